This is an optimization exercise on Yosys and OpenROAD, whose aim is small area, not a production implementation. At most, simulation tests tie the RTL to the original design; equivalence was not proved. Order is by start time. A run may have started before the one above it ended, and the first run may already hold edits. Not every run is shown, and edits may drop behaviour that the tests do not exercise. Function not checked in run 3: the RTL went through the layout flow alone. Power and IR drop assume default switching activity.

File: flow/run.sh
#!/bin/bash
# synth_recipe.tcl (not shown) runs the flow's synth.tcl, then flattens the netlist and writes it again
# the make line also repeats each setting of config.mk as NAME=value (left out here)
make -C /OpenROAD-flow-scripts/flow DESIGN_CONFIG=/design/flow/config.mk WORK_HOME=/design/flow/orfs CLKGATE_MAP_FILE= SYNTH_SCRIPT=/design/flow/synth_recipe.tcl finish
File: flow/config.mk
export PLATFORM = sky130hd
export DESIGN_NAME = nvme_cmd_top
export DESIGN_NICKNAME = nvme_cmd_top
export VERILOG_FILES = /design/flow/design.v
export SDC_FILE = /design/flow/constraint.sdc
export NUM_CORES = 4
export LEC_CHECK = 0
export CAP_MARGIN = 20
export CORE_MARGIN = 2
export CORE_UTILIZATION = 40
export PLACE_DENSITY = 0.6
export SLEW_MARGIN = 20
File: flow/constraint.sdc
create_clock -name core_clock -period 10.0 [get_ports {clk_in}]
set_input_delay 2.0000 -clock core_clock [delete_from_list [all_inputs] [get_ports {clk_in}]]
set_output_delay 2.0000 -clock core_clock [all_outputs]
set_load 0.01 [all_outputs]
File: flow/design.v
module nvme_cmd_top #( 
    parameter  BASE_ADDR_XDMA = 64'h4_0000_0000 ,
    parameter  BASE_ADDR_BRAM = 32'ha010_0000 ,
    parameter  BASE_ADDR_BAR = 32'ha000_0000 ,
    parameter  PRPLIST_HEAP = 64'ha012_0000 ,
    parameter  ADDR_WIDTH = 32'd64 ,
    parameter  DATA_WIDTH = 32'd128 ,
    parameter  BLOCK_SIZE_EXP = 20 ,  
    parameter ASQ_ADDR = 32'ha010_0000 ,
    parameter ACQ_ADDR = 32'ha010_1000 ,
    parameter IO_SIZE = 16'h003f ,
    parameter IOSQ_ADDR = 32'ha010_2000 ,
    parameter IOCQ_ADDR = 32'ha010_3000 ,
    parameter idController_ADDR = 32'ha010_4000 ,
    parameter idNamespace_ADDR = 32'ha010_5000
) (  
    input clk_in ,
    input resetb ,
    input link_up ,  
    input init_start ,   
    output init_finish ,  
    input write_in_start , 
    output write_in_start_ack ,
    input write_done_ack ,
    output write_done ,
    input read_in_start ,  
    output read_in_start_ack ,
    input data_transfer_ready ,
    input [63:0]prp1_addr ,
    input [63:0]destLBA_in ,
    input [63:0]bytesToRead_or_Write ,
    input read_done_ack ,
    output read_done ,
    output                           bus_arvalid,
    input                            bus_arready,
    output [63:0]                    bus_araddr,
    output [1:0]                     bus_arburst,
    output [3:0]                     bus_arcache,
    output [7:0]                     bus_arlen,
    output [2:0]                     bus_arprot,
    output [2:0]                     bus_arsize,
    output [11:0]                    bus_aruser,
    output                             bus_arid,
    input                            bus_rvalid,
    input  [31:0]                    bus_rdata,
    input                            bus_rlast,
    input  [1:0]                     bus_rresp,
    input                            bus_rid,
    output                           bus_rready,
    input                            bus_awready,
    output                           bus_awvalid,
    output [63:0]                    bus_awaddr,
    output [1:0]                     bus_awburst,
    output [3:0]                     bus_awcache,
    output [7:0]                     bus_awlen,
    output [2:0]                     bus_awprot,
    output [2:0]                     bus_awsize,
    output [11:0]                    bus_awuser,
    output                             bus_awid,
    input                            bus_wready,
    output                           bus_wvalid,
    output                           bus_wlast,
    output [31:0]                    bus_wdata,
    output [3:0]                     bus_wstrb,
    input                            bus_bvalid,
    input  [1:0]                     bus_bresp,
    output                           bus_bready,
    input                           bus_bid,
    output                     cmd_awready,
    input                      cmd_awvalid,
    input[ADDR_WIDTH-1:0]      cmd_awaddr,
    input[7:0]                 cmd_awlen,
    input[2:0]                 cmd_awsize,
    input[4:0]                cmd_awid,
    input[3:0]  cmd_wstrb,
    output                     cmd_wready,
    input                      cmd_wvalid,
    input                      cmd_wlast,
    input[31:0]    cmd_wdata,
    output  [1:0]            cmd_bresp,
    output                     cmd_bvalid,
    input                      cmd_bready,
    output[4:0]             cmd_bid,
    output                     cmd_arready,
    input                      cmd_arvalid,
    input[31:0]                cmd_araddr,
    input[7:0]                 cmd_arlen,
    input[2:0]                 cmd_arsize,
    input[4:0]                cmd_arid,
    input                      cmd_rready,
    output                     cmd_rvalid,
    output                     cmd_rlast,
    output[31:0]               cmd_rdata,
    output[1:0]                cmd_rresp,
    output[4:0]               cmd_rid,
    output                    prp_arready,
    input                      prp_arvalid,
    input[ADDR_WIDTH-1:0]      prp_araddr,
    input[7:0]                 prp_arlen,
    input[2:0]                 prp_arsize,
    input[4:0]    prp_arid,
    input                      prp_rready,
    output                     prp_rvalid,
    output                     prp_rlast,
    output[63:0]               prp_rdata,
    output[1:0]                prp_rresp,
    output[4:0]   prp_rid,
    output [15:0] MaxNumTags ,
    output [3:0] PageSize ,
    output [7:0] MDTS ,
    output  [63:0] NS_SIZE ,
    output  [7:0] BlockSize ,
    output  [31:0] MaxTransferSize ,
    output [63:0] speed_cnt ,  
	output [31:0] speed_max ,
	output [31:0] speed_min ,
	output [31:0] speed_cnt_latch ,
	output flag ,
	output [31:0] wait_min ,
	output [31:0] wait_max ,
	output [63:0] block_cnt 
);
reg is_io_queue ;
wire write_axi_start ;
wire write_axi_start_ack ;
wire [63:0] reg_out_addr ;
wire [63:0] reg_out_data ;
wire read_axi_start ;
wire read_axi_start_ack ;
wire [63:0] reg_in_data ;
wire sys_write_master_done ;
wire sys_read_master_done ;
wire ap_done ;
wire seq_tail_done ;
wire seq_tail_done_ack ;
wire acq_head_done ;
wire acq_head_done_ack ;
wire [31:0] config_data ;
wire init_busy ;
wire [63:0] numLBA ;
wire iocq_read_start ;
wire NVMERead_out ;
wire NVMEWrite_out ;
wire [63:0] io_create_queue_cnt ;
wire [63:0] io_complete_queue_cnt ;
wire [7:0] max_completion_out ;
wire [63:0] WritedestLBA_out ;
wire [63:0] ReadsrcLBA_out ;
wire iosq_tail_done_ack ;
wire iosq_tail_done ;
wire iocq_head_done_ack ;
wire iocq_head_done ;
wire [63:0] prp_list_head ;
wire [3:0] MPSMIN ;
wire [15:0] admin_create_queue_cnt ;
wire [15:0] admin_complete_queue_cnt ;
wire write_start_check_phase ;
wire write_start_check_phase_ack ;
wire read_start_check_phase ;
wire read_start_check_phase_ack ;
wire [7:0] admin_opc ;
wire [7:0] PSDT_FUSE ;
wire [15:0] cid ;
wire [31:0] nsid_out ;
wire [63:0] MPTR ;
wire [63:0] PRP1 ;
wire [63:0] PRP2 ;
wire [31:0] CDW10 ;
wire [31:0] CDW11 ;
wire [31:0] CDW12 ;
wire [31:0] CDW13 ;
wire [31:0] CDW14 ;
wire [31:0] CDW15 ;
wire [31:0]bram_cmd_addrb_check_phase ;
wire [3:0] bram_cmd_web_check_phase ;
wire [15:0] seq_tail_local ;
wire [15:0] acq_head_local_out ;
wire [15:0] iosq_tail_local ;
wire [15:0] iocq_head_local_out ;
wire sys_write_req ;  
wire [63:0] sys_write_addr ; 
wire [31:0] sys_write_data ;  
wire sys_write_master_ready ;
wire sys_read_req ;  
wire [63:0] sys_read_addr ; 
wire [31:0] sys_read_data ;
wire sys_read_master_ready ;
wire sys_read_data_valid ;
wire fifo_pop ;
wire [DATA_WIDTH-1:0]data_from_fifo ;
wire fifo_empty ;
wire fifo_underflow ;
wire fifo_full ;
wire [DATA_WIDTH-1:0]data_to_fifo ;
wire fifo_overflow ;
wire fifo_push ;
always @ ( posedge clk_in )
begin
    if ( resetb == 1'b1 )
        is_io_queue <= 1'b0 ;
     else if ( init_finish )
        is_io_queue <= ~ is_io_queue ;
end
xdma_init #(
    .BASE_ADDR_XDMA ( BASE_ADDR_XDMA ) ,
    .BASE_ADDR_BRAM ( BASE_ADDR_BRAM ) ,
    .BASE_ADDR_BAR ( BASE_ADDR_BAR ) ,
    .ASQ_ADDR ( ASQ_ADDR ) ,
    .ACQ_ADDR ( ACQ_ADDR )
)xdma_init(
    .aclk ( clk_in ) ,
    .rst ( resetb ) ,
    .link_up ( link_up ) ,
    .ap_start ( init_start ) ,
    .write_start ( write_axi_start ) ,
    .write_start_ack ( write_axi_start_ack ) ,
    .reg_out_addr ( reg_out_addr ) ,
    .reg_out_data ( reg_out_data ) ,
    .read_start ( read_axi_start ) ,
    .read_start_ack ( read_axi_start_ack ) ,
    .reg_in_data ( reg_in_data ) ,
    .sys_write_master_done ( sys_write_master_done ) ,
    .sys_read_master_done ( sys_read_master_done ) ,
    .ap_done ( ap_done ) ,
    .MaxNumTags ( MaxNumTags ) ,
	.PageSize ( PageSize ) 
) ;
nvme_init nvme_init (
    .clk_in ( clk_in ) ,
    .resetb ( resetb ) ,
    .init_start ( ap_done ) ,
    .seq_tail_done_ack ( seq_tail_done_ack ) ,
    .seq_tail_done ( seq_tail_done ) ,
    .cmd_complete ( acq_head_done ) ,
    .cmd_complete_ack ( acq_head_done_ack ) ,
    .config_data ( config_data ) ,
    .init_finish ( init_finish ) ,
    .init_busy ( init_busy ) 
) ;
nvme_read_write_control #( 
    .PRPLIST_HEAP ( PRPLIST_HEAP ) ,
    .BLOCK_SIZE_EXP ( BLOCK_SIZE_EXP ) ,
    .IO_SIZE ( IO_SIZE ) ,
    .DDR_PAGE_SIZE_EXP ( 12 )
) nvme_read_write_control(
    .clk_in ( clk_in ) ,
    .resetb ( resetb ) ,
    .init_busy ( init_busy ) ,
    .numLBA_out ( numLBA ) ,
    .iocq_read_start ( iocq_read_start ) ,
    .read_start ( read_in_start ) ,
    .read_start_ack ( read_in_start_ack ) ,
    .destLBA_in ( destLBA_in ) ,
    .ReadsrcLBA_out ( ReadsrcLBA_out ) ,
    .bytesToRead_or_Write ( bytesToRead_or_Write ) ,
    .NVMERead_out ( NVMERead_out ) ,
    .read_done_ack ( read_done_ack ) ,
    .read_done ( read_done ) ,
    .write_start ( write_in_start && data_transfer_ready ) ,
    .write_start_ack ( write_in_start_ack ) ,
    .WritedestLBA_out ( WritedestLBA_out ) ,
    .NVMEWrite_out ( NVMEWrite_out ) ,
    .write_done_ack ( write_done_ack ) ,
    .write_done ( write_done ) ,
    .io_create_queue_cnt ( io_create_queue_cnt ) ,
    .io_complete_queue_cnt ( io_complete_queue_cnt ) ,
    .iocq_head_done_ack ( iocq_head_done_ack ) ,
    .iocq_head_done ( iocq_head_done ) ,
    .iosq_tail_done_ack ( iosq_tail_done_ack ) ,
    .iosq_tail_done ( iosq_tail_done ) ,
    .prp_list_head ( prp_list_head ) ,
     .speed_cnt ( speed_cnt ) ,
	 .speed_max ( speed_max ) ,
	 .speed_min ( speed_min ) ,
	 .speed_cnt_latch ( speed_cnt_latch ) ,
	 .flag ( flag ) ,
	 .wait_min ( wait_min ) ,
	 .wait_max ( wait_max ) ,
	 .block_cnt ( block_cnt ) 
) ;
nvme_control # ( 
    .IO_SIZE ( IO_SIZE ) ,
    .IOSQ_ADDR ( IOSQ_ADDR ) ,
    .IOCQ_ADDR ( IOCQ_ADDR ) ,
    .idController_ADDR ( idController_ADDR ) ,
    .idNamespace_ADDR ( idNamespace_ADDR )
) nvme_control (
    .clk_in ( clk_in ) ,
    .resetb ( resetb ) ,
    .IsTrim_in ( 1'b0 ) ,
    .GetSMARTHealth_in ( 1'b0 ) ,
    .IsFlush_in ( 1'b0 ) ,
    .nsid_in ( 32'd1 ) ,
    .numLBA ( numLBA ) ,
    .is_io_queue ( is_io_queue ) ,
    .init_finish ( init_finish ) ,
    .config_data ( config_data ) ,
    .NVMEWrite ( NVMEWrite_out ) ,
    .WRITE_ADDR ( prp1_addr ) ,
    .WritedestLBA ( WritedestLBA_out ) ,
    .NVMERead ( NVMERead_out ) ,
    .READ_ADDR ( prp1_addr ) ,
    .ReadsrcLBA ( ReadsrcLBA_out ) ,
    .PRP_LIST ( prp_list_head ) ,
    .admin_create_queue_cnt ( admin_create_queue_cnt ) ,
    .admin_complete_queue_cnt ( admin_complete_queue_cnt ) ,
    .io_create_queue_cnt ( io_create_queue_cnt ) ,
    .io_complete_queue_cnt ( io_complete_queue_cnt ) ,
    .write_start ( write_start_check_phase ) ,
    .write_start_ack ( write_start_check_phase_ack ) ,
    .read_start ( read_start_check_phase ) ,
    .read_start_ack ( read_start_check_phase_ack ) ,
    .seq_tail_done_ack ( seq_tail_done_ack ) ,
    .seq_tail_done ( seq_tail_done ) ,
    .acq_head_done ( acq_head_done ) ,
    .acq_head_done_ack ( acq_head_done_ack ) ,
    .iocq_head_done_ack ( iocq_head_done_ack ) ,
    .iocq_head_done ( iocq_head_done ) ,
    .iosq_tail_done_ack ( iosq_tail_done_ack ) ,
    .iosq_tail_done ( iosq_tail_done ) ,
    .admin_opc ( admin_opc ) ,
    .PSDT_FUSE ( PSDT_FUSE ) ,
    .cid ( cid ) ,
    .nsid ( nsid_out ) ,
    .MPTR ( MPTR ) ,
    .PRP1 ( PRP1 ) ,
    .PRP2 ( PRP2 ) ,
    .CDW10 ( CDW10 ) ,
    .CDW11 ( CDW11 ) ,
    .CDW12 ( CDW12 ) ,
    .CDW13 ( CDW13 ) ,
    .CDW14 ( CDW14 ) ,
    .CDW15 ( CDW15 ) 
) ;
ipr_nvme_io_cmd_axi #( 
       .BLOCK_SIZE_EXP ( BLOCK_SIZE_EXP ) ,
       .IO_SIZE ( IO_SIZE ) ,
       .ACQ_ADDR ( ACQ_ADDR ) ,
       .IOSQ_ADDR ( IOSQ_ADDR ) ,
       .IOCQ_ADDR ( IOCQ_ADDR ) ,
       .idController_ADDR ( idController_ADDR ) ,
       .idNamespace_ADDR ( idNamespace_ADDR ) 
) ipr_nvme_io_cmd_axi (
    .clk_in ( clk_in ) ,
    .resetb ( resetb ) ,
    .cmd_awready ( cmd_awready ) ,
    .cmd_awvalid ( cmd_awvalid ) ,
    .cmd_awaddr ( cmd_awaddr ) ,
    .cmd_awlen ( cmd_awlen ) ,
    .cmd_awsize ( cmd_awsize ) ,
    .cmd_awid ( cmd_awid ) ,
    .cmd_wstrb ( cmd_wstrb ) ,
    .cmd_wready ( cmd_wready ) ,
    .cmd_wvalid ( cmd_wvalid ) ,
    .cmd_wlast ( cmd_wlast ) ,
    .cmd_wdata ( cmd_wdata ) ,
    .cmd_bresp ( cmd_bresp ) ,
    .cmd_bvalid ( cmd_bvalid ) ,
    .cmd_bready ( cmd_bready ) ,
    .cmd_bid ( cmd_bid ) ,
    .cmd_arready ( cmd_arready ) ,
    .cmd_arvalid ( cmd_arvalid ) ,
    .cmd_araddr ( cmd_araddr ) ,
    .cmd_arlen ( cmd_arlen ) ,
    .cmd_arsize ( cmd_arsize ) ,
    .cmd_arid ( cmd_arid ) ,
    .cmd_rready ( cmd_rready ) ,
    .cmd_rvalid ( cmd_rvalid ) ,
    .cmd_rlast ( cmd_rlast ) ,
    .cmd_rdata ( cmd_rdata ) ,
    .cmd_rresp ( cmd_rresp ) ,
    .cmd_rid ( cmd_rid ) ,
    .prp_arready ( prp_arready ) ,
    .prp_arvalid ( prp_arvalid ) ,
    .prp_araddr ( prp_araddr ) ,
    .prp_arlen ( prp_arlen ) ,
    .prp_arsize ( prp_arsize ) ,
    .prp_arid ( prp_arid ) ,
    .prp_rready ( prp_rready ) ,
    .prp_rvalid ( prp_rvalid ) ,
    .prp_rlast ( prp_rlast ) ,
    .prp_rdata ( prp_rdata ) ,
    .prp_rresp ( prp_rresp ) ,
    .prp_rid ( prp_rid ) ,
    .write_start ( write_start_check_phase ) ,
    .write_start_ack ( write_start_check_phase_ack ) ,
    .read_start ( read_start_check_phase ) ,
    .read_start_ack ( read_start_check_phase_ack ) ,
    .prp1_addr ( prp1_addr ) ,
    .is_io_queue ( is_io_queue ) ,
    .max_completion ( max_completion_out ) ,
    .iocq_read_start ( iocq_read_start ) ,
    .admin_opc ( admin_opc ) ,
    .PSDT_FUSE ( PSDT_FUSE ) ,
    .cid ( cid ) ,
    .nsid ( nsid_out ) ,
    .MPTR ( MPTR ) ,
    .PRP1 ( PRP1 ) ,
    .PRP2 ( PRP2 ) ,
    .CDW10 ( CDW10 ) ,
    .CDW11 ( CDW11 ) ,
    .CDW12 ( CDW12 ) ,
    .CDW13 ( CDW13 ) ,
    .CDW14 ( CDW14 ) ,
    .CDW15 ( CDW15 ) ,
    .admin_create_queue_cnt ( admin_create_queue_cnt ) ,
    .admin_complete_queue_cnt ( admin_complete_queue_cnt ) ,
    .io_create_queue_cnt ( io_create_queue_cnt ) ,
    .io_complete_queue_cnt ( io_complete_queue_cnt ) ,
    .seq_tail_local ( seq_tail_local ) ,
    .seq_tail_done_ack ( seq_tail_done_ack ) ,
    .seq_tail_done ( seq_tail_done ) ,
    .acq_head_done ( acq_head_done ) ,
    .acq_head_done_ack ( acq_head_done_ack ) ,
    .acq_head_local_out ( acq_head_local_out ) ,
    .iocq_head_local_out ( iocq_head_local_out ) ,
    .iocq_head_done ( iocq_head_done ) ,
    .iocq_head_done_ack ( iocq_head_done_ack ) ,
    .iosq_tail_local ( iosq_tail_local ) ,
    .iosq_tail_done ( iosq_tail_done ) ,
    .iosq_tail_done_ack ( iosq_tail_done_ack ) ,
    .PageSize ( PageSize ) ,
    .MDTS ( MDTS ) ,
    .NS_SIZE ( NS_SIZE ) ,
    .BlockSize ( BlockSize ) ,
    .MaxTransferSize ( MaxTransferSize )
) ;
axi_arbit # ( 
    .BASE_ADDR_BAR ( BASE_ADDR_BAR )
) axi_arbit (
    .clk_in ( clk_in ) ,
    .areset_n ( ~ resetb ) ,
    .read_start ( read_axi_start ) ,
    .write_start ( write_axi_start ) ,
    .read_start_ack ( read_axi_start_ack ) ,
    .write_start_ack ( write_axi_start_ack ) ,
    .reg_out_data ( reg_out_data ) ,
    .reg_out_addr ( reg_out_addr ) ,
    .reg_in_addr ( reg_out_addr ) ,
    .reg_in_data ( reg_in_data ) ,
    .sys_write_master_ready ( sys_write_master_ready ) ,
    .sys_write_addr ( sys_write_addr ) ,
    .sys_write_data ( sys_write_data ) ,
    .sys_write_req ( sys_write_req ) ,
    .sys_write_master_done ( sys_write_master_done ) ,
    .sys_read_master_ready ( sys_read_master_ready ) ,
    .sys_read_addr ( sys_read_addr ) ,
    .sys_read_data ( sys_read_data ) ,
    .sys_read_data_valid ( sys_read_data_valid ) ,
    .sys_read_req ( sys_read_req ) ,
    .sys_read_master_done ( sys_read_master_done ) ,
    .seq_tail_local ( seq_tail_local ) ,
    .seq_tail_done ( seq_tail_done ) ,
    .seq_tail_done_ack ( seq_tail_done_ack ) ,
    .acq_head_local ( acq_head_local_out ) ,
    .acq_head_done ( acq_head_done ) ,
    .acq_head_done_ack ( acq_head_done_ack ) ,
    .iosq_tail_done ( iosq_tail_done ) ,
    .iosq_tail_local ( iosq_tail_local ) ,
    .iosq_tail_done_ack ( iosq_tail_done_ack ) ,
    .iocq_head_done ( iocq_head_done ) ,
    .iocq_head_local ( iocq_head_local_out ) ,
    .iocq_head_done_ack ( iocq_head_done_ack ) 
) ;
IP_axi_master IP_axi_master (
    .clock  ( clk_in ) ,
    .reset_n ( ~ resetb ) ,
    .bus_arvalid ( bus_arvalid ),
    .bus_arready ( bus_arready ) ,
    .bus_araddr ( bus_araddr ) ,
    .bus_arburst ( bus_arburst ),
    .bus_arcache ( bus_arcache ),
    .bus_arlen ( bus_arlen ) ,
    .bus_arprot ( bus_arprot ),
    .bus_arsize ( bus_arsize ),
    .bus_aruser ( bus_aruser ),
    .bus_arid ( bus_arid ) ,
    .bus_rvalid ( bus_rvalid ),
    .bus_rdata ( bus_rdata ),
    .bus_rlast ( bus_rlast ),
    .bus_rresp ( bus_rresp ),
    .bus_rid ( bus_rid ) ,
    .bus_rready ( bus_rready ) ,
    .bus_awready ( bus_awready ) , 
    .bus_awvalid ( bus_awvalid ) ,
    .bus_awaddr ( bus_awaddr ) ,
    .bus_awburst ( bus_awburst ) ,
    .bus_awcache ( bus_awcache ) ,
    .bus_awlen ( bus_awlen ),
    .bus_awprot ( bus_awprot ),
    .bus_awsize ( bus_awsize ),
    .bus_awuser ( bus_awuser ),
    .bus_awid ( bus_awid ) ,
    .bus_wready ( bus_wready ),
    .bus_wvalid ( bus_wvalid ),
    .bus_wlast ( bus_wlast ) ,
    .bus_wdata ( bus_wdata ) ,
    .bus_wstrb ( bus_wstrb ) ,
    .bus_bvalid ( bus_bvalid ) ,
    .bus_bresp ( bus_bresp ),
    .bus_bready ( bus_bready ),
    .bus_bid ( bus_bid ) ,
    .sys_read_keyhole_addr ( 1'b0 ) ,
    .sys_read_burst_size ( 16'd1 ) ,
    .sys_read_addr ( sys_read_addr ) ,
    .sys_read_data ( sys_read_data ) ,
    .sys_read_data_valid ( sys_read_data_valid ) ,
    .sys_read_req ( sys_read_req ) ,
    .sys_read_req_id ( 1'b0 ) ,
    .sys_read_master_ready ( sys_read_master_ready ) ,
    .sys_write_keyhole_addr ( 1'b0 ) ,
    .sys_write_burst_size ( 16'd1 ) ,
    .sys_write_addr ( sys_write_addr ) ,
    .sys_write_req ( sys_write_req ) ,
    .sys_write_req_id ( 1'b0 ) ,
    .sys_write_data ( sys_write_data ) ,
    .sys_write_master_ready ( sys_write_master_ready ) ,
    .sys_byte_enable ( 4'hf ) ,
    .sys_write_resp_ready ( 1'b1 ) ,
    .sys_fifo_empty ( 1'b0 ) ,
    .sys_read_err ( sys_read_err ) ,
    .sys_write_err ( sys_write_err ) 
) ;
endmodule
`timescale 1ns / 1ps
module xdma_init # ( 
	parameter BASE_ADDR_BRAM = 64'ha0100000 ,
	parameter BASE_ADDR_XDMA = 64'h4_0000_0000 ,
	parameter BASE_ADDR_BAR = 64'ha0000000 ,
    parameter ASQ_ADDR = 32'ha0100000 ,
	parameter ACQ_ADDR = 32'ha0101000 
) (
	input aclk ,
	input rst ,
	input link_up ,
	input ap_start ,
	output reg ap_done ,
	output reg write_start ,
	output reg read_start ,
	input write_start_ack ,
	input read_start_ack ,
	input sys_write_master_done ,
	input sys_read_master_done ,
	input [31:0] reg_in_data ,
	output reg [63:0] reg_out_addr ,
	output reg [31:0] reg_out_data  ,
	output reg [15:0] MaxNumTags ,
	output reg [3:0] PageSize 
    );
	reg ap_start_d0 ;
	reg ap_start_d1 ;
	reg ap_start_pulse ;
	reg en ;
    reg [31:0] counter ;
	reg [31:0] lut_index ;
    reg [7:0] CAPPtr ;
	reg [7:0] CAPPtr_dev ;
	reg [2:0] MPSS ;
	reg [7:0] PXCAP ;
	reg [7:0] PXCAP_dev ;
	reg [31:0] PXDC_Data ;
    wire [68:0] lut_data ;
    xdma_config_lut #( 
		.BASE_ADDR_BRAM ( BASE_ADDR_BRAM ) ,
		.BASE_ADDR_BAR ( BASE_ADDR_BAR ) ,
		.ASQ_ADDR ( ASQ_ADDR ) ,
		.ACQ_ADDR ( ACQ_ADDR )
	) xdma_config_lut (
        .lut_index ( lut_index ) ,
        .lut_data ( lut_data ) ,
        .CAPPtr ( CAPPtr ) ,
        .CAPPtr_dev ( CAPPtr_dev ) ,
        .MPSS ( MPSS ) ,
        .PXCAP ( PXCAP ) ,
        .PXCAP_dev ( PXCAP_dev ) ,
        .PXDC_Data ( PXDC_Data )
    ) ;
	always @ ( posedge aclk )
	begin
		if ( rst == 1'b1 ) begin
			ap_start_d0 <= 1'b0 ;
			ap_start_d1 <= 1'b0 ;
		end
		else begin
			ap_start_d0 <= ap_start ;
			ap_start_d1 <= ap_start_d0 ;
		end
	end
    always @ ( posedge aclk )
    begin
		if ( rst == 1'b1 )
			ap_start_pulse <= 1'b0 ;
		else if ( ap_start_d0 && ( ~ ap_start_d1 ) )
			ap_start_pulse <= 1'b1 ;
		else	
			ap_start_pulse <= 1'b0 ;
    	if ( rst == 1'b1 )
    		en <= 1'b0 ;
    	else if ( ap_start_pulse ) 
    		en <= 1'b1 ;	
        else if ( read_start || write_start ) 
            en <= 1'b0 ;
        else if ( sys_write_master_done || sys_read_master_done )
            en <= 1'b1 ; 
		if ( rst == 1'b1 )
			read_start <= 1'b0 ;
		else if ( ( lut_data[64] == 1'b1 ) && ( lut_data[66] == 1'b0 ) && ( en ) ) 
			read_start <= 1'b1 ;
		else if ( read_start_ack )
			read_start <= 1'b0 ;
		if ( rst == 1'b1 )
			write_start <= 1'b0 ;
		else if ( ( ( lut_data[64] == 1'b0 ) && ( lut_data[66] == 1'b0 ) ) && ( en ) ) 
			write_start <= 1'b1 ;
		else if ( write_start_ack )
			write_start <= 1'b0 ;	
    	if ( rst == 1'b1 )
    		lut_index <= 32'd0 ;
    	else if ( sys_write_master_done || sys_read_master_done )
    		lut_index <= lut_index + 32'd1 ;
        else if ( ( lut_index == 32'd5 ) && ( link_up ) )
            lut_index <= lut_index + 32'd1 ;
    	if ( rst == 1'b1 )
    		reg_out_addr <= 32'd0 ;
    	else if ( lut_data[65] == 1'b0 )
    		reg_out_addr <= BASE_ADDR_XDMA + { 32'd0 , lut_data[63:32] } ;
		else if ( lut_data[65] == 1'b1 )
			reg_out_addr <= BASE_ADDR_BAR + { 32'd0 , lut_data[63:32] } ;
    	if ( rst == 1'b1 )
    		reg_out_data <= 32'd0 ;
    	else if ( lut_data[68:67] == 2'b00 )
    		reg_out_data <= lut_data[31:0] ;
        else if ( lut_data[68:67] == 2'b01 )
            reg_out_data <= reg_in_data & lut_data[31:0] ;
        else if ( lut_data[68:67] == 2'b10 )
            reg_out_data <= reg_in_data | lut_data[31:0] ;    
        if ( rst == 1'b1 )
            CAPPtr <= 8'd0 ;
        else if ( lut_index == 32'd15 )
            CAPPtr <= reg_in_data[7:0] ;
        if ( rst == 1'b1 )
            PXCAP <= 8'd0 ;
        else if ( ( lut_index == 32'd16 ) && ( reg_in_data[7:0] == 8'h10 ) )
            PXCAP <= reg_in_data[15:8] ;
        if ( rst == 1'b1 )
            CAPPtr_dev <= 8'd0 ;
        else if ( lut_index == 32'd13 ) 
            CAPPtr_dev <= reg_in_data[7:0] ;
         if ( rst === 1'b1 )
            PXCAP_dev <= 8'd0 ;
         else if ( ( lut_index == 32'd14 ) && ( reg_in_data[7:0] == 8'h10 ) )
            PXCAP_dev <= reg_in_data[15:8] ;
        if ( rst == 1'b1 )
            MPSS <= 3'b111 ;
        else if ( lut_index == 32'd15 ) 
            MPSS <= reg_in_data[2:0] ;
        else if ( ( lut_index == 32'd16 ) && ( MPSS > reg_in_data[2:0] ) )
            MPSS <= reg_in_data[2:0] ;
        if ( rst == 1'b1 )
            PXDC_Data <= 32'd0 ;
        else if ( ( lut_index == 32'd17 ) || ( lut_index == 32'd19 ) )
            PXDC_Data <= reg_in_data ;
        if ( rst == 1'b1 ) 
            MaxNumTags <= 16'd0 ;
        else if ( lut_index == 32'd38 )
            MaxNumTags <= reg_in_data[15:0] ;
        if ( rst == 1'b1 )
            PageSize <= 4'h0 ;
        else if ( lut_index == 32'd39 )
            PageSize <= reg_in_data[19:16] ;
		if ( rst == 1'b1 )
			counter <= 32'd0 ;
		else if ( ( lut_index == 32'd41 ) && ( counter < 32'd1_000 ) )
			counter <= counter + 32'd1 ;	
		if ( rst == 1'b1 )
		   ap_done <= 1'b0 ;
	    else if ( counter == 32'd999 )
	       ap_done <= 1'b1 ;	
    end	
endmodule
`timescale 1ns / 1ps
module xdma_config_lut # ( 
	parameter BASE_ADDR_BRAM = 32'ha0100000 ,
	parameter BASE_ADDR_BAR = 32'ha0000000 ,
	parameter ASQ_ADDR = 32'ha0100000 ,
	parameter ACQ_ADDR = 32'ha0101000 
) (
	input [31:0] lut_index ,
	output reg [68:0] lut_data ,
	input [7:0] CAPPtr ,
	input [7:0] CAPPtr_dev ,
	input [2:0] MPSS ,
	input [7:0] PXCAP ,
	input [7:0] PXCAP_dev ,
	input [31:0] PXDC_Data 
     );
     localparam integer XDMAPCIE_IM_OFFSET = 32'h0000013c ;
     localparam integer XDMAPCIE_ID_OFFSET = 32'h00000138 ;
     localparam integer PCIE_CFG_CMD_STATUS_REG = 32'h00000004 ;
     localparam integer PCIE_CFG_PRI_SEC_BUS_REG = 32'h00000018 ;
     localparam integer XDMAPCIE_IM_ENABLE_ALL_MASK = 32'hffffffff ;
	 localparam integer XDMAPCIE_ID_CLEAR_ALL_MASK = 32'hffffffff ;
	 localparam integer PCIE_CFG_CMD_BUSM_EN = 32'h00000004 ;
	 localparam integer PCIE_CFG_CMD_MEM_EN = 32'h00000002 ;
	 localparam integer PCIE_CFG_CMD_IO_EN = 32'h00000001 ;
	 localparam integer PCIE_CFG_CMD_PARITY = 32'h00000040 ;
	 localparam integer PCIE_CFG_CMD_SERR_EN = 32'h00000100 ;
	 localparam integer PCIE_CFG_PRIM_SEC_BUS = 32'h00070100 ;
     localparam integer XDMAPCIE_CFG_CMD_BUSM_EN = 32'h00000004 ;
     localparam integer XDMAPCIE_CFG_CMD_MEM_EN = 32'h00000002 ;
     always @ ( * )
     begin
        lut_data = 69'd0 ;
     	case ( lut_index )
     			32'd0 : lut_data = { 2'b00,3'b001 , XDMAPCIE_IM_OFFSET , 32'h00000000 } ;
     			32'd1 : lut_data = { 2'b01,3'b000 , XDMAPCIE_IM_OFFSET , ( ~ XDMAPCIE_IM_ENABLE_ALL_MASK ) } ;
     			32'd2 : lut_data = { 2'b00,3'b001 , XDMAPCIE_ID_OFFSET , 32'h00000000 } ;
     			32'd3 : lut_data = { 2'b01,3'b000 , XDMAPCIE_ID_OFFSET , XDMAPCIE_ID_CLEAR_ALL_MASK } ;
     			32'd4 : lut_data = { 2'b00,3'b001 , PCIE_CFG_CMD_STATUS_REG , 32'h00000000 } ;
     			32'd5 : lut_data = { 2'b00,3'b100 , 32'h00000000 , 32'h00000000 } ;
     			32'd6 : lut_data = { 2'b10,3'b000 , PCIE_CFG_CMD_STATUS_REG, PCIE_CFG_CMD_BUSM_EN | PCIE_CFG_CMD_MEM_EN | PCIE_CFG_CMD_IO_EN | PCIE_CFG_CMD_PARITY | PCIE_CFG_CMD_SERR_EN } ;
     			32'd7 : lut_data = { 2'b00,3'b000 , PCIE_CFG_PRI_SEC_BUS_REG , PCIE_CFG_PRIM_SEC_BUS } ;
     			32'd8 : lut_data = { 2'b00,3'b000 , 32'h00000018 , 32'h00ff0100 } ;
     		    32'd9 : lut_data = { 2'b00,3'b000 , 32'h00000020 , 32'h00000000 } ;
     		    32'd10 : lut_data = { 2'b00,3'b000 , 32'h00000024 , 32'h0000a000 } ;
     		    32'd11 : lut_data = { 2'b00,3'b000 , 32'h00000028 , 32'h00000000 } ;
     		    32'd12 : lut_data = { 2'b00,3'b000 , 32'h00100004 , 32'h00000007 } ;    
     		    32'd13 : lut_data = { 2'b00,3'b001 , 32'h00100034 , 32'h00000000 } ;    
     		    32'd14 : lut_data = { 2'b00,3'b001 , 32'h00100000 + CAPPtr_dev , 32'h00000000 } ;    
     		    32'd15 : lut_data = { 2'b00,3'b001 , 32'h00100034 , 32'h00000000 } ;    
     		    32'd16 : lut_data = { 2'b00,3'b001 , 32'h00000000 + CAPPtr , 32'h00000000 } ; 
     		    32'd17 : lut_data = { 2'b00,3'b001 , 32'h00000000 + PXCAP_dev + 32'h4 , 32'h00000000 } ; 
     		    32'd18 : lut_data = { 2'b00,3'b001 , 32'h00000000 + PXCAP + 32'h4 , 32'h00000000 } ; 
     		    32'd19 : lut_data = { 2'b00,3'b001 , 32'h00100000 + PXCAP_dev + 32'h8 , 32'h00000000 } ; 
     		    32'd20 : lut_data = { 2'b00,3'b000 , 32'h00100000 + PXCAP_dev + 32'h8 , { PXDC_Data[31:8] , MPSS , PXDC_Data[4:0] } } ; 
     		    32'd21 : lut_data = { 2'b00,3'b001 , 32'h00000000 + PXCAP + 32'h8 , 32'h00000000 } ; 
     		    32'd22 : lut_data = { 2'b00,3'b000 , 32'h00000000 + PXCAP + 32'h8 , { PXDC_Data[31:8] , MPSS , PXDC_Data[4:0] } } ; 
     		    32'd23 : lut_data = { 2'b00,3'b000 , 32'h00100010 , 32'ha0000000 } ;
     		    32'd24 : lut_data = { 2'b00,3'b000 , 32'h00100014 , 32'h00000000 } ;
     		    32'd25 : lut_data = { 2'b00,3'b001 , 32'h00100004 , 32'h00000000 } ;
     		    32'd26 : lut_data = { 2'b10,3'b000 , 32'h00100004 , 32'h00000006 } ;
     		    32'd27 : lut_data = { 2'b00,3'b000 , 32'h00000018 , 32'h00010100 } ;
     		    32'd28 : lut_data = { 2'b00,3'b000 , 32'h00000020 , 32'h00200000 } ;
     		    32'd29 : lut_data = { 2'b00,3'b000 , 32'h00000024 , 32'ha020a000 } ;
     		    32'd30 : lut_data = { 2'b00,3'b000 , 32'h0000002c , 32'h00000000 } ;
     		    32'd31 : lut_data = { 2'b00,3'b001 , 32'h00000004 , 32'h00000000 } ;
     		    32'd32 : lut_data = { 2'b10,3'b000 , 32'h00000004 , 32'h00000006 } ;
     		    32'd33 : lut_data = { 2'b00,3'b001 , 32'h00000148 , 32'h00000000 } ;
     		    32'd34 : lut_data = { 2'b10,3'b000 , 32'h00000148 , 32'h00000001 } ;
				32'd35 : lut_data = { 2'b00,3'b010 , 32'h00000024 , 32'h000f000f } ;
				32'd36 : lut_data = { 2'b00,3'b010 , 32'h00000028 , ASQ_ADDR } ;
				32'd37 : lut_data = { 2'b00,3'b010 , 32'h00000030 , ACQ_ADDR } ;
				32'd38 : lut_data = { 2'b00,3'b011 , 32'h00000000 , 32'h00000000 } ;
				32'd39 : lut_data = { 2'b00,3'b011 , 32'h00000004 , 32'h00000000 } ;
				32'd40 : lut_data = { 2'b00,3'b010 , 32'h00000014 , 32'h00460001 } ;
      		    32'd41 : lut_data = { 2'b00,3'b100 , 32'h00000000 ,  32'h00000000 } ;	
     	endcase
     end
endmodule
`timescale 1ns / 1ps
module nvme_init #(
	parameter IDENTIFY_CONTROLLER = 32'd1 ,
	parameter IDENTIFY_NAMESPACE_0 = 32'd2 ,
	parameter IDENTIFY_NAMESPACE_1 = 32'd3 ,
	parameter CREATE_IO_QUEUES_0 = 32'd4 ,
	parameter CREATE_IO_QUEUES_1 = 32'd5
)(
	input clk_in ,
	input resetb ,
	input init_start ,
	output [31:0] nsid ,
	output reg [31:0] config_data ,
	input seq_tail_done_ack ,
	input seq_tail_done ,
	input cmd_complete ,
	input cmd_complete_ack ,
	output reg init_finish ,	
	output reg init_busy  
    );
    localparam S_IDLE = 5'b00001 ;
    localparam S_IDENTIFY_CONTROLLER = 5'b00010 ;
    localparam S_IDENTIFY_NAMESPACE = 5'b00100 ;
    localparam S_CREATE_IO_QUEUES = 5'b01000 ;
    localparam S_INIT_DONE = 5'b10000 ;
    reg init_start_d0 ;
    reg init_start_d1 ;
    reg keyhole_control_d0 ;
    reg init_start_pulse ;
    reg [4:0] state ;
    reg [4:0] next_state ;
    reg [1:0] namespace_cnt ;
    reg io_cnt ;
	assign nsid = 1'b1 ;
    always @ ( posedge clk_in )
    begin
    	if ( resetb == 1'b1 ) begin
    		init_start_d0 <= 1'b0 ;
    		init_start_d1 <= 1'b0 ;
    	end
    	else begin
    		init_start_d0 <= init_start ;
    		init_start_d1 <= init_start_d0 ;
    	end
    end
    always @ ( posedge clk_in )
    begin
    	if ( resetb == 1'b1 )
    		state <= S_IDLE ;
    	else
    		state <= next_state ;
    end
    always @ ( * )
    begin
        next_state = state ;
    	if ( resetb == 1'b1 )
    		next_state = S_IDLE ;
    	else
    		case ( state )
    			S_IDLE :
    				begin
    					if ( init_start_pulse )
    						next_state = S_IDENTIFY_CONTROLLER ;
    					else
    						next_state = S_IDLE ;
    				end
    			S_IDENTIFY_CONTROLLER :
    				begin
    					if ( cmd_complete && cmd_complete_ack )
    						next_state = S_IDENTIFY_NAMESPACE ;
    					else
    						next_state = S_IDENTIFY_CONTROLLER ;
    				end
    			S_IDENTIFY_NAMESPACE :	
    				begin
    					if ( cmd_complete && cmd_complete_ack ) 
    						next_state = S_CREATE_IO_QUEUES ;
    					else
    						next_state = S_IDENTIFY_NAMESPACE ;
    				end
    		  S_CREATE_IO_QUEUES :
    		  	   begin
    		  	   		if ( ( cmd_complete && cmd_complete_ack ) && ( io_cnt == 1'b1 ) )
    		  	   			next_state = S_INIT_DONE ;
    		  	   		else
    		  	   			next_state = S_CREATE_IO_QUEUES ;
    		  	   end	
    		 S_INIT_DONE :
    		 	begin
    		 		next_state = S_IDLE ;	
    		 	end
    		 default : ;
    	endcase	 
    end
    always @ ( posedge clk_in )
    begin
    	if ( resetb == 1'b1 )
    		init_start_pulse <= 1'b0 ;
    	else if ( ( init_start_d0 == 1'b1 ) && ( init_start_d1 == 1'b0 ) )
    		init_start_pulse <= 1'b1 ;
    	else
    		init_start_pulse <= 1'b0 ;
    	if ( resetb == 1'b1 )
    		io_cnt <= 1'b0 ;
    	else if ( ( state == S_CREATE_IO_QUEUES ) && ( cmd_complete && cmd_complete_ack ) )
    	 	io_cnt <= ~ io_cnt ;	
    	else if ( state != S_CREATE_IO_QUEUES )
    		io_cnt <= 1'b0 ;
    	if ( resetb == 1'b1 )
    		init_finish <= 1'b0 ;
    	else if ( ( next_state == S_IDLE ) && ( state == S_INIT_DONE ) )
    		init_finish <= 1'b1 ;
    	else
    		init_finish <= 1'b0 ;
    	if ( resetb == 1'b1 )
    		init_busy <= 1'b0 ;
    	else if ( state != S_IDLE )
    		init_busy <= 1'b1 ;
    	else
    		init_busy <= 1'b0 ;	
    	if ( resetb == 1'b1 )
    		config_data <= 32'd0 ;
    	else if ( next_state == S_IDENTIFY_CONTROLLER  ) 
    		config_data <= IDENTIFY_CONTROLLER ;
    	else if ( next_state == S_IDENTIFY_NAMESPACE )
    		config_data <= IDENTIFY_NAMESPACE_1 ;
    	else if ( ( next_state == S_CREATE_IO_QUEUES ) && ( io_cnt == 1'b0 ) )
    		config_data <= CREATE_IO_QUEUES_0 ;
    	else if ( ( next_state == S_CREATE_IO_QUEUES ) && ( io_cnt == 1'b1 ) )
    		config_data <= CREATE_IO_QUEUES_1 ;
    end
endmodule
`timescale 1ns / 1ps
module nvme_read_write_control # ( 
    parameter PRPLIST_HEAP = 32'h44a0_4000 ,
    parameter BLOCK_SIZE_EXP = 16 ,
    parameter DDR_PAGE_SIZE_EXP = 12 ,
    parameter IO_SIZE = 16'h003f ,
    parameter LBA_SIZE_EXP = 9
) (
	input clk_in ,
	input resetb ,
	input init_busy ,
	input read_start ,
	output reg read_start_ack ,
	input [63:0] destLBA_in ,
	input [63:0] bytesToRead_or_Write ,
	output reg [63:0] ReadsrcLBA_out ,
	output reg NVMERead_out ,
	output reg read_done ,
	input  read_done_ack ,
	input write_start ,
	output reg write_start_ack ,
	output reg [63:0] WritedestLBA_out ,
	output reg NVMEWrite_out ,
	output reg write_done ,
	input write_done_ack ,
	output reg [63:0] prp_list_head ,
	output reg [63:0] speed_cnt ,
	output reg [31:0] speed_max ,
	output reg [31:0] speed_min ,
	output reg [31:0] speed_cnt_latch ,
	output reg flag ,
	output reg [31:0] wait_min ,
	output reg [31:0] wait_max ,
	output reg [63:0] block_cnt ,
	output reg [63:0] numLBA_out ,	
	input [15:0] io_create_queue_cnt ,
	input [15:0] io_complete_queue_cnt ,
	output reg iocq_read_start ,
	input iocq_head_done_ack ,
	input iocq_head_done ,
	input iosq_tail_done_ack ,
	input iosq_tail_done 
    );
    localparam S_IDLE = 10'b00_0000_0001 ;
    localparam S_REG_CONFIG = 10'b00_0000_0010 ;
    localparam S_GET_PAR = 10'b00_0000_0100 ;
    localparam S_GEN_PRP = 10'b00_0000_1000 ;
    localparam S_SET_PAGE = 10'b00_0001_0000 ;
    localparam S_SET_LBA = 10'b00_0010_0000 ;
    localparam S_TRANSFER_DATA = 10'b00_0100_0000 ;
    localparam S_WAIT = 10'b00_1000_0000 ;
    localparam S_PRP_DONE = 10'b01_0000_0000 ;
    localparam S_DONE = 10'b10_0000_0000 ;
    reg [9:0] next_state ;
    reg [9:0] state ;
    reg start_pulse ;
    reg [31:0] page_cnt ;
    reg  lba_cnt ;
    reg [31:0] ddr_page_num ;
    reg read_start_latch ;
    reg write_start_latch ;
    reg [63:0] numLBA ;
    reg [63:0] lbaPerBlock ;
    reg [31:0] time_cnt ;
    reg [31:0] wait_cnt ;
    reg [31:0] wait_cnt_latch ;
   always @ ( posedge clk_in )
   begin
   	if ( resetb == 1'b1 )
   		state <= S_IDLE ;
   	else
   		state <= next_state ;
   end
   always @ ( * )
   begin
        next_state = state ;
   	if ( resetb == 1'b1 )
   		next_state = S_IDLE ;
   	else
   		case ( state )
   			S_IDLE :
   				begin
   					if ( start_pulse == 1'b1 )
   						next_state = S_REG_CONFIG ;
   					else
   						next_state = S_IDLE ;	
   				end
   			S_REG_CONFIG :
   				begin
   					next_state = S_GET_PAR ;
   				end
   			S_GET_PAR :
   				begin
   				   if ( ( ( bytesToRead_or_Write >> BLOCK_SIZE_EXP ) > 0 ) ) 
   			          next_state = S_TRANSFER_DATA ;
   			      else 
   					  next_state = S_DONE ;   
   				end	
   			S_SET_PAGE :
   			   begin
   			          next_state = S_TRANSFER_DATA ;
   			   end	
   			S_SET_LBA :
   			  begin
                    next_state = S_TRANSFER_DATA ;
              end   
   			S_TRANSFER_DATA :
   				begin
   					if ( ( ( io_create_queue_cnt - io_complete_queue_cnt ) >= 8'h3e ) && ( iosq_tail_done && iosq_tail_done_ack ) )
   						next_state = S_WAIT ;
   					else if ( iosq_tail_done && iosq_tail_done_ack )
   					    next_state = S_DONE ;	
   					else
   						next_state = S_TRANSFER_DATA ;
   				end
   			S_WAIT :
   				begin
   					if ( iocq_head_done && iocq_head_done_ack )
   						next_state = S_DONE ;
   					else 
   						next_state = S_WAIT ;
   				end	
   			S_DONE :
   				begin
   					if ( block_cnt < ( bytesToRead_or_Write >> BLOCK_SIZE_EXP ) )
   						next_state = S_GET_PAR ;
   					else if ( ( page_cnt < ( bytesToRead_or_Write[BLOCK_SIZE_EXP-1:0] >> DDR_PAGE_SIZE_EXP ) ) ) 
   					    next_state = S_SET_PAGE ;
   					else if ( ( bytesToRead_or_Write[DDR_PAGE_SIZE_EXP-1:0] > 0 ) && ( lba_cnt == 1'b0 ) )
   					    next_state = S_SET_LBA ;        
   					else 
   						next_state = S_IDLE ;	
   				end
   			default : ;
   		endcase
   end
   always @ ( posedge clk_in )
   begin
   		if ( resetb == 1'b1 )
   			start_pulse <= 1'b0 ;
   		else if ( ( read_start && read_start_ack ) || ( write_start && write_start_ack ) )
   			start_pulse <= 1'b1 ;
   		else 
   			start_pulse <= 1'b0 ;
   		if ( resetb == 1'b1 )
   			read_start_ack <= 1'b0 ;
   		else if ( read_start && ( next_state == S_IDLE ) && ( ~ init_busy ) )
   			read_start_ack <= 1'b1 ;
   		else
   			read_start_ack <= 1'b0 ;
   		if ( resetb == 1'b1 )
   			write_start_ack <= 1'b0 ;
   		else if ( write_start && ( next_state == S_IDLE ) && ( ~ init_busy ) )	
   			write_start_ack <= 1'b1 ;
   		else
   			write_start_ack <= 1'b0 ;
   		if ( resetb == 1'b1 )
   			write_start_latch <= 1'b0 ;
   		else if ( write_start && write_start_ack )
   			write_start_latch <= 1'b1 ;
   		else if ( ( next_state == S_IDLE ) && ( state == S_DONE ) ) 
   			write_start_latch <= 1'b0 ;	
   		if ( resetb == 1'b1 )
   			read_start_latch <= 1'b0 ;
   		else if ( read_start && read_start_ack )
   			read_start_latch <= 1'b1 ;
   		else if ( ( next_state == S_IDLE ) && ( state == S_DONE ) )  
   			read_start_latch <= 1'b0 ;		
   		if ( resetb == 1'b1 )
   			lbaPerBlock <= 64'd0 ;
   		else if ( next_state == S_GET_PAR )
   			lbaPerBlock <= ( 1 << BLOCK_SIZE_EXP ) >> LBA_SIZE_EXP ;
   		else if ( next_state == S_SET_PAGE )
   			lbaPerBlock <= ( 1 << DDR_PAGE_SIZE_EXP ) >> LBA_SIZE_EXP ; 
   		else if ( next_state == S_SET_LBA )    
   		    lbaPerBlock <= bytesToRead_or_Write[DDR_PAGE_SIZE_EXP-1:LBA_SIZE_EXP] ;	
   		if ( resetb == 1'b1 )
   		   read_done <= 1'b0 ;
   		else if ( ( next_state == S_IDLE ) && ( state == S_DONE ) && read_start_latch )
   		   read_done <= 1'b1 ;
   		else if ( read_done_ack )
   		   read_done <= 1'b0 ;
   	    if ( resetb == 1'b1 )
   		   write_done <= 1'b0 ;
   		else if ( ( next_state == S_IDLE ) && ( state == S_DONE ) && write_start_latch )
   		   write_done <= 1'b1 ;
   		else if ( write_done_ack )
   		   write_done <= 1'b0 ;	   
   		if ( resetb == 1'b1 )
   		   iocq_read_start <= 1'b0 ;
   		else if ( next_state == S_WAIT )
   		   iocq_read_start <= 1'b1 ;
   		else
   		   iocq_read_start <= 1'b0 ;
   		if ( resetb == 1'b1 )
   			block_cnt <= 32'd0 ;
   		else if ( ( next_state == S_DONE ) && ( next_state != state ) )
   			block_cnt <= block_cnt + 32'd1 ;
   		else if ( next_state == S_IDLE )
   			block_cnt <= 32'd0 ;	
   		if ( resetb == 1'b1 )
   		   page_cnt <= 32'd0 ;
   		else if ( ( next_state == S_SET_PAGE ) && ( state == S_DONE ) )
   		   page_cnt <= page_cnt + 32'd1 ;
   		else if ( state == S_IDLE )
   		   page_cnt <= 32'd0 ;
   		if ( resetb == 1'b1 )
   		   lba_cnt <= 1'b0 ;
   		else if ( ( next_state == S_SET_LBA ) && ( state == S_DONE ) )
   		   lba_cnt <= 1'b1 ;
   		else if ( state == S_IDLE )
   		   lba_cnt <= 1'b0 ;
   		if ( resetb == 1'b1 )
   			ReadsrcLBA_out <= 64'd0 ;
   		else if ( read_start && read_start_ack )
   			ReadsrcLBA_out <= destLBA_in ;
   		else if ( ( next_state != state ) && ( state == S_TRANSFER_DATA ) && ( read_start_latch ) )
   			ReadsrcLBA_out <= ReadsrcLBA_out + lbaPerBlock ;
   		if ( resetb == 1'b1 )
   			WritedestLBA_out <= 64'd0 ;
   		else if ( write_start && write_start_ack )
   			WritedestLBA_out <= destLBA_in ;
   		else if ( ( next_state != state ) && ( state == S_TRANSFER_DATA ) &&  ( write_start_latch ) )
   			WritedestLBA_out <= WritedestLBA_out + lbaPerBlock ;
   		if ( resetb == 1'b1 )
   		   numLBA_out <= 64'd0 ;
   		else if ( next_state == S_GET_PAR )
   		   numLBA_out <= ( 1 << BLOCK_SIZE_EXP ) >> LBA_SIZE_EXP ;
   		else if ( next_state == S_SET_PAGE )
   		   numLBA_out <= ( 1 << DDR_PAGE_SIZE_EXP ) >> LBA_SIZE_EXP ;
   		else if ( next_state == S_SET_LBA )
   		   numLBA_out <= bytesToRead_or_Write[DDR_PAGE_SIZE_EXP-1:LBA_SIZE_EXP] ;	            
   		if ( resetb == 1'b1 )
   		   NVMERead_out <= 1'b0 ;
   	   else if ( ( next_state == S_TRANSFER_DATA ) && ( ( state == S_GET_PAR ) || ( state == S_SET_PAGE ) || ( state == S_SET_LBA ) ) && ( read_start_latch ) )
   	      NVMERead_out <= 1'b1 ;
   	   else 
   	      NVMERead_out <= 1'b0 ;  
   	    if ( resetb == 1'b1 )
   		   NVMEWrite_out <= 1'b0 ;
   	   else if ( ( next_state == S_TRANSFER_DATA ) && ( ( state == S_GET_PAR ) || ( state == S_SET_PAGE ) || ( state == S_SET_LBA ) ) && ( write_start_latch ) )
   	      NVMEWrite_out <= 1'b1 ;
   	   else 
   	      NVMEWrite_out <= 1'b0 ;     
   		if ( resetb == 1'b1 )
   		   time_cnt <= 32'd0 ;
   		else if ( time_cnt == 32'd2_047 )
   		   time_cnt <= 32'd0 ;
   		else 
   		   time_cnt <= time_cnt + 32'd1 ;   
   		if ( resetb == 1'b1 )
   		   flag <= 1'b0 ;
   		else if ( time_cnt == 32'd2_047 )
   		   flag <= 1'b1 ;
   		else 
   		   flag <= 1'b0 ;
   		if ( resetb == 1'b1 )
   		   speed_cnt <= 64'd0 ;
   		else if ( write_start && write_start_ack ) 
   		   speed_cnt <= 64'd0 ;
   		else if ( ( next_state == S_IDLE ) && ( state == S_DONE ) )
   		   speed_cnt <= 64'd0 ;
   		else if ( next_state != S_IDLE )
   		   speed_cnt <= speed_cnt + 64'd1 ;       
   		if ( resetb == 1'b1 )
   		   speed_cnt_latch <= 32'd0 ;
   		else if ( flag == 1'b1 )
   		   speed_cnt_latch <= 32'd0 ;
   		else if ( ( next_state == S_DONE ) && ( next_state != state ) )
   		   speed_cnt_latch <= speed_cnt_latch + 32'd1 ;
   		if ( resetb == 1'b1 )
   		   speed_min <= 32'hffff_ffff ;
   		else if ( ( flag ) && ( speed_min > speed_cnt_latch ) && ( speed_cnt_latch > 32'd0 ) )
   		   speed_min <= speed_cnt_latch ;
   		if ( resetb == 1'b1 )
   		   speed_max <= 32'd0 ;
   		else if ( ( speed_max < speed_cnt_latch ) && ( flag ) )
   		   speed_max <= speed_cnt_latch ;
   		if ( resetb == 1'b1 )
   		   wait_cnt <= 32'd0 ;
   		else if ( state == S_WAIT )
   		   wait_cnt <= wait_cnt + 32'd1 ;
   		else 
   		   wait_cnt <= 32'd0 ;
   		if ( resetb == 1'b1 )
   		   wait_cnt_latch <= 32'd0 ;
   		else if ( ( next_state == S_DONE ) && ( state == S_WAIT ) )      
   			wait_cnt_latch <= wait_cnt ;
   		if ( resetb == 1'b1 )
   		   wait_max <= 32'd0 ;
   		else if ( wait_max < wait_cnt_latch )
   		   wait_max <= wait_cnt_latch ;
   		if ( resetb == 1'b1 )
   		   wait_min <= 32'hffff_ffff ;
   		else if ( ( wait_min > wait_cnt_latch ) && ( wait_cnt_latch > 32'd0 ) )
   		   wait_min <= wait_cnt_latch ; 
   		if ( resetb == 1'b1 )
   		   	prp_list_head <= 64'd0 ;
   	    else if ( ( next_state == S_GET_PAR ) && ( BLOCK_SIZE_EXP > DDR_PAGE_SIZE_EXP ) )
   	        prp_list_head <= PRPLIST_HEAP + ( ( io_create_queue_cnt & IO_SIZE ) * ( ( ( 1 << BLOCK_SIZE_EXP ) >> DDR_PAGE_SIZE_EXP ) << 3 ) ) ; 
   end
endmodule
`timescale 1ns / 1ps
module nvme_control # ( 
	parameter IDENTIFY_CONTROLLER = 32'd1 ,
	parameter IDENTIFY_NAMESPACE_0 = 32'd2 ,
	parameter IDENTIFY_NAMESPACE_1 = 32'd3 ,
	parameter CREATE_IO_QUEUES_0 = 32'd4 ,
	parameter CREATE_IO_QUEUES_1 = 32'd5 ,
	parameter IO_SIZE = 16'h003f ,
	parameter IOSQ_ADDR = 32'ha010_2000 ,
	parameter IOCQ_ADDR = 32'ha010_3000 ,
	parameter idController_ADDR = 32'ha010_4000 ,
	parameter idNamespace_ADDR = 32'ha010_5000 
) (
	input clk_in ,
	input resetb ,
	input [31:0] nsid_in ,
	input  IsTrim_in ,
	output reg IsTrim_ack ,
	input  GetSMARTHealth_in ,
	output reg GetSMARTHealth_ack ,
	input  IsFlush_in ,
	output reg IsFlush_ack ,
	input  NVMERead ,
	input  NVMEWrite ,
	input  [63:0]numLBA ,
	input is_io_queue ,
	output reg [7:0] admin_opc ,
	output  [7:0] PSDT_FUSE ,
	output reg [15:0] cid ,
	output reg [31:0] nsid ,
	output  [63:0] MPTR ,
	output reg [63:0] PRP1 ,
	output reg [63:0] PRP2 ,
	output reg [31:0] CDW10 ,
	output reg [31:0] CDW11 ,
	output reg [31:0] CDW12 ,
	output  [31:0] CDW13 ,
	output  [31:0] CDW14 ,
	output  [31:0] CDW15 ,
	input [63:0]WRITE_ADDR ,
	input [63:0]READ_ADDR ,
	input [63:0]PRP_LIST ,
	input [63:0]ReadsrcLBA ,
	input [63:0]WritedestLBA ,
	input [15:0]admin_create_queue_cnt ,
	input [15:0]admin_complete_queue_cnt ,
	input [15:0]io_create_queue_cnt ,
	input [15:0]io_complete_queue_cnt ,
	input write_start_ack ,
	output reg write_start ,
	input read_start_ack ,
	output reg read_start ,
	input init_finish ,
	input [31:0] config_data ,
	input  seq_tail_done_ack ,
	input seq_tail_done ,
	input acq_head_done_ack ,
	input acq_head_done ,
	input iosq_tail_done_ack ,
	input iosq_tail_done ,
	input iocq_head_done_ack ,
	input iocq_head_done
    );
    localparam S_IDLE = 12'b0000_0000_0001 ;
    localparam S_NVME_INIT_WRITE = 12'b0000_0000_0010 ;
    localparam S_NVME_INIT_READ = 12'b0000_0000_0100 ;
    localparam S_WAIT = 12'b0000_0000_1000 ;
    localparam S_IsTrim = 12'b0000_0001_0000 ;
    localparam S_GetSMARTHealth = 12'b0000_0010_0000 ;
    localparam S_IsFlush = 12'b0000_0100_0000 ;
    localparam S_NVME_READ = 12'b0000_1000_0000 ;
    localparam S_NVME_WRITE = 12'b0001_0000_0000 ;
    localparam S_READ_STATUS = 12'b0010_0000_0000 ;
    localparam S_READ_GetSMARTHealth = 12'b0100_0000_0000 ;
    localparam S_BLOCK_STATUS = 12'b1000_0000_0000 ;
    localparam iosq = IOSQ_ADDR ;
    localparam iocq = IOCQ_ADDR ;
    localparam idController = idController_ADDR ;
    localparam idNamespace = idNamespace_ADDR ;
    localparam logSMARTHealth = 32'ha0106000 ;
    localparam dsmRange = 32'h10008000 ;
    reg [11:0] next_state ;
    reg [11:0] state ;
    reg [31:0] config_data_d0 ;
    reg [31:0] config_data_d1 ;
    reg config_data_pulse ;
    reg IsTrim_d0 ;
    reg IsTrim_d1 ;
    reg IsTrim_pulse ;
    reg GetSMARTHealth_d0 ;
    reg GetSMARTHealth_d1 ;
    reg GetSMARTHealth_pulse ;
    reg IsFlush_d0 ;
    reg IsFlush_d1 ;
    reg IsFlush_pulse ;
    reg NVMERead_d0 ;
    reg NVMERead_d1 ;
    reg NVMERead_pulse ;
    reg NVMEWrite_d0 ;
    reg NVMEWrite_d1 ;
    reg NVMEWrite_pulse ;
    assign PSDT_FUSE = 8'd0 ;
    assign MPTR = 64'd0 ;
    assign CDW13 = 32'd0 ;
    assign CDW14 = 32'd0 ;
    assign CDW15 = 32'd0 ;
    always @ ( posedge clk_in )
    begin
    	if ( resetb == 1'b1 ) begin
    		config_data_d0 <= 32'd0 ;
    		config_data_d1 <= 32'd0 ;
    	end
    	else begin 
    		config_data_d0 <= config_data ;
    		config_data_d1 <= config_data_d0 ;	
    	end
    	if ( resetb == 1'b1 ) begin
    		NVMERead_d0 <= 1'b0 ;
    		NVMERead_d1 <= 1'b0 ;
    	end
    	else begin
    		NVMERead_d0 <= NVMERead ;
    		NVMERead_d1 <= NVMERead_d0 ;
    	end
        if ( resetb == 1'b1 ) begin
    		NVMEWrite_d0 <= 1'b0 ;
    		NVMEWrite_d1 <= 1'b0 ;
    	end
    	else begin
    		NVMEWrite_d0 <= NVMEWrite ;
    		NVMEWrite_d1 <= NVMEWrite_d0 ;
    	end
    end
    always @ ( posedge clk_in )
    begin
    	if ( resetb == 1'b1 )
    		state <= S_IDLE ;
    	else 
    		state <= next_state ;
    end
    always @ ( * )
    begin
    	if ( resetb == 1'b1 )
    		next_state = S_IDLE ;
    	else
    		case ( state )
    			S_IDLE :
    				begin
    					if ( init_finish )
    						next_state = S_WAIT ;
    					else if ( config_data_pulse )
    						next_state = S_NVME_INIT_WRITE ;
    					else 
    						next_state = S_IDLE ;
    				end
    			S_NVME_INIT_WRITE :	
    				begin
    					if ( seq_tail_done_ack && seq_tail_done )
    						next_state = S_NVME_INIT_READ ;
    					else
    						next_state = S_NVME_INIT_WRITE ;
    				end
    			S_NVME_INIT_READ :
    				begin
    					if ( acq_head_done_ack && acq_head_done )
    						next_state = S_IDLE ;
    					else 
    						next_state = S_NVME_INIT_READ ;
    				end
    			S_WAIT :
    				begin
    					if ( IsTrim_pulse ) 
    						next_state = S_IsTrim ;
    					else if ( GetSMARTHealth_pulse )
    						next_state = S_GetSMARTHealth ;
    					else if ( IsFlush_pulse )
    						next_state = S_IsFlush ;
    					else if ( NVMERead_pulse )
    						next_state = S_NVME_READ ;
    					else if ( NVMEWrite_pulse )
    						next_state = S_NVME_WRITE ;
    					else
    						next_state = S_WAIT ;
    				end
    			S_IsTrim :
    				begin
    					if ( iosq_tail_done_ack && iosq_tail_done )
    						next_state = S_READ_STATUS ;
    					else
    						next_state = S_IsTrim ;
    				end
    			S_GetSMARTHealth :
    				begin
    					if ( seq_tail_done_ack && seq_tail_done )
    						next_state = S_READ_GetSMARTHealth ;
    					else 
    						next_state = S_GetSMARTHealth ;
    				end	
    			S_READ_GetSMARTHealth :
    		        begin
    					if ( acq_head_done_ack && acq_head_done )
    						next_state = S_WAIT ;
    					else
    						next_state = S_READ_GetSMARTHealth ;
    				end
    			 S_IsFlush :
    				begin
    					if ( iosq_tail_done_ack && iosq_tail_done )
    						next_state = S_READ_STATUS ;
    					else 
    						next_state = S_IsFlush ;
    				end
    			 S_NVME_READ :
    				begin
    					if ( iosq_tail_done && iosq_tail_done_ack )
    					   next_state = S_BLOCK_STATUS ;	
    					else 
    						next_state = S_NVME_READ ;
    				end
    			  S_NVME_WRITE :
    				begin
    					if ( iosq_tail_done && iosq_tail_done_ack )
    					   next_state = S_BLOCK_STATUS ;		
    					else 
    						next_state = S_NVME_WRITE ;
    				end	
    			S_BLOCK_STATUS :
    			     begin
    			         if ( iocq_head_done_ack && iocq_head_done )
    			             next_state = S_WAIT ;
    			         else if ( NVMERead_pulse )
    			             next_state = S_NVME_READ ;
    			         else if ( NVMEWrite_pulse )
    			             next_state = S_NVME_WRITE ;
    			         else
    			             next_state = S_BLOCK_STATUS ;
    			     end	
    			S_READ_STATUS :
    				begin
    					if ( iocq_head_done_ack && iocq_head_done )
    						next_state = S_WAIT ;
    					else
    						next_state = S_READ_STATUS ;
    				end
    			default : next_state = S_IDLE ;
    		endcase
    end
    always @ ( posedge clk_in )
    begin
    	if ( resetb == 1'b1 )
    		config_data_pulse <= 1'b0 ;
    	else if ( config_data_d0 != config_data_d1 )
    		config_data_pulse <= 1'b1 ;
    	else
    		config_data_pulse <= 1'b0 ;
    	if ( resetb == 1'b1 )
    	   IsTrim_ack <= 1'b0 ;
       else if ( ( IsTrim_in == 1'b1 ) && ( next_state == S_WAIT ) )
    	   IsTrim_ack <= 1'b1 ;
       else if ( IsTrim_in == 1'b0 )
          IsTrim_ack <= 1'b0 ; 
    	if ( resetb == 1'b1 )
    		IsTrim_pulse <= 1'b0 ;
    	else if ( ( IsTrim_in == 1'b1 ) && ( IsTrim_ack == 1'b1 ) )
    		IsTrim_pulse <= 1'b1 ;
    	else
    		IsTrim_pulse <= 1'b0 ;
      if ( resetb == 1'b1 )
    	   GetSMARTHealth_ack <= 1'b0 ;
       else if ( ( GetSMARTHealth_in == 1'b1 ) && ( next_state == S_WAIT ) )
    	   GetSMARTHealth_ack <= 1'b1 ;
       else if ( GetSMARTHealth_in == 1'b0 )
          GetSMARTHealth_ack <= 1'b0 ; 	
    	if ( resetb == 1'b1 )
    		GetSMARTHealth_pulse <= 1'b0 ;
    	else if ( ( GetSMARTHealth_in == 1'b1 ) && ( GetSMARTHealth_ack == 1'b1 ) )
    		GetSMARTHealth_pulse <= 1'b1 ;
    	else
    		GetSMARTHealth_pulse <= 1'b0 ;
    	if ( resetb == 1'b1 )
    	   IsFlush_ack <= 1'b0 ;
       else if ( ( IsFlush_in == 1'b1 ) && ( next_state == S_WAIT ) )
    	   IsFlush_ack <= 1'b1 ;
       else if ( IsFlush_in == 1'b0 )
          IsFlush_ack <= 1'b0 ; 	
    	if ( resetb == 1'b1 )
    		IsFlush_pulse <= 1'b0 ;
    	else if ( ( IsFlush_in == 1'b1 ) && ( IsFlush_ack == 1'b1 ) )
    		IsFlush_pulse <= 1'b1 ;
    	else 
    		IsFlush_pulse <= 1'b0 ;
    	if ( resetb == 1'b1 )
    		NVMERead_pulse <= 1'b0 ;
    	else if ( ( NVMERead_d0 == 1'b1 ) && ( NVMERead_d1 == 1'b0 ) )
    		NVMERead_pulse <= 1'b1 ;
    	else
    		NVMERead_pulse <= 1'b0 ;
    	if ( resetb == 1'b1 )
    		NVMEWrite_pulse <= 1'b0 ;
    	else if ( ( NVMEWrite_d0 == 1'b1 ) && ( NVMEWrite_d1 == 1'b0 ) )
    		NVMEWrite_pulse <= 1'b1 ;
    	else
    		NVMEWrite_pulse <= 1'b0 ;				
    end
    always @ ( posedge clk_in )
    begin
    	if ( resetb == 1'b1 )
    		admin_opc <= 8'd0 ;
    	else if ( ( ( config_data == IDENTIFY_CONTROLLER ) || ( config_data == IDENTIFY_NAMESPACE_0 ) || ( config_data == IDENTIFY_NAMESPACE_1 ) ) && ( next_state == S_NVME_INIT_WRITE ) ) 
    		admin_opc <= 8'h06 ;
    	else if ( ( config_data == CREATE_IO_QUEUES_0 ) && ( next_state == S_NVME_INIT_WRITE ) )
    		admin_opc <= 8'h05 ;
    	else if ( ( config_data == CREATE_IO_QUEUES_1 ) && ( next_state == S_NVME_INIT_WRITE ) )
    		admin_opc <= 8'h01 ;
        else if ( next_state == S_GetSMARTHealth ) 
    		admin_opc <= 8'h02 ;
    	else if ( next_state == S_IsFlush ) 
    		admin_opc <= 8'h00 ;	
    	else if ( next_state == S_IsTrim )
    		admin_opc <= 8'h09 ;	
    	else if ( next_state == S_NVME_WRITE ) 
    		admin_opc <= 8'h01 ;
    	else if ( next_state == S_NVME_READ )
    		admin_opc <= 8'h02 ;		
    	else
    		admin_opc <= 8'h00 ;
    	if ( resetb == 1'b1 )
    		cid <= 16'd0 ;
    	else if ( is_io_queue )
    		cid <= io_create_queue_cnt ;
        else
            cid <= admin_create_queue_cnt ;
    	if ( resetb == 1'b1 )
    		PRP1 <= 64'd0 ;
    	else if ( ( config_data == IDENTIFY_CONTROLLER ) && ( next_state == S_NVME_INIT_WRITE ) )
    		PRP1 <= idController ;
    	else if ( ( ( config_data == IDENTIFY_NAMESPACE_0 ) || ( config_data == IDENTIFY_NAMESPACE_1 ) ) && ( next_state == S_NVME_INIT_WRITE ) ) 
    		PRP1 <= idNamespace ;
    	else if ( ( config_data == CREATE_IO_QUEUES_0 ) && ( next_state == S_NVME_INIT_WRITE ) )
    		PRP1 <= iocq ;
    	else if ( ( config_data == CREATE_IO_QUEUES_1 ) && ( next_state == S_NVME_INIT_WRITE ) )
    		PRP1 <= iosq ;	
    	else if ( next_state == S_GetSMARTHealth ) 
    	 	PRP1 <= logSMARTHealth ;
    	else if ( next_state == S_IsTrim ) 
    		PRP1 <= dsmRange ;
    	else if ( next_state == S_NVME_WRITE ) 
    		PRP1 <= WRITE_ADDR ;
    	else if ( next_state == S_NVME_READ ) 
    		PRP1 <= READ_ADDR ; 
    	else
    		PRP1 <= 64'd0 ;
    	if ( resetb == 1'b1 )
    		PRP2 <= 64'd0 ;
    	else if ( ( next_state == S_NVME_WRITE ) || ( next_state == S_NVME_READ ) )
    		PRP2 <= PRP_LIST ;
    	else
    		PRP2 <= 64'd0 ;	
    	if ( resetb == 1'b1 )
    		CDW10 <= 32'd0 ;
    	else if ( ( config_data == IDENTIFY_CONTROLLER ) && ( next_state == S_NVME_INIT_WRITE ) )
    		CDW10 <= 32'd1 ;
    	else if ( ( config_data == IDENTIFY_NAMESPACE_0 ) && ( next_state == S_NVME_INIT_WRITE ) ) 
    		CDW10 <= 32'd2 ; 
    	else if ( ( config_data == IDENTIFY_NAMESPACE_1 ) && ( next_state == S_NVME_INIT_WRITE ) )
    		CDW10 <= 32'd0 ;
    	else if ( ( ( config_data == CREATE_IO_QUEUES_0 ) || ( config_data == CREATE_IO_QUEUES_1 ) ) && ( next_state == S_NVME_INIT_WRITE ) )
    		CDW10 <= ( IO_SIZE << 16) | 32'h0000_0001; 	
    	else if ( next_state == S_GetSMARTHealth ) 
    		CDW10 <= 32'h007F0002 ;
    	else if ( next_state == S_IsTrim ) 
    		CDW10 <= 32'h00000000 ;
    	else if ( next_state == S_NVME_WRITE ) 
    		CDW10 <= WritedestLBA[31:0] ;
    	else if ( next_state == S_NVME_READ ) 
    		CDW10 <= ReadsrcLBA[31:0] ;
    	else 
    		CDW10 <= 32'd0 ;
    	if ( resetb == 1'b1 )
    		CDW11 <= 32'd0 ;
    	else if ( ( config_data == CREATE_IO_QUEUES_0 ) && ( next_state == S_NVME_INIT_WRITE ) )
    		CDW11 <= 32'h00000001 ;
    	else if ( ( config_data == CREATE_IO_QUEUES_1 ) && ( next_state == S_NVME_INIT_WRITE ) )	
    		CDW11 <= 32'h00010001 ;
    	else if ( next_state == S_IsTrim ) 
    		CDW11 <= 32'h00000004 ;
    	else if ( next_state == S_NVME_WRITE )
    		CDW11 <= WritedestLBA[63:32] ;
    	else if ( next_state == S_NVME_READ ) 
    		CDW11 <= ReadsrcLBA[63:32] ;
    	else
    		CDW11 <= 32'd0 ;
    	if ( resetb == 1'b1 )
    		CDW12 <= 32'd0 ;
    	else if ( ( next_state == S_NVME_WRITE ) || ( next_state == S_NVME_READ ) )
    		CDW12 <= numLBA - 32'd1 ;
    	else
    		CDW12 <= 32'd0 ;
    	if ( resetb == 1'b1 )
    		nsid <= 32'd0 ;
    	else if ( ( config_data == IDENTIFY_NAMESPACE_1 ) && ( next_state == S_NVME_INIT_WRITE ) )
    		nsid <= nsid_in ;    		
    	else if ( next_state == S_GetSMARTHealth )
    		nsid <= 32'hffff_ffff ;
    	else if ( next_state == S_IsTrim ) 
    		nsid <= nsid_in ;
    	else if ( next_state == S_IsFlush )
    		nsid <= nsid_in ;
    	else if ( next_state == S_NVME_WRITE ) 
    		nsid <= nsid_in ;
    	else if ( next_state == S_NVME_READ )
    		nsid <= nsid_in ;
    	else 
    		nsid <= 32'd0 ;
    end
    always @ ( posedge clk_in )	
    begin
    	if ( resetb == 1'b1 )
    		read_start <= 1'b0 ;
    	else if ( ( ( next_state == S_READ_STATUS ) || ( next_state == S_NVME_INIT_READ ) ) && ( next_state != state ) )	
    		read_start <= 1'b1 ;	
    	else if ( read_start_ack )
    		read_start <= 1'b0 ;
    	if ( resetb == 1'b1 )
    		write_start <= 1'b0 ;
    	else if ( ( ( next_state != S_READ_STATUS ) && ( next_state != S_NVME_INIT_READ ) && ( next_state != S_BLOCK_STATUS ) && ( next_state != S_WAIT ) && ( next_state != S_IDLE ) ) && ( next_state != state ) )		
    		write_start <= 1'b1 ;
    	else if ( write_start_ack )
    		write_start <= 1'b0 ;
   end
endmodule
module ipr_nvme_io_cmd_axi # ( 
    parameter UNIQUE_ID_SZ    = 3,
    parameter BUS_MULTIPLIER  = 1,
    parameter ADDR_WIDTH      = 32,
    parameter DATA_WIDTH      = 32 ,
    parameter BLOCK_SIZE_EXP = 16 ,
    parameter IO_SIZE = 16'h003f ,
    parameter ACQ_ADDR = 32'ha010_1000 ,
    parameter IOSQ_ADDR = 32'ha010_2000 ,
	parameter IOCQ_ADDR = 32'ha010_3000 ,
	parameter idController_ADDR = 32'ha010_4000 ,
	parameter idNamespace_ADDR = 32'ha010_5000 
) (
	input clk_in ,
	input resetb ,
    output                     cmd_awready,
    input                      cmd_awvalid,
    input[ADDR_WIDTH-1:0]      cmd_awaddr,
    input[7:0]                 cmd_awlen,
    input[2:0]                 cmd_awsize,
    input[UNIQUE_ID_SZ-1:0]    cmd_awid,
    input[(DATA_WIDTH/8)-1:0]  cmd_wstrb,
    output                     cmd_wready,
    input                      cmd_wvalid,
    input                      cmd_wlast,
    input[(DATA_WIDTH-1):0]    cmd_wdata,
    output   [1:0]            cmd_bresp,
    output                     cmd_bvalid,
    input                      cmd_bready,
    output[UNIQUE_ID_SZ-1:0]   cmd_bid,
    output                     cmd_arready,
    input                      cmd_arvalid,
    input[ADDR_WIDTH-1:0]      cmd_araddr,
    input[7:0]                 cmd_arlen,
    input[2:0]                 cmd_arsize,
    input[UNIQUE_ID_SZ-1:0]    cmd_arid,
    input                      cmd_rready,
    output                     cmd_rvalid,
    output                     cmd_rlast,
    output[(DATA_WIDTH-1):0]   cmd_rdata,
    output[1:0]                cmd_rresp,
    output[UNIQUE_ID_SZ-1:0]   cmd_rid,
    output                  prp_arready,
    input                      prp_arvalid,
    input[ADDR_WIDTH-1:0]      prp_araddr,
    input[7:0]                 prp_arlen,
    input[2:0]                 prp_arsize,
    input[UNIQUE_ID_SZ-1:0]    prp_arid,
    input                      prp_rready,
    output                     prp_rvalid,
    output                     prp_rlast,
    output[63:0]           prp_rdata,
    output[1:0]                prp_rresp,
    output[UNIQUE_ID_SZ-1:0]   prp_rid,
	input                      write_start ,
	output                     write_start_ack ,
    input                      read_start ,
    output                     read_start_ack ,
    input                      is_io_queue ,
    input [7:0]                max_completion ,
    input                      iocq_read_start ,
    input [63:0]               prp1_addr ,
	input [7:0]                 admin_opc ,
	input [7:0]                 PSDT_FUSE ,
	input [15:0]                cid ,
	input [31:0]                nsid ,
	input [63:0]                MPTR ,
	input [63:0]                PRP1 ,
	input [63:0]                PRP2 ,
	input [31:0]                CDW10 ,
	input [31:0]                CDW11 ,
	input [31:0]                CDW12 ,
	input [31:0]                CDW13 ,
	input [31:0]                CDW14 ,
	input [31:0]                CDW15 ,
	output [15:0]               admin_create_queue_cnt ,
    output [15:0]               admin_complete_queue_cnt ,
	output [15:0]               io_create_queue_cnt ,
    output [15:0]               io_complete_queue_cnt ,
	output [15:0]               seq_tail_local ,
	input                       seq_tail_done_ack ,
	output                      seq_tail_done ,
    output [15:0]               acq_head_local_out ,
	input                       acq_head_done_ack ,
	output                      acq_head_done ,
	output [15:0]               iosq_tail_local ,
	input                       iosq_tail_done_ack ,
	output                      iosq_tail_done ,
    output [15:0]               iocq_head_local_out ,
	input                       iocq_head_done_ack ,
	output                      iocq_head_done ,
    output                      sq_fifo_wr_en ,
    output [31:0]               sq_data_in ,
    output                      cq_fifo_rd_en ,
    output [31:0]               cq_data_out ,
    output                      ip_slave_write_fifo_push ,
    output [31:0]               ip_slave_write_data_in_fifo ,
    output                      wr_en ,
    output [31:0]               data_in ,
    output [31:0]               addr_latch ,
    input [3:0] PageSize ,
    output [63:0] NS_SIZE ,
    output [7:0] MDTS ,
    output [7:0] BlockSize ,
    output [31:0] MaxTransferSize 
    );
    wire [31:0] ip_slave_read_data_from_fifo ;
    wire           ip_slave_read_fifo_empty ;
    wire           ip_slave_read_fifo_full ;
    wire           ip_slave_read_fifo_pop ;
    wire           ip_slave_read_fifo_underflow ;
    wire           ip_slave_write_fifo_full ;
    wire           ip_slave_write_fifo_empty ;
    wire           ip_slave_write_fifo_overflow ;
    wire        prp_fifo_pop ;
    wire        prp_fifo_empty ;
    wire        prp_fifo_underflow ;
    wire [63:0]  prp_data_from_fifo ;
    sq_fifo_control # ( 
        .DATA_WIDTH ( 32 ) ,
        .DATA_DEPTH ( 64 )
    ) sq_fifo_control_0 (
        .aclk ( clk_in ) ,
        .aresetn ( ~ resetb ) ,
        .prog_full ( ip_slave_read_fifo_full ) ,
        .fifo_pop ( ip_slave_read_fifo_pop ) ,
        .wr_en ( sq_fifo_wr_en ) ,
        .data_in ( sq_data_in ) ,
        .data_from_fifo ( ip_slave_read_data_from_fifo ) ,
        .fifo_empty ( ip_slave_read_fifo_empty ) ,
        .fifo_underflow ( ip_slave_read_fifo_underflow ) 
    ) ;
    IP_axi_slave_read #( 
        .DATA_WIDTH ( DATA_WIDTH )
        ) IP_axi_slave_read (
        .clock ( clk_in ) ,
        .reset_n ( ~ resetb ) ,
        .arready ( cmd_arready ) ,
        .arvalid ( cmd_arvalid ) ,
        .araddr ( cmd_araddr ) ,
        .arlen ( cmd_arlen ) ,
        .arsize ( cmd_arsize ) ,
        .arid ( cmd_arid ) ,
        .rready ( cmd_rready ) ,
        .rvalid ( cmd_rvalid ) ,
        .rlast ( cmd_rlast ) , 
        .rdata ( cmd_rdata ) ,
        .rresp ( cmd_rresp ) ,
        .rid ( cmd_rid ) ,
        .data_from_fifo ( ip_slave_read_data_from_fifo ) ,
        .fifo_empty ( ip_slave_read_fifo_empty ) ,
        .fifo_underflow ( ip_slave_read_fifo_underflow ) ,
        .fifo_pop ( ip_slave_read_fifo_pop )
    ) ;
    ipr_nvme_sq_sm # ( 
        .IO_SIZE ( IO_SIZE ) 
    ) ipr_nvme_sq_sm (
        .clk_in ( clk_in ) ,
        .resetb ( resetb ) ,
        .write_start ( write_start ) ,
        .write_start_ack ( write_start_ack ) ,
        .is_io_queue ( is_io_queue ) ,
        .admin_opc ( admin_opc ) ,
        .PSDT_FUSE ( PSDT_FUSE ) ,
        .cid ( cid ) ,
        .nsid ( nsid ) ,
        .MPTR ( MPTR ) ,
        .PRP1 ( PRP1 ) ,
        .PRP2 ( PRP2 ) ,
        .CDW10 ( CDW10 ) ,
        .CDW11 ( CDW11 ) ,
        .CDW12 ( CDW12 ) ,
        .CDW13 ( CDW13 ) ,
        .CDW14 ( CDW14 ) ,
        .CDW15 ( CDW15 ) ,
        .admin_create_queue_cnt ( admin_create_queue_cnt ) ,
        .io_create_queue_cnt ( io_create_queue_cnt ) ,
        .doutb ( sq_data_in ) ,
        .wr_en ( sq_fifo_wr_en ) ,
        .sq_fifo_full ( ip_slave_read_fifo_full ) ,
        .seq_tail_local ( seq_tail_local ) ,
        .seq_tail_done ( seq_tail_done ) ,
        .seq_tail_done_ack ( seq_tail_done_ack ) ,
        .iosq_tail_local ( iosq_tail_local ) ,
        .iosq_tail_done ( iosq_tail_done ) ,
        .iosq_tail_done_ack ( iosq_tail_done_ack ) 
     ) ;
    prp_fifo_control # ( 
        .DATA_WIDTH ( 64 ) ,
        .BLOCK_SIZE_EXP ( BLOCK_SIZE_EXP ) 
    ) prp_fifo_control (
        .aclk ( clk_in ) ,
        .aresetn ( ~ resetb ) ,
        .prog_full ( prp_fifo_full ) ,
        .fifo_pop ( prp_fifo_pop ) ,
        .prp1_addr ( prp1_addr ) ,
        .data_from_fifo ( prp_data_from_fifo ) ,
        .fifo_empty ( prp_fifo_empty ) ,
        .fifo_underflow ( prp_fifo_underflow ) 
    ) ; 
    IP_axi_slave_read #( 
        .DATA_WIDTH ( 64 )
    ) IP_axi_slave_read_1 (
        .clock ( clk_in ) ,
        .reset_n ( ~ resetb ) ,
        .arready ( prp_arready ) ,
        .arvalid ( prp_arvalid ) ,
        .araddr ( prp_araddr ) ,
        .arlen ( prp_arlen ) ,
        .arsize ( prp_arsize ) ,
        .arid ( prp_arid ) ,
        .rready ( prp_rready ) ,
        .rvalid ( prp_rvalid ) ,
        .rlast ( prp_rlast ) , 
        .rdata ( prp_rdata ) ,
        .rresp ( prp_rresp ) ,
        .rid ( prp_rid ) ,
        .data_from_fifo ( prp_data_from_fifo ) ,
        .fifo_empty ( prp_fifo_empty ) ,
        .fifo_underflow ( prp_fifo_underflow ) ,
        .fifo_pop ( prp_fifo_pop )
    ) ;
    cq_fifo_control # (
        .DATA_WIDTH ( 32 ) ,
        .ACQ_ADDR ( ACQ_ADDR ) ,
        .IOCQ_ADDR ( IOCQ_ADDR ) ,
        .idController_ADDR ( idController_ADDR ) ,
        .idNamespace_ADDR ( idNamespace_ADDR )
    ) cq_fifo_control_0 (
        .aclk ( clk_in ) ,
        .aresetn ( ~ resetb ) ,
        .awready ( cmd_awready ) ,
        .awvalid ( cmd_awvalid ) ,
        .awaddr ( cmd_awaddr ) , 
        .fifo_empty ( ip_slave_write_fifo_empty ) ,
        .fifo_full ( ip_slave_write_fifo_full ) ,
        .fifo_push ( ip_slave_write_fifo_push ) ,
        .fifo_overflow ( ip_slave_write_fifo_overflow ) ,
        .data_in_fifo ( ip_slave_write_data_in_fifo ) ,
        .wr_en ( wr_en ) ,
        .data_in ( data_in ) ,
        .addr_latch ( addr_latch ) ,
        .rd_en ( cq_fifo_rd_en ) ,
        .data_out_fifo ( cq_data_out ) ,
        .PageSize ( PageSize ) ,
        .MDTS ( MDTS ) ,
        .NS_SIZE ( NS_SIZE ) ,
        .BlockSize ( BlockSize ) ,
        .MaxTransferSize ( MaxTransferSize )
    ) ;
    IP_axi_slave_write # ( 
        .DATA_WIDTH ( DATA_WIDTH )
    ) IP_axi_slave_write (
        .clock ( clk_in ) ,
        .reset_n ( ~ resetb ) ,
        .awready ( cmd_awready ) ,
        .awvalid ( cmd_awvalid ) ,
        .awaddr ( cmd_awaddr ) ,
        .awlen ( cmd_awlen ) ,
        .awsize ( cmd_awsize ) ,
        .awid ( cmd_awid ) ,
        .wready ( cmd_wready ) ,
        .wvalid ( cmd_wvalid ) ,
        .wlast ( cmd_wlast ) ,
        .wstrb ( cmd_wstrb ) ,
        .wdata ( cmd_wdata ) ,
        .bresp ( cmd_bresp ) ,
        .bvalid ( cmd_bvalid ) ,
        .bready ( cmd_bready ) ,
        .bid ( cmd_bid ) ,
        .data_to_fifo ( ip_slave_write_data_in_fifo ) ,
        .fifo_full ( ip_slave_write_fifo_full ) ,
        .fifo_overflow (ip_slave_write_fifo_overflow ) ,
        .fifo_push ( ip_slave_write_fifo_push )
    ) ;
    ipr_nvme_cq_sm # (
        .IO_SIZE ( IO_SIZE ) 
     ) ipr_nvme_cq_sm   (
        .clk_in ( clk_in ) ,
        .resetb ( resetb ) ,
        .read_start ( read_start ) ,
        .read_start_ack ( read_start_ack ) ,
        .is_io_queue ( is_io_queue ) ,
        .admin_complete_queue_cnt ( admin_complete_queue_cnt ) ,
        .io_complete_queue_cnt ( io_complete_queue_cnt ) ,
        .cq_fifo_empty ( ip_slave_write_fifo_empty ) ,
        .dinb ( cq_data_out ) ,
        .rd_en ( cq_fifo_rd_en ) ,
        .acq_head_local_out ( acq_head_local_out ) ,
        .acq_head_done ( acq_head_done ) ,
        .acq_head_done_ack ( acq_head_done_ack ) ,
        .iocq_head_local_out ( iocq_head_local_out ) ,
        .iocq_head_done ( iocq_head_done ) ,
        .iocq_head_done_ack ( iocq_head_done_ack )
    ) ;
    endmodule
`timescale 1ns / 1ps
module sq_fifo_control # (
    parameter DATA_WIDTH = 32 ,
    parameter DATA_DEPTH = 4096 
) (
    input aclk ,
    input aresetn ,
    output prog_full ,
    input fifo_pop ,
    output [14:0] data_count ,
	input wr_en ,
	input [DATA_WIDTH-1:0] data_in ,
	input [8:0] length ,
	output [DATA_WIDTH-1:0] data_from_fifo ,
	output fifo_empty ,
	output fifo_underflow 
    );
    wire empty_n ;
    wire full_n ;
    assign fifo_empty = ( DATA_WIDTH == 64 ) ? 1'b0 : ( ~ empty_n ) ;
    assign prog_full = ( data_count > DATA_DEPTH - 17 ) ? 1'b1 : 1'b0 ;
    assign fifo_underflow = ~ full_n ;
	ddr3_hls_write_gmem_m_axi_fifo # ( 
	   .DATA_BITS ( DATA_WIDTH ) ,
	   .DEPTH ( DATA_DEPTH ) ,
	   .DEPTH_BITS ( $clog2(DATA_DEPTH) )
	 ) ddr3_hls_write_gmem_m_axi_fifo_wdata (
	      .sclk ( aclk ) ,
          .reset ( ~ aresetn ),
          .sclk_en ( 1'b1 ) ,
          .empty_n ( empty_n ) ,
          .full_n ( full_n ) ,
          .rdreq ( fifo_pop ) ,
          .wrreq ( wr_en ) ,
          .data_count ( data_count ) ,
          .q ( data_from_fifo ) ,
          .data ( data_in )
	 ) ;
endmodule
`timescale 1ns/1ps
module IP_axi_slave_read #(
parameter UNIQUE_ID_SZ    = 3,
parameter BUS_MULTIPLIER  = 1,
parameter ADDR_WIDTH      = 64,
parameter DATA_WIDTH      = 64,
parameter    FIFO_ADDR_SHIFT = 7 ,
  parameter        FIFO_ADDR_WIDTH = 25,
  parameter        MEM_ADDR_SHIFT  = 7,
  parameter        MEM_ADDR_WIDTH  = 25
)
(
input clock,
input reset_n,
output reg                 arready,
input                      arvalid,
input[ADDR_WIDTH-1:0]      araddr,
input[7:0]                 arlen,
input[2:0]                 arsize,
input[UNIQUE_ID_SZ-1:0]    arid,
input                      rready,
output                     rvalid,
output                     rlast,
output[(DATA_WIDTH-1):0]   rdata,
output[1:0]                rresp,
output[UNIQUE_ID_SZ-1:0]   rid,
output   wire [8:0]  Length,
input [(DATA_WIDTH-1):0]    data_from_fifo,
input                       fifo_empty,
input                       fifo_underflow,
output                      fifo_pop,
output reg [FIFO_ADDR_WIDTH-1:0] read_addr,
output reg [MEM_ADDR_WIDTH-1 :0] read_addr_mem,
output reg [12:0]           read_byte_sz,
output reg                  read_req
);
reg[1:0] cstate_ar, nstate_ar, cstate_r, nstate_r;
reg[UNIQUE_ID_SZ-1:0] IDreg;
localparam[1:0] READ_ADDR_IDLE = 2'b00,
                READ_ADDR_WAIT = 2'b10;
localparam[1:0] READ_DATA_IDLE = 2'b00,
                READ_DATA_WAIT = 2'b01,
                READ_DATA_CHECK = 2'b10;
wire RValidReady;
reg  [8:0]  BytesPerTransfer;
reg  [12:0] DataCnt;
wire [12:0] BeatByteCnt;
reg  [2:0]  Size;
assign rresp = fifo_underflow ? 2'b10 : 2'b00;
always@(posedge clock or negedge reset_n)
  if (!reset_n)
    BytesPerTransfer <= 'b0;
  else if (arready & arvalid)
    BytesPerTransfer <= (arsize == 3'b000) ? 1:
                        (arsize == 3'b001) ? 2:
                        (arsize == 3'b010) ? 4:
                        (arsize == 3'b011) ? 8:
                        (arsize == 3'b100) ? 16:
                        (arsize == 3'b101) ? 32:
                        (arsize == 3'b110) ? 64:
                        (arsize == 3'b111) ? 128: 0;
  else
    BytesPerTransfer <= BytesPerTransfer;
always@(posedge clock or negedge reset_n)
  if (!reset_n)
    cstate_ar <= READ_ADDR_IDLE;
  else
    cstate_ar <= nstate_ar;
always@(posedge clock or negedge reset_n)
  if (!reset_n)
    cstate_r <= READ_DATA_IDLE;
  else
    cstate_r <= nstate_r;
always@(posedge clock or negedge reset_n)
  if (!reset_n)
    Size <= 'b0;
  else if (arready & arvalid)
    Size <= arsize;
  else
    Size <= Size;
always@(posedge clock or negedge reset_n)
  if (!reset_n)
    IDreg <= 8'b00;
  else if (arvalid & arready)
    IDreg <= arid;
  else
    IDreg <= IDreg;
assign Length = arlen + 1;
assign transfer_done =  (cstate_r != READ_DATA_IDLE) ? (DataCnt == BytesPerTransfer) : 1'b0;
always@(posedge clock or negedge reset_n)
  if (!reset_n)
    arready <= 1'b1;
  else if (arvalid & arready)
    arready <= 1'b0;
  else if (cstate_ar == READ_ADDR_IDLE)
    arready <= 1'b1;
  else
    arready <= arready;
always@(posedge clock or negedge reset_n) begin
  if (!reset_n)
    read_addr <= 'b0;
  else if (arvalid & arready)
    read_addr <= araddr >> FIFO_ADDR_SHIFT;
  else
    read_addr <= read_addr;
end
always@(posedge clock or negedge reset_n) begin
  if (!reset_n)
    read_addr_mem <= 'b0;
  else if (arvalid & arready)
    read_addr_mem <= araddr >> MEM_ADDR_SHIFT;
  else if (rvalid & rready)
    read_addr_mem <= read_addr_mem + 1;
  else
    read_addr_mem <= read_addr_mem;
end
always @(posedge clock) begin
    if (!reset_n)
        read_byte_sz <= 13'b0;
    else if (arvalid & arready)
        read_byte_sz <= BeatByteCnt;
    else
        read_byte_sz <= read_byte_sz;
end
always @(posedge clock) begin
    if (arvalid & arready)
        read_req <= 1'b1;
    else
        read_req <= 1'b0;
end
always@(*)
  case(cstate_ar)
    READ_ADDR_IDLE:
      if (arvalid & arready)
        nstate_ar = READ_ADDR_WAIT;
      else
        nstate_ar = READ_ADDR_IDLE;
    READ_ADDR_WAIT:
      if (|DataCnt)
        nstate_ar = READ_ADDR_WAIT;
      else
        nstate_ar = READ_ADDR_IDLE;
    default:
        nstate_ar = cstate_ar;
  endcase
assign BeatByteCnt = Length << arsize;
always@(posedge clock or negedge reset_n)
  if (!reset_n)
    DataCnt <= 'h0;
  else if (arvalid & arready)
    DataCnt <= (Length << arsize);
  else if (rvalid & rready)
    DataCnt <= (DataCnt - BytesPerTransfer);
  else if (cstate_ar == READ_ADDR_IDLE & cstate_r == READ_DATA_IDLE)
    DataCnt <= 'h0;
  else
    DataCnt <= DataCnt;
assign rdata = data_from_fifo;
assign fifo_pop = (rvalid & rready) & !fifo_empty;
assign rlast = (cstate_r != READ_DATA_IDLE) ? (DataCnt == BytesPerTransfer) : 1'b0;
assign rvalid = (cstate_r == READ_DATA_WAIT)? ( !fifo_empty ) : 1'b0;
assign RValidReady = (cstate_ar == READ_ADDR_WAIT) ? !rlast : 1'b0;
assign rid = IDreg;
always@(*)
  case(cstate_r)
    READ_DATA_IDLE:
      if (RValidReady & !fifo_empty)
        nstate_r = READ_DATA_WAIT;
      else
        nstate_r = READ_DATA_IDLE;
    READ_DATA_WAIT:
      if (rlast & rvalid & rready)
        nstate_r = READ_DATA_CHECK;
      else
        nstate_r = READ_DATA_WAIT;
    READ_DATA_CHECK:
      if (!(|DataCnt))
        nstate_r = READ_DATA_IDLE;
      else
        nstate_r = READ_DATA_WAIT;
    default:
      nstate_r = cstate_r;
  endcase
function integer onehot2dec(input integer oneHotVal);
  begin: ONE_HOT_2_DEC
    if ((oneHotVal & (oneHotVal -1)) != 0) begin  
      oneHotVal = 0;
    end else begin
      for (onehot2dec = -1; oneHotVal > 0; onehot2dec = onehot2dec + 1) begin
        oneHotVal = oneHotVal >> 1;
      end
    end
  end
endfunction
function integer clogb2(input [511:0] depth);
  reg [511:0] depth_m1;
  begin: CLOGB2_FUNC
    if (depth <= 1) begin
      clogb2 = 1;
    end else begin
      depth_m1 = depth - 1'b1;
      for (clogb2 = 0; depth_m1 > 0; clogb2 = clogb2 + 1) begin
        depth_m1 = depth_m1 >> 1;
      end
    end
  end
endfunction
endmodule
`timescale 1ns / 1ps
module ipr_nvme_sq_sm # ( 
    parameter IO_SIZE = 16'h003f 
) (
	input clk_in ,
	input resetb ,
	input write_start ,
	output reg write_start_ack ,
    input is_io_queue ,
	input [7:0] admin_opc ,
	input [7:0] PSDT_FUSE ,
	input [15:0] cid ,
	input [31:0] nsid ,
	input [63:0] MPTR ,
	input [63:0] PRP1 ,
	input [63:0] PRP2 ,
	input [31:0] CDW10 ,
	input [31:0] CDW11 ,
	input [31:0] CDW12 ,
	input [31:0] CDW13 ,
	input [31:0] CDW14 ,
	input [31:0] CDW15 ,
	output reg [15:0] admin_create_queue_cnt ,
	output reg [31:0] io_create_queue_cnt ,
  	output reg [31:0] doutb ,
	output wr_en ,
	input  sq_fifo_full ,
	output reg [15:0] seq_tail_local ,
	input     seq_tail_done_ack ,
	output reg seq_tail_done ,
	output reg [15:0] iosq_tail_local ,
	input     iosq_tail_done_ack ,
	output reg iosq_tail_done 
    );
    localparam  S_IDLE = 4'b0001 ;
	localparam  S_PACK_HEAD = 4'b0010 ;
	localparam  S_RESERVE_MODE = 4'b0100 ;
	localparam  S_CDW = 4'b1000 ;
	reg [3:0] state ;
	reg [3:0] next_state ;
    reg [1:0] idle_cnt ;
	reg write_start_d0 ;
	reg write_start_d1 ;
	reg write_start_pulse ;
	reg [3:0] counter ;	  
	reg [7:0] seq_tail_local_d0 ;
	reg [7:0] iosq_tail_local_d0 ;
	assign wr_en = ( state != S_IDLE ) ? 1'b1 : 1'b0 ;
	always @ ( posedge clk_in )
	begin
		if ( resetb == 1'b1 )
			doutb <= 32'd0 ;
		else
		case ( { state , counter } )
		    8'b00010001 : doutb <= { cid , PSDT_FUSE , admin_opc } ;
		    8'b00100001 : doutb <= nsid ;
			8'b00100010 : doutb <= 32'd0 ;
			8'b01000001 : doutb <= 32'd0;
			8'b01000010 : doutb <= MPTR[31:0] ;
			8'b01000011 : doutb <= MPTR[63:32] ;
			8'b01000100 : doutb <= PRP1[31:0] ;
			8'b01000101 : doutb <= PRP1[63:32] ;
			8'b01000110 : doutb <= PRP2[31:0] ;
			8'b01000111 : doutb <= PRP2[63:32] ;
			8'b01001000 : doutb <= CDW10 ;
			8'b10000001 : doutb <= CDW11 ;
			8'b10000010 : doutb <= CDW12 ;
			8'b10000011 : doutb <= CDW13 ;
			8'b10000100 : doutb <= CDW14 ;
			8'b10000101 : doutb <= CDW15 ;
			default : ;
		endcase
	end
	always @ ( posedge clk_in )
	begin
		if ( resetb == 1'b1 ) begin
			write_start_d0 <= 1'b0 ;
			write_start_d1 <= 1'b0 ;
		end
		else begin
			write_start_d0 <= write_start ;
			write_start_d1 <= write_start_d0 ;
		end
	end
	always @ ( posedge clk_in )
	begin
		if ( resetb == 1'b1 ) 
			state <= S_IDLE ;
		else	
			state <= next_state ;
	end
	always @ ( * )
	begin
		next_state = state ;
		if ( resetb == 1'b1 ) begin
			next_state = S_IDLE ;
		end
		else begin
			case ( state )
				S_IDLE :
					begin
						if ( write_start_pulse == 1'b1 )
							next_state = S_PACK_HEAD ;
						else
							next_state = S_IDLE ;
					end
				S_PACK_HEAD :
					begin
						if ( counter == 4'd2 )
							next_state = S_RESERVE_MODE ;
						else
							next_state = S_PACK_HEAD ;
					end
				S_RESERVE_MODE :
					begin
						if ( counter == 4'd8 )
							next_state = S_CDW ;
						else
							next_state = S_RESERVE_MODE ;
					end
				S_CDW :
					begin
						if ( counter == 4'd6 )
							next_state = S_IDLE ;
						else 
							next_state = S_CDW ;	
					end
				default : ;
			endcase
		end
	end
	always @ ( posedge clk_in )
	begin
		if ( resetb == 1'b1 )
			write_start_pulse <= 1'b0 ;
		else if ( ( write_start == 1'b1 ) && ( write_start_ack == 1'b1 ) )
			write_start_pulse <= 1'b1 ;
		else	
			write_start_pulse <= 1'b0 ;
        if ( resetb == 1'b1 )
            write_start_ack <= 1'b0 ;
        else if ( ( write_start == 1'b1 ) && ( next_state == S_IDLE ) && ( ~ sq_fifo_full ) )
            write_start_ack <= 1'b1 ;
        else if ( write_start == 1'b0 )
            write_start_ack <= 1'b0 ;
		if ( resetb == 1'b1 )
			counter <= 4'd1 ;
		else if ( next_state != state )
			counter <= 4'd1 ;
		else if ( next_state != S_IDLE )
			counter <= counter + 4'd1 ; 
		if ( resetb == 1'b1 )
			seq_tail_local <= 4'h0 ;
		else if ( ( next_state == S_IDLE ) && ( state == S_CDW ) && ( ~ is_io_queue ) )
			if ( seq_tail_local == 8'h0f )
				seq_tail_local <= 8'h0 ;
			else
				seq_tail_local <= seq_tail_local + 8'h1 ;
		if ( resetb == 1'b1 )
			seq_tail_local_d0 <= 4'h0 ;
		else 
			seq_tail_local_d0 <= seq_tail_local ;
       if ( resetb == 1'b1 )
			iosq_tail_local <= 4'h0 ;
		else if ( ( next_state == S_IDLE ) && ( state == S_CDW ) && ( is_io_queue ) )
			if ( iosq_tail_local == IO_SIZE )
				iosq_tail_local <= 8'h0 ;
			else
				iosq_tail_local <= iosq_tail_local + 8'h1 ;
		if ( resetb == 1'b1 )
			iosq_tail_local_d0 <= 4'h0 ;
		else 
			iosq_tail_local_d0 <= iosq_tail_local ;
	  if ( resetb == 1'b1 )
	       admin_create_queue_cnt <= 16'd0 ;
	  else if ( seq_tail_done_ack && seq_tail_done )
	       admin_create_queue_cnt <= admin_create_queue_cnt + 16'd1 ;	
	  if ( resetb == 1'b1 )
	       io_create_queue_cnt <= 32'd0 ;
	  else if ( iosq_tail_done_ack && iosq_tail_done )
	       io_create_queue_cnt <= io_create_queue_cnt + 32'd1 ;	    
	   if ( resetb == 1'b1 )
	       seq_tail_done <= 1'b0 ;	  
	   else if ( ( next_state == S_IDLE ) && ( state == S_CDW ) && ( ~ is_io_queue ) )		
	       seq_tail_done <= 1'b1 ;
	   else  if ( seq_tail_done_ack )
	       seq_tail_done <= 1'b0 ;
	   	if ( resetb == 1'b1 )
	       iosq_tail_done <= 1'b0 ;	  
	   else if ( ( next_state == S_IDLE ) && ( state == S_CDW ) && ( is_io_queue ) )		
	       iosq_tail_done <= 1'b1 ;
	   else  if ( iosq_tail_done_ack )
	       iosq_tail_done <= 1'b0 ;   
	end
endmodule
`timescale 1ns / 1ps
module prp_fifo_control # (
    parameter DATA_WIDTH = 64 ,
    parameter DDR_BASE_ADDR = 64'h10_0000_0000 ,
    parameter BLOCK_SIZE_EXP = 16 ,
    parameter DDR_PAGE_SIZE_EXP = 12
) (
    input aclk ,
    input aresetn ,
    output prog_full ,
    input fifo_pop ,
    output [14:0] data_count ,
	input [63:0] prp1_addr ,
	input [8:0] length ,
	output [DATA_WIDTH-1:0] data_from_fifo ,
	output fifo_empty ,
	output fifo_underflow 
    );
    reg [63:0] prp_list_data ;
    reg [31:0] prp_cnt ;
    wire empty_n ;
    wire full_n ;
    assign fifo_empty = 1'b0 ;
    assign prog_full = 1'b0 ;
    assign fifo_underflow = 1'b0 ;
    assign data_from_fifo = prp_list_data ;
    always @ ( posedge aclk )
    begin
        if ( aresetn == 1'b0 )
            prp_cnt <= 32'd1 ;
        else if ( fifo_pop )
            if ( prp_cnt == ( ( ( ( 1 << BLOCK_SIZE_EXP ) >> DDR_PAGE_SIZE_EXP ) - 1 ) ) )
                prp_cnt <= 32'd1 ;
            else
                prp_cnt <= prp_cnt + 32'd1 ;    
        if ( aresetn == 1'b0 )
            prp_list_data <= prp1_addr ;
        else if ( fifo_pop )   
            if ( prp_cnt == ( ( ( ( 1 << BLOCK_SIZE_EXP ) >> DDR_PAGE_SIZE_EXP ) - 1 ) ) )
                prp_list_data <= prp1_addr + 64'h1000 ;
            else 
                prp_list_data <= prp_list_data + 64'h1000 ;   
    end
endmodule
`timescale 1ns / 1ps
module cq_fifo_control# (
    parameter ADDR_WIDTH = 32 ,
    parameter DATA_WIDTH = 32 ,
    parameter idController_ADDR = 32'ha010_4000 ,
	parameter idNamespace_ADDR = 32'ha010_5000 ,
	parameter ACQ_ADDR = 32'ha010_1000 ,
	parameter IOCQ_ADDR = 32'ha010_3000
) (
    input aclk ,
    input aresetn ,
    input awvalid ,
    input awready ,
    input [ADDR_WIDTH-1:0] awaddr ,
    input [DATA_WIDTH-1:0] data_in_fifo ,
    output fifo_empty ,
    output fifo_full ,
    input fifo_push ,
    output fifo_overflow ,
    input [3:0] PageSize ,
    output reg [63:0] NS_SIZE ,
    output reg [7:0] BlockSize ,
    output reg [7:0] MDTS ,
    output reg [31:0] MaxTransferSize ,
    output reg [ADDR_WIDTH-1:0] addr_latch ,
    output reg [DATA_WIDTH-1:0] data_in ,
    output reg wr_en ,
    input rd_en ,
    output wire [DATA_WIDTH-1:0] data_out_fifo  
    );
    reg [7:0] cur_lbaf ;
    wire [3:0] data_count ;
    wire empty_n ;
    wire full_n ;
    wire [DATA_WIDTH-1:0] data_out ;
    assign fifo_empty = ~ empty_n ;
    assign fifo_full = ( data_count > 4'd12) ? 1'b1 : 1'b0 ;
    assign fifo_overflow = ~ full_n ;
    always @ ( posedge aclk )
    begin
        if ( aresetn == 1'b0 )
            addr_latch <= {DATA_WIDTH{1'b0}} ;
        else if ( awvalid && awready )
            addr_latch <= awaddr ;
        else if ( fifo_push )
            addr_latch <= addr_latch + ( DATA_WIDTH/8 ) ;
        if ( aresetn == 1'b0 )
            data_in <= {DATA_WIDTH{1'b0}} ; 
        else if ( fifo_push && ( addr_latch[3:0] == 4'hc ) && ( ( addr_latch[15:12] == ACQ_ADDR[15:12] ) || ( addr_latch[15:12] == IOCQ_ADDR[15:12] ) ) )
            data_in <= data_in_fifo ;
        if ( aresetn == 1'b0 )
           MDTS <= 8'd0 ;
        else if ( fifo_push && ( addr_latch[15:0] == ( idController_ADDR[15:0] + 16'd76 ) ) )
           MDTS <= data_in_fifo[15:8] ;
       if ( aresetn == 1'b0 )
           NS_SIZE <= 64'd0 ;
       else if ( fifo_push && ( addr_latch[15:0] == idNamespace_ADDR[15:0] ) )
          NS_SIZE[31:0] = data_in_fifo ;
       else if ( fifo_push && ( addr_latch[15:0] == idNamespace_ADDR[15:0] + 16'd4 ) )
          NS_SIZE[63:32] = data_in_fifo ;   
      if ( aresetn == 1'b0 )
         cur_lbaf <= 8'd0 ;
      else if ( fifo_push && ( addr_latch[15:0] == idNamespace_ADDR[15:0] + 16'd24 ) )
         cur_lbaf <= data_in_fifo[19:16] ;    
      if ( aresetn == 1'b0 )
          BlockSize <= 4'h0 ;
      else if ( fifo_push && ( addr_latch[15:0] == idNamespace_ADDR[15:0] + 16'd128 + ( cur_lbaf << 2 ) ) )    
          BlockSize <= data_in_fifo[19:16] - 4'h9 ;  
      if ( aresetn == 1'b0 )
         MaxTransferSize <= 13'h0 ;
       else 
         MaxTransferSize <= 1 << ( MDTS + 12 ) ;    
       if ( aresetn == 1'b0 )
            wr_en <= 1'b0 ;
       else if ( fifo_push && ( addr_latch[3:0] == 4'hc ) && ( ( addr_latch[15:12] == ACQ_ADDR[15:12] ) || ( addr_latch[15:12] == IOCQ_ADDR[15:12] ) ) )
            wr_en <= 1'b1 ;
       else
            wr_en <= 1'b0 ;                     
    end
	ddr3_hls_write_gmem_m_axi_fifo # ( 
	   .DATA_BITS ( DATA_WIDTH ) ,
	   .DEPTH ( 16 ) ,
	   .DEPTH_BITS ( 4 )
	 ) ddr3_hls_write_gmem_m_axi_fifo_wdata (
	      .sclk ( aclk ) ,
          .reset ( ~ aresetn ),
          .sclk_en ( 1'b1 ) ,
          .empty_n ( empty_n ) ,
          .full_n ( full_n ) ,
          .rdreq ( rd_en ) ,
          .wrreq ( wr_en ) ,
          .data_count ( data_count ) ,
          .q ( data_out_fifo ) ,
          .data ( data_in )
	 ) ;
endmodule
`timescale 1ns / 1ps
module ddr3_hls_write_gmem_m_axi_fifo
#(parameter
    DATA_BITS  = 8,
    DEPTH      = 16,
    DEPTH_BITS = 4
)(
    input  wire                 sclk,
    input  wire                 reset,
    input  wire                 sclk_en,
    output reg                  empty_n,
    output reg                  full_n,
    input  wire                 rdreq,
    input  wire                 wrreq,
    output wire [DEPTH_BITS-1:0] data_count ,
    output reg  [DATA_BITS-1:0] q,
    input  wire [DATA_BITS-1:0] data
);
wire                  push;
wire                  pop;
wire                  full_cond;
reg                   data_vld;
reg  [DEPTH_BITS-1:0] rd_pout;
reg  [DEPTH_BITS-1:0] wr_pout;
reg  [DEPTH_BITS-1:0] pout;
reg  [DATA_BITS-1:0]  mem[0:DEPTH-1];
assign data_count = pout ;
assign push = full_n & wrreq;
assign pop  = data_vld & (~(empty_n & ~rdreq));
generate
if (DEPTH >= 2) begin
assign full_cond = push && ~pop && pout == DEPTH - 2 && data_vld;
end else begin
assign full_cond = push && ~pop;
end
endgenerate
always @(posedge sclk)
begin
    if (reset) begin
        q <= 0;  
    end
    else if (~(empty_n & ~rdreq)) begin
            q <= mem[rd_pout];
    end
end
always @(posedge sclk)
begin
    if (reset)
        empty_n <= 1'b0;
    else if (~(empty_n & ~rdreq))
            empty_n <= data_vld;
end
always @(posedge sclk)
begin
    if (reset)
        data_vld <= 1'b0;
     else if (push)
         data_vld <= 1'b1;
     else if (~push && pop && pout == 1'b0)
            data_vld <= 1'b0;
end
always @(posedge sclk)
begin
    if (reset)
        full_n <= 1'b1;
     else if (pop)
         full_n <= 1'b1;
      else if (full_cond)
            full_n <= 1'b0;
end
always @ ( posedge sclk )
begin
    if ( reset )
        wr_pout <= 1'b0 ;
    else if ( push )
        wr_pout <= wr_pout + 1'b1 ;
end
always @ ( posedge sclk )
begin
    if ( reset )
        rd_pout <= 1'b0 ;
    else if ( pop )
        rd_pout <= rd_pout + 1'b1 ;
end
always @(posedge sclk)
begin
    if (reset)
        pout <= 1'b0;
    else  if (push & ~pop & data_vld)
         pout <= pout + 1'b1;
     else if (~push && pop && pout != 1'b0)
            pout <= pout - 1'b1;
end
integer i;
always @(posedge sclk)
begin
      if (push) begin
        mem[wr_pout] <= data;
      end
end
endmodule
`timescale 1ns/1ps
module IP_axi_slave_write #(
parameter UNIQUE_ID_SZ    = 3,
parameter BUS_MULTIPLIER  = 1,
parameter ADDR_WIDTH      = 64,
parameter DATA_WIDTH      = 64,
parameter    FIFO_ADDR_SHIFT = 7 ,
  parameter        FIFO_ADDR_WIDTH = 25,
  parameter        MEM_ADDR_SHIFT  = 7,
  parameter        MEM_ADDR_WIDTH  = 25
)
(
input clock,
input reset_n,
output reg                 awready,
input                      awvalid,
input[ADDR_WIDTH-1:0]      awaddr,
input[7:0]                 awlen,
input[2:0]                 awsize,
input[UNIQUE_ID_SZ-1:0]    awid,
input[(DATA_WIDTH/8)-1:0]  wstrb,
output                     wready,
input                      wvalid,
input                      wlast,
input[(DATA_WIDTH-1):0]    wdata,
output reg[1:0]            bresp,
output                     bvalid,
input                      bready,
output[UNIQUE_ID_SZ-1:0]   bid,
input                                 fifo_full,
input                                 fifo_overflow,
output wire [(DATA_WIDTH-1):0]        data_to_fifo,
output wire                           fifo_push,
output reg  [FIFO_ADDR_WIDTH-1:0]     write_addr,
output reg  [MEM_ADDR_WIDTH-1:0]      write_addr_mem,
output reg  [12:0]                    write_byte_sz,
output reg                            write_req
);
reg[1:0] cstate_aw, nstate_aw, cstate_w, nstate_w, cstate_b, nstate_b;
reg[UNIQUE_ID_SZ-1:0] IDreg;
localparam[1:0] WRITE_ADDR_IDLE = 2'b00,
                WRITE_ADDR_WAIT = 2'b01;
localparam[1:0] WRITE_DATA_IDLE = 2'b00,
                WRITE_DATA_WAIT = 2'b01,
                WRITE_DATA_CHECK = 2'b10;
localparam[1:0] WRITE_RESP_IDLE = 2'b00,
                WRITE_RESP_WAIT = 2'b01,
                WRITE_RESP_VALID = 2'b10;
reg  [ 8:0] BytesPerTransfer;
reg  [12:0] DataCnt;
wire [12:0] BeatByteCnt;
reg  [ 2:0] Size;
wire [ 8:0] Length;
assign Length = (awready) ? awlen + 1 : 8'h01;
always@(posedge clock or negedge reset_n)
  if (!reset_n)
    BytesPerTransfer <= 'b0;
  else if (awready & awvalid)
    BytesPerTransfer <= (awsize == 3'b000) ? 1:
                        (awsize == 3'b001) ? 2:
                        (awsize == 3'b010) ? 4:
                        (awsize == 3'b011) ? 8:
                        (awsize == 3'b100) ? 16:
                        (awsize == 3'b101) ? 32:
                        (awsize == 3'b110) ? 64:
                        (awsize == 3'b111) ? 128: 0;
  else
    BytesPerTransfer <= BytesPerTransfer;
always@(posedge clock or negedge reset_n)
  if (!reset_n)
    cstate_aw <= WRITE_ADDR_IDLE;
  else
    cstate_aw <= nstate_aw;
always@(posedge clock or negedge reset_n)
  if (!reset_n)
    cstate_w <= WRITE_DATA_IDLE;
  else
    cstate_w <= nstate_w;
always@(posedge clock or negedge reset_n)
  if (!reset_n)
    cstate_b <= WRITE_RESP_IDLE;
  else
    cstate_b <= nstate_b;
always@(posedge clock or negedge reset_n)
  if (!reset_n)
    Size <= 'b0;
  else if (awready & awvalid)
    Size <= awsize;
  else
    Size <= Size;
always@(posedge clock or negedge reset_n)
  if (!reset_n)
    awready <= 1'b1;
  else if (awvalid & awready)
      awready <= 1'b0;
  else if (cstate_aw == WRITE_ADDR_WAIT)
      awready <= 1'b0;
  else
      awready <= 1'b1;
always@(posedge clock) begin
    if (awvalid & awready)
        write_req <= 1'b1;
    else
        write_req <= 1'b0;
end
always@(posedge clock) begin
    if (!reset_n)
        write_byte_sz <= 8'b0;
    else if (awvalid & awready)
        write_byte_sz <= BeatByteCnt;
    else
        write_byte_sz <= write_byte_sz;
end
always@(posedge clock or negedge reset_n)
  if (!reset_n)
    IDreg <= 8'b00;
  else if (awvalid & awready)
    IDreg <= awid;
  else
    IDreg <= IDreg;
always@(posedge clock or negedge reset_n) begin
  if (!reset_n)
    write_addr <= 'b0;
  else if (awvalid & awready)
    write_addr <= awaddr >> FIFO_ADDR_SHIFT;
  else
    write_addr <= write_addr;
end
always@(posedge clock or negedge reset_n) begin
  if (!reset_n)
    write_addr_mem <= 'b0;
  else if (awvalid & awready)
    write_addr_mem <= awaddr >> MEM_ADDR_SHIFT;
  else if (wvalid & wready)
    write_addr_mem <= write_addr_mem + 1;
  else
    write_addr_mem <= write_addr_mem;
end
always@(*)
  case(cstate_aw)
    WRITE_ADDR_IDLE:
      if (awvalid & awready)
        nstate_aw = WRITE_ADDR_WAIT;
      else
        nstate_aw = WRITE_ADDR_IDLE;
    WRITE_ADDR_WAIT:
      if (|DataCnt | (cstate_b == WRITE_RESP_IDLE))  
        nstate_aw = WRITE_ADDR_WAIT;
      else
        nstate_aw = WRITE_ADDR_IDLE;
    default:
        nstate_aw = cstate_aw;
  endcase
assign BeatByteCnt = Length << awsize;
always@(posedge clock or negedge reset_n)
  if (!reset_n)
    DataCnt <= 'h0;
  else if (awvalid & awready)
    DataCnt <= BeatByteCnt;
  else if (wvalid & wready)
    DataCnt <= (DataCnt - BytesPerTransfer);
  else if (cstate_aw == WRITE_ADDR_IDLE & cstate_w == WRITE_DATA_IDLE)
    DataCnt <= 'h0;
  else
    DataCnt <= DataCnt;
assign fifo_push  = (wvalid & wready) & !fifo_full & (|wstrb);
assign data_to_fifo = wdata;
assign wready = ((cstate_w == WRITE_DATA_WAIT) & (|DataCnt)) ? (!fifo_full) : 1'b0;
always@(*)
  case(cstate_w)
    WRITE_DATA_IDLE:
      if ( !fifo_full &
          (cstate_aw == WRITE_ADDR_WAIT) &
          (cstate_b == WRITE_RESP_IDLE))  
         nstate_w = WRITE_DATA_WAIT;
      else
         nstate_w = WRITE_DATA_IDLE;
    WRITE_DATA_WAIT:
      if (|DataCnt)
         nstate_w = WRITE_DATA_WAIT;
      else
         nstate_w = WRITE_DATA_IDLE;
    default:
        nstate_w = cstate_w;
  endcase
wire BValidReady;
assign BValidReady = (cstate_w == WRITE_DATA_WAIT) ? 1'b1 : 1'b0;
always@(posedge clock or negedge reset_n)
  if (!reset_n)
    bresp <= 2'b00;
  else if (cstate_b == WRITE_RESP_WAIT)
    bresp <= (!fifo_overflow) ? 2'b00 : 2'b11;
  else
    bresp <= bresp;
assign bid =   IDreg  ;
assign bvalid = (cstate_b == WRITE_RESP_VALID);
always@(*)
  case(cstate_b)
    WRITE_RESP_IDLE:
      if (BValidReady & wlast & wvalid & wready)  
        nstate_b = WRITE_RESP_VALID;
      else if (BValidReady)
        nstate_b = WRITE_RESP_WAIT;
      else
        nstate_b = WRITE_RESP_IDLE;
    WRITE_RESP_WAIT:     
      if (wlast & wvalid & wready)
        nstate_b = WRITE_RESP_VALID;
      else
        nstate_b = WRITE_RESP_WAIT;
    WRITE_RESP_VALID:
      if (bready)
       nstate_b = WRITE_RESP_IDLE;
      else
       nstate_b = WRITE_RESP_VALID;
    default:
      nstate_b = cstate_b;
  endcase
function integer onehot2dec(input integer oneHotVal);
  begin: ONE_HOT_2_DEC
    if ((oneHotVal & (oneHotVal -1)) != 0) begin  
      oneHotVal = 0;
    end else begin
      for (onehot2dec = -1; oneHotVal > 0; onehot2dec = onehot2dec + 1) begin
        oneHotVal = oneHotVal >> 1;
      end
    end
  end
endfunction
function integer clogb2(input [511:0] depth);
  reg [511:0] depth_m1;
  begin: CLOGB2_FUNC
    if (depth <= 1) begin
      clogb2 = 1;
    end else begin
      depth_m1 = depth - 1'b1;
      for (clogb2 = 0; depth_m1 > 0; clogb2 = clogb2 + 1) begin
        depth_m1 = depth_m1 >> 1;
      end
    end
  end
endfunction
endmodule
`timescale 1ns / 1ps
module ipr_nvme_cq_sm # ( 
    parameter IO_SIZE = 16'h003f
) (
	input clk_in ,
	input resetb ,
	input read_start ,
	output reg read_start_ack ,
    input is_io_queue ,
	output reg [15:0] admin_complete_queue_cnt ,
	output reg [31:0] io_complete_queue_cnt ,
    input       cq_fifo_empty ,
	input [31:0] dinb ,
	output reg rd_en ,
	output reg [15:0] acq_head_local_out ,
	input      acq_head_done_ack ,
	output reg acq_head_done ,
	output reg [15:0] iocq_head_local_out ,
	input      iocq_head_done_ack ,
	output reg iocq_head_done 
    );
    localparam  S_IDLE = 4'b0001 ;
	localparam S_READ_STATUS = 4'b0010 ;
	localparam S_REV = 4'b0100 ;
	localparam S_ERR = 4'b1000 ;
	reg [3:0] state ;
	reg [3:0] next_state ;
    reg [31:0] cnt ;
    reg read_start_pulse ;
    reg [1:0] idle_cnt ;
	reg acq_head_done_tmp ;  
    reg iocq_head_done_tmp ;  	  
	reg rec_flag ;
	reg finish_flag ;
	reg [7:0] iocq_head_cnt ;
    reg [15:0] io_cid_last_complete ;
	reg [7:0] acq_head_local ;
    reg [7:0] acq_head_local_d0 ;
    reg [7:0] iocq_head_local ;
    reg [7:0] iocq_head_local_d0 ;
    reg [15:0] dinb_tmp ;
    reg acq_phase ;
    reg io_phase ;
	always @ ( posedge clk_in )
	begin
		if ( resetb == 1'b1 ) 
			state <= S_IDLE ;
		else	
			state <= next_state ;
	end
	always @ ( * )
	begin
		next_state = state ;
		if ( resetb == 1'b1 ) begin
			next_state = S_IDLE ;
		end
		else begin
			case ( state )
				S_IDLE :
					begin
                    if ( is_io_queue && ( idle_cnt == 2'd3 ) && ( ~ cq_fifo_empty ) )
					   		next_state = S_READ_STATUS ;
					   else if ( read_start_pulse == 1'b1 ) 
					       next_state = S_READ_STATUS ;
						else
							next_state = S_IDLE ;
					end
			   S_READ_STATUS :
			      begin
			          if ( rec_flag && is_io_queue )
			             next_state = S_REV ;
			          else if ( rec_flag )
			             next_state = S_IDLE ;   
			          else if ( cnt == 32'd5 ) 
			             next_state = S_ERR ;
			          else
			             next_state = S_READ_STATUS ;
			      end
			   S_REV :
			     begin
			         if ( iocq_head_done && iocq_head_done_ack )
			             next_state = S_IDLE ;
			         else
			             next_state = S_REV ;
			     end   
			   S_ERR :
			     begin
			         next_state = S_ERR ;
			     end 
				default : ;
			endcase
		end
	end
    always @ ( posedge clk_in )
    begin
        if ( resetb == 1'b1 )
            read_start_pulse <= 1'b0 ;
       else if ( ( read_start == 1'b1 ) && ( read_start_ack == 1'b1 ) )
            read_start_pulse <= 1'b1 ;
       else
            read_start_pulse <= 1'b0 ; 
        if ( resetb == 1'b1 )
            read_start_ack <= 1'b0 ;
        else if ( ( read_start == 1'b1 ) && ( next_state == S_IDLE ) && ( ~ cq_fifo_empty ) && ( ~ is_io_queue ) )
            read_start_ack <= 1'b1 ;
         else 
            read_start_ack <= 1'b0 ;    
    	if ( resetb == 1'b1 )
    		acq_head_local <= 8'd0 ;
    	else if ( ( rec_flag ) && ( state == S_READ_STATUS ) && ( ~ is_io_queue ) )
			if ( acq_head_local == 8'h0f )
				acq_head_local <= 8'd0 ;
			else
    			acq_head_local <= acq_head_local + 8'd1 ;
    	if ( resetb == 1'b1 )
    	   acq_head_local_d0 <= 4'd0 ;
    	else 
    	   acq_head_local_d0 <= acq_head_local ;	
        if ( resetb == 1'b1 )
            idle_cnt <= 2'b00 ;
        else if ( ( state == S_IDLE  ) && ( idle_cnt < 2'b11) )
            idle_cnt <= idle_cnt + 2'b01 ;
        else 
            idle_cnt <= 2'b00 ;    
        if ( resetb == 1'b1 )
            cnt <= 32'd0 ;
        else if ( next_state == S_READ_STATUS )
            cnt <= cnt + 32'd1 ;
        else
            cnt <= 32'd0 ;
    	if ( resetb == 1'b1 )
    		iocq_head_local <= 8'd0 ;
    	else if ( ( rec_flag ) && ( state == S_READ_STATUS ) && is_io_queue )
			if ( iocq_head_local == IO_SIZE )
				iocq_head_local <= 8'd0 ;
			else
    			iocq_head_local <= iocq_head_local + 8'd1 ;
    	if ( resetb == 1'b1 )
    	   iocq_head_local_d0 <= 4'd0 ;
    	else 
    	   iocq_head_local_d0 <= iocq_head_local ;   
    	if ( resetb == 1'b1 )
    	   rd_en <= 1'b0 ;
        else if ( ( state == S_IDLE ) && ( next_state == S_READ_STATUS ) )
    	   rd_en <= 1'b1 ;
        else 
           rd_en <= 1'b0 ;
    	if ( resetb == 1'b1 )
    	   dinb_tmp <= 16'd0 ;
    	else if ( rd_en )
    	   dinb_tmp <= dinb[31:16] ;
    	else if ( ~ is_io_queue )
    	   dinb_tmp <= {15'd0,acq_phase} ;
       else 
           dinb_tmp <= {15'd0,io_phase} ;
    	if ( resetb == 1'b1 )
    	   rec_flag <= 1'b0 ;
    	else if ( ( state == S_READ_STATUS ) && ( dinb_tmp == { 15'd0, ( ~ io_phase ) } ) && ( is_io_queue ) && ( rec_flag == 1'b0 ) )
    	   rec_flag <= 1'b1 ;
    	else if ( ( state == S_READ_STATUS ) && ( dinb_tmp == { 15'd0, ( ~ acq_phase ) } ) && ( ~ is_io_queue ) && ( rec_flag == 1'b0 ) )
    	   rec_flag <= 1'b1 ;   
    	else if ( state != S_READ_STATUS ) 
    	   rec_flag <= 1'b0 ;   
    	if ( resetb == 1'b1 )
    	   acq_phase <= 1'b0 ;
    	else if ( ( acq_head_local == 8'h0 ) && ( acq_head_local_d0 == 8'h0f ) && ( ~ is_io_queue ) )
    	   acq_phase <= ~ acq_phase ;	   
        if ( resetb == 1'b1 )
    	   io_phase <= 1'b0 ;
    	else if ( ( iocq_head_local == 8'h0 ) && ( iocq_head_local_d0 == IO_SIZE ) && ( is_io_queue ) )
    	   io_phase <= ~ io_phase ;	   	   
    	if ( resetb == 1'b1 )
    	   admin_complete_queue_cnt <= 16'd0 ;
    	else if ( acq_head_done_ack && acq_head_done )
    	   admin_complete_queue_cnt <= admin_complete_queue_cnt + 16'd1 ;
    	if ( resetb == 1'b1 )
    		acq_head_done_tmp <= 1'b0 ;
    	else if ( rec_flag && ( state == S_READ_STATUS ) && ( ~ is_io_queue ) )
    		acq_head_done_tmp <= 1'b1 ;
    	else 
    		acq_head_done_tmp <= 1'b0 ;	
    	if ( resetb == 1'b1 )
    	   	io_cid_last_complete <= 16'd0 ;
    	else if ( rec_flag && ( state == S_READ_STATUS ) && is_io_queue )  
    	   	io_cid_last_complete <= dinb[15:0] ;
        if ( resetb == 1'b1 )
            acq_head_done <= 1'b0 ;
        else if ( acq_head_done_tmp == 1'b1 )
            acq_head_done <= 1'b1 ;
        else if ( acq_head_done_ack == 1'b1 )
            acq_head_done <= 1'b0 ;
        if ( resetb == 1'b1 )
            acq_head_local_out <= 4'h0 ;
        else if ( acq_head_done_tmp )
            acq_head_local_out <= acq_head_local ;   	
        if ( resetb == 1'b1 )
    	   io_complete_queue_cnt <= 32'd0 ;
    	else if ( iocq_head_done_tmp == 1'b1 )
    	   io_complete_queue_cnt <= io_complete_queue_cnt + 32'd1 ;
    	if ( resetb == 1'b1 )
    		iocq_head_done_tmp <= 1'b0 ;
    	else if ( ( next_state == S_REV ) && ( state == S_READ_STATUS ) )
    		iocq_head_done_tmp <= 1'b1 ;
    	else 
    		iocq_head_done_tmp <= 1'b0 ;		
        if ( resetb == 1'b1 )
            iocq_head_done <= 1'b0 ;
        else if ( iocq_head_done_tmp == 1'b1 )
            iocq_head_done <= 1'b1 ;
        else if ( iocq_head_done_ack == 1'b1 )
            iocq_head_done <= 1'b0 ;
        if ( resetb == 1'b1 )
            iocq_head_local_out <= 4'h0 ;
        else if ( iocq_head_done_tmp == 1'b1 )
            iocq_head_local_out <= iocq_head_local ;   	     	
    end
endmodule
`timescale 1ns / 1ps
module axi_arbit#( 
	parameter BASE_ADDR_BAR = 32'h0000_0000 
) (
	input clk_in ,
	input areset_n ,
	input read_start ,
	input write_start ,
	output reg write_start_ack ,
	output reg read_start_ack ,
	output reg [31:0] reg_in_data ,
	input  [31:0] reg_out_data ,
	input  [63:0] reg_out_addr ,
	input  [63:0] reg_in_addr ,
	input sys_write_master_ready ,
	output reg sys_write_req ,
	output reg [63:0]sys_write_addr ,
	output reg [31:0]sys_write_data ,
    output reg sys_write_master_done ,
	input sys_read_master_ready ,
	output reg sys_read_req ,
	output reg [63:0] sys_read_addr ,
	input [31:0] sys_read_data , 
	input     sys_read_data_valid ,
	output reg sys_read_master_done ,
	input [15:0] seq_tail_local ,
	output reg seq_tail_done_ack ,
	input seq_tail_done ,
	input [15:0] acq_head_local ,
	output reg acq_head_done_ack ,
	input acq_head_done ,
	input [15:0] iosq_tail_local ,
	output  reg    iosq_tail_done_ack ,
	input       iosq_tail_done ,
	input [15:0] iocq_head_local ,
	output  reg      iocq_head_done_ack ,
	input  iocq_head_done 
    );
    localparam S_IDLE = 4'b0001 ;
    localparam S_WRITE = 4'b0010 ;
    localparam S_READ = 4'b0100 ;
    localparam S_DONE = 4'b1000 ;
    reg write_start_d0 ;
    reg write_start_d1 ;
    reg read_start_d0 ;
    reg read_start_d1 ;
    reg sys_write_master_ready_d0 ;
    reg sys_write_master_ready_d1 ;
    reg sys_read_master_ready_d0 ;
    reg sys_read_master_ready_d1 ;
    reg sys_write_data_idle ;
    reg [3:0] state ;
    reg [3:0] next_state ;
    always @ ( posedge clk_in )
    begin
    	if ( areset_n == 1'b0 ) begin
    		write_start_d0 <= 1'b0 ;
    		write_start_d1 <= 1'b0 ;
    	end
    	else begin
    		write_start_d0 <= write_start ;
    		write_start_d1 <= write_start_d0 ;
    	end
    	if ( areset_n == 1'b0 ) begin
    		read_start_d0 <= 1'b0 ;
    		read_start_d1 <= 1'b0 ;
    	end
    	else begin
    		read_start_d0 <= read_start ;
    		read_start_d1 <= read_start_d1 ;
    	end
    	if ( areset_n == 1'b0 ) begin
    		sys_write_master_ready_d0 <= 1'b0 ;
    		sys_write_master_ready_d1 <= 1'b0 ;
    	end	
    	else begin
    		sys_write_master_ready_d0 <= sys_write_master_ready ;	
    		sys_write_master_ready_d1 <= sys_write_master_ready_d0 ;
    	end
    	if ( areset_n == 1'b0 ) begin
    		sys_read_master_ready_d0 <= 1'b0 ;
    		sys_read_master_ready_d1 <= 1'b0 ;
    	end
    	else begin
    		sys_read_master_ready_d0 <= sys_read_master_ready ;
    		sys_read_master_ready_d1 <= sys_read_master_ready_d0 ;
    	end
    end
    always @ ( posedge clk_in )
    begin
    	if ( areset_n == 1'b0 )
    		state <= S_IDLE ;
    	else
    		state <= next_state ;
    end
    always @ ( * )
    begin
        next_state = state ;
    	if ( areset_n == 1'b0 )
    		next_state = S_IDLE ;
    	else
    		case ( state )
    			S_IDLE :
    				begin
    					if ( write_start && write_start_ack )
    						next_state = S_WRITE ;
    					else if ( read_start && read_start_ack )
    						next_state = S_READ ;
    					else
    						next_state = S_IDLE ;
    				end
    			S_WRITE :
    				begin
    					if ( sys_write_master_done )
    						next_state = S_DONE ;
    					else 
    						next_state = S_WRITE ;
    				end	
    			S_READ :
    				begin
    					if ( sys_read_master_done )
    						next_state = S_DONE ;
    					else
    						next_state = S_READ ;
    				end
    			S_DONE :	
    				begin
    					next_state = S_IDLE ;
    				end
    			default : ;
    		endcase
    end
    always @ ( posedge clk_in )
    begin
    	if ( areset_n == 1'b0 )
    		write_start_ack <= 1'b0 ;
    	else if ( write_start && sys_write_master_ready )
    		write_start_ack <= 1'b1 ;
    	else if ( write_start == 1'b0 )
    		write_start_ack <= 1'b0 ;
    	if ( areset_n == 1'b0 )
    		read_start_ack <= 1'b0 ;
    	else if ( read_start && sys_read_master_ready )
    		read_start_ack <= 1'b1 ;
    	else if ( read_start == 1'b0 )
    		read_start_ack <= 1'b0 ;
    	if ( areset_n == 1'b0 )
    		sys_write_master_done <= 1'b0 ;
    	else if ( sys_write_master_ready_d0 && ( ~ sys_write_master_ready_d1 ) && ( next_state == S_WRITE ) )	
    		sys_write_master_done <= 1'b1 ;
    	else
    		sys_write_master_done <= 1'b0 ;
    	if ( areset_n == 1'b0 )
    	   sys_write_data_idle <= 1'b1 ;
       else if ( sys_write_master_ready_d0 && ( ~ sys_write_master_ready_d1 ) )
           sys_write_data_idle <= 1'b1 ;	   
       else if ( sys_write_master_ready && ( seq_tail_done || acq_head_done || iosq_tail_done || iocq_head_done ) )
           sys_write_data_idle <= 1'b0 ;
    	if ( areset_n == 1'b0 )
    		sys_read_master_done <= 1'b0 ;
    	else if ( sys_read_master_ready_d0 && ( ~ sys_read_master_ready_d1 ) && ( next_state == S_READ ) )
    		sys_read_master_done <= 1'b1 ;
    	else
    		sys_read_master_done <= 1'b0 ;				 
    end
    always @ ( posedge clk_in )
    begin
    	if ( areset_n == 1'b0 )
    		seq_tail_done_ack <= 1'b0 ;
    	else if ( sys_write_data_idle && seq_tail_done )
    		seq_tail_done_ack <= 1'b1 ;
    	else if ( seq_tail_done == 1'b0 )
    		seq_tail_done_ack <= 1'b0 ;
    	if ( areset_n == 1'b0 )
    		acq_head_done_ack <= 1'b0 ;
    	else if ( sys_write_data_idle && acq_head_done && ( ~ seq_tail_done ) )
    		acq_head_done_ack <= 1'b1 ;
    	else if ( acq_head_done == 1'b0 )
    		acq_head_done_ack <= 1'b0 ;
    	if ( areset_n == 1'b0 )
    		iosq_tail_done_ack <= 1'b0 ;
    	else if ( sys_write_data_idle && iosq_tail_done )
    		iosq_tail_done_ack <= 1'b1 ;
    	else if ( iosq_tail_done == 1'b0 )
    		iosq_tail_done_ack <= 1'b0 ;
    	if ( areset_n == 1'b0 )
    		iocq_head_done_ack <= 1'b0 ;
    	else if ( sys_write_data_idle && iocq_head_done && ( ~ iosq_tail_done ) )
    		iocq_head_done_ack <= 1'b1 ;			
    	else if ( iocq_head_done == 1'b0 )
    		iocq_head_done_ack <= 1'b0 ;	
    end
    always @ ( posedge clk_in )
    begin
    	if ( areset_n == 1'b0 )
    		sys_write_req <= 1'b0 ;
    	else if ( write_start_ack && ( ~ write_start ) )
    		sys_write_req <= 1'b1 ;
    	else if ( seq_tail_done_ack && ( ~ seq_tail_done ) )
    		sys_write_req <= 1'b1 ;
    	else if ( acq_head_done_ack && ( ~ acq_head_done ) )
    		sys_write_req <= 1'b1 ;
    	else if ( iosq_tail_done_ack && ( ~ iosq_tail_done ) )
    		sys_write_req <= 1'b1 ;
    	else if ( iocq_head_done_ack && ( ~ iocq_head_done ) )
    		sys_write_req <= 1'b1 ;
    	else
    		sys_write_req <= 1'b0 ;
    	if ( areset_n == 1'b0 )
    		sys_write_data <= 32'd0 ;
    	else if ( write_start && write_start_ack )
    		sys_write_data <= reg_out_data ;
    	else if ( sys_write_data_idle && seq_tail_done )
    		sys_write_data <= { 16'd0 , seq_tail_local } ;
    	else if ( sys_write_data_idle && acq_head_done )
    		sys_write_data <= { 16'd0 , acq_head_local } ; 
    	else if ( sys_write_data_idle && iosq_tail_done )
    		sys_write_data <= { 16'd0 , iosq_tail_local } ;
    	else if ( sys_write_data_idle && iocq_head_done )
    		sys_write_data <= { 16'd0 , iocq_head_local } ;
    	if ( areset_n == 1'b0 )
    		sys_write_addr <= 32'd0 ;
    	else if ( write_start && write_start_ack )
    		sys_write_addr <= reg_out_addr ;
    	else if ( sys_write_data_idle && seq_tail_done )
    		sys_write_addr <= BASE_ADDR_BAR + 32'h00001000 ;
    	else if ( sys_write_data_idle && acq_head_done )
    		sys_write_addr <= BASE_ADDR_BAR + 32'h00001004 ;
    	else if ( sys_write_data_idle && iosq_tail_done )
    		sys_write_addr <= BASE_ADDR_BAR + 32'h00001008 ;
    	else if ( sys_write_data_idle && iocq_head_done )
    		sys_write_addr <= BASE_ADDR_BAR + 32'h0000100c ;		
    	if ( areset_n == 1'b0 )
    		sys_read_req <= 1'b0 ;
    	else if ( ( ~ read_start ) && read_start_ack )
    		sys_read_req <= 1'b1 ;
    	else
    		sys_read_req <= 1'b0 ;
    	if ( areset_n == 1'b0 )
    		sys_read_addr <= 32'd0 ;
    	else if ( read_start && read_start_ack )
    		sys_read_addr <= reg_in_addr ;
    	if ( areset_n == 1'b0 )
    		reg_in_data <= 32'd0 ;
    	else if ( sys_read_data_valid )
    		reg_in_data <= sys_read_data ;				
    end
endmodule
`timescale 1ns/1ps
module IP_axi_master #(
   parameter BUS_MULTIPLIER        = 1,
   parameter ALLOW_DATA_PAUSING    = "FALSE",
   parameter ALLOW_RD_DATA_PAUSING = "FALSE",
   parameter ALLOW_BYTE_ACCESS     = "FALSE",
   parameter BYTE_EN_PASSTHROUGH   = "FALSE",
   parameter ALLOW_ERR_INTR        = "FALSE",
   parameter ENFORCE_4K_BOUND      = "FALSE",
   parameter ALLOW_AWCACHE_CTL     = "FALSE",
   parameter ALLOW_ARCACHE_CTL     = "FALSE",
   parameter MAX_ACTIVE_REQS       = 1,
   parameter MAX_BURST_REQ_SIZE    = 32768,
   parameter NUM_IDS               = 1,
   parameter ADDR_WIDTH            = 64,
   parameter ENABLE_STATISTICS     = 0,
   parameter ENABLE_STATISTICS_REG = 1
 )
 (
    input clock,
    input reset_n,
    output                           bus_arvalid,
    input                            bus_arready,
    output [ADDR_WIDTH-1:0]          bus_araddr,
    output [1:0]                     bus_arburst,
    output [3:0]                     bus_arcache,
    output [7:0]                     bus_arlen,
    output [2:0]                     bus_arprot,
    output [2:0]                     bus_arsize,
    output [11:0]                    bus_aruser,
    output                             bus_arid,
    input                            bus_rvalid,
    input  [32*BUS_MULTIPLIER-1:0]   bus_rdata,
    input                            bus_rlast,
    input  [1:0]                     bus_rresp,
    input                            bus_rid,
    output                           bus_rready,
    input                            bus_awready,
    output                           bus_awvalid,
    output [ADDR_WIDTH-1:0]          bus_awaddr,
    output [1:0]                     bus_awburst,
    output [3:0]                     bus_awcache,
    output [7:0]                     bus_awlen,
    output [2:0]                     bus_awprot,
    output [2:0]                     bus_awsize,
    output [11:0]                    bus_awuser,
    output                             bus_awid,
    input                            bus_wready,
    output                           bus_wvalid,
    output                           bus_wlast,
    output [32*BUS_MULTIPLIER-1:0]   bus_wdata,
    output [ 4*BUS_MULTIPLIER-1:0]   bus_wstrb,
    input                            bus_bvalid,
    input  [1:0]                     bus_bresp,
    output                           bus_bready,
    input                           bus_bid,
    input                                      sys_read_keyhole_addr,
    input  [15:0]  sys_read_burst_size,
    input  [ADDR_WIDTH-1:0]                    sys_read_addr,
    input                                      sys_read_req,
    input                                       sys_read_req_id,
    input  [3:0]                               sys_read_modifiable,
    output [32*BUS_MULTIPLIER-1:0]             sys_read_data,
    output                                     sys_read_data_valid,
    output                                     sys_read_data_last,
    input                                      sys_read_throttle,
    output                                     sys_read_master_ready,
    output                                     sys_read_resp_id,
    output [1:0]                               sys_read_resp,
    output                                     sys_read_err,
    input                                      sys_write_keyhole_addr,
    input                                      sys_write_req,
    input                                    sys_write_req_id,
    input  [15:0]  sys_write_burst_size,  
    input  [3:0]      sys_write_byte_size,
    input  [ADDR_WIDTH-1:0]                    sys_write_addr,
    input  [32*BUS_MULTIPLIER-1:0]             sys_write_data,
    input  [ 4*BUS_MULTIPLIER-1:0]             sys_byte_enable,
    input  [3:0]                               sys_write_modifiable,
    output                                     sys_write_master_ready,
    input                                      sys_write_resp_ready,
    output                                     sys_write_resp_valid,
    output [1:0]                               sys_write_resp,
    output                                     sys_write_resp_id,
    output                                     sys_write_err,
    output                                sys_fifo_read,
    input                                 sys_fifo_warn,
    input                                 sys_fifo_empty,
    output wire [63:0]                        IP_RdData_rd,
    input  wire [3:0]                         IP_WrEn_rd,
    input  wire [3:0]                         IP_Addr_rd,
    input  wire [31:0]                        IP_WrData_rd,
    output wire                               rap_thresh_intr,
    output wire                               rdp_thresh_intr,
    output wire [63:0]                        IP_RdData_wr,
    input  wire [3:0]                         IP_WrEn_wr,
    input  wire [3:0]                         IP_Addr_wr,
    input  wire [31:0]                        IP_WrData_wr,
    output wire                               wap_thresh_intr,
    output wire                               wdp_thresh_intr,
    output wire                               wrp_thresh_intr,
    output [4:0]                          c_state_wap,
    output [4:0]                          c_state_wdp,
    output [4:0]                          c_state_rap,
    output [4:0]                          c_state_rdp
 );
  IP_axi_master_write #(
    .BUS_MULTIPLIER       (BUS_MULTIPLIER),
    .ADDR_WIDTH           (ADDR_WIDTH),
    .ALLOW_DATA_PAUSING   (ALLOW_DATA_PAUSING),
    .ALLOW_BYTE_ACCESS    (ALLOW_BYTE_ACCESS),
    .ALLOW_ERR_INTR       (ALLOW_ERR_INTR),
    .ENFORCE_4K_BOUND     (ENFORCE_4K_BOUND),
    .BYTE_EN_PASSTHROUGH  (BYTE_EN_PASSTHROUGH),
    .MAX_ACTIVE_REQS      (MAX_ACTIVE_REQS),
    .MAX_BURST_REQ_SIZE   (MAX_BURST_REQ_SIZE),
    .ALLOW_AWCACHE_CTL    (ALLOW_AWCACHE_CTL),
    .NUM_IDS              (NUM_IDS),
    .ENABLE_STATISTICS    (ENABLE_STATISTICS),
    .ENABLE_STATISTICS_REG(ENABLE_STATISTICS_REG)
  ) i_wr_channel (
    .clock                          (clock),
    .reset_n                        (reset_n),
    .sys_fifo_empty                 (sys_fifo_empty),
    .sys_fifo_warn                  (sys_fifo_warn),
    .sys_write_data                 (sys_write_data),
    .sys_fifo_read                  (sys_fifo_read),
    .sys_byte_enable                (sys_byte_enable),
    .sys_write_addr                 (sys_write_addr),
    .sys_write_keyhole_addr         (sys_write_keyhole_addr),
    .sys_write_modifiable           (sys_write_modifiable),
    .sys_write_burst_size           (sys_write_burst_size),
    .sys_write_byte_size            (sys_write_byte_size),
    .sys_write_req                  (sys_write_req),
    .sys_write_req_id               (sys_write_req_id),
    .sys_write_master_ready         (sys_write_master_ready),
    .sys_write_resp_ready           (sys_write_resp_ready),
    .sys_write_resp_valid           (sys_write_resp_valid),
    .sys_write_resp                 (sys_write_resp),
    .sys_write_resp_id              (sys_write_resp_id),
    .sys_write_err                  (sys_write_err),
    .bus_awready                    (bus_awready),
    .bus_awvalid                    (bus_awvalid),
    .bus_awaddr                     (bus_awaddr),
    .bus_awburst                    (bus_awburst),
    .bus_awcache                    (bus_awcache),
    .bus_awlen                      (bus_awlen),
    .bus_awprot                     (bus_awprot),
    .bus_awsize                     (bus_awsize),
    .bus_awuser                     (bus_awuser),
    .bus_awid                       (bus_awid),
    .bus_wready                     (bus_wready),
    .bus_wvalid                     (bus_wvalid),
    .bus_wlast                      (bus_wlast),
    .bus_wdata                      (bus_wdata),
    .bus_wstrb                      (bus_wstrb),
    .bus_bvalid                     (bus_bvalid),
    .bus_bresp                      (bus_bresp),
    .bus_bready                     (bus_bready),
    .bus_bid                        (bus_bid),
    .IP_RdData                      (IP_RdData_wr),
    .IP_WrEn                        (IP_WrEn_wr),
    .IP_Addr                        (IP_Addr_wr),
    .IP_WrData                      (IP_WrData_wr),
    .wap_thresh_intr                (wap_thresh_intr),
    .wdp_thresh_intr                (wdp_thresh_intr),
    .wrp_thresh_intr                (wrp_thresh_intr),
    .c_state_wap                    (c_state_wap),
    .c_state_wdp                    (c_state_wdp)
  );
  IP_axi_master_read #(
    .BUS_MULTIPLIER       (BUS_MULTIPLIER),
    .ADDR_WIDTH           (ADDR_WIDTH),
    .ALLOW_RD_DATA_PAUSING(ALLOW_RD_DATA_PAUSING),
    .ALLOW_ERR_INTR       (ALLOW_ERR_INTR),
    .ENFORCE_4K_BOUND     (ENFORCE_4K_BOUND),
    .MAX_BURST_REQ_SIZE   (MAX_BURST_REQ_SIZE),
    .MAX_ACTIVE_REQS      (MAX_ACTIVE_REQS),
    .ALLOW_ARCACHE_CTL    (ALLOW_ARCACHE_CTL),
    .NUM_IDS              (NUM_IDS),
    .ENABLE_STATISTICS    (ENABLE_STATISTICS),
    .ENABLE_STATISTICS_REG(ENABLE_STATISTICS_REG)
  ) i_rd_channel (
    .clock                        (clock),
    .reset_n                      (reset_n),
    .sys_read_throttle            (sys_read_throttle),
    .sys_read_data                (sys_read_data),
    .sys_read_data_valid          (sys_read_data_valid),
    .sys_read_resp                (sys_read_resp),
    .sys_read_resp_id             (sys_read_resp_id),
    .sys_read_data_last           (sys_read_data_last),
    .sys_read_addr                (sys_read_addr),
    .sys_read_keyhole_addr        (sys_read_keyhole_addr),
    .sys_read_modifiable          (sys_read_modifiable),
    .sys_read_burst_size          (sys_read_burst_size),
    .sys_read_req                 (sys_read_req),
    .sys_read_req_id              (sys_read_req_id),
    .sys_read_master_ready        (sys_read_master_ready),
    .sys_read_err                 (sys_read_err),
    .bus_arvalid                  (bus_arvalid),
    .bus_arready                  (bus_arready),
    .bus_araddr                   (bus_araddr),
    .bus_arburst                  (bus_arburst),
    .bus_arcache                  (bus_arcache),
    .bus_arlen                    (bus_arlen),
    .bus_arprot                   (bus_arprot),
    .bus_arsize                   (bus_arsize),
    .bus_aruser                   (bus_aruser),
    .bus_arid                     (bus_arid),
    .bus_rvalid                   (bus_rvalid),
    .bus_rdata                    (bus_rdata),
    .bus_rlast                    (bus_rlast),
    .bus_rresp                    (bus_rresp),
    .bus_rid                      (bus_rid),
    .bus_rready                   (bus_rready),
    .IP_RdData                      (IP_RdData_rd),
    .IP_WrEn                        (IP_WrEn_rd),
    .IP_Addr                        (IP_Addr_rd),
    .IP_WrData                      (IP_WrData_rd),
    .rap_thresh_intr                (rap_thresh_intr),
    .rdp_thresh_intr                (rdp_thresh_intr),
    .c_state_rap                  (c_state_rap),
    .c_state_rdp                  (c_state_rdp)
  );
function integer onehot2dec(input integer oneHotVal);
  begin: ONE_HOT_2_DEC
    if ((oneHotVal & (oneHotVal -1)) != 0) begin  
      oneHotVal = 0;
    end else begin
      for (onehot2dec = -1; oneHotVal > 0; onehot2dec = onehot2dec + 1) begin
        oneHotVal = oneHotVal >> 1;
      end
    end
  end
endfunction
function integer clogb2(input [511:0] depth);
  reg [511:0] depth_m1;
  begin: CLOGB2_FUNC
    if (depth <= 1) begin
      clogb2 = 1;
    end else begin
      depth_m1 = depth - 1'b1;
      for (clogb2 = 0; depth_m1 > 0; clogb2 = clogb2 + 1) begin
        depth_m1 = depth_m1 >> 1;
      end
    end
  end
endfunction
endmodule
`timescale 1ns/1ps
module IP_axi_master_read #(
   parameter BUS_MULTIPLIER     = 4,
   parameter ADDR_WIDTH         = 32,
   parameter ALLOW_RD_DATA_PAUSING = "FALSE",
   parameter ALLOW_ERR_INTR     = "FALSE",
   parameter ENFORCE_4K_BOUND   = "FALSE",
   parameter MAX_BURST_REQ_SIZE = 32768,  
   parameter MAX_ACTIVE_REQS    = 1,    
   parameter ALLOW_ARCACHE_CTL  = "FALSE",
   parameter NUM_IDS            = 1,
   parameter ENABLE_STATISTICS     = 0,
   parameter ENABLE_STATISTICS_REG = 0
 )
 (
    input clock,
    input reset_n,
    input                                          sys_read_throttle,  
    output reg [32*BUS_MULTIPLIER-1:0]             sys_read_data,
    output reg                                     sys_read_data_valid,
    output reg [1:0]                               sys_read_resp,
    output reg [clogb2(NUM_IDS)-1:0]               sys_read_resp_id,
    output reg                                     sys_read_data_last,
    input wire [ADDR_WIDTH-1:0]                    sys_read_addr,
    input wire                                     sys_read_keyhole_addr,
    input wire [3:0]                               sys_read_modifiable,
    input wire [clogb2(MAX_BURST_REQ_SIZE+1)-1:0]  sys_read_burst_size,
    input wire                                     sys_read_req,
    input wire [clogb2(NUM_IDS)-1:0]               sys_read_req_id,
    input wire                                     sys_fifo_full,  
    output wire                                    sys_read_master_ready,
    output wire                                    sys_read_err,
    output reg                                bus_arvalid,
    input                                     bus_arready,
    output reg [ADDR_WIDTH-1:0]               bus_araddr,
    output reg [1:0]                          bus_arburst,
    output reg [3:0]                          bus_arcache,
    output reg [7:0]                          bus_arlen,
    output reg [2:0]                          bus_arprot,
    output reg [2:0]                          bus_arsize,
    output reg [11:0]                         bus_aruser,
    output reg [clogb2(NUM_IDS)-1:0]          bus_arid,
    input                                     bus_rvalid,
    input      [32*BUS_MULTIPLIER-1:0]        bus_rdata,
    input                                     bus_rlast,
    input [1:0]                               bus_rresp,
    input [clogb2(NUM_IDS)-1:0]               bus_rid,
    output reg                                bus_rready,
    output wire [63:0]                        IP_RdData,
    input  wire [3:0]                         IP_WrEn,
    input  wire [3:0]                         IP_Addr,
    input  wire [31:0]                        IP_WrData,
    output wire                               rap_thresh_intr,
    output wire                               rdp_thresh_intr,
    output reg [4:0]                          c_state_rap,
    output reg [4:0]                          c_state_rdp
    );
  localparam [1:0] BURST_FIXED = 2'b00; 
  localparam [1:0] BURST_INCR  = 2'b01; 
  localparam [1:0] BURST_WRAP  = 2'b10; 
  localparam [1:0] RESP_OKAY = 2'b00;  
  localparam [1:0] RESP_EXOK = 2'b01;  
  localparam [1:0] RESP_SLAVE_ERR  = 2'b10;  
  localparam [1:0] RESP_DECODE_ERR = 2'b11;  
 localparam [4:0] READ_ADDR_IDLE = 5'h00,
                  READ_ADDR_REQ  = 5'h01,
                  READ_ADDR_CALC_REQ = 5'h02;
 localparam [4:0] READ_DATA_IDLE = 5'h00,
                  READ_DATA_WAIT = 5'h01;
 localparam       M_BURST_BYTES     = 4*BUS_MULTIPLIER*MAX_BURST_REQ_SIZE;
 localparam       M_ACT_BURST_BYTES = (          M_BURST_BYTES           )*MAX_ACTIVE_REQS;
 localparam       ENABLE_STATS_FOR_RUN =
                                         ENABLE_STATISTICS ? ENABLE_STATISTICS :
                                         ENABLE_STATISTICS_REG;
 reg [4:0] n_state_rap;
 reg [4:0] n_state_rdp;
 reg [ADDR_WIDTH-1:0]                  ReadSysAddr_r;
 reg [1:0]                             ReadBurstType_r;
 reg [3:0]                             ReadCacheType_r;
 reg [clogb2(M_ACT_BURST_BYTES+1)-1:0] RRemainingBurstDataByteCount;
 reg [clogb2(M_BURST_BYTES+1)-1:0]     RRemainingBurstReqByteCount;
 reg [2:0]                             ReadBurstSize_r;
 reg [clogb2(NUM_IDS)-1:0]             ReadID_r;
 reg [8:0]                             cur_read_burst_length_d;
 wire [8:0] read_max_burst_length  = (ReadBurstType_r  == BURST_FIXED) ? 16 :
                                     (ENFORCE_4K_BOUND == "TRUE" &
                                      ((4096-ReadSysAddr_r[11:0]) <
                                       256*(4*BUS_MULTIPLIER)))        ? ((4096-ReadSysAddr_r[11:0]) >>
                                                                         clogb2(4*BUS_MULTIPLIER)) :
                                                                         256;
 wire [8:0] cur_read_burst_length = (RRemainingBurstReqByteCount<(4*BUS_MULTIPLIER)) ? 1 :
        ((RRemainingBurstReqByteCount/(4*BUS_MULTIPLIER)) < {4'h0,read_max_burst_length}) ?
         (RRemainingBurstReqByteCount/(4*BUS_MULTIPLIER)) : read_max_burst_length;
 wire [ADDR_WIDTH-1:0]   sys_read_addr_aligned;
 assign sys_read_addr_aligned = {sys_read_addr[ADDR_WIDTH-1 : clogb2(BUS_MULTIPLIER*4)],
                                 {clogb2(BUS_MULTIPLIER*4){1'b0}}};
  assign sys_read_master_ready = (MAX_ACTIVE_REQS == 1) ?
                                 ((c_state_rap == READ_ADDR_IDLE) & (c_state_rdp == READ_DATA_IDLE)) :
                                  (c_state_rap == READ_ADDR_IDLE);
     assign IP_RdData       = 64'h0;
     assign rap_thresh_intr = 1'b0;
     assign rdp_thresh_intr = 1'b0;
 always@(posedge clock or negedge reset_n)
  if (!reset_n)
   c_state_rap <= READ_ADDR_IDLE;
  else
   c_state_rap <= n_state_rap;
 always@(posedge clock or negedge reset_n)
  if (!reset_n)
   c_state_rdp <= READ_DATA_IDLE;
  else
   c_state_rdp <= n_state_rdp;
  always @(posedge clock or negedge reset_n)
   if(!reset_n)
     cur_read_burst_length_d <= 9'b0;
   else
     cur_read_burst_length_d <= cur_read_burst_length;
  always@(posedge clock or negedge reset_n)
   if(!reset_n)
     RRemainingBurstReqByteCount <=  {clogb2(M_BURST_BYTES+1){1'b0}};
   else if ((c_state_rap == READ_ADDR_IDLE) & sys_read_req)
     RRemainingBurstReqByteCount <=  sys_read_burst_size*4*BUS_MULTIPLIER;
   else if ((c_state_rap == READ_ADDR_REQ) & bus_arready)
     RRemainingBurstReqByteCount <= (RRemainingBurstReqByteCount >= (cur_read_burst_length<<ReadBurstSize_r)) ?
                                    (RRemainingBurstReqByteCount - (cur_read_burst_length<<ReadBurstSize_r)) :
                                    {clogb2(M_BURST_BYTES+1){1'b0}};
   else
     RRemainingBurstReqByteCount <=  RRemainingBurstReqByteCount;
  always@(posedge clock or negedge reset_n)
   if(!reset_n)
     RRemainingBurstDataByteCount <= 'h0;
   else if (sys_read_req & (MAX_ACTIVE_REQS > 1) & (c_state_rdp == READ_DATA_WAIT) & bus_rvalid & bus_rready)
     RRemainingBurstDataByteCount <= RRemainingBurstDataByteCount + sys_read_burst_size*4*BUS_MULTIPLIER - 4*BUS_MULTIPLIER;
   else if (sys_read_req & ((MAX_ACTIVE_REQS > 1) | (c_state_rdp == READ_DATA_IDLE)))
     RRemainingBurstDataByteCount <= RRemainingBurstDataByteCount + sys_read_burst_size*4*BUS_MULTIPLIER;
   else if ((c_state_rdp == READ_DATA_WAIT) & bus_rvalid & bus_rready)
     RRemainingBurstDataByteCount <= (RRemainingBurstDataByteCount >= 4*BUS_MULTIPLIER) ?
                                     (RRemainingBurstDataByteCount - 4*BUS_MULTIPLIER) :
                                     'h0;
   else
     RRemainingBurstDataByteCount <= RRemainingBurstDataByteCount;
 wire [2:0] arsize_wire = (BUS_MULTIPLIER ==  1) ? 3'b010 :  
                          (BUS_MULTIPLIER ==  2) ? 3'b011 :  
                          (BUS_MULTIPLIER ==  4) ? 3'b100 :  
                          (BUS_MULTIPLIER ==  8) ? 3'b101 :  
                          (BUS_MULTIPLIER == 16) ? 3'b110 :  
                          (BUS_MULTIPLIER == 32) ? 3'b111 :  
                                                   3'b000;   
 wire [ADDR_WIDTH-1:0] IncrReadSysAddr = (ReadBurstType_r == BURST_FIXED) ?
                                          ReadSysAddr_r :
                                          (ReadSysAddr_r + ({8'h00,cur_read_burst_length_d}<<ReadBurstSize_r));
    always@(posedge clock or negedge reset_n)
     if(!reset_n) begin
       ReadSysAddr_r   <= 32'h0;
       ReadBurstType_r <=  2'b0;
       ReadCacheType_r <=  4'b0;
       ReadBurstSize_r <=  3'b0;
       ReadID_r        <= {clogb2(NUM_IDS){1'b0}};
     end
     else if ((c_state_rap == READ_ADDR_IDLE) & sys_read_req) begin
       ReadSysAddr_r   <= sys_read_keyhole_addr ? sys_read_addr : sys_read_addr_aligned;
       ReadBurstType_r <= sys_read_keyhole_addr ? BURST_FIXED : BURST_INCR;
       ReadCacheType_r <= (ALLOW_ARCACHE_CTL == "TRUE") ? sys_read_modifiable : 4'b0;  
       ReadBurstSize_r <= arsize_wire;
       ReadID_r        <= sys_read_req_id;
     end
     else if (c_state_rap == READ_ADDR_CALC_REQ) begin
       ReadSysAddr_r   <= IncrReadSysAddr;
       ReadBurstType_r <= ReadBurstType_r;
       ReadCacheType_r <= ReadCacheType_r;
       ReadBurstSize_r <= arsize_wire;
       ReadID_r        <= ReadID_r;
     end
     else begin
       ReadSysAddr_r   <= ReadSysAddr_r;
       ReadBurstType_r <= ReadBurstType_r;
       ReadCacheType_r <= ReadCacheType_r;
       ReadBurstSize_r <= ReadBurstSize_r;
       ReadID_r        <= ReadID_r;
     end
    always@(*)
     case(c_state_rap)
       READ_ADDR_IDLE: begin
        bus_arvalid = 1'b0;
        bus_araddr  = ReadSysAddr_r;
        bus_arburst = ReadBurstType_r;
        bus_arcache = ReadCacheType_r;
        bus_arlen   = 8'h0;
        bus_arprot  = 3'h0;  
        bus_arsize  = ReadBurstSize_r;
        bus_aruser  = 12'h0;
        bus_arid    = {clogb2(NUM_IDS){1'b0}};
       end
       READ_ADDR_REQ: begin
        bus_arvalid = 1'b1;
        bus_araddr  = ReadSysAddr_r;
        bus_arburst = ReadBurstType_r;
        bus_arcache = ReadCacheType_r;
        bus_arlen   = cur_read_burst_length-1;
        bus_arprot  = 3'h0;  
        bus_arsize  = ReadBurstSize_r;
        bus_aruser  = cur_read_burst_length*4*BUS_MULTIPLIER;  
        bus_arid    = ReadID_r;
       end
       READ_ADDR_CALC_REQ: begin
        bus_arvalid = 1'b0;
        bus_araddr  = ReadSysAddr_r;
        bus_arburst = ReadBurstType_r;
        bus_arcache = ReadCacheType_r;
        bus_arlen   = cur_read_burst_length-1;
        bus_arprot  = 3'h0;  
        bus_arsize  = ReadBurstSize_r;
        bus_aruser  = 12'h0;
        bus_arid    = ReadID_r;
       end
      default: begin
        bus_arvalid = 1'b0;
        bus_araddr  = ReadSysAddr_r;
        bus_arburst = ReadBurstType_r;
        bus_arcache = ReadCacheType_r;
        bus_arlen   = cur_read_burst_length-1;
        bus_arprot  = 3'h0;  
        bus_arsize  = ReadBurstSize_r;
        bus_aruser  = 12'h0;
        bus_arid    = {clogb2(NUM_IDS){1'b0}};
      end
      endcase
    always@(*)
     case(c_state_rap)
       READ_ADDR_IDLE:
        if(sys_read_req)
          n_state_rap = READ_ADDR_REQ;
        else
          n_state_rap = READ_ADDR_IDLE;
       READ_ADDR_REQ:
        if(bus_arready & (RRemainingBurstReqByteCount <= (cur_read_burst_length*4*BUS_MULTIPLIER)))
          n_state_rap = READ_ADDR_IDLE;
        else if (bus_arready)
          n_state_rap = READ_ADDR_CALC_REQ;
        else
          n_state_rap = READ_ADDR_REQ;
       READ_ADDR_CALC_REQ:
          n_state_rap = READ_ADDR_REQ;
      default:
       n_state_rap = c_state_rap;
     endcase
    always@(posedge clock or negedge reset_n)
     if(!reset_n) begin
      sys_read_data       <= {BUS_MULTIPLIER{32'h0}};
      sys_read_data_valid <= 1'b0;
      sys_read_resp       <= 2'b00;
      sys_read_resp_id    <= {clogb2(NUM_IDS){1'b0}};
     end
     else if (bus_rvalid & bus_rready) begin
      sys_read_data       <= bus_rdata;
      sys_read_data_valid <= 1'b1;
      sys_read_resp       <= bus_rresp;
      sys_read_resp_id    <= bus_rid;
     end
     else begin
      sys_read_data       <= sys_read_data;
      sys_read_data_valid <= 1'b0;
      sys_read_resp       <= sys_read_resp;
      sys_read_resp_id    <= sys_read_resp_id;
     end
    always@(posedge clock) begin
      sys_read_data_last     <= bus_rlast;
    end
  generate
   if (ALLOW_ERR_INTR == "TRUE") begin: READ_ERR_DETECT
    reg ReadErrOccurrence_r;
    assign sys_read_err = ReadErrOccurrence_r;
    always@(posedge clock or negedge reset_n)
     if(!reset_n)
       ReadErrOccurrence_r <= 1'b0;
     else case (c_state_rdp)
       READ_DATA_IDLE:
         ReadErrOccurrence_r <= (bus_rvalid & bus_rready) | ReadErrOccurrence_r;
       READ_DATA_WAIT:
         ReadErrOccurrence_r <= (bus_rvalid & bus_rready & (bus_rresp != RESP_OKAY)) | ReadErrOccurrence_r;
       default:
         ReadErrOccurrence_r <= (bus_rvalid & bus_rready) | ReadErrOccurrence_r;
     endcase
   end  
   else begin: NO_READ_ERR_DETECT
     assign sys_read_err = 1'b0;
   end  
  endgenerate
    wire rready_pause = (ALLOW_RD_DATA_PAUSING == "TRUE") ? sys_read_throttle : 1'b0;
    always@(posedge clock or negedge reset_n)
     if(!reset_n)
                      bus_rready <= 1'b0;
     else if (bus_rready & bus_rvalid & bus_rlast &
              ((MAX_ACTIVE_REQS > 1) ? (RRemainingBurstDataByteCount <= 4*BUS_MULTIPLIER) : 1'b1))
                      bus_rready <= 1'b0;
     else case (c_state_rdp)
      READ_DATA_IDLE: bus_rready <= 1'b0;
      READ_DATA_WAIT: bus_rready <= ~rready_pause;
      default:        bus_rready <= 1'b0;
     endcase
    always@(*)
     case(c_state_rdp)
      READ_DATA_IDLE:
       if(sys_read_req)
        n_state_rdp = READ_DATA_WAIT;
       else
        n_state_rdp = READ_DATA_IDLE;
      READ_DATA_WAIT:
       if((bus_rlast & bus_rvalid & bus_rready) & (RRemainingBurstDataByteCount <= 4*BUS_MULTIPLIER) & ~sys_read_req)
        n_state_rdp = READ_DATA_IDLE;
       else
        n_state_rdp = READ_DATA_WAIT;
      default:
       n_state_rdp = c_state_rdp;
     endcase
function integer onehot2dec(input integer oneHotVal);
  begin: ONE_HOT_2_DEC
    if ((oneHotVal & (oneHotVal -1)) != 0) begin  
      oneHotVal = 0;
    end else begin
      for (onehot2dec = -1; oneHotVal > 0; onehot2dec = onehot2dec + 1) begin
        oneHotVal = oneHotVal >> 1;
      end
    end
  end
endfunction
function integer clogb2(input [511:0] depth);
  reg [511:0] depth_m1;
  begin: CLOGB2_FUNC
    if (depth <= 1) begin
      clogb2 = 1;
    end else begin
      depth_m1 = depth - 1'b1;
      for (clogb2 = 0; depth_m1 > 0; clogb2 = clogb2 + 1) begin
        depth_m1 = depth_m1 >> 1;
      end
    end
  end
endfunction
endmodule
`timescale 1ns/1ps
module IP_axi_master_write #(
   parameter BUS_MULTIPLIER                 = 4,
   parameter ADDR_WIDTH                     = 32,
   parameter ALLOW_DATA_PAUSING             = "TRUE",
   parameter ALLOW_BYTE_ACCESS              = "FALSE",
   parameter ALLOW_ERR_INTR                 = "FALSE",
   parameter ENFORCE_4K_BOUND               = "FALSE",
   parameter BYTE_EN_PASSTHROUGH            = "FALSE",
   parameter MAX_ACTIVE_REQS                = 1,
   parameter MAX_BURST_REQ_SIZE             = 32768,  
   parameter ALLOW_AWCACHE_CTL              = "FALSE",
   parameter NUM_IDS                        = 1,
   parameter ENABLE_STATISTICS     = 0,
   parameter ENABLE_STATISTICS_REG = 0
 )
 (
    input clock,
    input reset_n,
    input                         sys_fifo_empty,
    input                         sys_fifo_warn,
    input [32*BUS_MULTIPLIER-1:0] sys_write_data,
    output                        sys_fifo_read,
    input [4*BUS_MULTIPLIER-1:0]  sys_byte_enable,
    input wire [ADDR_WIDTH-1:0]                    sys_write_addr,
    input wire                                     sys_write_keyhole_addr,
    input wire [3:0]                               sys_write_modifiable,
    input wire [clogb2(MAX_BURST_REQ_SIZE+1)-1:0]  sys_write_burst_size,  
    input wire [clogb2(BUS_MULTIPLIER*4)-1:0]      sys_write_byte_size,
    input wire                                     sys_write_req,
    input wire [clogb2(NUM_IDS)-1:0]               sys_write_req_id,
    output wire                                    sys_write_master_ready,
    input wire                                     sys_write_resp_ready,
    output wire                                    sys_write_resp_valid,
    output wire [1:0]                              sys_write_resp,
    output wire [clogb2(NUM_IDS)-1:0]              sys_write_resp_id,
    output wire                                    sys_write_err,
    input                                  bus_awready,
    output reg                             bus_awvalid,
    output reg [ADDR_WIDTH-1:0]            bus_awaddr,
    output reg [1:0]                       bus_awburst,
    output reg [3:0]                       bus_awcache,
    output reg [7:0]                       bus_awlen,
    output reg [2:0]                       bus_awprot,
    output reg [2:0]                       bus_awsize,
    output reg [11:0]                      bus_awuser,
    output reg [clogb2(NUM_IDS)-1:0]       bus_awid,
    input                                  bus_wready,
    output reg                             bus_wvalid,
    output                                 bus_wlast,
    output   [32*BUS_MULTIPLIER-1:0] bus_wdata,  
    output reg [ 4*BUS_MULTIPLIER-1:0]     bus_wstrb,
    input                                  bus_bvalid,
    input                      [1:0]       bus_bresp,
    input   [clogb2(NUM_IDS)-1:0]          bus_bid,
    output reg                             bus_bready,
    output wire [63:0]                        IP_RdData,
    input  wire [3:0]                         IP_WrEn,
    input  wire [3:0]                         IP_Addr,
    input  wire [31:0]                        IP_WrData,
    output wire                               wap_thresh_intr,
    output wire                               wdp_thresh_intr,
    output wire                               wrp_thresh_intr,
    output reg [4:0] c_state_wap,
    output reg [4:0] c_state_wdp
    );
  localparam [1:0] BURST_FIXED = 2'b00; 
  localparam [1:0] BURST_INCR  = 2'b01; 
  localparam [1:0] BURST_WRAP  = 2'b10; 
  localparam [1:0] RESP_OKAY = 2'b00;  
  localparam [1:0] RESP_EXOK = 2'b01;  
  localparam [1:0] RESP_SLAVE_ERR  = 2'b10;  
  localparam [1:0] RESP_DECODE_ERR = 2'b11;  
 localparam [4:0] WRITE_ADDR_IDLE     = 5'h00,
                  WRITE_ADDR_REQ      = 5'h01,
                  WRITE_ADDR_CALC_REQ = 5'h02;
 localparam [4:0] WRITE_DATA_IDLE = 5'h00,
                  WRITE_DATA_WAIT = 5'h01,
                  WRITE_DATA_CALC_BURST = 5'h02;
 localparam [4:0] WRITE_RESP_IDLE = 5'h00,
                  WRITE_RESP_WAIT = 5'h01;
 localparam       M_ACT_BYTES_WIDTH = clogb2(4*BUS_MULTIPLIER*MAX_BURST_REQ_SIZE+1);
 localparam       ENABLE_STATS_FOR_RUN =
                                         ENABLE_STATISTICS ? ENABLE_STATISTICS :
                                         ENABLE_STATISTICS_REG;
 reg [4:0] n_state_wap;
 reg [4:0] n_state_wdp;
 reg [4:0] c_state_wrp, n_state_wrp;
 reg [ADDR_WIDTH-1:0]        WriteSysAddr_r;
 reg [1:0]                   WriteBurstType_r;
 reg [3:0]                   WriteCacheType_r;
 reg [M_ACT_BYTES_WIDTH-1:0] WRemainingBurstDataByteCount;
 reg [M_ACT_BYTES_WIDTH-1:0] WRemainingBurstReqByteCount;
 reg [7:0]                   WBurstWordCount;
 reg [2:0]                   WriteBurstSize_r;
 reg [clogb2(NUM_IDS)-1:0]   WriteID_r;
 reg [4*BUS_MULTIPLIER-1:0]  WriteSteadyByteEn_r;
 reg [7:0]                   OutstandingWriteReq;
 wire                        last_resp_active;
 reg [8:0]                   cur_write_burst_length_d;
 wire [8:0] write_max_burst_length = (WriteBurstType_r == BURST_FIXED) ? 16 :
                                     (ENFORCE_4K_BOUND == "TRUE" &
                                      ((4096-WriteSysAddr_r[11:0]) <
                                       256*(4*BUS_MULTIPLIER)))        ? ((4096-WriteSysAddr_r[11:0]) >>
                                                                         clogb2(4*BUS_MULTIPLIER)) :
                                                                         256;
 reg  [8:0] checkpoint;
 wire [M_ACT_BYTES_WIDTH-1:0] WRemainingBurstReq = WRemainingBurstReqByteCount/(4*BUS_MULTIPLIER);
 wire [8:0] cur_write_burst_length = (WRemainingBurstReqByteCount<(4*BUS_MULTIPLIER))       ? 1                  :
                                     (WRemainingBurstReq <
                                      {{M_ACT_BYTES_WIDTH-9{1'b0}},write_max_burst_length}) ? WRemainingBurstReq :
                                                                                              write_max_burst_length;
     assign IP_RdData       = 64'h0;
     assign wap_thresh_intr = 1'b0;
     assign wdp_thresh_intr = 1'b0;
     assign wrp_thresh_intr = 1'b0;
 wire wbeat_complete = bus_wlast & bus_wready & bus_wvalid;
 generate
   if (ENFORCE_4K_BOUND == "TRUE") begin: CHECKPOINT_4K
     reg first_req_not_made;
     always@(posedge clock or negedge reset_n)
       if (!reset_n)
         first_req_not_made <= 1'b1;
       else if ((c_state_wap == WRITE_ADDR_IDLE) & sys_write_req)
         first_req_not_made <= 1'b1;
       else if ((c_state_wap == WRITE_ADDR_REQ) & bus_awvalid & bus_awready)
         first_req_not_made <= 1'b0;
       else
         first_req_not_made <= first_req_not_made;
     always@(posedge clock or negedge reset_n)
       if (!reset_n)
         checkpoint <= 9'h000;
       else if (((c_state_wap == WRITE_ADDR_REQ) & bus_awvalid & bus_awready & first_req_not_made) |
           wbeat_complete |
           (c_state_wdp == WRITE_DATA_IDLE))
         checkpoint <= write_max_burst_length;
       else if ((checkpoint == 1) & (c_state_wap == WRITE_ADDR_REQ) & bus_awvalid & first_req_not_made)
         checkpoint <= 9'h000;
       else
         checkpoint <= checkpoint;
   end  
   else begin: CHECKPOINT_DEFAULT
     always@(*) checkpoint = write_max_burst_length;
   end  
 endgenerate
 assign bus_wlast = ((WBurstWordCount+8'h1) == checkpoint) |
                    (WRemainingBurstDataByteCount <= 4*BUS_MULTIPLIER);
 wire wap_idle = (c_state_wap == WRITE_ADDR_IDLE);
 wire wdp_idle = (c_state_wdp == WRITE_DATA_IDLE);
 wire wrp_idle = (MAX_ACTIVE_REQS == 1) ? ((c_state_wrp == WRITE_RESP_IDLE) |
                                          ((c_state_wrp == WRITE_RESP_WAIT) & last_resp_active)) :
                                          1'b1;
 assign sys_write_master_ready = wap_idle &
                                 wdp_idle &
                                 wrp_idle;
 always@(posedge clock or negedge reset_n)
  if (!reset_n)
   c_state_wdp <= WRITE_DATA_IDLE;
  else
   c_state_wdp <= n_state_wdp;
 always@(posedge clock or negedge reset_n)
  if (!reset_n)
   c_state_wap <= WRITE_ADDR_IDLE;
  else
   c_state_wap <= n_state_wap;
 always@(posedge clock or negedge reset_n)
  if (!reset_n)
   c_state_wrp <= WRITE_ADDR_IDLE;
  else
   c_state_wrp <= n_state_wrp;
  always @(posedge clock or negedge reset_n)
   if(!reset_n)
     cur_write_burst_length_d <= 9'b0;
   else
     cur_write_burst_length_d <= cur_write_burst_length;
  always@(posedge clock or negedge reset_n)
   if(!reset_n)
     WRemainingBurstReqByteCount <=  'h0;
   else if ((c_state_wap == WRITE_ADDR_IDLE) & sys_write_req)
     WRemainingBurstReqByteCount <=  sys_write_burst_size*4*BUS_MULTIPLIER +
                                     (((ALLOW_BYTE_ACCESS == "TRUE") && |sys_write_byte_size) ?
                                      4*BUS_MULTIPLIER : 'h0);  
   else if ((c_state_wap == WRITE_ADDR_REQ) & bus_awready)
     WRemainingBurstReqByteCount <= (WRemainingBurstReqByteCount >= ({8'h00,cur_write_burst_length}<<WriteBurstSize_r)) ?
                                    WRemainingBurstReqByteCount - ({8'h00,cur_write_burst_length}<<WriteBurstSize_r) :
                                    'h0;
   else
     WRemainingBurstReqByteCount <=  WRemainingBurstReqByteCount;
   generate
     if (MAX_ACTIVE_REQS == 1) begin
       always@(posedge clock or negedge reset_n)
        if(!reset_n)
         OutstandingWriteReq <= 8'h0;
        else case ({(bus_awvalid&bus_awready),(bus_bvalid&bus_bready)})
          2'b00: OutstandingWriteReq <= OutstandingWriteReq;
          2'b01: OutstandingWriteReq <= OutstandingWriteReq - 8'h1;
          2'b10: OutstandingWriteReq <= OutstandingWriteReq + 8'h1;
          2'b11: OutstandingWriteReq <= OutstandingWriteReq;
         endcase
     end else begin
       always@(*) OutstandingWriteReq = 8'h0;
     end
   endgenerate
  always@(posedge clock or negedge reset_n)
   if(!reset_n)
     WRemainingBurstDataByteCount <= 'h0;
   else if ((c_state_wdp == WRITE_DATA_IDLE) & sys_write_req)
     WRemainingBurstDataByteCount <=  sys_write_burst_size*4*BUS_MULTIPLIER +
                                      ((ALLOW_BYTE_ACCESS == "TRUE") ? sys_write_byte_size : 'h0);
   else if ((c_state_wdp == WRITE_DATA_WAIT) & bus_wready & bus_wvalid)
     WRemainingBurstDataByteCount <= (WRemainingBurstDataByteCount >= 4*BUS_MULTIPLIER) ?
                                     (WRemainingBurstDataByteCount - 4*BUS_MULTIPLIER) :
                                     'h0;
   else
     WRemainingBurstDataByteCount <=  WRemainingBurstDataByteCount;
   always@(posedge clock or negedge reset_n)
    if(!reset_n)
     WBurstWordCount <= 8'h0;
    else if (wbeat_complete)
     WBurstWordCount <= 8'h0;
    else if ((c_state_wdp == WRITE_DATA_WAIT) & bus_wready & bus_wvalid)
     WBurstWordCount <= WBurstWordCount + 8'h1;
    else
     WBurstWordCount <= WBurstWordCount;
 wire [2:0] awsize_wire = (BUS_MULTIPLIER ==  1) ? 3'b010 :  
                          (BUS_MULTIPLIER ==  2) ? 3'b011 :  
                          (BUS_MULTIPLIER ==  4) ? 3'b100 :  
                          (BUS_MULTIPLIER ==  8) ? 3'b101 :  
                          (BUS_MULTIPLIER == 16) ? 3'b110 :  
                          (BUS_MULTIPLIER == 32) ? 3'b111 :  
                                                   3'b000;   
wire [ADDR_WIDTH-1:0] sys_write_addr_aligned = {sys_write_addr[ADDR_WIDTH-1:clogb2(4*BUS_MULTIPLIER)],
                                                {(clogb2(4*BUS_MULTIPLIER)){1'b0}}};
wire [ADDR_WIDTH-1:0] IncrWriteSysAddr = (WriteBurstType_r == BURST_FIXED) ?
                                         WriteSysAddr_r :
                                         (WriteSysAddr_r + ({8'h00,cur_write_burst_length_d}<<WriteBurstSize_r));
    always@(posedge clock or negedge reset_n)
     if(!reset_n) begin
       WriteSysAddr_r    <= 32'h0;
       WriteBurstType_r  <=  2'b0;
       WriteCacheType_r  <=  4'b0;
       WriteBurstSize_r  <=  3'b0;
       WriteID_r         <= {clogb2(NUM_IDS){1'b0}};
     end
     else if ((c_state_wap == WRITE_ADDR_IDLE) & sys_write_req) begin
       WriteSysAddr_r    <= sys_write_keyhole_addr ?
                            sys_write_addr :
                            sys_write_addr_aligned;
       WriteBurstType_r  <= sys_write_keyhole_addr ? BURST_FIXED : BURST_INCR;
       WriteCacheType_r  <=  (ALLOW_AWCACHE_CTL == "TRUE") ? sys_write_modifiable : 4'b0;  
       WriteBurstSize_r  <=  awsize_wire;
       WriteID_r         <= sys_write_req_id;
     end
     else if (c_state_wap == WRITE_ADDR_CALC_REQ) begin
       WriteSysAddr_r    <= IncrWriteSysAddr;
       WriteBurstType_r  <= WriteBurstType_r;
       WriteCacheType_r  <= WriteCacheType_r;
       WriteBurstSize_r  <=  awsize_wire;
       WriteID_r         <= WriteID_r;
     end
     else begin
       WriteSysAddr_r    <= WriteSysAddr_r;
       WriteBurstType_r  <= WriteBurstType_r;
       WriteCacheType_r  <= WriteCacheType_r;
       WriteBurstSize_r  <= WriteBurstSize_r;
       WriteID_r         <= WriteID_r;
     end
    always@(*)
     case(c_state_wap)
      WRITE_ADDR_IDLE: begin
       bus_awvalid = 1'b0;
       bus_awaddr  = WriteSysAddr_r;
       bus_awburst = WriteBurstType_r;
       bus_awcache = WriteCacheType_r;
       bus_awlen   = 8'h0;
       bus_awprot  = 3'h0;  
       bus_awsize  = WriteBurstSize_r;
       bus_awuser  = 12'h0;
       bus_awid    = {clogb2(NUM_IDS){1'b0}};
      end
      WRITE_ADDR_REQ: begin
       bus_awvalid = 1'b1;
       bus_awaddr  = WriteSysAddr_r;
       bus_awburst = WriteBurstType_r;
       bus_awcache = WriteCacheType_r;
       bus_awlen   = cur_write_burst_length-8'h1;
       bus_awprot  = 3'h0;  
       bus_awsize  = WriteBurstSize_r;
       bus_awuser  = cur_write_burst_length*4*BUS_MULTIPLIER;  
       bus_awid    = WriteID_r;
      end
      WRITE_ADDR_CALC_REQ: begin
       bus_awvalid = 1'b0;
       bus_awaddr  = WriteSysAddr_r;
       bus_awburst = WriteBurstType_r;
       bus_awcache = WriteCacheType_r;
       bus_awlen   = 8'h0;
       bus_awprot  = 3'h0;  
       bus_awsize  = WriteBurstSize_r;
       bus_awuser  = 12'h0;
       bus_awid    = {clogb2(NUM_IDS){1'b0}};
      end
      default: begin
       bus_awvalid = 1'b0;
       bus_awaddr  = WriteSysAddr_r;
       bus_awburst = WriteBurstType_r;
       bus_awcache = WriteCacheType_r;
       bus_awlen   = 8'h0;
       bus_awprot  = 3'h0;  
       bus_awsize  = WriteBurstSize_r;
       bus_awuser  = 12'h0;
       bus_awid    = {clogb2(NUM_IDS){1'b0}};
      end
     endcase
    always@(*)
     case(c_state_wap)
       WRITE_ADDR_IDLE:
        if(sys_write_req)
          n_state_wap = WRITE_ADDR_REQ;
        else
          n_state_wap = WRITE_ADDR_IDLE;
       WRITE_ADDR_REQ:
        if(bus_awready & (WRemainingBurstReqByteCount <= (cur_write_burst_length*4*BUS_MULTIPLIER)))  
          n_state_wap = WRITE_ADDR_IDLE;
        else if (bus_awready)
          n_state_wap = WRITE_ADDR_CALC_REQ;
        else
          n_state_wap = WRITE_ADDR_REQ;
       WRITE_ADDR_CALC_REQ:
          n_state_wap = WRITE_ADDR_REQ;
      default:
       n_state_wap = c_state_wap;
     endcase
    always@(posedge clock or negedge reset_n)
     if(!reset_n)
       WriteSteadyByteEn_r <= {BUS_MULTIPLIER{4'h0}};
     else if (sys_write_req)
       WriteSteadyByteEn_r <= sys_byte_enable;
     else
       WriteSteadyByteEn_r <= WriteSteadyByteEn_r;
  generate
  if (BYTE_EN_PASSTHROUGH == "TRUE") begin
    always@(*)
      bus_wstrb = sys_byte_enable;
  end
  else begin
    always@(posedge clock or negedge reset_n)
      if(!reset_n)
         bus_wstrb <= {BUS_MULTIPLIER{4'b0}};
      else case(c_state_wdp)
        WRITE_DATA_IDLE:
         bus_wstrb <= {BUS_MULTIPLIER{4'b0}};
        WRITE_DATA_WAIT:
         if(wbeat_complete)
           bus_wstrb  <= {BUS_MULTIPLIER{4'b0}};
         else
           bus_wstrb  <= WriteSteadyByteEn_r;  
        default:
         bus_wstrb <= {BUS_MULTIPLIER{4'b0}};
      endcase
  end
  endgenerate
    always@(posedge clock or negedge reset_n)
     if(!reset_n) begin
        bus_wvalid <= 1'b0;
     end
     else case(c_state_wdp)
       WRITE_DATA_IDLE: begin
        bus_wvalid <= 1'b0;
       end
       WRITE_DATA_WAIT:
        if(wbeat_complete) begin
          bus_wvalid <= 1'b0;
        end
        else begin
          bus_wvalid <= ((ALLOW_DATA_PAUSING == "TRUE") & (WRemainingBurstDataByteCount > (4*BUS_MULTIPLIER))) ?
                        (!sys_fifo_empty & !sys_fifo_warn) :
                        (!sys_fifo_empty);
        end
       default: begin
        bus_wvalid <= 1'b0;
       end
      endcase
     assign bus_wdata = sys_write_data;
    assign sys_fifo_read = !sys_fifo_empty & (bus_wvalid & bus_wready);
    always@(*)
     case(c_state_wdp)
      WRITE_DATA_IDLE:
       if(sys_write_req)
        n_state_wdp = WRITE_DATA_WAIT;
       else
        n_state_wdp = WRITE_DATA_IDLE;
      WRITE_DATA_WAIT:
       if(wbeat_complete)
        n_state_wdp = WRITE_DATA_CALC_BURST;
       else
        n_state_wdp = WRITE_DATA_WAIT;
      WRITE_DATA_CALC_BURST:
       if(|WRemainingBurstDataByteCount)
        n_state_wdp = WRITE_DATA_WAIT;
       else
        n_state_wdp = WRITE_DATA_IDLE;
      default:
       n_state_wdp = c_state_wdp;
     endcase
   generate
     if (MAX_ACTIVE_REQS == 1) begin
       always@(posedge clock or negedge reset_n)
        if(!reset_n)  begin
         bus_bready <= 1'b0;
        end
        else case(c_state_wrp)
          WRITE_RESP_IDLE: begin
           bus_bready <= 1'b0;
          end
          WRITE_RESP_WAIT: begin
           bus_bready <= 1'b1;
          end
          default: begin
           bus_bready <= 1'b0;
          end
        endcase
     end else begin
       always@(*) bus_bready = sys_write_resp_ready;
     end
   endgenerate
    assign sys_write_resp_valid = bus_bvalid;
    assign sys_write_resp       = bus_bresp;
    assign sys_write_resp_id    = bus_bid;
  generate
   if (ALLOW_ERR_INTR == "TRUE") begin: WRITE_ERR_DETECT
    reg WriteErrOccurrence_r;
    assign sys_write_err = WriteErrOccurrence_r;
    always@(posedge clock or negedge reset_n)
     if(!reset_n) begin
       WriteErrOccurrence_r <= 1'b0;
     end else if (((c_state_wrp == WRITE_RESP_WAIT)|(MAX_ACTIVE_REQS > 1)) & bus_bvalid & bus_bready & (bus_bresp != RESP_OKAY)) begin
       WriteErrOccurrence_r <= 1'b1;
     end else begin
       WriteErrOccurrence_r <= WriteErrOccurrence_r;
     end
   end  
   else begin: NO_WRITE_ERR_DETECT
     assign sys_write_err = 1'b0;
   end  
  endgenerate
assign last_resp_active = (OutstandingWriteReq == 1) & (bus_bready & bus_bvalid) & !(bus_awready & bus_awvalid);
    always@(*)
     case(c_state_wrp)
      WRITE_RESP_IDLE:
       if(bus_awvalid&bus_awready & (MAX_ACTIVE_REQS == 1))
        n_state_wrp = WRITE_RESP_WAIT;
       else
        n_state_wrp = WRITE_RESP_IDLE;
      WRITE_RESP_WAIT:
       if(last_resp_active)
        n_state_wrp = WRITE_RESP_IDLE;
       else
        n_state_wrp = WRITE_RESP_WAIT;
      default:
       n_state_wrp = c_state_wrp;
     endcase
function integer onehot2dec(input integer oneHotVal);
  begin: ONE_HOT_2_DEC
    if ((oneHotVal & (oneHotVal -1)) != 0) begin  
      oneHotVal = 0;
    end else begin
      for (onehot2dec = -1; oneHotVal > 0; onehot2dec = onehot2dec + 1) begin
        oneHotVal = oneHotVal >> 1;
      end
    end
  end
endfunction
function integer clogb2(input [511:0] depth);
  reg [511:0] depth_m1;
  begin: CLOGB2_FUNC
    if (depth <= 1) begin
      clogb2 = 1;
    end else begin
      depth_m1 = depth - 1'b1;
      for (clogb2 = 0; depth_m1 > 0; clogb2 = clogb2 + 1) begin
        depth_m1 = depth_m1 >> 1;
      end
    end
  end
endfunction
endmodule
function integer onehot2dec(input integer oneHotVal);
  begin: ONE_HOT_2_DEC
    if ((oneHotVal & (oneHotVal -1)) != 0) begin  
      oneHotVal = 0;
    end else begin
      for (onehot2dec = -1; oneHotVal > 0; onehot2dec = onehot2dec + 1) begin
        oneHotVal = oneHotVal >> 1;
      end
    end
  end
endfunction
function integer clogb2(input [511:0] depth);
  reg [511:0] depth_m1;
  begin: CLOGB2_FUNC
    if (depth <= 1) begin
      clogb2 = 1;
    end else begin
      depth_m1 = depth - 1'b1;
      for (clogb2 = 0; depth_m1 > 0; clogb2 = clogb2 + 1) begin
        depth_m1 = depth_m1 >> 1;
      end
    end
  end
endfunction
==> results.txt, run 1 <==
DIE WIDTH 685.2 um; post-DP HPWL 365100 um; I/O Buffers 1091; Power Density 190.7 nW/um2; number of DRC markers in iteration 0 12040; vias in the first global route 118600; Fin. Hold Viols 0; First-pass DRT Iterations 7; most used flip-flop cell after synthesis edfxtp_1; Slew Limit Fails 0; gr usage total 22.85%; cts hold-fix bufs 0; CP Data Required Time 8.00 ns; postcts setup bufs 0; post-CTS sizing 0; Final GP Congestion 0.8939; core area 462900 um2; gr ovfl total 0; relative slew slack 19.77%; synth warn 48; Reg clk slew, reported paths 0.07 ns; Fillers 41130; Worst-Skew Late Latency 1.05 ns; most frequent cells in the layout 2368 x edfxtp_1, 1535 x dfxtp_1, 1465 x nor2_1, 1287 x nand2_1, 1090 x clkdlybuf4s50_1; # H-tree levels 5; post-synthesis cell type count 121; layout net count 16750; Worst Clk Skew 0.08995 ns; Async SR Flop Fraction 8.492%; Post-Syn Area 185600 um2; detailed-route DRC error count 0; Place WS 2.880 ns; initial antenna violation count 72; full die area 469600 um2; peak supply drop 0.0001560 V; fin crit share 72.20%; Via density 5.544; Hold Path Class flip-flop to flip-flop; Max Fclk 0.1385 GHz; clk root buf clkbuf_16; unrepaired setup endpoints after global routing no; Critical Path AT 5.22 ns; total of max-cap violations 0; routed len/inst 24.71 um; CTS tree done; commonest non-fill, non-tap cell in the layout edfxtp_1; final wirelength 555200 um; final setup violating endpoints 0; number of flops mapped to enable cells by yosys 2368; Setup CP Type flip-flop to primary output; via count 124600; Ports 1285; status finished clean; Initial Utilization 40.10%; Layout area overhead 18.21%; Seq/Total Area, Yosys 60.24%; share of cells above drive strength 1 12.23%; first-pass GRT wire length 809700 um; LEAKAGE 0.07653 uW; Post-Syn Instances 14850; CP max FO 16; Hold WS 0.3842 ns; Final ANT Viol Nets 0; CP startpoint kind flip-flop; maximum number of pins on one net before global-route repair 175; Final WS setup 2.780 ns; clk sinks 4310; Syn Area/Cell 12.51 um2; crit end category primary output; post-synthesis register bit count 4310; num rows 250; CTS buffer count 455; Period minus WS final 7.220 ns; transition time at the pin with the least slew margin 1.199 ns; setup_tns 0 ns; chip height 685.2 um; Clock Tree Buf Depth 4
Yosys cell counts, types with 59 or more instances:
cell / count / area, um2
nor2b_1: 142 / 888.4
nor4_1: 169 / 1057
o211ai_1: 77 / 578.1
o31ai_1: 64 / 480.5
dfrtp_1: 363 / 9084
mux2_2: 67 / 754.5
nand2_1: 1291 / 4846
edfxtp_1: 2368 / 71110
mux4_2: 745 / 16780
and4_1: 59 / 516.8
ha_1: 386 / 4830
mux2i_1: 296 / 2963
and2_1: 146 / 913.4
nor3_1: 210 / 1051
a21oi_1: 853 / 4269
or3_1: 76 / 475.5
inv_1: 410 / 1539
a22o_1: 106 / 928.4
a31oi_1: 63 / 394.1
a22oi_1: 87 / 653.1
nor2_1: 1533 / 5754
nand3_1: 418 / 2092
and3_1: 255 / 1595
clkbuf_1: 598 / 2245
dfxtp_1: 1576 / 31550
xnor2_1: 369 / 3232
a21o_1: 100 / 750.7
xor2_1: 401 / 3512
o21ai_0: 482 / 2412
nand4_1: 225 / 1408
buf_1: 108 / 405.4
critical path, stage by stage, from the launching register on:
cell	delay, ns
dfrtp_1	0.45
or4_1	0.61
nor4_1	0.22
buf_4	0.19
nand2_1	0.05
nor2_1	0.75
a21oi_1	0.52
ha_1	0.36
nand3_1	0.11
nor3_1	0.08
xnor2_1	0.23
and2_1	0.15
clkdlybuf4s50_1	0.53
cell type report:
cell class	count	area, um2	area share (%)
Clock inverter	224	2537	1.156
Multi-Input combinational cell	9343	69800	31.81
Sequential cell	4310	111900	50.99
Tap cell	6174	7725	3.520
Clock buffer	634	12970	5.912
Timing Repair Buffer	1333	12860	5.860
Inverter	415	1565	0.7133
Antenna cell	39	97.59	0.04447
report_power, final:
part / internal, uW / total [uW] / switching, uW
registers: 19500 / 20000 / 474
clock network: 10100 / 17400 / 7360
logic: 1720 / 4440 / 2720
cell families (layout without fill, tap and decap cells):
| logic type | count (synthesis) | in the layout | synth area share [%] |
|---|---|---|---|
| xor gates and xnor gates | 770 | 770 | 3.633 |
| and+or+nand+nor | 4754 | 4754 | 12.07 |
| other | 1 | 76 | 0.002020 |
| AOI/OAI and AO/OA | 2274 | 2274 | 7.656 |
| muxes | 1109 | 1109 | 11.05 |
| DFF | 4310 | 4310 | 60.24 |
| adders and majority gates | 399 | 399 | 2.736 |
| buffers and inverters | 1228 | 2606 | 2.623 |
worst paths after layout:
check                                                                           endpoint  slack [ns]  cells past startpoint                             start
worst max register to register                                                 flip-flop        4.02                     21                         flip-flop
max in group asynchronous       IP_axi_master.i_rd_channel.sys_read_data_valid$_DFF_PP0_        6.64                      4                            resetb
worst min register to register                       xdma_init.ap_start_pulse$_SDFF_PP0_        0.38                      1  xdma_init.ap_start_d1$_SDFF_PP0_
worst max-delay path                                                        bus_awlen[6]        2.78                     12                         flip-flop
worst min-delay path                                 xdma_init.ap_start_pulse$_SDFF_PP0_        0.38                      1  xdma_init.ap_start_d1$_SDFF_PP0_
min in group asynchronous                                     asynchronous set/reset pin        1.81                      3                            resetb
through the flow:
stage | utilization (%) | cell area [um2] | std cells | total power [uW]
5_1_grt | 47.39 | 219400 | 22460 | 43310
3_5_place_dp | 44.03 | 203800 | 21580 | 24770
4_1_cts | 47.38 | 219300 | 22430 | 42190
2_1_floorplan | - | 185800 | 14880 | 23010
6_report | 47.40 | 219400 | 22470 | 41840
3_3_place_gp | 44.03 | 203800 | 21580 | 24710
metal layers:
| metal | vias up | share of wire, % | track usage [%] |
|---|---|---|---|
| li1 | 56950 | - | - |
| met1 | 62610 | 42 | 31.14 |
| met2 | 4139 | 47 | 36.86 |
| met3 | 867 | 7.1 | 4.037 |
| met4 | 16 | 3.6 | 7.958 |
| met5 | - | 0.020 | 0 |
==> inputs of run 2 (changes only) <==
--- a/flow/design.v
+++ b/flow/design.v
@@ -137,5 +137,5 @@
 wire acq_head_done_ack ;
-wire [31:0] config_data ;
+wire [2:0] config_data ;
 wire init_busy ;
-wire [63:0] numLBA ;
+wire [11:0] numLBA ;
 wire iocq_read_start ;
@@ -143,4 +143,4 @@
 wire NVMEWrite_out ;
-wire [63:0] io_create_queue_cnt ;
-wire [63:0] io_complete_queue_cnt ;
+wire [15:0] io_create_queue_cnt ;
+wire [15:0] io_complete_queue_cnt ;
 wire [7:0] max_completion_out ;
@@ -152,3 +152,3 @@
 wire iocq_head_done ;
-wire [63:0] prp_list_head ;
+wire [6:0] prp_list_head ;
 wire [3:0] MPSMIN ;
@@ -160,21 +160,14 @@
 wire read_start_check_phase_ack ;
-wire [7:0] admin_opc ;
-wire [7:0] PSDT_FUSE ;
-wire [15:0] cid ;
-wire [31:0] nsid_out ;
-wire [63:0] MPTR ;
-wire [63:0] PRP1 ;
-wire [63:0] PRP2 ;
-wire [31:0] CDW10 ;
-wire [31:0] CDW11 ;
-wire [31:0] CDW12 ;
-wire [31:0] CDW13 ;
-wire [31:0] CDW14 ;
-wire [31:0] CDW15 ;
+wire [18:0] f0_d ;
+wire f1_d ;
+wire [63:0] prp1_d ;
+wire [6:0] prp2_d ;
+wire [63:0] lba_d ;
+wire [4:0] cdw12_d ;
 wire [31:0]bram_cmd_addrb_check_phase ;
 wire [3:0] bram_cmd_web_check_phase ;
-wire [15:0] seq_tail_local ;
-wire [15:0] acq_head_local_out ;
-wire [15:0] iosq_tail_local ;
-wire [15:0] iocq_head_local_out ;
+wire [3:0] seq_tail_local ;
+wire [3:0] acq_head_local_out ;
+wire [5:0] iosq_tail_local ;
+wire [5:0] iocq_head_local_out ;
 wire sys_write_req ;  
@@ -289,6 +282,2 @@
     .resetb ( resetb ) ,
-    .IsTrim_in ( 1'b0 ) ,
-    .GetSMARTHealth_in ( 1'b0 ) ,
-    .IsFlush_in ( 1'b0 ) ,
-    .nsid_in ( 32'd1 ) ,
     .numLBA ( numLBA ) ,
@@ -298,6 +287,5 @@
     .NVMEWrite ( NVMEWrite_out ) ,
-    .WRITE_ADDR ( prp1_addr ) ,
+    .prp1_addr ( prp1_addr ) ,
     .WritedestLBA ( WritedestLBA_out ) ,
     .NVMERead ( NVMERead_out ) ,
-    .READ_ADDR ( prp1_addr ) ,
     .ReadsrcLBA ( ReadsrcLBA_out ) ,
@@ -305,5 +293,3 @@
     .admin_create_queue_cnt ( admin_create_queue_cnt ) ,
-    .admin_complete_queue_cnt ( admin_complete_queue_cnt ) ,
     .io_create_queue_cnt ( io_create_queue_cnt ) ,
-    .io_complete_queue_cnt ( io_complete_queue_cnt ) ,
     .write_start ( write_start_check_phase ) ,
@@ -320,15 +306,8 @@
     .iosq_tail_done ( iosq_tail_done ) ,
-    .admin_opc ( admin_opc ) ,
-    .PSDT_FUSE ( PSDT_FUSE ) ,
-    .cid ( cid ) ,
-    .nsid ( nsid_out ) ,
-    .MPTR ( MPTR ) ,
-    .PRP1 ( PRP1 ) ,
-    .PRP2 ( PRP2 ) ,
-    .CDW10 ( CDW10 ) ,
-    .CDW11 ( CDW11 ) ,
-    .CDW12 ( CDW12 ) ,
-    .CDW13 ( CDW13 ) ,
-    .CDW14 ( CDW14 ) ,
-    .CDW15 ( CDW15 ) 
+    .f0_d ( f0_d ) ,
+    .f1_d ( f1_d ) ,
+    .prp1_d ( prp1_d ) ,
+    .prp2_d ( prp2_d ) ,
+    .lba_d ( lba_d ) ,
+    .cdw12_d ( cdw12_d ) 
 ) ;
@@ -392,15 +371,8 @@
     .iocq_read_start ( iocq_read_start ) ,
-    .admin_opc ( admin_opc ) ,
-    .PSDT_FUSE ( PSDT_FUSE ) ,
-    .cid ( cid ) ,
-    .nsid ( nsid_out ) ,
-    .MPTR ( MPTR ) ,
-    .PRP1 ( PRP1 ) ,
-    .PRP2 ( PRP2 ) ,
-    .CDW10 ( CDW10 ) ,
-    .CDW11 ( CDW11 ) ,
-    .CDW12 ( CDW12 ) ,
-    .CDW13 ( CDW13 ) ,
-    .CDW14 ( CDW14 ) ,
-    .CDW15 ( CDW15 ) ,
+    .f0_d ( f0_d ) ,
+    .f1_d ( f1_d ) ,
+    .prp1_d ( prp1_d ) ,
+    .prp2_d ( prp2_d ) ,
+    .lba_d ( lba_d ) ,
+    .cdw12_d ( cdw12_d ) ,
     .admin_create_queue_cnt ( admin_create_queue_cnt ) ,
@@ -771,3 +743,3 @@
 	output [31:0] nsid ,
-	output reg [31:0] config_data ,
+	output reg [2:0] config_data ,
 	input seq_tail_done_ack ,
@@ -880,3 +852,3 @@
     	if ( resetb == 1'b1 )
-    		config_data <= 32'd0 ;
+    		config_data <= 3'd0 ;
     	else if ( next_state == S_IDENTIFY_CONTROLLER  ) 
@@ -916,7 +888,7 @@
 	input write_done_ack ,
-	output reg [63:0] prp_list_head ,
+	output reg [6:0] prp_list_head ,    
 	output reg [63:0] speed_cnt ,
-	output reg [31:0] speed_max ,
-	output reg [31:0] speed_min ,
-	output reg [31:0] speed_cnt_latch ,
+	output [31:0] speed_max ,
+	output [31:0] speed_min ,
+	output [31:0] speed_cnt_latch ,
 	output reg flag ,
@@ -925,3 +897,3 @@
 	output reg [63:0] block_cnt ,
-	output reg [63:0] numLBA_out ,	
+	output reg [11:0] numLBA_out ,	
 	input [15:0] io_create_queue_cnt ,
@@ -947,10 +919,15 @@
     reg start_pulse ;
-    reg [31:0] page_cnt ;
+    reg [7:0] page_cnt ;
     reg  lba_cnt ;
-    reg [31:0] ddr_page_num ;
     reg read_start_latch ;
     reg write_start_latch ;
-    reg [63:0] numLBA ;
-    reg [63:0] lbaPerBlock ;
-    reg [31:0] time_cnt ;
+    wire [11:0] lbaPerBlock = numLBA_out ;
+    reg [10:0] time_cnt ;
+    reg [11:0] speed_cnt_latch_r ;
+    reg [11:0] speed_max_r ;
+    reg [11:0] speed_min_r ;
+    reg        speed_min_init ;
+    assign speed_cnt_latch = { 20'd0 , speed_cnt_latch_r } ;
+    assign speed_max = { 20'd0 , speed_max_r } ;
+    assign speed_min = { { 20 { speed_min_init } } , speed_min_r } ;
     reg [31:0] wait_cnt ;
@@ -1060,10 +1037,2 @@
    		if ( resetb == 1'b1 )
-   			lbaPerBlock <= 64'd0 ;
-   		else if ( next_state == S_GET_PAR )
-   			lbaPerBlock <= ( 1 << BLOCK_SIZE_EXP ) >> LBA_SIZE_EXP ;
-   		else if ( next_state == S_SET_PAGE )
-   			lbaPerBlock <= ( 1 << DDR_PAGE_SIZE_EXP ) >> LBA_SIZE_EXP ; 
-   		else if ( next_state == S_SET_LBA )    
-   		    lbaPerBlock <= bytesToRead_or_Write[DDR_PAGE_SIZE_EXP-1:LBA_SIZE_EXP] ;	
-   		if ( resetb == 1'b1 )
    		   read_done <= 1'b0 ;
@@ -1092,7 +1061,7 @@
    		if ( resetb == 1'b1 )
-   		   page_cnt <= 32'd0 ;
+   		   page_cnt <= 8'd0 ;
    		else if ( ( next_state == S_SET_PAGE ) && ( state == S_DONE ) )
-   		   page_cnt <= page_cnt + 32'd1 ;
+   		   page_cnt <= page_cnt + 8'd1 ;
    		else if ( state == S_IDLE )
-   		   page_cnt <= 32'd0 ;
+   		   page_cnt <= 8'd0 ;
    		if ( resetb == 1'b1 )
@@ -1116,3 +1085,3 @@
    		if ( resetb == 1'b1 )
-   		   numLBA_out <= 64'd0 ;
+   		   numLBA_out <= 12'd0 ;
    		else if ( next_state == S_GET_PAR )
@@ -1136,10 +1105,8 @@
    		if ( resetb == 1'b1 )
-   		   time_cnt <= 32'd0 ;
-   		else if ( time_cnt == 32'd2_047 )
-   		   time_cnt <= 32'd0 ;
+   		   time_cnt <= 11'd0 ;
    		else 
-   		   time_cnt <= time_cnt + 32'd1 ;   
+   		   time_cnt <= time_cnt + 11'd1 ;   
    		if ( resetb == 1'b1 )
    		   flag <= 1'b0 ;
-   		else if ( time_cnt == 32'd2_047 )
+   		else if ( time_cnt == 11'd2_047 )
    		   flag <= 1'b1 ;
@@ -1156,15 +1123,19 @@
    		if ( resetb == 1'b1 )
-   		   speed_cnt_latch <= 32'd0 ;
+   		   speed_cnt_latch_r <= 12'd0 ;
    		else if ( flag == 1'b1 )
-   		   speed_cnt_latch <= 32'd0 ;
+   		   speed_cnt_latch_r <= 12'd0 ;
    		else if ( ( next_state == S_DONE ) && ( next_state != state ) )
-   		   speed_cnt_latch <= speed_cnt_latch + 32'd1 ;
-   		if ( resetb == 1'b1 )
-   		   speed_min <= 32'hffff_ffff ;
-   		else if ( ( flag ) && ( speed_min > speed_cnt_latch ) && ( speed_cnt_latch > 32'd0 ) )
-   		   speed_min <= speed_cnt_latch ;
-   		if ( resetb == 1'b1 )
-   		   speed_max <= 32'd0 ;
-   		else if ( ( speed_max < speed_cnt_latch ) && ( flag ) )
-   		   speed_max <= speed_cnt_latch ;
+   		   speed_cnt_latch_r <= speed_cnt_latch_r + 12'd1 ;
+   		if ( resetb == 1'b1 ) begin
+   		   speed_min_r <= 12'hfff ;
+   		   speed_min_init <= 1'b1 ;
+   		end
+   		else if ( ( flag ) && ( speed_min_init || ( speed_min_r > speed_cnt_latch_r ) ) && ( speed_cnt_latch_r != 12'd0 ) ) begin
+   		   speed_min_r <= speed_cnt_latch_r ;
+   		   speed_min_init <= 1'b0 ;
+   		end
+   		if ( resetb == 1'b1 )
+   		   speed_max_r <= 12'd0 ;
+   		else if ( ( speed_max_r < speed_cnt_latch_r ) && ( flag ) )
+   		   speed_max_r <= speed_cnt_latch_r ;
    		if ( resetb == 1'b1 )
@@ -1188,5 +1159,5 @@
    		if ( resetb == 1'b1 )
-   		   	prp_list_head <= 64'd0 ;
-   	    else if ( ( next_state == S_GET_PAR ) && ( BLOCK_SIZE_EXP > DDR_PAGE_SIZE_EXP ) )
-   	        prp_list_head <= PRPLIST_HEAP + ( ( io_create_queue_cnt & IO_SIZE ) * ( ( ( 1 << BLOCK_SIZE_EXP ) >> DDR_PAGE_SIZE_EXP ) << 3 ) ) ; 
+   		   	prp_list_head <= 7'd0 ;
+   	    else if ( next_state == S_GET_PAR )
+   	        prp_list_head <= { 1'b1 , io_create_queue_cnt[5:0] } ; 
    end
@@ -1194,3 +1165,3 @@
 `timescale 1ns / 1ps
-module nvme_control # ( 
+module nvme_control # (
 	parameter IDENTIFY_CONTROLLER = 32'd1 ,
@@ -1204,3 +1175,3 @@
 	parameter idController_ADDR = 32'ha010_4000 ,
-	parameter idNamespace_ADDR = 32'ha010_5000 
+	parameter idNamespace_ADDR = 32'ha010_5000
 ) (
@@ -1208,29 +1179,14 @@
 	input resetb ,
-	input [31:0] nsid_in ,
-	input  IsTrim_in ,
-	output reg IsTrim_ack ,
-	input  GetSMARTHealth_in ,
-	output reg GetSMARTHealth_ack ,
-	input  IsFlush_in ,
-	output reg IsFlush_ack ,
 	input  NVMERead ,
 	input  NVMEWrite ,
-	input  [63:0]numLBA ,
+	input  [11:0] numLBA ,
 	input is_io_queue ,
-	output reg [7:0] admin_opc ,
-	output  [7:0] PSDT_FUSE ,
-	output reg [15:0] cid ,
-	output reg [31:0] nsid ,
-	output  [63:0] MPTR ,
-	output reg [63:0] PRP1 ,
-	output reg [63:0] PRP2 ,
-	output reg [31:0] CDW10 ,
-	output reg [31:0] CDW11 ,
-	output reg [31:0] CDW12 ,
-	output  [31:0] CDW13 ,
-	output  [31:0] CDW14 ,
-	output  [31:0] CDW15 ,
-	input [63:0]WRITE_ADDR ,
-	input [63:0]READ_ADDR ,
-	input [63:0]PRP_LIST ,
+	output [18:0] f0_d ,
+	output        f1_d ,
+	output reg [63:0] prp1_d ,
+	output [6:0]  prp2_d ,
+	output reg [63:0] lba_d ,
+	output [4:0]  cdw12_d ,
+	input [63:0] prp1_addr ,
+	input [6:0]  PRP_LIST ,
 	input [63:0]ReadsrcLBA ,
@@ -1238,5 +1194,3 @@
 	input [15:0]admin_create_queue_cnt ,
-	input [15:0]admin_complete_queue_cnt ,
 	input [15:0]io_create_queue_cnt ,
-	input [15:0]io_complete_queue_cnt ,
 	input write_start_ack ,
@@ -1246,3 +1200,3 @@
 	input init_finish ,
-	input [31:0] config_data ,
+	input [2:0] config_data ,
 	input  seq_tail_done_ack ,
@@ -1256,34 +1210,14 @@
     );
-    localparam S_IDLE = 12'b0000_0000_0001 ;
-    localparam S_NVME_INIT_WRITE = 12'b0000_0000_0010 ;
-    localparam S_NVME_INIT_READ = 12'b0000_0000_0100 ;
-    localparam S_WAIT = 12'b0000_0000_1000 ;
-    localparam S_IsTrim = 12'b0000_0001_0000 ;
-    localparam S_GetSMARTHealth = 12'b0000_0010_0000 ;
-    localparam S_IsFlush = 12'b0000_0100_0000 ;
-    localparam S_NVME_READ = 12'b0000_1000_0000 ;
-    localparam S_NVME_WRITE = 12'b0001_0000_0000 ;
-    localparam S_READ_STATUS = 12'b0010_0000_0000 ;
-    localparam S_READ_GetSMARTHealth = 12'b0100_0000_0000 ;
-    localparam S_BLOCK_STATUS = 12'b1000_0000_0000 ;
-    localparam iosq = IOSQ_ADDR ;
-    localparam iocq = IOCQ_ADDR ;
-    localparam idController = idController_ADDR ;
-    localparam idNamespace = idNamespace_ADDR ;
-    localparam logSMARTHealth = 32'ha0106000 ;
-    localparam dsmRange = 32'h10008000 ;
-    reg [11:0] next_state ;
-    reg [11:0] state ;
-    reg [31:0] config_data_d0 ;
-    reg [31:0] config_data_d1 ;
+    localparam [2:0] S_IDLE = 3'd0 ;
+    localparam [2:0] S_NVME_INIT_WRITE = 3'd1 ;
+    localparam [2:0] S_NVME_INIT_READ = 3'd2 ;
+    localparam [2:0] S_WAIT = 3'd3 ;
+    localparam [2:0] S_NVME_READ = 3'd4 ;
+    localparam [2:0] S_NVME_WRITE = 3'd5 ;
+    localparam [2:0] S_BLOCK_STATUS = 3'd6 ;
+    reg [2:0] next_state ;
+    reg [2:0] state ;
+    reg [2:0] config_data_d0 ;
+    reg [2:0] config_data_d1 ;
     reg config_data_pulse ;
-    reg IsTrim_d0 ;
-    reg IsTrim_d1 ;
-    reg IsTrim_pulse ;
-    reg GetSMARTHealth_d0 ;
-    reg GetSMARTHealth_d1 ;
-    reg GetSMARTHealth_pulse ;
-    reg IsFlush_d0 ;
-    reg IsFlush_d1 ;
-    reg IsFlush_pulse ;
     reg NVMERead_d0 ;
@@ -1294,7 +1228,2 @@
     reg NVMEWrite_pulse ;
-    assign PSDT_FUSE = 8'd0 ;
-    assign MPTR = 64'd0 ;
-    assign CDW13 = 32'd0 ;
-    assign CDW14 = 32'd0 ;
-    assign CDW15 = 32'd0 ;
     always @ ( posedge clk_in )
@@ -1302,18 +1231,6 @@
     	if ( resetb == 1'b1 ) begin
-    		config_data_d0 <= 32'd0 ;
-    		config_data_d1 <= 32'd0 ;
-    	end
-    	else begin 
-    		config_data_d0 <= config_data ;
-    		config_data_d1 <= config_data_d0 ;	
-    	end
-    	if ( resetb == 1'b1 ) begin
+    		config_data_d0 <= 3'd0 ;
+    		config_data_d1 <= 3'd0 ;
     		NVMERead_d0 <= 1'b0 ;
     		NVMERead_d1 <= 1'b0 ;
-    	end
-    	else begin
-    		NVMERead_d0 <= NVMERead ;
-    		NVMERead_d1 <= NVMERead_d0 ;
-    	end
-        if ( resetb == 1'b1 ) begin
     		NVMEWrite_d0 <= 1'b0 ;
@@ -1322,2 +1239,6 @@
     	else begin
+    		config_data_d0 <= config_data ;
+    		config_data_d1 <= config_data_d0 ;
+    		NVMERead_d0 <= NVMERead ;
+    		NVMERead_d1 <= NVMERead_d0 ;
     		NVMEWrite_d0 <= NVMEWrite ;
@@ -1330,3 +1251,3 @@
     		state <= S_IDLE ;
-    	else 
+    	else
     		state <= next_state ;
@@ -1335,2 +1256,3 @@
     begin
+    	next_state = state ;
     	if ( resetb == 1'b1 )
@@ -1340,3 +1262,2 @@
     			S_IDLE :
-    				begin
     					if ( init_finish )
@@ -1345,28 +1266,10 @@
     						next_state = S_NVME_INIT_WRITE ;
-    					else 
-    						next_state = S_IDLE ;
-    				end
-    			S_NVME_INIT_WRITE :	
-    				begin
+    			S_NVME_INIT_WRITE :
     					if ( seq_tail_done_ack && seq_tail_done )
     						next_state = S_NVME_INIT_READ ;
-    					else
-    						next_state = S_NVME_INIT_WRITE ;
-    				end
     			S_NVME_INIT_READ :
-    				begin
     					if ( acq_head_done_ack && acq_head_done )
     						next_state = S_IDLE ;
-    					else 
-    						next_state = S_NVME_INIT_READ ;
-    				end
     			S_WAIT :
-    				begin
-    					if ( IsTrim_pulse ) 
-    						next_state = S_IsTrim ;
-    					else if ( GetSMARTHealth_pulse )
-    						next_state = S_GetSMARTHealth ;
-    					else if ( IsFlush_pulse )
-    						next_state = S_IsFlush ;
-    					else if ( NVMERead_pulse )
+    					if ( NVMERead_pulse )
     						next_state = S_NVME_READ ;
@@ -1374,49 +1277,6 @@
     						next_state = S_NVME_WRITE ;
-    					else
-    						next_state = S_WAIT ;
-    				end
-    			S_IsTrim :
-    				begin
-    					if ( iosq_tail_done_ack && iosq_tail_done )
-    						next_state = S_READ_STATUS ;
-    					else
-    						next_state = S_IsTrim ;
-    				end
-    			S_GetSMARTHealth :
-    				begin
-    					if ( seq_tail_done_ack && seq_tail_done )
-    						next_state = S_READ_GetSMARTHealth ;
-    					else 
-    						next_state = S_GetSMARTHealth ;
-    				end	
-    			S_READ_GetSMARTHealth :
-    		        begin
-    					if ( acq_head_done_ack && acq_head_done )
-    						next_state = S_WAIT ;
-    					else
-    						next_state = S_READ_GetSMARTHealth ;
-    				end
-    			 S_IsFlush :
-    				begin
-    					if ( iosq_tail_done_ack && iosq_tail_done )
-    						next_state = S_READ_STATUS ;
-    					else 
-    						next_state = S_IsFlush ;
-    				end
-    			 S_NVME_READ :
-    				begin
-    					if ( iosq_tail_done && iosq_tail_done_ack )
-    					   next_state = S_BLOCK_STATUS ;	
-    					else 
-    						next_state = S_NVME_READ ;
-    				end
-    			  S_NVME_WRITE :
-    				begin
+    			S_NVME_READ , S_NVME_WRITE :
     					if ( iosq_tail_done && iosq_tail_done_ack )
-    					   next_state = S_BLOCK_STATUS ;		
-    					else 
-    						next_state = S_NVME_WRITE ;
-    				end	
+    					   next_state = S_BLOCK_STATUS ;
     			S_BLOCK_STATUS :
-    			     begin
     			         if ( iocq_head_done_ack && iocq_head_done )
@@ -1427,12 +1287,2 @@
     			             next_state = S_NVME_WRITE ;
-    			         else
-    			             next_state = S_BLOCK_STATUS ;
-    			     end	
-    			S_READ_STATUS :
-    				begin
-    					if ( iocq_head_done_ack && iocq_head_done )
-    						next_state = S_WAIT ;
-    					else
-    						next_state = S_READ_STATUS ;
-    				end
     			default : next_state = S_IDLE ;
@@ -1444,167 +1294,95 @@
     		config_data_pulse <= 1'b0 ;
-    	else if ( config_data_d0 != config_data_d1 )
-    		config_data_pulse <= 1'b1 ;
     	else
-    		config_data_pulse <= 1'b0 ;
-    	if ( resetb == 1'b1 )
-    	   IsTrim_ack <= 1'b0 ;
-       else if ( ( IsTrim_in == 1'b1 ) && ( next_state == S_WAIT ) )
-    	   IsTrim_ack <= 1'b1 ;
-       else if ( IsTrim_in == 1'b0 )
-          IsTrim_ack <= 1'b0 ; 
-    	if ( resetb == 1'b1 )
-    		IsTrim_pulse <= 1'b0 ;
-    	else if ( ( IsTrim_in == 1'b1 ) && ( IsTrim_ack == 1'b1 ) )
-    		IsTrim_pulse <= 1'b1 ;
-    	else
-    		IsTrim_pulse <= 1'b0 ;
-      if ( resetb == 1'b1 )
-    	   GetSMARTHealth_ack <= 1'b0 ;
-       else if ( ( GetSMARTHealth_in == 1'b1 ) && ( next_state == S_WAIT ) )
-    	   GetSMARTHealth_ack <= 1'b1 ;
-       else if ( GetSMARTHealth_in == 1'b0 )
-          GetSMARTHealth_ack <= 1'b0 ; 	
-    	if ( resetb == 1'b1 )
-    		GetSMARTHealth_pulse <= 1'b0 ;
-    	else if ( ( GetSMARTHealth_in == 1'b1 ) && ( GetSMARTHealth_ack == 1'b1 ) )
-    		GetSMARTHealth_pulse <= 1'b1 ;
-    	else
-    		GetSMARTHealth_pulse <= 1'b0 ;
-    	if ( resetb == 1'b1 )
-    	   IsFlush_ack <= 1'b0 ;
-       else if ( ( IsFlush_in == 1'b1 ) && ( next_state == S_WAIT ) )
-    	   IsFlush_ack <= 1'b1 ;
-       else if ( IsFlush_in == 1'b0 )
-          IsFlush_ack <= 1'b0 ; 	
-    	if ( resetb == 1'b1 )
-    		IsFlush_pulse <= 1'b0 ;
-    	else if ( ( IsFlush_in == 1'b1 ) && ( IsFlush_ack == 1'b1 ) )
-    		IsFlush_pulse <= 1'b1 ;
-    	else 
-    		IsFlush_pulse <= 1'b0 ;
+    		config_data_pulse <= ( config_data_d0 != config_data_d1 ) ;
     	if ( resetb == 1'b1 )
     		NVMERead_pulse <= 1'b0 ;
-    	else if ( ( NVMERead_d0 == 1'b1 ) && ( NVMERead_d1 == 1'b0 ) )
-    		NVMERead_pulse <= 1'b1 ;
     	else
-    		NVMERead_pulse <= 1'b0 ;
+    		NVMERead_pulse <= NVMERead_d0 & ~ NVMERead_d1 ;
     	if ( resetb == 1'b1 )
     		NVMEWrite_pulse <= 1'b0 ;
-    	else if ( ( NVMEWrite_d0 == 1'b1 ) && ( NVMEWrite_d1 == 1'b0 ) )
-    		NVMEWrite_pulse <= 1'b1 ;
     	else
-    		NVMEWrite_pulse <= 1'b0 ;				
+    		NVMEWrite_pulse <= NVMEWrite_d0 & ~ NVMEWrite_d1 ;
     end
-    always @ ( posedge clk_in )
+    wire n_iw = ( next_state == S_NVME_INIT_WRITE ) ;
+    wire n_wr = ( next_state == S_NVME_WRITE ) ;
+    wire n_rd = ( next_state == S_NVME_READ ) ;
+    wire n_io = n_wr | n_rd ;
+    wire cd1 = ( config_data == 3'd1 ) ;
+    wire cd2 = ( config_data == 3'd2 ) ;
+    wire cd3 = ( config_data == 3'd3 ) ;
+    wire cd4 = ( config_data == 3'd4 ) ;
+    wire cd5 = ( config_data == 3'd5 ) ;
+    reg [2:0] opc ;
+    always @ ( * )
     begin
     	if ( resetb == 1'b1 )
-    		admin_opc <= 8'd0 ;
-    	else if ( ( ( config_data == IDENTIFY_CONTROLLER ) || ( config_data == IDENTIFY_NAMESPACE_0 ) || ( config_data == IDENTIFY_NAMESPACE_1 ) ) && ( next_state == S_NVME_INIT_WRITE ) ) 
-    		admin_opc <= 8'h06 ;
-    	else if ( ( config_data == CREATE_IO_QUEUES_0 ) && ( next_state == S_NVME_INIT_WRITE ) )
-    		admin_opc <= 8'h05 ;
-    	else if ( ( config_data == CREATE_IO_QUEUES_1 ) && ( next_state == S_NVME_INIT_WRITE ) )
-    		admin_opc <= 8'h01 ;
-        else if ( next_state == S_GetSMARTHealth ) 
-    		admin_opc <= 8'h02 ;
-    	else if ( next_state == S_IsFlush ) 
-    		admin_opc <= 8'h00 ;	
-    	else if ( next_state == S_IsTrim )
-    		admin_opc <= 8'h09 ;	
-    	else if ( next_state == S_NVME_WRITE ) 
-    		admin_opc <= 8'h01 ;
-    	else if ( next_state == S_NVME_READ )
-    		admin_opc <= 8'h02 ;		
+    		opc = 3'd0 ;
+    	else if ( ( cd1 || cd2 || cd3 ) && n_iw )
+    		opc = 3'h6 ;
+    	else if ( cd4 && n_iw )
+    		opc = 3'h5 ;
+    	else if ( cd5 && n_iw )
+    		opc = 3'h1 ;
+    	else if ( n_wr )
+    		opc = 3'h1 ;
+    	else if ( n_rd )
+    		opc = 3'h2 ;
     	else
-    		admin_opc <= 8'h00 ;
-    	if ( resetb == 1'b1 )
-    		cid <= 16'd0 ;
-    	else if ( is_io_queue )
-    		cid <= io_create_queue_cnt ;
-        else
-            cid <= admin_create_queue_cnt ;
-    	if ( resetb == 1'b1 )
-    		PRP1 <= 64'd0 ;
-    	else if ( ( config_data == IDENTIFY_CONTROLLER ) && ( next_state == S_NVME_INIT_WRITE ) )
-    		PRP1 <= idController ;
-    	else if ( ( ( config_data == IDENTIFY_NAMESPACE_0 ) || ( config_data == IDENTIFY_NAMESPACE_1 ) ) && ( next_state == S_NVME_INIT_WRITE ) ) 
-    		PRP1 <= idNamespace ;
-    	else if ( ( config_data == CREATE_IO_QUEUES_0 ) && ( next_state == S_NVME_INIT_WRITE ) )
-    		PRP1 <= iocq ;
-    	else if ( ( config_data == CREATE_IO_QUEUES_1 ) && ( next_state == S_NVME_INIT_WRITE ) )
-    		PRP1 <= iosq ;	
-    	else if ( next_state == S_GetSMARTHealth ) 
-    	 	PRP1 <= logSMARTHealth ;
-    	else if ( next_state == S_IsTrim ) 
-    		PRP1 <= dsmRange ;
-    	else if ( next_state == S_NVME_WRITE ) 
-    		PRP1 <= WRITE_ADDR ;
-    	else if ( next_state == S_NVME_READ ) 
-    		PRP1 <= READ_ADDR ; 
-    	else
-    		PRP1 <= 64'd0 ;
+    		opc = 3'h0 ;
+    end
+    wire [15:0] cid = resetb ? 16'd0 : is_io_queue ? io_create_queue_cnt : admin_create_queue_cnt ;
+    assign f0_d = { cid , opc } ;
+    assign f1_d = ~ resetb & ( ( cd3 & n_iw ) | n_io ) ;
+    always @ ( * )
+    begin
     	if ( resetb == 1'b1 )
-    		PRP2 <= 64'd0 ;
-    	else if ( ( next_state == S_NVME_WRITE ) || ( next_state == S_NVME_READ ) )
-    		PRP2 <= PRP_LIST ;
+    		prp1_d = 64'd0 ;
+    	else if ( cd1 && n_iw )
+    		prp1_d = idController_ADDR ;
+    	else if ( ( cd2 || cd3 ) && n_iw )
+    		prp1_d = idNamespace_ADDR ;
+    	else if ( cd4 && n_iw )
+    		prp1_d = IOCQ_ADDR ;
+    	else if ( cd5 && n_iw )
+    		prp1_d = IOSQ_ADDR ;
+    	else if ( n_io )
+    		prp1_d = prp1_addr ;
     	else
-    		PRP2 <= 64'd0 ;	
-    	if ( resetb == 1'b1 )
-    		CDW10 <= 32'd0 ;
-    	else if ( ( config_data == IDENTIFY_CONTROLLER ) && ( next_state == S_NVME_INIT_WRITE ) )
-    		CDW10 <= 32'd1 ;
-    	else if ( ( config_data == IDENTIFY_NAMESPACE_0 ) && ( next_state == S_NVME_INIT_WRITE ) ) 
-    		CDW10 <= 32'd2 ; 
-    	else if ( ( config_data == IDENTIFY_NAMESPACE_1 ) && ( next_state == S_NVME_INIT_WRITE ) )
-    		CDW10 <= 32'd0 ;
-    	else if ( ( ( config_data == CREATE_IO_QUEUES_0 ) || ( config_data == CREATE_IO_QUEUES_1 ) ) && ( next_state == S_NVME_INIT_WRITE ) )
-    		CDW10 <= ( IO_SIZE << 16) | 32'h0000_0001; 	
-    	else if ( next_state == S_GetSMARTHealth ) 
-    		CDW10 <= 32'h007F0002 ;
-    	else if ( next_state == S_IsTrim ) 
-    		CDW10 <= 32'h00000000 ;
-    	else if ( next_state == S_NVME_WRITE ) 
-    		CDW10 <= WritedestLBA[31:0] ;
-    	else if ( next_state == S_NVME_READ ) 
-    		CDW10 <= ReadsrcLBA[31:0] ;
-    	else 
-    		CDW10 <= 32'd0 ;
+    		prp1_d = 64'd0 ;
+    end
+    assign prp2_d = ( ~ resetb & n_io ) ? PRP_LIST : 7'd0 ;
+    always @ ( * )
+    begin
     	if ( resetb == 1'b1 )
-    		CDW11 <= 32'd0 ;
-    	else if ( ( config_data == CREATE_IO_QUEUES_0 ) && ( next_state == S_NVME_INIT_WRITE ) )
-    		CDW11 <= 32'h00000001 ;
-    	else if ( ( config_data == CREATE_IO_QUEUES_1 ) && ( next_state == S_NVME_INIT_WRITE ) )	
-    		CDW11 <= 32'h00010001 ;
-    	else if ( next_state == S_IsTrim ) 
-    		CDW11 <= 32'h00000004 ;
-    	else if ( next_state == S_NVME_WRITE )
-    		CDW11 <= WritedestLBA[63:32] ;
-    	else if ( next_state == S_NVME_READ ) 
-    		CDW11 <= ReadsrcLBA[63:32] ;
+    		lba_d[31:0] = 32'd0 ;
+    	else if ( cd1 && n_iw )
+    		lba_d[31:0] = 32'd1 ;
+    	else if ( cd2 && n_iw )
+    		lba_d[31:0] = 32'd2 ;
+    	else if ( cd3 && n_iw )
+    		lba_d[31:0] = 32'd0 ;
+    	else if ( ( cd4 || cd5 ) && n_iw )
+    		lba_d[31:0] = ( IO_SIZE << 16 ) | 32'h0000_0001 ;
+    	else if ( n_wr )
+    		lba_d[31:0] = WritedestLBA[31:0] ;
+    	else if ( n_rd )
+    		lba_d[31:0] = ReadsrcLBA[31:0] ;
     	else
-    		CDW11 <= 32'd0 ;
+    		lba_d[31:0] = 32'd0 ;
     	if ( resetb == 1'b1 )
-    		CDW12 <= 32'd0 ;
-    	else if ( ( next_state == S_NVME_WRITE ) || ( next_state == S_NVME_READ ) )
-    		CDW12 <= numLBA - 32'd1 ;
+    		lba_d[63:32] = 32'd0 ;
+    	else if ( cd4 && n_iw )
+    		lba_d[63:32] = 32'h00000001 ;
+    	else if ( cd5 && n_iw )
+    		lba_d[63:32] = 32'h00010001 ;
+    	else if ( n_wr )
+    		lba_d[63:32] = WritedestLBA[63:32] ;
+    	else if ( n_rd )
+    		lba_d[63:32] = ReadsrcLBA[63:32] ;
     	else
-    		CDW12 <= 32'd0 ;
-    	if ( resetb == 1'b1 )
-    		nsid <= 32'd0 ;
-    	else if ( ( config_data == IDENTIFY_NAMESPACE_1 ) && ( next_state == S_NVME_INIT_WRITE ) )
-    		nsid <= nsid_in ;    		
-    	else if ( next_state == S_GetSMARTHealth )
-    		nsid <= 32'hffff_ffff ;
-    	else if ( next_state == S_IsTrim ) 
-    		nsid <= nsid_in ;
-    	else if ( next_state == S_IsFlush )
-    		nsid <= nsid_in ;
-    	else if ( next_state == S_NVME_WRITE ) 
-    		nsid <= nsid_in ;
-    	else if ( next_state == S_NVME_READ )
-    		nsid <= nsid_in ;
-    	else 
-    		nsid <= 32'd0 ;
+    		lba_d[63:32] = 32'd0 ;
     end
-    always @ ( posedge clk_in )	
+    wire [11:0] nlm1 = numLBA - 12'd1 ;
+    assign cdw12_d = ( ~ resetb & n_io ) ? { ( numLBA == 12'd0 ) , numLBA[11] , nlm1[2:0] } : 5'd0 ;
+    always @ ( posedge clk_in )
     begin
@@ -1612,4 +1390,4 @@
     		read_start <= 1'b0 ;
-    	else if ( ( ( next_state == S_READ_STATUS ) || ( next_state == S_NVME_INIT_READ ) ) && ( next_state != state ) )	
-    		read_start <= 1'b1 ;	
+    	else if ( ( next_state == S_NVME_INIT_READ ) && ( next_state != state ) )
+    		read_start <= 1'b1 ;
     	else if ( read_start_ack )
@@ -1618,3 +1396,3 @@
     		write_start <= 1'b0 ;
-    	else if ( ( ( next_state != S_READ_STATUS ) && ( next_state != S_NVME_INIT_READ ) && ( next_state != S_BLOCK_STATUS ) && ( next_state != S_WAIT ) && ( next_state != S_IDLE ) ) && ( next_state != state ) )		
+    	else if ( ( n_iw || n_io ) && ( next_state != state ) )
     		write_start <= 1'b1 ;
@@ -1686,15 +1464,8 @@
     input [63:0]               prp1_addr ,
-	input [7:0]                 admin_opc ,
-	input [7:0]                 PSDT_FUSE ,
-	input [15:0]                cid ,
-	input [31:0]                nsid ,
-	input [63:0]                MPTR ,
-	input [63:0]                PRP1 ,
-	input [63:0]                PRP2 ,
-	input [31:0]                CDW10 ,
-	input [31:0]                CDW11 ,
-	input [31:0]                CDW12 ,
-	input [31:0]                CDW13 ,
-	input [31:0]                CDW14 ,
-	input [31:0]                CDW15 ,
+	input [18:0]                f0_d ,
+	input                       f1_d ,
+	input [63:0]                prp1_d ,
+	input [6:0]                 prp2_d ,
+	input [63:0]                lba_d ,
+	input [4:0]                 cdw12_d ,
 	output [15:0]               admin_create_queue_cnt ,
@@ -1703,18 +1474,16 @@
     output [15:0]               io_complete_queue_cnt ,
-	output [15:0]               seq_tail_local ,
+	output [3:0]                seq_tail_local ,
 	input                       seq_tail_done_ack ,
 	output                      seq_tail_done ,
-    output [15:0]               acq_head_local_out ,
+    output [3:0]                acq_head_local_out ,
 	input                       acq_head_done_ack ,
 	output                      acq_head_done ,
-	output [15:0]               iosq_tail_local ,
+	output [5:0]                iosq_tail_local ,
 	input                       iosq_tail_done_ack ,
 	output                      iosq_tail_done ,
-    output [15:0]               iocq_head_local_out ,
+    output [5:0]                iocq_head_local_out ,
 	input                       iocq_head_done_ack ,
 	output                      iocq_head_done ,
-    output                      sq_fifo_wr_en ,
-    output [31:0]               sq_data_in ,
     output                      cq_fifo_rd_en ,
-    output [31:0]               cq_data_out ,
+    output [1:0]                cq_data_out ,
     output                      ip_slave_write_fifo_push ,
@@ -1722,4 +1491,4 @@
     output                      wr_en ,
-    output [31:0]               data_in ,
-    output [31:0]               addr_latch ,
+    output [1:0]                data_in ,
+    output [15:0]               addr_latch ,
     input [3:0] PageSize ,
@@ -1742,16 +1511,2 @@
     wire [63:0]  prp_data_from_fifo ;
-    sq_fifo_control # ( 
-        .DATA_WIDTH ( 32 ) ,
-        .DATA_DEPTH ( 64 )
-    ) sq_fifo_control_0 (
-        .aclk ( clk_in ) ,
-        .aresetn ( ~ resetb ) ,
-        .prog_full ( ip_slave_read_fifo_full ) ,
-        .fifo_pop ( ip_slave_read_fifo_pop ) ,
-        .wr_en ( sq_fifo_wr_en ) ,
-        .data_in ( sq_data_in ) ,
-        .data_from_fifo ( ip_slave_read_data_from_fifo ) ,
-        .fifo_empty ( ip_slave_read_fifo_empty ) ,
-        .fifo_underflow ( ip_slave_read_fifo_underflow ) 
-    ) ;
     IP_axi_slave_read #( 
@@ -1778,4 +1533,4 @@
     ) ;
-    ipr_nvme_sq_sm # ( 
-        .IO_SIZE ( IO_SIZE ) 
+    ipr_nvme_sq_sm # (
+        .IO_SIZE ( IO_SIZE )
     ) ipr_nvme_sq_sm (
@@ -1786,20 +1541,14 @@
         .is_io_queue ( is_io_queue ) ,
-        .admin_opc ( admin_opc ) ,
-        .PSDT_FUSE ( PSDT_FUSE ) ,
-        .cid ( cid ) ,
-        .nsid ( nsid ) ,
-        .MPTR ( MPTR ) ,
-        .PRP1 ( PRP1 ) ,
-        .PRP2 ( PRP2 ) ,
-        .CDW10 ( CDW10 ) ,
-        .CDW11 ( CDW11 ) ,
-        .CDW12 ( CDW12 ) ,
-        .CDW13 ( CDW13 ) ,
-        .CDW14 ( CDW14 ) ,
-        .CDW15 ( CDW15 ) ,
+        .f0_d ( f0_d ) ,
+        .f1_d ( f1_d ) ,
+        .prp1_d ( prp1_d ) ,
+        .prp2_d ( prp2_d ) ,
+        .lba_d ( lba_d ) ,
+        .cdw12_d ( cdw12_d ) ,
         .admin_create_queue_cnt ( admin_create_queue_cnt ) ,
         .io_create_queue_cnt ( io_create_queue_cnt ) ,
-        .doutb ( sq_data_in ) ,
-        .wr_en ( sq_fifo_wr_en ) ,
-        .sq_fifo_full ( ip_slave_read_fifo_full ) ,
+        .fifo_pop ( ip_slave_read_fifo_pop ) ,
+        .fifo_q ( ip_slave_read_data_from_fifo ) ,
+        .fifo_empty ( ip_slave_read_fifo_empty ) ,
+        .fifo_underflow ( ip_slave_read_fifo_underflow ) ,
         .seq_tail_local ( seq_tail_local ) ,
@@ -1809,3 +1558,3 @@
         .iosq_tail_done ( iosq_tail_done ) ,
-        .iosq_tail_done_ack ( iosq_tail_done_ack ) 
+        .iosq_tail_done_ack ( iosq_tail_done_ack )
      ) ;
@@ -2168,4 +1917,4 @@
 `timescale 1ns / 1ps
-module ipr_nvme_sq_sm # ( 
-    parameter IO_SIZE = 16'h003f 
+module ipr_nvme_sq_sm # (
+    parameter IO_SIZE = 16'h003f
 ) (
@@ -2176,26 +1925,20 @@
     input is_io_queue ,
-	input [7:0] admin_opc ,
-	input [7:0] PSDT_FUSE ,
-	input [15:0] cid ,
-	input [31:0] nsid ,
-	input [63:0] MPTR ,
-	input [63:0] PRP1 ,
-	input [63:0] PRP2 ,
-	input [31:0] CDW10 ,
-	input [31:0] CDW11 ,
-	input [31:0] CDW12 ,
-	input [31:0] CDW13 ,
-	input [31:0] CDW14 ,
-	input [31:0] CDW15 ,
+	input [18:0] f0_d ,       
+	input        f1_d ,       
+	input [63:0] prp1_d ,
+	input [6:0]  prp2_d ,     
+	input [63:0] lba_d ,      
+	input [4:0]  cdw12_d ,    
 	output reg [15:0] admin_create_queue_cnt ,
-	output reg [31:0] io_create_queue_cnt ,
-  	output reg [31:0] doutb ,
-	output wr_en ,
-	input  sq_fifo_full ,
-	output reg [15:0] seq_tail_local ,
+	output reg [15:0] io_create_queue_cnt ,
+	input         fifo_pop ,
+	output reg [31:0] fifo_q ,
+	output        fifo_empty ,
+	output        fifo_underflow ,
+	output reg [3:0] seq_tail_local ,
 	input     seq_tail_done_ack ,
 	output reg seq_tail_done ,
-	output reg [15:0] iosq_tail_local ,
+	output reg [5:0] iosq_tail_local ,
 	input     iosq_tail_done_ack ,
-	output reg iosq_tail_done 
+	output reg iosq_tail_done
     );
@@ -2207,33 +1950,93 @@
 	reg [3:0] next_state ;
-    reg [1:0] idle_cnt ;
-	reg write_start_d0 ;
-	reg write_start_d1 ;
 	reg write_start_pulse ;
-	reg [3:0] counter ;	  
-	reg [7:0] seq_tail_local_d0 ;
-	reg [7:0] iosq_tail_local_d0 ;
-	assign wr_en = ( state != S_IDLE ) ? 1'b1 : 1'b0 ;
+	reg [3:0] counter ;
+	wire wr_en = ( state != S_IDLE ) ;
+	reg        empty_n ;
+	reg        full_n ;
+	reg        data_vld ;
+	reg  [5:0] pout ;
+	wire       rd_cond = ~ ( empty_n & ~ fifo_pop ) ;
+	wire       push = full_n & wr_en ;
+	wire       pop  = data_vld & rd_cond ;
+	wire       full_cond = push && ~pop && pout == 6'd62 && data_vld ;
+	wire       sq_fifo_full = ( pout > 6'd47 ) ;
+	assign fifo_empty = ~ empty_n ;
+	assign fifo_underflow = ~ full_n ;
 	always @ ( posedge clk_in )
 	begin
-		if ( resetb == 1'b1 )
-			doutb <= 32'd0 ;
-		else
-		case ( { state , counter } )
-		    8'b00010001 : doutb <= { cid , PSDT_FUSE , admin_opc } ;
-		    8'b00100001 : doutb <= nsid ;
-			8'b00100010 : doutb <= 32'd0 ;
-			8'b01000001 : doutb <= 32'd0;
-			8'b01000010 : doutb <= MPTR[31:0] ;
-			8'b01000011 : doutb <= MPTR[63:32] ;
-			8'b01000100 : doutb <= PRP1[31:0] ;
-			8'b01000101 : doutb <= PRP1[63:32] ;
-			8'b01000110 : doutb <= PRP2[31:0] ;
-			8'b01000111 : doutb <= PRP2[63:32] ;
-			8'b01001000 : doutb <= CDW10 ;
-			8'b10000001 : doutb <= CDW11 ;
-			8'b10000010 : doutb <= CDW12 ;
-			8'b10000011 : doutb <= CDW13 ;
-			8'b10000100 : doutb <= CDW14 ;
-			8'b10000101 : doutb <= CDW15 ;
-			default : ;
+		if ( resetb )
+			empty_n <= 1'b0 ;
+		else if ( rd_cond )
+			empty_n <= data_vld ;
+		if ( resetb )
+			data_vld <= 1'b0 ;
+		else if ( push )
+			data_vld <= 1'b1 ;
+		else if ( ~push && pop && pout == 6'd0 )
+			data_vld <= 1'b0 ;
+		if ( resetb )
+			full_n <= 1'b1 ;
+		else if ( pop )
+			full_n <= 1'b1 ;
+		else if ( full_cond )
+			full_n <= 1'b0 ;
+		if ( resetb )
+			pout <= 6'd0 ;
+		else if ( push & ~pop & data_vld )
+			pout <= pout + 6'd1 ;
+		else if ( ~push && pop && pout != 6'd0 )
+			pout <= pout - 6'd1 ;
+	end
+	reg [18:0] s_f0   [0:4] ;
+	reg        s_f1   [0:4] ;
+	reg [31:0] s_prp1l[0:4] ;
+	reg [31:0] s_prp1h[0:4] ;
+	reg [6:0]  s_prp2 [0:4] ;
+	reg [31:0] s_cdw10[0:4] ;
+	reg [31:0] s_cdw11[0:4] ;
+	reg [4:0]  s_cdw12[0:4] ;
+	reg        s_w15  [0:4] ;
+	reg [2:0] cw ;    
+	reg [2:0] cr ;    
+	reg [3:0] rtype ;  
+	wire [2:0] cw_inc = ( cw == 3'd4 ) ? 3'd0 : cw + 3'd1 ;
+	wire [2:0] cr_inc = ( cr == 3'd4 ) ? 3'd0 : cr + 3'd1 ;
+	wire [7:0] sc = { state , counter } ;
+	wire idle_stay  = ( state == S_IDLE ) & ~ write_start_pulse ;
+	wire idle_leave = ( state == S_IDLE ) &   write_start_pulse ;
+	always @ ( posedge clk_in )
+	begin
+		if ( idle_stay )            s_f0[cw_inc] <= f0_d ;
+		if ( idle_leave )           s_f1[cw_inc] <= f1_d ;
+		if ( sc == 8'b01000011 )    s_prp1l[cw] <= prp1_d[31:0] ;
+		if ( sc == 8'b01000100 )    s_prp1h[cw] <= prp1_d[63:32] ;
+		if ( sc == 8'b01000101 )    s_prp2[cw]  <= prp2_d ;
+		if ( sc == 8'b01000111 )    s_cdw10[cw] <= lba_d[31:0] ;
+		if ( sc == 8'b01001000 )    s_cdw11[cw] <= lba_d[63:32] ;
+		if ( sc == 8'b10000001 )    s_cdw12[cw] <= cdw12_d ;
+		if ( sc == 8'b10000110 )    s_w15[cw]   <= full_n ;
+	end
+	always @ ( posedge clk_in )
+	begin
+		if ( resetb )
+			cw <= 3'd0 ;
+		else if ( idle_leave )
+			cw <= cw_inc ;
+	end
+	wire [3:0] ntype = ( rtype == 4'd14 ) ? ( s_w15[cr] ? 4'd15 : 4'd0 ) :
+	                   ( rtype == 4'd15 ) ? 4'd0 : rtype + 4'd1 ;
+	wire [2:0] ncr = ( ntype == 4'd0 ) ? cr_inc : cr ;
+	reg [31:0] word ;
+	always @ ( * )
+	begin
+		case ( ntype )
+			4'd0 : word = { s_f0[ncr][18:3] , 13'd0 , s_f0[ncr][2:0] } ;
+			4'd1 : word = { 31'd0 , s_f1[ncr] } ;
+			4'd6 : word = s_prp1l[ncr] ;
+			4'd7 : word = s_prp1h[ncr] ;
+			4'd8 : word = s_prp2[ncr][6] ? ( 32'ha012_0000 | { 15'd0 , s_prp2[ncr][5:0] , 11'd0 } ) : 32'd0 ;
+			4'd10 : word = s_cdw10[ncr] ;
+			4'd11 : word = s_cdw11[ncr] ;
+			4'd12 : word = s_cdw12[ncr][4] ? 32'hffff_ffff : s_cdw12[ncr][3] ? 32'h0000_07ff : { 29'd0 , s_cdw12[ncr][2:0] } ;
+			default : word = 32'd0 ;
 		endcase
@@ -2242,9 +2045,11 @@
 	begin
-		if ( resetb == 1'b1 ) begin
-			write_start_d0 <= 1'b0 ;
-			write_start_d1 <= 1'b0 ;
+		if ( resetb ) begin
+			rtype <= 4'd15 ;
+			cr <= 3'd0 ;
+			fifo_q <= 32'd0 ;
 		end
-		else begin
-			write_start_d0 <= write_start ;
-			write_start_d1 <= write_start_d0 ;
+		else if ( pop ) begin
+			rtype <= ntype ;
+			cr <= ncr ;
+			fifo_q <= word ;
 		end
@@ -2253,5 +2058,5 @@
 	begin
-		if ( resetb == 1'b1 ) 
+		if ( resetb == 1'b1 )
 			state <= S_IDLE ;
-		else	
+		else
 			state <= next_state ;
@@ -2291,4 +2096,4 @@
 							next_state = S_IDLE ;
-						else 
-							next_state = S_CDW ;	
+						else
+							next_state = S_CDW ;
 					end
@@ -2304,3 +2109,3 @@
 			write_start_pulse <= 1'b1 ;
-		else	
+		else
 			write_start_pulse <= 1'b0 ;
@@ -2317,3 +2122,3 @@
 		else if ( next_state != S_IDLE )
-			counter <= counter + 4'd1 ; 
+			counter <= counter + 4'd1 ;
 		if ( resetb == 1'b1 )
@@ -2321,21 +2126,7 @@
 		else if ( ( next_state == S_IDLE ) && ( state == S_CDW ) && ( ~ is_io_queue ) )
-			if ( seq_tail_local == 8'h0f )
-				seq_tail_local <= 8'h0 ;
-			else
-				seq_tail_local <= seq_tail_local + 8'h1 ;
-		if ( resetb == 1'b1 )
-			seq_tail_local_d0 <= 4'h0 ;
-		else 
-			seq_tail_local_d0 <= seq_tail_local ;
+			seq_tail_local <= seq_tail_local + 4'h1 ;
        if ( resetb == 1'b1 )
-			iosq_tail_local <= 4'h0 ;
+			iosq_tail_local <= 6'h0 ;
 		else if ( ( next_state == S_IDLE ) && ( state == S_CDW ) && ( is_io_queue ) )
-			if ( iosq_tail_local == IO_SIZE )
-				iosq_tail_local <= 8'h0 ;
-			else
-				iosq_tail_local <= iosq_tail_local + 8'h1 ;
-		if ( resetb == 1'b1 )
-			iosq_tail_local_d0 <= 4'h0 ;
-		else 
-			iosq_tail_local_d0 <= iosq_tail_local ;
+			iosq_tail_local <= iosq_tail_local + 6'h1 ;
 	  if ( resetb == 1'b1 )
@@ -2343,10 +2134,10 @@
 	  else if ( seq_tail_done_ack && seq_tail_done )
-	       admin_create_queue_cnt <= admin_create_queue_cnt + 16'd1 ;	
+	       admin_create_queue_cnt <= admin_create_queue_cnt + 16'd1 ;
 	  if ( resetb == 1'b1 )
-	       io_create_queue_cnt <= 32'd0 ;
+	       io_create_queue_cnt <= 16'd0 ;
 	  else if ( iosq_tail_done_ack && iosq_tail_done )
-	       io_create_queue_cnt <= io_create_queue_cnt + 32'd1 ;	    
+	       io_create_queue_cnt <= io_create_queue_cnt + 16'd1 ;
 	   if ( resetb == 1'b1 )
-	       seq_tail_done <= 1'b0 ;	  
-	   else if ( ( next_state == S_IDLE ) && ( state == S_CDW ) && ( ~ is_io_queue ) )		
+	       seq_tail_done <= 1'b0 ;
+	   else if ( ( next_state == S_IDLE ) && ( state == S_CDW ) && ( ~ is_io_queue ) )
 	       seq_tail_done <= 1'b1 ;
@@ -2355,7 +2146,7 @@
 	   	if ( resetb == 1'b1 )
-	       iosq_tail_done <= 1'b0 ;	  
-	   else if ( ( next_state == S_IDLE ) && ( state == S_CDW ) && ( is_io_queue ) )		
+	       iosq_tail_done <= 1'b0 ;
+	   else if ( ( next_state == S_IDLE ) && ( state == S_CDW ) && ( is_io_queue ) )
 	       iosq_tail_done <= 1'b1 ;
 	   else  if ( iosq_tail_done_ack )
-	       iosq_tail_done <= 1'b0 ;   
+	       iosq_tail_done <= 1'b0 ;
 	end
@@ -2430,7 +2221,7 @@
     output reg [31:0] MaxTransferSize ,
-    output reg [ADDR_WIDTH-1:0] addr_latch ,
-    output reg [DATA_WIDTH-1:0] data_in ,
+    output reg [15:0] addr_latch ,
+    output reg [1:0] data_in ,
     output reg wr_en ,
     input rd_en ,
-    output wire [DATA_WIDTH-1:0] data_out_fifo  
+    output wire [1:0] data_out_fifo  
     );
@@ -2440,3 +2231,2 @@
     wire full_n ;
-    wire [DATA_WIDTH-1:0] data_out ;
     assign fifo_empty = ~ empty_n ;
@@ -2447,11 +2237,11 @@
         if ( aresetn == 1'b0 )
-            addr_latch <= {DATA_WIDTH{1'b0}} ;
+            addr_latch <= 16'd0 ;
         else if ( awvalid && awready )
-            addr_latch <= awaddr ;
+            addr_latch <= awaddr[15:0] ;
         else if ( fifo_push )
-            addr_latch <= addr_latch + ( DATA_WIDTH/8 ) ;
+            addr_latch <= addr_latch + 16'd4 ;
         if ( aresetn == 1'b0 )
-            data_in <= {DATA_WIDTH{1'b0}} ; 
+            data_in <= 2'b00 ; 
         else if ( fifo_push && ( addr_latch[3:0] == 4'hc ) && ( ( addr_latch[15:12] == ACQ_ADDR[15:12] ) || ( addr_latch[15:12] == IOCQ_ADDR[15:12] ) ) )
-            data_in <= data_in_fifo ;
+            data_in <= { ( data_in_fifo[31:17] != 15'd0 ) , data_in_fifo[16] } ;
         if ( aresetn == 1'b0 )
@@ -2486,3 +2276,3 @@
 	ddr3_hls_write_gmem_m_axi_fifo # ( 
-	   .DATA_BITS ( DATA_WIDTH ) ,
+	   .DATA_BITS ( 2 ) ,
 	   .DEPTH ( 16 ) ,
@@ -2856,10 +2646,10 @@
 	output reg [15:0] admin_complete_queue_cnt ,
-	output reg [31:0] io_complete_queue_cnt ,
+	output reg [15:0] io_complete_queue_cnt ,
     input       cq_fifo_empty ,
-	input [31:0] dinb ,
+	input [1:0] dinb ,    
 	output reg rd_en ,
-	output reg [15:0] acq_head_local_out ,
+	output reg [3:0] acq_head_local_out ,
 	input      acq_head_done_ack ,
 	output reg acq_head_done ,
-	output reg [15:0] iocq_head_local_out ,
+	output reg [5:0] iocq_head_local_out ,
 	input      iocq_head_done_ack ,
@@ -2873,3 +2663,3 @@
 	reg [3:0] next_state ;
-    reg [31:0] cnt ;
+    reg [2:0] cnt ;
     reg read_start_pulse ;
@@ -2882,7 +2672,7 @@
     reg [15:0] io_cid_last_complete ;
-	reg [7:0] acq_head_local ;
-    reg [7:0] acq_head_local_d0 ;
-    reg [7:0] iocq_head_local ;
-    reg [7:0] iocq_head_local_d0 ;
-    reg [15:0] dinb_tmp ;
+	reg [3:0] acq_head_local ;
+    reg [3:0] acq_head_local_d0 ;
+    reg [5:0] iocq_head_local ;
+    reg [5:0] iocq_head_local_d0 ;
+    reg [1:0] dinb_tmp ;
     reg acq_phase ;
@@ -2919,3 +2709,3 @@
 			             next_state = S_IDLE ;   
-			          else if ( cnt == 32'd5 ) 
+			          else if ( cnt == 3'd5 ) 
 			             next_state = S_ERR ;
@@ -2956,6 +2746,3 @@
     	else if ( ( rec_flag ) && ( state == S_READ_STATUS ) && ( ~ is_io_queue ) )
-			if ( acq_head_local == 8'h0f )
-				acq_head_local <= 8'd0 ;
-			else
-    			acq_head_local <= acq_head_local + 8'd1 ;
+    			acq_head_local <= acq_head_local + 4'd1 ;
     	if ( resetb == 1'b1 )
@@ -2971,7 +2758,7 @@
         if ( resetb == 1'b1 )
-            cnt <= 32'd0 ;
+            cnt <= 3'd0 ;
         else if ( next_state == S_READ_STATUS )
-            cnt <= cnt + 32'd1 ;
+            cnt <= cnt + 3'd1 ;
         else
-            cnt <= 32'd0 ;
+            cnt <= 3'd0 ;
     	if ( resetb == 1'b1 )
@@ -2979,6 +2766,3 @@
     	else if ( ( rec_flag ) && ( state == S_READ_STATUS ) && is_io_queue )
-			if ( iocq_head_local == IO_SIZE )
-				iocq_head_local <= 8'd0 ;
-			else
-    			iocq_head_local <= iocq_head_local + 8'd1 ;
+    			iocq_head_local <= iocq_head_local + 6'd1 ;
     	if ( resetb == 1'b1 )
@@ -2994,14 +2778,14 @@
     	if ( resetb == 1'b1 )
-    	   dinb_tmp <= 16'd0 ;
+    	   dinb_tmp <= 2'd0 ;
     	else if ( rd_en )
-    	   dinb_tmp <= dinb[31:16] ;
+    	   dinb_tmp <= dinb ;
     	else if ( ~ is_io_queue )
-    	   dinb_tmp <= {15'd0,acq_phase} ;
+    	   dinb_tmp <= {1'b0,acq_phase} ;
        else 
-           dinb_tmp <= {15'd0,io_phase} ;
+           dinb_tmp <= {1'b0,io_phase} ;
     	if ( resetb == 1'b1 )
     	   rec_flag <= 1'b0 ;
-    	else if ( ( state == S_READ_STATUS ) && ( dinb_tmp == { 15'd0, ( ~ io_phase ) } ) && ( is_io_queue ) && ( rec_flag == 1'b0 ) )
+    	else if ( ( state == S_READ_STATUS ) && ( dinb_tmp == { 1'b0, ( ~ io_phase ) } ) && ( is_io_queue ) && ( rec_flag == 1'b0 ) )
     	   rec_flag <= 1'b1 ;
-    	else if ( ( state == S_READ_STATUS ) && ( dinb_tmp == { 15'd0, ( ~ acq_phase ) } ) && ( ~ is_io_queue ) && ( rec_flag == 1'b0 ) )
+    	else if ( ( state == S_READ_STATUS ) && ( dinb_tmp == { 1'b0, ( ~ acq_phase ) } ) && ( ~ is_io_queue ) && ( rec_flag == 1'b0 ) )
     	   rec_flag <= 1'b1 ;   
@@ -3011,3 +2795,3 @@
     	   acq_phase <= 1'b0 ;
-    	else if ( ( acq_head_local == 8'h0 ) && ( acq_head_local_d0 == 8'h0f ) && ( ~ is_io_queue ) )
+    	else if ( ( acq_head_local == 4'h0 ) && ( acq_head_local_d0 == 4'hf ) && ( ~ is_io_queue ) )
     	   acq_phase <= ~ acq_phase ;	   
@@ -3015,3 +2799,3 @@
     	   io_phase <= 1'b0 ;
-    	else if ( ( iocq_head_local == 8'h0 ) && ( iocq_head_local_d0 == IO_SIZE ) && ( is_io_queue ) )
+    	else if ( ( iocq_head_local == 6'h0 ) && ( iocq_head_local_d0 == 6'h3f ) && ( is_io_queue ) )
     	   io_phase <= ~ io_phase ;	   	   
@@ -3027,6 +2811,2 @@
     		acq_head_done_tmp <= 1'b0 ;	
-    	if ( resetb == 1'b1 )
-    	   	io_cid_last_complete <= 16'd0 ;
-    	else if ( rec_flag && ( state == S_READ_STATUS ) && is_io_queue )  
-    	   	io_cid_last_complete <= dinb[15:0] ;
         if ( resetb == 1'b1 )
@@ -3042,5 +2822,5 @@
         if ( resetb == 1'b1 )
-    	   io_complete_queue_cnt <= 32'd0 ;
+    	   io_complete_queue_cnt <= 16'd0 ;
     	else if ( iocq_head_done_tmp == 1'b1 )
-    	   io_complete_queue_cnt <= io_complete_queue_cnt + 32'd1 ;
+    	   io_complete_queue_cnt <= io_complete_queue_cnt + 16'd1 ;
     	if ( resetb == 1'b1 )
==> run 2 against run 1 <==
Maximum frequency is 5.1% higher. Synthesized cell count decreased by 20%. Sequential power down 45%. Utilization is 0.88 points higher. Hold slack got worse by 0.014 ns. Critical endpoint is now nvme_read_write_control.speed_cnt[54]$_SDFFE_PP0P_. Setup slack gained 0.35 ns. Highest routed layer unchanged. Clock power decreased by 41%. Largest power group unchanged. Cell count down 26%. Still clean. Sequential share of layout area fell by 8.3 points. Clock-buffer cell count down 261. Power down 41%. Final area decreased by 37%.
==> results.txt, run 2 <==
Final ANT Viol Nets 0 (unchanged); Worst Clk Skew 0.07095 ns (was 0.08995 ns); total of max-cap violations 0 (unchanged); final wirelength 405900 um (was 555200 um); cts hold-fix bufs 0 (unchanged); clk sinks 2422 (was 4310); Async SR Flop Fraction 15.11% (was 8.492%); commonest non-fill, non-tap cell in the layout nand2_1 (was edfxtp_1); maximum number of pins on one net before global-route repair 168 (was 175); Initial Utilization 40.24% (was 40.10%); Worst-Skew Late Latency 0.91 ns (was 1.05 ns); Period minus WS final 6.872 ns (was 7.220 ns); LEAKAGE 0.05215 uW (was 0.07653 uW); Post-Syn Area 116000 um2 (was 185600 um2); final core utilization 48.28% (was 47.40%); gr usage total 26.46% (was 22.85%); CTS tree done (unchanged); fin crit share 68.72% (was 72.20%); Hold WS 0.3707 ns (was 0.3842 ns); Seq/Total Area, Yosys 51.18% (was 60.24%); top post-synthesis cells by count 1455 x nand2_1, 1206 x nor2_1, 1155 x dfxtp_1 (was 2368 x edfxtp_1, 1576 x dfxtp_1, 1533 x nor2_1); placed insts 16180 (was 21580); first-pass GRT wire length 593900 um (was 809700 um); post-synthesis cell type count 94 (was 121); Via density 5.726 (was 5.544); cell with the most instances after synthesis nand2_1 (was edfxtp_1); post-CTS sizing 0 (unchanged); num rows 197 (was 250); gr ovfl total 0 (unchanged); layout net count 13530 (was 16750); transition time at the pin with the least slew margin 1.267 ns (was 1.199 ns); number of DRC markers in iteration 0 9158 (was 12040); share of cells above drive strength 1 6.630% (was 12.23%); CTS buffer count 277 (was 455); Synth top area share 23.33% (was 38.31%); peak supply drop 0.0001387 V (was 0.0001560 V); Power Density 178.8 nW/um2 (was 190.7 nW/um2); Setup CP Type input port to flip-flop (was flip-flop to primary output); final setup violating endpoints 0 (unchanged); Critical Path AT 7.58 ns (was 5.22 ns); DIE WIDTH 542.4 um (was 685.2 um); CP startpoint kind input port (was flip-flop); leading area contributor after synthesis edfxtp_1 (unchanged); status finished clean (unchanged); synth warn 42 (was 48); most frequent cells in the layout 1447 x nand2_1, 1181 x nor2_1, 1155 x dfxtp_1, 1050 x clkdlybuf4s50_1, 901 x edfxtp_1 (was 2368 x edfxtp_1, 1535 x dfxtp_1, 1465 x nor2_1, 1287 x nand2_1, 1090 x clkdlybuf4s50_1); core area 288100 um2 (was 462900 um2); postcts setup bufs 0 (unchanged); crit end category flip-flop (was primary output); number of flops mapped to enable cells by yosys 901 (was 2368); # H-tree levels 5 (unchanged); post-synthesis register bit count 2422 (was 4310); Post-DP Area 129800 um2 (was 203800 um2); Non-Filler Cell Area, Final 139100 um2 (was 219400 um2); setup_tns 0 ns (unchanged); fin cells 16710 (was 22470); routed len/inst 24.29 um (was 24.71 um); CP Data Required Time 10.71 ns (was 8.00 ns); detailed-route DRC error count 0 (unchanged); Post-Syn Instances 11840 (was 14850); synth top area cells edfxtp_1 23%, dfxtp_1 20%, dfrtp_1 7.8% (was edfxtp_1 38%, dfxtp_1 17%, mux4_2 9.0%); Slew Limit Fails 0 (unchanged); initial antenna violation count 60 (was 72); Fin. Hold Viols 0 (unchanged); First-pass DRT Iterations 6 (was 7); clk root buf clkbuf_16 (unchanged); Layout area overhead 19.97% (was 18.21%); Clock Tree Buf Depth 4 (unchanged); CP max FO 37 (was 16); most used flip-flop cell after synthesis dfxtp_1 (was edfxtp_1); full die area 294200 um2 (was 469600 um2); I/O Buffers 1051 (was 1091); Syn Area/Cell 9.790 um2 (was 12.51 um2); relative slew slack 14.76% (was 19.77%); Max Fclk 0.1455 GHz (was 0.1385 GHz); vias in the first global route 91170 (was 118600); Reg clk slew, reported paths 0.06 ns (was 0.07 ns); unrepaired setup endpoints after global routing no (unchanged); post-DP HPWL 292000 um (was 365100 um); chip height 542.4 um (was 685.2 um); Hold Path Class flip-flop to flip-flop (unchanged); via count 95680 (was 124600); Final GP Congestion 0.9331 (was 0.8939); Ports 1285 (unchanged)
## run 2: cell types whose count changed after synthesis, moves of 57 or more
cell      before   now
a211oi_1      33   153
nand2_1     1291  1455
mux4_2       745    79
buf_4         48   106
edfxtp_1    2368   901
xor2_1       401   293
clkbuf_1     598   528
nor2_1      1533  1206
or3_1         76   139
xnor2_1      369   284
and2_1       146    89
dfxtp_1     1576  1155
## run 2: final cells by class
class | count | area [um2]
Antenna cell | 33 | 82.58
Clock buffer | 373 | 7844
Clock inverter | 128 | 1365
Fill cell | 26280 | 149000
Inverter | 365 | 1378
Multi-Input combinational cell | 8412 | 52690
Sequential cell | 2422 | 59340
Tap cell | 3781 | 4731
Timing Repair Buffer | 1195 | 11680
## run 2: metrics by stage
step	power, uW	setup slack (ns)
2_1_floorplan	13520	1.247
3_3_place_gp	14650	2.284
3_5_place_dp	14740	2.295
4_1_cts	25040	3.191
5_1_grt	25880	2.811
6_report	24870	3.128
## run 2: path summary, 6_finish.rpt
path | endpoint | start | slack (ns) | cells after the start
worst min-delay path | nvme_init.init_start_pulse$_SDFF_PP0_ | nvme_init.init_start_d1$_SDFF_PP0_ | 0.37 | 1
worst max register to register | flip-flop | IP_axi_master.i_wr_channel.WriteBurstType_r[0]$_DFFE_PP0P_ | 3.87 | 18
worst max-delay path | nvme_read_write_control.speed_cnt[54]$_SDFFE_PP0P_ | bytesToRead_or_Write[34] | 3.13 | 15
min in group asynchronous | IP_axi_master.i_rd_channel.sys_read_data[7]$_DFFE_PP0P_ | resetb | 2.19 | 3
worst min register to register | nvme_init.init_start_pulse$_SDFF_PP0_ | nvme_init.init_start_d1$_SDFF_PP0_ | 0.37 | 1
max in group asynchronous | asynchronous set/reset pin | resetb | 6.51 | 4
## run 2: where the power goes
group	internal (uW)	switching, uW	total, uW
clock network	5940	4360	10300
logic	1440	2170	3620
registers	10500	413	11000
## run 2: kinds of logic (layout without fill, tap and decap cells)
family                     count (synthesis)  after routing  synth area share, %
and+or+nand+nor                         4521           4521                18.29
xor gates and xnor gates                 577            577                4.358
DFF                                     2422           2422                51.18
AOI/OAI and AO/OA                       2387           2387                13.12
buffers and inverters                   1086           2061                3.928
adders and majority gates                361            361                3.973
other                                      1            110             0.003234
muxes                                    489            489                5.147
## run 2: routing by layer
layer	part of all wire, %	vias to the layer above	global-route usage [%]
met2	45	3800	41.31
met5	0.054	-	0
met4	3.9	32	9.775
met3	8.8	635	6.070
li1	-	44260	-
met1	43	46950	35.68
## run 2: critical path, stage by stage
cell,delay (ns)
clkdlybuf4s50_1,0.50
inv_1,0.06
ha_1,0.32
nand4_1,0.16
or4_1,0.55
o32a_1,0.32
a21oi_1,0.21
o21ai_1,0.27
a2111oi_0,0.66
o211ai_1,0.25
buf_4,0.23
or4_2,0.70
o211ai_4,0.70
buf_4,0.52
a21oi_1,0.09
==> inputs of run 3 (changes only) <==
--- a/flow/design.v
+++ b/flow/design.v
@@ -474,4 +474,2 @@
     .bus_bid ( bus_bid ) ,
-    .sys_read_keyhole_addr ( 1'b0 ) ,
-    .sys_read_burst_size ( 16'd1 ) ,
     .sys_read_addr ( sys_read_addr ) ,
@@ -480,16 +478,7 @@
     .sys_read_req ( sys_read_req ) ,
-    .sys_read_req_id ( 1'b0 ) ,
     .sys_read_master_ready ( sys_read_master_ready ) ,
-    .sys_write_keyhole_addr ( 1'b0 ) ,
-    .sys_write_burst_size ( 16'd1 ) ,
     .sys_write_addr ( sys_write_addr ) ,
     .sys_write_req ( sys_write_req ) ,
-    .sys_write_req_id ( 1'b0 ) ,
     .sys_write_data ( sys_write_data ) ,
-    .sys_write_master_ready ( sys_write_master_ready ) ,
-    .sys_byte_enable ( 4'hf ) ,
-    .sys_write_resp_ready ( 1'b1 ) ,
-    .sys_fifo_empty ( 1'b0 ) ,
-    .sys_read_err ( sys_read_err ) ,
-    .sys_write_err ( sys_write_err ) 
+    .sys_write_master_ready ( sys_write_master_ready ) 
 ) ;
@@ -525,3 +514,3 @@
 	reg en ;
-    reg [31:0] counter ;
+    reg [9:0] counter ;
 	reg [31:0] lut_index ;
@@ -643,8 +632,8 @@
 		if ( rst == 1'b1 )
-			counter <= 32'd0 ;
-		else if ( ( lut_index == 32'd41 ) && ( counter < 32'd1_000 ) )
-			counter <= counter + 32'd1 ;	
+			counter <= 10'd0 ;
+		else if ( ( lut_index == 32'd41 ) && ( counter < 10'd1_000 ) )
+			counter <= counter + 10'd1 ;	
 		if ( rst == 1'b1 )
 		   ap_done <= 1'b0 ;
-	    else if ( counter == 32'd999 )
+	    else if ( counter == 10'd999 )
 	       ap_done <= 1'b1 ;	
@@ -2172,3 +2161,3 @@
     reg [63:0] prp_list_data ;
-    reg [31:0] prp_cnt ;
+    reg [7:0] prp_cnt ;
     wire empty_n ;
@@ -2182,8 +2171,8 @@
         if ( aresetn == 1'b0 )
-            prp_cnt <= 32'd1 ;
+            prp_cnt <= 8'd1 ;
         else if ( fifo_pop )
             if ( prp_cnt == ( ( ( ( 1 << BLOCK_SIZE_EXP ) >> DDR_PAGE_SIZE_EXP ) - 1 ) ) )
-                prp_cnt <= 32'd1 ;
+                prp_cnt <= 8'd1 ;
             else
-                prp_cnt <= prp_cnt + 32'd1 ;    
+                prp_cnt <= prp_cnt + 8'd1 ;    
         if ( aresetn == 1'b0 )
@@ -2220,3 +2209,3 @@
     output reg [7:0] MDTS ,
-    output reg [31:0] MaxTransferSize ,
+    output [31:0] MaxTransferSize ,
     output reg [15:0] addr_latch ,
@@ -2228,2 +2217,5 @@
     reg [7:0] cur_lbaf ;
+    reg [7:0] MDTS_d ;
+    reg       mts_valid ;
+    assign MaxTransferSize = mts_valid ? ( 32'd1 << ( { 24'd0 , MDTS_d } + 32'd12 ) ) : 32'd0 ;
     wire [3:0] data_count ;
@@ -2264,6 +2256,10 @@
           BlockSize <= data_in_fifo[19:16] - 4'h9 ;  
-      if ( aresetn == 1'b0 )
-         MaxTransferSize <= 13'h0 ;
-       else 
-         MaxTransferSize <= 1 << ( MDTS + 12 ) ;    
+      if ( aresetn == 1'b0 ) begin
+         MDTS_d <= 8'd0 ;
+         mts_valid <= 1'b0 ;
+      end
+      else begin
+         MDTS_d <= MDTS ;
+         mts_valid <= 1'b1 ;
+      end
        if ( aresetn == 1'b0 )
@@ -3093,17 +3089,3 @@
 module IP_axi_master #(
-   parameter BUS_MULTIPLIER        = 1,
-   parameter ALLOW_DATA_PAUSING    = "FALSE",
-   parameter ALLOW_RD_DATA_PAUSING = "FALSE",
-   parameter ALLOW_BYTE_ACCESS     = "FALSE",
-   parameter BYTE_EN_PASSTHROUGH   = "FALSE",
-   parameter ALLOW_ERR_INTR        = "FALSE",
-   parameter ENFORCE_4K_BOUND      = "FALSE",
-   parameter ALLOW_AWCACHE_CTL     = "FALSE",
-   parameter ALLOW_ARCACHE_CTL     = "FALSE",
-   parameter MAX_ACTIVE_REQS       = 1,
-   parameter MAX_BURST_REQ_SIZE    = 32768,
-   parameter NUM_IDS               = 1,
-   parameter ADDR_WIDTH            = 64,
-   parameter ENABLE_STATISTICS     = 0,
-   parameter ENABLE_STATISTICS_REG = 1
+   parameter ADDR_WIDTH            = 64
  )
@@ -3121,5 +3103,5 @@
     output [11:0]                    bus_aruser,
-    output                             bus_arid,
+    output                           bus_arid,
     input                            bus_rvalid,
-    input  [32*BUS_MULTIPLIER-1:0]   bus_rdata,
+    input  [31:0]                    bus_rdata,
     input                            bus_rlast,
@@ -3127,3 +3109,3 @@
     input                            bus_rid,
-    output                           bus_rready,
+    output reg                       bus_rready,
     input                            bus_awready,
@@ -3137,1031 +3119,140 @@
     output [11:0]                    bus_awuser,
-    output                             bus_awid,
+    output                           bus_awid,
     input                            bus_wready,
-    output                           bus_wvalid,
+    output reg                       bus_wvalid,
     output                           bus_wlast,
-    output [32*BUS_MULTIPLIER-1:0]   bus_wdata,
-    output [ 4*BUS_MULTIPLIER-1:0]   bus_wstrb,
+    output [31:0]                    bus_wdata,
+    output [3:0]                     bus_wstrb,
     input                            bus_bvalid,
     input  [1:0]                     bus_bresp,
-    output                           bus_bready,
-    input                           bus_bid,
-    input                                      sys_read_keyhole_addr,
-    input  [15:0]  sys_read_burst_size,
-    input  [ADDR_WIDTH-1:0]                    sys_read_addr,
-    input                                      sys_read_req,
-    input                                       sys_read_req_id,
-    input  [3:0]                               sys_read_modifiable,
-    output [32*BUS_MULTIPLIER-1:0]             sys_read_data,
-    output                                     sys_read_data_valid,
-    output                                     sys_read_data_last,
-    input                                      sys_read_throttle,
-    output                                     sys_read_master_ready,
-    output                                     sys_read_resp_id,
-    output [1:0]                               sys_read_resp,
-    output                                     sys_read_err,
-    input                                      sys_write_keyhole_addr,
-    input                                      sys_write_req,
-    input                                    sys_write_req_id,
-    input  [15:0]  sys_write_burst_size,  
-    input  [3:0]      sys_write_byte_size,
-    input  [ADDR_WIDTH-1:0]                    sys_write_addr,
-    input  [32*BUS_MULTIPLIER-1:0]             sys_write_data,
-    input  [ 4*BUS_MULTIPLIER-1:0]             sys_byte_enable,
-    input  [3:0]                               sys_write_modifiable,
-    output                                     sys_write_master_ready,
-    input                                      sys_write_resp_ready,
-    output                                     sys_write_resp_valid,
-    output [1:0]                               sys_write_resp,
-    output                                     sys_write_resp_id,
-    output                                     sys_write_err,
-    output                                sys_fifo_read,
-    input                                 sys_fifo_warn,
-    input                                 sys_fifo_empty,
-    output wire [63:0]                        IP_RdData_rd,
-    input  wire [3:0]                         IP_WrEn_rd,
-    input  wire [3:0]                         IP_Addr_rd,
-    input  wire [31:0]                        IP_WrData_rd,
-    output wire                               rap_thresh_intr,
-    output wire                               rdp_thresh_intr,
-    output wire [63:0]                        IP_RdData_wr,
-    input  wire [3:0]                         IP_WrEn_wr,
-    input  wire [3:0]                         IP_Addr_wr,
-    input  wire [31:0]                        IP_WrData_wr,
-    output wire                               wap_thresh_intr,
-    output wire                               wdp_thresh_intr,
-    output wire                               wrp_thresh_intr,
-    output [4:0]                          c_state_wap,
-    output [4:0]                          c_state_wdp,
-    output [4:0]                          c_state_rap,
-    output [4:0]                          c_state_rdp
+    output reg                       bus_bready,
+    input                            bus_bid,
+    input  [ADDR_WIDTH-1:0]          sys_read_addr,
+    input                            sys_read_req,
+    output reg [31:0]                sys_read_data,
+    output reg                       sys_read_data_valid,
+    output                           sys_read_master_ready,
+    input                            sys_write_req,
+    input  [ADDR_WIDTH-1:0]          sys_write_addr,
+    input  [31:0]                    sys_write_data,
+    output                           sys_write_master_ready
  );
-  IP_axi_master_write #(
-    .BUS_MULTIPLIER       (BUS_MULTIPLIER),
-    .ADDR_WIDTH           (ADDR_WIDTH),
-    .ALLOW_DATA_PAUSING   (ALLOW_DATA_PAUSING),
-    .ALLOW_BYTE_ACCESS    (ALLOW_BYTE_ACCESS),
-    .ALLOW_ERR_INTR       (ALLOW_ERR_INTR),
-    .ENFORCE_4K_BOUND     (ENFORCE_4K_BOUND),
-    .BYTE_EN_PASSTHROUGH  (BYTE_EN_PASSTHROUGH),
-    .MAX_ACTIVE_REQS      (MAX_ACTIVE_REQS),
-    .MAX_BURST_REQ_SIZE   (MAX_BURST_REQ_SIZE),
-    .ALLOW_AWCACHE_CTL    (ALLOW_AWCACHE_CTL),
-    .NUM_IDS              (NUM_IDS),
-    .ENABLE_STATISTICS    (ENABLE_STATISTICS),
-    .ENABLE_STATISTICS_REG(ENABLE_STATISTICS_REG)
-  ) i_wr_channel (
-    .clock                          (clock),
-    .reset_n                        (reset_n),
-    .sys_fifo_empty                 (sys_fifo_empty),
-    .sys_fifo_warn                  (sys_fifo_warn),
-    .sys_write_data                 (sys_write_data),
-    .sys_fifo_read                  (sys_fifo_read),
-    .sys_byte_enable                (sys_byte_enable),
-    .sys_write_addr                 (sys_write_addr),
-    .sys_write_keyhole_addr         (sys_write_keyhole_addr),
-    .sys_write_modifiable           (sys_write_modifiable),
-    .sys_write_burst_size           (sys_write_burst_size),
-    .sys_write_byte_size            (sys_write_byte_size),
-    .sys_write_req                  (sys_write_req),
-    .sys_write_req_id               (sys_write_req_id),
-    .sys_write_master_ready         (sys_write_master_ready),
-    .sys_write_resp_ready           (sys_write_resp_ready),
-    .sys_write_resp_valid           (sys_write_resp_valid),
-    .sys_write_resp                 (sys_write_resp),
-    .sys_write_resp_id              (sys_write_resp_id),
-    .sys_write_err                  (sys_write_err),
-    .bus_awready                    (bus_awready),
-    .bus_awvalid                    (bus_awvalid),
-    .bus_awaddr                     (bus_awaddr),
-    .bus_awburst                    (bus_awburst),
-    .bus_awcache                    (bus_awcache),
-    .bus_awlen                      (bus_awlen),
-    .bus_awprot                     (bus_awprot),
-    .bus_awsize                     (bus_awsize),
-    .bus_awuser                     (bus_awuser),
-    .bus_awid                       (bus_awid),
-    .bus_wready                     (bus_wready),
-    .bus_wvalid                     (bus_wvalid),
-    .bus_wlast                      (bus_wlast),
-    .bus_wdata                      (bus_wdata),
-    .bus_wstrb                      (bus_wstrb),
-    .bus_bvalid                     (bus_bvalid),
-    .bus_bresp                      (bus_bresp),
-    .bus_bready                     (bus_bready),
-    .bus_bid                        (bus_bid),
-    .IP_RdData                      (IP_RdData_wr),
-    .IP_WrEn                        (IP_WrEn_wr),
-    .IP_Addr                        (IP_Addr_wr),
-    .IP_WrData                      (IP_WrData_wr),
-    .wap_thresh_intr                (wap_thresh_intr),
-    .wdp_thresh_intr                (wdp_thresh_intr),
-    .wrp_thresh_intr                (wrp_thresh_intr),
-    .c_state_wap                    (c_state_wap),
-    .c_state_wdp                    (c_state_wdp)
-  );
-  IP_axi_master_read #(
-    .BUS_MULTIPLIER       (BUS_MULTIPLIER),
-    .ADDR_WIDTH           (ADDR_WIDTH),
-    .ALLOW_RD_DATA_PAUSING(ALLOW_RD_DATA_PAUSING),
-    .ALLOW_ERR_INTR       (ALLOW_ERR_INTR),
-    .ENFORCE_4K_BOUND     (ENFORCE_4K_BOUND),
-    .MAX_BURST_REQ_SIZE   (MAX_BURST_REQ_SIZE),
-    .MAX_ACTIVE_REQS      (MAX_ACTIVE_REQS),
-    .ALLOW_ARCACHE_CTL    (ALLOW_ARCACHE_CTL),
-    .NUM_IDS              (NUM_IDS),
-    .ENABLE_STATISTICS    (ENABLE_STATISTICS),
-    .ENABLE_STATISTICS_REG(ENABLE_STATISTICS_REG)
-  ) i_rd_channel (
-    .clock                        (clock),
-    .reset_n                      (reset_n),
-    .sys_read_throttle            (sys_read_throttle),
-    .sys_read_data                (sys_read_data),
-    .sys_read_data_valid          (sys_read_data_valid),
-    .sys_read_resp                (sys_read_resp),
-    .sys_read_resp_id             (sys_read_resp_id),
-    .sys_read_data_last           (sys_read_data_last),
-    .sys_read_addr                (sys_read_addr),
-    .sys_read_keyhole_addr        (sys_read_keyhole_addr),
-    .sys_read_modifiable          (sys_read_modifiable),
-    .sys_read_burst_size          (sys_read_burst_size),
-    .sys_read_req                 (sys_read_req),
-    .sys_read_req_id              (sys_read_req_id),
-    .sys_read_master_ready        (sys_read_master_ready),
-    .sys_read_err                 (sys_read_err),
-    .bus_arvalid                  (bus_arvalid),
-    .bus_arready                  (bus_arready),
-    .bus_araddr                   (bus_araddr),
-    .bus_arburst                  (bus_arburst),
-    .bus_arcache                  (bus_arcache),
-    .bus_arlen                    (bus_arlen),
-    .bus_arprot                   (bus_arprot),
-    .bus_arsize                   (bus_arsize),
-    .bus_aruser                   (bus_aruser),
-    .bus_arid                     (bus_arid),
-    .bus_rvalid                   (bus_rvalid),
-    .bus_rdata                    (bus_rdata),
-    .bus_rlast                    (bus_rlast),
-    .bus_rresp                    (bus_rresp),
-    .bus_rid                      (bus_rid),
-    .bus_rready                   (bus_rready),
-    .IP_RdData                      (IP_RdData_rd),
-    .IP_WrEn                        (IP_WrEn_rd),
-    .IP_Addr                        (IP_Addr_rd),
-    .IP_WrData                      (IP_WrData_rd),
-    .rap_thresh_intr                (rap_thresh_intr),
-    .rdp_thresh_intr                (rdp_thresh_intr),
-    .c_state_rap                  (c_state_rap),
-    .c_state_rdp                  (c_state_rdp)
-  );
-function integer onehot2dec(input integer oneHotVal);
-  begin: ONE_HOT_2_DEC
-    if ((oneHotVal & (oneHotVal -1)) != 0) begin  
-      oneHotVal = 0;
-    end else begin
-      for (onehot2dec = -1; oneHotVal > 0; onehot2dec = onehot2dec + 1) begin
-        oneHotVal = oneHotVal >> 1;
-      end
-    end
-  end
-endfunction
-function integer clogb2(input [511:0] depth);
-  reg [511:0] depth_m1;
-  begin: CLOGB2_FUNC
-    if (depth <= 1) begin
-      clogb2 = 1;
-    end else begin
-      depth_m1 = depth - 1'b1;
-      for (clogb2 = 0; depth_m1 > 0; clogb2 = clogb2 + 1) begin
-        depth_m1 = depth_m1 >> 1;
-      end
-    end
-  end
-endfunction
-endmodule
-`timescale 1ns/1ps
-module IP_axi_master_read #(
-   parameter BUS_MULTIPLIER     = 4,
-   parameter ADDR_WIDTH         = 32,
-   parameter ALLOW_RD_DATA_PAUSING = "FALSE",
-   parameter ALLOW_ERR_INTR     = "FALSE",
-   parameter ENFORCE_4K_BOUND   = "FALSE",
-   parameter MAX_BURST_REQ_SIZE = 32768,  
-   parameter MAX_ACTIVE_REQS    = 1,    
-   parameter ALLOW_ARCACHE_CTL  = "FALSE",
-   parameter NUM_IDS            = 1,
-   parameter ENABLE_STATISTICS     = 0,
-   parameter ENABLE_STATISTICS_REG = 0
- )
- (
-    input clock,
-    input reset_n,
-    input                                          sys_read_throttle,  
-    output reg [32*BUS_MULTIPLIER-1:0]             sys_read_data,
-    output reg                                     sys_read_data_valid,
-    output reg [1:0]                               sys_read_resp,
-    output reg [clogb2(NUM_IDS)-1:0]               sys_read_resp_id,
-    output reg                                     sys_read_data_last,
-    input wire [ADDR_WIDTH-1:0]                    sys_read_addr,
-    input wire                                     sys_read_keyhole_addr,
-    input wire [3:0]                               sys_read_modifiable,
-    input wire [clogb2(MAX_BURST_REQ_SIZE+1)-1:0]  sys_read_burst_size,
-    input wire                                     sys_read_req,
-    input wire [clogb2(NUM_IDS)-1:0]               sys_read_req_id,
-    input wire                                     sys_fifo_full,  
-    output wire                                    sys_read_master_ready,
-    output wire                                    sys_read_err,
-    output reg                                bus_arvalid,
-    input                                     bus_arready,
-    output reg [ADDR_WIDTH-1:0]               bus_araddr,
-    output reg [1:0]                          bus_arburst,
-    output reg [3:0]                          bus_arcache,
-    output reg [7:0]                          bus_arlen,
-    output reg [2:0]                          bus_arprot,
-    output reg [2:0]                          bus_arsize,
-    output reg [11:0]                         bus_aruser,
-    output reg [clogb2(NUM_IDS)-1:0]          bus_arid,
-    input                                     bus_rvalid,
-    input      [32*BUS_MULTIPLIER-1:0]        bus_rdata,
-    input                                     bus_rlast,
-    input [1:0]                               bus_rresp,
-    input [clogb2(NUM_IDS)-1:0]               bus_rid,
-    output reg                                bus_rready,
-    output wire [63:0]                        IP_RdData,
-    input  wire [3:0]                         IP_WrEn,
-    input  wire [3:0]                         IP_Addr,
-    input  wire [31:0]                        IP_WrData,
-    output wire                               rap_thresh_intr,
-    output wire                               rdp_thresh_intr,
-    output reg [4:0]                          c_state_rap,
-    output reg [4:0]                          c_state_rdp
-    );
-  localparam [1:0] BURST_FIXED = 2'b00; 
-  localparam [1:0] BURST_INCR  = 2'b01; 
-  localparam [1:0] BURST_WRAP  = 2'b10; 
-  localparam [1:0] RESP_OKAY = 2'b00;  
-  localparam [1:0] RESP_EXOK = 2'b01;  
-  localparam [1:0] RESP_SLAVE_ERR  = 2'b10;  
-  localparam [1:0] RESP_DECODE_ERR = 2'b11;  
- localparam [4:0] READ_ADDR_IDLE = 5'h00,
-                  READ_ADDR_REQ  = 5'h01,
-                  READ_ADDR_CALC_REQ = 5'h02;
- localparam [4:0] READ_DATA_IDLE = 5'h00,
-                  READ_DATA_WAIT = 5'h01;
- localparam       M_BURST_BYTES     = 4*BUS_MULTIPLIER*MAX_BURST_REQ_SIZE;
- localparam       M_ACT_BURST_BYTES = (          M_BURST_BYTES           )*MAX_ACTIVE_REQS;
- localparam       ENABLE_STATS_FOR_RUN =
-                                         ENABLE_STATISTICS ? ENABLE_STATISTICS :
-                                         ENABLE_STATISTICS_REG;
- reg [4:0] n_state_rap;
- reg [4:0] n_state_rdp;
- reg [ADDR_WIDTH-1:0]                  ReadSysAddr_r;
- reg [1:0]                             ReadBurstType_r;
- reg [3:0]                             ReadCacheType_r;
- reg [clogb2(M_ACT_BURST_BYTES+1)-1:0] RRemainingBurstDataByteCount;
- reg [clogb2(M_BURST_BYTES+1)-1:0]     RRemainingBurstReqByteCount;
- reg [2:0]                             ReadBurstSize_r;
- reg [clogb2(NUM_IDS)-1:0]             ReadID_r;
- reg [8:0]                             cur_read_burst_length_d;
- wire [8:0] read_max_burst_length  = (ReadBurstType_r  == BURST_FIXED) ? 16 :
-                                     (ENFORCE_4K_BOUND == "TRUE" &
-                                      ((4096-ReadSysAddr_r[11:0]) <
-                                       256*(4*BUS_MULTIPLIER)))        ? ((4096-ReadSysAddr_r[11:0]) >>
-                                                                         clogb2(4*BUS_MULTIPLIER)) :
-                                                                         256;
- wire [8:0] cur_read_burst_length = (RRemainingBurstReqByteCount<(4*BUS_MULTIPLIER)) ? 1 :
-        ((RRemainingBurstReqByteCount/(4*BUS_MULTIPLIER)) < {4'h0,read_max_burst_length}) ?
-         (RRemainingBurstReqByteCount/(4*BUS_MULTIPLIER)) : read_max_burst_length;
- wire [ADDR_WIDTH-1:0]   sys_read_addr_aligned;
- assign sys_read_addr_aligned = {sys_read_addr[ADDR_WIDTH-1 : clogb2(BUS_MULTIPLIER*4)],
-                                 {clogb2(BUS_MULTIPLIER*4){1'b0}}};
-  assign sys_read_master_ready = (MAX_ACTIVE_REQS == 1) ?
-                                 ((c_state_rap == READ_ADDR_IDLE) & (c_state_rdp == READ_DATA_IDLE)) :
-                                  (c_state_rap == READ_ADDR_IDLE);
-     assign IP_RdData       = 64'h0;
-     assign rap_thresh_intr = 1'b0;
-     assign rdp_thresh_intr = 1'b0;
- always@(posedge clock or negedge reset_n)
-  if (!reset_n)
-   c_state_rap <= READ_ADDR_IDLE;
-  else
-   c_state_rap <= n_state_rap;
- always@(posedge clock or negedge reset_n)
-  if (!reset_n)
-   c_state_rdp <= READ_DATA_IDLE;
-  else
-   c_state_rdp <= n_state_rdp;
+  reg                  rd_req_st ;      
+  reg                  rd_wait_st ;     
+  reg [ADDR_WIDTH-1:0] ReadSysAddr_r ;
+  assign sys_read_master_ready = ~ rd_req_st & ~ rd_wait_st ;
   always @(posedge clock or negedge reset_n)
-   if(!reset_n)
-     cur_read_burst_length_d <= 9'b0;
+    if (!reset_n)
+      ReadSysAddr_r <= {ADDR_WIDTH{1'b0}};
+    else if (~rd_req_st & sys_read_req)
+      ReadSysAddr_r <= {sys_read_addr[ADDR_WIDTH-1:2], 2'b00};
+  always @(posedge clock or negedge reset_n)
+    if (!reset_n)
+      rd_req_st <= 1'b0;
+    else if (~rd_req_st)
+      rd_req_st <= sys_read_req;
+    else if (bus_arready)
+      rd_req_st <= 1'b0;
+  assign bus_arvalid = rd_req_st;
+  assign bus_araddr  = ReadSysAddr_r;
+  assign bus_arburst = 2'b01;
+  assign bus_arcache = 4'h0;
+  assign bus_arlen   = 8'h0;
+  assign bus_arprot  = 3'h0;
+  assign bus_arsize  = 3'b010;
+  assign bus_aruser  = 12'd4;
+  assign bus_arid    = 1'b0;
+  always@(posedge clock or negedge reset_n)
+   if(!reset_n) begin
+    sys_read_data       <= 32'h0;
+    sys_read_data_valid <= 1'b0;
+   end
+   else if (bus_rvalid & bus_rready) begin
+    sys_read_data       <= bus_rdata;
+    sys_read_data_valid <= 1'b1;
+   end
    else
-     cur_read_burst_length_d <= cur_read_burst_length;
+    sys_read_data_valid <= 1'b0;
   always@(posedge clock or negedge reset_n)
    if(!reset_n)
-     RRemainingBurstReqByteCount <=  {clogb2(M_BURST_BYTES+1){1'b0}};
-   else if ((c_state_rap == READ_ADDR_IDLE) & sys_read_req)
-     RRemainingBurstReqByteCount <=  sys_read_burst_size*4*BUS_MULTIPLIER;
-   else if ((c_state_rap == READ_ADDR_REQ) & bus_arready)
-     RRemainingBurstReqByteCount <= (RRemainingBurstReqByteCount >= (cur_read_burst_length<<ReadBurstSize_r)) ?
-                                    (RRemainingBurstReqByteCount - (cur_read_burst_length<<ReadBurstSize_r)) :
-                                    {clogb2(M_BURST_BYTES+1){1'b0}};
+     bus_rready <= 1'b0;
+   else if (bus_rready & bus_rvalid & bus_rlast)
+     bus_rready <= 1'b0;
    else
-     RRemainingBurstReqByteCount <=  RRemainingBurstReqByteCount;
+     bus_rready <= rd_wait_st;
   always@(posedge clock or negedge reset_n)
    if(!reset_n)
-     RRemainingBurstDataByteCount <= 'h0;
-   else if (sys_read_req & (MAX_ACTIVE_REQS > 1) & (c_state_rdp == READ_DATA_WAIT) & bus_rvalid & bus_rready)
-     RRemainingBurstDataByteCount <= RRemainingBurstDataByteCount + sys_read_burst_size*4*BUS_MULTIPLIER - 4*BUS_MULTIPLIER;
-   else if (sys_read_req & ((MAX_ACTIVE_REQS > 1) | (c_state_rdp == READ_DATA_IDLE)))
-     RRemainingBurstDataByteCount <= RRemainingBurstDataByteCount + sys_read_burst_size*4*BUS_MULTIPLIER;
-   else if ((c_state_rdp == READ_DATA_WAIT) & bus_rvalid & bus_rready)
-     RRemainingBurstDataByteCount <= (RRemainingBurstDataByteCount >= 4*BUS_MULTIPLIER) ?
-                                     (RRemainingBurstDataByteCount - 4*BUS_MULTIPLIER) :
-                                     'h0;
-   else
-     RRemainingBurstDataByteCount <= RRemainingBurstDataByteCount;
- wire [2:0] arsize_wire = (BUS_MULTIPLIER ==  1) ? 3'b010 :  
-                          (BUS_MULTIPLIER ==  2) ? 3'b011 :  
-                          (BUS_MULTIPLIER ==  4) ? 3'b100 :  
-                          (BUS_MULTIPLIER ==  8) ? 3'b101 :  
-                          (BUS_MULTIPLIER == 16) ? 3'b110 :  
-                          (BUS_MULTIPLIER == 32) ? 3'b111 :  
-                                                   3'b000;   
- wire [ADDR_WIDTH-1:0] IncrReadSysAddr = (ReadBurstType_r == BURST_FIXED) ?
-                                          ReadSysAddr_r :
-                                          (ReadSysAddr_r + ({8'h00,cur_read_burst_length_d}<<ReadBurstSize_r));
-    always@(posedge clock or negedge reset_n)
-     if(!reset_n) begin
-       ReadSysAddr_r   <= 32'h0;
-       ReadBurstType_r <=  2'b0;
-       ReadCacheType_r <=  4'b0;
-       ReadBurstSize_r <=  3'b0;
-       ReadID_r        <= {clogb2(NUM_IDS){1'b0}};
-     end
-     else if ((c_state_rap == READ_ADDR_IDLE) & sys_read_req) begin
-       ReadSysAddr_r   <= sys_read_keyhole_addr ? sys_read_addr : sys_read_addr_aligned;
-       ReadBurstType_r <= sys_read_keyhole_addr ? BURST_FIXED : BURST_INCR;
-       ReadCacheType_r <= (ALLOW_ARCACHE_CTL == "TRUE") ? sys_read_modifiable : 4'b0;  
-       ReadBurstSize_r <= arsize_wire;
-       ReadID_r        <= sys_read_req_id;
-     end
-     else if (c_state_rap == READ_ADDR_CALC_REQ) begin
-       ReadSysAddr_r   <= IncrReadSysAddr;
-       ReadBurstType_r <= ReadBurstType_r;
-       ReadCacheType_r <= ReadCacheType_r;
-       ReadBurstSize_r <= arsize_wire;
-       ReadID_r        <= ReadID_r;
-     end
-     else begin
-       ReadSysAddr_r   <= ReadSysAddr_r;
-       ReadBurstType_r <= ReadBurstType_r;
-       ReadCacheType_r <= ReadCacheType_r;
-       ReadBurstSize_r <= ReadBurstSize_r;
-       ReadID_r        <= ReadID_r;
-     end
-    always@(*)
-     case(c_state_rap)
-       READ_ADDR_IDLE: begin
-        bus_arvalid = 1'b0;
-        bus_araddr  = ReadSysAddr_r;
-        bus_arburst = ReadBurstType_r;
-        bus_arcache = ReadCacheType_r;
-        bus_arlen   = 8'h0;
-        bus_arprot  = 3'h0;  
-        bus_arsize  = ReadBurstSize_r;
-        bus_aruser  = 12'h0;
-        bus_arid    = {clogb2(NUM_IDS){1'b0}};
-       end
-       READ_ADDR_REQ: begin
-        bus_arvalid = 1'b1;
-        bus_araddr  = ReadSysAddr_r;
-        bus_arburst = ReadBurstType_r;
-        bus_arcache = ReadCacheType_r;
-        bus_arlen   = cur_read_burst_length-1;
-        bus_arprot  = 3'h0;  
-        bus_arsize  = ReadBurstSize_r;
-        bus_aruser  = cur_read_burst_length*4*BUS_MULTIPLIER;  
-        bus_arid    = ReadID_r;
-       end
-       READ_ADDR_CALC_REQ: begin
-        bus_arvalid = 1'b0;
-        bus_araddr  = ReadSysAddr_r;
-        bus_arburst = ReadBurstType_r;
-        bus_arcache = ReadCacheType_r;
-        bus_arlen   = cur_read_burst_length-1;
-        bus_arprot  = 3'h0;  
-        bus_arsize  = ReadBurstSize_r;
-        bus_aruser  = 12'h0;
-        bus_arid    = ReadID_r;
-       end
-      default: begin
-        bus_arvalid = 1'b0;
-        bus_araddr  = ReadSysAddr_r;
-        bus_arburst = ReadBurstType_r;
-        bus_arcache = ReadCacheType_r;
-        bus_arlen   = cur_read_burst_length-1;
-        bus_arprot  = 3'h0;  
-        bus_arsize  = ReadBurstSize_r;
-        bus_aruser  = 12'h0;
-        bus_arid    = {clogb2(NUM_IDS){1'b0}};
-      end
-      endcase
-    always@(*)
-     case(c_state_rap)
-       READ_ADDR_IDLE:
-        if(sys_read_req)
-          n_state_rap = READ_ADDR_REQ;
-        else
-          n_state_rap = READ_ADDR_IDLE;
-       READ_ADDR_REQ:
-        if(bus_arready & (RRemainingBurstReqByteCount <= (cur_read_burst_length*4*BUS_MULTIPLIER)))
-          n_state_rap = READ_ADDR_IDLE;
-        else if (bus_arready)
-          n_state_rap = READ_ADDR_CALC_REQ;
-        else
-          n_state_rap = READ_ADDR_REQ;
-       READ_ADDR_CALC_REQ:
-          n_state_rap = READ_ADDR_REQ;
-      default:
-       n_state_rap = c_state_rap;
-     endcase
-    always@(posedge clock or negedge reset_n)
-     if(!reset_n) begin
-      sys_read_data       <= {BUS_MULTIPLIER{32'h0}};
-      sys_read_data_valid <= 1'b0;
-      sys_read_resp       <= 2'b00;
-      sys_read_resp_id    <= {clogb2(NUM_IDS){1'b0}};
-     end
-     else if (bus_rvalid & bus_rready) begin
-      sys_read_data       <= bus_rdata;
-      sys_read_data_valid <= 1'b1;
-      sys_read_resp       <= bus_rresp;
-      sys_read_resp_id    <= bus_rid;
-     end
-     else begin
-      sys_read_data       <= sys_read_data;
-      sys_read_data_valid <= 1'b0;
-      sys_read_resp       <= sys_read_resp;
-      sys_read_resp_id    <= sys_read_resp_id;
-     end
-    always@(posedge clock) begin
-      sys_read_data_last     <= bus_rlast;
-    end
-  generate
-   if (ALLOW_ERR_INTR == "TRUE") begin: READ_ERR_DETECT
-    reg ReadErrOccurrence_r;
-    assign sys_read_err = ReadErrOccurrence_r;
-    always@(posedge clock or negedge reset_n)
-     if(!reset_n)
-       ReadErrOccurrence_r <= 1'b0;
-     else case (c_state_rdp)
-       READ_DATA_IDLE:
-         ReadErrOccurrence_r <= (bus_rvalid & bus_rready) | ReadErrOccurrence_r;
-       READ_DATA_WAIT:
-         ReadErrOccurrence_r <= (bus_rvalid & bus_rready & (bus_rresp != RESP_OKAY)) | ReadErrOccurrence_r;
-       default:
-         ReadErrOccurrence_r <= (bus_rvalid & bus_rready) | ReadErrOccurrence_r;
-     endcase
-   end  
-   else begin: NO_READ_ERR_DETECT
-     assign sys_read_err = 1'b0;
-   end  
-  endgenerate
-    wire rready_pause = (ALLOW_RD_DATA_PAUSING == "TRUE") ? sys_read_throttle : 1'b0;
-    always@(posedge clock or negedge reset_n)
-     if(!reset_n)
-                      bus_rready <= 1'b0;
-     else if (bus_rready & bus_rvalid & bus_rlast &
-              ((MAX_ACTIVE_REQS > 1) ? (RRemainingBurstDataByteCount <= 4*BUS_MULTIPLIER) : 1'b1))
-                      bus_rready <= 1'b0;
-     else case (c_state_rdp)
-      READ_DATA_IDLE: bus_rready <= 1'b0;
-      READ_DATA_WAIT: bus_rready <= ~rready_pause;
-      default:        bus_rready <= 1'b0;
-     endcase
-    always@(*)
-     case(c_state_rdp)
-      READ_DATA_IDLE:
-       if(sys_read_req)
-        n_state_rdp = READ_DATA_WAIT;
-       else
-        n_state_rdp = READ_DATA_IDLE;
-      READ_DATA_WAIT:
-       if((bus_rlast & bus_rvalid & bus_rready) & (RRemainingBurstDataByteCount <= 4*BUS_MULTIPLIER) & ~sys_read_req)
-        n_state_rdp = READ_DATA_IDLE;
-       else
-        n_state_rdp = READ_DATA_WAIT;
-      default:
-       n_state_rdp = c_state_rdp;
-     endcase
-function integer onehot2dec(input integer oneHotVal);
-  begin: ONE_HOT_2_DEC
-    if ((oneHotVal & (oneHotVal -1)) != 0) begin  
-      oneHotVal = 0;
-    end else begin
-      for (onehot2dec = -1; oneHotVal > 0; onehot2dec = onehot2dec + 1) begin
-        oneHotVal = oneHotVal >> 1;
-      end
-    end
-  end
-endfunction
-function integer clogb2(input [511:0] depth);
-  reg [511:0] depth_m1;
-  begin: CLOGB2_FUNC
-    if (depth <= 1) begin
-      clogb2 = 1;
-    end else begin
-      depth_m1 = depth - 1'b1;
-      for (clogb2 = 0; depth_m1 > 0; clogb2 = clogb2 + 1) begin
-        depth_m1 = depth_m1 >> 1;
-      end
-    end
-  end
-endfunction
-endmodule
-`timescale 1ns/1ps
-module IP_axi_master_write #(
-   parameter BUS_MULTIPLIER                 = 4,
-   parameter ADDR_WIDTH                     = 32,
-   parameter ALLOW_DATA_PAUSING             = "TRUE",
-   parameter ALLOW_BYTE_ACCESS              = "FALSE",
-   parameter ALLOW_ERR_INTR                 = "FALSE",
-   parameter ENFORCE_4K_BOUND               = "FALSE",
-   parameter BYTE_EN_PASSTHROUGH            = "FALSE",
-   parameter MAX_ACTIVE_REQS                = 1,
-   parameter MAX_BURST_REQ_SIZE             = 32768,  
-   parameter ALLOW_AWCACHE_CTL              = "FALSE",
-   parameter NUM_IDS                        = 1,
-   parameter ENABLE_STATISTICS     = 0,
-   parameter ENABLE_STATISTICS_REG = 0
- )
- (
-    input clock,
-    input reset_n,
-    input                         sys_fifo_empty,
-    input                         sys_fifo_warn,
-    input [32*BUS_MULTIPLIER-1:0] sys_write_data,
-    output                        sys_fifo_read,
-    input [4*BUS_MULTIPLIER-1:0]  sys_byte_enable,
-    input wire [ADDR_WIDTH-1:0]                    sys_write_addr,
-    input wire                                     sys_write_keyhole_addr,
-    input wire [3:0]                               sys_write_modifiable,
-    input wire [clogb2(MAX_BURST_REQ_SIZE+1)-1:0]  sys_write_burst_size,  
-    input wire [clogb2(BUS_MULTIPLIER*4)-1:0]      sys_write_byte_size,
-    input wire                                     sys_write_req,
-    input wire [clogb2(NUM_IDS)-1:0]               sys_write_req_id,
-    output wire                                    sys_write_master_ready,
-    input wire                                     sys_write_resp_ready,
-    output wire                                    sys_write_resp_valid,
-    output wire [1:0]                              sys_write_resp,
-    output wire [clogb2(NUM_IDS)-1:0]              sys_write_resp_id,
-    output wire                                    sys_write_err,
-    input                                  bus_awready,
-    output reg                             bus_awvalid,
-    output reg [ADDR_WIDTH-1:0]            bus_awaddr,
-    output reg [1:0]                       bus_awburst,
-    output reg [3:0]                       bus_awcache,
-    output reg [7:0]                       bus_awlen,
-    output reg [2:0]                       bus_awprot,
-    output reg [2:0]                       bus_awsize,
-    output reg [11:0]                      bus_awuser,
-    output reg [clogb2(NUM_IDS)-1:0]       bus_awid,
-    input                                  bus_wready,
-    output reg                             bus_wvalid,
-    output                                 bus_wlast,
-    output   [32*BUS_MULTIPLIER-1:0] bus_wdata,  
-    output reg [ 4*BUS_MULTIPLIER-1:0]     bus_wstrb,
-    input                                  bus_bvalid,
-    input                      [1:0]       bus_bresp,
-    input   [clogb2(NUM_IDS)-1:0]          bus_bid,
-    output reg                             bus_bready,
-    output wire [63:0]                        IP_RdData,
-    input  wire [3:0]                         IP_WrEn,
-    input  wire [3:0]                         IP_Addr,
-    input  wire [31:0]                        IP_WrData,
-    output wire                               wap_thresh_intr,
-    output wire                               wdp_thresh_intr,
-    output wire                               wrp_thresh_intr,
-    output reg [4:0] c_state_wap,
-    output reg [4:0] c_state_wdp
-    );
-  localparam [1:0] BURST_FIXED = 2'b00; 
-  localparam [1:0] BURST_INCR  = 2'b01; 
-  localparam [1:0] BURST_WRAP  = 2'b10; 
-  localparam [1:0] RESP_OKAY = 2'b00;  
-  localparam [1:0] RESP_EXOK = 2'b01;  
-  localparam [1:0] RESP_SLAVE_ERR  = 2'b10;  
-  localparam [1:0] RESP_DECODE_ERR = 2'b11;  
- localparam [4:0] WRITE_ADDR_IDLE     = 5'h00,
-                  WRITE_ADDR_REQ      = 5'h01,
-                  WRITE_ADDR_CALC_REQ = 5'h02;
- localparam [4:0] WRITE_DATA_IDLE = 5'h00,
-                  WRITE_DATA_WAIT = 5'h01,
-                  WRITE_DATA_CALC_BURST = 5'h02;
- localparam [4:0] WRITE_RESP_IDLE = 5'h00,
-                  WRITE_RESP_WAIT = 5'h01;
- localparam       M_ACT_BYTES_WIDTH = clogb2(4*BUS_MULTIPLIER*MAX_BURST_REQ_SIZE+1);
- localparam       ENABLE_STATS_FOR_RUN =
-                                         ENABLE_STATISTICS ? ENABLE_STATISTICS :
-                                         ENABLE_STATISTICS_REG;
- reg [4:0] n_state_wap;
- reg [4:0] n_state_wdp;
- reg [4:0] c_state_wrp, n_state_wrp;
- reg [ADDR_WIDTH-1:0]        WriteSysAddr_r;
- reg [1:0]                   WriteBurstType_r;
- reg [3:0]                   WriteCacheType_r;
- reg [M_ACT_BYTES_WIDTH-1:0] WRemainingBurstDataByteCount;
- reg [M_ACT_BYTES_WIDTH-1:0] WRemainingBurstReqByteCount;
- reg [7:0]                   WBurstWordCount;
- reg [2:0]                   WriteBurstSize_r;
- reg [clogb2(NUM_IDS)-1:0]   WriteID_r;
- reg [4*BUS_MULTIPLIER-1:0]  WriteSteadyByteEn_r;
- reg [7:0]                   OutstandingWriteReq;
- wire                        last_resp_active;
- reg [8:0]                   cur_write_burst_length_d;
- wire [8:0] write_max_burst_length = (WriteBurstType_r == BURST_FIXED) ? 16 :
-                                     (ENFORCE_4K_BOUND == "TRUE" &
-                                      ((4096-WriteSysAddr_r[11:0]) <
-                                       256*(4*BUS_MULTIPLIER)))        ? ((4096-WriteSysAddr_r[11:0]) >>
-                                                                         clogb2(4*BUS_MULTIPLIER)) :
-                                                                         256;
- reg  [8:0] checkpoint;
- wire [M_ACT_BYTES_WIDTH-1:0] WRemainingBurstReq = WRemainingBurstReqByteCount/(4*BUS_MULTIPLIER);
- wire [8:0] cur_write_burst_length = (WRemainingBurstReqByteCount<(4*BUS_MULTIPLIER))       ? 1                  :
-                                     (WRemainingBurstReq <
-                                      {{M_ACT_BYTES_WIDTH-9{1'b0}},write_max_burst_length}) ? WRemainingBurstReq :
-                                                                                              write_max_burst_length;
-     assign IP_RdData       = 64'h0;
-     assign wap_thresh_intr = 1'b0;
-     assign wdp_thresh_intr = 1'b0;
-     assign wrp_thresh_intr = 1'b0;
- wire wbeat_complete = bus_wlast & bus_wready & bus_wvalid;
- generate
-   if (ENFORCE_4K_BOUND == "TRUE") begin: CHECKPOINT_4K
-     reg first_req_not_made;
-     always@(posedge clock or negedge reset_n)
-       if (!reset_n)
-         first_req_not_made <= 1'b1;
-       else if ((c_state_wap == WRITE_ADDR_IDLE) & sys_write_req)
-         first_req_not_made <= 1'b1;
-       else if ((c_state_wap == WRITE_ADDR_REQ) & bus_awvalid & bus_awready)
-         first_req_not_made <= 1'b0;
-       else
-         first_req_not_made <= first_req_not_made;
-     always@(posedge clock or negedge reset_n)
-       if (!reset_n)
-         checkpoint <= 9'h000;
-       else if (((c_state_wap == WRITE_ADDR_REQ) & bus_awvalid & bus_awready & first_req_not_made) |
-           wbeat_complete |
-           (c_state_wdp == WRITE_DATA_IDLE))
-         checkpoint <= write_max_burst_length;
-       else if ((checkpoint == 1) & (c_state_wap == WRITE_ADDR_REQ) & bus_awvalid & first_req_not_made)
-         checkpoint <= 9'h000;
-       else
-         checkpoint <= checkpoint;
-   end  
-   else begin: CHECKPOINT_DEFAULT
-     always@(*) checkpoint = write_max_burst_length;
-   end  
- endgenerate
- assign bus_wlast = ((WBurstWordCount+8'h1) == checkpoint) |
-                    (WRemainingBurstDataByteCount <= 4*BUS_MULTIPLIER);
- wire wap_idle = (c_state_wap == WRITE_ADDR_IDLE);
- wire wdp_idle = (c_state_wdp == WRITE_DATA_IDLE);
- wire wrp_idle = (MAX_ACTIVE_REQS == 1) ? ((c_state_wrp == WRITE_RESP_IDLE) |
-                                          ((c_state_wrp == WRITE_RESP_WAIT) & last_resp_active)) :
-                                          1'b1;
- assign sys_write_master_ready = wap_idle &
-                                 wdp_idle &
-                                 wrp_idle;
- always@(posedge clock or negedge reset_n)
-  if (!reset_n)
-   c_state_wdp <= WRITE_DATA_IDLE;
-  else
-   c_state_wdp <= n_state_wdp;
- always@(posedge clock or negedge reset_n)
-  if (!reset_n)
-   c_state_wap <= WRITE_ADDR_IDLE;
-  else
-   c_state_wap <= n_state_wap;
- always@(posedge clock or negedge reset_n)
-  if (!reset_n)
-   c_state_wrp <= WRITE_ADDR_IDLE;
-  else
-   c_state_wrp <= n_state_wrp;
+     rd_wait_st <= 1'b0;
+   else if (~rd_wait_st)
+     rd_wait_st <= sys_read_req;
+   else if (bus_rlast & bus_rvalid & bus_rready & ~sys_read_req)
+     rd_wait_st <= 1'b0;
+  reg                  wr_req_st ;      
+  reg                  wd_wait_st ;     
+  reg                  wd_calc_st ;     
+  reg                  wr_resp_st ;     
+  reg [7:0]            OutstandingWriteReq ;
+  reg [ADDR_WIDTH-1:0] WriteSysAddr_r ;
+  wire aw_hs = bus_awvalid & bus_awready ;
+  wire b_hs  = bus_bvalid & bus_bready ;
+  wire last_resp_active = (OutstandingWriteReq == 8'h1) & b_hs & ~aw_hs ;
+  assign sys_write_master_ready = ~wr_req_st & ~wd_wait_st & ~wd_calc_st &
+                                  (~wr_resp_st | last_resp_active) ;
+  always @(posedge clock or negedge reset_n)
+    if (!reset_n)
+      WriteSysAddr_r <= {ADDR_WIDTH{1'b0}};
+    else if (~wr_req_st & sys_write_req)
+      WriteSysAddr_r <= {sys_write_addr[ADDR_WIDTH-1:2], 2'b00};
   always @(posedge clock or negedge reset_n)
+    if (!reset_n)
+      wr_req_st <= 1'b0;
+    else if (~wr_req_st)
+      wr_req_st <= sys_write_req;
+    else if (bus_awready)
+      wr_req_st <= 1'b0;
+  assign bus_awvalid = wr_req_st;
+  assign bus_awaddr  = WriteSysAddr_r;
+  assign bus_awburst = 2'b01;
+  assign bus_awcache = 4'h0;
+  assign bus_awlen   = 8'h0;
+  assign bus_awprot  = 3'h0;
+  assign bus_awsize  = 3'b010;
+  assign bus_awuser  = 12'd4;
+  assign bus_awid    = 1'b0;
+  always@(posedge clock or negedge reset_n)
    if(!reset_n)
-     cur_write_burst_length_d <= 9'b0;
-   else
-     cur_write_burst_length_d <= cur_write_burst_length;
+     OutstandingWriteReq <= 8'h0;
+   else if (aw_hs & ~b_hs)
+     OutstandingWriteReq <= OutstandingWriteReq + 8'h1;
+   else if (~aw_hs & b_hs)
+     OutstandingWriteReq <= OutstandingWriteReq - 8'h1;
+  always@(posedge clock or negedge reset_n)
+   if(!reset_n) begin
+     wd_wait_st <= 1'b0;
+     wd_calc_st <= 1'b0;
+   end
+   else begin
+     wd_wait_st <= wd_wait_st ? ~(bus_wready & bus_wvalid) : (~wd_calc_st & sys_write_req);
+     wd_calc_st <= wd_wait_st & bus_wready & bus_wvalid;
+   end
   always@(posedge clock or negedge reset_n)
    if(!reset_n)
-     WRemainingBurstReqByteCount <=  'h0;
-   else if ((c_state_wap == WRITE_ADDR_IDLE) & sys_write_req)
-     WRemainingBurstReqByteCount <=  sys_write_burst_size*4*BUS_MULTIPLIER +
-                                     (((ALLOW_BYTE_ACCESS == "TRUE") && |sys_write_byte_size) ?
-                                      4*BUS_MULTIPLIER : 'h0);  
-   else if ((c_state_wap == WRITE_ADDR_REQ) & bus_awready)
-     WRemainingBurstReqByteCount <= (WRemainingBurstReqByteCount >= ({8'h00,cur_write_burst_length}<<WriteBurstSize_r)) ?
-                                    WRemainingBurstReqByteCount - ({8'h00,cur_write_burst_length}<<WriteBurstSize_r) :
-                                    'h0;
+     bus_wvalid <= 1'b0;
    else
-     WRemainingBurstReqByteCount <=  WRemainingBurstReqByteCount;
-   generate
-     if (MAX_ACTIVE_REQS == 1) begin
-       always@(posedge clock or negedge reset_n)
-        if(!reset_n)
-         OutstandingWriteReq <= 8'h0;
-        else case ({(bus_awvalid&bus_awready),(bus_bvalid&bus_bready)})
-          2'b00: OutstandingWriteReq <= OutstandingWriteReq;
-          2'b01: OutstandingWriteReq <= OutstandingWriteReq - 8'h1;
-          2'b10: OutstandingWriteReq <= OutstandingWriteReq + 8'h1;
-          2'b11: OutstandingWriteReq <= OutstandingWriteReq;
-         endcase
-     end else begin
-       always@(*) OutstandingWriteReq = 8'h0;
-     end
-   endgenerate
+     bus_wvalid <= wd_wait_st & ~(bus_wready & bus_wvalid);
+  assign bus_wlast = 1'b1;
+  assign bus_wstrb = 4'hf;
+  assign bus_wdata = sys_write_data;
   always@(posedge clock or negedge reset_n)
    if(!reset_n)
-     WRemainingBurstDataByteCount <= 'h0;
-   else if ((c_state_wdp == WRITE_DATA_IDLE) & sys_write_req)
-     WRemainingBurstDataByteCount <=  sys_write_burst_size*4*BUS_MULTIPLIER +
-                                      ((ALLOW_BYTE_ACCESS == "TRUE") ? sys_write_byte_size : 'h0);
-   else if ((c_state_wdp == WRITE_DATA_WAIT) & bus_wready & bus_wvalid)
-     WRemainingBurstDataByteCount <= (WRemainingBurstDataByteCount >= 4*BUS_MULTIPLIER) ?
-                                     (WRemainingBurstDataByteCount - 4*BUS_MULTIPLIER) :
-                                     'h0;
+     bus_bready <= 1'b0;
    else
-     WRemainingBurstDataByteCount <=  WRemainingBurstDataByteCount;
-   always@(posedge clock or negedge reset_n)
-    if(!reset_n)
-     WBurstWordCount <= 8'h0;
-    else if (wbeat_complete)
-     WBurstWordCount <= 8'h0;
-    else if ((c_state_wdp == WRITE_DATA_WAIT) & bus_wready & bus_wvalid)
-     WBurstWordCount <= WBurstWordCount + 8'h1;
-    else
-     WBurstWordCount <= WBurstWordCount;
- wire [2:0] awsize_wire = (BUS_MULTIPLIER ==  1) ? 3'b010 :  
-                          (BUS_MULTIPLIER ==  2) ? 3'b011 :  
-                          (BUS_MULTIPLIER ==  4) ? 3'b100 :  
-                          (BUS_MULTIPLIER ==  8) ? 3'b101 :  
-                          (BUS_MULTIPLIER == 16) ? 3'b110 :  
-                          (BUS_MULTIPLIER == 32) ? 3'b111 :  
-                                                   3'b000;   
-wire [ADDR_WIDTH-1:0] sys_write_addr_aligned = {sys_write_addr[ADDR_WIDTH-1:clogb2(4*BUS_MULTIPLIER)],
-                                                {(clogb2(4*BUS_MULTIPLIER)){1'b0}}};
-wire [ADDR_WIDTH-1:0] IncrWriteSysAddr = (WriteBurstType_r == BURST_FIXED) ?
-                                         WriteSysAddr_r :
-                                         (WriteSysAddr_r + ({8'h00,cur_write_burst_length_d}<<WriteBurstSize_r));
-    always@(posedge clock or negedge reset_n)
-     if(!reset_n) begin
-       WriteSysAddr_r    <= 32'h0;
-       WriteBurstType_r  <=  2'b0;
-       WriteCacheType_r  <=  4'b0;
-       WriteBurstSize_r  <=  3'b0;
-       WriteID_r         <= {clogb2(NUM_IDS){1'b0}};
-     end
-     else if ((c_state_wap == WRITE_ADDR_IDLE) & sys_write_req) begin
-       WriteSysAddr_r    <= sys_write_keyhole_addr ?
-                            sys_write_addr :
-                            sys_write_addr_aligned;
-       WriteBurstType_r  <= sys_write_keyhole_addr ? BURST_FIXED : BURST_INCR;
-       WriteCacheType_r  <=  (ALLOW_AWCACHE_CTL == "TRUE") ? sys_write_modifiable : 4'b0;  
-       WriteBurstSize_r  <=  awsize_wire;
-       WriteID_r         <= sys_write_req_id;
-     end
-     else if (c_state_wap == WRITE_ADDR_CALC_REQ) begin
-       WriteSysAddr_r    <= IncrWriteSysAddr;
-       WriteBurstType_r  <= WriteBurstType_r;
-       WriteCacheType_r  <= WriteCacheType_r;
-       WriteBurstSize_r  <=  awsize_wire;
-       WriteID_r         <= WriteID_r;
-     end
-     else begin
-       WriteSysAddr_r    <= WriteSysAddr_r;
-       WriteBurstType_r  <= WriteBurstType_r;
-       WriteCacheType_r  <= WriteCacheType_r;
-       WriteBurstSize_r  <= WriteBurstSize_r;
-       WriteID_r         <= WriteID_r;
-     end
-    always@(*)
-     case(c_state_wap)
-      WRITE_ADDR_IDLE: begin
-       bus_awvalid = 1'b0;
-       bus_awaddr  = WriteSysAddr_r;
-       bus_awburst = WriteBurstType_r;
-       bus_awcache = WriteCacheType_r;
-       bus_awlen   = 8'h0;
-       bus_awprot  = 3'h0;  
-       bus_awsize  = WriteBurstSize_r;
-       bus_awuser  = 12'h0;
-       bus_awid    = {clogb2(NUM_IDS){1'b0}};
-      end
-      WRITE_ADDR_REQ: begin
-       bus_awvalid = 1'b1;
-       bus_awaddr  = WriteSysAddr_r;
-       bus_awburst = WriteBurstType_r;
-       bus_awcache = WriteCacheType_r;
-       bus_awlen   = cur_write_burst_length-8'h1;
-       bus_awprot  = 3'h0;  
-       bus_awsize  = WriteBurstSize_r;
-       bus_awuser  = cur_write_burst_length*4*BUS_MULTIPLIER;  
-       bus_awid    = WriteID_r;
-      end
-      WRITE_ADDR_CALC_REQ: begin
-       bus_awvalid = 1'b0;
-       bus_awaddr  = WriteSysAddr_r;
-       bus_awburst = WriteBurstType_r;
-       bus_awcache = WriteCacheType_r;
-       bus_awlen   = 8'h0;
-       bus_awprot  = 3'h0;  
-       bus_awsize  = WriteBurstSize_r;
-       bus_awuser  = 12'h0;
-       bus_awid    = {clogb2(NUM_IDS){1'b0}};
-      end
-      default: begin
-       bus_awvalid = 1'b0;
-       bus_awaddr  = WriteSysAddr_r;
-       bus_awburst = WriteBurstType_r;
-       bus_awcache = WriteCacheType_r;
-       bus_awlen   = 8'h0;
-       bus_awprot  = 3'h0;  
-       bus_awsize  = WriteBurstSize_r;
-       bus_awuser  = 12'h0;
-       bus_awid    = {clogb2(NUM_IDS){1'b0}};
-      end
-     endcase
-    always@(*)
-     case(c_state_wap)
-       WRITE_ADDR_IDLE:
-        if(sys_write_req)
-          n_state_wap = WRITE_ADDR_REQ;
-        else
-          n_state_wap = WRITE_ADDR_IDLE;
-       WRITE_ADDR_REQ:
-        if(bus_awready & (WRemainingBurstReqByteCount <= (cur_write_burst_length*4*BUS_MULTIPLIER)))  
-          n_state_wap = WRITE_ADDR_IDLE;
-        else if (bus_awready)
-          n_state_wap = WRITE_ADDR_CALC_REQ;
-        else
-          n_state_wap = WRITE_ADDR_REQ;
-       WRITE_ADDR_CALC_REQ:
-          n_state_wap = WRITE_ADDR_REQ;
-      default:
-       n_state_wap = c_state_wap;
-     endcase
-    always@(posedge clock or negedge reset_n)
-     if(!reset_n)
-       WriteSteadyByteEn_r <= {BUS_MULTIPLIER{4'h0}};
-     else if (sys_write_req)
-       WriteSteadyByteEn_r <= sys_byte_enable;
-     else
-       WriteSteadyByteEn_r <= WriteSteadyByteEn_r;
-  generate
-  if (BYTE_EN_PASSTHROUGH == "TRUE") begin
-    always@(*)
-      bus_wstrb = sys_byte_enable;
-  end
-  else begin
-    always@(posedge clock or negedge reset_n)
-      if(!reset_n)
-         bus_wstrb <= {BUS_MULTIPLIER{4'b0}};
-      else case(c_state_wdp)
-        WRITE_DATA_IDLE:
-         bus_wstrb <= {BUS_MULTIPLIER{4'b0}};
-        WRITE_DATA_WAIT:
-         if(wbeat_complete)
-           bus_wstrb  <= {BUS_MULTIPLIER{4'b0}};
-         else
-           bus_wstrb  <= WriteSteadyByteEn_r;  
-        default:
-         bus_wstrb <= {BUS_MULTIPLIER{4'b0}};
-      endcase
-  end
-  endgenerate
-    always@(posedge clock or negedge reset_n)
-     if(!reset_n) begin
-        bus_wvalid <= 1'b0;
-     end
-     else case(c_state_wdp)
-       WRITE_DATA_IDLE: begin
-        bus_wvalid <= 1'b0;
-       end
-       WRITE_DATA_WAIT:
-        if(wbeat_complete) begin
-          bus_wvalid <= 1'b0;
-        end
-        else begin
-          bus_wvalid <= ((ALLOW_DATA_PAUSING == "TRUE") & (WRemainingBurstDataByteCount > (4*BUS_MULTIPLIER))) ?
-                        (!sys_fifo_empty & !sys_fifo_warn) :
-                        (!sys_fifo_empty);
-        end
-       default: begin
-        bus_wvalid <= 1'b0;
-       end
-      endcase
-     assign bus_wdata = sys_write_data;
-    assign sys_fifo_read = !sys_fifo_empty & (bus_wvalid & bus_wready);
-    always@(*)
-     case(c_state_wdp)
-      WRITE_DATA_IDLE:
-       if(sys_write_req)
-        n_state_wdp = WRITE_DATA_WAIT;
-       else
-        n_state_wdp = WRITE_DATA_IDLE;
-      WRITE_DATA_WAIT:
-       if(wbeat_complete)
-        n_state_wdp = WRITE_DATA_CALC_BURST;
-       else
-        n_state_wdp = WRITE_DATA_WAIT;
-      WRITE_DATA_CALC_BURST:
-       if(|WRemainingBurstDataByteCount)
-        n_state_wdp = WRITE_DATA_WAIT;
-       else
-        n_state_wdp = WRITE_DATA_IDLE;
-      default:
-       n_state_wdp = c_state_wdp;
-     endcase
-   generate
-     if (MAX_ACTIVE_REQS == 1) begin
-       always@(posedge clock or negedge reset_n)
-        if(!reset_n)  begin
-         bus_bready <= 1'b0;
-        end
-        else case(c_state_wrp)
-          WRITE_RESP_IDLE: begin
-           bus_bready <= 1'b0;
-          end
-          WRITE_RESP_WAIT: begin
-           bus_bready <= 1'b1;
-          end
-          default: begin
-           bus_bready <= 1'b0;
-          end
-        endcase
-     end else begin
-       always@(*) bus_bready = sys_write_resp_ready;
-     end
-   endgenerate
-    assign sys_write_resp_valid = bus_bvalid;
-    assign sys_write_resp       = bus_bresp;
-    assign sys_write_resp_id    = bus_bid;
-  generate
-   if (ALLOW_ERR_INTR == "TRUE") begin: WRITE_ERR_DETECT
-    reg WriteErrOccurrence_r;
-    assign sys_write_err = WriteErrOccurrence_r;
-    always@(posedge clock or negedge reset_n)
-     if(!reset_n) begin
-       WriteErrOccurrence_r <= 1'b0;
-     end else if (((c_state_wrp == WRITE_RESP_WAIT)|(MAX_ACTIVE_REQS > 1)) & bus_bvalid & bus_bready & (bus_bresp != RESP_OKAY)) begin
-       WriteErrOccurrence_r <= 1'b1;
-     end else begin
-       WriteErrOccurrence_r <= WriteErrOccurrence_r;
-     end
-   end  
-   else begin: NO_WRITE_ERR_DETECT
-     assign sys_write_err = 1'b0;
-   end  
-  endgenerate
-assign last_resp_active = (OutstandingWriteReq == 1) & (bus_bready & bus_bvalid) & !(bus_awready & bus_awvalid);
-    always@(*)
-     case(c_state_wrp)
-      WRITE_RESP_IDLE:
-       if(bus_awvalid&bus_awready & (MAX_ACTIVE_REQS == 1))
-        n_state_wrp = WRITE_RESP_WAIT;
-       else
-        n_state_wrp = WRITE_RESP_IDLE;
-      WRITE_RESP_WAIT:
-       if(last_resp_active)
-        n_state_wrp = WRITE_RESP_IDLE;
-       else
-        n_state_wrp = WRITE_RESP_WAIT;
-      default:
-       n_state_wrp = c_state_wrp;
-     endcase
-function integer onehot2dec(input integer oneHotVal);
-  begin: ONE_HOT_2_DEC
-    if ((oneHotVal & (oneHotVal -1)) != 0) begin  
-      oneHotVal = 0;
-    end else begin
-      for (onehot2dec = -1; oneHotVal > 0; onehot2dec = onehot2dec + 1) begin
-        oneHotVal = oneHotVal >> 1;
-      end
-    end
-  end
-endfunction
-function integer clogb2(input [511:0] depth);
-  reg [511:0] depth_m1;
-  begin: CLOGB2_FUNC
-    if (depth <= 1) begin
-      clogb2 = 1;
-    end else begin
-      depth_m1 = depth - 1'b1;
-      for (clogb2 = 0; depth_m1 > 0; clogb2 = clogb2 + 1) begin
-        depth_m1 = depth_m1 >> 1;
-      end
-    end
-  end
-endfunction
+     bus_bready <= wr_resp_st;
+  always@(posedge clock or negedge reset_n)
+   if(!reset_n)
+     wr_resp_st <= 1'b0;
+   else if (~wr_resp_st)
+     wr_resp_st <= aw_hs;
+   else if (last_resp_active)
+     wr_resp_st <= 1'b0;
 endmodule
--- a/flow/config.mk
+++ b/flow/config.mk
@@ -7,6 +7,6 @@
 export LEC_CHECK = 0
-export CAP_MARGIN = 20
+export CAP_MARGIN = 0
 export CORE_MARGIN = 2
-export CORE_UTILIZATION = 40
-export PLACE_DENSITY = 0.6
-export SLEW_MARGIN = 20
+export CORE_UTILIZATION = 65
+export PLACE_DENSITY = 0.75
+export SLEW_MARGIN = 0
==> run 3 against run 2 <==
Via count fell by 12%. Register-to-register slack improved by 0.39 ns. Flip-flop and latch count fell by 278. Sequential share of layout area rose by 1.7 points. Global-route usage rose by 13 points. Critical path type unchanged. Power fell by 19%. Still clean.
==> results.txt, run 3 <==
gr ovfl total 0 (unchanged); maximum number of pins on one net before global-route repair 168 (unchanged); Final Power 20150 uW (was 24870 uW); post-synthesis cell type count 111 (was 94); Period minus WS final 6.048 ns (was 6.872 ns); post-synthesis register bit count 2144 (was 2422); synth top area cells edfxtp_1 27%, dfxtp_1 21%, nand2_1 4.3% (was edfxtp_1 23%, dfxtp_1 20%, dfrtp_1 7.8%); Via density 6.432 (was 5.726); clk root buf clkbuf_16 (unchanged); Non-Filler Cell Area, Final 118800 um2 (was 139100 um2); cts hold-fix bufs 0 (unchanged); status finished clean (unchanged); postcts setup bufs 0 (unchanged); peak supply drop 0.0001622 V (was 0.0001387 V); final wirelength 325800 um (was 405900 um); layout net count 11520 (was 13530); fin crit share 60.48% (was 68.72%); Hold Path Class flip-flop to flip-flop (unchanged); vias in the first global route 80050 (was 91170); core area 155800 um2 (was 288100 um2); commonest non-fill, non-tap cell in the layout nand2_1 (unchanged); Clock Tree Buf Depth 3 (was 4); transition time at the pin with the least slew margin 1.326 ns (was 1.267 ns); CTS buffer count 215 (was 277); clk sinks 2144 (was 2422); chip height 399.5 um (was 542.4 um); multi-input logic area 44770 um2 (was 52690 um2); CP max FO 91 (was 37); gr usage total 39.62% (was 26.46%); First-pass DRT Iterations 7 (was 6); CP Data Required Time 10.79 ns (was 10.71 ns); first-pass GRT wire length 483200 um (was 593900 um); CTS tree done (unchanged); Post-Syn Area 101700 um2 (was 116000 um2); Worst-Skew Late Latency 0.87 ns (was 0.91 ns); final core utilization 76.21% (was 48.28%); most frequent cells in the layout 1164 x nand2_1, 1086 x dfxtp_1, 902 x clkdlybuf4s50_1, 901 x edfxtp_1, 848 x nor2_1 (was 1447 x nand2_1, 1181 x nor2_1, 1155 x dfxtp_1, 1050 x clkdlybuf4s50_1, 901 x edfxtp_1); detailed-route DRC error count 0 (unchanged); synth warn 38 (was 42); Final ANT Viol Nets 0 (unchanged); # H-tree levels 4 (was 5); Critical Path AT 6.84 ns (was 7.58 ns); setup_tns 0 ns (unchanged); most used flip-flop cell after synthesis dfxtp_1 (unchanged); I/O Buffers 903 (was 1051); Ports 1285 (unchanged); Power Density 169.6 nW/um2 (was 178.8 nW/um2); Worst Clk Skew 0.05375 ns (was 0.07095 ns); Fin. Hold Viols 0 (unchanged); routed len/inst 25.00 um (was 24.29 um); number of flops mapped to enable cells by yosys 901 (unchanged); Post-Syn Instances 10110 (was 11840); final setup violating endpoints 0 (unchanged); Slew Limit Fails 0 (unchanged); number of DRC markers in iteration 0 10380 (was 9158); Post-DP Area 111200 um2 (was 129800 um2); num rows 145 (was 197); initial antenna violation count 34 (was 60); post-CTS sizing 0 (unchanged); via count 83810 (was 95680); Seq/Total Area, Yosys 51.86% (was 51.18%); relative slew slack 11.30% (was 14.76%); LEAKAGE 0.04377 uW (was 0.05215 uW); crit end category flip-flop (unchanged); Fillers 10490 (was 26280); DIE WIDTH 399.5 um (was 542.4 um); Max Fclk 0.1653 GHz (was 0.1455 GHz); post-DP HPWL 228300 um (was 292000 um); CP startpoint kind input port (unchanged); share of cells above drive strength 1 7.255% (was 6.630%); unrepaired setup endpoints after global routing no (unchanged); Async SR Flop Fraction 7.323% (was 15.11%); top post-synthesis cells by count 1169 x nand2_1, 1086 x dfxtp_1, 901 x edfxtp_1 (was 1455 x nand2_1, 1206 x nor2_1, 1155 x dfxtp_1); cell with the most instances after synthesis nand2_1 (unchanged); Syn Area/Cell 10.06 um2 (was 9.790 um2); Synth top area share 26.61% (was 23.33%); Initial Utilization 65.24% (was 40.24%); full die area 159600 um2 (was 294200 um2); total of max-cap violations 0 (unchanged); Setup CP Type input port to flip-flop (unchanged); leading area contributor after synthesis edfxtp_1 (unchanged); Reg clk slew, reported paths 0.06 ns (about the same); Layout area overhead 16.81% (was 19.97%); FF+latch area 52730 um2 (was 59340 um2); Final GP Congestion 0.9738 (was 0.9331); Hold WS 0.3818 ns (was 0.3707 ns)
-- run 3: logic make-up (layout without fill, tap and decap cells) --
| family | count (synthesis) | in the layout | share of synthesized area [%] |
|---|---|---|---|
| AO/OA/AOI/OAI | 2119 | 2119 | 13.13 |
| AND/OR/NAND/NOR | 3547 | 3547 | 16.62 |
| adder cells (fa/ha/maj) | 272 | 272 | 3.406 |
| XOR/XNOR | 351 | 351 | 3.023 |
| buffers and inverters | 1145 | 1759 | 5.245 |
| multiplexers | 527 | 527 | 6.705 |
| other | 2 | 253 | 0.007386 |
| flip-flops | 2144 | 2144 | 51.86 |
-- run 3: area by class of cell --
type	count	share of cell area (%)
Antenna cell	28	0.05899
Timing Repair Buffer	1013	8.341
Clock inverter	113	1.139
Inverter	335	1.065
Tap cell	2058	2.168
Multi-Input combinational cell	7041	37.69
Sequential cell	2144	44.40
Clock buffer	298	5.140
-- run 3: worst max-delay path: stages --
cell and delay [ns]:
clkdlybuf4s50_1 0.48, inv_1 0.05, ha_1 0.30, and2_1 0.18, a221oi_1 0.27, o21ai_0 0.18
a221o_1 0.38, a221oi_1 0.83, nor4b_1 0.10, or3_1 0.39, o211a_4 0.31, buf_4 0.45
or4_2 0.70, a21oi_1 0.15
-- run 3: where the power goes --
| group | switching [uW] | internal [uW] | total, uW |
|---|---|---|---|
| clock network | 3590 | 4840 | 8440 |
| registers | 342 | 9390 | 9730 |
| logic | 1120 | 867 | 1980 |
| total | 5050 | 15100 | 20100 |
-- run 3: final timing paths --
path,start,endpoint,slack [ns],depth (start not counted)
max reg2reg,ipr_nvme_io_cmd_axi.ipr_nvme_sq_sm.rtype[0]$_SDFFE_PP1P_,ipr_nvme_io_cmd_axi.ipr_nvme_sq_sm.fifo_q[11]$_SDFFE_PP0P_,4.26,12
min,nvme_control.NVMERead_d1$_SDFF_PP0_,nvme_control.NVMERead_pulse$_SDFF_PP0_,0.38,1
max in group asynchronous,resetb,IP_axi_master.sys_read_data_valid$_DFF_PP0_,5.51,5
min reg2reg,nvme_control.NVMERead_d1$_SDFF_PP0_,nvme_control.NVMERead_pulse$_SDFF_PP0_,0.38,1
min in group asynchronous,resetb,ipr_nvme_io_cmd_axi.IP_axi_slave_read_1.IDreg[2]$_DFFE_PP0P_,1.77,2
max,bytesToRead_or_Write[27],nvme_read_write_control.speed_cnt[7]$_SDFFE_PP0P_,3.95,14
-- run 3: per-layer routing --
metal | up-vias | GRT usage [%] | wire length, um
met5 | - | 0 | 59
met4 | 8 | 27.60 | 26430
met3 | 1057 | 9.647 | 34770
met2 | 4768 | 62.50 | 149000
met1 | 40390 | 47.96 | 115600
li1 | 37590 | - | -
-- run 3: through the flow --
step / setup WS (ns) / std cells
6_report: 3.952 / 13030
5_1_grt: 3.744 / 13020
4_1_cts: 4.045 / 13000
3_5_place_dp: 3.166 / 12590
3_3_place_gp: 3.230 / 12590
2_1_floorplan: 1.988 / 10330
==> inputs of run 4 (changes only) <==
--- a/flow/design.v
+++ b/flow/design.v
@@ -740,7 +740,7 @@
     );
-    localparam S_IDLE = 5'b00001 ;
-    localparam S_IDENTIFY_CONTROLLER = 5'b00010 ;
-    localparam S_IDENTIFY_NAMESPACE = 5'b00100 ;
-    localparam S_CREATE_IO_QUEUES = 5'b01000 ;
-    localparam S_INIT_DONE = 5'b10000 ;
+    localparam S_IDLE = 3'd0 ;
+    localparam S_IDENTIFY_CONTROLLER = 3'd1 ;
+    localparam S_IDENTIFY_NAMESPACE = 3'd2 ;
+    localparam S_CREATE_IO_QUEUES = 3'd3 ;
+    localparam S_INIT_DONE = 3'd4 ;
     reg init_start_d0 ;
@@ -749,4 +749,4 @@
     reg init_start_pulse ;
-    reg [4:0] state ;
-    reg [4:0] next_state ;
+    reg [2:0] state ;
+    reg [2:0] next_state ;
     reg [1:0] namespace_cnt ;
@@ -895,14 +895,14 @@
     );
-    localparam S_IDLE = 10'b00_0000_0001 ;
-    localparam S_REG_CONFIG = 10'b00_0000_0010 ;
-    localparam S_GET_PAR = 10'b00_0000_0100 ;
-    localparam S_GEN_PRP = 10'b00_0000_1000 ;
-    localparam S_SET_PAGE = 10'b00_0001_0000 ;
-    localparam S_SET_LBA = 10'b00_0010_0000 ;
-    localparam S_TRANSFER_DATA = 10'b00_0100_0000 ;
-    localparam S_WAIT = 10'b00_1000_0000 ;
-    localparam S_PRP_DONE = 10'b01_0000_0000 ;
-    localparam S_DONE = 10'b10_0000_0000 ;
-    reg [9:0] next_state ;
-    reg [9:0] state ;
+    localparam S_IDLE = 4'd0 ;
+    localparam S_REG_CONFIG = 4'd1 ;
+    localparam S_GET_PAR = 4'd2 ;
+    localparam S_GEN_PRP = 4'd3 ;
+    localparam S_SET_PAGE = 4'd4 ;
+    localparam S_SET_LBA = 4'd5 ;
+    localparam S_TRANSFER_DATA = 4'd6 ;
+    localparam S_WAIT = 4'd7 ;
+    localparam S_PRP_DONE = 4'd8 ;
+    localparam S_DONE = 4'd9 ;
+    reg [3:0] next_state ;
+    reg [3:0] state ;
     reg start_pulse ;
@@ -1923,3 +1923,3 @@
 	input         fifo_pop ,
-	output reg [31:0] fifo_q ,
+	output [31:0] fifo_q ,
 	output        fifo_empty ,
@@ -1933,11 +1933,7 @@
     );
-    localparam  S_IDLE = 4'b0001 ;
-	localparam  S_PACK_HEAD = 4'b0010 ;
-	localparam  S_RESERVE_MODE = 4'b0100 ;
-	localparam  S_CDW = 4'b1000 ;
-	reg [3:0] state ;
-	reg [3:0] next_state ;
+	reg [4:0] pos ;
 	reg write_start_pulse ;
-	reg [3:0] counter ;
-	wire wr_en = ( state != S_IDLE ) ;
+	wire cmd_end = ( pos == 5'd16 ) ;
+	wire idle_next = ( ( pos == 5'd0 ) & ~ write_start_pulse ) | cmd_end ;
+	wire wr_en = ( pos != 5'd0 ) ;
 	reg        empty_n ;
@@ -1992,5 +1988,4 @@
 	wire [2:0] cr_inc = ( cr == 3'd4 ) ? 3'd0 : cr + 3'd1 ;
-	wire [7:0] sc = { state , counter } ;
-	wire idle_stay  = ( state == S_IDLE ) & ~ write_start_pulse ;
-	wire idle_leave = ( state == S_IDLE ) &   write_start_pulse ;
+	wire idle_stay  = ( pos == 5'd0 ) & ~ write_start_pulse ;
+	wire idle_leave = ( pos == 5'd0 ) &   write_start_pulse ;
 	always @ ( posedge clk_in )
@@ -1999,9 +1994,9 @@
 		if ( idle_leave )           s_f1[cw_inc] <= f1_d ;
-		if ( sc == 8'b01000011 )    s_prp1l[cw] <= prp1_d[31:0] ;
-		if ( sc == 8'b01000100 )    s_prp1h[cw] <= prp1_d[63:32] ;
-		if ( sc == 8'b01000101 )    s_prp2[cw]  <= prp2_d ;
-		if ( sc == 8'b01000111 )    s_cdw10[cw] <= lba_d[31:0] ;
-		if ( sc == 8'b01001000 )    s_cdw11[cw] <= lba_d[63:32] ;
-		if ( sc == 8'b10000001 )    s_cdw12[cw] <= cdw12_d ;
-		if ( sc == 8'b10000110 )    s_w15[cw]   <= full_n ;
+		if ( pos == 5'd5 )          s_prp1l[cw] <= prp1_d[31:0] ;
+		if ( pos == 5'd6 )          s_prp1h[cw] <= prp1_d[63:32] ;
+		if ( pos == 5'd7 )          s_prp2[cw]  <= prp2_d ;
+		if ( pos == 5'd9 )          s_cdw10[cw] <= lba_d[31:0] ;
+		if ( pos == 5'd10 )         s_cdw11[cw] <= lba_d[63:32] ;
+		if ( pos == 5'd11 )         s_cdw12[cw] <= cdw12_d ;
+		if ( pos == 5'd16 )         s_w15[cw]   <= full_n ;
 	end
@@ -2020,11 +2015,11 @@
 	begin
-		case ( ntype )
-			4'd0 : word = { s_f0[ncr][18:3] , 13'd0 , s_f0[ncr][2:0] } ;
-			4'd1 : word = { 31'd0 , s_f1[ncr] } ;
-			4'd6 : word = s_prp1l[ncr] ;
-			4'd7 : word = s_prp1h[ncr] ;
-			4'd8 : word = s_prp2[ncr][6] ? ( 32'ha012_0000 | { 15'd0 , s_prp2[ncr][5:0] , 11'd0 } ) : 32'd0 ;
-			4'd10 : word = s_cdw10[ncr] ;
-			4'd11 : word = s_cdw11[ncr] ;
-			4'd12 : word = s_cdw12[ncr][4] ? 32'hffff_ffff : s_cdw12[ncr][3] ? 32'h0000_07ff : { 29'd0 , s_cdw12[ncr][2:0] } ;
+		case ( rtype )
+			4'd0 : word = { s_f0[cr][18:3] , 13'd0 , s_f0[cr][2:0] } ;
+			4'd1 : word = { 31'd0 , s_f1[cr] } ;
+			4'd6 : word = s_prp1l[cr] ;
+			4'd7 : word = s_prp1h[cr] ;
+			4'd8 : word = s_prp2[cr][6] ? ( 32'ha012_0000 | { 15'd0 , s_prp2[cr][5:0] , 11'd0 } ) : 32'd0 ;
+			4'd10 : word = s_cdw10[cr] ;
+			4'd11 : word = s_cdw11[cr] ;
+			4'd12 : word = s_cdw12[cr][4] ? 32'hffff_ffff : s_cdw12[cr][3] ? 32'h0000_07ff : { 29'd0 , s_cdw12[cr][2:0] } ;
 			default : word = 32'd0 ;
@@ -2032,2 +2027,3 @@
 	end
+	assign fifo_q = word ;
 	always @ ( posedge clk_in )
@@ -2037,3 +2033,2 @@
 			cr <= 3'd0 ;
-			fifo_q <= 32'd0 ;
 		end
@@ -2042,3 +2037,2 @@
 			cr <= ncr ;
-			fifo_q <= word ;
 		end
@@ -2048,48 +2042,7 @@
 		if ( resetb == 1'b1 )
-			state <= S_IDLE ;
-		else
-			state <= next_state ;
-	end
-	always @ ( * )
-	begin
-		next_state = state ;
-		if ( resetb == 1'b1 ) begin
-			next_state = S_IDLE ;
-		end
-		else begin
-			case ( state )
-				S_IDLE :
-					begin
-						if ( write_start_pulse == 1'b1 )
-							next_state = S_PACK_HEAD ;
-						else
-							next_state = S_IDLE ;
-					end
-				S_PACK_HEAD :
-					begin
-						if ( counter == 4'd2 )
-							next_state = S_RESERVE_MODE ;
-						else
-							next_state = S_PACK_HEAD ;
-					end
-				S_RESERVE_MODE :
-					begin
-						if ( counter == 4'd8 )
-							next_state = S_CDW ;
-						else
-							next_state = S_RESERVE_MODE ;
-					end
-				S_CDW :
-					begin
-						if ( counter == 4'd6 )
-							next_state = S_IDLE ;
-						else
-							next_state = S_CDW ;
-					end
-				default : ;
-			endcase
-		end
-	end
-	always @ ( posedge clk_in )
-	begin
+			pos <= 5'd0 ;
+		else if ( pos != 5'd0 )
+			pos <= cmd_end ? 5'd0 : pos + 5'd1 ;
+		else if ( write_start_pulse )
+			pos <= 5'd1 ;
 		if ( resetb == 1'b1 )
@@ -2102,3 +2055,3 @@
             write_start_ack <= 1'b0 ;
-        else if ( ( write_start == 1'b1 ) && ( next_state == S_IDLE ) && ( ~ sq_fifo_full ) )
+        else if ( ( write_start == 1'b1 ) && idle_next && ( ~ sq_fifo_full ) )
             write_start_ack <= 1'b1 ;
@@ -2107,10 +2060,4 @@
 		if ( resetb == 1'b1 )
-			counter <= 4'd1 ;
-		else if ( next_state != state )
-			counter <= 4'd1 ;
-		else if ( next_state != S_IDLE )
-			counter <= counter + 4'd1 ;
-		if ( resetb == 1'b1 )
 			seq_tail_local <= 4'h0 ;
-		else if ( ( next_state == S_IDLE ) && ( state == S_CDW ) && ( ~ is_io_queue ) )
+		else if ( cmd_end && ( ~ is_io_queue ) )
 			seq_tail_local <= seq_tail_local + 4'h1 ;
@@ -2118,3 +2065,3 @@
 			iosq_tail_local <= 6'h0 ;
-		else if ( ( next_state == S_IDLE ) && ( state == S_CDW ) && ( is_io_queue ) )
+		else if ( cmd_end && ( is_io_queue ) )
 			iosq_tail_local <= iosq_tail_local + 6'h1 ;
@@ -2130,3 +2077,3 @@
 	       seq_tail_done <= 1'b0 ;
-	   else if ( ( next_state == S_IDLE ) && ( state == S_CDW ) && ( ~ is_io_queue ) )
+	   else if ( cmd_end && ( ~ is_io_queue ) )
 	       seq_tail_done <= 1'b1 ;
@@ -2136,3 +2083,3 @@
 	       iosq_tail_done <= 1'b0 ;
-	   else if ( ( next_state == S_IDLE ) && ( state == S_CDW ) && ( is_io_queue ) )
+	   else if ( cmd_end && ( is_io_queue ) )
 	       iosq_tail_done <= 1'b1 ;
@@ -2164,2 +2111,3 @@
     wire full_n ;
+    wire [63:0] prp_base = ( prp_cnt == ( ( ( ( 1 << BLOCK_SIZE_EXP ) >> DDR_PAGE_SIZE_EXP ) - 1 ) ) ) ? prp1_addr : prp_list_data ;
     assign fifo_empty = 1'b0 ;
@@ -2179,7 +2127,4 @@
             prp_list_data <= prp1_addr ;
-        else if ( fifo_pop )   
-            if ( prp_cnt == ( ( ( ( 1 << BLOCK_SIZE_EXP ) >> DDR_PAGE_SIZE_EXP ) - 1 ) ) )
-                prp_list_data <= prp1_addr + 64'h1000 ;
-            else 
-                prp_list_data <= prp_list_data + 64'h1000 ;   
+        else if ( fifo_pop )
+            prp_list_data <= prp_base + 64'h1000 ;
     end
@@ -2653,8 +2598,8 @@
     );
-    localparam  S_IDLE = 4'b0001 ;
-	localparam S_READ_STATUS = 4'b0010 ;
-	localparam S_REV = 4'b0100 ;
-	localparam S_ERR = 4'b1000 ;
-	reg [3:0] state ;
-	reg [3:0] next_state ;
+    localparam  S_IDLE = 2'd0 ;
+	localparam S_READ_STATUS = 2'd1 ;
+	localparam S_REV = 2'd2 ;
+	localparam S_ERR = 2'd3 ;
+	reg [1:0] state ;
+	reg [1:0] next_state ;
     reg [2:0] cnt ;
@@ -2877,6 +2822,6 @@
     );
-    localparam S_IDLE = 4'b0001 ;
-    localparam S_WRITE = 4'b0010 ;
-    localparam S_READ = 4'b0100 ;
-    localparam S_DONE = 4'b1000 ;
+    localparam S_IDLE = 2'd0 ;
+    localparam S_WRITE = 2'd1 ;
+    localparam S_READ = 2'd2 ;
+    localparam S_DONE = 2'd3 ;
     reg write_start_d0 ;
@@ -2890,4 +2835,4 @@
     reg sys_write_data_idle ;
-    reg [3:0] state ;
-    reg [3:0] next_state ;
+    reg [1:0] state ;
+    reg [1:0] next_state ;
     always @ ( posedge clk_in )
--- a/flow/config.mk
+++ b/flow/config.mk
@@ -7,6 +7,6 @@
 export LEC_CHECK = 0
-export CAP_MARGIN = 0
+export CAP_MARGIN = 20
 export CORE_MARGIN = 2
-export CORE_UTILIZATION = 65
-export PLACE_DENSITY = 0.75
-export SLEW_MARGIN = 0
+export CORE_UTILIZATION = 40
+export PLACE_DENSITY = 0.6
+export SLEW_MARGIN = 20
==> run 4 against run 3 <==
Hold slack improved by 0.0026 ns. Critical path depth decreased by 7. Flip-flop and latch count decreased by 47. Area after synthesis decreased by 2.3%. Largest power group unchanged. First-iteration DRC count decreased by 31%. Final area decreased by 0.28%. Maximum frequency decreased by 10%. Clock power increased by 3.6%. Power increased by 5.4%. Non-clock buffer count increased by 3. Setup slack got worse by 0.68 ns.
==> results.txt, run 4 <==
status finished clean (unchanged); hold-critical path endpoint nvme_init.init_start_pulse$_SDFF_PP0_ (was nvme_control.NVMERead_pulse$_SDFF_PP0_); total of max-cap violations 0 (unchanged); Clock Tree Buf Depth 3 (unchanged); Synth top area share 27.23% (was 26.61%); slowest stage delay, CP 0.70 ns (was 0.83 ns); cell-internal power 15560 uW (was 15100 uW); detailed-route DRC error count 0 (unchanged); Reg clk slew, reported paths 0.06 ns (about the same); First-pass DRT Iterations 6 (was 7); reg2reg start ipr_nvme_io_cmd_axi.prp_fifo_control.prp_cnt[0]$_SDFFE_PP1P_ (was ipr_nvme_io_cmd_axi.ipr_nvme_sq_sm.rtype[0]$_SDFFE_PP1P_); fin cells 13930 (was 13030); min-delay src nvme_init.init_start_d1$_SDFF_PP0_ (was nvme_control.NVMERead_d1$_SDFF_PP0_); Critical Path AT 4.73 ns (was 6.84 ns); Period minus WS final 6.731 ns (was 6.048 ns); R2R setup slack 4.83 ns (was 4.26 ns); layout net count 11180 (was 11520); Via density 5.609 (was 6.432); first-pass GRT wire length 476300 um (was 483200 um); Clock power frac 41.1% (was 41.9%); synth warn 38 (unchanged); post-synthesis register bit count 2097 (was 2144); cell with the most instances after synthesis dfxtp_1 (was nand2_1); CTS tree done (unchanged); sequential power share 45.4% (was 48.3%); via count 78150 (was 83810); fin crit share 67.31% (was 60.48%); peak supply drop 0.0001559 V (was 0.0001622 V); core area 246400 um2 (was 155800 um2); Adder-Cell Fraction of Synth Area 3.510% (was 3.406%); Synth Area in XOR/XNOR 3.393% (was 3.023%); most frequent cells in the layout 1036 x dfxtp_1, 960 x nand2_1, 935 x nor2_1, 902 x clkdlybuf4s50_1, 901 x edfxtp_1 (was 1164 x nand2_1, 1086 x dfxtp_1, 902 x clkdlybuf4s50_1, 901 x edfxtp_1, 848 x nor2_1); Setup CP Type flip-flop to primary output (was input port to flip-flop); top post-synthesis cells by count 1039 x dfxtp_1, 966 x nand2_1, 962 x nor2_1 (was 1169 x nand2_1, 1086 x dfxtp_1, 901 x edfxtp_1); full die area 252400 um2 (was 159600 um2); Final ANT Viol Nets 0 (unchanged); Initial Utilization 40.33% (was 65.24%); vias in the first global route 74900 (was 80050); synth top area cells edfxtp_1 27%, dfxtp_1 21%, dfrtp_1 3.9% (was edfxtp_1 27%, dfxtp_1 21%, nand2_1 4.3%); largest family of logic cells by synthesized area simple AND/OR/NAND/NOR gates (unchanged); post-CTS sizing 0 (unchanged); unrepaired setup endpoints after global routing no (unchanged); Fin. Hold Viols 0 (unchanged); Syn Area/Cell 10.22 um2 (was 10.06 um2); Fillers 22680 (was 10490); routed len/inst 23.25 um (was 25.00 um); number of flops mapped to enable cells by yosys 901 (unchanged); leading area contributor after synthesis edfxtp_1 (unchanged); multiplexer share of the synthesized area 7.411% (was 6.705%); Worst-Skew Late Latency 0.90 ns (was 0.87 ns); Final GP Congestion 0.8996 (was 0.9738); number of DRC markers in iteration 0 7187 (was 10380); transition time at the pin with the least slew margin 1.297 ns (was 1.326 ns); Layout area overhead 19.19% (was 16.81%); CP startpoint kind flip-flop (was input port); CP max FO 29 (was 91); relative slew slack 13.51% (was 11.30%); Slew Limit Fails 0 (unchanged); Hold Path Depth 1 (unchanged); commonest non-fill, non-tap cell in the layout dfxtp_1 (was nand2_1); crit end category primary output (was flip-flop); Worst Clk Skew 0.1086 ns (was 0.05375 ns); most used flip-flop cell after synthesis dfxtp_1 (unchanged); share of cells above drive strength 1 7.528% (was 7.255%); clk root buf clkbuf_16 (unchanged); CTS buffer count 224 (was 215); Seq/Total Area, Yosys 52.12% (was 51.86%); cts hold-fix bufs 0 (unchanged); I/O Buffers 903 (unchanged); # H-tree levels 4 (unchanged); final setup violating endpoints 0 (unchanged); post-synthesis compound-gate area fraction 12.46% (was 13.13%); switching power 5676 uW (was 5051 uW); gr ovfl total 0 (unchanged); Hold Path Class flip-flop to flip-flop (unchanged); Post-Syn Instances 9724 (was 10110); Post-Synth Simple-Gate Area 15.96% (was 16.62%); CP Data Required Time 8.00 ns (was 10.79 ns); Comb pwr share 13.5% (was 9.8%); maximum number of pins on one net before global-route repair 196 (was 168); post-DP HPWL 229600 um (was 228300 um); Post-Syn Area 99370 um2 (was 101700 um2); post-synthesis cell type count 105 (was 111); setup_tns 0 ns (unchanged); postcts setup bufs 0 (unchanged); Async SR Flop Fraction 7.487% (was 7.323%); num rows 182 (was 145); Net Sw Frac 26.73% (was 25.07%); Max Fclk 0.1486 GHz (was 0.1653 GHz); Worst path top cell family by delay simple AND/OR/NAND/NOR gates (was compound AO/OA/AOI/OAI gates); Power Density 179.3 nW/um2 (was 169.6 nW/um2); DIE WIDTH 502.4 um (was 399.5 um); initial antenna violation count 31 (was 34); final wirelength 324000 um (was 325800 um); gr usage total 24.63% (was 39.62%); r2r worst-path depth 13 (was 12); LEAKAGE 0.04329 uW (was 0.04377 uW); Slowest cell on crit path and2_1 (was a221oi_1); Critical Path, Cell by Cell nor2b_1 > and2_1 > buf_4 > a222oi_1 > and3_1 > o21ai_0 > clkdlybuf4s50_1 (was clkdlybuf4s50_1 > inv_1 > ha_1 > and2_1 > a221oi_1 > o21ai_0 > a221o_1 > a221oi_1 > nor4b_1 > or3_1 > o211a_4 > buf_4 > or4_2 > a21oi_1); Ports 1285 (unchanged); placed insts 13490 (was 12590); chip height 502.4 um (was 399.5 um); final core utilization 48.07% (was 76.21%); clk sinks 2097 (was 2144); Buf/Inv on CP 2 (was 3)
## run 4: changes by cell type in the layout (fill, tap and decap cells not counted), moves of 51 or more
cell | before | now
a211oi_1 | 47 | 99
a21oi_1 | 733 | 652
a31oi_1 | 110 | 48
nand2_1 | 1164 | 960
nand3_1 | 353 | 302
nor2_1 | 848 | 935
o31ai_1 | 95 | 35
or4_1 | 88 | 34
## run 4: how the worst max path moves through the flow
stage	start	to	cells past startpoint
finish	ipr_nvme_io_cmd_axi.ipr_nvme_sq_sm.rtype[3]$_SDFFE_PP1P_	cmd_rdata[31]	7
global route	flip-flop	cmd_rdata[12]	7
CTS	flip-flop	cmd_rdata[12]	7
detailed placement	bytesToRead_or_Write[25]	nvme_read_write_control.block_cnt[2]$_SDFFE_PP0P_	11
global placement	bytesToRead_or_Write[25]	nvme_read_write_control.block_cnt[2]$_SDFFE_PP0P_	11
floorplan	resetb	flip-flop	7
## run 4: routing by layer
layer	GRT usage (%)	vias up	share of wire (%)
met5	0	-	0.027
met4	8.239	12	3.5
met3	4.951	516	7.5
met2	41.33	2828	48
met1	31.64	38560	41
li1	-	36230	-
## run 4: kinds of logic (layout without fill, tap and decap cells)
family | count (synthesis) | count (layout)
and+or+nand+nor | 3344 | 3344
DFF | 2097 | 2097
AOI/OAI and AO/OA | 1952 | 1952
buffers and inverters | 1103 | 1757
muxes | 567 | 567
xor gates and xnor gates | 385 | 385
adders and majority gates | 274 | 274
other | 2 | 245
## run 4: area by class of cell
class	count	area, um2	area share [%]
Multi-Input combinational cell	6747	43560	36.78
Clock buffer	296	6231	5.261
Sequential cell	2097	51800	43.74
Inverter	320	1209	1.020
Clock inverter	125	1509	1.274
Tap cell	3312	4144	3.499
Antenna cell	20	50.05	0.04226
Timing Repair Buffer	1016	9933	8.387
## run 4: power by group through the flow
stage / Combinational, uW / Clock [uW] / Sequential (uW)
final: 2860 / 8740 / 9640
after global routing: 3110 / 9250 / 9690
after CTS: 2850 / 8900 / 9640
after detailed placement: 2830 / 0 / 9820
after global placement: 2790 / 0 / 9800
after floorplan: 1990 / 0 / 9690
## run 4: through the flow
stage          setup slack (ns)  instance area (um2)  hold WS, ns  total power (uW)
2_1_floorplan             1.813               100200       0.3674             11680
3_3_place_gp              3.521               110600       0.3758             12590
3_5_place_dp              3.408               110600       0.3749             12650
4_1_cts                   3.285               118300       0.3872             21390
5_1_grt                   3.251               118400       0.4046             22050
6_report                  3.269               118400       0.3844             21240
==> inputs of run 5 (changes only) <==
==> flow/flow/run.sh (new file) <==
#!/bin/bash
set -euo pipefail
export BUFFER_PORTS_ARGS="-buffer_cell sky130_fd_sc_hd__buf_1"
export CTS_ARGS="-sink_clustering_enable -repair_clock_nets -dont_use_dummy_load"
bash standard.sh > standard_sh.log 2>&1
==> flow/standard.sh (new file) <==
#!/bin/bash
# synth_recipe.tcl (not shown) runs the flow's synth.tcl, then flattens the netlist and writes it again
# the make line also repeats each setting of config.mk as NAME=value (left out here)
make -C /OpenROAD-flow-scripts/flow DESIGN_CONFIG=/design/flow/config.mk WORK_HOME=/design/flow/orfs CLKGATE_MAP_FILE= SYNTH_SCRIPT=/design/flow/synth_recipe.tcl "${@:-finish}"
removed: flow/run.sh
==> run 5 against run 4 <==
Flip-flop and latch count is the same. Non-clock buffer count shrank 6. Clock power shrank about 20%. Global-route usage shrank 0.48 points. Setup slack gained 0.38 ns. Cell count shrank 1.5%. Synthesized cell count is the same. Routed wire length shrank 1.8%. First-iteration DRC count grew 0.29%. Clock-buffer cell count shrank 72. Combinational power shrank 7.3%. Final area shrank 6.6%. Critical path type unchanged. Largest power group unchanged. Highest routed layer unchanged.
==> results.txt, run 5 <==
synth warn 38 (unchanged); Seq/Total Area, Yosys 52.12% (unchanged); routed len/inst 23.18 um (was 23.25 um); I/O Buffers 903 (unchanged); Place WS 3.756 ns (was 3.408 ns); Fin. Hold Viols 0 (unchanged); Post-Syn Area 99370 um2 (unchanged); post-DP HPWL 227400 um (was 229600 um); slowest stage delay, CP 0.95 ns (was 0.70 ns); detailed-route DRC error count 0 (unchanged); cts hold-fix bufs 0 (unchanged); Layout area overhead 11.35% (was 19.19%); final setup violating endpoints 0 (unchanged); switching power 5209 uW (was 5676 uW); Slew Limit Fails 0 (unchanged); cell-internal power 14140 uW (was 15560 uW); total of max-cap violations 0 (unchanged); Reg clk slew, reported paths 0.06 ns (about the same); Non-Filler Cell Area, Final 110700 um2 (was 118400 um2); CP max FO 45 (was 29); gr ovfl total 0 (unchanged); postcts setup bufs 0 (unchanged); post-CTS sizing 0 (unchanged); Final WS setup 3.645 ns (was 3.269 ns); peak supply drop 0.0001555 V (was 0.0001559 V); Final ANT Viol Nets 0 (unchanged); maximum number of pins on one net before global-route repair 120 (was 196); final core utilization 44.91% (was 48.07%); Clock power frac 36.3% (was 41.1%); Async SR Flop Fraction 7.487% (unchanged); Period minus WS final 6.355 ns (was 6.731 ns); fin crit share 63.55% (was 67.31%); post-synthesis register bit count 2097 (unchanged); cell with the most instances after synthesis dfxtp_1 (unchanged); sequential power share 50.0% (was 45.4%); Max Fclk 0.1574 GHz (was 0.1486 GHz); clk sinks 2097 (unchanged); # H-tree levels 4 (unchanged); Slowest cell on crit path dfxtp_4 (was and2_1); chip height 502.4 um (unchanged); setup_tns 0 ns (unchanged); Hold WS 0.3827 ns (was 0.3844 ns); share of cells above drive strength 1 6.290% (was 7.528%); Critical Path, Cell by Cell buf_4 > mux4_2 > a22oi_1 > nand3_1 > o21ai_0 > nand2_1 > buf_1 (was nor2b_1 > and2_1 > buf_4 > a222oi_1 > and3_1 > o21ai_0 > clkdlybuf4s50_1); DIE WIDTH 502.4 um (unchanged); Syn Area/Cell 10.22 um2 (unchanged); Net Sw Frac 26.92% (was 26.73%); leading area contributor after synthesis edfxtp_1 (unchanged); Post-DP Area 104900 um2 (was 110600 um2); num rows 182 (unchanged); commonest non-fill, non-tap cell in the layout dfxtp_1 (unchanged); core area 246400 um2 (unchanged); number of DRC markers in iteration 0 7208 (was 7187); relative slew slack 22.44% (was 13.51%); Comb pwr share 13.7% (was 13.5%); vias in the first global route 74240 (was 74900); Clock Tree Buf Depth 3 (unchanged); first-pass GRT wire length 467600 um (was 476300 um); Final GP Congestion 0.8894 (was 0.8996); Setup CP Type flip-flop to primary output (unchanged); Power Density 174.9 nW/um2 (was 179.3 nW/um2); transition time at the pin with the least slew margin 1.162 ns (was 1.297 ns); Worst-Skew Late Latency 0.90 ns (about the same); post-synthesis cell type count 105 (unchanged); clk root buf clkbuf_16 (unchanged); crit end category primary output (unchanged); First-pass DRT Iterations 6 (unchanged); full die area 252400 um2 (unchanged); CP Data Required Time 8.00 ns (about the same); CP startpoint kind flip-flop (unchanged); CTS buffer count 224 (unchanged); most used flip-flop cell after synthesis dfxtp_1 (unchanged); Initial Utilization 40.33% (unchanged); number of flops mapped to enable cells by yosys 901 (unchanged); Post-Syn Instances 9724 (unchanged); final wirelength 318300 um (was 324000 um); Ports 1285 (unchanged); top post-synthesis cells by count 1039 x dfxtp_1, 966 x nand2_1, 962 x nor2_1 (unchanged); status finished clean (unchanged); Synth top area share 27.23% (unchanged); most frequent cells in the layout 1036 x dfxtp_1, 961 x nand2_1, 935 x nor2_1, 902 x buf_1, 901 x edfxtp_1 (was 1036 x dfxtp_1, 960 x nand2_1, 935 x nor2_1, 902 x clkdlybuf4s50_1, 901 x edfxtp_1); synth top area cells edfxtp_1 27%, dfxtp_1 21%, dfrtp_1 3.9% (unchanged); layout net count 11170 (was 11180); initial antenna violation count 36 (was 31); Worst Clk Skew 0.1477 ns (was 0.1086 ns); Hold Path Class flip-flop to flip-flop (unchanged); gr usage total 24.14% (was 24.63%); Critical Path AT 4.35 ns (was 4.73 ns); Via density 5.659 (was 5.609); CTS tree done (unchanged); via count 77690 (was 78150); unrepaired setup endpoints after global routing no (unchanged); LEAKAGE 0.03996 uW (was 0.04329 uW)
## run 5: cell count changes in the layout (fill, tap and decap cells not counted), sizes merged
| cell | change |
|---|---|
| clkinv | -70 |
| clkdlybuf4s50 | -902 |
| clkbuf | -71 |
| buf | +895 |
| clkinvlp | -9 |
| inv | -18 |
| bufinv | -28 |
## run 5: layer usage
layer	GRT usage [%]	share of wire, %	routed length [um]	vias to the layer above
met2	40.59	48	153400	2839
met3	4.406	7.4	23610	536
met5	0	0.033	104	-
met4	8.820	3.9	12420	16
met1	30.97	40	128800	38320
li1	-	-	-	35990
## run 5: power by group through the flow
stage | clock network [uW] | registers [uW] | logic, uW
floorplan | 0 | 9690 | 1990
global placement | 0 | 9830 | 2570
detailed placement | 0 | 9840 | 2620
CTS | 7170 | 9670 | 2630
global route | 7460 | 9730 | 2900
finish | 7030 | 9670 | 2650
## run 5: metrics by stage
step           instances  total power [uW]
5_1_grt            13720             20090
6_report           13730             19350
3_3_place_gp       13480             12390
3_5_place_dp       13480             12460
4_1_cts            13710             19480
2_1_floorplan       9947             11680
## run 5: cell families after synthesis
kind of cell	synth area share, %
and+or+nand+nor	15.96
DFF	52.12
AOI/OAI and AO/OA	12.46
buffers and inverters	5.143
muxes	7.411
xor gates and xnor gates	3.393
adders and majority gates	3.510
other	0.007557
## run 5: layout make-up
| type | count | area, um2 |
|---|---|---|
| Antenna cell | 20 | 50.05 |
| Sequential cell | 2097 | 51800 |
| Fill cell | 23310 | 135700 |
| Clock buffer | 224 | 5605 |
| Timing Repair Buffer | 1010 | 4242 |
| Multi-Input combinational cell | 6747 | 43600 |
| Tap cell | 3312 | 4144 |
| Inverter | 320 | 1209 |
## run 5: critical path, delay by kind of cell, from the launching register on
family / cells / cell delay (ns)
mux: 1 / 0.58
buf+inv: 2 / 0.88
simple gates: 2 / 0.39
compound gates: 2 / 0.73
flops: 1 / 0.95
## run 5: path summary, 6_finish.rpt
path / depth (start not counted) / end / slack [ns] / from
setup / recovery: 7 / cmd_rdata[13] / 3.65 / flip-flop
hold / removal: 1 / xdma_init.ap_start_pulse$_SDFF_PP0_ / 0.38 / xdma_init.ap_start_d1$_SDFF_PP0_
setup reg to reg: 13 / flip-flop / 4.74 / ipr_nvme_io_cmd_axi.prp_fifo_control.prp_cnt[0]$_SDFFE_PP1P_
hold reg to reg: 1 / xdma_init.ap_start_pulse$_SDFF_PP0_ / 0.38 / xdma_init.ap_start_d1$_SDFF_PP0_
max in group asynchronous: 3 / asynchronous set/reset pin / 7.11 / resetb
min in group asynchronous: 2 / asynchronous set/reset pin / 1.63 / resetb
==> inputs of run 6 (changes only) <==
==> flow/flow/run.sh (replaced) <==
#!/bin/bash
set -euo pipefail
export BUFFER_PORTS_ARGS="-buffer_cell sky130_fd_sc_hd__buf_1"
export CTS_ARGS="-sink_clustering_enable -repair_clock_nets -dont_use_dummy_load -sink_clustering_size 24 -sink_clustering_max_diameter 80 -buf_list sky130_fd_sc_hd__clkbuf_16"
bash standard.sh > standard_sh.log 2>&1
--- a/flow/config.mk
+++ b/flow/config.mk
@@ -7,6 +7,6 @@
 export LEC_CHECK = 0
-export CAP_MARGIN = 20
+export CAP_MARGIN = 0
 export CORE_MARGIN = 2
-export CORE_UTILIZATION = 40
-export PLACE_DENSITY = 0.6
-export SLEW_MARGIN = 20
+export CORE_UTILIZATION = 65
+export PLACE_DENSITY = 0.75
+export SLEW_MARGIN = 0
==> run 6 against run 5 <==
Highest routed layer unchanged. Clock-buffer cell count shrank 115. Clock skew decreased by 0.068 ns. Sequential share of layout area is 2.0 points higher. Utilization grew 25 points. Clock power down 35%. Hold slack worse by 0.0059 ns. Synthesized cell count unchanged. Via count up 0.39%. Largest cell class unchanged. Sequential power about the same. Routed wire length decreased by 6.7%. Critical path depth up 2.
==> results.txt, run 6 <==
core area 151900 um2 (was 246400 um2); grt met3 use 5.788% (was 4.406%); final core utilization 69.83% (was 44.91%); GRT Max-Usage Layer met2 (unchanged); Via density 6.324 (was 5.659); commonest non-fill, non-tap cell in the layout dfxtp_1 (unchanged); Worst Clk Skew 0.07997 ns (was 0.1477 ns); Ports 1285 (unchanged); routed len/inst 24.09 um (was 23.18 um); transition time at the pin with the least slew margin 1.331 ns (was 1.162 ns); Initial Utilization 65.42% (was 40.33%); final wirelength 297000 um (was 318300 um); relative slew slack 10.88% (was 22.44%); vias in the first global route 73580 (was 74240); I/O Buffers 903 (unchanged); crit end category primary output (unchanged); First-pass DRT Iterations 9 (was 6); Final GP Congestion 0.9493 (was 0.8894); setup_tns 0 ns (unchanged); CP Data Required Time 8.00 ns (about the same); Period minus WS final 6.325 ns (was 6.355 ns); cell with the most instances after synthesis dfxtp_1 (unchanged); Async SR Flop Fraction 7.487% (unchanged); slowest stage delay, CP 0.81 ns (was 0.95 ns); via count 78000 (was 77690); CP startpoint kind flip-flop (unchanged); Non-Filler Cell Area, Final 106100 um2 (was 110700 um2); Fin. Hold Viols 0 (unchanged); # H-tree levels 3 (was 4); chip height 395 um (was 502.4 um); number of DRC markers in iteration 0 8929 (was 7208); maximum number of pins on one net before global-route repair 216 (was 120); leading area contributor after synthesis edfxtp_1 (unchanged); first-pass GRT wire length 445500 um (was 467600 um); post-CTS sizing 0 (unchanged); placed insts 12200 (was 13480); Slew Limit Fails 0 (unchanged); Slowest cell on crit path dfxtp_4 (unchanged); gr usage total 36.88% (was 24.14%); CTS tree done (unchanged); most frequent cells in the layout 1036 x dfxtp_1, 962 x nand2_1, 937 x nor2_1, 902 x buf_1, 901 x edfxtp_1 (was 1036 x dfxtp_1, 961 x nand2_1, 935 x nor2_1, 902 x buf_1, 901 x edfxtp_1); top post-synthesis cells by count 1039 x dfxtp_1, 966 x nand2_1, 962 x nor2_1 (unchanged); Syn Area/Cell 10.22 um2 (unchanged); Worst-Skew Late Latency 0.78 ns (was 0.90 ns); CTS buffer count 109 (was 224); total of max-cap violations 0 (unchanged); LEAKAGE 0.03847 uW (was 0.03996 uW); Max Fclk 0.1581 GHz (was 0.1574 GHz); Critical Path, Cell by Cell buf_12 > buf_4 > mux2i_1 > o22ai_1 > nor3_1 > a21oi_1 > a211oi_1 > o21ai_0 > buf_1 (was buf_4 > mux4_2 > a22oi_1 > nand3_1 > o21ai_0 > nand2_1 > buf_1); post-DP HPWL 213700 um (was 227400 um); unrepaired setup endpoints after global routing no (unchanged); Power Density 158.9 nW/um2 (was 174.9 nW/um2); clk sinks 2097 (unchanged); number of flops mapped to enable cells by yosys 901 (unchanged); met2 global-route usage 59.97% (was 40.59%); detailed-route DRC error count 0 (unchanged); post-synthesis register bit count 2097 (unchanged); full die area 156000 um2 (was 252400 um2); layout net count 11050 (was 11170); Clock Tree Buf Depth 3 (unchanged); synth top area cells edfxtp_1 27%, dfxtp_1 21%, dfrtp_1 3.9% (unchanged); peak supply drop 0.0001515 V (was 0.0001555 V); most used flip-flop cell after synthesis dfxtp_1 (unchanged); CP max FO 87 (was 45); postcts setup bufs 0 (unchanged); gr ovfl total 0 (unchanged); Global Route met1 Usage 47.54% (was 30.97%); Layout area overhead 6.752% (was 11.35%); Reg clk slew, reported paths 0.09 ns (was 0.06 ns); Final ANT Viol Nets 0 (unchanged); DIE WIDTH 395 um (was 502.4 um); post-synthesis cell type count 105 (unchanged); num rows 143 (was 182); Post-Syn Area 99370 um2 (unchanged); Post-Syn Instances 9724 (unchanged); Critical Path AT 4.32 ns (was 4.35 ns); status finished clean (unchanged); Synth top area share 27.23% (unchanged); Hold WS 0.3767 ns (was 0.3827 ns); initial antenna violation count 28 (was 36); fin crit share 63.25% (was 63.55%); fin cells 12330 (was 13730); synth warn 38 (unchanged); share of cells above drive strength 1 5.080% (was 6.290%); Seq/Total Area, Yosys 52.12% (unchanged); Hold Path Class flip-flop to flip-flop (unchanged); final setup violating endpoints 0 (unchanged); Setup CP Type flip-flop to primary output (unchanged); Post-DP Area 103300 um2 (was 104900 um2); clk root buf clkbuf_16 (unchanged); cts hold-fix bufs 0 (unchanged)
run 6: cell counts after synthesis:
Identical to the previous run, type by type.
run 6: worst paths after layout:
| kind | slack (ns) | endpoint | from | depth (start not counted) |
|---|---|---|---|---|
| setup reg to reg | 4.60 | flip-flop | ipr_nvme_io_cmd_axi.prp_fifo_control.prp_cnt[0]$_SDFFE_PP1P_ | 13 |
| hold / removal | 0.38 | axi_arbit.sys_write_master_done$_SDFF_PP0_ | axi_arbit.sys_write_master_ready_d1$_SDFF_PP0_ | 1 |
| setup / recovery | 3.68 | cmd_rdata[21] | flip-flop | 9 |
| max in group asynchronous | 6.17 | asynchronous set/reset pin | resetb | 4 |
| hold reg to reg | 0.38 | axi_arbit.sys_write_master_done$_SDFF_PP0_ | axi_arbit.sys_write_master_ready_d1$_SDFF_PP0_ | 1 |
| min in group asynchronous | 1.69 | asynchronous set/reset pin | resetb | 2 |
run 6: where the power goes:
part	switching [uW]	total (uW)	leakage (uW)	internal, uW
sequential	382	9640	0.0197	9260
clock	2660	4590	0.00134	1930
combinational	1640	2620	0.0174	987
run 6: through the flow:
step,setup WS (ns),power (uW)
2_1_floorplan,1.813,11680
3_3_place_gp,3.831,12310
3_5_place_dp,3.801,12390
4_1_cts,3.687,16840
5_1_grt,3.519,17460
6_report,3.675,16860
run 6: cell type report:
class | instances | area (um2)
flip-flops and latches | 2097 | 51800
fillers | 11580 | 45820
multi-input cells | 6747 | 43570
repair buffers | 1003 | 4169
clock buffers | 109 | 2728
well taps | 2030 | 2540
inverters | 320 | 1209
diodes | 27 | 67.56
run 6: metal layers:
metal  routed length [um]  vias up  part of all wire (%)
met3                25930      705                   8.7
met2               140100     3779                    47
met4                18870        8                   6.4
met5                   50        -                 0.017
li1                     -    35700                     -
met1               112100    37800                    38
run 6: logic make-up (layout without fill, tap and decap cells):
family	Yosys count	after routing	share of synthesized area, %
and+or+nand+nor	3344	3344	15.96
other	2	252	0.007557
muxes	567	567	7.411
adders and majority gates	274	274	3.510
DFF	2097	2097	52.12
xor gates and xnor gates	385	385	3.393
AOI/OAI and AO/OA	1952	1952	12.46
buffers and inverters	1103	1432	5.143
run 6: critical path: cells and delay by family (launching register included):
family                 cells  cell delay, ns
muxes                      1            0.16
buffers and inverters      3            1.32
and+or+nand+nor            1            0.08
AOI/OAI and AO/OA          4            1.11
DFF                        1            0.81
==> inputs of run 7 (changes only) <==
--- a/flow/design.v
+++ b/flow/design.v
@@ -1974,16 +1974,12 @@
 	end
-	reg [18:0] s_f0   [0:4] ;
-	reg        s_f1   [0:4] ;
-	reg [31:0] s_prp1l[0:4] ;
-	reg [31:0] s_prp1h[0:4] ;
-	reg [6:0]  s_prp2 [0:4] ;
-	reg [31:0] s_cdw10[0:4] ;
-	reg [31:0] s_cdw11[0:4] ;
-	reg [4:0]  s_cdw12[0:4] ;
-	reg        s_w15  [0:4] ;
-	reg [2:0] cw ;    
-	reg [2:0] cr ;    
-	reg [3:0] rtype ;  
-	wire [2:0] cw_inc = ( cw == 3'd4 ) ? 3'd0 : cw + 3'd1 ;
-	wire [2:0] cr_inc = ( cr == 3'd4 ) ? 3'd0 : cr + 3'd1 ;
+	reg [18:0] s_f0   [0:3] ;
+	reg        s_f1   [0:3] ;
+	reg [31:0] s_prp1l[0:3] ;
+	reg [31:0] s_prp1h[0:3] ;
+	reg [6:0]  s_prp2 [0:3] ;
+	reg [31:0] s_cdw10[0:3] ;
+	reg [31:0] s_cdw11[0:3] ;
+	reg [4:0]  s_cdw12[0:3] ;
+	reg [1:0]  cw ;      
+	reg [5:0]  rp ;      
 	wire idle_stay  = ( pos == 5'd0 ) & ~ write_start_pulse ;
@@ -1992,4 +1988,4 @@
 	begin
-		if ( idle_stay )            s_f0[cw_inc] <= f0_d ;
-		if ( idle_leave )           s_f1[cw_inc] <= f1_d ;
+		if ( idle_stay & write_start & write_start_ack ) s_f0[cw] <= f0_d ;
+		if ( idle_leave )           s_f1[cw]    <= f1_d ;
 		if ( pos == 5'd5 )          s_prp1l[cw] <= prp1_d[31:0] ;
@@ -2000,3 +1996,2 @@
 		if ( pos == 5'd11 )         s_cdw12[cw] <= cdw12_d ;
-		if ( pos == 5'd16 )         s_w15[cw]   <= full_n ;
 	end
@@ -2005,35 +2000,31 @@
 		if ( resetb )
-			cw <= 3'd0 ;
-		else if ( idle_leave )
-			cw <= cw_inc ;
-	end
-	wire [3:0] ntype = ( rtype == 4'd14 ) ? ( s_w15[cr] ? 4'd15 : 4'd0 ) :
-	                   ( rtype == 4'd15 ) ? 4'd0 : rtype + 4'd1 ;
-	wire [2:0] ncr = ( ntype == 4'd0 ) ? cr_inc : cr ;
-	reg [31:0] word ;
+			cw <= 2'd0 ;
+		else if ( cmd_end )
+			cw <= cw + 2'd1 ;
+	end
+	reg [31:0] sw [0:3] ;
+	integer si ;
 	always @ ( * )
 	begin
-		case ( rtype )
-			4'd0 : word = { s_f0[cr][18:3] , 13'd0 , s_f0[cr][2:0] } ;
-			4'd1 : word = { 31'd0 , s_f1[cr] } ;
-			4'd6 : word = s_prp1l[cr] ;
-			4'd7 : word = s_prp1h[cr] ;
-			4'd8 : word = s_prp2[cr][6] ? ( 32'ha012_0000 | { 15'd0 , s_prp2[cr][5:0] , 11'd0 } ) : 32'd0 ;
-			4'd10 : word = s_cdw10[cr] ;
-			4'd11 : word = s_cdw11[cr] ;
-			4'd12 : word = s_cdw12[cr][4] ? 32'hffff_ffff : s_cdw12[cr][3] ? 32'h0000_07ff : { 29'd0 , s_cdw12[cr][2:0] } ;
-			default : word = 32'd0 ;
-		endcase
+		for ( si = 0 ; si < 4 ; si = si + 1 ) begin
+			case ( rp[3:0] )
+				4'd0 : sw[si] = { s_f0[si][18:3] , 13'd0 , s_f0[si][2:0] } ;
+				4'd1 : sw[si] = { 31'd0 , s_f1[si] } ;
+				4'd6 : sw[si] = s_prp1l[si] ;
+				4'd7 : sw[si] = s_prp1h[si] ;
+				4'd8 : sw[si] = s_prp2[si][6] ? ( 32'ha012_0000 | { 15'd0 , s_prp2[si][5:0] , 11'd0 } ) : 32'd0 ;
+				4'd10 : sw[si] = s_cdw10[si] ;
+				4'd11 : sw[si] = s_cdw11[si] ;
+				4'd12 : sw[si] = s_cdw12[si][4] ? 32'hffff_ffff : s_cdw12[si][3] ? 32'h0000_07ff : { 29'd0 , s_cdw12[si][2:0] } ;
+				default : sw[si] = 32'd0 ;
+			endcase
+		end
 	end
-	assign fifo_q = word ;
+	assign fifo_q = sw[rp[5:4]] ;
 	always @ ( posedge clk_in )
 	begin
-		if ( resetb ) begin
-			rtype <= 4'd15 ;
-			cr <= 3'd0 ;
-		end
-		else if ( pop ) begin
-			rtype <= ntype ;
-			cr <= ncr ;
-		end
+		if ( resetb )
+			rp <= 6'd63 ;
+		else if ( pop )
+			rp <= rp + 6'd1 ;
 	end
@@ -2111,3 +2102,4 @@
     wire full_n ;
-    wire [63:0] prp_base = ( prp_cnt == ( ( ( ( 1 << BLOCK_SIZE_EXP ) >> DDR_PAGE_SIZE_EXP ) - 1 ) ) ) ? prp1_addr : prp_list_data ;
+    wire prp_rst = ( aresetn == 1'b0 ) ;
+    wire [63:0] prp_base = ( prp_rst || ( prp_cnt == ( ( ( ( 1 << BLOCK_SIZE_EXP ) >> DDR_PAGE_SIZE_EXP ) - 1 ) ) ) ) ? prp1_addr : prp_list_data ;
     assign fifo_empty = 1'b0 ;
@@ -2125,6 +2117,4 @@
                 prp_cnt <= prp_cnt + 8'd1 ;    
-        if ( aresetn == 1'b0 )
-            prp_list_data <= prp1_addr ;
-        else if ( fifo_pop )
-            prp_list_data <= prp_base + 64'h1000 ;
+        if ( prp_rst || fifo_pop )
+            prp_list_data <= prp_base + { 51'd0 , ~ prp_rst , 12'd0 } ;
     end
==> run 7 against run 6 <==
Still clean. Clock skew up 0.0099 ns. Register-to-register slack got worse by 0.07 ns. First-iteration DRC count decreased by 6.1%. Largest cell class unchanged.
==> results.txt, run 7 <==
CP startpoint kind flip-flop (unchanged); min-delay src nvme_init.init_start_d1$_SDFF_PP0_ (was axi_arbit.sys_write_master_ready_d1$_SDFF_PP0_); status finished clean (unchanged); Final Power 15490 uW (was 16860 uW); CTS tree done (unchanged); R2R setup slack 4.53 ns (was 4.60 ns); detailed-route DRC error count 0 (unchanged); synth warn 39 (was 38); LEAKAGE 0.03517 uW (was 0.03847 uW); CP Data Required Time 8.00 ns (about the same); Post-DP Area 93850 um2 (was 103300 um2); Period minus WS final 7.254 ns (was 6.325 ns); Final ANT Viol Nets 0 (unchanged); top post-synthesis cells by count 1034 x dfxtp_1, 1019 x nand2_1, 849 x nor2_1 (was 1039 x dfxtp_1, 966 x nand2_1, 962 x nor2_1); post-synthesis cell type count 102 (was 105); final setup violating endpoints 0 (unchanged); First-pass DRT Iterations 6 (was 9); Fillers 10630 (was 11580); Power Density 160.8 nW/um2 (was 158.9 nW/um2); num rows 136 (was 143); final wirelength 290100 um (was 297000 um); full die area 141900 um2 (was 156000 um2); Hold Path Class flip-flop to flip-flop (unchanged); via count 73770 (was 78000); # H-tree levels 3 (unchanged); Post-Syn Instances 9168 (was 9724); Async SR Flop Fraction 8.147% (was 7.487%); chip height 376.6 um (was 395 um); Hold WS 0.3913 ns (was 0.3767 ns); first-pass GRT wire length 427000 um (was 445500 um); commonest non-fill, non-tap cell in the layout dfxtp_1 (unchanged); crit end category primary output (unchanged); vias in the first global route 68780 (was 73580); Post-Syn Area 90250 um2 (was 99370 um2); Slew Limit Fails 0 (unchanged); DIE WIDTH 376.6 um (was 395 um); cts hold-fix bufs 0 (unchanged); Syn Area/Cell 9.844 um2 (was 10.22 um2); most frequent cells in the layout 1034 x dfxtp_1, 1018 x nand2_1, 902 x buf_1, 841 x nor2_1, 736 x edfxtp_1 (was 1036 x dfxtp_1, 962 x nand2_1, 937 x nor2_1, 902 x buf_1, 901 x edfxtp_1); synth top area cells edfxtp_1 24%, dfxtp_1 23%, dfrtp_1 4.3% (was edfxtp_1 27%, dfxtp_1 21%, dfrtp_1 3.9%); fin crit share 72.54% (was 63.25%); number of DRC markers in iteration 0 8386 (was 8929); postcts setup bufs 0 (unchanged); Hold Path Depth 1 (unchanged); Worst R2R End nvme_read_write_control.block_cnt[11]$_SDFFE_PP0P_; I/O Buffers 903 (unchanged); share of cells above drive strength 1 3.582% (was 5.080%); Ports 1285 (unchanged); post-synthesis register bit count 1927 (was 2097); Max Fclk 0.1379 GHz (was 0.1581 GHz); maximum number of pins on one net before global-route repair 155 (was 216); clk sinks 1927 (was 2097); hold-critical path endpoint nvme_init.init_start_pulse$_SDFF_PP0_ (was axi_arbit.sys_write_master_done$_SDFF_PP0_); Final GP Congestion 0.9755 (was 0.9493); relative slew slack 9.237% (was 10.88%); transition time at the pin with the least slew margin 1.352 ns (was 1.331 ns); Fin. Hold Viols 0 (unchanged); total of max-cap violations 0 (unchanged); Worst-Skew Late Latency 0.77 ns (was 0.78 ns); Via density 6.389 (was 6.324); initial antenna violation count 19 (was 28); core area 137700 um2 (was 151900 um2); fin cells 11550 (was 12330); Reg clk slew, reported paths 0.09 ns (about the same); CTS buffer count 98 (was 109); post-CTS sizing 0 (unchanged); Critical Path AT 5.25 ns (was 4.32 ns); r2r worst-path depth 15 (was 13); Synth top area share 24.49% (was 27.23%); Clock Tree Buf Depth 3 (unchanged); leading area contributor after synthesis edfxtp_1 (unchanged); Layout area overhead 6.733% (was 6.752%); unrepaired setup endpoints after global routing no (unchanged); Initial Utilization 65.56% (was 65.42%); layout net count 10520 (was 11050); Worst Clk Skew 0.08988 ns (was 0.07997 ns); placed insts 11440 (was 12200); Non-Filler Cell Area, Final 96330 um2 (was 106100 um2); number of flops mapped to enable cells by yosys 736 (was 901); clk root buf clkbuf_16 (unchanged); Setup CP Type flip-flop to primary output (unchanged); cell with the most instances after synthesis dfxtp_1 (unchanged); gr ovfl total 0 (unchanged); Seq/Total Area, Yosys 51.78% (was 52.12%); setup_tns 0 ns (unchanged); post-DP HPWL 206600 um (was 213700 um); peak supply drop 0.0002043 V (was 0.0001515 V); most used flip-flop cell after synthesis dfxtp_1 (unchanged); gr usage total 39.58% (was 36.88%); routed len/inst 25.12 um (was 24.09 um); CP max FO 68 (was 87)
## run 7: cell type report
cell class	instances	area [um2]	area share (%)
Tap cell	1794	2245	2.330
Antenna cell	10	25.02	0.02598
Clock buffer	98	2452	2.546
Multi-Input combinational cell	6439	39720	41.24
Timing Repair Buffer	991	4066	4.221
Sequential cell	1927	46730	48.51
Inverter	287	1085	1.126
## run 7: critical path, cell delays in order, from the launching register on
cell and delay [ns]:
dfxtp_1 0.67, nor2b_1 0.45, and2_4 0.75, buf_4 0.80, a22oi_1 0.21, nand3_1 0.16
a221oi_1 0.06, o22ai_1 0.18, nor2_1 0.06, nor3_1 0.92, buf_1 0.24
## run 7: cells by family (layout without fill, tap and decap cells)
logic type / count (synthesis) / in the layout / share of synthesized area, %
simple gates: 3208 / 3208 / 16.68
flops: 1927 / 1927 / 51.78
compound gates: 1921 / 1921 / 13.75
buf+inv: 1025 / 1376 / 5.343
xor+xnor: 470 / 470 / 4.561
mux: 340 / 340 / 4.004
fa+ha+maj: 275 / 275 / 3.879
other cells: 2 / 235 / 0.008321
## run 7: routing by layer
layer	part of all wire, %	GRT usage [%]
met3	11	8.579
met2	44	60.84
met5	0.032	0
met4	8.9	29.17
met1	36	49.32
## run 7: how the worst max path moves through the flow
stage                                                         end  slack, ns                                                  start
2_1_floorplan                                           flip-flop       1.84                                                 resetb
5_1_grt                                              cmd_rdata[2]       2.61  ipr_nvme_io_cmd_axi.ipr_nvme_sq_sm.rp[3]$_SDFFE_PP1P_
3_5_place_dp   nvme_read_write_control.block_cnt[11]$_SDFFE_PP0P_       3.30                               bytesToRead_or_Write[22]
6_report                                             cmd_rdata[2]       2.75  ipr_nvme_io_cmd_axi.ipr_nvme_sq_sm.rp[3]$_SDFFE_PP1P_
4_1_cts                                              cmd_rdata[2]       2.74  ipr_nvme_io_cmd_axi.ipr_nvme_sq_sm.rp[3]$_SDFFE_PP1P_
3_3_place_gp    nvme_read_write_control.block_cnt[6]$_SDFFE_PP0P_       3.42                               bytesToRead_or_Write[22]
## run 7: power by group
group | total, uW | internal (uW) | switching [uW]
Clock | 4200 | 1750 | 2450
Combinational | 2490 | 873 | 1620
Sequential | 8810 | 8450 | 352
## run 7: stage by stage
step,util (%),worst slack [ns]
floorplan,-,1.842
global placement,68.18,3.425
detailed placement,68.18,3.302
CTS,69.96,2.742
global route,69.97,2.606
finish,69.98,2.746
==> inputs of run 8 (changes only) <==
--- a/flow/design.v
+++ b/flow/design.v
@@ -2102,4 +2102,3 @@
     wire full_n ;
-    wire prp_rst = ( aresetn == 1'b0 ) ;
-    wire [63:0] prp_base = ( prp_rst || ( prp_cnt == ( ( ( ( 1 << BLOCK_SIZE_EXP ) >> DDR_PAGE_SIZE_EXP ) - 1 ) ) ) ) ? prp1_addr : prp_list_data ;
+    wire [63:0] prp_base = ( prp_cnt == ( ( ( ( 1 << BLOCK_SIZE_EXP ) >> DDR_PAGE_SIZE_EXP ) - 1 ) ) ) ? prp1_addr : prp_list_data ;
     assign fifo_empty = 1'b0 ;
@@ -2117,4 +2116,6 @@
                 prp_cnt <= prp_cnt + 8'd1 ;    
-        if ( prp_rst || fifo_pop )
-            prp_list_data <= prp_base + { 51'd0 , ~ prp_rst , 12'd0 } ;
+        if ( aresetn == 1'b0 )
+            prp_list_data <= prp1_addr ;
+        else if ( fifo_pop )
+            prp_list_data <= prp_base + 64'h1000 ;
     end
==> run 8 against run 7 <==
Sequential share of layout area is 1.2 points lower. Non-clock buffer count grew 17. Critical endpoint is now cmd_rdata[17]. Sequential power hardly changed. Critical path depth is 2 lower. Hold slack worse by 0.0077 ns. Die area up 2.5%. Combinational power fell by 6%. Synthesized cell count rose by 4.5%. Still clean on timing, DRC and antenna.
==> results.txt, run 8 <==
CP max FO 66 (was 68); I/O Buffers 903 (unchanged); largest family of logic cells by synthesized area simple AND/OR/NAND/NOR gates (unchanged); Hold Path Depth 0 (was 1); gr usage total 40.63% (was 39.58%); layout net count 10880 (was 10520); Post-Syn Area 92580 um2 (was 90250 um2); CP Data Required Time 8.00 ns (about the same); Net Sw Frac 28.22% (was 28.53%); Initial Utilization 65.47% (was 65.56%); Via density 6.469 (was 6.389); top post-synthesis cells by count 1034 x dfxtp_1, 1001 x nand2_1, 812 x nor2_1 (was 1034 x dfxtp_1, 1019 x nand2_1, 849 x nor2_1); commonest non-fill, non-tap cell in the layout dfxtp_1 (unchanged); Post-Synth Simple-Gate Area 17.75% (was 16.68%); Reg clk slew, reported paths 0.10 ns (was 0.09 ns); First-pass DRT Iterations 8 (was 6); initial antenna violation count 44 (was 19); cell-internal power 11030 uW (was 11070 uW); Max Fclk 0.1408 GHz (was 0.1379 GHz); reg2reg start ipr_nvme_io_cmd_axi.prp_fifo_control.prp_cnt[0]$_SDFFE_PP1P_; sequential power share 57.4% (was 56.8%); Non-Filler Cell Area, Final 98740 um2 (was 96330 um2); Synth Area in XOR/XNOR 3.567% (was 4.561%); routed len/inst 25.42 um (was 25.12 um); share of cells above drive strength 1 4.046% (was 3.582%); Power Density 155.6 nW/um2 (was 160.8 nW/um2); full die area 145500 um2 (was 141900 um2); number of flops mapped to enable cells by yosys 736 (unchanged); most frequent cells in the layout 1033 x dfxtp_1, 997 x nand2_1, 902 x buf_1, 807 x nor2_1, 736 x edfxtp_1 (was 1034 x dfxtp_1, 1018 x nand2_1, 902 x buf_1, 841 x nor2_1, 736 x edfxtp_1); Worst-Skew Late Latency 0.77 ns (about the same); postcts setup bufs 0 (unchanged); final setup violating endpoints 0 (unchanged); min-delay src IP_axi_master.wr_resp_st$_DFF_PP0_ (was nvme_init.init_start_d1$_SDFF_PP0_); post-synthesis register bit count 1927 (unchanged); crit end category primary output (unchanged); core area 141400 um2 (was 137700 um2); relative slew slack 12.21% (was 9.237%); clk root buf clkbuf_16 (unchanged); vias in the first global route 72700 (was 68780); slowest stage delay, CP 1.03 ns (was 0.92 ns); CTS tree done (unchanged); leading area contributor after synthesis edfxtp_1 (unchanged); Seq/Total Area, Yosys 50.48% (was 51.78%); cts hold-fix bufs 0 (unchanged); Final GP Congestion 1.014 (was 0.9755); switching power 4337 uW (was 4419 uW); CP startpoint kind flip-flop (unchanged); Critical Path, Cell by Cell nor2b_1 > and2_4 > buf_4 > a22oi_1 > nand4_1 > o21ai_0 > a2111oi_2 > buf_1 (was nor2b_1 > and2_4 > buf_4 > a22oi_1 > nand3_1 > a221oi_1 > o22ai_1 > nor2_1 > nor3_1 > buf_1); unrepaired setup endpoints after global routing no (unchanged); LEAKAGE 0.03569 uW (was 0.03517 uW); Slowest cell on crit path a2111oi_2 (was nor3_1); num rows 138 (was 136); post-synthesis cell type count 105 (was 102); chip height 381.4 um (was 376.6 um); gr ovfl total 0 (unchanged); Setup CP Type flip-flop to primary output (unchanged); # H-tree levels 3 (unchanged); Final ANT Viol Nets 0 (unchanged); placed insts 11900 (was 11440); DIE WIDTH 381.4 um (was 376.6 um); Final Power 15370 uW (was 15490 uW); Critical Path AT 5.10 ns (was 5.25 ns); Ports 1285 (unchanged); via count 77860 (was 73770); post-CTS sizing 0 (unchanged); transition time at the pin with the least slew margin 1.307 ns (was 1.352 ns); synth top area cells edfxtp_1 24%, dfxtp_1 22%, dfrtp_1 4.2% (was edfxtp_1 24%, dfxtp_1 23%, dfrtp_1 4.3%); clk sinks 1927 (unchanged); Slew Limit Fails 0 (unchanged); Post-DP Area 96190 um2 (was 93850 um2); fin cells 12040 (was 11550); peak supply drop 0.0001468 V (was 0.0002043 V); Hold Path Class flip-flop to flip-flop (unchanged); Fin. Hold Viols 0 (unchanged); r2r worst-path depth 11 (was 15); Clock Tree Buf Depth 3 (unchanged); first-pass GRT wire length 452700 um (was 427000 um); Syn Area/Cell 9.666 um2 (was 9.844 um2); Synth top area share 23.87% (was 24.49%); post-synthesis compound-gate area fraction 15.02% (was 13.75%); most used flip-flop cell after synthesis dfxtp_1 (unchanged); setup_tns 0 ns (unchanged); post-DP HPWL 219500 um (was 206600 um); Clock power frac 27.4% (was 27.1%); Adder-Cell Fraction of Synth Area 3.768% (was 3.879%); detailed-route DRC error count 0 (unchanged); Post-Syn Instances 9578 (was 9168); R2R setup slack 4.51 ns (was 4.53 ns); Hold WS 0.3836 ns (was 0.3913 ns); Worst Clk Skew 0.1056 ns (was 0.08988 ns); CTS buffer count 98 (unchanged); Async SR Flop Fraction 8.147% (unchanged); Period minus WS final 7.100 ns (was 7.254 ns); final wirelength 306000 um (was 290100 um); multiplexer share of the synthesized area 3.829% (was 4.004%); hold-critical path endpoint IP_axi_master.bus_bready$_DFF_PP0_ (was nvme_init.init_start_pulse$_SDFF_PP0_); Comb pwr share 15.2% (was 16.1%); synth warn 39 (unchanged); Layout area overhead 6.658% (was 6.733%); status finished clean (unchanged); maximum number of pins on one net before global-route repair 132 (was 155); cell with the most instances after synthesis dfxtp_1 (unchanged); number of DRC markers in iteration 0 8978 (was 8386); fin crit share 71.00% (was 72.54%); total of max-cap violations 0 (unchanged)
==> run 8: through the flow <==
step | worst slack, ns | utilization, %
2_1_floorplan | 2.505 | -
3_3_place_gp | 3.697 | 68.02
3_5_place_dp | 3.645 | 68.02
4_1_cts | 3.036 | 69.76
5_1_grt | 2.843 | 69.80
6_report | 2.900 | 69.82
==> run 8: layer usage <==
layer / global-route usage, % / up-vias / part of all wire, %
met4: 27.74 / 24 / 8.0
met3: 9.107 / 841 / 10
met1: 50.12 / 37440 / 36
li1: - / 35200 / -
met5: 0 / - / 0.051
met2: 63.79 / 4357 / 45
==> run 8: worst max-delay path, delay by kind of cell (launching register included) <==
family                 cells  cell delay (ns)
buffers and inverters      2             0.94
and+or+nand+nor            3             1.34
DFF                        1             0.69
AOI/OAI and AO/OA          3             1.29
==> run 8: area by class of cell <==
type,count,area [um2]
sequential,1927,46740
fill,10980,42670
tap,1890,2365
inverter,298,1126
multi-input combinational,6777,41760
timing repair buffer,1008,4207
clock buffer,98,2452
antenna,39,97.59
==> run 8: power groups by stage <==
stage	clock (uW)	sequential, uW	combinational [uW]
2_1_floorplan	0	8870	1720
3_3_place_gp	0	8970	2230
3_5_place_dp	0	8990	2280
4_1_cts	4240	8810	2300
5_1_grt	4480	8870	2560
6_report	4200	8820	2340
==> run 8: worst max path at each step <==
stage	startpoint	depth (start not counted)	to	slack (ns)
3_3_place_gp	bytesToRead_or_Write[63]	13	nvme_read_write_control.block_cnt[7]$_SDFFE_PP0P_	3.70
3_5_place_dp	bytesToRead_or_Write[63]	13	nvme_read_write_control.block_cnt[23]$_SDFFE_PP0P_	3.64
2_1_floorplan	resetb	5	flip-flop	2.51
4_1_cts	ipr_nvme_io_cmd_axi.ipr_nvme_sq_sm.rp[3]$_SDFFE_PP1P_	8	cmd_rdata[17]	3.04
6_report	ipr_nvme_io_cmd_axi.ipr_nvme_sq_sm.rp[3]$_SDFFE_PP1P_	8	cmd_rdata[17]	2.90
5_1_grt	ipr_nvme_io_cmd_axi.ipr_nvme_sq_sm.rp[3]$_SDFFE_PP1P_	8	cmd_rdata[17]	2.84
==> run 8: logic make-up (layout without fill, tap and decap cells) <==
group	Yosys count	after routing
AO/OA/AOI/OAI	2174	2174
XOR/XNOR	377	377
adder cells (fa/ha/maj)	274	274
buffers and inverters	1097	1404
flip-flops	1927	1927
multiplexers	332	332
other	2	264
AND/OR/NAND/NOR	3395	3395
==> inputs of run 9 (changes only) <==
--- a/flow/design.v
+++ b/flow/design.v
@@ -2102,3 +2102,4 @@
     wire full_n ;
-    wire [63:0] prp_base = ( prp_cnt == ( ( ( ( 1 << BLOCK_SIZE_EXP ) >> DDR_PAGE_SIZE_EXP ) - 1 ) ) ) ? prp1_addr : prp_list_data ;
+    wire prp_rst = ( aresetn == 1'b0 ) ;
+    wire [63:0] prp_base = ( prp_rst || ( prp_cnt == ( ( ( ( 1 << BLOCK_SIZE_EXP ) >> DDR_PAGE_SIZE_EXP ) - 1 ) ) ) ) ? prp1_addr : prp_list_data ;
     assign fifo_empty = 1'b0 ;
@@ -2116,6 +2117,4 @@
                 prp_cnt <= prp_cnt + 8'd1 ;    
-        if ( aresetn == 1'b0 )
-            prp_list_data <= prp1_addr ;
-        else if ( fifo_pop )
-            prp_list_data <= prp_base + 64'h1000 ;
+        if ( prp_rst || fifo_pop )
+            prp_list_data <= prp_base + { 51'd0 , ~ prp_rst , 12'd0 } ;
     end
==> flow/flow/run.sh (replaced) <==
#!/bin/bash
set -euo pipefail
export BUFFER_PORTS_ARGS="-buffer_cell sky130_fd_sc_hd__buf_1"
export CTS_ARGS="-sink_clustering_enable -repair_clock_nets -dont_use_dummy_load -sink_clustering_size 16 -sink_clustering_max_diameter 60 -buf_list sky130_fd_sc_hd__clkbuf_8"
bash standard.sh > standard_sh.log 2>&1
==> run 9 against run 8 <==
Utilization shrank 0.11 points. Routed wire length is 5.0% lower. Hold slack better by 0.0049 ns. First-iteration DRC count decreased by 5.3%. Via count down 5.4%. Sequential share of layout area up 1.4 points. Setup slack got worse by 0.38 ns. Largest cell class unchanged.
==> results.txt, run 9 <==
via count 73620 (was 77860); Reg clk slew, reported paths 0.10 ns (about the same); CP max FO 68 (was 66); LEAKAGE 0.03504 uW (was 0.03569 uW); Period minus WS final 7.477 ns (was 7.100 ns); DIE WIDTH 376.6 um (was 381.4 um); chip height 376.6 um (was 381.4 um); Final ANT Viol Nets 0 (unchanged); Worst Clk Skew 0.07742 ns (was 0.1056 ns); maximum number of pins on one net before global-route repair 155 (was 132); commonest non-fill, non-tap cell in the layout dfxtp_1 (unchanged); peak supply drop 0.0002034 V (was 0.0001468 V); Setup CP Type flip-flop to primary output (unchanged); fin crit share 74.77% (was 71.00%); gr usage total 39.78% (was 40.63%); synth top area cells edfxtp_1 24%, dfxtp_1 23%, dfrtp_1 4.3% (was edfxtp_1 24%, dfxtp_1 22%, dfrtp_1 4.2%); Comb pwr share 16.5% (was 15.2%); relative slew slack 11.14% (was 12.21%); post-DP HPWL 206600 um (was 219500 um); Ports 1285 (unchanged); num rows 136 (was 138); final wirelength 290700 um (was 306000 um); Initial Utilization 65.56% (was 65.47%); postcts setup bufs 0 (unchanged); clk root buf clkbuf_8 (was clkbuf_16); Post-Syn Area 90250 um2 (was 92580 um2); Synth top area share 24.49% (was 23.87%); routed len/inst 25.05 um (was 25.42 um); cell with the most instances after synthesis dfxtp_1 (unchanged); Hold Path Class flip-flop to flip-flop (unchanged); status finished clean (unchanged); layout net count 10570 (was 10880); Worst path top cell family by delay simple AND/OR/NAND/NOR gates (unchanged); Place WS 3.302 ns (was 3.645 ns); Final GP Congestion 0.9755 (was 1.014); Slew Limit Fails 0 (unchanged); unrepaired setup endpoints after global routing no (unchanged); post-CTS sizing 0 (unchanged); Seq/Total Area, Yosys 51.78% (was 50.48%); Fin. Hold Viols 0 (unchanged); Clock power frac 25.2% (was 27.4%); CP Data Required Time 8.00 ns (about the same); Power Density 157.3 nW/um2 (was 155.6 nW/um2); most used flip-flop cell after synthesis dfxtp_1 (unchanged); switching power 4422 uW (was 4337 uW); Max Fclk 0.1337 GHz (was 0.1408 GHz); transition time at the pin with the least slew margin 1.324 ns (was 1.307 ns); number of flops mapped to enable cells by yosys 736 (unchanged); number of DRC markers in iteration 0 8505 (was 8978); first-pass GRT wire length 428200 um (was 452700 um); Post-Syn Instances 9168 (was 9578); gr ovfl total 0 (unchanged); final setup violating endpoints 0 (unchanged); Slowest cell on crit path nor3_1 (was a2111oi_2); most frequent cells in the layout 1034 x dfxtp_1, 1018 x nand2_1, 902 x buf_1, 841 x nor2_1, 736 x edfxtp_1 (was 1033 x dfxtp_1, 997 x nand2_1, 902 x buf_1, 807 x nor2_1, 736 x edfxtp_1); core area 137700 um2 (was 141400 um2); Layout area overhead 6.329% (was 6.658%); crit end category primary output (unchanged); # H-tree levels 4 (was 3); total of max-cap violations 0 (unchanged); share of cells above drive strength 1 4.094% (was 4.046%); post-synthesis cell type count 102 (was 105); Critical Path, Cell by Cell nor2b_1 > and2_4 > buf_4 > a22oi_1 > nand3_1 > a221oi_1 > o22ai_1 > nor2_1 > nor3_1 > buf_1 (was nor2b_1 > and2_4 > buf_4 > a22oi_1 > nand4_1 > o21ai_0 > a2111oi_2 > buf_1); Via density 6.343 (was 6.469); Syn Area/Cell 9.844 um2 (was 9.666 um2); CTS buffer count 150 (was 98); CTS tree done (unchanged); full die area 141900 um2 (was 145500 um2); setup_tns 0 ns (unchanged); sequential power share 58.3% (was 57.4%); post-synthesis register bit count 1927 (unchanged); detailed-route DRC error count 0 (unchanged); Async SR Flop Fraction 8.147% (unchanged); Worst-Skew Late Latency 0.94 ns (was 0.77 ns); cell-internal power 10670 uW (was 11030 uW); CP startpoint kind flip-flop (unchanged); vias in the first global route 69120 (was 72700); slowest stage delay, CP 0.95 ns (was 1.03 ns); Clock Tree Buf Depth 3 (unchanged); Critical Path AT 5.48 ns (was 5.10 ns); cts hold-fix bufs 0 (unchanged); Net Sw Frac 29.29% (was 28.22%); clk sinks 1927 (unchanged); leading area contributor after synthesis edfxtp_1 (unchanged); First-pass DRT Iterations 9 (was 8); top post-synthesis cells by count 1034 x dfxtp_1, 1019 x nand2_1, 849 x nor2_1 (was 1034 x dfxtp_1, 1001 x nand2_1, 812 x nor2_1); synth warn 39 (unchanged); Buf/Inv on CP 2 (unchanged); Final WS setup 2.523 ns (was 2.900 ns); initial antenna violation count 28 (was 44); I/O Buffers 903 (unchanged)
run 9: changes by cell type in the layout (fill, tap and decap cells not counted), moves of 89 or more:
cell,delta
a21oi_1,-96
nand3_1,-89
clkbuf_16,-98
clkbuf_8,+150
and3_1,-95
o21ai_0,-106
run 9: kinds of logic after synthesis:
family	Yosys count	synth area share (%)
compound gates	1921	13.75
xor+xnor	470	4.561
fa+ha+maj	275	3.879
buf+inv	1025	5.343
flops	1927	51.78
mux	340	4.004
other cells	2	0.008321
simple gates	3208	16.68
run 9: through the flow:
| stage | instances | cell area, um2 | power [uW] | hold slack (ns) | utilization (%) |
|---|---|---|---|---|---|
| 6_report | 11610 | 95970 | 15090 | 0.3884 | 69.71 |
| 4_1_cts | 11590 | 95920 | 15060 | 0.3889 | 69.68 |
| 5_1_grt | 11600 | 95950 | 15660 | 0.4002 | 69.70 |
| 2_1_floorplan | 9391 | 91090 | 10670 | 0.3477 | - |
| 3_5_place_dp | 11440 | 93850 | 11400 | 0.3746 | 68.18 |
| 3_3_place_gp | 11440 | 93850 | 11320 | 0.3736 | 68.18 |
run 9: area by class of cell:
| type | instances | area [um2] |
|---|---|---|
| sequential | 1927 | 46730 |
| fill | 10720 | 41700 |
| multi-input combinational | 6439 | 39720 |
| timing repair buffer | 991 | 4066 |
| tap | 1794 | 2245 |
| clock buffer | 150 | 2064 |
| inverter | 287 | 1085 |
| antenna | 19 | 47.55 |
run 9: worst paths after layout:
kind                                                                       start                                                 end  slack [ns]  cells past startpoint
hold reg to reg                                 xdma_init.ap_start_d1$_SDFF_PP0_                 xdma_init.ap_start_pulse$_SDFF_PP0_        0.39                      1
min in group asynchronous                                                 resetb                          asynchronous set/reset pin        1.81                      3
hold / removal                                  xdma_init.ap_start_d1$_SDFF_PP0_                 xdma_init.ap_start_pulse$_SDFF_PP0_        0.39                      1
setup reg to reg                                                       flip-flop  nvme_read_write_control.block_cnt[18]$_SDFFE_PP0P_        4.55                     15
max in group asynchronous                                                 resetb                          asynchronous set/reset pin        6.94                      4
setup / recovery           ipr_nvme_io_cmd_axi.ipr_nvme_sq_sm.rp[3]$_SDFFE_PP1P_                                        cmd_rdata[2]        2.52                     10
run 9: per-layer routing:
metal	vias to the layer above	routed length, um	GRT usage, %
met5	-	99	0
met4	16	24370	29.12
met3	797	31250	9.221
met2	3984	129700	61.30
met1	35320	105300	49.13
li1	33500	-	-
run 9: power by group through the flow:
stage / combinational (uW) / sequential (uW) / clock, uW
final: 2490 / 8810 / 3800
after CTS: 2440 / 8800 / 3830
after global routing: 2720 / 8850 / 4090
after floorplan: 1800 / 8870 / 0
after detailed placement: 2430 / 8970 / 0
after global placement: 2360 / 8960 / 0
==> inputs of run 10 (changes only) <==
--- a/flow/config.mk
+++ b/flow/config.mk
@@ -9,4 +9,4 @@
 export CORE_MARGIN = 2
-export CORE_UTILIZATION = 65
-export PLACE_DENSITY = 0.75
+export CORE_UTILIZATION = 70
+export PLACE_DENSITY = 0.8
 export SLEW_MARGIN = 0
==> run 10 against run 9 <==
Cell count is 1.1% lower. Via count is 1.6% higher. Power is 0.16% higher. Flip-flop and latch count stayed put. Global-route usage is 2.6 points higher. Hold slack better by 0.00085 ns. First-iteration DRC count is 7.2% higher. Critical path type unchanged. Critical endpoint is now cmd_rdata[0]. Highest routed layer unchanged.
==> results.txt, run 10 <==
Hold Path Class flip-flop to flip-flop (unchanged); postcts setup bufs 0 (unchanged); hold-critical path endpoint nvme_control.NVMERead_pulse$_SDFF_PP0_ (was xdma_init.ap_start_pulse$_SDFF_PP0_); most used flip-flop cell after synthesis dfxtp_1 (unchanged); multiplexer share of the synthesized area 4.004% (unchanged); peak supply drop 0.0001555 V (was 0.0002034 V); Layout area overhead 6.198% (was 6.329%); final wirelength 288100 um (was 290700 um); number of DRC markers in iteration 0 9119 (was 8505); final core utilization 75.07% (was 69.71%); Syn Area/Cell 9.844 um2 (unchanged); Critical Path, Cell by Cell nor2b_1 > and2_4 > buf_4 > a21oi_1 > o2111ai_1 > o21ai_0 > a21oi_1 > buf_1 (was nor2b_1 > and2_4 > buf_4 > a22oi_1 > nand3_1 > a221oi_1 > o22ai_1 > nor2_1 > nor3_1 > buf_1); Worst Clk Skew 0.1158 ns (was 0.07742 ns); leading area contributor after synthesis edfxtp_1 (unchanged); post-synthesis compound-gate area fraction 13.75% (unchanged); most used cell, CP a21oi_1; cts hold-fix bufs 0 (unchanged); core area 127700 um2 (was 137700 um2); CTS buffer count 152 (was 150); full die area 131800 um2 (was 141900 um2); final setup violating endpoints 0 (unchanged); Period minus WS final 7.111 ns (was 7.477 ns); synth top area cells edfxtp_1 24%, dfxtp_1 23%, dfrtp_1 4.3% (unchanged); Fin. Hold Viols 0 (unchanged); Post-Syn Instances 9168 (unchanged); num rows 131 (was 136); post-CTS sizing 0 (unchanged); top post-synthesis cells by count 1034 x dfxtp_1, 1019 x nand2_1, 849 x nor2_1 (unchanged); r2r worst-path depth 13 (was 15); Slowest cell on crit path buf_4 (was nor3_1); Worst path top cell family by delay compound AO/OA/AOI/OAI gates (was simple AND/OR/NAND/NOR gates); Post-Syn Area 90250 um2 (unchanged); post-DP HPWL 206000 um (was 206600 um); Seq/Total Area, Yosys 51.78% (unchanged); crit end category primary output (unchanged); CP startpoint kind flip-flop (unchanged); Adder-Cell Fraction of Synth Area 3.879% (unchanged); synth warn 39 (unchanged); clk root buf clkbuf_8 (unchanged); # H-tree levels 4 (unchanged); share of cells above drive strength 1 4.151% (was 4.094%); largest family of logic cells by synthesized area simple AND/OR/NAND/NOR gates (unchanged); reg2reg start nvme_read_write_control.block_cnt[2]$_SDFFE_PP0P_; Worst R2R End nvme_read_write_control.block_cnt[4]$_SDFFE_PP0P_ (was nvme_read_write_control.block_cnt[18]$_SDFFE_PP0P_); layout net count 10580 (was 10570); Power Density 157.7 nW/um2 (was 157.3 nW/um2); R2R setup slack 4.61 ns (was 4.55 ns); gr ovfl total 0 (unchanged); Initial Utilization 70.69% (was 65.56%); maximum number of pins on one net before global-route repair 120 (was 155); setup_tns 0 ns (unchanged); Critical Path AT 5.11 ns (was 5.48 ns); post-synthesis register bit count 1927 (unchanged); Ports 1285 (unchanged); Via density 6.517 (was 6.343); via count 74810 (was 73620); min-delay src nvme_control.NVMERead_d1$_SDFF_PP0_ (was xdma_init.ap_start_d1$_SDFF_PP0_); Setup CP Type flip-flop to primary output (unchanged); Place WS 3.168 ns (was 3.302 ns); CP Data Required Time 8.00 ns (about the same); gr usage total 42.42% (was 39.78%); DIE WIDTH 363.1 um (was 376.6 um); Synth top area share 24.49% (unchanged); Worst-Skew Late Latency 0.95 ns (was 0.94 ns); relative slew slack 19.10% (was 11.14%); Reg clk slew, reported paths 0.10 ns (about the same); total of max-cap violations 0 (unchanged); first-pass GRT wire length 425700 um (was 428200 um); routed len/inst 25.10 um (was 25.05 um); Async SR Flop Fraction 8.147% (unchanged); Hold Path Depth 1 (unchanged); Fillers 9052 (was 10720); number of flops mapped to enable cells by yosys 736 (unchanged); commonest non-fill, non-tap cell in the layout dfxtp_1 (unchanged); unrepaired setup endpoints after global routing no (unchanged); slowest stage delay, CP 0.88 ns (was 0.95 ns); initial antenna violation count 21 (was 28); Clock Tree Buf Depth 3 (unchanged); Synth Area in XOR/XNOR 4.561% (unchanged); detailed-route DRC error count 0 (unchanged); cell with the most instances after synthesis dfxtp_1 (unchanged); Final WS setup 2.889 ns (was 2.523 ns); Post-Synth Simple-Gate Area 16.68% (unchanged); most frequent cells in the layout 1034 x dfxtp_1, 1018 x nand2_1, 902 x buf_1, 841 x nor2_1, 736 x edfxtp_1 (unchanged); transition time at the pin with the least slew margin 1.211 ns (was 1.324 ns); fin crit share 71.11% (was 74.77%); Final ANT Viol Nets 0 (unchanged); Final GP Congestion 1.005 (was 0.9755); Buf/Inv on CP 2 (unchanged); status finished clean (unchanged); clk sinks 1927 (unchanged); post-synthesis cell type count 102 (unchanged); Max Fclk 0.1406 GHz (was 0.1337 GHz); Slew Limit Fails 0 (unchanged); chip height 363.1 um (was 376.6 um); I/O Buffers 903 (unchanged); CP max FO 79 (was 68); vias in the first global route 70500 (was 69120); LEAKAGE 0.03509 uW (was 0.03504 uW); First-pass DRT Iterations 8 (was 9); CTS tree done (unchanged)
==> run 10: cell counts after synthesis <==
Identical to the previous run, type by type.
==> run 10: kinds of logic after synthesis <==
| logic type | count (synthesis) |
|---|---|
| AND/OR/NAND/NOR | 3208 |
| flip-flops | 1927 |
| AO/OA/AOI/OAI | 1921 |
| buffers and inverters | 1025 |
| XOR/XNOR | 470 |
| multiplexers | 340 |
| adder cells (fa/ha/maj) | 275 |
| other | 2 |
==> run 10: worst max path at each step <==
| stage | cells past startpoint | startpoint | endpoint |
|---|---|---|---|
| after floorplan | 17 | resetb | flip-flop |
| after global placement | 15 | bytesToRead_or_Write[22] | nvme_read_write_control.block_cnt[11]$_SDFFE_PP0P_ |
| after detailed placement | 15 | bytesToRead_or_Write[22] | nvme_read_write_control.block_cnt[4]$_SDFFE_PP0P_ |
| after CTS | 8 | ipr_nvme_io_cmd_axi.ipr_nvme_sq_sm.rp[3]$_SDFFE_PP1P_ | cmd_rdata[0] |
| after global routing | 8 | ipr_nvme_io_cmd_axi.ipr_nvme_sq_sm.rp[3]$_SDFFE_PP1P_ | cmd_rdata[0] |
| final | 8 | ipr_nvme_io_cmd_axi.ipr_nvme_sq_sm.rp[3]$_SDFFE_PP1P_ | cmd_rdata[0] |
==> run 10: stage by stage <==
stage	instances	hold slack [ns]	total power, uW	instance area [um2]
final	11480	0.3893	15120	95850
after detailed placement	11320	0.3722	11400	93730
after CTS	11470	0.3872	15050	95820
after global placement	11320	0.3726	11290	93730
after global routing	11480	0.4037	15630	95840
after floorplan	9391	0.3477	10670	91090
==> run 10: area by class of cell <==
class / count / area (um2) / share of cell area, %
Clock buffer: 152 / 2092 / 2.183
Antenna cell: 12 / 30.03 / 0.03133
Inverter: 287 / 1085 / 1.132
Multi-Input combinational cell: 6439 / 39710 / 41.43
Sequential cell: 1927 / 46730 / 48.76
Timing Repair Buffer: 1000 / 4121 / 4.300
Tap cell: 1662 / 2079 / 2.170
==> run 10: power by group <==
group	switching, uW	leakage, uW	internal, uW
clock	2440	0.00109	1360
combinational	1620	0.0162	872
sequential	369	0.0178	8450
total	4430	0.0351	10700
==> run 10: routing by layer <==
| layer | track usage (%) | up-vias | share of wire, % |
|---|---|---|---|
| met4 | 33.25 | 14 | 9.3 |
| li1 | - | 33540 | - |
| met2 | 65.21 | 4702 | 44 |
| met1 | 50.63 | 35620 | 34 |
| met5 | 0 | - | 0.034 |
| met3 | 11.54 | 936 | 12 |

afterwards: timing with drivers on the ports:
How much do the figures lean on ideal ports? The routed layouts below were timed once more, with nothing changed but the port constraints.
Step 1 assumes that a clkbuf_16 drives the clock port and a buf_2 every other input.
Step 2 adds t to the input delays and takes it off the output delays; t is the mean of the earliest and latest rising clock arrival at the registers after step 1. Input paths then give back, and output paths get back, about the clock's delay inside the block.
Three values: ideal ports, drivers, drivers and shift; two values: the first two.
run | t (ns) | setup slack, ns | worst slew at a driven data input, ns
run 1 | 1.137 | 2.780 / 2.647 / 2.743 | 0.41
run 2 | 0.968 | 3.128 / 3.164 / 2.223 | 0.35
run 3 | 0.932 | 3.952 / 4.009 / 3.077 | 0.33
run 4 | 0.944 | 3.269 / 3.166 / 3.295 | 0.28
run 5 | 0.922 | 3.645 / 3.548 / 3.573 | 0.29
run 6 | 0.835 | 3.675 / 3.582 / 3.640 | 0.24
run 7 | 0.820 | 2.746 / 2.656 / 3.174 | 0.30
run 8 | 0.807 | 2.900 / 2.815 / 3.477 | 0.29
run 9 | 0.978 | 2.523 / 2.433 / 3.134 | 0.31
run 10 | 0.983 | 2.889 / 2.801 / 3.014 | 0.27
After both steps setup and hold are still met in every run listed. The setup slack of run 2, which loses most, moves by +0.036 ns with the drivers and by -0.905 ns with both steps.
